This is an optimization exercise on Yosys and OpenROAD, whose aim is small area, a short achievable clock period and few clock cycles, not a production implementation. RTL that was checked went through simulation tests only; none was proved equivalent to the original. Runs are listed by start time; runs that overlapped did not see each other's results, and the first one shown may already differ from the original design. Not every run is shown, and edits may drop behaviour that the tests do not exercise. No functional check of the RTL was part of runs 2 to 6, 13 to 16, 27, 30, 34, 39 and 41.

==> design/flow/design.v <==
module fxp_smul
#( parameter QINT=8,
    parameter QFRAC=16)
(out, a, b);
    localparam BIT_WIDTH = QINT + QFRAC; 
    output signed [BIT_WIDTH-1:0] out;
    input signed [BIT_WIDTH-1:0] a;
    input signed [BIT_WIDTH-1:0] b;
    wire [BIT_WIDTH*2-1:0] mul_out;
    assign mul_out = a * b;
    assign out = {mul_out[BIT_WIDTH*2-1],mul_out[BIT_WIDTH*2-QINT-2:QFRAC]};
endmodule
module cordic(i_clk, i_rst, i_en, o_vld, o_cosine, o_sine, i_theta);
    input i_clk;
    input i_rst;
    input i_en;
    input signed [23:0] i_theta;
    output signed [23:0] o_cosine;
    output signed [23:0] o_sine;
    output o_vld;
    localparam W = 19;
    reg signed [W-1:0] x, y, q;
    reg signed [23:0]  p;
    reg [5:0]          cnt;      
    reg                busy;
    reg                rot;      
    reg [3:0]          sh;       
    reg                zb;       
    reg                minv;     
    reg                vld;
    assign o_vld = vld;
    assign o_cosine = {{6{q[W-1]}}, q[W-1:1]};
    assign o_sine   = {{6{p[W-1]}}, p[W-1:1]};
    reg [15:0] ang;
    always @* begin
        case (sh)
            4'd0:  ang = 16'hc90f;  4'd1:  ang = 16'h76b1;
            4'd2:  ang = 16'h3eb6;  4'd3:  ang = 16'h1fd5;
            4'd4:  ang = 16'h0ffa;  4'd5:  ang = 16'h07ff;
            4'd6:  ang = 16'h03ff;  4'd7:  ang = 16'h01ff;
            4'd8:  ang = 16'h00ff;  4'd9:  ang = 16'h007f;
            4'd10: ang = 16'h003f;  4'd11: ang = 16'h001f;
            4'd12: ang = 16'h0010;  4'd13: ang = 16'h0008;
            default: ang = 16'h0004;
        endcase
    end
    wire pneg = p[23];
    wire signed [W-1:0] bx = zb ? {W{1'b0}} : (rot ? y : q);
    wire signed [W-1:0] by = zb ? {W{1'b0}} : (rot ? x : p[W-1:0]);
    wire signed [W-1:0] sx = bx >>> sh;
    wire signed [W-1:0] sy = by >>> sh;
    wire ix = rot ? ~pneg : minv;      
    wire iy = rot ?  pneg : minv;
    wire cx = rot & ~pneg;             
    wire cy = rot &  pneg;
    wire signed [W-1:0] xa = x + (ix ? ~sx : sx) + cx;
    wire signed [W-1:0] ya = y + (iy ? ~sy : sy) + cy;
    wire signed [23:0]  pa = pneg ? p + {8'd0, ang} : p - {8'd0, ang};
    wire [5:0] cn = cnt + 6'd1;
    always @(posedge i_clk) begin
        if (i_rst) begin
            busy <= 1'b0;
            vld  <= 1'b0;
        end else if (i_en) begin
            busy <= 1'b1;
            vld  <= 1'b0;
        end else begin
            vld <= busy && cnt == 6'd36;
            if (busy && cnt == 6'd36) busy <= 1'b0;
        end
        q <= xa;
        if (i_en) begin
            x    <= 19'sh10000;
            y    <= 0;
            p    <= i_theta;
            cnt  <= 0;
            rot  <= 1'b1;
            sh   <= 4'd0;
            zb   <= 1'b0;
            minv <= 1'b1;
        end else begin
            cnt <= cn;
            if (rot) begin
                x <= xa;
                y <= ya;
                p <= pa;
            end else begin
                p[W-1:0] <= ya;
            end
            rot  <= cn < 6'd30;
            sh   <= cn < 6'd30 ? cn[4:1] : (cn == 6'd35 ? 4'd4 : 4'd2);
            zb   <= cn == 6'd30;
            minv <= cn != 6'd35;
        end
    end
endmodule
==> design/flow/run.sh <==
#!/bin/bash
# synth_recipe.tcl (not shown) runs the flow's synth.tcl, then flattens the netlist and writes it again
# the make line also repeats each setting of config.mk as NAME=value (left out here)
make -C /OpenROAD-flow-scripts/flow DESIGN_CONFIG=/design/flow/config.mk WORK_HOME=/design/flow/orfs CLKGATE_MAP_FILE= SYNTH_SCRIPT=/design/flow/synth_recipe.tcl finish
==> design/flow/config.mk <==
export PLATFORM = sky130hd
export DESIGN_NAME = cordic
export DESIGN_NICKNAME = cordic
export VERILOG_FILES = /design/flow/design.v
export SDC_FILE = /design/flow/constraint.sdc
export NUM_CORES = 4
export LEC_CHECK = 0
export CAP_MARGIN = 20
export CORE_MARGIN = 2
export CORE_UTILIZATION = 40
export SLEW_MARGIN = 20
==> design/flow/constraint.sdc <==
create_clock -name core_clock -period 10.0 [get_ports {i_clk}]
set_input_delay 2.0000 -clock core_clock [delete_from_list [all_inputs] [get_ports {i_clk}]]
set_output_delay 2.0000 -clock core_clock [all_outputs]
set_load 0.01 [all_outputs]
==> results of run 1 <==
## cell families (layout without fill, tap and decap cells)
kind of cell / count (synthesis) / in the layout
XOR/XNOR: 97 / 97
flip-flops: 96 / 96
buffers and inverters: 144 / 139
AO/OA/AOI/OAI: 306 / 306
multiplexers: 107 / 107
adder cells (fa/ha/maj): 74 / 74
AND/OR/NAND/NOR: 350 / 350
## flip-flops by register name, summed over array words and instances (netlist names)
name,flops
busy,1
cnt,6
minv,1
p,24
q,19
rot,1
sh,4
vld,1
x,19
y,19
zb,1
## placed cells by master, fill, tap and decap left out, drive strengths merged, types with 6 or more instances in the layout
cell,Yosys,routed
xor2,39,39
buf,69,15
inv,31,31
o2111ai,7,7
nand4,7,7
clkinv,3,6
nand2,88,88
nor2b,8,8
clkdlybuf4s50,0,74
xnor2,58,58
nor2,135,135
nor3,29,29
a31oi,10,10
a211oi,28,28
clkbuf,41,10
nand2b,29,29
a21oi,81,81
o21bai,6,6
mux2,11,11
mux4,25,25
o211ai,8,8
and3,9,9
dfxtp,91,91
ha,69,69
a21o,12,12
mux2i,71,71
or3,7,7
nand3,21,21
o21ai,87,87
o21a,18,18
## final cells by class
| cell class | count | area (um^2) | area share [%] |
|---|---|---|---|
| well taps | 319 | 399 | 3.82 |
| repair buffers | 89 | 851 | 8.15 |
| inverters | 34 | 128 | 1.22 |
| flip-flops and latches | 96 | 1980 | 18.9 |
| clock inverters | 6 | 108 | 1.03 |
| clock buffers | 10 | 229 | 2.19 |
| multi-input cells | 934 | 6750 | 64.6 |
## critical path: cells and delay by family, from the launching register on
| kind | cells | cell delay [ps] |
|---|---|---|
| muxes | 1 | 250 |
| buffers and inverters | 2 | 790 |
| xor gates and xnor gates | 2 | 360 |
| and+or+nand+nor | 2 | 320 |
| AOI/OAI and AO/OA | 6 | 2590 |
| adders and majority gates | 2 | 830 |
| DFF | 1 | 310 |
## path summary, 6_finish.rpt
kind / endpoint / from / cells after the start
setup reg to reg: p[23] / sh[0] / 15
hold / removal: cnt[0] / cnt[0] / 1
setup / recovery: p[23] / sh[0] / 15
hold reg to reg: cnt[0] / cnt[0] / 1
## metrics by stage
stage	instances	worst slack, ps	utilization [%]	hold slack (ps)
6_report	1488	4270	44.7	484
3_5_place_dp	1472	4430	43.3	475
4_1_cts	1488	4400	44.7	491
5_1_grt	1488	3940	44.7	523
2_1_floorplan	1174	5470	-	437
3_3_place_gp	1472	4430	43.3	459
## per-layer routing
metal / global-route usage [%] / vias up / share of wire, %
met5: 0 / - / 0
met4: 6.19 / 0 / 1.7
met3: 3.48 / 22 / 5.0
met2: 35.5 / 266 / 46
met1: 30.2 / 3989 / 47
li1: - / 4162 / -
## synth_stat cells, types with 21 or more instances
master,count,area [um^2]
dfxtp_1,91,1820
a21oi_1,80,400
nand2b_1,29,181
buf_4,48,360
o21ai_0,86,430
clkbuf_1,41,154
a211oi_1,28,210
nand3_1,21,105
xor2_1,39,342
xnor2_1,58,508
nor2_1,135,507
mux4_2,25,563
mux2i_1,71,711
inv_1,30,113
ha_1,69,863
nand2_1,88,330
nor3_1,28,140
==> out/qor.yml, run 1 <==
grt_pass1_vias: 7764
post_dp_cell_area_um2: 10100
cts.path.max_buffers: 2
synth.distinct_cells: 70
crit_slowest_cell: "o32ai_1"
grt_max_degree: 80
synth-simple-area-share_pct: 16.9
dr.pass1.iters: 6
netlist_area_um2: 9450
fill_cells: 2361
dpl.hpwl_um: 20300
io_buffer_count: 75
die_h_um: 158
drt_iter0_markers: 637
relSlewSlack_pct: 42.3
overflow: 0
wire_per_inst_um: 18.2
skew_ps: 11.6
syn-instance-count: 1174
pin_count: 76
synth_fp_nets: 1275
synth_flop_cell: "dfxtp_1"
drc: 0
clk-insertion-delay-late_ps: 360
max_freq_mhz: 175
synth_top_family_by_area: "compound AO/OA/AOI/OAI gates"
synth_mux_area_share_pct: 14.8
synth_seq_area_share_pct: 20.9
synth-xor-area-share_pct: 8.99
rsz0062_at_grt: "no"
tritoncts: "yes"
final_nets: 1265
synth-seq-cells: 96
root_buffer: "clkbuf_16"
critPathMaxFanout: 42
finalCritPeriodShare_pct: 57.3
setup_viol: 0
synth_compound_area_share_pct: 20.5
critPathMaxStageDelay_ps: 780
slew_viol_final: 0
r2r_slack_ps: 4270
grt_pass1_wl_um: 42700
cp.arrival_ps: 5840
drive_above_1_share_pct: 6.67
dieWidth_um: 158
async_reset_ff_share_pct: 0
initial_core_util_pct: 40.5
hold_path_class: "reg2reg"
final_antenna_net_count: 0
postCtsHoldBufs: 0
antenna_found_initial: 1
worst_setup_path_end_kind: "register"
cts_resized: 0
synth-edff-count: 5
worst_pin_slew_ps: 862
cp.required_ps: 10110
cpMostUsedCell: "ha_1"
area_growth_syn_to_layout_pct: 10.5
synthAdderAreaFrac_pct: 10.2
finalCriticalPeriod_ps: 5730
path_class: "reg2reg"
h-tree-depth: 3
hold_violations: 0
vias_per_cell: 5.67
status: "no timing/DRC/antenna violations"
gp_congestion: 0.886
cts_setup_buffers: 0
crit_path_start_kind: "register"
grtUsageTotal_pct: 21.9
cts_buffers: 9
maxCapViolCount: 0
vias: 8439
final_area_um2: 10400
cts.sinks: 96
finalSetupTns_ps: 0
clk_pin_slew_ps: 70
wl_um: 27000
die-area_um2: 24900
coreArea_um2: 23300
crit_chain: "buf_4 > inv_2 > ha_1 > o32ai_1 > a21oi_2 > xor2_1 > ha_1 > a21o_1 > a2111oi_0 > o211ai_1 > nand2_1 > nor4b_1 > a211o_1 > xnor2_1 > mux2_2"
antenna-diode-count: 0
yosysWarnings: 1
rows: 56
syn_area_per_cell_um2: 8.05
Testbench counts, summed over its fixed seeds: cycles 77,832.
Power of run 1 is not shown: the default activity estimate is doubtful for this run.
==> inputs of run 2 (changes only) <==
==> design/flow/design.v (replaced) <==
module fxp_smul
#( parameter QINT=8,
    parameter QFRAC=16)
(out, a, b);
    localparam BIT_WIDTH = QINT + QFRAC; 
    output signed [BIT_WIDTH-1:0] out;
    input signed [BIT_WIDTH-1:0] a;
    input signed [BIT_WIDTH-1:0] b;
    wire [BIT_WIDTH*2-1:0] mul_out;
    assign mul_out = a * b;
    assign out = {mul_out[BIT_WIDTH*2-1],mul_out[BIT_WIDTH*2-QINT-2:QFRAC]};
endmodule
module cordic(i_clk, i_rst, i_en, o_vld, o_cosine, o_sine, i_theta);
    input i_clk;
    input i_rst;
    input i_en;
    input signed [23:0] i_theta;
    output signed [23:0] o_cosine;
    output signed [23:0] o_sine;
    output o_vld;
    localparam W = 19;
    reg signed [W-1:0] x, y, q;
    reg signed [23:0]  p;
    reg [5:0]          cnt;      
    reg                busy;
    reg                rot;      
    reg                wy;       
    reg [3:0]          sh;       
    reg                m1;       
    reg                minv;     
    reg                vld;
    assign o_vld = vld;
    assign o_cosine = {{6{q[W-1]}}, q[W-1:1]};
    assign o_sine   = {{6{p[W-1]}}, p[W-1:1]};
    wire [3:0] ai = cnt[4:1];
    wire [15:0] ang =
        ai == 4'd0 ? 16'hc90f :
        ai == 4'd1 ? 16'h76b1 :
        ai == 4'd2 ? 16'h3eb6 :
        ai == 4'd3 ? 16'h1fd5 :
        ai == 4'd4 ? 16'h0ffa :
        ai == 4'd5 ? 16'h07ff :
        ai == 4'd6 ? 16'h03ff :
        ai == 4'd7 ? 16'h01ff :
        ai == 4'd8 ? 16'h00ff :
        ai == 4'd9 ? 16'h007f :
        ai == 4'd10 ? 16'h003f :
        ai == 4'd11 ? 16'h001f :
        ai == 4'd12 ? 16'h0010 :
        ai == 4'd13 ? 16'h0008 :
        16'h0004;
    wire pneg = p[23];
    wire signed [W-1:0] bx = rot ? y : q;
    wire signed [W-1:0] by = rot ? x : p[W-1:0];
    wire signed [W-1:0] sx = bx >>> sh;
    wire signed [W-1:0] sy = by >>> sh;
    wire ix = rot ? ~pneg : minv;
    wire iy = rot ?  pneg : minv;
    wire cx = rot ? ~pneg : (m1 & ~|q[1:0]);
    wire cy = rot ?  pneg : (m1 & ~|p[1:0]);
    wire [W:0]  xs1 = {x, cx} + {ix ? ~sx : sx, cx};
    wire [W:0]  ys1 = {y, cy} + {iy ? ~sy : sy, cy};
    wire [24:0] ps1 = {p, ~pneg} + {pneg ? {8'd0, ang} : ~{8'd0, ang}, ~pneg};
    wire signed [W-1:0] xa = xs1[W:1];
    wire signed [W-1:0] ya = ys1[W:1];
    wire signed [23:0]  pa = ps1[24:1];
    wire [5:0] cn = cnt + 6'd1;
    always @(posedge i_clk) begin
        if (i_rst) begin
            busy <= 1'b0;
            vld  <= 1'b0;
        end else if (i_en) begin
            busy <= 1'b1;
            vld  <= 1'b0;
        end else begin
            vld <= busy && cnt == 6'd35;
            if (busy && cnt == 6'd35) busy <= 1'b0;
        end
        q <= xa;
        if (i_en) begin
            x    <= 19'sh10000;
            y    <= 0;
            p    <= i_theta;
            cnt  <= 0;
            rot  <= 1'b1;
            wy   <= 1'b0;
            sh   <= 4'd0;
            m1   <= 1'b0;
            minv <= 1'b1;
        end else begin
            cnt <= cn;
            if (rot) begin
                x <= xa;
                y <= ya;
            end
            if (wy) p[W-1:0] <= ya;
            else    p <= pa;
            rot  <= cn < 6'd30;
            wy   <= cn >= 6'd29;
            sh   <= cn < 6'd30 ? cn[4:1] : (cn == 6'd34 ? 4'd4 : 4'd2);
            m1   <= cn == 6'd30;
            minv <= cn != 6'd34;
        end
    end
endmodule
--- a/design/flow/config.mk
+++ b/design/flow/config.mk
@@ -8,4 +8,5 @@
 export CAP_MARGIN = 20
 export CORE_MARGIN = 2
 export CORE_UTILIZATION = 40
+export SETUP_SLACK_MARGIN = 5
 export SLEW_MARGIN = 20
==> run 2 against run 1 <==
Against the previous run: hold slack better by 1.4 ps; register-to-register slack gained 1000 ps; non-clock buffer count decreased by 4; design area up 1.9%; final cell count decreased by 1.4%; critical path type unchanged; critical endpoint is now p[16].
==> out/qor.yml, run 2 <==
vias_per_cell: 5.76  # was 5.67
synth_seq_area_share_pct: 20.7  # was 20.9%
setup_viol: 0  # unchanged
pin_count: 76  # unchanged
cts.sinks: 97  # was 96
area_growth_syn_to_layout_pct: 10.3  # was 10.5%
slew_viol_final: 0  # unchanged
cp.arrival_ps: 4960  # was 5840 ps
rows: 56  # unchanged
netlist_area_um2: 9650  # was 9450 um^2
grt_pass1_vias: 7743  # was 7,764
crit_path_start_kind: "register"  # unchanged
synthTopCellsByCount: "nor2_1 (113), dfxtp_1 (92), o21ai_0 (83)"  # was nor2_1 (135), dfxtp_1 (91), nand2_1 (88)
max_freq_mhz: 212  # was 175 MHz
yosysWarnings: 1  # unchanged
synth_flop_cell: "dfxtp_1"  # unchanged
yosysTopAreaCell: "dfxtp_1"  # unchanged
final_cell_mix: "nor2_1 (113), dfxtp_1 (89), o21ai_0 (83)"  # was nor2_1 (135), dfxtp_1 (89), nand2_1 (88)
io_buffer_count: 75  # unchanged
status: "no timing/DRC/antenna violations"  # unchanged
synth-edff-count: 5  # unchanged
drt_iter0_markers: 623  # was 637
grt_pass1_wl_um: 42800  # was 42,700 um
grtUsageTotal_pct: 20.9  # was 21.9%
path_class: "reg2reg"  # unchanged
regArea_um2: 2000  # was 1980 um^2
grt_max_degree: 75  # was 80
regMostFlops: "p"  # unchanged
multi_input_area_um2: 6930  # was 6750 um^2
worst_pin_slew_ps: 1020  # was 862 ps
hold_violations: 0  # unchanged
yosysMostFrequentCell: "nor2_1"  # unchanged
final_nets: 1239  # was 1,265
maxCapViolCount: 0  # unchanged
clk-insertion-delay-late_ps: 370  # was 360 ps
tritoncts: "yes"  # unchanged
drive_above_1_share_pct: 9.84  # was 6.67%
wl_um: 27000  # about the same
final_common_cell: "nor2_1"  # unchanged
clk_pin_slew_ps: 70  # about the same
synth_top_area_share_pct: 19.1  # was 19.3%
critPathMaxFanout: 29  # was 42
die_h_um: 159  # was 158 um
final_antenna_net_count: 0  # unchanged
overflow: 0  # unchanged
initial_core_util_pct: 41.0  # was 40.5%
synth_area_leaders: "dfxtp_1 (19%), ha_1 (8.7%), mux4_2 (7.5%)"  # was dfxtp_1 (19%), ha_1 (9.1%), mux2i_1 (7.5%)
syn_area_per_cell_um2: 8.35  # was 8.05 um^2
coreArea_um2: 23500  # was 23,300 um^2
finalSetupTns_ps: 0  # unchanged
gp_congestion: 0.955  # was 0.886
skew_ps: 20.0  # was 11.6 ps
fill_cells: 2373  # was 2,361
dr.pass1.iters: 5  # was 6
synth-seq-cells: 97  # was 96
worst_setup_path_end_kind: "register"  # unchanged
synth.distinct_cells: 84  # was 70
syn-instance-count: 1155  # was 1,174
finalCriticalPeriod_ps: 4720  # was 5730 ps
largest_register_ff_count: 24  # unchanged
cts.path.max_buffers: 2  # unchanged
cp.required_ps: 10240  # was 10,110 ps
hold_path_class: "reg2reg"  # unchanged
root_buffer: "clkbuf_16"  # unchanged
synth_fp_nets: 1251  # was 1,275
wire_per_inst_um: 18.4  # was 18.2 um
h-tree-depth: 3  # unchanged
antenna-diode-count: 0  # unchanged
finalCritPeriodShare_pct: 47.2  # was 57.3%
vias: 8451  # was 8,439
drc: 0  # unchanged
dpl.hpwl_um: 20200  # was 20,300 um
antenna_found_initial: 0  # was 1
rsz0062_at_grt: "yes"  # was no
dieWidth_um: 159  # was 158 um
async_reset_ff_share_pct: 0  # unchanged
final_area_um2: 10600  # was 10,400 um^2
relSlewSlack_pct: 32.0  # was 42.3%
post_dp_cell_area_um2: 10300  # was 10,100 um^2
cts_buffers: 9  # unchanged
die-area_um2: 25400  # was 24,900 um^2
run 2: worst paths after layout:
| kind | start | to | slack (ps) | cells past startpoint |
|---|---|---|---|---|
| min | busy | vld | 490 | 1 |
| max | sh[3] | p[16] | 5280 | 14 |
| max reg2reg | sh[3] | p[16] | 5280 | 14 |
| min reg2reg | busy | vld | 490 | 1 |
run 2: metrics by stage:
stage | hold slack (ps) | util, % | instances | worst slack, ps
after global placement | 464 | 43.6 | 1449 | 5060
after CTS | 490 | 44.9 | 1465 | 5040
final | 486 | 45.2 | 1467 | 5280
after detailed placement | 479 | 43.6 | 1449 | 4950
after floorplan | 441 | - | 1155 | 5630
after global routing | 508 | 45.2 | 1467 | 4940
run 2: cell families after synthesis:
family	Yosys count	synth area share [%]
flops	97	20.7
simple gates	318	15.9
xor+xnor	106	9.63
buf+inv	142	7.60
compound gates	312	21.1
fa+ha+maj	69	9.11
mux	111	15.9
run 2: area by class of cell:
cell class	instances	area share (%)
multi-input cells	916	65.2
clock inverters	6	0.847
clock buffers	10	2.15
well taps	319	3.75
flip-flops and latches	97	18.8
inverters	33	1.20
repair inverters	1	0.0470
repair buffers	85	8.06
run 2: worst max-delay path: stages, from the launching register on:
cell,delay [ps]
dfxtp_1,990
clkinvlp_2,820
mux2i_1,250
nand2_1,80
o21ai_0,120
xnor2_1,160
ha_1,370
a21o_1,210
a21o_1,200
a21oi_1,320
o21ba_2,230
a21oi_1,70
o21a_1,220
o211a_1,210
or3_1,350
run 2: per-layer routing:
metal  GRT usage [%]  part of all wire, %
met3            3.02                  4.3
met4            5.95                  2.3
met5               0                    0
met1            28.7                   47
met2            34.2                   47
run 2: timing repair:
item / CTS / global route
buffers inserted: 0 / 1
setup endpoints to repair: 1 / 21
resized for setup: 1 / 11
hold buffers: 0 / 0
cloned: 0 / 1
Power of run 2 is not shown: the default activity estimate is doubtful for this run.
==> inputs of run 3 (changes only) <==
--- a/design/flow/config.mk
+++ b/design/flow/config.mk
@@ -8,5 +8,4 @@
 export CAP_MARGIN = 20
 export CORE_MARGIN = 2
 export CORE_UTILIZATION = 40
-export SETUP_SLACK_MARGIN = 5
 export SLEW_MARGIN = 20
==> run 3 against run 2 <==
Against the previous run: first-iteration DRC count is 11% lower; setup slack worse by 420 ps; non-clock buffer count shrank 1; synthesized area unchanged; core utilization down 0.27 points; via count is 0.32% higher; sequential cell count unchanged; maximum frequency fell by 8.1%; register-to-register slack got worse by 420 ps; global-route usage unchanged; wire length down 0.37%; critical endpoint is now x[18]; largest cell class unchanged.
==> out/qor.yml, run 3 <==
overflow: 0  # unchanged
cp.arrival_ps: 5380  # was 4960 ps
max_freq_mhz: 195  # was 212 MHz
cts_buffers: 9  # unchanged
hold_path_class: "reg2reg"  # unchanged
synth_top_area_share_pct: 19.1  # unchanged
synth-seq-cells: 97  # unchanged
final_common_cell: "nor2_1"  # unchanged
clk-insertion-delay-late_ps: 370  # about the same
cts_setup_buffers: 0  # unchanged
area_growth_syn_to_layout_pct: 9.66  # was 10.3%
cts.path.max_buffers: 2  # unchanged
root_buffer: "clkbuf_16"  # unchanged
final_nets: 1237  # was 1,239
syn_area_per_cell_um2: 8.35  # unchanged
worst_setup_path_end_kind: "register"  # unchanged
dpl.hpwl_um: 20200  # unchanged
crit_path_start_kind: "register"  # unchanged
finalSetupTns_ps: 0  # unchanged
synth.distinct_cells: 84  # unchanged
gp_congestion: 0.955  # unchanged
rows: 56  # unchanged
antenna-diode-count: 0  # unchanged
drc: 0  # unchanged
cts_resized: 0  # was 1
finalCriticalPeriod_ps: 5130  # was 4720 ps
largest_register_ff_count: 24  # unchanged
wl_um: 26900  # was 27,000 um
slew_viol_final: 0  # unchanged
netlist_area_um2: 9650  # unchanged
path_class: "reg2reg"  # unchanged
h-tree-depth: 3  # unchanged
critPathMaxFanout: 55  # was 29
yosysMostFrequentCell: "nor2_1"  # unchanged
tritoncts: "yes"  # unchanged
die_h_um: 159  # unchanged
drive_above_1_share_pct: 9.42  # was 9.84%
postCtsHoldBufs: 0  # unchanged
worst_pin_slew_ps: 1000  # was 1020 ps
grt_max_degree: 75  # unchanged
pin_count: 76  # unchanged
initial_core_util_pct: 41.0  # unchanged
coreArea_um2: 23500  # unchanged
status: "no timing/DRC/antenna violations"  # unchanged
dieWidth_um: 159  # unchanged
yosysWarnings: 1  # unchanged
syn-instance-count: 1155  # unchanged
final_antenna_net_count: 0  # unchanged
finalCritPeriodShare_pct: 51.3  # was 47.2%
synth_flop_cell: "dfxtp_1"  # unchanged
grt_pass1_wl_um: 42800  # about the same
yosysTopAreaCell: "dfxtp_1"  # unchanged
io_buffer_count: 75  # unchanged
async_reset_ff_share_pct: 0  # unchanged
grtUsageTotal_pct: 20.9  # unchanged
synth_fp_nets: 1251  # unchanged
rsz0062_at_grt: "no"  # was yes
synth-edff-count: 5  # unchanged
fill_cells: 2378  # was 2,373
vias: 8478  # was 8,451
drt_iter0_markers: 553  # was 623
hold_violations: 0  # unchanged
final_cell_mix: "nor2_1 (113), dfxtp_1 (89), o21ai_0 (83)"  # unchanged
grt_pass1_vias: 7733  # was 7,743
clk_pin_slew_ps: 70  # about the same
synth_area_leaders: "dfxtp_1 (19%), ha_1 (8.7%), mux4_2 (7.5%)"  # unchanged
regMostFlops: "p"  # unchanged
wire_per_inst_um: 18.4  # about the same
cp.required_ps: 10250  # was 10,240 ps
die-area_um2: 25400  # unchanged
skew_ps: 25.0  # was 20.0 ps
antenna_found_initial: 0  # unchanged
synth_seq_area_share_pct: 20.7  # unchanged
cts.sinks: 97  # unchanged
setup_viol: 0  # unchanged
dr.pass1.iters: 5  # unchanged
relSlewSlack_pct: 33.1  # was 32.0%
maxCapViolCount: 0  # unchanged
synthTopCellsByCount: "nor2_1 (113), dfxtp_1 (92), o21ai_0 (83)"  # unchanged
vias_per_cell: 5.79  # was 5.76
## run 3: cell counts after synthesis
No cell type changed its count.
## run 3: layer usage
layer  global-route usage [%]  vias to the layer above  share of wire (%)
met4                     5.91                        0                2.3
li1                         -                     4150                  -
met2                     34.2                      279                 47
met5                        0                        -                  0
met3                     3.00                       37                4.7
met1                     28.7                     4012                 46
## run 3: cell type report
cell class	instances	area (um^2)	share of cell area [%]
clock inverters	6	90.1	0.852
clock buffers	10	229	2.16
flip-flops and latches	97	2000	18.9
multi-input cells	916	6920	65.5
well taps	319	399	3.77
repair buffers	84	813	7.69
inverters	33	124	1.17
## run 3: critical path: stages, from the launching register on
cell	delay, ps
dfxtp_4	550
buf_4	730
mux4_2	430
mux2_2	290
o21ai_0	250
o21ai_0	140
xor2_1	190
ha_1	400
a21oi_1	230
nor3b_1	190
o21ai_0	140
a221oi_1	370
a31oi_1	200
a31oi_1	310
mux2i_1	240
mux2_2	340
## run 3: cell families after synthesis
group	count (synthesis)	share of synthesized area (%)
simple gates	318	15.9
buf+inv	142	7.60
flops	97	20.7
xor+xnor	106	9.63
fa+ha+maj	69	9.11
compound gates	312	21.1
mux	111	15.9
## run 3: stage by stage
stage,hold WS (ps),instances,utilization (%),setup WS (ps),cell area (um^2)
after CTS,490,1465,44.9,4940,10600
after global placement,464,1449,43.6,5060,10300
after detailed placement,479,1449,43.6,4950,10300
after floorplan,441,1155,-,5630,9650
final,486,1465,44.9,4870,10600
after global routing,508,1465,44.9,4440,10600
## run 3: worst paths after layout
| kind | to | cells after the start | slack (ps) | startpoint |
|---|---|---|---|---|
| max reg2reg | x[18] | 15 | 4870 | rot |
| min | vld | 1 | 490 | busy |
| max | x[18] | 15 | 4870 | rot |
| min reg2reg | vld | 1 | 490 | busy |
Power of run 3 is not shown: the default activity estimate is doubtful for this run.
==> inputs of run 4 (changes only) <==
==> design/flow/design.v (replaced) <==
module fxp_smul
#( parameter QINT=8,
    parameter QFRAC=16)
(out, a, b);
    localparam BIT_WIDTH = QINT + QFRAC; 
    output signed [BIT_WIDTH-1:0] out;
    input signed [BIT_WIDTH-1:0] a;
    input signed [BIT_WIDTH-1:0] b;
    wire [BIT_WIDTH*2-1:0] mul_out;
    assign mul_out = a * b;
    assign out = {mul_out[BIT_WIDTH*2-1],mul_out[BIT_WIDTH*2-QINT-2:QFRAC]};
endmodule
module cordic(i_clk, i_rst, i_en, o_vld, o_cosine, o_sine, i_theta);
    input i_clk;
    input i_rst;
    input i_en;
    input signed [23:0] i_theta;
    output signed [23:0] o_cosine;
    output signed [23:0] o_sine;
    output o_vld;
    localparam W = 19;
    reg signed [W-1:0] x, y, q;
    reg signed [23:0]  p;
    reg [5:0]          cnt;      
    reg                busy;
    reg                rot;      
    reg                lst;      
    reg [3:0]          shx;      
    reg [3:0]          shyn;     
    reg                ix, iy;   
    reg                cxr, cyr; 
    reg                ip;       
    reg                m1;       
    reg                vld;
    assign o_vld = vld;
    assign o_cosine = {{6{y[W-1]}}, y[W-1:1]};
    assign o_sine   = {{6{x[W-1]}}, x[W-1:1]};
    wire [4:0] ai = cnt[5:1];
    wire [15:0] ang =
        ai == 5'd0  ? 16'hc90f :
        ai == 5'd1  ? 16'h76b1 :
        ai == 5'd2  ? 16'h3eb6 :
        ai == 5'd3  ? 16'h1fd5 :
        ai == 5'd4  ? 16'h0ffa :
        ai == 5'd5  ? 16'h07ff :
        ai == 5'd6  ? 16'h03ff :
        ai == 5'd7  ? 16'h01ff :
        ai == 5'd8  ? 16'h00ff :
        ai == 5'd9  ? 16'h007f :
        ai == 5'd10 ? 16'h003f :
        ai == 5'd11 ? 16'h001f :
        ai == 5'd12 ? 16'h0010 :
        ai == 5'd13 ? 16'h0008 :
        ai == 5'd14 ? 16'h0004 : 16'h0000;
    wire rw = rot | lst;
    wire signed [W-1:0] ax = rw ? x : q;
    wire signed [W-1:0] ay = rw ? y : p[W-1:0];
    wire signed [W-1:0] sx = y >>> shx;
    wire signed [W-1:0] sy = x >>> (~shyn);
    wire cx = cxr | (m1 & ~|y[1:0]);
    wire cy = cyr | (m1 & ~|x[1:0]);
    wire [W:0]  xs1 = {ax, cx} + {ix ? ~sx : sx, cx};
    wire [W:0]  ys1 = {ay, cy} + {iy ? ~sy : sy, cy};
    wire [24:0] ps1 = {p, ip} + {ip ? ~{8'd0, ang} : {8'd0, ang}, ip};
    wire signed [W-1:0] xa = xs1[W:1];
    wire signed [W-1:0] ya = ys1[W:1];
    wire signed [23:0]  pa = ps1[24:1];
    wire [5:0] cn = cnt + 6'd1;
    wire [3:0] shn = cn < 6'd30 ? cn[4:1] : (cn == 6'd34 ? 4'd4 : 4'd2);
    wire       minv = cn != 6'd34;
    always @(posedge i_clk) begin
        if (i_rst) begin
            busy <= 1'b0;
            vld  <= 1'b0;
        end else if (i_en) begin
            busy <= 1'b1;
            vld  <= 1'b0;
        end else begin
            vld <= busy && cnt == 6'd35;
            if (busy && cnt == 6'd35) busy <= 1'b0;
        end
        if (lst) q <= xa;
        if (i_en) begin
            x    <= 19'sh10000;
            y    <= 0;
            p    <= i_theta;
            cnt  <= 0;
            rot  <= 1'b1;
            lst  <= 1'b0;
            shx  <= 4'd0;
            shyn <= 4'd15;
            ix   <= ~i_theta[23];
            iy   <=  i_theta[23];
            cxr  <= ~i_theta[23];
            cyr  <=  i_theta[23];
            ip   <= ~i_theta[23];
            m1   <= 1'b0;
        end else begin
            cnt <= cn;
            if (rot) begin
                x <= xa;
                y <= ya;
            end else begin
                x <= ya;
                y <= xa;
            end
            if (lst) p[W-1:0] <= ya;
            else     p <= pa;
            rot  <= cn < 6'd29;
            lst  <= cn == 6'd29;
            shx  <= shn;
            shyn <= ~shn;
            ix   <= cn < 6'd30 ? ~pa[23] : minv;
            iy   <= cn < 6'd30 ?  pa[23] : minv;
            cxr  <= cn < 6'd30 & ~pa[23];
            cyr  <= cn < 6'd30 &  pa[23];
            ip   <= cn < 6'd30 & ~pa[23];
            m1   <= cn == 6'd30;
        end
    end
endmodule
--- a/design/flow/config.mk
+++ b/design/flow/config.mk
@@ -8,4 +8,5 @@
 export CAP_MARGIN = 20
 export CORE_MARGIN = 2
 export CORE_UTILIZATION = 40
+export SETUP_SLACK_MARGIN = 5
 export SLEW_MARGIN = 20
==> run 4 against run 3 <==
Against the previous run: non-clock buffer count grew 1; register-to-register slack gained 550 ps; die area grew 2.4%; highest routed layer unchanged; still clean on timing, DRC and antenna; synthesized cell count grew 4.2%; critical path type unchanged; wire length grew 5.7%; sequential share of layout area grew 2.6 points; hold slack gained 2.5 ps.
==> out/qor.yml, run 4 <==
cts.path.max_buffers: 2  # unchanged
tritoncts: "yes"  # unchanged
synth_area_leaders: "dfxtp_1 (16%), ha_1 (7.9%), edfxtp_1 (7.3%)"  # was dfxtp_1 (19%), ha_1 (8.7%), mux4_2 (7.5%)
hold_violations: 0  # unchanged
grt_pass1_wl_um: 44500  # was 42,800 um
initial_core_util_pct: 40.6  # was 41.0%
overflow: 0  # unchanged
cts_buffers: 9  # unchanged
use_met3_pct: 3.34  # was 3.00%
cp.arrival_ps: 4790  # was 5380 ps
h-tree-depth: 3  # unchanged
synth_flop_cell: "dfxtp_1"  # unchanged
regMostFlops: "p"  # unchanged
die_h_um: 161  # was 159 um
area_growth_syn_to_layout_pct: 9.33  # was 9.66%
synthTopCellsByCount: "nand2_1 (117), nor2_1 (103), a21oi_1 (82)"  # was nor2_1 (113), dfxtp_1 (92), o21ai_0 (83)
r2r_slack_ps: 5420  # was 4870 ps
finalSetupTns_ps: 0  # unchanged
maxCapViolCount: 0  # unchanged
grt_util_met2_pct: 36.9  # was 34.2%
pin_count: 76  # unchanged
setup_viol: 0  # unchanged
rsz0062_at_grt: "no"  # unchanged
vias: 8577  # was 8,478
antenna_found_initial: 0  # unchanged
hp-start: "busy"  # unchanged
hold-path-cell-count: 2  # was 1
clk_pin_slew_ps: 80  # was 70 ps
wire_per_inst_um: 18.8  # was 18.4 um
wl_um: 28500  # was 26,900 um
slew_viol_final: 0  # unchanged
drc: 0  # unchanged
rr_worst_depth: 12  # was 15
synth-seq-cells: 104  # was 97
critPathMaxStageDelay_ps: 640  # was 730 ps
drt_iter0_markers: 639  # was 553
vias_per_cell: 5.66  # was 5.79
final_cell_mix: "nand2_1 (117), nor2_1 (102), a21oi_1 (82)"  # was nor2_1 (113), dfxtp_1 (89), o21ai_0 (83)
top_usage_layer: "met2"  # unchanged
skew_ps: 9.55  # was 25.0 ps
worst_setup_path_end_kind: "register"  # unchanged
crit_slowest_cell: "dfxtp_2"  # was buf_4
root_buffer: "clkbuf_16"  # unchanged
dr.pass1.iters: 5  # unchanged
critPathMaxFanout: 22  # was 55
postCtsHoldBufs: 0  # unchanged
yosysWarnings: 1  # unchanged
r2r-end: "p[15]"  # was x[18]
yosysTopAreaCell: "dfxtp_1"  # unchanged
gr-usage-met1_pct: 29.7  # was 28.7%
final_common_cell: "nand2_1"  # was nor2_1
max_freq_mhz: 218  # was 195 MHz
path_buf_inv: 0  # was 1
grt_max_degree: 55  # was 75
clk-insertion-delay-late_ps: 370  # about the same
dpl.hpwl_um: 21900  # was 20,200 um
synth-edff-count: 24  # was 5
reg2reg_from: "shyn[1]"  # was rot
antenna-diode-count: 0  # unchanged
coreArea_um2: 24300  # was 23,500 um^2
min_to: "busy"  # was vld
cp.required_ps: 10210  # was 10,250 ps
finalCriticalPeriod_ps: 4580  # was 5130 ps
relSlewSlack_pct: 30.8  # was 33.1%
crit_path_start_kind: "register"  # unchanged
status: "no timing/DRC/antenna violations"  # unchanged
cts.sinks: 104  # was 97
async_reset_ff_share_pct: 0  # unchanged
largest_register_ff_count: 24  # unchanged
gp_congestion: 0.891  # was 0.955
netlist_area_um2: 9880  # was 9650 um^2
syn_area_per_cell_um2: 8.21  # was 8.35 um^2
path_class: "reg2reg"  # unchanged
synth_seq_area_share_pct: 23.5  # was 20.7%
dieWidth_um: 161  # was 159 um
finalCritPeriodShare_pct: 45.8  # was 51.3%
syn-instance-count: 1204  # was 1,155
crit_family: "compound AO/OA/AOI/OAI gates"  # unchanged
final_nets: 1277  # was 1,237
worst_pin_slew_ps: 1030  # was 1000 ps
grtUsageTotal_pct: 21.9  # was 20.9%
synth_fp_nets: 1295  # was 1,251
io_buffer_count: 75  # unchanged
final_antenna_net_count: 0  # unchanged
crit_chain: "mux2_2 > mux2_2 > mux4_2 > xor2_1 > ha_1 > a2111oi_0 > a211o_1 > a211oi_1 > or3_1 > a21oi_1 > xor2_1 > a222oi_1"  # was buf_4 > mux4_2 > mux2_2 > o21ai_0 > o21ai_0 > xor2_1 > ha_1 > a21oi_1 > nor3b_1 > o21ai_0 > a221oi_1 > a31oi_1 > a31oi_1 > mux2i_1 > mux2_2
synth.distinct_cells: 74  # was 84
drive_above_1_share_pct: 9.24  # was 9.42%
rows: 57  # was 56
grt_pass1_vias: 7966  # was 7,733
die-area_um2: 26000  # was 25,400 um^2
yosysMostFrequentCell: "nand2_1"  # was nor2_1
synth_top_area_share_pct: 16.2  # was 19.1%
hold_path_class: "reg2reg"  # unchanged
==> run 4: worst max path at each step <==
stage          endpoint  startpoint  slack, ps  cells past startpoint
2_1_floorplan     p[14]         lst       5900                     15
6_report          p[15]     shyn[1]       5420                     12
3_5_place_dp      p[16]     shyn[1]       5040                     16
4_1_cts           p[16]     shyn[1]       5010                     16
3_3_place_gp      p[16]     shyn[1]       5100                     16
5_1_grt           p[15]     shyn[1]       5060                     12
==> run 4: per-stage QoR <==
step | instance area (um^2) | setup slack [ps] | instances | util [%] | hold slack (ps)
2_1_floorplan | 9880 | 5900 | 1204 | - | 442
3_3_place_gp | 10500 | 5100 | 1497 | 43.1 | 469
3_5_place_dp | 10500 | 5040 | 1497 | 43.1 | 478
4_1_cts | 10800 | 5010 | 1513 | 44.3 | 493
5_1_grt | 10800 | 5060 | 1515 | 44.4 | 522
6_report | 10800 | 5420 | 1515 | 44.4 | 488
==> run 4: worst reg2reg max path, cell delays in order (launching register included) <==
cell and delay [ps]:
dfxtp_2 640, mux2_2 410, mux2_2 300, mux4_2 480, xor2_1 170, ha_1 360
a2111oi_0 540, a211o_1 290, a211oi_1 130, or3_1 360, a21oi_1 190, xor2_1 390
a222oi_1 160
==> run 4: layer usage <==
metal / part of all wire (%) / vias up
met4: 1.7 / 0
met1: 46 / 4064
met2: 47 / 219
met5: 0 / -
li1: - / 4262
met3: 4.9 / 32
==> run 4: logic make-up after synthesis <==
group,share of synthesized area (%)
buffers and inverters,7.95
multiplexers,14.9
flip-flops,23.5
AND/OR/NAND/NOR,16.3
AO/OA/AOI/OAI,19.2
XOR/XNOR,9.84
adder cells (fa/ha/maj),8.26
==> run 4: what timing repair did <==
item,CTS,global route
setup endpoints to repair,0,19
resized for setup,0,4
buffers inserted,0,2
==> run 4: area by class of cell <==
class | count | area, um^2
clock inverter | 6 | 53.8
clock buffer | 10 | 250
multi-input combinational | 944 | 6790
fill | 2460 | 13500
tap | 324 | 405
sequential | 104 | 2330
inverter | 42 | 158
timing repair buffer | 85 | 821
Power of run 4 is not shown: the default activity estimate is doubtful for this run.
==> inputs of run 5 (changes only) <==
--- a/design/flow/design.v
+++ b/design/flow/design.v
@@ -25,6 +25,8 @@
     reg                busy;
     reg                rot;      
     reg                lst;      
+    reg                rwx;      
+    reg                rwyn;     
     reg [3:0]          shx;      
     reg [3:0]          shyn;     
     reg                ix, iy;   
@@ -52,9 +54,8 @@
         ai == 5'd12 ? 16'h0010 :
         ai == 5'd13 ? 16'h0008 :
         ai == 5'd14 ? 16'h0004 : 16'h0000;
-    wire rw = rot | lst;
-    wire signed [W-1:0] ax = rw ? x : q;
-    wire signed [W-1:0] ay = rw ? y : p[W-1:0];
+    wire signed [W-1:0] ax = rwx ? x : q;
+    wire signed [W-1:0] ay = rwyn ? p[W-1:0] : y;
     wire signed [W-1:0] sx = y >>> shx;
     wire signed [W-1:0] sy = x >>> (~shyn);
     wire cx = cxr | (m1 & ~|y[1:0]);
@@ -87,6 +88,8 @@
             cnt  <= 0;
             rot  <= 1'b1;
             lst  <= 1'b0;
+            rwx  <= 1'b1;
+            rwyn <= 1'b0;
             shx  <= 4'd0;
             shyn <= 4'd15;
             ix   <= ~i_theta[23];
@@ -108,6 +111,8 @@
             else     p <= pa;
             rot  <= cn < 6'd29;
             lst  <= cn == 6'd29;
+            rwx  <= cn < 6'd30;
+            rwyn <= ~(cn < 6'd30);
             shx  <= shn;
             shyn <= ~shn;
             ix   <= cn < 6'd30 ? ~pa[23] : minv;
==> run 5 against run 4 <==
Against the previous run: critical path depth up 3; non-clock buffer count unchanged; synthesized area up 1.0%; global-route usage up 0.65 points; largest cell class unchanged.
==> out/qor.yml, run 5 <==
status: "no timing/DRC/antenna violations"  # unchanged
r2r_slack_ps: 5380  # was 5420 ps
fin_ws_ps: 5380  # was 5420 ps
yosysMostFrequentCell: "nor2_1"  # was nand2_1
r2r-end: "q[12]"  # was p[15]
reg2reg_from: "shx[1]"  # was shyn[1]
worst_pin_slew_ps: 1030  # about the same
crit_path_start_kind: "register"  # unchanged
largest_register_ff_count: 24  # unchanged
syn_area_per_cell_um2: 8.27  # was 8.21 um^2
synth_area_leaders: "dfxtp_1 (16%), ha_1 (7.8%), mux2i_1 (7.6%)"  # was dfxtp_1 (16%), ha_1 (7.9%), edfxtp_1 (7.3%)
rr_worst_depth: 15  # was 12
grt_max_degree: 44  # was 55
grt_pass1_wl_um: 45300  # was 44,500 um
dpl.hpwl_um: 22900  # was 21,900 um
gr-usage-met1_pct: 31.5  # was 29.7%
regArea_um2: 2370  # was 2330 um^2
crit_slowest_cell: "dfxtp_1"  # was dfxtp_2
setup_viol: 0  # unchanged
max_freq_mhz: 217  # was 218 MHz
cp.arrival_ps: 4710  # was 4790 ps
rows: 57  # unchanged
synthTopCellsByCount: "nor2_1 (103), nand2_1 (96), a21oi_1 (86)"  # was nand2_1 (117), nor2_1 (103), a21oi_1 (82)
finalCriticalPeriod_ps: 4620  # was 4580 ps
io_buffer_count: 75  # unchanged
cp-endpoint: "q[12]"  # was p[15]
relSlewSlack_pct: 31.2  # was 30.8%
die_h_um: 162  # was 161 um
drive_above_1_share_pct: 9.13  # was 9.24%
h-tree-depth: 3  # unchanged
syn-instance-count: 1207  # was 1,204
critPathMaxStageDelay_ps: 1000  # was 640 ps
finalSetupTns_ps: 0  # unchanged
cts_setup_buffers: 0  # unchanged
crit_chain: "mux2_2 > nor2_1 > a21oi_1 > mux2_2 > o21a_1 > xor2_1 > ha_1 > nand3_1 > a21oi_1 > o21a_1 > o21ai_0 > a311oi_1 > mux2i_1 > nor2_1 > inv_1"  # was mux2_2 > mux2_2 > mux4_2 > xor2_1 > ha_1 > a2111oi_0 > a211o_1 > a211oi_1 > or3_1 > a21oi_1 > xor2_1 > a222oi_1
synth_fp_nets: 1298  # was 1,295
synth-seq-cells: 106  # was 104
synth_flop_cell: "dfxtp_1"  # unchanged
tritoncts: "yes"  # unchanged
skew_ps: 14.4  # was 9.55 ps
die-area_um2: 26200  # was 26,000 um^2
wl_um: 29700  # was 28,500 um
hold_path_class: "reg2reg"  # unchanged
area_growth_syn_to_layout_pct: 9.15  # was 9.33%
cts.path.max_buffers: 2  # unchanged
yosysTopAreaCell: "dfxtp_1"  # unchanged
post-place-ws_ps: 5230  # was 5040 ps
async_reset_ff_share_pct: 0  # unchanged
use_met3_pct: 2.63  # was 3.34%
final_common_cell: "nor2_1"  # was nand2_1
drt_iter0_markers: 722  # was 639
drc: 0  # unchanged
clk-insertion-delay-late_ps: 360  # was 370 ps
cts_buffers: 9  # unchanged
wire_per_inst_um: 19.6  # was 18.8 um
dieWidth_um: 162  # was 161 um
rsz0062_at_grt: "no"  # unchanged
synth-edff-count: 24  # unchanged
worst_setup_path_end_kind: "register"  # unchanged
hold_violations: 0  # unchanged
path_class: "reg2reg"  # unchanged
synth.distinct_cells: 73  # was 74
finalCritPeriodShare_pct: 46.2  # was 45.8%
grtUsageTotal_pct: 22.5  # was 21.9%
root_buffer: "clkbuf_16"  # unchanged
overflow: 0  # unchanged
vias_per_cell: 5.68  # was 5.66
antenna-diode-count: 0  # unchanged
initial_core_util_pct: 40.9  # was 40.6%
clk_pin_slew_ps: 80  # about the same
slew_viol_final: 0  # unchanged
dr.pass1.iters: 5  # unchanged
multi_input_area_um2: 6820  # was 6790 um^2
maxCapViolCount: 0  # unchanged
cp.required_ps: 10100  # was 10,210 ps
grt_util_met2_pct: 35.9  # was 36.9%
vias: 8615  # was 8,577
netlist_area_um2: 9980  # was 9880 um^2
coreArea_um2: 24400  # was 24,300 um^2
fill_cells: 2492  # was 2,460
top_usage_layer: "met2"  # unchanged
worstSetupStartpoint: "shx[1]"  # was shyn[1]
synth_top_area_share_pct: 16.4  # was 16.2%
regMostFlops: "p"  # unchanged
gp_congestion: 0.915  # was 0.891
yosysWarnings: 1  # unchanged
cts.sinks: 106  # was 104
synth_seq_area_share_pct: 23.7  # was 23.5%
grt_pass1_vias: 7848  # was 7,966
final_antenna_net_count: 0  # unchanged
pin_count: 76  # unchanged
final_cell_mix: "nor2_1 (103), nand2_1 (96), a21oi_1 (86)"  # was nand2_1 (117), nor2_1 (102), a21oi_1 (82)
antenna_found_initial: 0  # unchanged
critPathMaxFanout: 24  # was 22
final_nets: 1280  # was 1,277
## run 5: timing repair
action,in CTS,in global routing
endpoints found under the setup margin,0,7
resized for setup,0,3
hold buffers,0,0
## run 5: cell families (layout without fill, tap and decap cells)
kind of cell	after synthesis	in the layout	share of synthesized area, %
compound gates	300	300	19.4
mux	138	138	16.1
fa+ha+maj	64	64	8.17
simple gates	329	329	15.2
buf+inv	162	149	8.03
xor+xnor	108	108	9.47
flops	106	106	23.7
## run 5: worst min-delay path by stage
| stage | start | to | slack [ps] | cells past startpoint |
|---|---|---|---|---|
| finish | busy | busy | 490 | 2 |
| CTS | busy | vld | 490 | 1 |
| detailed placement | busy | busy | 470 | 2 |
| floorplan | cnt[0] | cnt[0] | 440 | 1 |
| global placement | busy | busy | 460 | 2 |
| global route | busy | vld | 520 | 1 |
## run 5: per-layer routing
metal	part of all wire (%)	vias up
met5	0	-
met4	2.9	0
li1	-	4271
met2	45	300
met1	46	4000
met3	5.9	44
## run 5: worst max-delay path, delay by kind of cell (launching register included)
family / cells / cell delay, ps
buffers and inverters: 1 / 70
adder cells (fa/ha/maj): 1 / 360
multiplexers: 3 / 880
AND/OR/NAND/NOR: 3 / 490
XOR/XNOR: 1 / 150
AO/OA/AOI/OAI: 6 / 1420
flip-flops: 1 / 1000
## run 5: final cells by class
cell class / count / share of cell area, %
clock buffers: 12 / 2.26
clock inverters: 4 / 0.517
inverters: 48 / 1.65
multi-input cells: 939 / 62.6
flip-flops and latches: 106 / 21.7
well taps: 324 / 3.72
repair buffers: 85 / 7.53
## run 5: through the flow
stage	instances	cell area, um^2	hold slack, ps	util [%]
after floorplan	1207	9980	442	-
after global placement	1502	10600	458	43.4
after detailed placement	1502	10600	475	43.4
after CTS	1518	10900	490	44.7
after global routing	1518	10900	515	44.7
final	1518	10900	486	44.7
Power of run 5 is not shown: the default activity estimate is doubtful for this run.
==> inputs of run 6 (changes only) <==
--- a/design/flow/design.v
+++ b/design/flow/design.v
@@ -25,8 +25,6 @@
     reg                busy;
     reg                rot;      
     reg                lst;      
-    reg                rwx;      
-    reg                rwyn;     
     reg [3:0]          shx;      
     reg [3:0]          shyn;     
     reg                ix, iy;   
@@ -54,8 +52,9 @@
         ai == 5'd12 ? 16'h0010 :
         ai == 5'd13 ? 16'h0008 :
         ai == 5'd14 ? 16'h0004 : 16'h0000;
-    wire signed [W-1:0] ax = rwx ? x : q;
-    wire signed [W-1:0] ay = rwyn ? p[W-1:0] : y;
+    wire rw = rot | lst;
+    wire signed [W-1:0] ax = rw ? x : q;
+    wire signed [W-1:0] ay = rw ? y : p[W-1:0];
     wire signed [W-1:0] sx = y >>> shx;
     wire signed [W-1:0] sy = x >>> (~shyn);
     wire cx = cxr | (m1 & ~|y[1:0]);
@@ -88,8 +87,6 @@
             cnt  <= 0;
             rot  <= 1'b1;
             lst  <= 1'b0;
-            rwx  <= 1'b1;
-            rwyn <= 1'b0;
             shx  <= 4'd0;
             shyn <= 4'd15;
             ix   <= ~i_theta[23];
@@ -111,8 +108,6 @@
             else     p <= pa;
             rot  <= cn < 6'd29;
             lst  <= cn == 6'd29;
-            rwx  <= cn < 6'd30;
-            rwyn <= ~(cn < 6'd30);
             shx  <= shn;
             shyn <= ~shn;
             ix   <= cn < 6'd30 ? ~pa[23] : minv;
==> design/flow/flow/run.sh (new file) <==
#!/bin/bash
set -euo pipefail
export BUFFER_PORTS_ARGS="-buffer_cell sky130_fd_sc_hd__buf_1"
bash standard.sh finish > standard_flow.log 2>&1
==> design/flow/standard.sh (new file) <==
#!/bin/bash
# synth_recipe.tcl (not shown) runs the flow's synth.tcl, then flattens the netlist and writes it again
# the make line also repeats each setting of config.mk as NAME=value (left out here)
make -C /OpenROAD-flow-scripts/flow DESIGN_CONFIG=/design/flow/config.mk WORK_HOME=/design/flow/orfs CLKGATE_MAP_FILE= SYNTH_SCRIPT=/design/flow/synth_recipe.tcl "${@:-finish}"
removed: design/flow/run.sh
==> run 6 against run 5 <==
Against the previous run: critical path depth is 3 lower; via count is 0.68% lower; synthesized area is 1.0% lower; maximum frequency is 1.9% lower; still clean on timing, DRC and antenna; count of clock-buffer cells in the layout is 2 lower.
==> out/qor.yml, run 6 <==
status: "no timing/DRC/antenna violations"  # unchanged
syn_area_per_cell_um2: 8.21  # was 8.27 um^2
pin_count: 76  # unchanged
cts.sinks: 104  # was 106
wl_um: 28700  # was 29,700 um
crit_path_start_kind: "register"  # unchanged
dpl.hpwl_um: 21800  # was 22,900 um
drt_iter0_markers: 578  # was 722
crit_family: "compound AO/OA/AOI/OAI gates"  # unchanged
synth_fp_nets: 1295  # was 1,298
finalCritPeriodShare_pct: 47.1  # was 46.2%
syn-instance-count: 1204  # was 1,207
rsz0062_at_grt: "no"  # unchanged
wire_per_inst_um: 19.0  # was 19.6 um
h-tree-depth: 3  # unchanged
path_buf_inv: 0  # was 1
dr.pass1.iters: 5  # unchanged
synthTopCellsByCount: "nand2_1 (117), nor2_1 (103), a21oi_1 (82)"  # was nor2_1 (103), nand2_1 (96), a21oi_1 (86)
vias_per_cell: 5.66  # was 5.68
fin_ws_ps: 5290  # was 5380 ps
yosysTopAreaCell: "dfxtp_1"  # unchanged
path_class: "reg2reg"  # unchanged
grt_pass1_wl_um: 44600  # was 45,300 um
finalCriticalPeriod_ps: 4710  # was 4620 ps
antenna_found_initial: 0  # unchanged
slew_viol_final: 0  # unchanged
regMostFlops: "p"  # unchanged
tritoncts: "yes"  # unchanged
finalSetupTns_ps: 0  # unchanged
netlist_area_um2: 9880  # was 9980 um^2
synth-seq-cells: 104  # was 106
critPathMaxStageDelay_ps: 650  # was 1000 ps
cts_resized: 2  # was 0
post_dp_cell_area_um2: 10000  # was 10,600 um^2
die_h_um: 161  # was 162 um
setup_viol: 0  # unchanged
postCtsHoldBufs: 0  # unchanged
relSlewSlack_pct: 29.1  # was 31.2%
rows: 57  # unchanged
clk-insertion-delay-late_ps: 370  # was 360 ps
final_area_um2: 10300  # was 10,900 um^2
yosysWarnings: 1  # unchanged
post-place-ws_ps: 5000  # was 5230 ps
synth.distinct_cells: 74  # was 73
skew_ps: 12.5  # was 14.4 ps
largest_register_ff_count: 24  # unchanged
vias: 8556  # was 8,615
cts_buffers: 9  # unchanged
synth_top_area_share_pct: 16.2  # was 16.4%
hold_violations: 0  # unchanged
coreArea_um2: 24300  # was 24,400 um^2
final_common_cell: "nand2_1"  # was nor2_1
dp_cells: 1496  # was 1,502
crit_slowest_cell: "dfxtp_2"  # was dfxtp_1
critPathMaxFanout: 22  # was 24
cp.arrival_ps: 4910  # was 4710 ps
synth_area_leaders: "dfxtp_1 (16%), ha_1 (7.9%), edfxtp_1 (7.3%)"  # was dfxtp_1 (16%), ha_1 (7.8%), mux2i_1 (7.6%)
io_buffer_count: 75  # unchanged
maxCapViolCount: 0  # unchanged
antenna-diode-count: 0  # unchanged
area_growth_syn_to_layout_pct: 4.24  # was 9.15%
grtUsageTotal_pct: 22.0  # was 22.5%
grt_max_degree: 74  # was 44
synth_flop_cell: "dfxtp_1"  # unchanged
overflow: 0  # unchanged
max_freq_mhz: 213  # was 217 MHz
async_reset_ff_share_pct: 0  # unchanged
drc: 0  # unchanged
synth_seq_area_share_pct: 23.5  # was 23.7%
worst_setup_path_end_kind: "register"  # unchanged
layoutNonFillerInstCount: 1512  # was 1,518
worst_pin_slew_ps: 1060  # was 1030 ps
synth-edff-count: 24  # unchanged
grt_pass1_vias: 7936  # was 7,848
die-area_um2: 26000  # was 26,200 um^2
crit_chain: "mux2_2 > mux2_2 > mux4_2 > xor2_1 > ha_1 > a2111oi_1 > a211o_1 > a211oi_1 > or3_1 > a21oi_1 > xor2_1 > a222oi_1"  # was mux2_2 > nor2_1 > a21oi_1 > mux2_2 > o21a_1 > xor2_1 > ha_1 > nand3_1 > a21oi_1 > o21a_1 > o21ai_0 > a311oi_1 > mux2i_1 > nor2_1 > inv_1
cts.path.max_buffers: 2  # unchanged
final_cell_mix: "nand2_1 (117), nor2_1 (102), a21oi_1 (82)"  # was nor2_1 (103), nand2_1 (96), a21oi_1 (86)
clk_pin_slew_ps: 80  # about the same
initial_core_util_pct: 40.6  # was 40.9%
drive_above_1_share_pct: 8.92  # was 9.13%
dieWidth_um: 161  # was 162 um
cts_setup_buffers: 0  # unchanged
yosysMostFrequentCell: "nand2_1"  # was nor2_1
final_nets: 1274  # was 1,280
gp_congestion: 0.932  # was 0.915
final_antenna_net_count: 0  # unchanged
root_buffer: "clkbuf_16"  # unchanged
hold_path_class: "reg2reg"  # unchanged
cp.required_ps: 10210  # was 10,100 ps
[run 6: worst min-delay path, delay by kind of cell (launching register included)]
kind | cells | cell delay [ps]
flip-flops | 1 | 310
AND/OR/NAND/NOR | 2 | 130
[run 6: path summary, 6_finish.rpt]
check	startpoint	to	slack, ps	cells past startpoint
max	shyn[1]	p[15]	5290	12
min	busy	busy	490	2
max reg2reg	shyn[1]	p[15]	5290	12
min reg2reg	busy	busy	490	2
[run 6: cell type report]
class	count	area, um^2
Timing Repair Buffer	82	335
Tap cell	324	405
Sequential cell	104	2330
Clock inverter	6	57.6
Inverter	42	158
Multi-Input combinational cell	944	6790
Fill cell	2474	14000
Clock buffer	10	229
[run 6: cell families after synthesis]
| logic type | Yosys count | synth area share (%) |
|---|---|---|
| simple gates | 348 | 16.3 |
| buf+inv | 156 | 7.95 |
| compound gates | 296 | 19.2 |
| flops | 104 | 23.5 |
| fa+ha+maj | 64 | 8.26 |
| mux | 125 | 14.9 |
| xor+xnor | 111 | 9.84 |
[run 6: per-stage QoR]
stage	hold WS [ps]	util, %
floorplan	442	-
global placement	469	41.1
detailed placement	476	41.1
CTS	495	42.3
global route	552	42.4
finish	492	42.4
[run 6: per-layer routing]
| layer | up-vias | share of wire [%] | GRT usage, % |
|---|---|---|---|
| li1 | 4250 | - | - |
| met1 | 4048 | 47 | 31.3 |
| met2 | 234 | 46 | 35.8 |
| met3 | 24 | 5.0 | 2.93 |
| met4 | 0 | 1.5 | 4.79 |
| met5 | - | 0 | 0 |
Power of run 6 is not shown: the default activity estimate is doubtful for this run.
==> inputs of run 7 (changes only) <==
==> design/flow/design.v (replaced) <==
module fxp_smul
#( parameter QINT=8,
    parameter QFRAC=16)
(out, a, b);
    localparam BIT_WIDTH = QINT + QFRAC; 
    output signed [BIT_WIDTH-1:0] out;
    input signed [BIT_WIDTH-1:0] a;
    input signed [BIT_WIDTH-1:0] b;
    wire [BIT_WIDTH*2-1:0] mul_out;
    assign mul_out = a * b;
    assign out = {mul_out[BIT_WIDTH*2-1],mul_out[BIT_WIDTH*2-QINT-2:QFRAC]};
endmodule
module cordic(i_clk, i_rst, i_en, o_vld, o_cosine, o_sine, i_theta);
    input i_clk;
    input i_rst;
    input i_en;
    input signed [23:0] i_theta;
    output signed [23:0] o_cosine;
    output signed [23:0] o_sine;
    output o_vld;
    localparam W = 19;
    localparam R = 21;
    reg signed [W-1:0] x, y, q;
    reg signed [R-1:0] p;        
    reg [1:0]          mode;     
    reg [5:0]          cnt;      
    reg                busy;
    reg                rot;      
    reg                lst;      
    reg                rwx;      
    reg                rwyn;     
    reg                dbl;      
    reg [3:0]          shx;      
    reg [3:0]          shyn;     
    reg                ix, iy;   
    reg                cxr, cyr; 
    reg                ip;       
    reg                m1;       
    reg                vld;
    assign o_vld = vld;
    assign o_cosine = {{6{y[W-1]}}, y[W-1:1]};
    assign o_sine   = {{6{x[W-1]}}, x[W-1:1]};
    wire [4:0] ai = cnt[5:1];
    wire [16:0] ang =
        ai == 5'd0  ? (dbl ? 17'h1921e : 17'h0) :
        ai == 5'd1  ? 17'h76b1 :
        ai == 5'd2  ? 17'h3eb6 :
        ai == 5'd3  ? 17'h1fd5 :
        ai == 5'd4  ? 17'h0ffa :
        ai == 5'd5  ? 17'h07ff :
        ai == 5'd6  ? 17'h03ff :
        ai == 5'd7  ? 17'h01ff :
        ai == 5'd8  ? 17'h00ff :
        ai == 5'd9  ? 17'h007f :
        ai == 5'd10 ? 17'h003f :
        ai == 5'd11 ? 17'h001f :
        ai == 5'd12 ? 17'h0010 :
        ai == 5'd13 ? 17'h0008 :
        ai == 5'd14 ? 17'h0004 : 17'h0000;
    wire signed [W-1:0] ax = rwx ? x : q;
    wire signed [W-1:0] ay = rwyn ? p[W-1:0] : y;
    wire signed [W-1:0] sx = y >>> shx;
    wire signed [W-1:0] sy = x >>> (~shyn);
    wire cx = cxr | (m1 & ~|y[1:0]);
    wire cy = cyr | (m1 & ~|x[1:0]);
    wire [W:0]  xs1 = {ax, cx} + {ix ? ~sx : sx, cx};
    wire [W:0]  ys1 = {ay, cy} + {iy ? ~sy : sy, cy};
    wire [R:0]  ps1 = {p, ip} + {ip ? ~{4'd0, ang} : {4'd0, ang}, ip};
    wire signed [W-1:0] xa = xs1[W:1];
    wire signed [W-1:0] ya = ys1[W:1];
    wire signed [R-1:0] pa = ps1[R:1];
    wire pn = mode[1] ? (pa[R-1] | (mode[0] & ~pa[R-2])) : mode[0];
    wire [4:0] th = i_theta[23:19];
    wire [1:0] mode0 = th == 5'd0 ? 2'b10 : th == 5'h1f ? 2'b11 : {1'b0, i_theta[23]};
    wire d0n = i_theta[23];
    wire d1n = d0n ? (i_theta < -24'sd51471) : (i_theta < 24'sd51471);
    wire [5:0] cn = cnt + 6'd1;
    wire [3:0] shn = cn < 6'd30 ? cn[4:1] : (cn == 6'd34 ? 4'd4 : 4'd2);
    wire       minv = cn != 6'd34;
    always @(posedge i_clk) begin
        if (i_rst) begin
            busy <= 1'b0;
            vld  <= 1'b0;
        end else if (i_en) begin
            busy <= 1'b1;
            vld  <= 1'b0;
        end else begin
            vld <= busy && cnt == 6'd35;
            if (busy && cnt == 6'd35) busy <= 1'b0;
        end
        if (lst) q <= xa;
        if (i_en) begin
            x    <= 19'sh10000;
            y    <= d0n ? -19'sh10000 : 19'sh10000;
            p    <= {2'b00, i_theta[18:0]};
            mode <= mode0;
            dbl  <= d0n == d1n;
            cnt  <= 6'd1;
            rot  <= 1'b1;
            lst  <= 1'b0;
            rwx  <= 1'b1;
            rwyn <= 1'b0;
            shx  <= 4'd0;
            shyn <= 4'd15;
            ix   <= ~d1n;
            iy   <=  d1n;
            cxr  <= ~d1n;
            cyr  <=  d1n;
            ip   <= ~d0n;
            m1   <= 1'b0;
        end else begin
            cnt <= cn;
            if (rot) begin
                x <= xa;
                y <= ya;
            end else begin
                x <= ya;
                y <= xa;
            end
            if (lst) p[W-1:0] <= ya;
            else     p <= pa;
            rot  <= cn < 6'd29;
            lst  <= cn == 6'd29;
            rwx  <= cn < 6'd30;
            rwyn <= ~(cn < 6'd30);
            shx  <= shn;
            shyn <= ~shn;
            ix   <= cn < 6'd30 & ~pn | ~(cn < 6'd30) & minv;
            iy   <= cn < 6'd30 &  pn | ~(cn < 6'd30) & minv;
            cxr  <= cn < 6'd30 & ~pn;
            cyr  <= cn < 6'd30 &  pn;
            ip   <= cn < 6'd30 & ~pn;
            m1   <= cn == 6'd30;
        end
    end
endmodule
==> design/flow/run.sh (new file) <==
#!/bin/bash
# synth_recipe.tcl (not shown) runs the flow's synth.tcl, then flattens the netlist and writes it again
# the make line also repeats each setting of config.mk as NAME=value (left out here)
make -C /OpenROAD-flow-scripts/flow DESIGN_CONFIG=/design/flow/config.mk WORK_HOME=/design/flow/orfs CLKGATE_MAP_FILE= SYNTH_SCRIPT=/design/flow/synth_recipe.tcl finish
removed: design/flow/flow/run.sh
removed: design/flow/standard.sh
==> run 7 against run 6 <==
Against the previous run: still clean on timing, DRC and antenna; global-route usage up 0.71 points; synthesized area about the same; final cell count down 1.5%; via count down 0.78%; largest cell class unchanged; highest routed layer unchanged.
==> out/qor.yml, run 7 <==
final_common_cell: "nor2_1"  # was nand2_1
synth.distinct_cells: 75  # was 74
synth_seq_area_share_pct: 23.9  # was 23.5%
path_buf_inv: 1  # was 0
clk_pin_slew_ps: 80  # about the same
dieWidth_um: 161  # about the same
critPathMaxStageDelay_ps: 800  # was 650 ps
clk-insertion-delay-late_ps: 370  # about the same
crit_path_start_kind: "register"  # unchanged
wl_um: 29500  # was 28,700 um
grt_max_degree: 41  # was 74
hold_violations: 0  # unchanged
finalCriticalPeriod_ps: 4670  # was 4710 ps
initial_core_util_pct: 40.7  # was 40.6%
synth_area_leaders: "dfxtp_1 (17%), mux2i_1 (7.6%), ha_1 (7.5%)"  # was dfxtp_1 (16%), ha_1 (7.9%), edfxtp_1 (7.3%)
postCtsHoldBufs: 0  # unchanged
cts.sinks: 107  # was 104
path_class: "reg2reg"  # unchanged
coreArea_um2: 24300  # unchanged
rows: 57  # unchanged
overflow: 0  # unchanged
crit_family: "compound AO/OA/AOI/OAI gates"  # unchanged
io_buffer_count: 75  # unchanged
vias_per_cell: 5.70  # was 5.66
final_cell_mix: "nor2_1 (110), a21oi_1 (94), nand2_1 (88)"  # was nand2_1 (117), nor2_1 (102), a21oi_1 (82)
grtUsageTotal_pct: 22.7  # was 22.0%
antenna-diode-count: 0  # unchanged
critPathMaxFanout: 18  # was 22
netlist_area_um2: 9890  # was 9880 um^2
yosysMostFrequentCell: "nor2_1"  # was nand2_1
die-area_um2: 26000  # about the same
rsz0062_at_grt: "no"  # unchanged
area_growth_syn_to_layout_pct: 8.66  # was 4.24%
setup_viol: 0  # unchanged
antenna_found_initial: 0  # unchanged
vias: 8489  # was 8,556
dr.pass1.iters: 7  # was 5
cp.required_ps: 10120  # was 10,210 ps
synth_top_area_share_pct: 17.2  # was 16.2%
yosysWarnings: 1  # unchanged
multi_input_area_um2: 6740  # was 6790 um^2
skew_ps: 13.6  # was 12.5 ps
worst_setup_path_end_kind: "register"  # unchanged
h-tree-depth: 3  # unchanged
slew_viol_final: 0  # unchanged
cts_buffers: 9  # unchanged
synth_flop_cell: "dfxtp_1"  # unchanged
finalCritPeriodShare_pct: 46.7  # was 47.1%
root_buffer: "clkbuf_16"  # unchanged
syn_area_per_cell_um2: 8.36  # was 8.21 um^2
finalSetupTns_ps: 0  # unchanged
synth-seq-cells: 107  # was 104
fill_cells: 2414  # was 2,474
synth_fp_nets: 1270  # was 1,295
crit_slowest_cell: "dfxtp_1"  # was dfxtp_2
cpMostUsedCell: "a211oi_1"
wire_per_inst_um: 19.8  # was 19.0 um
pin_count: 76  # unchanged
drt_iter0_markers: 679  # was 578
final_antenna_net_count: 0  # unchanged
gp_congestion: 0.929  # was 0.932
drive_above_1_share_pct: 9.18  # was 8.92%
die_h_um: 161  # about the same
relSlewSlack_pct: 30.0  # was 29.1%
grt_pass1_wl_um: 45800  # was 44,600 um
async_reset_ff_share_pct: 0  # unchanged
hold_ws_ps: 465  # was 492 ps
largest_register_ff_count: 21  # was 24
final_nets: 1248  # was 1,274
yosysTopAreaCell: "dfxtp_1"  # unchanged
dpl.hpwl_um: 23400  # was 21,800 um
synth-edff-count: 22  # was 24
worst_pin_slew_ps: 1050  # was 1060 ps
tritoncts: "yes"  # unchanged
drc: 0  # unchanged
maxCapViolCount: 0  # unchanged
hold_path_class: "reg2reg"  # unchanged
cp.arrival_ps: 4790  # was 4910 ps
syn-instance-count: 1182  # was 1,204
regMostFlops: "p"  # unchanged
max_freq_mhz: 214  # was 213 MHz
grt_pass1_vias: 8004  # was 7,936
status: "no timing/DRC/antenna violations"  # unchanged
crit_chain: "inv_1 > a211oi_1 > a21oi_1 > mux4_2 > xor2_1 > ha_1 > or3_1 > o2bb2ai_1 > o211ai_1 > o21ai_0 > a211oi_1 > o21ai_1 > nor2b_1 > xnor2_1"  # was mux2_2 > mux2_2 > mux4_2 > xor2_1 > ha_1 > a2111oi_1 > a211o_1 > a211oi_1 > or3_1 > a21oi_1 > xor2_1 > a222oi_1
synthTopCellsByCount: "nor2_1 (110), a21oi_1 (94), nand2_1 (88)"  # was nand2_1 (117), nor2_1 (103), a21oi_1 (82)
cts.path.max_buffers: 2  # unchanged
regArea_um2: 2370  # was 2330 um^2
## run 7: cell types whose count changed after synthesis, sizes merged, moves of 5 or more
cell	delta
a21oi	+12
a31oi	-8
and2	+6
dfxtp	+5
mux2i	+13
nand2	-29
nand3	-9
nor2	+7
nor3b	-5
o21a	-6
o21ai	-9
o22ai	-7
xnor2	+16
xor2	-11
## run 7: routing by layer
layer  vias to the layer above  global-route usage, %  routed length [um]
met2                       243                   37.3               13800
met3                        38                   3.36                1290
li1                       4178                      -                   -
met1                      4030                   30.8               13700
met5                         -                      0                   0
met4                         0                   7.47                 782
## run 7: stage by stage
step | utilization, % | setup slack [ps] | instance area, um^2 | instances
after floorplan | - | 6210 | 9890 | 1182
after global placement | 42.9 | 5320 | 10400 | 1473
after detailed placement | 42.9 | 5330 | 10400 | 1473
after CTS | 44.2 | 5300 | 10700 | 1489
after global routing | 44.2 | 5000 | 10700 | 1489
final | 44.2 | 5330 | 10700 | 1489
## run 7: worst paths after layout
| path | startpoint | end | slack, ps | cells after the start |
|---|---|---|---|---|
| worst max-delay path | shx[0] | q[12] | 5330 | 14 |
| worst min-delay path | p[19] | p[19] | 470 | 2 |
| worst max register to register | shx[0] | q[12] | 5330 | 14 |
| worst min register to register | p[19] | p[19] | 470 | 2 |
## run 7: worst register-to-register path, stage by stage (launching register included)
cell and delay [ps]:
dfxtp_1 800, inv_1 370, a211oi_1 260, a21oi_1 110, mux4_2 510, xor2_1 160
ha_1 240, or3_1 310, o2bb2ai_1 380, o211ai_1 240, o21ai_0 350, a211oi_1 130
o21ai_1 270, nor2b_1 200, xnor2_1 80
## run 7: what timing repair did
item,4_1_cts,5_1_grt
resized for setup,0,3
setup buffers,0,0
endpoints found under the setup margin,0,11
## run 7: cell type report
cell class / count / area share (%)
well taps: 324 / 3.77
clock buffers: 12 / 2.60
flip-flops and latches: 107 / 22.0
clock inverters: 4 / 0.245
repair buffers: 80 / 7.29
multi-input cells: 923 / 62.7
inverters: 39 / 1.36
## run 7: cells by family (layout without fill, tap and decap cells)
kind of cell,Yosys count,in the layout,share of synthesized area (%)
compound gates,272,272,17.3
xor+xnor,116,116,10.3
fa+ha+maj,61,61,7.87
buf+inv,152,135,7.97
flops,107,107,23.9
mux,139,139,16.5
simple gates,335,335,16.2
Testbench counts for the RTL of run 7, summed over its fixed seeds: cycles 73,736.
Power of run 7 is not shown: the default activity estimate is doubtful for this run.
==> inputs of run 8 (changes only) <==
==> design/flow/flow/run.sh (new file) <==
#!/bin/bash
# The standard layout (standard.sh), except that the port buffers
# buffer_ports inserts are buf_1 cells instead of the larger delay buffers it
# picks by default (every port still gets one), and repair_timing aims at a
# setup slack margin of 5.7 ns.
set -euo pipefail
export BUFFER_PORTS_ARGS="-buffer_cell sky130_fd_sc_hd__buf_1"
bash standard.sh SETUP_SLACK_MARGIN=5.7 finish > standard_flow.log 2>&1
==> design/flow/standard.sh (new file) <==
#!/bin/bash
# synth_recipe.tcl (not shown) runs the flow's synth.tcl, then flattens the netlist and writes it again
# the make line also repeats each setting of config.mk as NAME=value (left out here)
make -C /OpenROAD-flow-scripts/flow DESIGN_CONFIG=/design/flow/config.mk WORK_HOME=/design/flow/orfs CLKGATE_MAP_FILE= SYNTH_SCRIPT=/design/flow/synth_recipe.tcl "${@:-finish}"
removed: design/flow/run.sh
==> run 8 against run 7 <==
Against the previous run: sequential share of layout area rose by 0.95 points; register-to-register slack improved by 500 ps; clock skew rose by 2.5 ps; wire length fell by 0.75%; core utilization fell by 1.5 points; non-clock buffer count rose by 3; synthesized area did not move; global-route usage fell by 0.46 points; final cell count rose by 0.20%; design area fell by 3.4%; critical path type unchanged; highest routed layer unchanged.
==> out/qor.yml, run 8 <==
worst_pin_slew_ps: 1120  # was 1050 ps
synthTopCellsByCount: "nor2_1 (110), a21oi_1 (94), nand2_1 (88)"  # unchanged
vias: 8488  # was 8,489
h-tree-depth: 3  # unchanged
synth_top_area_share_pct: 17.2  # unchanged
max_freq_mhz: 240  # was 214 MHz
io_buffer_count: 75  # unchanged
final_area_um2: 10400  # was 10,700 um^2
final_nets: 1251  # was 1,248
antenna-diode-count: 0  # unchanged
cts.sinks: 107  # unchanged
slew_viol_final: 0  # unchanged
post_dp_cell_area_um2: 9970  # was 10,400 um^2
grt_max_degree: 48  # was 41
dieWidth_um: 161  # unchanged
dpl.hpwl_um: 23200  # was 23,400 um
final_antenna_net_count: 0  # unchanged
yosysWarnings: 1  # unchanged
worst_setup_path_end_kind: "register"  # unchanged
tritoncts: "yes"  # unchanged
die_h_um: 161  # unchanged
regMostFlops: "p"  # unchanged
maxCapViolCount: 0  # unchanged
root_buffer: "clkbuf_16"  # unchanged
hold_violations: 0  # unchanged
async_reset_ff_share_pct: 0  # unchanged
wire_per_inst_um: 19.6  # was 19.8 um
synth-edff-count: 22  # unchanged
overflow: 0  # unchanged
cp.required_ps: 10220  # was 10,120 ps
largest_register_ff_count: 21  # unchanged
final_common_cell: "nor2_1"  # unchanged
syn_area_per_cell_um2: 8.36  # unchanged
yosysMostFrequentCell: "nor2_1"  # unchanged
syn-instance-count: 1182  # unchanged
finalCritPeriodShare_pct: 41.7  # was 46.7%
critPathMaxFanout: 18  # unchanged
hold_ws_ps: 462  # was 465 ps
skew_ps: 16.2  # was 13.6 ps
synth_seq_area_share_pct: 23.9  # unchanged
final_cell_mix: "nor2_1 (110), a21oi_1 (93), nand2_1 (88)"  # was nor2_1 (110), a21oi_1 (94), nand2_1 (88)
gp_congestion: 0.921  # was 0.929
drive_above_1_share_pct: 10.6  # was 9.18%
coreArea_um2: 24300  # unchanged
dr.pass1.iters: 6  # was 7
grt_pass1_wl_um: 44900  # was 45,800 um
fill_cells: 2472  # was 2,414
relSlewSlack_pct: 25.1  # was 30.0%
setup_viol: 0  # unchanged
drc: 0  # unchanged
cp.arrival_ps: 4390  # was 4790 ps
initial_core_util_pct: 40.7  # unchanged
grt_pass1_vias: 7756  # was 8,004
synth_flop_cell: "dfxtp_1"  # unchanged
status: "no timing/DRC/antenna violations"  # unchanged
netlist_area_um2: 9890  # unchanged
cts.path.max_buffers: 2  # unchanged
crit_path_start_kind: "register"  # unchanged
die-area_um2: 26000  # unchanged
yosysTopAreaCell: "dfxtp_1"  # unchanged
grtUsageTotal_pct: 22.3  # was 22.7%
clk-insertion-delay-late_ps: 360  # was 370 ps
dp_cells: 1473  # unchanged
finalCriticalPeriod_ps: 4170  # was 4670 ps
rows: 57  # unchanged
synth_area_leaders: "dfxtp_1 (17%), mux2i_1 (7.6%), ha_1 (7.5%)"  # unchanged
layoutNonFillerInstCount: 1492  # was 1,489
hold_path_class: "reg2reg"  # unchanged
synth_fp_nets: 1270  # unchanged
antenna_found_initial: 0  # unchanged
synth-seq-cells: 107  # unchanged
path_class: "reg2reg"  # unchanged
vias_per_cell: 5.69  # was 5.70
rsz0062_at_grt: "yes"  # was no
area_growth_syn_to_layout_pct: 4.99  # was 8.66%
wl_um: 29300  # was 29,500 um
synth.distinct_cells: 75  # unchanged
pin_count: 76  # unchanged
finalSetupTns_ps: 0  # unchanged
cts_buffers: 9  # unchanged
drt_iter0_markers: 598  # was 679
clk_pin_slew_ps: 80  # about the same
run 8: cell types whose count changed in the layout (fill, tap and decap cells not counted), sizes merged:
cell,before,now
clkbuf,12,13
clkdlybuf4s50,74,0
buf,6,81
clkinv,2,1
bufinv,0,1
clkinvlp,0,2
inv,41,40
run 8: final cells by class:
cell class                 count  area (um^2)  share of cell area [%]
clock buffer                  11          254                    2.45
clock inverter                 5         58.8                   0.567
inverter                      39          146                    1.41
multi-input combinational    923         6780                    65.3
sequential                   107         2380                    23.0
tap                          324          405                    3.91
timing repair buffer          83          355                    3.42
run 8: critical path, cell delays in order, from the launching register on:
cell and delay (ps):
dfxtp_1 500, or2_2 440, or4_1 470, xnor2_1 290, ha_1 380, and4_2 270
and4_1 200, o211ai_1 130, nand3b_1 220, a211oi_1 420, xnor2_1 180, a211oi_2 400
o21ai_1 130
run 8: cells by family (layout without fill, tap and decap cells):
group | Yosys count | count (layout) | share of synthesized area (%)
compound gates | 272 | 272 | 17.3
xor+xnor | 116 | 116 | 10.3
fa+ha+maj | 61 | 61 | 7.87
buf+inv | 152 | 138 | 7.97
flops | 107 | 107 | 23.9
mux | 139 | 139 | 16.5
simple gates | 335 | 335 | 16.2
run 8: path summary, 6_finish.rpt:
check | from | to | slack, ps | cells past startpoint
setup / recovery | cnt[4] | iy | 5830 | 12
hold / removal | p[19] | p[19] | 460 | 2
setup reg to reg | cnt[4] | iy | 5830 | 12
hold reg to reg | p[19] | p[19] | 460 | 2
run 8: metal layers:
metal	track usage, %	part of all wire, %
met5	0	0
met4	6.78	2.4
met3	3.60	5.3
met2	36.8	47
met1	30.0	46
run 8: through the flow:
stage	util [%]	setup slack (ps)
finish	42.7	5830
global route	42.7	5700
CTS	42.3	5700
detailed placement	41.0	5150
global placement	41.0	5270
floorplan	-	6210
run 8: repair_timing:
item / in CTS / in global routing
resized for setup: 9 / 14
pin swaps: 0 / 2
endpoints found under the setup margin: 39 / 34
setup buffers: 0 / 3
gates cloned: 0 / 0
hold buffers: 0 / 0
Power of run 8 is not shown: the default activity estimate is doubtful for this run.
==> inputs of run 9 (changes only) <==
==> design/flow/flow/run.sh (replaced) <==
#!/bin/bash
# The standard layout (standard.sh), except that the port buffers
# buffer_ports inserts are buf_1 cells instead of the larger delay buffers it
# picks by default (every port still gets one), and repair_timing aims at a
# setup slack margin of 5 ns.
set -euo pipefail
export BUFFER_PORTS_ARGS="-buffer_cell sky130_fd_sc_hd__buf_1"
bash standard.sh SETUP_SLACK_MARGIN=5 finish > standard_flow.log 2>&1
==> run 9 against run 8 <==
Against the previous run: still clean on timing, DRC and antenna; final cell count shrank 0.20%; maximum frequency shrank 12%; non-clock buffer count shrank 3; critical path depth is the same; global-route usage is the same; synthesized cell count is the same; via count shrank 0.90%; register-to-register slack lost 560 ps; sequential cell count is the same; count of clock-buffer cells in the layout is the same; clock skew grew 0.52 ps.
==> out/qor.yml, run 9 <==
reg2reg_from: "shyn[0]"  # was cnt[4]
skew_ps: 16.7  # was 16.2 ps
finalCritPeriodShare_pct: 47.4  # was 41.7%
path_class: "reg2reg"  # unchanged
netlist_area_um2: 9890  # unchanged
yosysTopAreaCell: "dfxtp_1"  # unchanged
root_buffer: "clkbuf_16"  # unchanged
drive_above_1_share_pct: 9.36  # was 10.6%
area_growth_syn_to_layout_pct: 4.06  # was 4.99%
syn_area_per_cell_um2: 8.36  # unchanged
cts.sinks: 107  # unchanged
rows: 57  # unchanged
synthTopCellsByCount: "nor2_1 (110), a21oi_1 (94), nand2_1 (88)"  # unchanged
maxCapViolCount: 0  # unchanged
setup_viol: 0  # unchanged
cts_setup_buffers: 0  # unchanged
worst_setup_path_end_kind: "register"  # unchanged
die_h_um: 161  # unchanged
pin_count: 76  # unchanged
largest_register_ff_count: 21  # unchanged
postCtsHoldBufs: 0  # unchanged
clk-insertion-delay-late_ps: 370  # was 360 ps
h-tree-depth: 3  # unchanged
syn-instance-count: 1182  # unchanged
vias_per_cell: 5.65  # was 5.69
grt_util_met2_pct: 36.8  # unchanged
synth_fp_nets: 1270  # unchanged
wire_per_inst_um: 19.5  # was 19.6 um
drt_iter0_markers: 566  # was 598
fill_cells: 2486  # was 2,472
use_met3_pct: 3.60  # unchanged
clk_pin_slew_ps: 80  # about the same
post-place-ws_ps: 5150  # unchanged
antenna-diode-count: 0  # unchanged
async_reset_ff_share_pct: 0  # unchanged
synth_top_area_share_pct: 17.2  # unchanged
slew_viol_final: 0  # unchanged
hold_path_class: "reg2reg"  # unchanged
final_common_cell: "nor2_1"  # unchanged
synth_seq_area_share_pct: 23.9  # unchanged
final_area_um2: 10300  # was 10,400 um^2
final_antenna_net_count: 0  # unchanged
grt_max_degree: 48  # unchanged
fin_ws_ps: 5260  # was 5830 ps
cp.required_ps: 10290  # was 10,220 ps
grt_pass1_vias: 7756  # unchanged
yosysMostFrequentCell: "nor2_1"  # unchanged
hold_violations: 0  # unchanged
drc: 0  # unchanged
grt_pass1_wl_um: 44900  # unchanged
worstSetupStartpoint: "shyn[0]"  # was cnt[4]
post_dp_cell_area_um2: 9970  # unchanged
crit_path_start_kind: "register"  # unchanged
die-area_um2: 26000  # unchanged
overflow: 0  # unchanged
io_buffer_count: 75  # unchanged
dpl.hpwl_um: 23200  # unchanged
finalSetupTns_ps: 0  # unchanged
cts.path.max_buffers: 2  # unchanged
top_usage_layer: "met2"  # unchanged
critPathMaxFanout: 19  # was 18
worst_pin_slew_ps: 1100  # was 1120 ps
vias: 8412  # was 8,488
initial_core_util_pct: 40.7  # unchanged
cts_buffers: 9  # unchanged
dr.pass1.iters: 5  # was 6
wl_um: 29100  # was 29,300 um
final_nets: 1248  # was 1,251
yosysWarnings: 1  # unchanged
gr-usage-met1_pct: 30.0  # unchanged
final_cell_mix: "nor2_1 (110), a21oi_1 (94), nand2_1 (88)"  # was nor2_1 (110), a21oi_1 (93), nand2_1 (88)
gp_congestion: 0.921  # unchanged
synth_flop_cell: "dfxtp_1"  # unchanged
coreArea_um2: 24300  # unchanged
cts_resized: 0  # was 9
rsz0062_at_grt: "no"  # was yes
cp.arrival_ps: 5020  # was 4390 ps
status: "no timing/DRC/antenna violations"  # unchanged
synth_area_leaders: "dfxtp_1 (17%), mux2i_1 (7.6%), ha_1 (7.5%)"  # unchanged
relSlewSlack_pct: 26.8  # was 25.1%
synth.distinct_cells: 75  # unchanged
dieWidth_um: 161  # unchanged
finalCriticalPeriod_ps: 4740  # was 4170 ps
antenna_found_initial: 0  # unchanged
grtUsageTotal_pct: 22.3  # unchanged
synth-seq-cells: 107  # unchanged
hp-start: "p[19]"  # unchanged
regMostFlops: "p"  # unchanged
max_freq_mhz: 211  # was 240 MHz
synth-edff-count: 22  # unchanged
tritoncts: "yes"  # unchanged
## run 9: cell counts after synthesis
No cell type changed its count.
## run 9: cell type report
class	instances	area, um^2	share of cell area (%)
Multi-Input combinational cell	923	6740	65.5
Sequential cell	107	2370	23.0
Tap cell	324	405	3.94
Timing Repair Buffer	80	320	3.11
Clock buffer	11	254	2.47
Inverter	39	146	1.42
Clock inverter	5	58.8	0.572
## run 9: cells by family (layout without fill, tap and decap cells)
group / after synthesis / in the layout / share of synthesized area [%]
flip-flops: 107 / 107 / 23.9
XOR/XNOR: 116 / 116 / 10.3
AO/OA/AOI/OAI: 272 / 272 / 17.3
multiplexers: 139 / 139 / 16.5
AND/OR/NAND/NOR: 335 / 335 / 16.2
buffers and inverters: 152 / 135 / 7.97
adder cells (fa/ha/maj): 61 / 61 / 7.87
## run 9: final timing paths
check / cells past startpoint / endpoint / slack (ps)
setup / recovery: 12 / p[13] / 5260
hold / removal: 2 / p[19] / 460
setup reg to reg: 12 / p[13] / 5260
hold reg to reg: 2 / p[19] / 460
## run 9: layer usage
| metal | vias up | part of all wire (%) |
|---|---|---|
| met5 | - | 0 |
| met4 | 0 | 2.2 |
| met3 | 29 | 5.4 |
| met2 | 242 | 47 |
| met1 | 3969 | 45 |
| li1 | 4172 | - |
## run 9: worst max-delay path: stages, from the launching register on
cell,delay [ps]
dfxtp_1,790
mux4_2,640
mux4_2,480
xor2_1,180
ha_1,410
a21oi_1,170
o21ai_0,140
or3_1,370
o211ai_1,260
nand2_1,80
o311ai_0,770
nand2_1,160
a2bb2oi_1,210
## run 9: per-stage QoR
| step | cells | hold WS (ps) | util (%) |
|---|---|---|---|
| after floorplan | 1182 | 429 | - |
| after global placement | 1473 | 447 | 41.0 |
| after detailed placement | 1473 | 451 | 41.0 |
| after CTS | 1489 | 465 | 42.3 |
| after global routing | 1489 | 477 | 42.3 |
| final | 1489 | 462 | 42.3 |
Power of run 9 is not shown: the default activity estimate is doubtful for this run.
==> inputs of run 10 (changes only) <==
==> design/flow/flow/run.sh (replaced) <==
#!/bin/bash
# The standard layout (standard.sh), except that the port buffers
# buffer_ports inserts are buf_1 cells instead of the larger delay buffers it
# picks by default (every port still gets one), and repair_timing aims at a
# setup slack margin of 6.4 ns.
set -euo pipefail
export BUFFER_PORTS_ARGS="-buffer_cell sky130_fd_sc_hd__buf_1"
bash standard.sh SETUP_SLACK_MARGIN=6.4 finish > standard_flow.log 2>&1
==> run 10 against run 9 <==
Against the previous run: non-clock buffer count is 59 higher; final cell count is 4.0% higher; register-to-register slack better by 960 ps; count of clock-buffer cells in the layout is 2 higher; largest cell class unchanged.
==> out/qor.yml, run 10 <==
status: "no timing/DRC/antenna violations"  # unchanged
hold_ws_ps: 477  # was 462 ps
dr.pass1.iters: 5  # unchanged
drc: 0  # unchanged
postCtsHoldBufs: 0  # unchanged
max_freq_mhz: 265  # was 211 MHz
synth-xor-area-share_pct: 10.3  # unchanged
root_buffer: "clkbuf_16"  # unchanged
largest_register_ff_count: 21  # unchanged
cp.required_ps: 10260  # was 10,290 ps
vias: 8900  # was 8,412
async_reset_ff_share_pct: 0  # unchanged
crit_path_start_kind: "register"  # unchanged
synth-seq-cells: 107  # unchanged
maxCapViolCount: 0  # unchanged
synth_mux_area_share_pct: 16.5  # unchanged
critPathMaxFanout: 6  # was 19
wl_um: 31800  # was 29,100 um
setup_viol: 0  # unchanged
yosysMostFrequentCell: "nor2_1"  # unchanged
drt_iter0_markers: 761  # was 566
grtUsageTotal_pct: 23.9  # was 22.3%
dpl.hpwl_um: 23400  # was 23,200 um
drive_above_1_share_pct: 26.3  # was 9.36%
synth-simple-area-share_pct: 16.2  # unchanged
coreArea_um2: 24300  # unchanged
syn-instance-count: 1182  # unchanged
synth_compound_area_share_pct: 17.3  # unchanged
initial_core_util_pct: 40.7  # unchanged
post_dp_cell_area_um2: 9960  # was 9970 um^2
dieWidth_um: 161  # unchanged
synth_flop_cell: "dfxtp_1"  # unchanged
synth_fp_nets: 1270  # unchanged
skew_ps: 10.7  # was 16.7 ps
clk_pin_slew_ps: 80  # about the same
final_area_um2: 11800  # was 10,300 um^2
synth_top_area_share_pct: 17.2  # unchanged
h-tree-depth: 3  # unchanged
antenna_found_initial: 0  # unchanged
synth_seq_area_share_pct: 23.9  # unchanged
io_buffer_count: 75  # unchanged
cts.sinks: 107  # unchanged
cts_buffers: 9  # unchanged
overflow: 0  # unchanged
pin_count: 76  # unchanged
die_h_um: 161  # unchanged
wire_per_inst_um: 20.5  # was 19.5 um
hold_path_class: "reg2reg"  # unchanged
synth-edff-count: 22  # unchanged
final_common_cell: "nor2_1"  # unchanged
path_class: "reg2reg"  # unchanged
yosysWarnings: 1  # unchanged
final_antenna_net_count: 0  # unchanged
synthTopCellsByCount: "nor2_1 (110), a21oi_1 (94), nand2_1 (88)"  # unchanged
relSlewSlack_pct: 28.3  # was 26.8%
final_nets: 1308  # was 1,248
tritoncts: "yes"  # unchanged
grt_pass1_wl_um: 48200  # was 44,900 um
syn_area_per_cell_um2: 8.36  # unchanged
netlist_area_um2: 9890  # unchanged
slew_viol_final: 0  # unchanged
rsz0062_at_grt: "yes"  # was no
gp_congestion: 0.982  # was 0.921
hold_violations: 0  # unchanged
clk-insertion-delay-late_ps: 370  # about the same
synth_top_family_by_area: "compound AO/OA/AOI/OAI gates"  # unchanged
grt_pass1_vias: 8415  # was 7,756
rows: 57  # unchanged
synthAdderAreaFrac_pct: 7.87  # unchanged
antenna-diode-count: 0  # unchanged
yosysTopAreaCell: "dfxtp_1"  # unchanged
vias_per_cell: 5.75  # was 5.65
synth_area_leaders: "dfxtp_1 (17%), mux2i_1 (7.6%), ha_1 (7.5%)"  # unchanged
finalCritPeriodShare_pct: 37.7  # was 47.4%
regMostFlops: "p"  # unchanged
worst_setup_path_end_kind: "register"  # unchanged
grt_max_degree: 41  # was 48
finalCriticalPeriod_ps: 3770  # was 4740 ps
worst_pin_slew_ps: 1070  # was 1100 ps
cts.path.max_buffers: 2  # unchanged
cp.arrival_ps: 4030  # was 5020 ps
finalSetupTns_ps: 0  # unchanged
die-area_um2: 26000  # unchanged
synth.distinct_cells: 75  # unchanged
area_growth_syn_to_layout_pct: 19.4  # was 4.06%
final_cell_mix: "nor2_1 (105), nand2_1 (86), buf_1 (72)"  # was nor2_1 (110), a21oi_1 (94), nand2_1 (88)
==> run 10: worst max-delay path: stages, from the launching register on <==
cell and delay (ps):
dfxtp_4 390, mux4_2 560, mux4_2 530, xor2_2 180, ha_4 220, a21o_1 180, a221o_1 410, o21ai_2 150
nand2_2 110, a211oi_4 290, xor2_2 290, mux2i_1 110, mux2_2 270
==> run 10: path summary, 6_finish.rpt <==
path | to | slack (ps) | from | depth (start not counted)
max | p[16] | 6230 | shyn[0] | 12
min | cnt[0] | 480 | cnt[0] | 1
max reg2reg | p[16] | 6230 | shyn[0] | 12
min reg2reg | cnt[0] | 480 | cnt[0] | 1
==> run 10: layout make-up <==
cell class                 count  area, um^2
timing repair inverter         1        5.00
tap                          324         405
sequential                   107        2420
multi-input combinational    923        7700
clock buffer                  13         272
clock inverter                 3        18.8
timing repair buffer         139         838
fill                        2278       12500
inverter                      39         154
==> run 10: metal layers <==
layer  vias up  part of all wire [%]  global-route usage (%)
met1      4300                    45                    32.7
met4         0                   2.5                    6.53
li1       4273                     -                       -
met3        40                   5.2                    3.31
met2       287                    47                    39.6
met5         -                     0                       0
==> run 10: cell families (layout without fill, tap and decap cells) <==
logic type,count (synthesis),after routing
and+or+nand+nor,335,335
AOI/OAI and AO/OA,272,272
buffers and inverters,152,195
muxes,139,139
xor gates and xnor gates,116,116
DFF,107,107
adders and majority gates,61,61
==> run 10: repair_timing <==
action | CTS | global route
resized for setup | 150 | 103
setup endpoints to repair | 73 | 57
gates cloned | 1 | 0
buffers inserted | 47 | 13
pin swaps | 56 | 55
==> run 10: per-stage QoR <==
step           setup WS [ps]  util [%]  instances
3_5_place_dp            5310      41.0       1472
6_report                6230      48.5       1549
2_1_floorplan           6380         -       1182
5_1_grt                 6070      48.5       1549
3_3_place_gp            5360      41.0       1472
4_1_cts                 6230      46.1       1536
Power of run 10 is not shown: default switching activity piles up to over one toggle a cycle in this logic, so the estimate is an artifact.
==> inputs of run 11 (changes only) <==
==> design/flow/flow/run.sh (replaced) <==
#!/bin/bash
# The standard layout (standard.sh), except that the port buffers
# buffer_ports inserts are buf_1 cells instead of the larger delay buffers it
# picks by default (every port still gets one), and repair_timing aims at a
# setup slack margin of 6.0 ns.
set -euo pipefail
export BUFFER_PORTS_ARGS="-buffer_cell sky130_fd_sc_hd__buf_1"
bash standard.sh SETUP_SLACK_MARGIN=6.0 finish > standard_flow.log 2>&1
==> run 11 against run 10 <==
Against the previous run: still clean on timing, DRC and antenna; via count is 3.4% lower; non-clock buffer count is 26 lower; critical path depth increased by 3; synthesized cell count unchanged; die area unchanged; register-to-register slack worse by 230 ps; clock skew is 6.0 ps higher; count of clock-buffer cells in the layout down 2; highest routed layer unchanged.
==> out/qor.yml, run 11 <==
final_common_cell: "nor2_1"  # unchanged
crit_path_start_kind: "register"  # unchanged
hold_violations: 0  # unchanged
synthTopCellsByCount: "nor2_1 (110), a21oi_1 (94), nand2_1 (88)"  # unchanged
synth-edff-count: 22  # unchanged
skew_ps: 16.6  # was 10.7 ps
path_class: "reg2reg"  # unchanged
critPathMaxFanout: 5  # was 6
synth_fp_nets: 1270  # unchanged
clk-insertion-delay-late_ps: 370  # about the same
slew_viol_final: 0  # unchanged
cp.required_ps: 10310  # was 10,260 ps
root_buffer: "clkbuf_16"  # unchanged
syn_area_per_cell_um2: 8.36  # unchanged
antenna_found_initial: 0  # unchanged
finalCriticalPeriod_ps: 4010  # was 3770 ps
relSlewSlack_pct: 23.8  # was 28.3%
drt_iter0_markers: 600  # was 761
cts.path.max_buffers: 2  # unchanged
clk_pin_slew_ps: 80  # about the same
area_growth_syn_to_layout_pct: 9.34  # was 19.4%
postCtsHoldBufs: 0  # unchanged
synth_top_area_share_pct: 17.2  # unchanged
hold_path_class: "reg2reg"  # unchanged
maxCapViolCount: 0  # unchanged
io_buffer_count: 75  # unchanged
yosysWarnings: 1  # unchanged
cts_buffers: 9  # unchanged
dieWidth_um: 161  # unchanged
syn-instance-count: 1182  # unchanged
synth_area_leaders: "dfxtp_1 (17%), mux2i_1 (7.6%), ha_1 (7.5%)"  # unchanged
initial_core_util_pct: 40.7  # unchanged
hold_ws_ps: 461  # was 477 ps
overflow: 0  # unchanged
synth_seq_area_share_pct: 23.9  # unchanged
worst_pin_slew_ps: 1140  # was 1070 ps
gp_congestion: 0.921  # was 0.982
layoutNonFillerInstCount: 1522  # was 1,549
yosysTopAreaCell: "dfxtp_1"  # unchanged
vias_per_cell: 5.65  # was 5.75
final_nets: 1281  # was 1,308
grt_pass1_wl_um: 45500  # was 48,200 um
cts.sinks: 107  # unchanged
grt_max_degree: 48  # was 41
final_cell_mix: "nor2_1 (109), nand2_1 (87), a21oi_1 (87)"  # was nor2_1 (105), nand2_1 (86), buf_1 (72)
async_reset_ff_share_pct: 0  # unchanged
largest_register_ff_count: 21  # unchanged
crit_family: "multiplexers"  # unchanged
final_antenna_net_count: 0  # unchanged
grtUsageTotal_pct: 22.6  # was 23.9%
drive_above_1_share_pct: 16.0  # was 26.3%
grt_pass1_vias: 7886  # was 8,415
max_freq_mhz: 250  # was 265 MHz
h-tree-depth: 3  # unchanged
dr.pass1.iters: 7  # was 5
cp.arrival_ps: 4310  # was 4030 ps
drc: 0  # unchanged
rows: 57  # unchanged
antenna-diode-count: 0  # unchanged
finalSetupTns_ps: 0  # unchanged
tritoncts: "yes"  # unchanged
crit_slowest_cell: "xnor2_1"  # was mux4_2
critPathMaxStageDelay_ps: 530  # was 560 ps
wl_um: 30100  # was 31,800 um
path_buf_inv: 2  # was 0
netlist_area_um2: 9890  # unchanged
wire_per_inst_um: 19.8  # was 20.5 um
vias: 8598  # was 8,900
pin_count: 76  # unchanged
finalCritPeriodShare_pct: 40.1  # was 37.7%
yosysMostFrequentCell: "nor2_1"  # unchanged
coreArea_um2: 24300  # unchanged
status: "no timing/DRC/antenna violations"  # unchanged
regMostFlops: "p"  # unchanged
rsz0062_at_grt: "yes"  # unchanged
setup_viol: 0  # unchanged
synth_flop_cell: "dfxtp_1"  # unchanged
synth-seq-cells: 107  # unchanged
die-area_um2: 26000  # unchanged
crit_chain: "buf_6 > mux2_2 > nor2_1 > a21oi_1 > mux4_2 > xor2_1 > ha_1 > and3_1 > a221o_1 > o21ai_2 > nand2_2 > buf_4 > xnor2_1 > nand2b_1 > nand3_1"  # was mux4_2 > mux4_2 > xor2_2 > ha_4 > a21o_1 > a221o_1 > o21ai_2 > nand2_2 > a211oi_4 > xor2_2 > mux2i_1 > mux2_2
worst_setup_path_end_kind: "register"  # unchanged
dpl.hpwl_um: 23200  # was 23,400 um
dp_cells: 1473  # was 1,472
fin_util_pct: 44.5  # was 48.5%
die_h_um: 161  # unchanged
synth.distinct_cells: 75  # unchanged
run 11: changes by cell type in the layout (fill, tap and decap cells not counted), moves of 10 or more:
cell / before / now
buf_4: 56 / 34
a21oi_2: 21 / 8
mux2i_1: 60 / 73
xnor2_2: 16 / 2
a21oi_1: 71 / 87
xnor2_1: 54 / 71
o21ai_0: 40 / 50
run 11: area by class of cell:
type	count	area, um^2
clock buffers	11	254
fillers	2435	13500
inverters	39	150
well taps	324	405
clock inverters	5	58.8
flip-flops and latches	107	2390
multi-input cells	923	6960
repair buffers	113	592
run 11: routing by layer:
metal | global-route usage [%] | part of all wire (%) | vias to the layer above
met5 | 0 | 0 | -
met4 | 7.14 | 2.7 | 0
met3 | 3.54 | 5.6 | 40
met2 | 37.2 | 47 | 261
met1 | 30.4 | 45 | 4074
li1 | - | - | 4223
run 11: repair_timing:
action	CTS	global route
gates resized for setup	27	48
buffers inserted	12	21
endpoints found under the hold margin	0	0
setup endpoints to repair	58	44
pin swaps	6	23
run 11: worst paths after layout:
check / startpoint / end / slack (ps) / cells past startpoint
max: shyn[1] / y[12] / 5990 / 15
max reg2reg: shyn[1] / y[12] / 5990 / 15
min reg2reg: p[19] / p[19] / 460 / 2
min: p[19] / p[19] / 460 / 2
run 11: cells by family after synthesis:
kind of cell,Yosys count,share of synthesized area [%]
xor+xnor,116,10.3
mux,139,16.5
flops,107,23.9
simple gates,335,16.2
buf+inv,152,7.97
fa+ha+maj,61,7.87
compound gates,272,17.3
run 11: stage by stage:
step	setup WS [ps]	cell area [um^2]
final	5990	10800
after CTS	6000	10500
after global placement	5270	9970
after detailed placement	5150	9970
after floorplan	6210	9890
after global routing	5920	10800
run 11: worst min-delay path: cells and delay by family, from the launching register on:
family,cells,cell delay (ps)
AO/OA/AOI/OAI,1,50
flip-flops,1,320
AND/OR/NAND/NOR,1,50
Power of run 11 is not shown: the default activity estimate is doubtful for this run.
==> inputs of run 12 (changes only) <==
--- a/design/flow/config.mk
+++ b/design/flow/config.mk
@@ -7,6 +7,7 @@
 export LEC_CHECK = 0
 export CAP_MARGIN = 20
 export CORE_MARGIN = 2
-export CORE_UTILIZATION = 40
+export CORE_UTILIZATION = 55
+export CTS_BUF_LIST = sky130_fd_sc_hd__clkbuf_4 sky130_fd_sc_hd__clkbuf_8
 export SETUP_SLACK_MARGIN = 5
 export SLEW_MARGIN = 20
==> run 12 against run 11 <==
Against the previous run: critical path depth stayed put; final cell count shrank 5.6%; wire length is 2.7% lower; sequential share of layout area up 0.10 points; non-clock buffer count increased by 9; hold slack gained 3.1 ps; die area down 27%; synthesized area is the same; global-route usage grew 6.6 points; maximum frequency increased by 1.2%; register-to-register slack gained 50 ps; setup slack better by 48 ps; critical endpoint is now q[17]; highest routed layer unchanged.
==> out/qor.yml, run 12 <==
vias_per_cell: 6.07  # was 5.65
io_buffer_count: 75  # unchanged
overflow: 0  # unchanged
final_antenna_net_count: 0  # unchanged
syn-instance-count: 1182  # unchanged
worst_setup_path_end_kind: "register"  # unchanged
die_h_um: 138  # was 161 um
crit_slowest_cell: "mux4_2"  # was xnor2_1
crit_chain: "buf_12 > buf_4 > mux2i_1 > a21oi_1 > mux4_2 > xor2_1 > ha_1 > nand4_1 > a21oi_1 > o311ai_2 > nand3_1 > a31o_2 > a21oi_1 > xor2_1 > inv_1"  # was buf_6 > mux2_2 > nor2_1 > a21oi_1 > mux4_2 > xor2_1 > ha_1 > and3_1 > a221o_1 > o21ai_2 > nand2_2 > buf_4 > xnor2_1 > nand2b_1 > nand3_1
gp_congestion: 0.942  # was 0.921
yosysWarnings: 1  # unchanged
synthTopCellsByCount: "nor2_1 (110), a21oi_1 (94), nand2_1 (88)"  # unchanged
synth-edff-count: 22  # unchanged
async_reset_ff_share_pct: 0  # unchanged
cpMostUsedCell: "a21oi_1"
worst_pin_slew_ps: 1110  # was 1140 ps
drive_above_1_share_pct: 18.0  # was 16.0%
final_nets: 1291  # was 1,281
antenna-diode-count: 0  # unchanged
area_growth_syn_to_layout_pct: 8.83  # was 9.34%
crit_family: "compound AO/OA/AOI/OAI gates"  # was multiplexers
regMostFlops: "p"  # unchanged
cts_buffers: 9  # unchanged
syn_area_per_cell_um2: 8.36  # unchanged
finalSetupTns_ps: 0  # unchanged
critPathMaxFanout: 6  # was 5
slew_viol_final: 0  # unchanged
synth_fp_nets: 1270  # unchanged
routed-wl-met2_um: 13900  # was 14,100 um
root_buffer: "clkbuf_8"  # was clkbuf_16
dr.pass1.iters: 5  # was 7
grtUsageTotal_pct: 29.2  # was 22.6%
rsz0062_at_grt: "yes"  # unchanged
path_class: "reg2reg"  # unchanged
synth_seq_area_share_pct: 23.9  # unchanged
largest_register_ff_count: 21  # unchanged
synth_flop_cell: "dfxtp_1"  # unchanged
rows: 49  # was 57
cp.required_ps: 10160  # was 10,310 ps
status: "no timing/DRC/antenna violations"  # unchanged
tritoncts: "yes"  # unchanged
finalCritPeriodShare_pct: 39.6  # was 40.1%
dieWidth_um: 138  # was 161 um
hold_violations: 0  # unchanged
drc: 0  # unchanged
grt_pass1_vias: 7818  # was 7,886
coreArea_um2: 17800  # was 24,300 um^2
pin_count: 76  # unchanged
final_common_cell: "nor2_1"  # unchanged
die-area_um2: 19100  # was 26,000 um^2
h-tree-depth: 3  # unchanged
synth_area_leaders: "dfxtp_1 (17%), mux2i_1 (7.6%), ha_1 (7.5%)"  # unchanged
clk-insertion-delay-late_ps: 400  # was 370 ps
wl_met3_um: 1710  # was 1670 um
critPathMaxStageDelay_ps: 490  # was 530 ps
maxCapViolCount: 0  # unchanged
wl_met1_um: 13000  # was 13,500 um
cts.path.max_buffers: 2  # unchanged
relSlewSlack_pct: 25.6  # was 23.8%
cts.sinks: 107  # unchanged
netlist_area_um2: 9890  # unchanged
postCtsHoldBufs: 0  # unchanged
drt_iter0_markers: 684  # was 600
finalCriticalPeriod_ps: 3960  # was 4010 ps
cp.arrival_ps: 4120  # was 4310 ps
synth_top_area_share_pct: 17.2  # unchanged
vias: 8717  # was 8,598
initial_core_util_pct: 55.6  # was 40.7%
hold_path_class: "reg2reg"  # unchanged
grt_pass1_wl_um: 43900  # was 45,500 um
max_freq_mhz: 253  # was 250 MHz
grt_max_degree: 61  # was 48
final_cell_mix: "nor2_1 (109), nand2_1 (87), a21oi_1 (86)"  # was nor2_1 (109), nand2_1 (87), a21oi_1 (87)
setup_viol: 0  # unchanged
yosysTopAreaCell: "dfxtp_1"  # unchanged
dpl.hpwl_um: 21900  # was 23,200 um
clk_pin_slew_ps: 110  # was 80 ps
crit_path_start_kind: "register"  # unchanged
skew_ps: 9.92  # was 16.6 ps
synth.distinct_cells: 75  # unchanged
wire_per_inst_um: 20.4  # was 19.8 um
yosysMostFrequentCell: "nor2_1"  # unchanged
synth-seq-cells: 107  # unchanged
wl_um: 29300  # was 30,100 um
antenna_found_initial: 0  # unchanged
path_buf_inv: 3  # was 2
top_layer: "met4"  # unchanged
-- run 12: kinds of logic (layout without fill, tap and decap cells) --
logic type,after synthesis,after routing,synth area share [%]
mux,139,139,16.5
simple gates,335,335,16.2
buf+inv,152,178,7.97
fa+ha+maj,61,61,7.87
compound gates,272,272,17.3
xor+xnor,116,116,10.3
flops,107,107,23.9
-- run 12: timing repair --
action,CTS,global route
pin swaps,3,31
setup buffers,7,37
resized for setup,27,77
gates cloned,0,1
endpoints found under the setup margin,55,47
-- run 12: worst paths after layout --
kind	from	cells after the start	endpoint	slack [ps]
setup / recovery	shx[1]	15	q[17]	6040
hold / removal	p[19]	2	p[19]	460
setup reg to reg	shx[1]	15	q[17]	6040
hold reg to reg	p[19]	2	p[19]	460
-- run 12: worst register-to-register path: stages, from the launching register on --
cell,delay [ps]
dfxtp_4,390
buf_12,110
buf_4,110
mux2i_1,320
a21oi_1,150
mux4_2,490
xor2_1,170
ha_1,420
nand4_1,120
a21oi_1,80
o311ai_2,430
nand3_1,160
a31o_2,250
a21oi_1,160
xor2_1,280
inv_1,70
-- run 12: cell type report --
cell class | instances | area (um^2)
Tap cell | 229 | 287
Multi-Input combinational cell | 923 | 7050
Clock buffer | 11 | 145
Fill cell | 1648 | 7020
Timing Repair inverter | 1 | 5.00
Timing Repair Buffer | 122 | 679
Sequential cell | 107 | 2390
Inverter | 39 | 154
Clock inverter | 5 | 46.3
-- run 12: per-stage QoR --
step / utilization (%) / hold slack [ps] / worst slack, ps / cells / area (um^2)
after floorplan: - / 429 / 6210 / 1182 / 9890
after global placement: 55.3 / 448 / 5180 / 1376 / 9840
after detailed placement: 55.3 / 454 / 5140 / 1376 / 9840
after CTS: 57.1 / 472 / 5960 / 1399 / 10100
after global routing: 60.5 / 507 / 5940 / 1437 / 10800
final: 60.5 / 464 / 6040 / 1437 / 10800
-- run 12: per-layer routing --
layer	vias to the layer above	global-route usage, %
li1	4236	-
met1	4140	39.9
met2	292	49.0
met3	49	3.60
met4	0	7.79
met5	-	0
Power of run 12 is not shown: the default activity estimate is doubtful for this run.
==> inputs of run 13 (changes only) <==
--- a/design/flow/design.v
+++ b/design/flow/design.v
@@ -59,12 +59,12 @@
         ai == 5'd14 ? 17'h0004 : 17'h0000;
     wire signed [W-1:0] ax = rwx ? x : q;
     wire signed [W-1:0] ay = rwyn ? p[W-1:0] : y;
-    wire signed [W-1:0] sx = y >>> shx;
-    wire signed [W-1:0] sy = x >>> (~shyn);
+    wire signed [W-1:0] sx = (ix ? ~y : y) >>> shx;
+    wire signed [W-1:0] sy = (iy ? ~x : x) >>> (~shyn);
     wire cx = cxr | (m1 & ~|y[1:0]);
     wire cy = cyr | (m1 & ~|x[1:0]);
-    wire [W:0]  xs1 = {ax, cx} + {ix ? ~sx : sx, cx};
-    wire [W:0]  ys1 = {ay, cy} + {iy ? ~sy : sy, cy};
+    wire [W:0]  xs1 = {ax, cx} + {sx, cx};
+    wire [W:0]  ys1 = {ay, cy} + {sy, cy};
     wire [R:0]  ps1 = {p, ip} + {ip ? ~{4'd0, ang} : {4'd0, ang}, ip};
     wire signed [W-1:0] xa = xs1[W:1];
     wire signed [W-1:0] ya = ys1[W:1];
--- a/design/flow/config.mk
+++ b/design/flow/config.mk
@@ -7,7 +7,6 @@
 export LEC_CHECK = 0
 export CAP_MARGIN = 20
 export CORE_MARGIN = 2
-export CORE_UTILIZATION = 55
-export CTS_BUF_LIST = sky130_fd_sc_hd__clkbuf_4 sky130_fd_sc_hd__clkbuf_8
+export CORE_UTILIZATION = 40
 export SETUP_SLACK_MARGIN = 5
 export SLEW_MARGIN = 20
==> run 13 against run 12 <==
Against the previous run: count of clock-buffer cells in the layout is 2 lower; first-iteration DRC count shrank 1.9%; sequential cell count is the same; wire length is 1.5% higher; via count is 1.9% lower; non-clock buffer count decreased by 21; global-route usage fell by 6.8 points; critical endpoint is now q[11]; highest routed layer unchanged; critical path depth grew 1; hold slack improved by 23 ps; sequential share of layout area grew 0.17 points; maximum frequency rose by 2.6%.
==> out/qor.yml, run 13 <==
status: "no timing/DRC/antenna violations"  # unchanged
grt_pass1_wl_um: 45200  # was 43,900 um
clk_pin_slew_ps: 80  # was 110 ps
synth_fp_nets: 1277  # was 1,270
area_growth_syn_to_layout_pct: 8.10  # was 8.83%
antenna_found_initial: 0  # unchanged
finalSetupTns_ps: 0  # unchanged
dieWidth_um: 161  # was 138 um
vias: 8548  # was 8,717
synth-edff-count: 22  # unchanged
finalCriticalPeriod_ps: 3860  # was 3960 ps
synth_flop_cell: "dfxtp_1"  # unchanged
rsz0062_at_grt: "no"  # was yes
die-area_um2: 26000  # was 19,100 um^2
grt_max_degree: 84  # was 61
hold_violations: 0  # unchanged
critPathMaxFanout: 7  # was 6
synth.distinct_cells: 76  # was 75
async_reset_ff_share_pct: 0  # unchanged
relSlewSlack_pct: 32.1  # was 25.6%
yosysWarnings: 1  # unchanged
netlist_area_um2: 9900  # was 9890 um^2
root_buffer: "clkbuf_16"  # was clkbuf_8
worst_pin_slew_ps: 1020  # was 1110 ps
skew_ps: 9.92  # about the same
finalCritPeriodShare_pct: 38.6  # was 39.6%
tritoncts: "yes"  # unchanged
initial_core_util_pct: 40.7  # was 55.6%
synth_top_area_share_pct: 17.2  # about the same
synth_seq_area_share_pct: 23.9  # about the same
vias_per_cell: 5.62  # was 6.07
dr.pass1.iters: 8  # was 5
final_antenna_net_count: 0  # unchanged
wire_per_inst_um: 19.5  # was 20.4 um
io_buffer_count: 75  # unchanged
hold_path_class: "reg2reg"  # unchanged
final_nets: 1280  # was 1,291
path_class: "reg2reg"  # unchanged
rows: 57  # was 49
largest_register_ff_count: 21  # unchanged
wl_um: 29700  # was 29,300 um
yosysMostFrequentCell: "nor2_1"  # unchanged
h-tree-depth: 3  # unchanged
cts_buffers: 9  # unchanged
regMostFlops: "p"  # unchanged
dpl.hpwl_um: 22400  # was 21,900 um
hold_ws_ps: 487  # was 464 ps
yosysTopAreaCell: "dfxtp_1"  # unchanged
crit_path_start_kind: "register"  # unchanged
setup_viol: 0  # unchanged
drt_iter0_markers: 671  # was 684
max_freq_mhz: 259  # was 253 MHz
dp_cells: 1485  # was 1,376
die_h_um: 161  # was 138 um
coreArea_um2: 24300  # was 17,800 um^2
cts.path.max_buffers: 2  # unchanged
grtUsageTotal_pct: 22.4  # was 29.2%
grt_pass1_vias: 7801  # was 7,818
pin_count: 76  # unchanged
synth-seq-cells: 107  # unchanged
crit_chain: "mux2_2 > mux2_2 > mux2_2 > xor2_1 > nand2_1 > o21ai_0 > ha_1 > and3_1 > o21ai_0 > nand2_1 > a21bo_2 > a21o_1 > a21o_1 > a21oi_1 > xnor2_2 > inv_1"  # was buf_12 > buf_4 > mux2i_1 > a21oi_1 > mux4_2 > xor2_1 > ha_1 > nand4_1 > a21oi_1 > o311ai_2 > nand3_1 > a31o_2 > a21oi_1 > xor2_1 > inv_1
cpMostUsedCell: "mux2_2"  # was a21oi_1
cp.arrival_ps: 3980  # was 4120 ps
clk-insertion-delay-late_ps: 370  # was 400 ps
syn_area_per_cell_um2: 8.33  # was 8.36 um^2
postCtsHoldBufs: 0  # unchanged
gp_congestion: 0.896  # was 0.942
cp.required_ps: 10120  # was 10,160 ps
critPathMaxStageDelay_ps: 420  # was 490 ps
synthTopCellsByCount: "nor2_1 (106), nand2_1 (101), dfxtp_1 (85)"  # was nor2_1 (110), a21oi_1 (94), nand2_1 (88)
maxCapViolCount: 0  # unchanged
antenna-diode-count: 0  # unchanged
drc: 0  # unchanged
overflow: 0  # unchanged
syn-instance-count: 1189  # was 1,182
drive_above_1_share_pct: 14.8  # was 18.0%
worst_setup_path_end_kind: "register"  # unchanged
slew_viol_final: 0  # unchanged
synth_area_leaders: "dfxtp_1 (17%), ha_1 (7.5%), mux2i_1 (7.1%)"  # was dfxtp_1 (17%), mux2i_1 (7.6%), ha_1 (7.5%)
final_cell_mix: "nor2_1 (105), nand2_1 (101), buf_1 (74)"  # was nor2_1 (109), nand2_1 (87), a21oi_1 (86)
crit_slowest_cell: "dfxtp_4"  # was mux4_2
layoutNonFillerInstCount: 1521  # was 1,437
final_common_cell: "nor2_1"  # unchanged
cts.sinks: 107  # unchanged
==> run 13: changes by cell type after synthesis, moves of 5 or more <==
cell | previous run | this run
o21a_1 | 4 | 10
a21oi_1 | 94 | 76
a21o_1 | 16 | 22
o22ai_1 | 1 | 7
buf_2 | 9 | 3
inv_1 | 36 | 49
o21ai_0 | 57 | 65
buf_1 | 9 | 16
xor2_1 | 43 | 50
xnor2_1 | 73 | 66
nand2_1 | 88 | 101
a31oi_1 | 9 | 14
or3_1 | 9 | 2
mux2i_1 | 75 | 70
==> run 13: what timing repair did <==
item,4_1_cts,5_1_grt
buffers inserted,3,17
pin swaps,0,11
setup endpoints to repair,57,43
resized for setup,23,45
==> run 13: cell families (layout without fill, tap and decap cells) <==
kind of cell	Yosys count	after routing	share of synthesized area, %
xor+xnor	116	116	10.3
fa+ha+maj	61	61	7.86
compound gates	278	278	18.2
simple gates	327	327	15.2
buf+inv	161	169	8.05
flops	107	107	23.9
mux	139	139	16.6
==> run 13: cell type report <==
cell class	count	area, um^2
Clock inverter	7	51.3
Inverter	52	195
Multi-Input combinational cell	921	6940
Tap cell	324	405
Timing Repair Buffer	101	485
Fill cell	2453	13600
Sequential cell	107	2400
Clock buffer	9	225
==> run 13: critical path: cells and delay by family, from the launching register on <==
kind	cells	cell delay, ps
buffers and inverters	1	70
DFF	1	420
xor gates and xnor gates	2	360
muxes	3	900
and+or+nand+nor	3	410
adders and majority gates	1	370
AOI/OAI and AO/OA	6	1070
==> run 13: final timing paths <==
kind	endpoint	start	slack [ps]	depth (start not counted)
max reg2reg	q[11]	shx[0]	6140	16
min	cnt[0]	cnt[0]	490	1
max	q[11]	shx[0]	6140	16
min reg2reg	cnt[0]	cnt[0]	490	1
==> run 13: per-stage QoR <==
stage                     area (um^2)  utilization, %  setup WS [ps]
after CTS                       10400            42.8           5980
after global routing            10700            44.0           5990
after global placement          10000            41.3           5310
after detailed placement        10000            41.3           5230
final                           10700            44.0           6140
after floorplan                  9900               -           6100
==> run 13: per-layer routing <==
layer / vias up / wire [um] / GRT usage [%]
met5: - / 0 / 0
met4: 0 / 284 / 3.49
met3: 21 / 1580 / 2.70
met2: 266 / 13900 / 37.0
met1: 4053 / 13900 / 31.9
li1: 4208 / - / -
Power of run 13 is not shown: the default activity estimate is doubtful for this run.
==> inputs of run 14 (changes only) <==
==> design/flow/design.v (replaced) <==
module fxp_smul
#( parameter QINT=8,
    parameter QFRAC=16)
(out, a, b);
    localparam BIT_WIDTH = QINT + QFRAC; 
    output signed [BIT_WIDTH-1:0] out;
    input signed [BIT_WIDTH-1:0] a;
    input signed [BIT_WIDTH-1:0] b;
    wire [BIT_WIDTH*2-1:0] mul_out;
    assign mul_out = a * b;
    assign out = {mul_out[BIT_WIDTH*2-1],mul_out[BIT_WIDTH*2-QINT-2:QFRAC]};
endmodule
module cordic(i_clk, i_rst, i_en, o_vld, o_cosine, o_sine, i_theta);
    input i_clk;
    input i_rst;
    input i_en;
    input signed [23:0] i_theta;
    output signed [23:0] o_cosine;
    output signed [23:0] o_sine;
    output o_vld;
    localparam W = 19;
    localparam R = 21;
    reg signed [W-1:0] r1, r2, q;
    reg signed [R-1:0] p;        
    reg [1:0]          mode;     
    reg [5:0]          cnt;      
    reg                busy;
    reg                lst;      
    reg                rw1;      
    reg                rw2n;     
    reg                dbl;      
    reg [3:0]          sh1;      
    reg [3:0]          sh2n;     
    reg                i1, i2;   
    reg                c1r, c2r; 
    reg                ip;       
    reg                m1;       
    reg                vld;
    assign o_vld = vld;
    assign o_cosine = {{6{r2[W-1]}}, r2[W-1:1]};
    assign o_sine   = {{6{r1[W-1]}}, r1[W-1:1]};
    wire [4:0] ai = cnt[5:1];
    wire [16:0] ang =
        ai == 5'd0  ? (dbl ? 17'h1921e : 17'h0) :
        ai == 5'd1  ? 17'h76b1 :
        ai == 5'd2  ? 17'h3eb6 :
        ai == 5'd3  ? 17'h1fd5 :
        ai == 5'd4  ? 17'h0ffa :
        ai == 5'd5  ? 17'h07ff :
        ai == 5'd6  ? 17'h03ff :
        ai == 5'd7  ? 17'h01ff :
        ai == 5'd8  ? 17'h00ff :
        ai == 5'd9  ? 17'h007f :
        ai == 5'd10 ? 17'h003f :
        ai == 5'd11 ? 17'h001f :
        ai == 5'd12 ? 17'h0010 :
        ai == 5'd13 ? 17'h0008 :
        ai == 5'd14 ? 17'h0004 : 17'h0000;
    wire signed [W-1:0] a1 = rw1 ? r1 : q;
    wire signed [W-1:0] a2 = rw2n ? p[W-1:0] : r2;
    wire signed [W-1:0] s1 = (i1 ? ~r2 : r2) >>> sh1;
    wire signed [W-1:0] s2 = (i2 ? ~r1 : r1) >>> (~sh2n);
    wire c1 = c1r | (m1 & ~|r2[1:0]);
    wire c2 = c2r | (m1 & ~|r1[1:0]);
    wire [W:0]  t1 = {a1, c1} + {s1, c1};
    wire [W:0]  t2 = {a2, c2} + {s2, c2};
    wire [R:0]  tp = {p, ip} + {ip ? ~{4'd0, ang} : {4'd0, ang}, ip};
    wire signed [W-1:0] n1 = t1[W:1];
    wire signed [W-1:0] n2 = t2[W:1];
    wire signed [R-1:0] pa = tp[R:1];
    wire pn = mode[1] ? (pa[R-1] | (mode[0] & ~pa[R-2])) : mode[0];
    wire [4:0] th = i_theta[23:19];
    wire [1:0] mode0 = th == 5'd0 ? 2'b10 : th == 5'h1f ? 2'b11 : {1'b0, i_theta[23]};
    wire d0n = i_theta[23];
    wire d1n = d0n ? (i_theta < -24'sd51471) : (i_theta < 24'sd51471);
    wire [5:0] cn = cnt + 6'd1;
    wire       rn = cn < 6'd30;    
    wire [3:0] shn = rn ? cn[4:1] : (cn == 6'd34 ? 4'd4 : 4'd2);
    wire       minv = cn != 6'd34;
    wire       sub1 = pn ^ cn[0];
    always @(posedge i_clk) begin
        if (i_rst) begin
            busy <= 1'b0;
            vld  <= 1'b0;
        end else if (i_en) begin
            busy <= 1'b1;
            vld  <= 1'b0;
        end else begin
            vld <= busy && cnt == 6'd35;
            if (busy && cnt == 6'd35) busy <= 1'b0;
        end
        if (lst) q <= n1;
        if (i_en) begin
            r1   <= 19'sh10000;
            r2   <= d0n ? -19'sh10000 : 19'sh10000;
            p    <= {2'b00, i_theta[18:0]};
            mode <= mode0;
            dbl  <= d0n == d1n;
            cnt  <= 6'd1;
            lst  <= 1'b0;
            rw1  <= 1'b1;
            rw2n <= 1'b0;
            sh1  <= 4'd0;
            sh2n <= 4'd15;
            i1   <= ~d1n;
            i2   <=  d1n;
            c1r  <= ~d1n;
            c2r  <=  d1n;
            ip   <= ~d0n;
            m1   <= 1'b0;
        end else begin
            cnt <= cn;
            r1 <= n2;
            r2 <= n1;
            if (lst) p[W-1:0] <= n2;
            else     p <= pa;
            lst  <= cn == 6'd29;
            rw1  <= rn;
            rw2n <= ~rn;
            sh1  <= shn;
            sh2n <= ~shn;
            i1   <= rn ?  sub1 : minv;
            i2   <= rn ? ~sub1 : minv;
            c1r  <= rn &  sub1;
            c2r  <= rn & ~sub1;
            ip   <= rn & ~pn;
            m1   <= cn == 6'd30;
        end
    end
endmodule
==> run 14 against run 13 <==
Against the previous run: still clean; non-clock buffer count decreased by 2; core utilization increased by 0.068 points; register-to-register slack got worse by 110 ps; global-route usage decreased by 0.14 points; synthesized cell count decreased by 7.8%; hold slack got worse by 17 ps.
==> out/qor.yml, run 14 <==
async_reset_ff_share_pct: 0  # unchanged
finalCriticalPeriod_ps: 3970  # was 3860 ps
initial_core_util_pct: 40.7  # about the same
critPathMaxFanout: 8  # was 7
finalSetupTns_ps: 0  # unchanged
die_h_um: 158  # was 161 um
coreArea_um2: 23400  # was 24,300 um^2
synth-edff-count: 22  # unchanged
setup_viol: 0  # unchanged
drt_iter0_markers: 743  # was 671
die-area_um2: 25100  # was 26,000 um^2
worstSetupStartpoint: "sh2n[0]"  # was shx[0]
cts.path.max_buffers: 2  # unchanged
synth_seq_area_share_pct: 24.6  # was 23.9%
hold_violations: 0  # unchanged
regMostFlops: "p"  # unchanged
final_area_um2: 10300  # was 10,700 um^2
cts.sinks: 106  # was 107
postCtsHoldBufs: 0  # unchanged
antenna-diode-count: 0  # unchanged
final_common_cell: "nand2_1"  # was nor2_1
hp-start: "p[19]"  # was cnt[0]
grtUsageTotal_pct: 22.2  # was 22.4%
crit_family: "compound AO/OA/AOI/OAI gates"  # unchanged
worst_pin_slew_ps: 1030  # was 1020 ps
syn_area_per_cell_um2: 8.69  # was 8.33 um^2
rr_worst_depth: 15  # was 16
synth.distinct_cells: 77  # was 76
reg2reg_from: "sh2n[0]"  # was shx[0]
worst_setup_path_end_kind: "register"  # unchanged
grt_pass1_wl_um: 42300  # was 45,200 um
min_to: "p[19]"  # was cnt[0]
final_cell_mix: "nand2_1 (80), a21oi_1 (76), buf_1 (74)"  # was nor2_1 (105), nand2_1 (101), buf_1 (74)
max_freq_mhz: 252  # was 259 MHz
slew_viol_final: 0  # unchanged
overflow: 0  # unchanged
cp.required_ps: 10250  # was 10,120 ps
dieWidth_um: 158  # was 161 um
h-tree-depth: 3  # unchanged
rsz0062_at_grt: "yes"  # was no
netlist_area_um2: 9520  # was 9900 um^2
cp.arrival_ps: 4220  # was 3980 ps
synth_top_area_share_pct: 17.7  # was 17.2%
io_buffer_count: 75  # unchanged
grt_pass1_vias: 7338  # was 7,801
clk-insertion-delay-late_ps: 370  # about the same
layoutNonFillerInstCount: 1423  # was 1,521
crit_path_start_kind: "register"  # unchanged
critPathMaxStageDelay_ps: 500  # was 420 ps
dp_cells: 1389  # was 1,485
hold_ws_ps: 470  # was 487 ps
yosysTopAreaCell: "dfxtp_1"  # unchanged
yosysMostFrequentCell: "dfxtp_1"  # was nor2_1
skew_ps: 12.6  # was 9.92 ps
wl_um: 27900  # was 29,700 um
status: "no timing/DRC/antenna violations"  # unchanged
antenna_found_initial: 0  # unchanged
drive_above_1_share_pct: 16.8  # was 14.8%
gp_congestion: 0.924  # was 0.896
rows: 56  # was 57
area_growth_syn_to_layout_pct: 8.34  # was 8.10%
cts_buffers: 9  # unchanged
synth_area_leaders: "dfxtp_1 (18%), ha_1 (7.8%), edfxtp_1 (6.9%)"  # was dfxtp_1 (17%), ha_1 (7.5%), mux2i_1 (7.1%)
tritoncts: "yes"  # unchanged
vias: 8011  # was 8,548
synth_fp_nets: 1184  # was 1,277
wire_per_inst_um: 19.6  # was 19.5 um
crit_slowest_cell: "mux4_2"  # was dfxtp_4
synth-seq-cells: 106  # was 107
relSlewSlack_pct: 31.2  # was 32.1%
clk_pin_slew_ps: 80  # about the same
r2r-end: "p[17]"  # was q[11]
root_buffer: "clkbuf_16"  # unchanged
final_antenna_net_count: 0  # unchanged
hold-path-cell-count: 2  # was 1
final_nets: 1187  # was 1,280
finalCritPeriodShare_pct: 39.7  # was 38.6%
grt_max_degree: 89  # was 84
path_buf_inv: 1  # unchanged
largest_register_ff_count: 21  # unchanged
maxCapViolCount: 0  # unchanged
crit_chain: "buf_6 > mux4_2 > xor2_1 > o211ai_1 > o21ai_1 > ha_1 > a21o_1 > a21oi_4 > a21oi_2 > or3_4 > a2111oi_4 > o41ai_2 > xnor2_2 > mux2i_1 > mux2_2"  # was mux2_2 > mux2_2 > mux2_2 > xor2_1 > nand2_1 > o21ai_0 > ha_1 > and3_1 > o21ai_0 > nand2_1 > a21bo_2 > a21o_1 > a21o_1 > a21oi_1 > xnor2_2 > inv_1
dr.pass1.iters: 7  # was 8
r2r_slack_ps: 6030  # was 6140 ps
synth_flop_cell: "dfxtp_1"  # unchanged
path_class: "reg2reg"  # unchanged
syn-instance-count: 1096  # was 1,189
synthTopCellsByCount: "dfxtp_1 (84), a21oi_1 (83), nand2_1 (80)"  # was nor2_1 (106), nand2_1 (101), dfxtp_1 (85)
drc: 0  # unchanged
hold_path_class: "reg2reg"  # unchanged
dpl.hpwl_um: 20700  # was 22,400 um
vias_per_cell: 5.63  # was 5.62
post_dp_cell_area_um2: 9650  # was 10,000 um^2
yosysWarnings: 1  # unchanged
pin_count: 76  # unchanged
## run 14: how the worst max path moves through the flow
stage / end / slack (ps) / cells after the start
after floorplan: p[17] / 6080 / 19
after global placement: r2[17] / 5350 / 15
after detailed placement: r2[17] / 5270 / 15
after CTS: r2[17] / 5970 / 18
after global routing: p[17] / 5840 / 15
final: p[17] / 6030 / 15
## run 14: tightest hold or removal path, stage by stage (launching register included)
cell	delay, ps
dfxtp_1	330
nand2_1	60
a21oi_1	50
## run 14: cell type report
| cell class | count | area [um^2] |
|---|---|---|
| fillers | 2327 | 13100 |
| multi-input cells | 852 | 6630 |
| flip-flops and latches | 106 | 2380 |
| repair buffers | 99 | 489 |
| well taps | 319 | 399 |
| clock buffers | 9 | 225 |
| inverters | 31 | 116 |
| clock inverters | 7 | 85.1 |
## run 14: what timing repair did
item	CTS	global route
endpoints found under the setup margin	47	28
pin swaps	3	12
gates cloned	0	0
resized for setup	22	47
setup buffers	9	9
## run 14: through the flow
step	util (%)	setup WS [ps]
floorplan	-	6080
global placement	41.2	5350
detailed placement	41.2	5270
CTS	43.0	5970
global route	44.1	5840
finish	44.1	6030
## run 14: cells by family after synthesis
kind of cell	count (synthesis)	share of synthesized area, %
adder cells (fa/ha/maj)	61	8.17
AND/OR/NAND/NOR	289	14.8
multiplexers	121	15.8
flip-flops	106	24.6
XOR/XNOR	119	11.2
AO/OA/AOI/OAI	262	17.9
buffers and inverters	138	7.58
## run 14: metal layers
metal / global-route usage, % / vias to the layer above / share of wire, %
li1: - / 3897 / -
met1: 31.3 / 3856 / 46
met2: 35.7 / 230 / 47
met3: 3.46 / 28 / 5.1
met4: 5.49 / 0 / 1.8
met5: 0 / - / 0
Power of run 14 is not shown: the default activity estimate is doubtful for this run.
==> inputs of run 15 (changes only) <==
==> design/flow/flow/run.sh (replaced) <==
#!/bin/bash
# The standard layout (standard.sh), except that the port buffers
# buffer_ports inserts are buf_1 cells instead of the larger delay buffers it
# picks by default (every port still gets one), and repair_timing aims at a
# setup slack margin of 6.5 ns.
set -euo pipefail
export BUFFER_PORTS_ARGS="-buffer_cell sky130_fd_sc_hd__buf_1"
bash standard.sh SETUP_SLACK_MARGIN=6.5 finish > standard_flow.log 2>&1
==> run 15 against run 14 <==
Against the previous run: still clean; synthesized area stayed put; critical path depth is 2 higher; sequential share of layout area down 2.4 points; wire length grew 6.7%; non-clock buffer count increased by 75; hold slack improved by 9.9 ps; clock skew grew 3.3 ps; design area increased by 12%; die area unchanged; global-route usage is 0.79 points higher; count of clock-buffer cells in the layout grew 2; synthesized cell count stayed put; largest cell class unchanged.
==> out/qor.yml, run 15 <==
synthTopCellsByCount: "dfxtp_1 (84), a21oi_1 (83), nand2_1 (80)"  # unchanged
overflow: 0  # unchanged
worstSetupStartpoint: "sh2n[0]"  # unchanged
hold_violations: 0  # unchanged
async_reset_ff_share_pct: 0  # unchanged
syn-instance-count: 1096  # unchanged
cts_buffers: 9  # unchanged
synth_area_leaders: "dfxtp_1 (18%), ha_1 (7.8%), edfxtp_1 (6.9%)"  # unchanged
h-tree-depth: 3  # unchanged
worst_setup_path_end_kind: "register"  # unchanged
drc: 0  # unchanged
tritoncts: "yes"  # unchanged
finalSetupTns_ps: 0  # unchanged
antenna_found_initial: 0  # unchanged
final_nets: 1262  # was 1,187
wire_per_inst_um: 19.8  # was 19.6 um
regMostFlops: "p"  # unchanged
vias: 8436  # was 8,011
antenna-diode-count: 0  # unchanged
max_freq_mhz: 255  # was 252 MHz
slew_viol_final: 0  # unchanged
synth_top_area_share_pct: 17.7  # unchanged
clk_pin_slew_ps: 80  # about the same
synth-seq-cells: 106  # unchanged
reg2reg_from: "sh2n[0]"  # unchanged
synth.distinct_cells: 77  # unchanged
pin_count: 76  # unchanged
worst_pin_slew_ps: 989  # was 1030 ps
rows: 56  # unchanged
hold-path-cell-count: 2  # unchanged
crit_family: "compound AO/OA/AOI/OAI gates"  # unchanged
hold_path_class: "reg2reg"  # unchanged
coreArea_um2: 23400  # unchanged
fill_cells: 2207  # was 2,327
grt_max_degree: 74  # was 89
synth_fp_nets: 1184  # unchanged
die_h_um: 158  # unchanged
crit_slowest_cell: "dfxtp_4"  # was mux4_2
drt_iter0_markers: 543  # was 743
crit_chain: "buf_12 > mux2i_2 > mux2i_1 > xnor2_1 > nand2_1 > o21ai_1 > a21oi_1 > ha_1 > a21oi_2 > o21bai_1 > or3_1 > or3_4 > a2111oi_4 > o41ai_2 > xnor2_2 > mux2i_1 > mux2_2"  # was buf_6 > mux4_2 > xor2_1 > o211ai_1 > o21ai_1 > ha_1 > a21o_1 > a21oi_4 > a21oi_2 > or3_4 > a2111oi_4 > o41ai_2 > xnor2_2 > mux2i_1 > mux2_2
cp.required_ps: 10250  # about the same
critPathMaxStageDelay_ps: 390  # was 500 ps
rsz0062_at_grt: "yes"  # unchanged
rr_worst_depth: 17  # was 15
final_cell_mix: "buf_4 (79), nand2_1 (76), buf_1 (72)"  # was nand2_1 (80), a21oi_1 (76), buf_1 (74)
vias_per_cell: 5.63  # about the same
crit_cells: 17  # was 15
cp.arrival_ps: 4180  # was 4220 ps
path_buf_inv: 1  # unchanged
cts.sinks: 106  # unchanged
relSlewSlack_pct: 34.0  # was 31.2%
skew_ps: 15.8  # was 12.6 ps
grt_pass1_vias: 7624  # was 7,338
die-area_um2: 25100  # unchanged
synth_seq_area_share_pct: 24.6  # unchanged
initial_core_util_pct: 40.7  # unchanged
critPathMaxFanout: 6  # was 8
finalCriticalPeriod_ps: 3930  # was 3970 ps
finalCritPeriodShare_pct: 39.3  # was 39.7%
dieWidth_um: 158  # unchanged
crit_path_start_kind: "register"  # unchanged
r2r-end: "p[17]"  # unchanged
maxCapViolCount: 0  # unchanged
io_buffer_count: 75  # unchanged
area_growth_syn_to_layout_pct: 21.8  # was 8.34%
yosysMostFrequentCell: "dfxtp_1"  # unchanged
drive_above_1_share_pct: 29.9  # was 16.8%
gp_congestion: 0.902  # was 0.924
largest_register_ff_count: 21  # unchanged
clk-insertion-delay-late_ps: 370  # about the same
cpMostUsedCell: "mux2i_1"
path_class: "reg2reg"  # unchanged
wl_um: 29700  # was 27,900 um
dr.pass1.iters: 5  # was 7
r2r_slack_ps: 6070  # was 6030 ps
setup_viol: 0  # unchanged
dpl.hpwl_um: 20600  # was 20,700 um
status: "no timing/DRC/antenna violations"  # unchanged
netlist_area_um2: 9520  # unchanged
synth_flop_cell: "dfxtp_1"  # unchanged
yosysTopAreaCell: "dfxtp_1"  # unchanged
final_antenna_net_count: 0  # unchanged
yosysWarnings: 1  # unchanged
grt_pass1_wl_um: 43500  # was 42,300 um
cts.path.max_buffers: 2  # unchanged
syn_area_per_cell_um2: 8.69  # unchanged
grtUsageTotal_pct: 23.0  # was 22.2%
final_common_cell: "buf_4"  # was nand2_1
cp-endpoint: "p[17]"  # unchanged
synth-edff-count: 22  # unchanged
root_buffer: "clkbuf_16"  # unchanged
==> run 15: changes by cell type in the layout (fill, tap and decap cells not counted), moves of 10 or more <==
cell     delta
o21ai_0    -18
a21oi_2    +14
o21ai_1    +10
buf_6      +10
a21oi_1    -16
buf_4      +59
==> run 15: how the worst min path moves through the flow <==
| stage | startpoint | endpoint | slack [ps] |
|---|---|---|---|
| after floorplan | p[19] | p[19] | 440 |
| after global placement | busy | busy | 460 |
| after detailed placement | p[19] | p[19] | 470 |
| after CTS | p[19] | p[19] | 490 |
| after global routing | busy | busy | 510 |
| final | p[19] | p[19] | 480 |
==> run 15: cells by family after synthesis <==
| group | after synthesis | synth area share, % |
|---|---|---|
| AOI/OAI and AO/OA | 262 | 17.9 |
| muxes | 121 | 15.8 |
| and+or+nand+nor | 289 | 14.8 |
| buffers and inverters | 138 | 7.58 |
| adders and majority gates | 61 | 8.17 |
| xor gates and xnor gates | 119 | 11.2 |
| DFF | 106 | 24.6 |
==> run 15: worst reg2reg max path, cell delays in order (launching register included) <==
cell and delay [ps]:
dfxtp_4 390, buf_12 130, mux2i_2 230, mux2i_1 130
xnor2_1 270, nand2_1 90, o21ai_1 100, a21oi_1 100
ha_1 350, a21oi_2 160, o21bai_1 110, or3_1 310
or3_4 350, a2111oi_4 390, o41ai_2 130, xnor2_2 210
mux2i_1 100, mux2_2 280
==> run 15: per-layer routing <==
metal | wire length, um | GRT usage, %
met5 | 0 | 0
met1 | 13200 | 31.0
met4 | 1110 | 9.09
met3 | 1780 | 3.84
met2 | 13700 | 36.8
==> run 15: cell type report <==
| type | count | area, um^2 | area share, % |
|---|---|---|---|
| flip-flops and latches | 106 | 2400 | 20.7 |
| inverters | 31 | 120 | 1.04 |
| multi-input cells | 852 | 7210 | 62.2 |
| repair buffers | 174 | 1160 | 9.98 |
| well taps | 319 | 399 | 3.44 |
| clock buffers | 11 | 233 | 2.01 |
| clock inverters | 5 | 80.1 | 0.690 |
==> run 15: repair_timing <==
| action | in CTS | in global routing |
|---|---|---|
| resized for setup | 128 | 90 |
| endpoints found under the setup margin | 64 | 49 |
| pin swaps | 60 | 57 |
| buffers inserted | 63 | 29 |
| hold buffers | 0 | 0 |
==> run 15: through the flow <==
stage | hold slack, ps | cell area, um^2 | instances | setup slack [ps] | util (%)
after CTS | 485 | 10900 | 1469 | 6160 | 46.7
after global placement | 457 | 9670 | 1390 | 5450 | 41.3
after detailed placement | 474 | 9670 | 1390 | 5370 | 41.3
after floorplan | 436 | 9610 | 1096 | 6370 | -
after global routing | 505 | 11600 | 1498 | 5880 | 49.6
final | 480 | 11600 | 1498 | 6070 | 49.6
Power of run 15 is not shown: the default activity estimate is doubtful for this run.
==> inputs of run 16 (changes only) <==
==> design/flow/flow/run.sh (replaced) <==
#!/bin/bash
# The standard layout (standard.sh), except that the port buffers
# buffer_ports inserts are buf_1 cells instead of the larger delay buffers it
# picks by default (every port still gets one), and repair_timing aims at a
# setup slack margin of 6.25 ns.
set -euo pipefail
export BUFFER_PORTS_ARGS="-buffer_cell sky130_fd_sc_hd__buf_1"
bash standard.sh SETUP_SLACK_MARGIN=6.25 finish > standard_flow.log 2>&1
==> run 16 against run 15 <==
Against the previous run: still clean on timing, DRC and antenna; setup slack gained 84 ps; sequential share of layout area up 1.6 points; die area stayed put; core utilization fell by 3.6 points; non-clock buffer count shrank 41; final cell count is 2.7% lower; critical path depth down 2; critical path type unchanged; critical endpoint unchanged; largest cell class unchanged.
==> out/qor.yml, run 16 <==
synthAdderAreaFrac_pct: 8.17  # unchanged
cp.arrival_ps: 4090  # was 4180 ps
syn_area_per_cell_um2: 8.69  # unchanged
antenna_found_initial: 0  # unchanged
grt_pass1_vias: 7540  # was 7,624
status: "no timing/DRC/antenna violations"  # unchanged
synth.distinct_cells: 77  # unchanged
vias_per_cell: 5.55  # was 5.63
fin_util_pct: 45.9  # was 49.6%
skew_ps: 11.2  # was 15.8 ps
final_common_cell: "nand2_1"  # was buf_4
synth-seq-cells: 106  # unchanged
coreArea_um2: 23400  # unchanged
area_growth_syn_to_layout_pct: 12.9  # was 21.8%
rsz0062_at_grt: "yes"  # unchanged
critPathMaxFanout: 6  # unchanged
synth_seq_area_share_pct: 24.6  # unchanged
yosysMostFrequentCell: "dfxtp_1"  # unchanged
clk_pin_slew_ps: 80  # about the same
grt_max_degree: 75  # was 74
crit_path_start_kind: "register"  # unchanged
pin_count: 76  # unchanged
grtUsageTotal_pct: 22.7  # was 23.0%
maxCapViolCount: 0  # unchanged
path_class: "reg2reg"  # unchanged
drive_above_1_share_pct: 21.8  # was 29.9%
hold_path_class: "reg2reg"  # unchanged
slew_viol_final: 0  # unchanged
finalSetupTns_ps: 0  # unchanged
grt_pass1_wl_um: 42900  # was 43,500 um
clk-insertion-delay-late_ps: 360  # was 370 ps
path_buf_inv: 3  # was 1
synth-simple-area-share_pct: 14.8  # unchanged
setup_viol: 0  # unchanged
synth_compound_area_share_pct: 17.9  # unchanged
hold-path-cell-count: 2  # unchanged
critPathMaxStageDelay_ps: 500  # was 390 ps
cts.path.max_buffers: 2  # unchanged
root_buffer: "clkbuf_16"  # unchanged
die-area_um2: 25100  # unchanged
crit_cells: 15  # was 17
wire_per_inst_um: 19.6  # was 19.8 um
cp.required_ps: 10250  # about the same
cpMostUsedCell: "inv_1"  # was mux2i_1
synth_top_area_share_pct: 17.7  # unchanged
vias: 8094  # was 8,436
gp_congestion: 0.882  # was 0.902
hold_violations: 0  # unchanged
relSlewSlack_pct: 37.5  # was 34.0%
crit_slowest_cell: "mux4_2"  # was dfxtp_4
worst_pin_slew_ps: 936  # was 989 ps
overflow: 0  # unchanged
drc: 0  # unchanged
dpl.hpwl_um: 20600  # about the same
synth_area_leaders: "dfxtp_1 (18%), ha_1 (7.8%), edfxtp_1 (6.9%)"  # unchanged
drt_iter0_markers: 678  # was 543
async_reset_ff_share_pct: 0  # unchanged
post-place-ws_ps: 5310  # was 5370 ps
final_cell_mix: "nand2_1 (79), a21oi_1 (75), buf_1 (74)"  # was buf_4 (79), nand2_1 (76), buf_1 (72)
die_h_um: 158  # unchanged
initial_core_util_pct: 40.7  # unchanged
synth_mux_area_share_pct: 15.8  # unchanged
synth-xor-area-share_pct: 11.2  # unchanged
cts_buffers: 9  # unchanged
syn-instance-count: 1096  # unchanged
tritoncts: "yes"  # unchanged
synthTopCellsByCount: "dfxtp_1 (84), a21oi_1 (83), nand2_1 (80)"  # unchanged
crit_chain: "buf_4 > mux4_2 > xor2_1 > inv_1 > o21ai_1 > ha_1 > inv_1 > o21bai_1 > or3_1 > or3_4 > a2111oi_4 > o41ai_2 > xnor2_2 > mux2i_1 > mux2_2"  # was buf_12 > mux2i_2 > mux2i_1 > xnor2_1 > nand2_1 > o21ai_1 > a21oi_1 > ha_1 > a21oi_2 > o21bai_1 > or3_1 > or3_4 > a2111oi_4 > o41ai_2 > xnor2_2 > mux2i_1 > mux2_2
synth_fp_nets: 1184  # unchanged
dr.pass1.iters: 5  # unchanged
fin_ws_ps: 6150  # was 6070 ps
rows: 56  # unchanged
io_buffer_count: 75  # unchanged
largest_register_ff_count: 21  # unchanged
regMostFlops: "p"  # unchanged
synth-edff-count: 22  # unchanged
wl_um: 28600  # was 29,700 um
synth_flop_cell: "dfxtp_1"  # unchanged
netlist_area_um2: 9520  # unchanged
final_nets: 1221  # was 1,262
cts.sinks: 106  # unchanged
final_antenna_net_count: 0  # unchanged
synth_top_family_by_area: "compound AO/OA/AOI/OAI gates"  # unchanged
yosysTopAreaCell: "dfxtp_1"  # unchanged
finalCritPeriodShare_pct: 38.5  # was 39.3%
worst_setup_path_end_kind: "register"  # unchanged
rr_worst_depth: 15  # was 17
max_freq_mhz: 260  # was 255 MHz
finalCriticalPeriod_ps: 3850  # was 3930 ps
h-tree-depth: 3  # unchanged
dieWidth_um: 158  # unchanged
yosysWarnings: 1  # unchanged
crit_family: "multiplexers"  # was compound AO/OA/AOI/OAI gates
-- run 16: repair_timing --
action                     4_1_cts  5_1_grt
setup endpoints to repair       64       35
resized for setup               71       56
buffers inserted                33       18
pin swaps                       19       37
hold buffers                     0        0
-- run 16: path summary, 6_finish.rpt --
| path | start | endpoint | slack (ps) |
|---|---|---|---|
| setup reg to reg | sh2n[0] | p[17] | 6150 |
| hold reg to reg | p[19] | p[19] | 480 |
| setup / recovery | sh2n[0] | p[17] | 6150 |
| hold / removal | p[19] | p[19] | 480 |
-- run 16: final cells by class --
type	count	area [um^2]
antenna	1	2.50
clock buffer	11	253
clock inverter	5	37.5
fill	2329	12700
inverter	31	116
multi-input combinational	852	6790
sequential	106	2390
tap	319	399
timing repair buffer	133	762
-- run 16: stage by stage --
stage	cell area [um^2]	hold WS [ps]	instances
2_1_floorplan	9560	436	1096
3_3_place_gp	9660	462	1390
3_5_place_dp	9660	474	1390
4_1_cts	10400	485	1439
5_1_grt	10700	507	1457
6_report	10800	475	1458
-- run 16: kinds of logic after synthesis --
group	count (synthesis)
multiplexers	121
AND/OR/NAND/NOR	289
XOR/XNOR	119
flip-flops	106
buffers and inverters	138
adder cells (fa/ha/maj)	61
AO/OA/AOI/OAI	262
-- run 16: worst min-delay path: cells and delay by family (launching register included) --
family             cells  cell delay [ps]
AOI/OAI and AO/OA      1               50
DFF                    1              330
and+or+nand+nor        1               50
-- run 16: layer usage --
metal  wire length, um  part of all wire (%)  GRT usage [%]  vias to the layer above
li1                  -                     -              -                     3968
met1             12900                    45           31.3                     3843
met2             13400                    47           36.9                      243
met3              1520                   5.3           3.05                       40
met4               796                   2.8           7.08                        0
met5                 0                     0              0                        -
Power of run 16 is not shown: the default activity estimate is doubtful for this run.
==> inputs of run 17 (changes only) <==
--- a/design/flow/design.v
+++ b/design/flow/design.v
@@ -73,6 +73,7 @@
     wire [1:0] mode0 = th == 5'd0 ? 2'b10 : th == 5'h1f ? 2'b11 : {1'b0, i_theta[23]};
     wire d0n = i_theta[23];
     wire d1n = d0n ? (i_theta < -24'sd51471) : (i_theta < 24'sd51471);
+    wire [W-1:0] pe = i_en ? i_theta[W-1:0] : pa[W-1:0];
     wire [5:0] cn = cnt + 6'd1;
     wire       rn = cn < 6'd30;    
     wire [3:0] shn = rn ? cn[4:1] : (cn == 6'd34 ? 4'd4 : 4'd2);
@@ -90,10 +91,11 @@
             if (busy && cnt == 6'd35) busy <= 1'b0;
         end
         if (lst) q <= n1;
+        p[W-1:0] <= (lst & ~i_en) ? n2 : pe;
         if (i_en) begin
             r1   <= 19'sh10000;
             r2   <= d0n ? -19'sh10000 : 19'sh10000;
-            p    <= {2'b00, i_theta[18:0]};
+            p[R-1:W] <= 2'b00;
             mode <= mode0;
             dbl  <= d0n == d1n;
             cnt  <= 6'd1;
@@ -112,8 +114,7 @@
             cnt <= cn;
             r1 <= n2;
             r2 <= n1;
-            if (lst) p[W-1:0] <= n2;
-            else     p <= pa;
+            p[R-1:W] <= pa[R-1:W];
             lst  <= cn == 6'd29;
             rw1  <= rn;
             rw2n <= ~rn;
==> design/flow/flow/run.sh (replaced) <==
#!/bin/bash
# The standard layout (standard.sh), except that the port buffers
# buffer_ports inserts are buf_1 cells instead of the larger delay buffers it
# picks by default (every port still gets one), and repair_timing aims at a
# setup slack margin of 6.0 ns.
set -euo pipefail
export BUFFER_PORTS_ARGS="-buffer_cell sky130_fd_sc_hd__buf_1"
bash standard.sh SETUP_SLACK_MARGIN=6.0 finish > standard_flow.log 2>&1
==> run 17 against run 16 <==
Against the previous run: still clean; synthesized cell count shrank 1.3%; clock skew grew 0.55 ps; first-iteration DRC count shrank 28%; critical endpoint is now i1.
==> out/qor.yml, run 17 <==
async_reset_ff_share_pct: 0  # unchanged
gp_congestion: 0.849  # was 0.882
use_met3_pct: 2.37  # was 3.05%
fill_cells: 2321  # was 2,329
dpl.hpwl_um: 19100  # was 20,600 um
area_growth_syn_to_layout_pct: 11.6  # was 12.9%
die-area_um2: 24700  # was 25,100 um^2
coreArea_um2: 23300  # was 23,400 um^2
finalSetupTns_ps: 0  # unchanged
pin_count: 76  # unchanged
yosysTopAreaCell: "dfxtp_1"  # unchanged
worst_pin_slew_ps: 898  # was 936 ps
critPathMaxFanout: 12  # was 6
r2r_slack_ps: 6100  # was 6150 ps
initial_core_util_pct: 40.4  # was 40.7%
clk-insertion-delay-late_ps: 370  # was 360 ps
dieWidth_um: 157  # was 158 um
skew_ps: 11.8  # was 11.2 ps
yosysWarnings: 1  # unchanged
io_buffer_count: 75  # unchanged
cts_buffers: 9  # unchanged
drc: 0  # unchanged
final_common_cell: "nor2_1"  # was nand2_1
regArea_um2: 2380  # was 2390 um^2
netlist_area_um2: 9400  # was 9520 um^2
relSlewSlack_pct: 40.1  # was 37.5%
setup_viol: 0  # unchanged
clk_pin_slew_ps: 80  # about the same
slew_viol_final: 0  # unchanged
wl_um: 25900  # was 28,600 um
synth_area_leaders: "dfxtp_1 (18%), ha_1 (7.9%), edfxtp_1 (7.0%)"  # was dfxtp_1 (18%), ha_1 (7.8%), edfxtp_1 (6.9%)
top_usage_layer: "met2"  # unchanged
crit_path_start_kind: "register"  # unchanged
worst_setup_path_end_kind: "register"  # unchanged
synth_top_area_share_pct: 17.9  # was 17.7%
hold_violations: 0  # unchanged
synth-seq-cells: 106  # unchanged
root_buffer: "clkbuf_16"  # unchanged
finalCriticalPeriod_ps: 3900  # was 3850 ps
maxCapViolCount: 0  # unchanged
vias: 7866  # was 8,094
syn_area_per_cell_um2: 8.68  # was 8.69 um^2
yosysMostFrequentCell: "dfxtp_1"  # unchanged
antenna_found_initial: 0  # unchanged
drive_above_1_share_pct: 18.0  # was 21.8%
max_freq_mhz: 257  # was 260 MHz
grtUsageTotal_pct: 20.6  # was 22.7%
h-tree-depth: 3  # unchanged
cts.path.max_buffers: 2  # unchanged
vias_per_cell: 5.54  # was 5.55
hp-start: "busy"  # was p[19]
final_antenna_net_count: 0  # unchanged
status: "no timing/DRC/antenna violations"  # unchanged
worstSetupStartpoint: "cnt[2]"  # was sh2n[0]
synth_fp_nets: 1170  # was 1,184
die_h_um: 157  # was 158 um
drt_iter0_markers: 487  # was 678
synth_flop_cell: "dfxtp_1"  # unchanged
final_cell_mix: "nor2_1 (77), buf_1 (74), nand2_1 (71)"  # was nand2_1 (79), a21oi_1 (75), buf_1 (74)
synth.distinct_cells: 85  # was 77
path_class: "reg2reg"  # unchanged
final_nets: 1185  # was 1,221
cts.sinks: 106  # unchanged
synth-edff-count: 22  # unchanged
syn-instance-count: 1082  # was 1,096
largest_register_ff_count: 21  # unchanged
synthTopCellsByCount: "dfxtp_1 (84), a21oi_1 (79), nor2_1 (78)"  # was dfxtp_1 (84), a21oi_1 (83), nand2_1 (80)
cp.required_ps: 10240  # was 10,250 ps
grt_util_met2_pct: 33.5  # was 36.9%
finalCritPeriodShare_pct: 39.0  # was 38.5%
tritoncts: "yes"  # unchanged
cp.arrival_ps: 4140  # was 4090 ps
grt_pass1_vias: 7119  # was 7,540
gr-usage-met1_pct: 28.5  # was 31.3%
wire_per_inst_um: 18.2  # was 19.6 um
dr.pass1.iters: 5  # unchanged
rsz0062_at_grt: "yes"  # unchanged
hold_path_class: "reg2reg"  # unchanged
overflow: 0  # unchanged
reg2reg_from: "cnt[2]"  # was sh2n[0]
antenna-diode-count: 0  # was 1
regMostFlops: "p"  # unchanged
rows: 56  # unchanged
grt_pass1_wl_um: 39200  # was 42,900 um
synth_seq_area_share_pct: 24.9  # was 24.6%
multi_input_area_um2: 6640  # was 6790 um^2
grt_max_degree: 80  # was 75
[run 17: changes by cell type in the layout (fill, tap and decap cells not counted), moves of 7 or more]
cell	before	now
dfxtp_2	14	6
mux2_2	53	46
o21ai_2	13	5
nand2_1	79	71
a21oi_1	75	68
buf_4	51	29
dfxtp_1	62	69
[run 17: worst paths after layout]
check | cells past startpoint | end
hold reg to reg | 1 | vld
setup reg to reg | 14 | i1
setup / recovery | 14 | i1
hold / removal | 1 | vld
[run 17: cells by family after synthesis]
family	Yosys count	share of synthesized area, %
and+or+nand+nor	291	15.3
AOI/OAI and AO/OA	255	18.0
buffers and inverters	141	7.68
xor gates and xnor gates	115	10.7
muxes	113	15.1
DFF	106	24.9
adders and majority gates	61	8.28
[run 17: area by class of cell]
cell class / instances / area share [%]
Timing Repair Buffer: 111 / 5.98
Sequential cell: 106 / 22.7
Tap cell: 319 / 3.81
Clock buffer: 9 / 2.15
Inverter: 34 / 1.22
Multi-Input combinational cell: 835 / 63.3
Clock inverter: 7 / 0.800
[run 17: worst max-delay path, stage by stage (launching register included)]
cell and delay (ps):
dfxtp_4 390, or3_1 380, a21oi_1 190, nor3b_2 80
xor2_1 190, ha_2 360, a2111o_1 470, a31oi_4 220
o31ai_4 130, a21oi_2 260, a311oi_2 150, xnor2_1 180
a22oi_2 270, xnor2_1 140, o211ai_1 360
[run 17: stage by stage]
step / worst slack, ps / utilization, % / hold slack [ps] / cells / cell area, um^2
after floorplan: 6010 / - / 439 / 1082 / 9400
after global placement: 5340 / 41.1 / 460 / 1378 / 9550
after detailed placement: 5310 / 41.1 / 485 / 1378 / 9550
after CTS: 5990 / 43.1 / 498 / 1400 / 10000
after global routing: 5940 / 45.1 / 541 / 1421 / 10500
final: 6100 / 45.1 / 498 / 1421 / 10500
[run 17: repair_timing]
item	CTS	global route
hold buffers	0	0
gates resized for setup	32	60
setup endpoints to repair	43	26
pin swaps	1	28
gates cloned	0	2
setup buffers	6	19
[run 17: layer usage]
| metal | vias to the layer above | share of wire, % | wire (um) |
|---|---|---|---|
| met5 | - | 0 | 0 |
| met4 | 0 | 2.1 | 554 |
| met3 | 26 | 4.4 | 1130 |
| met2 | 217 | 46 | 12000 |
| met1 | 3744 | 47 | 12200 |
| li1 | 3879 | - | - |
Testbench counts for the RTL of run 17, summed over its fixed seeds: cycles 73,736.
Power of run 17 is not shown: the default activity estimate is doubtful for this run.
==> inputs of run 18 (changes only) <==
--- a/design/flow/config.mk
+++ b/design/flow/config.mk
@@ -7,6 +7,7 @@
 export LEC_CHECK = 0
 export CAP_MARGIN = 20
 export CORE_MARGIN = 2
-export CORE_UTILIZATION = 40
+export CORE_UTILIZATION = 60
+export PLACE_DENSITY = 0.75
 export SETUP_SLACK_MARGIN = 5
 export SLEW_MARGIN = 20
==> run 18 against run 17 <==
Against the previous run: global-route usage up 8.4 points; wire length shrank 2.5%; die area is 33% lower; critical endpoint is now q[17]; maximum frequency fell by 3.3%.
==> out/qor.yml, run 18 <==
dr.pass1.iters: 5  # unchanged
cpMostUsedCell: "mux2i_1"  # was xnor2_1
final_nets: 1185  # unchanged
crit_slowest_cell: "mux4_2"  # was a2111o_1
yosysMostFrequentCell: "dfxtp_1"  # unchanged
synth.distinct_cells: 85  # unchanged
cts.sinks: 106  # unchanged
critPathMaxFanout: 6  # was 12
slew_viol_final: 0  # unchanged
die-area_um2: 16700  # was 24,700 um^2
drive_above_1_share_pct: 18.1  # was 18.0%
hold_path_class: "reg2reg"  # unchanged
grt_pass1_vias: 7029  # was 7,119
antenna-diode-count: 0  # unchanged
wire_per_inst_um: 19.2  # was 18.2 um
synth_seq_area_share_pct: 24.9  # unchanged
initial_core_util_pct: 61.6  # was 40.4%
dieWidth_um: 129  # was 157 um
vias: 8088  # was 7,866
grt_pass1_wl_um: 37700  # was 39,200 um
crit_path_start_kind: "register"  # unchanged
hold_violations: 0  # unchanged
max_freq_mhz: 248  # was 257 MHz
crit_chain: "buf_6 > mux4_2 > xor2_2 > mux2i_1 > mux2i_1 > ha_1 > nor2b_4 > o21ai_2 > a21boi_2 > o2111ai_2 > a31oi_4 > a21oi_2 > o211ai_1 > o311a_1 > or2_1"  # was or3_1 > a21oi_1 > nor3b_2 > xor2_1 > ha_2 > a2111o_1 > a31oi_4 > o31ai_4 > a21oi_2 > a311oi_2 > xnor2_1 > a22oi_2 > xnor2_1 > o211ai_1
syn_area_per_cell_um2: 8.68  # unchanged
post-place-ws_ps: 5190  # was 5310 ps
rsz0062_at_grt: "yes"  # unchanged
synthTopCellsByCount: "dfxtp_1 (84), a21oi_1 (79), nor2_1 (78)"  # unchanged
tritoncts: "yes"  # unchanged
h-tree-depth: 3  # unchanged
grtUsageTotal_pct: 29.0  # was 20.6%
yosysWarnings: 1  # unchanged
synth_compound_area_share_pct: 18.0  # unchanged
worst_pin_slew_ps: 1110  # was 898 ps
synth_top_family_by_area: "compound AO/OA/AOI/OAI gates"  # unchanged
grt_max_degree: 90  # was 80
drt_iter0_markers: 754  # was 487
finalCritPeriodShare_pct: 40.3  # was 39.0%
area_growth_syn_to_layout_pct: 9.38  # was 11.6%
clk-insertion-delay-late_ps: 370  # about the same
worst_setup_path_end_kind: "register"  # unchanged
maxCapViolCount: 0  # unchanged
dpl.hpwl_um: 17900  # was 19,100 um
synth_flop_cell: "dfxtp_1"  # unchanged
relSlewSlack_pct: 26.2  # was 40.1%
synth-simple-area-share_pct: 15.3  # unchanged
skew_ps: 9.94  # was 11.8 ps
vias_per_cell: 6.16  # was 5.54
status: "no timing/DRC/antenna violations"  # unchanged
reg2reg_from: "sh1[0]"  # was cnt[2]
cts.path.max_buffers: 2  # unchanged
pin_count: 76  # unchanged
overflow: 0  # unchanged
setup_viol: 0  # unchanged
final_antenna_net_count: 0  # unchanged
synth_fp_nets: 1170  # unchanged
synth-edff-count: 22  # unchanged
final_cell_mix: "nor2_1 (76), buf_1 (74), nand2_1 (72)"  # was nor2_1 (77), buf_1 (74), nand2_1 (71)
io_buffer_count: 75  # unchanged
largest_register_ff_count: 21  # unchanged
path_buf_inv: 1  # was 0
synth_top_area_share_pct: 17.9  # unchanged
hp-start: "busy"  # unchanged
drc: 0  # unchanged
syn-instance-count: 1082  # unchanged
clk_pin_slew_ps: 80  # about the same
synth_mux_area_share_pct: 15.1  # unchanged
netlist_area_um2: 9400  # unchanged
postCtsHoldBufs: 0  # unchanged
synth_area_leaders: "dfxtp_1 (18%), ha_1 (7.9%), edfxtp_1 (7.0%)"  # unchanged
hold_ws_ps: 482  # was 498 ps
wl_um: 25200  # was 25,900 um
rows: 45  # was 56
hold-path-cell-count: 1  # unchanged
r2r-end: "q[17]"  # was i1
path_class: "reg2reg"  # unchanged
rr_worst_depth: 15  # was 14
die_h_um: 129  # was 157 um
cp.arrival_ps: 4150  # was 4140 ps
critPathMaxStageDelay_ps: 510  # was 470 ps
synth-seq-cells: 106  # unchanged
worstSetupStartpoint: "sh1[0]"  # was cnt[2]
final_common_cell: "nor2_1"  # unchanged
synth-xor-area-share_pct: 10.7  # unchanged
r2r_slack_ps: 5970  # was 6100 ps
antenna_found_initial: 0  # unchanged
yosysTopAreaCell: "dfxtp_1"  # unchanged
root_buffer: "clkbuf_16"  # unchanged
coreArea_um2: 15300  # was 23,300 um^2
fin_ws_ps: 5970  # was 6100 ps
min_to: "vld"  # unchanged
synthAdderAreaFrac_pct: 8.28  # unchanged
finalCriticalPeriod_ps: 4030  # was 3900 ps
regMostFlops: "p"  # unchanged
gp_congestion: 0.942  # was 0.849
cp.required_ps: 10120  # was 10,240 ps
finalSetupTns_ps: 0  # unchanged
crit_family: "compound AO/OA/AOI/OAI gates"  # unchanged
async_reset_ff_share_pct: 0  # unchanged
cts_buffers: 9  # unchanged
## run 18: cell types whose count changed in the layout (fill, tap and decap cells not counted), moves of 2 or more
cell	change
xor2_1	-2
xor2_2	+2
clkinv_8	-2
clkinv_4	+2
nor2b_1	-2
a21oi_1	+2
o21ai_1	+2
clkbuf_16	-2
## run 18: worst max-delay path by stage
stage / endpoint / slack (ps) / cells after the start
floorplan: q[17] / 6010 / 16
global placement: q[17] / 5270 / 14
detailed placement: q[17] / 5190 / 14
CTS: q[17] / 5880 / 15
global route: q[17] / 5860 / 16
finish: q[17] / 5970 / 15
## run 18: layer usage
metal / vias to the layer above / track usage (%) / wire [um]
met5: - / 0 / 0
met4: 0 / 4.99 / 401
met3: 33 / 4.29 / 1650
met2: 368 / 46.3 / 11500
met1: 3823 / 42.4 / 11700
li1: 3864 / - / -
## run 18: cells by family after synthesis
logic type | count (synthesis)
AOI/OAI and AO/OA | 255
xor gates and xnor gates | 115
adders and majority gates | 61
buffers and inverters | 141
DFF | 106
muxes | 113
and+or+nand+nor | 291
## run 18: layout make-up
class / instances / area [um^2]
Multi-Input combinational cell: 835 / 6620
Fill cell: 1275 / 4980
Sequential cell: 106 / 2380
Timing Repair Buffer: 111 / 591
Tap cell: 211 / 264
Clock buffer: 10 / 229
Inverter: 34 / 128
Clock inverter: 6 / 62.6
## run 18: worst register-to-register path, cell delays in order (launching register included)
cell       delay (ps)
dfxtp_4           420
buf_6             110
mux4_2            510
xor2_2            180
mux2i_1           220
mux2i_1           140
ha_1              370
nor2b_4           150
o21ai_2           160
a21boi_2          100
o2111ai_2         320
a31oi_4           160
a21oi_2           210
o211ai_1          140
o311a_1           360
or2_1             230
## run 18: what timing repair did
item / CTS / global route
pin swaps: 3 / 27
cloned: 0 / 0
setup buffers: 7 / 23
setup endpoints to repair: 42 / 26
gates resized for setup: 22 / 69
## run 18: per-stage QoR
| stage | instances | utilization, % | cell area [um^2] |
|---|---|---|---|
| finish | 1313 | 67.3 | 10300 |
| global route | 1313 | 67.3 | 10300 |
| CTS | 1290 | 64.3 | 9810 |
| detailed placement | 1267 | 61.6 | 9390 |
| global placement | 1267 | 61.6 | 9390 |
| floorplan | 1082 | - | 9400 |
Power of run 18 is not shown: the default activity estimate is doubtful for this run.
==> inputs of run 19 (changes only) <==
--- a/design/flow/config.mk
+++ b/design/flow/config.mk
@@ -7,7 +7,7 @@
 export LEC_CHECK = 0
 export CAP_MARGIN = 20
 export CORE_MARGIN = 2
-export CORE_UTILIZATION = 60
-export PLACE_DENSITY = 0.75
+export CORE_UTILIZATION = 40
+export PLACE_DENSITY = 0.7
 export SETUP_SLACK_MARGIN = 5
 export SLEW_MARGIN = 20
==> run 19 against run 18 <==
Against the previous run: count of clock-buffer cells in the layout increased by 1; synthesized area stayed put; global-route usage down 8.8 points; design area rose by 2.6%; die area is 48% higher; non-clock buffer count is 7 higher; first-iteration DRC count decreased by 22%; critical path depth did not move; final cell count up 8.8%; clock skew rose by 2.1 ps; still clean; register-to-register slack better by 30 ps.
==> out/qor.yml, run 19 <==
drive_above_1_share_pct: 18.2  # was 18.1%
synth_seq_area_share_pct: 24.9  # unchanged
pin_count: 76  # unchanged
cts_buffers: 9  # unchanged
worst_pin_slew_ps: 983  # was 1110 ps
setup_viol: 0  # unchanged
h-tree-depth: 3  # unchanged
area_growth_syn_to_layout_pct: 12.2  # was 9.38%
max_freq_mhz: 250  # was 248 MHz
grt_pass1_vias: 7377  # was 7,029
cts.path.max_buffers: 2  # unchanged
gp_congestion: 0.872  # was 0.942
worst_setup_path_end_kind: "register"  # unchanged
tritoncts: "yes"  # unchanged
finalCritPeriodShare_pct: 40.0  # was 40.3%
hold_violations: 0  # unchanged
finalSetupTns_ps: 0  # unchanged
hold_path_class: "reg2reg"  # unchanged
dp_cells: 1376  # was 1,267
cp.required_ps: 10120  # about the same
vias_per_cell: 5.59  # was 6.16
synth-seq-cells: 106  # unchanged
final_antenna_net_count: 0  # unchanged
root_buffer: "clkbuf_16"  # unchanged
drt_iter0_markers: 589  # was 754
dr.pass1.iters: 6  # was 5
vias: 7982  # was 8,088
synth_top_area_share_pct: 17.9  # unchanged
crit_slowest_cell: "mux4_2"  # unchanged
clk_pin_slew_ps: 80  # about the same
crit_chain: "buf_12 > mux4_2 > xnor2_1 > a21oi_1 > mux2_2 > ha_1 > a21oi_2 > a21oi_4 > o311ai_4 > a31oi_4 > a31oi_4 > nor2_4 > o31ai_4 > a21oi_2 > or2_1"  # was buf_6 > mux4_2 > xor2_2 > mux2i_1 > mux2i_1 > ha_1 > nor2b_4 > o21ai_2 > a21boi_2 > o2111ai_2 > a31oi_4 > a21oi_2 > o211ai_1 > o311a_1 > or2_1
path_buf_inv: 1  # unchanged
coreArea_um2: 23300  # was 15,300 um^2
postCtsHoldBufs: 0  # unchanged
die_h_um: 157  # was 129 um
synth_flop_cell: "dfxtp_1"  # unchanged
slew_viol_final: 0  # unchanged
largest_register_ff_count: 21  # unchanged
reg2reg_from: "sh1[0]"  # unchanged
antenna-diode-count: 0  # unchanged
rsz0062_at_grt: "yes"  # unchanged
overflow: 0  # unchanged
yosysTopAreaCell: "dfxtp_1"  # unchanged
syn-instance-count: 1082  # unchanged
crit_path_start_kind: "register"  # unchanged
final_common_cell: "nor2_1"  # unchanged
netlist_area_um2: 9400  # unchanged
cts.sinks: 106  # unchanged
cp.arrival_ps: 4130  # was 4150 ps
cp-endpoint: "q[18]"  # was q[17]
async_reset_ff_share_pct: 0  # unchanged
synth_fp_nets: 1170  # unchanged
crit_family: "compound AO/OA/AOI/OAI gates"  # unchanged
r2r_slack_ps: 6000  # was 5970 ps
fill_cells: 2240  # was 1,275
final_nets: 1192  # was 1,185
final_cell_mix: "nor2_1 (77), buf_1 (74), nand2_1 (71)"  # was nor2_1 (76), buf_1 (74), nand2_1 (72)
dpl.hpwl_um: 18600  # was 17,900 um
finalCriticalPeriod_ps: 4000  # was 4030 ps
maxCapViolCount: 0  # unchanged
drc: 0  # unchanged
grt_max_degree: 90  # unchanged
yosysMostFrequentCell: "dfxtp_1"  # unchanged
path_class: "reg2reg"  # unchanged
r2r-end: "q[18]"  # was q[17]
rr_worst_depth: 15  # unchanged
critPathMaxStageDelay_ps: 540  # was 510 ps
initial_core_util_pct: 40.4  # was 61.6%
regMostFlops: "p"  # unchanged
io_buffer_count: 75  # unchanged
status: "no timing/DRC/antenna violations"  # unchanged
yosysWarnings: 1  # unchanged
die-area_um2: 24700  # was 16,700 um^2
syn_area_per_cell_um2: 8.68  # unchanged
wire_per_inst_um: 18.2  # was 19.2 um
wl_um: 26000  # was 25,200 um
skew_ps: 12.1  # was 9.94 ps
grtUsageTotal_pct: 20.3  # was 29.0%
synth.distinct_cells: 85  # unchanged
worstSetupStartpoint: "sh1[0]"  # unchanged
layoutNonFillerInstCount: 1428  # was 1,313
rows: 56  # was 45
relSlewSlack_pct: 34.4  # was 26.2%
synth_area_leaders: "dfxtp_1 (18%), ha_1 (7.9%), edfxtp_1 (7.0%)"  # unchanged
grt_pass1_wl_um: 39100  # was 37,700 um
fin_util_pct: 45.3  # was 67.3%
dieWidth_um: 157  # was 129 um
synth-edff-count: 22  # unchanged
crit_cells: 15  # unchanged
clk-insertion-delay-late_ps: 370  # about the same
critPathMaxFanout: 6  # unchanged
antenna_found_initial: 0  # unchanged
synthTopCellsByCount: "dfxtp_1 (84), a21oi_1 (79), nor2_1 (78)"  # unchanged
-- run 19: logic make-up after synthesis --
group / share of synthesized area, %
AO/OA/AOI/OAI: 18.0
XOR/XNOR: 10.7
adder cells (fa/ha/maj): 8.28
buffers and inverters: 7.68
flip-flops: 24.9
multiplexers: 15.1
AND/OR/NAND/NOR: 15.3
-- run 19: worst min path at each step --
stage            from      to  slack (ps)  cells after the start
3_5_place_dp     busy     vld         470                      1
4_1_cts          busy     vld         490                      1
3_3_place_gp     busy    busy         460                      2
5_1_grt          busy     vld         530                      1
2_1_floorplan  cnt[0]  cnt[0]         440                      1
6_report         busy     vld         490                      1
-- run 19: timing repair --
action	4_1_cts	5_1_grt
cloned	0	2
resized for setup	23	68
pin swaps	1	29
setup buffers	9	25
endpoints found under the setup margin	43	31
-- run 19: per-layer routing --
metal / up-vias / global-route usage, % / routed length (um)
met5: - / 0 / 0
met4: 0 / 9.22 / 1030
met3: 55 / 2.26 / 1300
met2: 252 / 33.5 / 12300
met1: 3796 / 26.5 / 11300
li1: 3879 / - / -
-- run 19: worst register-to-register path: stages, from the launching register on --
cell and delay [ps]:
dfxtp_4 390, buf_12 120, mux4_2 540, xnor2_1 180
a21oi_1 120, mux2_2 320, ha_1 320, a21oi_2 230
a21oi_4 110, o311ai_4 370, a31oi_4 170, a31oi_4 290
nor2_4 70, o31ai_4 210, a21oi_2 90, or2_1 230
-- run 19: cell type report --
cell class / instances / area (um^2) / area share (%)
inverters: 34 / 128 / 1.21
clock inverters: 5 / 40.0 / 0.380
flip-flops and latches: 106 / 2380 / 22.6
well taps: 319 / 399 / 3.79
repair buffers: 118 / 682 / 6.47
clock buffers: 11 / 264 / 2.50
multi-input cells: 835 / 6640 / 63.0
-- run 19: per-stage QoR --
step                      setup WS [ps]  cell area [um^2]  hold slack, ps
final                              6000             10500             491
after global routing               5900             10500             529
after CTS                          5960              9980             490
after detailed placement           5260              9540             474
after global placement             5380              9540             460
after floorplan                    6010              9400             439
Power of run 19 is not shown: the default activity estimate is doubtful for this run.
==> inputs of run 20 (changes only) <==
--- a/design/flow/design.v
+++ b/design/flow/design.v
@@ -26,13 +26,11 @@
     reg [5:0]          cnt;      
     reg                busy;
     reg                lst;      
-    reg                rw1;      
-    reg                rw2n;     
+    reg                rw;       
     reg                dbl;      
     reg [3:0]          sh1;      
     reg [3:0]          sh2n;     
     reg                i1, i2;   
-    reg                c1r, c2r; 
     reg                ip;       
     reg                m1;       
     reg                vld;
@@ -56,12 +54,12 @@
         ai == 5'd12 ? 17'h0010 :
         ai == 5'd13 ? 17'h0008 :
         ai == 5'd14 ? 17'h0004 : 17'h0000;
-    wire signed [W-1:0] a1 = rw1 ? r1 : q;
-    wire signed [W-1:0] a2 = rw2n ? p[W-1:0] : r2;
+    wire signed [W-1:0] a1 = rw ? r1 : q;
+    wire signed [W-1:0] a2 = rw ? r2 : p[W-1:0];
     wire signed [W-1:0] s1 = (i1 ? ~r2 : r2) >>> sh1;
     wire signed [W-1:0] s2 = (i2 ? ~r1 : r1) >>> (~sh2n);
-    wire c1 = c1r | (m1 & ~|r2[1:0]);
-    wire c2 = c2r | (m1 & ~|r1[1:0]);
+    wire c1 = (rw & i1) | (m1 & ~|r2[1:0]);
+    wire c2 = (rw & i2) | (m1 & ~|r1[1:0]);
     wire [W:0]  t1 = {a1, c1} + {s1, c1};
     wire [W:0]  t2 = {a2, c2} + {s2, c2};
     wire [R:0]  tp = {p, ip} + {ip ? ~{4'd0, ang} : {4'd0, ang}, ip};
@@ -100,14 +98,11 @@
             dbl  <= d0n == d1n;
             cnt  <= 6'd1;
             lst  <= 1'b0;
-            rw1  <= 1'b1;
-            rw2n <= 1'b0;
+            rw   <= 1'b1;
             sh1  <= 4'd0;
             sh2n <= 4'd15;
             i1   <= ~d1n;
             i2   <=  d1n;
-            c1r  <= ~d1n;
-            c2r  <=  d1n;
             ip   <= ~d0n;
             m1   <= 1'b0;
         end else begin
@@ -116,14 +111,11 @@
             r2 <= n1;
             p[R-1:W] <= pa[R-1:W];
             lst  <= cn == 6'd29;
-            rw1  <= rn;
-            rw2n <= ~rn;
+            rw   <= rn;
             sh1  <= shn;
             sh2n <= ~shn;
             i1   <= rn ?  sub1 : minv;
             i2   <= rn ? ~sub1 : minv;
-            c1r  <= rn &  sub1;
-            c2r  <= rn & ~sub1;
             ip   <= rn & ~pn;
             m1   <= cn == 6'd30;
         end
--- a/design/flow/config.mk
+++ b/design/flow/config.mk
@@ -8,6 +8,5 @@
 export CAP_MARGIN = 20
 export CORE_MARGIN = 2
 export CORE_UTILIZATION = 40
-export PLACE_DENSITY = 0.7
 export SETUP_SLACK_MARGIN = 5
 export SLEW_MARGIN = 20
==> run 20 against run 19 <==
Against the previous run: clock skew fell by 6.1 ps; non-clock buffer count fell by 10; critical endpoint is now r2[18]; still clean; maximum frequency rose by 1.2%; via count fell by 1.8%.
==> out/qor.yml, run 20 <==
rsz0062_at_grt: "yes"  # unchanged
rows: 55  # was 56
tritoncts: "yes"  # unchanged
synthTopCellsByCount: "nor2_1 (97), dfxtp_1 (81), a21oi_1 (79)"  # was dfxtp_1 (84), a21oi_1 (79), nor2_1 (78)
slew_viol_final: 0  # unchanged
max_freq_mhz: 253  # was 250 MHz
path_buf_inv: 2  # was 1
clk_pin_slew_ps: 70  # was 80 ps
critPathMaxFanout: 5  # was 6
path_class: "reg2reg"  # unchanged
skew_ps: 5.94  # was 12.1 ps
syn_area_per_cell_um2: 8.57  # was 8.68 um^2
cts_buffers: 9  # unchanged
worstSetupStartpoint: "sh1[0]"  # unchanged
final_cell_mix: "nor2_1 (96), a21oi_1 (75), buf_1 (74)"  # was nor2_1 (77), buf_1 (74), nand2_1 (71)
synth.distinct_cells: 71  # was 85
die-area_um2: 24600  # was 24,700 um^2
die_h_um: 157  # about the same
relSlewSlack_pct: 32.3  # was 34.4%
status: "no timing/DRC/antenna violations"  # unchanged
regMostFlops: "p"  # unchanged
vias_per_cell: 5.52  # was 5.59
drive_above_1_share_pct: 16.8  # was 18.2%
antenna_found_initial: 0  # unchanged
initial_core_util_pct: 41.0  # was 40.4%
grt_pass1_vias: 7383  # was 7,377
final_antenna_net_count: 0  # unchanged
crit_slowest_cell: "mux4_2"  # unchanged
finalCriticalPeriod_ps: 3960  # was 4000 ps
critPathMaxStageDelay_ps: 530  # was 540 ps
final_common_cell: "nor2_1"  # unchanged
crit_family: "compound AO/OA/AOI/OAI gates"  # unchanged
area_growth_syn_to_layout_pct: 9.58  # was 12.2%
hold_path_class: "reg2reg"  # unchanged
grt_pass1_wl_um: 40700  # was 39,100 um
rr_worst_depth: 16  # was 15
post_dp_cell_area_um2: 9480  # was 9540 um^2
cts.path.max_buffers: 2  # unchanged
synth-edff-count: 22  # unchanged
root_buffer: "clkbuf_16"  # unchanged
crit_cells: 16  # was 15
hold_violations: 0  # unchanged
maxCapViolCount: 0  # unchanged
synth_fp_nets: 1177  # was 1,170
coreArea_um2: 22800  # was 23,300 um^2
cp.required_ps: 10250  # was 10,120 ps
finalSetupTns_ps: 0  # unchanged
fin_ws_ps: 6040  # was 6000 ps
drc: 0  # unchanged
reg2reg_from: "sh1[0]"  # unchanged
drt_iter0_markers: 445  # was 589
synth_top_area_share_pct: 17.4  # was 17.9%
finalCritPeriodShare_pct: 39.6  # was 40.0%
antenna-diode-count: 0  # unchanged
dpl.hpwl_um: 19600  # was 18,600 um
cp.arrival_ps: 4210  # was 4130 ps
layoutNonFillerInstCount: 1421  # was 1,428
synth_seq_area_share_pct: 24.5  # was 24.9%
gp_congestion: 0.844  # was 0.872
largest_register_ff_count: 21  # unchanged
dp_cells: 1379  # was 1,376
io_buffer_count: 75  # unchanged
vias: 7839  # was 7,982
final_nets: 1191  # was 1,192
h-tree-depth: 3  # unchanged
crit_path_start_kind: "register"  # unchanged
dr.pass1.iters: 4  # was 6
grtUsageTotal_pct: 21.6  # was 20.3%
worst_pin_slew_ps: 1010  # was 983 ps
setup_viol: 0  # unchanged
worst_setup_path_end_kind: "register"  # unchanged
async_reset_ff_share_pct: 0  # unchanged
synth_area_leaders: "dfxtp_1 (17%), ha_1 (7.9%), edfxtp_1 (7.1%)"  # was dfxtp_1 (18%), ha_1 (7.9%), edfxtp_1 (7.0%)
cts.sinks: 103  # was 106
yosysWarnings: 1  # unchanged
grt_max_degree: 57  # was 90
hold-path-cell-count: 1  # unchanged
synth-seq-cells: 103  # was 106
post-place-ws_ps: 5020  # was 5260 ps
fill_cells: 2273  # was 2,240
r2r_slack_ps: 6040  # was 6000 ps
final_area_um2: 10200  # was 10,500 um^2
wire_per_inst_um: 18.5  # was 18.2 um
hp-start: "cnt[0]"  # was busy
netlist_area_um2: 9330  # was 9400 um^2
synth_flop_cell: "dfxtp_1"  # unchanged
syn-instance-count: 1089  # was 1,082
clk-insertion-delay-late_ps: 360  # was 370 ps
yosysMostFrequentCell: "nor2_1"  # was dfxtp_1
overflow: 0  # unchanged
wl_um: 26300  # was 26,000 um
dieWidth_um: 157  # about the same
pin_count: 76  # unchanged
yosysTopAreaCell: "dfxtp_1"  # unchanged
crit_chain: "buf_6 > buf_6 > mux4_2 > mux2i_1 > xor2_1 > mux2i_1 > ha_2 > a211oi_4 > a2111oi_4 > o311a_4 > o41a_1 > a21oi_2 > a21oi_1 > a21oi_2 > xnor2_1 > mux2_4"  # was buf_12 > mux4_2 > xnor2_1 > a21oi_1 > mux2_2 > ha_1 > a21oi_2 > a21oi_4 > o311ai_4 > a31oi_4 > a31oi_4 > nor2_4 > o31ai_4 > a21oi_2 > or2_1
run 20: area by class of cell:
| type | instances | area (um^2) | area share (%) |
|---|---|---|---|
| sequential | 103 | 2320 | 22.6 |
| timing repair buffer | 108 | 542 | 5.30 |
| tap | 313 | 392 | 3.83 |
| inverter | 32 | 120 | 1.17 |
| clock inverter | 6 | 82.6 | 0.807 |
| clock buffer | 10 | 239 | 2.34 |
| multi-input combinational | 849 | 6540 | 63.9 |
run 20: through the flow:
stage,hold WS (ps),util [%]
2_1_floorplan,413,-
3_3_place_gp,435,41.6
3_5_place_dp,439,41.6
4_1_cts,455,43.4
5_1_grt,467,44.9
6_report,456,44.9
run 20: logic make-up (layout without fill, tap and decap cells):
group / Yosys count / in the layout / share of synthesized area (%)
fa+ha+maj: 61 / 61 / 8.34
simple gates: 292 / 292 / 14.9
flops: 103 / 103 / 24.5
mux: 115 / 115 / 15.4
compound gates: 270 / 270 / 18.9
xor+xnor: 111 / 111 / 10.4
buf+inv: 137 / 156 / 7.56
run 20: worst paths after layout:
path	end
setup / recovery	r2[18]
hold / removal	cnt[0]
setup reg to reg	r2[18]
hold reg to reg	cnt[0]
run 20: routing by layer:
layer | routed length (um) | global-route usage, % | vias up
met5 | 0 | 0 | -
met4 | 348 | 5.42 | 0
met3 | 1030 | 3.77 | 19
met2 | 12700 | 36.6 | 154
met1 | 12200 | 28.3 | 3769
li1 | - | - | 3897
run 20: timing repair:
item	in CTS	in global routing
gates resized for setup	24	57
cloned	0	0
hold endpoints to repair	0	0
endpoints found under the setup margin	49	32
setup buffers	6	20
hold buffers	0	0
pin swaps	0	21
Testbench counts for the RTL of run 20, summed over its fixed seeds: cycles 73,736.
Power of run 20 is not shown: the default activity estimate is doubtful for this run.
==> inputs of run 21 (changes only) <==
--- a/design/flow/config.mk
+++ b/design/flow/config.mk
@@ -8,5 +8,7 @@
 export CAP_MARGIN = 20
 export CORE_MARGIN = 2
 export CORE_UTILIZATION = 40
+export CTS_CLUSTER_DIAMETER = 100
+export CTS_CLUSTER_SIZE = 30
 export SETUP_SLACK_MARGIN = 5
 export SLEW_MARGIN = 20
==> run 21 against run 20 <==
Against the previous run: non-clock buffer count did not move; hold slack did not move; core utilization did not move; design area did not move; die area did not move; sequential cell count did not move; setup slack did not move; synthesized cell count did not move; global-route usage did not move; clock skew did not move; critical path type unchanged; highest routed layer unchanged.
==> out/qor.yml, run 21 <==
slew_viol_final: 0  # unchanged
synth_area_leaders: "dfxtp_1 (17%), ha_1 (7.9%), edfxtp_1 (7.1%)"  # unchanged
regMostFlops: "p"  # unchanged
synth_flop_cell: "dfxtp_1"  # unchanged
initial_core_util_pct: 41.0  # unchanged
r2r-end: "r2[18]"  # unchanged
final_cell_mix: "nor2_1 (96), a21oi_1 (75), buf_1 (74)"  # unchanged
gp_congestion: 0.844  # unchanged
r2r_slack_ps: 6040  # about the same
dieWidth_um: 157  # unchanged
hp-start: "cnt[0]"  # unchanged
die_h_um: 157  # unchanged
crit_slowest_cell: "mux4_2"  # unchanged
synth-edff-count: 22  # unchanged
syn_area_per_cell_um2: 8.57  # unchanged
dr.pass1.iters: 4  # unchanged
area_growth_syn_to_layout_pct: 9.58  # unchanged
maxCapViolCount: 0  # unchanged
root_buffer: "clkbuf_16"  # unchanged
wire_per_inst_um: 18.5  # unchanged
syn-instance-count: 1089  # unchanged
finalCriticalPeriod_ps: 3960  # unchanged
antenna-diode-count: 0  # unchanged
grt_pass1_vias: 7383  # unchanged
synth.distinct_cells: 71  # unchanged
skew_ps: 5.94  # unchanged
reg2reg_from: "sh1[0]"  # unchanged
clk_pin_slew_ps: 70  # about the same
worst_setup_path_end_kind: "register"  # unchanged
crit_path_start_kind: "register"  # unchanged
largest_register_ff_count: 21  # unchanged
grt_pass1_wl_um: 40700  # unchanged
rr_worst_depth: 16  # unchanged
path_class: "reg2reg"  # unchanged
final_common_cell: "nor2_1"  # unchanged
synth-seq-cells: 103  # unchanged
synth_top_area_share_pct: 17.4  # unchanged
cts_buffers: 9  # unchanged
synth-simple-area-share_pct: 14.9  # unchanged
crit_chain: "buf_6 > buf_6 > mux4_2 > mux2i_1 > xor2_1 > mux2i_1 > ha_2 > a211oi_4 > a2111oi_4 > o311a_4 > o41a_1 > a21oi_2 > a21oi_1 > a21oi_2 > xnor2_1 > mux2_4"  # unchanged
rows: 55  # unchanged
cp.required_ps: 10250  # about the same
rsz0062_at_grt: "yes"  # unchanged
yosysTopAreaCell: "dfxtp_1"  # unchanged
pin_count: 76  # unchanged
synth_compound_area_share_pct: 18.9  # unchanged
synth-xor-area-share_pct: 10.4  # unchanged
cp.arrival_ps: 4210  # about the same
path_buf_inv: 2  # unchanged
yosysMostFrequentCell: "nor2_1"  # unchanged
yosysWarnings: 1  # unchanged
vias_per_cell: 5.52  # unchanged
critPathMaxStageDelay_ps: 530  # about the same
min_to: "cnt[0]"  # unchanged
overflow: 0  # unchanged
tritoncts: "yes"  # unchanged
multi_input_area_um2: 6540  # unchanged
finalCritPeriodShare_pct: 39.6  # unchanged
grtUsageTotal_pct: 21.6  # unchanged
cts.sinks: 103  # unchanged
dp_cells: 1379  # unchanged
postCtsHoldBufs: 0  # unchanged
synth_mux_area_share_pct: 15.4  # unchanged
crit_family: "compound AO/OA/AOI/OAI gates"  # unchanged
hold_ws_ps: 456  # unchanged
netlist_area_um2: 9330  # unchanged
dpl.hpwl_um: 19600  # unchanged
regArea_um2: 2320  # unchanged
io_buffer_count: 75  # unchanged
finalSetupTns_ps: 0  # unchanged
vias: 7839  # unchanged
drc: 0  # unchanged
die-area_um2: 24600  # unchanged
drt_iter0_markers: 445  # unchanged
drive_above_1_share_pct: 16.8  # unchanged
wl_um: 26300  # unchanged
setup_viol: 0  # unchanged
h-tree-depth: 3  # unchanged
max_freq_mhz: 253  # unchanged
relSlewSlack_pct: 32.3  # unchanged
hold_violations: 0  # unchanged
worst_pin_slew_ps: 1010  # unchanged
synthAdderAreaFrac_pct: 8.34  # unchanged
grt_max_degree: 57  # unchanged
synth_seq_area_share_pct: 24.5  # unchanged
hold_path_class: "reg2reg"  # unchanged
final_antenna_net_count: 0  # unchanged
coreArea_um2: 22800  # unchanged
antenna_found_initial: 0  # unchanged
clk-insertion-delay-late_ps: 360  # about the same
layoutNonFillerInstCount: 1421  # unchanged
synth_top_family_by_area: "compound AO/OA/AOI/OAI gates"  # unchanged
cts.path.max_buffers: 2  # unchanged
synth_fp_nets: 1177  # unchanged
hold-path-cell-count: 1  # unchanged
synthTopCellsByCount: "nor2_1 (97), dfxtp_1 (81), a21oi_1 (79)"  # unchanged
final_nets: 1191  # unchanged
fill_cells: 2273  # unchanged
critPathMaxFanout: 5  # unchanged
async_reset_ff_share_pct: 0  # unchanged
status: "no timing/DRC/antenna violations"  # unchanged
## run 21: cell counts after synthesis
Identical to the previous run, type by type.
## run 21: cell families after synthesis
| group | count (synthesis) |
|---|---|
| muxes | 115 |
| DFF | 103 |
| buffers and inverters | 137 |
| adders and majority gates | 61 |
| xor gates and xnor gates | 111 |
| AOI/OAI and AO/OA | 270 |
| and+or+nand+nor | 292 |
## run 21: through the flow
stage | area [um^2] | util (%) | setup WS [ps]
after floorplan | 9340 | - | 6030
after global placement | 9480 | 41.6 | 5100
after detailed placement | 9480 | 41.6 | 5020
after CTS | 9890 | 43.4 | 5990
after global routing | 10200 | 44.9 | 5900
final | 10200 | 44.9 | 6040
## run 21: worst max-delay path by stage
| stage | slack [ps] | start | to | cells past startpoint |
|---|---|---|---|---|
| detailed placement | 5020 | sh1[0] | r2[17] | 15 |
| CTS | 5990 | r2[8] | r2[17] | 18 |
| finish | 6040 | sh1[0] | r2[18] | 16 |
| floorplan | 6030 | sh1[1] | r2[17] | 16 |
| global route | 5900 | sh1[0] | r2[18] | 16 |
| global placement | 5100 | sh1[0] | r2[17] | 15 |
## run 21: layout make-up
class	instances	share of cell area (%)
clock buffer	10	2.34
clock inverter	6	0.807
inverter	32	1.17
multi-input combinational	849	63.9
sequential	103	22.6
tap	313	3.83
timing repair buffer	108	5.30
## run 21: routing by layer
layer | GRT usage (%) | vias up | wire (um)
li1 | - | 3897 | -
met3 | 3.77 | 19 | 1030
met2 | 36.6 | 154 | 12700
met1 | 28.3 | 3769 | 12200
met4 | 5.42 | 0 | 348
met5 | 0 | - | 0
## run 21: repair_timing
action                     CTS  global route
setup endpoints to repair   49            32
pin swaps                    0            21
resized for setup           24            57
buffers inserted             6            20
gates cloned                 0             0
Power of run 21 is not shown: the default activity estimate is doubtful for this run.
==> inputs of run 22 (changes only) <==
==> design/flow/config.mk (replaced) <==
export PLATFORM = sky130hd
export DESIGN_NAME = cordic
export DESIGN_NICKNAME = cordic
export VERILOG_FILES = /design/flow/design.v
export SDC_FILE = /design/flow/constraint.sdc
export NUM_CORES = 4
export LEC_CHECK = 0
export ABC_AREA = 1
export CAP_MARGIN = 20
export CORE_MARGIN = 2
export CORE_UTILIZATION = 40
export SETUP_SLACK_MARGIN = 5
export SLEW_MARGIN = 20
==> run 22 against run 21 <==
Against the previous run: synthesized cell count rose by 29%; global-route usage rose by 1.6 points; critical path type unchanged; first-iteration DRC count rose by 50%; count of clock-buffer cells in the layout did not move; final cell count rose by 22%; sequential cell count did not move; hold slack got worse by 11 ps; largest cell class unchanged; critical path depth rose by 3; core utilization fell by 2.0 points; design area fell by 2.5%; register-to-register slack improved by 250 ps; clock skew fell by 1.2 ps.
==> out/qor.yml, run 22 <==
crit_path_start_kind: "register"  # unchanged
skew_ps: 4.72  # was 5.94 ps
tritoncts: "yes"  # unchanged
drive_above_1_share_pct: 5.94  # was 16.8%
finalCriticalPeriod_ps: 3710  # was 3960 ps
cpMostUsedCell: "nand2_1"
final_nets: 1497  # was 1,191
crit_family: "compound AO/OA/AOI/OAI gates"  # unchanged
cp.required_ps: 10300  # was 10,250 ps
final_cell_mix: "nand2_1 (353), o21ai_0 (152), inv_1 (147)"  # was nor2_1 (96), a21oi_1 (75), buf_1 (74)
synthTopCellsByCount: "nand2_1 (353), o21ai_0 (155), inv_1 (150)"  # was nor2_1 (97), dfxtp_1 (81), a21oi_1 (79)
cts.sinks: 103  # unchanged
grt_max_degree: 73  # was 57
clk-insertion-delay-late_ps: 360  # about the same
rr_worst_depth: 19  # was 16
hp-start: "busy"  # was cnt[0]
r2r-end: "r2[15]"  # was r2[18]
grt_pass1_vias: 8176  # was 7,383
yosysWarnings: 1  # unchanged
synthAdderAreaFrac_pct: 8.28  # was 8.34%
pin_count: 76  # unchanged
antenna_found_initial: 0  # unchanged
root_buffer: "clkbuf_16"  # unchanged
synth-seq-cells: 103  # unchanged
worstSetupStartpoint: "sh1[0]"  # unchanged
synth_top_area_share_pct: 17.2  # was 17.4%
synth-simple-area-share_pct: 25.3  # was 14.9%
hold_violations: 0  # unchanged
hold_ws_ps: 445  # was 456 ps
overflow: 0  # unchanged
h-tree-depth: 3  # unchanged
drc: 0  # unchanged
dpl.hpwl_um: 23400  # was 19,600 um
r2r_slack_ps: 6290  # was 6040 ps
reg2reg_from: "sh1[0]"  # unchanged
grt_pass1_wl_um: 44200  # was 40,700 um
syn-instance-count: 1408  # was 1,089
status: "no timing/DRC/antenna violations"  # unchanged
fin_ws_ps: 6290  # was 6040 ps
cts_buffers: 9  # unchanged
post-place-ws_ps: 5720  # was 5020 ps
largest_register_ff_count: 21  # unchanged
regMostFlops: "p"  # unchanged
maxCapViolCount: 0  # unchanged
rows: 56  # was 55
dr.pass1.iters: 5  # was 4
wl_um: 28700  # was 26,300 um
synth_mux_area_share_pct: 0.745  # was 15.4%
synth-edff-count: 22  # unchanged
max_freq_mhz: 269  # was 253 MHz
setup_viol: 0  # unchanged
async_reset_ff_share_pct: 0  # unchanged
path_buf_inv: 3  # was 2
netlist_area_um2: 9400  # was 9330 um^2
synth_fp_nets: 1496  # was 1,177
dieWidth_um: 157  # about the same
worst_pin_slew_ps: 791  # was 1010 ps
synth-xor-area-share_pct: 9.78  # was 10.4%
syn_area_per_cell_um2: 6.68  # was 8.57 um^2
synth_area_leaders: "dfxtp_1 (17%), nand2_1 (14%), o21ai_0 (8.3%)"  # was dfxtp_1 (17%), ha_1 (7.9%), edfxtp_1 (7.1%)
cp.arrival_ps: 4020  # was 4210 ps
postCtsHoldBufs: 0  # unchanged
cts.path.max_buffers: 2  # unchanged
path_class: "reg2reg"  # unchanged
synth_flop_cell: "dfxtp_1"  # unchanged
io_buffer_count: 75  # unchanged
synth_top_family_by_area: "simple AND/OR/NAND/NOR gates"  # was compound AO/OA/AOI/OAI gates
vias: 9001  # was 7,839
grtUsageTotal_pct: 23.2  # was 21.6%
synth_seq_area_share_pct: 24.3  # was 24.5%
final_common_cell: "nand2_1"  # was nor2_1
slew_viol_final: 0  # unchanged
synth.distinct_cells: 58  # was 71
finalCritPeriodShare_pct: 37.1  # was 39.6%
critPathMaxStageDelay_ps: 460  # was 530 ps
wire_per_inst_um: 16.6  # was 18.5 um
die_h_um: 157  # about the same
antenna-diode-count: 0  # unchanged
vias_per_cell: 5.19  # was 5.52
relSlewSlack_pct: 47.2  # was 32.3%
finalSetupTns_ps: 0  # unchanged
drt_iter0_markers: 667  # was 445
hold_path_class: "reg2reg"  # unchanged
synth_compound_area_share_pct: 19.2  # was 18.9%
area_growth_syn_to_layout_pct: 6.11  # was 9.58%
crit_slowest_cell: "dfxtp_4"  # was mux4_2
worst_setup_path_end_kind: "register"  # unchanged
clk_pin_slew_ps: 70  # about the same
critPathMaxFanout: 16  # was 5
die-area_um2: 24700  # was 24,600 um^2
coreArea_um2: 23300  # was 22,800 um^2
rsz0062_at_grt: "no"  # was yes
crit_chain: "clkinvlp_4 > o21ai_0 > nand2_1 > o21ai_0 > nand2_1 > o21ai_1 > inv_1 > o21ai_0 > inv_1 > fa_1 > o31ai_2 > nand2_1 > nand2_1 > a21oi_2 > o21ai_2 > a21boi_1 > o21ai_2 > xor2_1 > and2_1"  # was buf_6 > buf_6 > mux4_2 > mux2i_1 > xor2_1 > mux2i_1 > ha_2 > a211oi_4 > a2111oi_4 > o311a_4 > o41a_1 > a21oi_2 > a21oi_1 > a21oi_2 > xnor2_1 > mux2_4
crit_cells: 19  # was 16
yosysMostFrequentCell: "nand2_1"  # was nor2_1
cp-endpoint: "r2[15]"  # was r2[18]
gp_congestion: 0.936  # was 0.844
initial_core_util_pct: 40.4  # was 41.0%
yosysTopAreaCell: "dfxtp_1"  # unchanged
final_antenna_net_count: 0  # unchanged
==> run 22: cell types whose count changed in the layout (fill, tap and decap cells not counted), sizes merged, moves of 24 or more <==
cell / delta
buf: -25
mux2: -49
nand3: +32
and2: -24
inv: +121
nand2: +289
o21ai: +99
mux2i: -41
==> run 22: layer usage <==
metal	track usage (%)	vias to the layer above	routed length, um
met5	0	-	0
met4	5.76	0	609
met3	3.17	38	1830
met2	37.8	282	13000
met1	32.3	4077	13300
li1	-	4604	-
==> run 22: cell families after synthesis <==
kind of cell / after synthesis
xor+xnor: 105
mux: 7
buf+inv: 255
fa+ha+maj: 61
flops: 103
simple gates: 565
compound gates: 312
==> run 22: worst min path at each step <==
stage | end | slack [ps] | cells past startpoint
floorplan | vld | 410 | 2
global placement | vld | 430 | 2
detailed placement | vld | 430 | 2
CTS | vld | 450 | 2
global route | vld | 480 | 2
finish | vld | 440 | 2
==> run 22: area by class of cell <==
class                           instances  area (um^2)
Clock inverter                          6         92.6
Sequential cell                       103         2300
Fill cell                            2549        13300
Timing Repair inverter                  4         22.5
Multi-Input combinational cell       1050         5980
Timing Repair Buffer                   83          350
Inverter                              158          604
Tap cell                              319          399
Clock buffer                           10          229
==> run 22: tightest hold or removal path, stage by stage (launching register included) <==
cell,delay (ps)
dfxtp_1,310
inv_1,40
nor4_1,40
==> run 22: what timing repair did <==
item / CTS / global route
cloned: 1 / 3
gates resized for setup: 4 / 21
endpoints found under the hold margin: 0 / 0
buffers inserted: 0 / 4
setup endpoints to repair: 29 / 41
==> run 22: through the flow <==
step | utilization, % | cell area (um^2) | cells
final | 42.9 | 9980 | 1733
after global routing | 42.9 | 9980 | 1733
after CTS | 42.5 | 9880 | 1726
after detailed placement | 41.0 | 9540 | 1709
after global placement | 41.0 | 9540 | 1709
after floorplan | - | 9400 | 1408
Power of run 22 is not shown: the default activity estimate is doubtful for this run.
==> inputs of run 23 (changes only) <==
==> design/flow/flow/run.sh (replaced) <==
#!/bin/bash
# The standard layout (standard.sh), except that the port buffers
# buffer_ports inserts are buf_1 cells instead of the larger delay buffers it
# picks by default (every port still gets one), and repair_timing aims at a
# setup slack margin of 6.8 ns.
set -euo pipefail
export BUFFER_PORTS_ARGS="-buffer_cell sky130_fd_sc_hd__buf_1"
bash standard.sh SETUP_SLACK_MARGIN=6.8 finish > standard_flow.log 2>&1
==> run 23 against run 22 <==
Against the previous run: synthesized cell count unchanged; first-iteration DRC count increased by 19%; register-to-register slack improved by 430 ps; core utilization up 10 points; design area increased by 24%; hold slack worse by 3.0 ps; count of clock-buffer cells in the layout decreased by 1; sequential cell count is the same; critical path depth up 1.
==> out/qor.yml, run 23 <==
regMostFlops: "p"  # unchanged
syn_area_per_cell_um2: 6.68  # unchanged
min_to: "vld"  # unchanged
wl_um: 31800  # was 28,700 um
setup_viol: 0  # unchanged
slew_viol_final: 0  # unchanged
pin_count: 76  # unchanged
status: "no timing/DRC/antenna violations"  # unchanged
dr.pass1.iters: 8  # was 5
gp_congestion: 0.955  # was 0.936
drt_iter0_markers: 794  # was 667
die-area_um2: 24700  # unchanged
critPathMaxFanout: 7  # was 16
tritoncts: "yes"  # unchanged
critPathMaxStageDelay_ps: 410  # was 460 ps
crit_slowest_cell: "dfxtp_4"  # unchanged
hold_violations: 0  # unchanged
dpl.hpwl_um: 23600  # was 23,400 um
synth_seq_area_share_pct: 24.3  # unchanged
final_antenna_net_count: 0  # unchanged
worst_setup_path_end_kind: "register"  # unchanged
skew_ps: 8.76  # was 4.72 ps
synth_area_leaders: "dfxtp_1 (17%), nand2_1 (14%), o21ai_0 (8.3%)"  # unchanged
yosysMostFrequentCell: "nand2_1"  # unchanged
wire_per_inst_um: 17.4  # was 16.6 um
yosysWarnings: 1  # unchanged
synth_top_area_share_pct: 17.2  # unchanged
async_reset_ff_share_pct: 0  # unchanged
grt_pass1_vias: 8545  # was 8,176
synth-seq-cells: 103  # unchanged
largest_register_ff_count: 21  # unchanged
syn-instance-count: 1408  # unchanged
worst_pin_slew_ps: 599  # was 791 ps
crit_chain: "buf_12 > buf_16 > xnor2_1 > nand2_1 > o21ai_1 > o21ai_0 > a21oi_1 > o21ai_0 > ha_1 > a21oi_2 > nor2_1 > o21ai_1 > nand2_1 > a21oi_2 > inv_2 > a21oi_4 > o21bai_4 > or2_1 > nand3_1 > nand3_1"  # was clkinvlp_4 > o21ai_0 > nand2_1 > o21ai_0 > nand2_1 > o21ai_1 > inv_1 > o21ai_0 > inv_1 > fa_1 > o31ai_2 > nand2_1 > nand2_1 > a21oi_2 > o21ai_2 > a21boi_1 > o21ai_2 > xor2_1 > and2_1
relSlewSlack_pct: 60.0  # was 47.2%
finalCritPeriodShare_pct: 32.8  # was 37.1%
yosysTopAreaCell: "dfxtp_1"  # unchanged
antenna-diode-count: 0  # unchanged
hold_path_class: "reg2reg"  # unchanged
io_buffer_count: 75  # unchanged
vias_per_cell: 5.27  # was 5.19
path_class: "reg2reg"  # unchanged
final_common_cell: "nand2_1"  # unchanged
fin_util_pct: 53.1  # was 42.9%
r2r-end: "p[16]"  # was r2[15]
maxCapViolCount: 0  # unchanged
synthTopCellsByCount: "nand2_1 (353), o21ai_0 (155), inv_1 (150)"  # unchanged
dieWidth_um: 157  # unchanged
synth.distinct_cells: 58  # unchanged
multi_input_area_um2: 7420  # was 5980 um^2
post-place-ws_ps: 5640  # was 5720 ps
netlist_area_um2: 9400  # unchanged
area_growth_syn_to_layout_pct: 31.5  # was 6.11%
root_buffer: "clkbuf_16"  # unchanged
final_nets: 1591  # was 1,497
grtUsageTotal_pct: 24.3  # was 23.2%
rr_worst_depth: 20  # was 19
hold_ws_ps: 442  # was 445 ps
drive_above_1_share_pct: 29.0  # was 5.94%
h-tree-depth: 3  # unchanged
max_freq_mhz: 305  # was 269 MHz
regArea_um2: 2340  # was 2300 um^2
drc: 0  # unchanged
postCtsHoldBufs: 0  # unchanged
final_cell_mix: "nand2_1 (326), inv_1 (135), nor2_1 (93)"  # was nand2_1 (353), o21ai_0 (152), inv_1 (147)
synth_fp_nets: 1496  # unchanged
cts.sinks: 103  # unchanged
grt_pass1_wl_um: 46400  # was 44,200 um
fin_ws_ps: 6720  # was 6290 ps
crit_path_start_kind: "register"  # unchanged
hold-path-cell-count: 2  # unchanged
synth-edff-count: 22  # unchanged
finalCriticalPeriod_ps: 3280  # was 3710 ps
hp-start: "busy"  # unchanged
cp.arrival_ps: 3540  # was 4020 ps
overflow: 0  # unchanged
grt_max_degree: 73  # unchanged
rows: 56  # unchanged
r2r_slack_ps: 6720  # was 6290 ps
synth_flop_cell: "dfxtp_1"  # unchanged
rsz0062_at_grt: "yes"  # was no
coreArea_um2: 23300  # unchanged
fill_cells: 2266  # was 2,549
antenna_found_initial: 0  # unchanged
vias: 9622  # was 9,001
die_h_um: 157  # unchanged
clk-insertion-delay-late_ps: 360  # about the same
initial_core_util_pct: 40.4  # unchanged
reg2reg_from: "i2"  # was sh1[0]
cp.required_ps: 10260  # was 10,300 ps
cts_buffers: 9  # unchanged
finalSetupTns_ps: 0  # unchanged
cts.path.max_buffers: 2  # unchanged
clk_pin_slew_ps: 80  # was 70 ps
[run 23: cell counts after synthesis]
Identical to the previous run, type by type.
[run 23: cells by family after synthesis]
kind of cell	count (synthesis)	synth area share, %
buffers and inverters	255	12.4
and+or+nand+nor	565	25.3
muxes	7	0.745
AOI/OAI and AO/OA	312	19.2
DFF	103	24.3
adders and majority gates	61	8.28
xor gates and xnor gates	105	9.78
[run 23: how the worst max path moves through the flow]
stage,start,endpoint,slack (ps),depth (start not counted)
2_1_floorplan,i2,p[14],6840,22
3_3_place_gp,i2,p[14],5710,18
3_5_place_dp,i2,p[14],5640,18
4_1_cts,i2,p[14],6700,23
5_1_grt,i1,r2[15],6550,22
6_report,i2,p[16],6720,20
[run 23: worst max-delay path: cells and delay by family, from the launching register on]
family,cells,cell delay (ps)
compound gates,9,1380
xor+xnor,1,190
fa+ha+maj,1,230
buf+inv,3,350
flops,1,410
simple gates,6,590
[run 23: final cells by class]
| class | instances | share of cell area, % |
|---|---|---|
| Clock inverter | 7 | 0.516 |
| Timing Repair Buffer | 177 | 10.2 |
| Timing Repair inverter | 4 | 0.223 |
| Tap cell | 319 | 3.23 |
| Inverter | 158 | 5.01 |
| Clock buffer | 9 | 1.82 |
| Multi-Input combinational cell | 1050 | 60.0 |
| Sequential cell | 103 | 18.9 |
[run 23: what timing repair did]
item,CTS,global route
pin swaps,50,100
gates resized for setup,203,260
gates cloned,6,0
setup endpoints to repair,78,55
buffers inserted,50,46
[run 23: metrics by stage]
stage	instances	area, um^2
final	1827	12400
after floorplan	1408	9410
after global routing	1827	12400
after CTS	1781	10800
after global placement	1709	9550
after detailed placement	1709	9550
[run 23: layer usage]
metal	part of all wire, %	up-vias	wire (um)	GRT usage (%)
met5	0	-	0	0
li1	-	4807	-	-
met3	5.7	40	1800	2.92
met2	48	321	15100	40.2
met1	44	4454	14100	33.3
met4	2.3	0	735	6.97
Power of run 23 is not shown: the default activity estimate is doubtful for this run.
==> inputs of run 24 (changes only) <==
==> design/flow/flow/run.sh (replaced) <==
#!/bin/bash
# The standard layout (standard.sh), except that the port buffers
# buffer_ports inserts are buf_1 cells instead of the larger delay buffers it
# picks by default (every port still gets one), and repair_timing aims at a
# setup slack margin of 7.1 ns.
set -euo pipefail
export BUFFER_PORTS_ARGS="-buffer_cell sky130_fd_sc_hd__buf_1"
bash standard.sh SETUP_SLACK_MARGIN=7.1 finish > standard_flow.log 2>&1
==> run 24 against run 23 <==
Against the previous run: still clean; clock skew rose by 3.2 ps; non-clock buffer count rose by 59; setup slack improved by 20 ps; core utilization rose by 6.2 points; critical path type unchanged; hold slack barely moved.
==> out/qor.yml, run 24 <==
grt_max_degree: 73  # unchanged
worstSetupStartpoint: "i2"  # unchanged
hold_violations: 0  # unchanged
critPathMaxFanout: 5  # was 7
cts.path.max_buffers: 2  # unchanged
antenna_found_initial: 0  # unchanged
root_buffer: "clkbuf_16"  # unchanged
clk_pin_slew_ps: 80  # about the same
cpMostUsedCell: "nand2_1"
drc: 0  # unchanged
dieWidth_um: 157  # unchanged
largest_register_ff_count: 21  # unchanged
yosysMostFrequentCell: "nand2_1"  # unchanged
die-area_um2: 24700  # unchanged
yosysTopAreaCell: "dfxtp_1"  # unchanged
yosysWarnings: 1  # unchanged
final_nets: 1654  # was 1,591
max_freq_mhz: 306  # was 305 MHz
clk-insertion-delay-late_ps: 370  # was 360 ps
synth_top_family_by_area: "simple AND/OR/NAND/NOR gates"  # unchanged
synthTopCellsByCount: "nand2_1 (353), o21ai_0 (155), inv_1 (150)"  # unchanged
crit_chain: "buf_12 > xnor2_2 > inv_1 > nand2_1 > o21ai_1 > inv_1 > o21ai_2 > nand2_1 > o21ai_2 > nand2_1 > nand2_2 > ha_4 > a21oi_2 > inv_1 > o21ai_1 > nand2_1 > a21oi_2 > inv_2 > a21oi_2 > o21bai_1 > or2_1 > nand2_1 > nand2_1"  # was buf_12 > buf_16 > xnor2_1 > nand2_1 > o21ai_1 > o21ai_0 > a21oi_1 > o21ai_0 > ha_1 > a21oi_2 > nor2_1 > o21ai_1 > nand2_1 > a21oi_2 > inv_2 > a21oi_4 > o21bai_4 > or2_1 > nand3_1 > nand3_1
setup_viol: 0  # unchanged
synth_top_area_share_pct: 17.2  # unchanged
io_buffer_count: 75  # unchanged
synth_seq_area_share_pct: 24.3  # unchanged
layoutNonFillerInstCount: 1890  # was 1,827
gp_congestion: 0.954  # was 0.955
crit_path_start_kind: "register"  # unchanged
syn_area_per_cell_um2: 6.68  # unchanged
hp-start: "busy"  # unchanged
cp.arrival_ps: 3490  # was 3540 ps
synth.distinct_cells: 58  # unchanged
grt_pass1_wl_um: 49700  # was 46,400 um
final_cell_mix: "nand2_1 (315), buf_4 (131), inv_1 (129)"  # was nand2_1 (326), inv_1 (135), nor2_1 (93)
synth-edff-count: 22  # unchanged
finalCritPeriodShare_pct: 32.6  # was 32.8%
netlist_area_um2: 9400  # unchanged
coreArea_um2: 23300  # unchanged
regMostFlops: "p"  # unchanged
pin_count: 76  # unchanged
grt_pass1_vias: 9288  # was 8,545
synth_fp_nets: 1496  # unchanged
wl_um: 35000  # was 31,800 um
rsz0062_at_grt: "yes"  # unchanged
synth_area_leaders: "dfxtp_1 (17%), nand2_1 (14%), o21ai_0 (8.3%)"  # unchanged
vias_per_cell: 5.41  # was 5.27
maxCapViolCount: 0  # unchanged
wire_per_inst_um: 18.5  # was 17.4 um
synth-xor-area-share_pct: 9.78  # unchanged
die_h_um: 157  # unchanged
async_reset_ff_share_pct: 0  # unchanged
final_common_cell: "nand2_1"  # unchanged
area_growth_syn_to_layout_pct: 46.8  # was 31.5%
synthAdderAreaFrac_pct: 8.28  # unchanged
postCtsHoldBufs: 0  # unchanged
path_class: "reg2reg"  # unchanged
relSlewSlack_pct: 60.5  # was 60.0%
rows: 56  # unchanged
synth_compound_area_share_pct: 19.2  # unchanged
dr.pass1.iters: 5  # was 8
finalCriticalPeriod_ps: 3260  # was 3280 ps
worst_pin_slew_ps: 592  # was 599 ps
h-tree-depth: 3  # unchanged
critPathMaxStageDelay_ps: 390  # was 410 ps
grtUsageTotal_pct: 26.1  # was 24.3%
synth-simple-area-share_pct: 25.3  # unchanged
slew_viol_final: 0  # unchanged
vias: 10200  # was 9,622
cp.required_ps: 10230  # was 10,260 ps
final_antenna_net_count: 0  # unchanged
finalSetupTns_ps: 0  # unchanged
status: "no timing/DRC/antenna violations"  # unchanged
reg2reg_from: "i2"  # unchanged
crit_slowest_cell: "dfxtp_4"  # unchanged
synth_flop_cell: "dfxtp_1"  # unchanged
dp_cells: 1709  # unchanged
skew_ps: 12.0  # was 8.76 ps
cts.sinks: 103  # unchanged
drive_above_1_share_pct: 42.5  # was 29.0%
overflow: 0  # unchanged
syn-instance-count: 1408  # unchanged
synth_mux_area_share_pct: 0.745  # unchanged
synth-seq-cells: 103  # unchanged
initial_core_util_pct: 40.4  # unchanged
dpl.hpwl_um: 23500  # was 23,600 um
worst_setup_path_end_kind: "register"  # unchanged
tritoncts: "yes"  # unchanged
drt_iter0_markers: 894  # was 794
antenna-diode-count: 0  # unchanged
cts_buffers: 9  # unchanged
hold_path_class: "reg2reg"  # unchanged
-- run 24: routing by layer --
metal  GRT usage (%)  share of wire (%)  vias up
met4            8.57                3.6        0
met3            3.52                5.3       73
li1                -                  -     4911
met2            43.9                 48      370
met1            34.5                 44     4871
met5               0                  0        -
-- run 24: layout make-up --
cell class	count	area (um^2)
multi-input combinational	1050	8100
inverter	158	623
sequential	103	2460
clock inverter	7	55.1
timing repair inverter	8	60.1
tap	319	399
fill	2016	9460
timing repair buffer	236	1870
clock buffer	9	225
-- run 24: path summary, 6_finish.rpt --
| check | end | slack, ps | depth (start not counted) |
|---|---|---|---|
| max | r1[16] | 6740 | 23 |
| min | vld | 440 | 2 |
| max reg2reg | r1[16] | 6740 | 23 |
| min reg2reg | vld | 440 | 2 |
-- run 24: metrics by stage --
stage	utilization [%]	area [um^2]	hold WS (ps)	setup slack [ps]
after floorplan	-	9560	413	6890
after global placement	41.6	9670	429	6000
after detailed placement	41.6	9670	426	5990
after CTS	51.9	12100	441	6830
after global routing	59.3	13800	473	6510
final	59.3	13800	442	6740
-- run 24: what timing repair did --
action                                  in CTS  in global routing
cloned                                       8                  1
pin swaps                                  119                146
endpoints found under the setup margin     135                117
setup buffers                               99                 57
resized for setup                          424                274
-- run 24: logic make-up (layout without fill, tap and decap cells) --
group / count (synthesis) / count (layout)
AOI/OAI and AO/OA: 312 / 312
xor gates and xnor gates: 105 / 105
adders and majority gates: 61 / 61
buffers and inverters: 255 / 418
DFF: 103 / 103
muxes: 7 / 7
and+or+nand+nor: 565 / 565
-- run 24: worst max-delay path: cells and delay by family (launching register included) --
kind	cells	cell delay [ps]
xor gates and xnor gates	1	130
DFF	1	390
and+or+nand+nor	8	770
buffers and inverters	5	460
AOI/OAI and AO/OA	8	1140
adders and majority gates	1	240
Power of run 24 is not shown: the default activity estimate is doubtful for this run.
==> inputs of run 25 (changes only) <==
==> design/flow/flow/run.sh (replaced) <==
#!/bin/bash
# The standard layout (standard.sh), except that the port buffers
# buffer_ports inserts are buf_1 cells instead of the larger delay buffers it
# picks by default (every port still gets one), and repair_timing aims at a
# setup slack margin of 6.5 ns.
set -euo pipefail
export BUFFER_PORTS_ARGS="-buffer_cell sky130_fd_sc_hd__buf_1"
bash standard.sh SETUP_SLACK_MARGIN=6.5 finish > standard_flow.log 2>&1
==> run 25 against run 24 <==
Against the previous run: still clean on timing, DRC and antenna; final cell count decreased by 6.6%; global-route usage decreased by 2.7 points; first-iteration DRC count decreased by 18%; die area unchanged; largest cell class unchanged.
==> out/qor.yml, run 25 <==
synth_top_area_share_pct: 17.2  # unchanged
cts.sinks: 103  # unchanged
syn_area_per_cell_um2: 6.68  # unchanged
synth.distinct_cells: 58  # unchanged
maxCapViolCount: 0  # unchanged
rr_worst_depth: 20  # was 23
top_usage_layer: "met2"  # unchanged
max_freq_mhz: 298  # was 306 MHz
use_met3_pct: 3.06  # was 3.52%
async_reset_ff_share_pct: 0  # unchanged
h-tree-depth: 3  # unchanged
rows: 56  # unchanged
cp.required_ps: 10110  # was 10,230 ps
hold_violations: 0  # unchanged
worst_setup_path_end_kind: "register"  # unchanged
wire_per_inst_um: 16.9  # was 18.5 um
finalCriticalPeriod_ps: 3350  # was 3260 ps
hold_path_class: "reg2reg"  # unchanged
wl_um: 29800  # was 35,000 um
yosysMostFrequentCell: "nand2_1"  # unchanged
status: "no timing/DRC/antenna violations"  # unchanged
drive_above_1_share_pct: 13.3  # was 42.5%
clk-insertion-delay-late_ps: 360  # was 370 ps
synth_flop_cell: "dfxtp_1"  # unchanged
syn-instance-count: 1408  # unchanged
reg2reg_from: "sh1[0]"  # was i2
slew_viol_final: 0  # unchanged
overflow: 0  # unchanged
drt_iter0_markers: 736  # was 894
final_nets: 1530  # was 1,654
grt_pass1_wl_um: 44700  # was 49,700 um
dr.pass1.iters: 8  # was 5
clk_pin_slew_ps: 70  # was 80 ps
path_buf_inv: 3  # was 5
crit_path_start_kind: "register"  # unchanged
final_common_cell: "nand2_1"  # unchanged
regMostFlops: "p"  # unchanged
crit_family: "compound AO/OA/AOI/OAI gates"  # unchanged
antenna-diode-count: 0  # unchanged
rsz0062_at_grt: "yes"  # unchanged
relSlewSlack_pct: 61.5  # was 60.5%
gp_congestion: 0.936  # was 0.954
skew_ps: 6.34  # was 12.0 ps
synth-seq-cells: 103  # unchanged
critPathMaxStageDelay_ps: 420  # was 390 ps
drc: 0  # unchanged
gr-usage-met1_pct: 32.7  # was 34.5%
r2r_slack_ps: 6650  # was 6740 ps
cp.arrival_ps: 3460  # was 3490 ps
r2r-end: "q[13]"  # was r1[16]
vias: 9272  # was 10.2k
setup_viol: 0  # unchanged
final_cell_mix: "nand2_1 (344), inv_1 (147), o21ai_0 (108)"  # was nand2_1 (315), buf_4 (131), inv_1 (129)
largest_register_ff_count: 21  # unchanged
grt_util_met2_pct: 38.2  # was 43.9%
die_h_um: 157  # unchanged
hp-start: "busy"  # unchanged
area_growth_syn_to_layout_pct: 13.0  # was 46.8%
postCtsHoldBufs: 0  # unchanged
yosysTopAreaCell: "dfxtp_1"  # unchanged
vias_per_cell: 5.25  # was 5.41
cpMostUsedCell: "nand2_1"  # unchanged
cp-endpoint: "q[13]"  # was r1[16]
crit_slowest_cell: "dfxtp_4"  # unchanged
crit_chain: "clkinvlp_4 > buf_4 > nand2_1 > o21ai_0 > nand2_1 > o21ai_0 > nand2_1 > o21ai_1 > nand2_1 > o21ai_0 > ha_1 > a21oi_2 > o31ai_4 > nand2_1 > nand2_1 > a21oi_2 > o21ai_2 > a21boi_2 > xor2_1 > inv_1"  # was buf_12 > xnor2_2 > inv_1 > nand2_1 > o21ai_1 > inv_1 > o21ai_2 > nand2_1 > o21ai_2 > nand2_1 > nand2_2 > ha_4 > a21oi_2 > inv_1 > o21ai_1 > nand2_1 > a21oi_2 > inv_2 > a21oi_2 > o21bai_1 > or2_1 > nand2_1 > nand2_1
critPathMaxFanout: 7  # was 5
finalSetupTns_ps: 0  # unchanged
finalCritPeriodShare_pct: 33.5  # was 32.6%
die-area_um2: 24700  # unchanged
cts.path.max_buffers: 2  # unchanged
synth-edff-count: 22  # unchanged
worst_pin_slew_ps: 577  # was 592 ps
path_class: "reg2reg"  # unchanged
cts_buffers: 9  # unchanged
io_buffer_count: 75  # unchanged
yosysWarnings: 1  # unchanged
synth_area_leaders: "dfxtp_1 (17%), nand2_1 (14%), o21ai_0 (8.3%)"  # unchanged
final_antenna_net_count: 0  # unchanged
synth_fp_nets: 1496  # unchanged
grtUsageTotal_pct: 23.4  # was 26.1%
dieWidth_um: 157  # unchanged
grt_pass1_vias: 8269  # was 9,288
pin_count: 76  # unchanged
synthTopCellsByCount: "nand2_1 (353), o21ai_0 (155), inv_1 (150)"  # unchanged
tritoncts: "yes"  # unchanged
synth_seq_area_share_pct: 24.3  # unchanged
crit_cells: 20  # was 23
initial_core_util_pct: 40.4  # unchanged
root_buffer: "clkbuf_16"  # unchanged
netlist_area_um2: 9400  # unchanged
worstSetupStartpoint: "sh1[0]"  # was i2
dpl.hpwl_um: 23400  # was 23,500 um
antenna_found_initial: 0  # unchanged
fill_cells: 2479  # was 2,016
grt_max_degree: 73  # unchanged
coreArea_um2: 23300  # unchanged
run 25: worst min path at each step:
stage | to | slack (ps) | cells after the start
2_1_floorplan | vld | 410 | 2
3_3_place_gp | vld | 430 | 2
3_5_place_dp | vld | 430 | 2
4_1_cts | vld | 450 | 2
5_1_grt | vld | 480 | 2
6_report | vld | 440 | 2
run 25: through the flow:
stage | instance area, um^2 | hold WS, ps | std cells | setup slack, ps | util, %
2_1_floorplan | 9400 | 413 | 1408 | 6760 | -
3_3_place_gp | 9540 | 430 | 1709 | 5720 | 41.0
3_5_place_dp | 9540 | 430 | 1709 | 5720 | 41.0
4_1_cts | 10100 | 446 | 1738 | 6490 | 43.3
5_1_grt | 10600 | 480 | 1766 | 6430 | 45.7
6_report | 10600 | 445 | 1766 | 6650 | 45.7
run 25: logic make-up after synthesis:
family | share of synthesized area (%)
multiplexers | 0.745
AO/OA/AOI/OAI | 19.2
XOR/XNOR | 9.78
AND/OR/NAND/NOR | 25.3
buffers and inverters | 12.4
adder cells (fa/ha/maj) | 8.28
flip-flops | 24.3
run 25: metal layers:
layer | vias to the layer above | wire length, um
li1 | 4670 | -
met1 | 4260 | 13600
met2 | 303 | 13900
met3 | 39 | 1740
met4 | 0 | 605
met5 | - | 0
run 25: cell type report:
cell class | instances | area [um^2] | area share, %
Multi-Input combinational cell | 1050 | 6330 | 59.6
Sequential cell | 103 | 2320 | 21.9
Timing Repair Buffer | 116 | 616 | 5.79
Inverter | 158 | 607 | 5.71
Tap cell | 319 | 399 | 3.76
Clock buffer | 10 | 229 | 2.15
Clock inverter | 6 | 92.6 | 0.871
Timing Repair inverter | 4 | 27.5 | 0.259
run 25: timing repair:
item / CTS / global route
setup buffers: 10 / 27
pin swaps: 5 / 29
setup endpoints to repair: 68 / 51
cloned: 3 / 1
gates resized for setup: 42 / 122
run 25: worst reg2reg max path, cell delays in order (launching register included):
cell and delay, ps:
dfxtp_4 420, clkinvlp_4 150, buf_4 150, nand2_1 50, o21ai_0 90, nand2_1 70
o21ai_0 100, nand2_1 80, o21ai_1 100, nand2_1 80, o21ai_0 110, ha_1 360
a21oi_2 230, o31ai_4 120, nand2_1 70, nand2_1 90, a21oi_2 230, o21ai_2 110
a21boi_2 210, xor2_1 220, inv_1 60
Power of run 25 is not shown: the default activity estimate is doubtful for this run.
==> inputs of run 26 (changes only) <==
==> design/flow/flow/run.sh (replaced) <==
#!/bin/bash
# The standard layout (standard.sh), except that the port buffers
# buffer_ports inserts are buf_1 cells instead of the larger delay buffers it
# picks by default (every port still gets one), and repair_timing aims at a
# setup slack margin of 6.8 ns.
set -euo pipefail
export BUFFER_PORTS_ARGS="-buffer_cell sky130_fd_sc_hd__buf_1"
bash standard.sh SETUP_SLACK_MARGIN=6.8 finish > standard_flow.log 2>&1
--- a/design/flow/config.mk
+++ b/design/flow/config.mk
@@ -11,3 +11,4 @@
 export CORE_UTILIZATION = 40
 export SETUP_SLACK_MARGIN = 5
 export SLEW_MARGIN = 20
+export TNS_END_PERCENT = 0
==> run 26 against run 25 <==
Against the previous run: still clean on timing, DRC and antenna; sequential share of layout area is 1.2 points lower; synthesized area stayed put; setup slack improved by 23 ps; sequential cell count is the same; wire length up 4.0%; global-route usage up 0.59 points; maximum frequency is 0.70% higher; count of clock-buffer cells in the layout shrank 1; hold slack lost 4.9 ps; die area is the same; design area rose by 6.1%; critical path type unchanged; critical endpoint is now p[17].
==> out/qor.yml, run 26 <==
netlist_area_um2: 9400  # unchanged
wire_per_inst_um: 17.2  # was 16.9 um
cp.arrival_ps: 3630  # was 3460 ps
gr-usage-met1_pct: 32.8  # was 32.7%
worst_setup_path_end_kind: "register"  # unchanged
skew_ps: 10.1  # was 6.34 ps
vias_per_cell: 5.30  # was 5.25
vias: 9543  # was 9,272
cp.required_ps: 10300  # was 10,110 ps
crit_path_start_kind: "register"  # unchanged
r2r_slack_ps: 6670  # was 6650 ps
synth_seq_area_share_pct: 24.3  # unchanged
tritoncts: "yes"  # unchanged
synth-edff-count: 22  # unchanged
synth-xor-area-share_pct: 9.78  # unchanged
crit_family: "compound AO/OA/AOI/OAI gates"  # unchanged
path_buf_inv: 3  # unchanged
regMostFlops: "p"  # unchanged
root_buffer: "clkbuf_16"  # unchanged
final_common_cell: "nand2_1"  # unchanged
yosysMostFrequentCell: "nand2_1"  # unchanged
max_freq_mhz: 301  # was 298 MHz
wl_um: 31000  # was 29,800 um
use_met3_pct: 3.44  # was 3.06%
antenna_found_initial: 0  # unchanged
drc: 0  # unchanged
rows: 56  # unchanged
path_class: "reg2reg"  # unchanged
async_reset_ff_share_pct: 0  # unchanged
crit_chain: "buf_12 > xnor2_1 > inv_1 > o21ai_0 > o21ai_0 > a21oi_1 > o21ai_1 > ha_1 > a21oi_2 > o21ai_2 > nand2_1 > o211ai_1 > buf_4 > nand2_1 > nand3_1 > xor2_2 > or2_2 > nand3_1"  # was clkinvlp_4 > buf_4 > nand2_1 > o21ai_0 > nand2_1 > o21ai_0 > nand2_1 > o21ai_1 > nand2_1 > o21ai_0 > ha_1 > a21oi_2 > o31ai_4 > nand2_1 > nand2_1 > a21oi_2 > o21ai_2 > a21boi_2 > xor2_1 > inv_1
finalCritPeriodShare_pct: 33.3  # was 33.5%
top_usage_layer: "met2"  # unchanged
synth.distinct_cells: 58  # unchanged
syn_area_per_cell_um2: 6.68  # unchanged
cts.sinks: 103  # unchanged
hold_violations: 0  # unchanged
finalSetupTns_ps: 0  # unchanged
setup_viol: 0  # unchanged
yosysWarnings: 1  # unchanged
gp_congestion: 0.967  # was 0.936
dieWidth_um: 157  # unchanged
die_h_um: 157  # unchanged
critPathMaxStageDelay_ps: 380  # was 420 ps
synth_compound_area_share_pct: 19.2  # unchanged
synth_flop_cell: "dfxtp_1"  # unchanged
antenna-diode-count: 0  # unchanged
maxCapViolCount: 0  # unchanged
worst_pin_slew_ps: 600  # was 577 ps
synth-simple-area-share_pct: 25.3  # unchanged
synth_fp_nets: 1496  # unchanged
synth_area_leaders: "dfxtp_1 (17%), nand2_1 (14%), o21ai_0 (8.3%)"  # unchanged
die-area_um2: 24700  # unchanged
grtUsageTotal_pct: 24.0  # was 23.4%
slew_viol_final: 0  # unchanged
grt_max_degree: 73  # unchanged
grt_util_met2_pct: 39.2  # was 38.2%
dr.pass1.iters: 5  # was 8
clk_pin_slew_ps: 70  # about the same
synthTopCellsByCount: "nand2_1 (353), o21ai_0 (155), inv_1 (150)"  # unchanged
synth-seq-cells: 103  # unchanged
largest_register_ff_count: 21  # unchanged
clk-insertion-delay-late_ps: 360  # about the same
synth_mux_area_share_pct: 0.745  # unchanged
critPathMaxFanout: 5  # was 7
overflow: 0  # unchanged
final_cell_mix: "nand2_1 (337), inv_1 (144), nor2_1 (97)"  # was nand2_1 (344), inv_1 (147), o21ai_0 (108)
h-tree-depth: 3  # unchanged
dpl.hpwl_um: 23700  # was 23,400 um
final_antenna_net_count: 0  # unchanged
final_nets: 1566  # was 1,530
cts_buffers: 9  # unchanged
drt_iter0_markers: 609  # was 736
grt_pass1_wl_um: 45700  # was 44,700 um
synth_top_area_share_pct: 17.2  # unchanged
drive_above_1_share_pct: 19.8  # was 13.3%
hold_path_class: "reg2reg"  # unchanged
coreArea_um2: 23300  # unchanged
io_buffer_count: 75  # unchanged
syn-instance-count: 1408  # unchanged
area_growth_syn_to_layout_pct: 19.9  # was 13.0%
relSlewSlack_pct: 60.0  # was 61.5%
synthAdderAreaFrac_pct: 8.28  # unchanged
status: "no timing/DRC/antenna violations"  # unchanged
cts.path.max_buffers: 2  # unchanged
pin_count: 76  # unchanged
crit_slowest_cell: "dfxtp_4"  # unchanged
rsz0062_at_grt: "yes"  # unchanged
yosysTopAreaCell: "dfxtp_1"  # unchanged
finalCriticalPeriod_ps: 3330  # was 3350 ps
synth_top_family_by_area: "simple AND/OR/NAND/NOR gates"  # unchanged
grt_pass1_vias: 8575  # was 8,269
initial_core_util_pct: 40.4  # unchanged
## run 26: cell count changes in the layout (fill, tap and decap cells not counted), moves of 7 or more
cell | previous run | this run
a21oi_1 | 57 | 50
nand2_1 | 344 | 337
o21ai_2 | 16 | 30
buf_4 | 36 | 68
o21ai_0 | 108 | 78
o21ai_1 | 38 | 53
## run 26: layout make-up
| cell class | instances | area, um^2 |
|---|---|---|
| multi-input cells | 1050 | 6660 |
| flip-flops and latches | 103 | 2330 |
| repair buffers | 153 | 980 |
| clock inverters | 7 | 55.1 |
| well taps | 319 | 399 |
| clock buffers | 9 | 225 |
| repair inverters | 3 | 22.5 |
| fillers | 2417 | 12000 |
| inverters | 158 | 607 |
## run 26: worst min-delay path, cell delays in order (launching register included)
cell and delay [ps]:
dfxtp_1 310, inv_1 50, nor4_1 40
## run 26: cell families (layout without fill, tap and decap cells)
kind of cell	after synthesis	in the layout
AOI/OAI and AO/OA	312	312
xor gates and xnor gates	105	105
adders and majority gates	61	61
buffers and inverters	255	330
DFF	103	103
muxes	7	7
and+or+nand+nor	565	565
## run 26: per-stage QoR
stage	util [%]	cells	worst slack, ps	instance area (um^2)	hold slack (ps)
floorplan	-	1408	6780	9410	413
global placement	41.0	1709	5710	9550	428
detailed placement	41.0	1709	5780	9550	435
CTS	44.8	1766	6710	10400	447
global route	48.5	1802	6520	11300	476
finish	48.5	1802	6670	11300	440
## run 26: what timing repair did
action	CTS	global route
hold buffers	0	0
pin swaps	19	85
resized for setup	100	188
setup buffers	38	36
cloned	3	0
setup endpoints to repair	78	63
## run 26: per-layer routing
metal / wire length, um / share of wire [%]
met5: 0 / 0
met4: 688 / 2.2
met1: 14000 / 45
met2: 14600 / 47
met3: 1720 / 5.6
## run 26: worst paths after layout
check / start / end / cells after the start
setup / recovery: i2 / p[17] / 18
hold / removal: busy / vld / 2
setup reg to reg: i2 / p[17] / 18
hold reg to reg: busy / vld / 2
Power of run 26 is not shown: the default activity estimate is doubtful for this run.
==> inputs of run 27 (changes only) <==
--- a/design/flow/design.v
+++ b/design/flow/design.v
@@ -28,8 +28,7 @@
     reg                lst;      
     reg                rw;       
     reg                dbl;      
-    reg [3:0]          sh1;      
-    reg [3:0]          sh2n;     
+    reg [3:0]          sh;       
     reg                i1, i2;   
     reg                ip;       
     reg                m1;       
@@ -56,8 +55,8 @@
         ai == 5'd14 ? 17'h0004 : 17'h0000;
     wire signed [W-1:0] a1 = rw ? r1 : q;
     wire signed [W-1:0] a2 = rw ? r2 : p[W-1:0];
-    wire signed [W-1:0] s1 = (i1 ? ~r2 : r2) >>> sh1;
-    wire signed [W-1:0] s2 = (i2 ? ~r1 : r1) >>> (~sh2n);
+    wire signed [W-1:0] s1 = (i1 ? ~r2 : r2) >>> sh;
+    wire signed [W-1:0] s2 = (i2 ? ~r1 : r1) >>> sh;
     wire c1 = (rw & i1) | (m1 & ~|r2[1:0]);
     wire c2 = (rw & i2) | (m1 & ~|r1[1:0]);
     wire [W:0]  t1 = {a1, c1} + {s1, c1};
@@ -99,8 +98,7 @@
             cnt  <= 6'd1;
             lst  <= 1'b0;
             rw   <= 1'b1;
-            sh1  <= 4'd0;
-            sh2n <= 4'd15;
+            sh   <= 4'd0;
             i1   <= ~d1n;
             i2   <=  d1n;
             ip   <= ~d0n;
@@ -112,8 +110,7 @@
             p[R-1:W] <= pa[R-1:W];
             lst  <= cn == 6'd29;
             rw   <= rn;
-            sh1  <= shn;
-            sh2n <= ~shn;
+            sh   <= shn;
             i1   <= rn ?  sub1 : minv;
             i2   <= rn ? ~sub1 : minv;
             ip   <= rn & ~pn;
==> design/flow/flow/run.sh (replaced) <==
#!/bin/bash
# The standard layout (standard.sh), except that the port buffers
# buffer_ports inserts are buf_1 cells instead of the larger delay buffers it
# picks by default (every port still gets one), and repair_timing aims at a
# setup slack margin of 6.5 ns.
set -euo pipefail
export BUFFER_PORTS_ARGS="-buffer_cell sky130_fd_sc_hd__buf_1"
bash standard.sh SETUP_SLACK_MARGIN=6.5 finish > standard_flow.log 2>&1
==> run 27 against run 26 <==
Against the previous run: still clean on timing, DRC and antenna; die area rose by 0.70%; global-route usage rose by 1.2 points; core utilization shrank 3.0 points; synthesized cell count is 2.8% higher; maximum frequency decreased by 3.3%; design area down 5.9%; setup slack worse by 110 ps; sequential share of layout area increased by 0.33 points; non-clock buffer count shrank 33; count of clock-buffer cells in the layout unchanged; critical endpoint is now p[15].
==> out/qor.yml, run 27 <==
final_antenna_net_count: 0  # unchanged
finalCritPeriodShare_pct: 34.4  # was 33.3%
cts_buffers: 9  # unchanged
synth_area_leaders: "dfxtp_1 (16%), nand2_1 (15%), ha_1 (7.8%)"  # was dfxtp_1 (17%), nand2_1 (14%), o21ai_0 (8.3%)
initial_core_util_pct: 40.6  # was 40.4%
worst_pin_slew_ps: 721  # was 600 ps
coreArea_um2: 23300  # about the same
dpl.hpwl_um: 24300  # was 23,700 um
final_common_cell: "nand2_1"  # unchanged
h-tree-depth: 3  # unchanged
io_buffer_count: 75  # unchanged
maxCapViolCount: 0  # unchanged
dieWidth_um: 158  # was 157 um
drc: 0  # unchanged
synth_seq_area_share_pct: 23.3  # was 24.3%
use_met3_pct: 3.20  # was 3.44%
gp_congestion: 0.988  # was 0.967
wire_per_inst_um: 17.7  # was 17.2 um
status: "no timing/DRC/antenna violations"  # unchanged
critPathMaxFanout: 10  # was 5
async_reset_ff_share_pct: 0  # unchanged
netlist_area_um2: 9470  # was 9400 um^2
synth.distinct_cells: 60  # was 58
gr-usage-met1_pct: 33.1  # was 32.8%
clk-insertion-delay-late_ps: 380  # was 360 ps
die_h_um: 158  # was 157 um
clk_pin_slew_ps: 80  # was 70 ps
vias_per_cell: 5.31  # was 5.30
synth-seq-cells: 99  # was 103
cp.arrival_ps: 3760  # was 3630 ps
dr.pass1.iters: 6  # was 5
grt_pass1_wl_um: 47400  # was 45,700 um
regMostFlops: "p"  # unchanged
grt_max_degree: 66  # was 73
relSlewSlack_pct: 51.8  # was 60.0%
slew_viol_final: 0  # unchanged
overflow: 0  # unchanged
largest_register_ff_count: 21  # unchanged
antenna-diode-count: 0  # unchanged
synthTopCellsByCount: "nand2_1 (368), inv_1 (150), o21ai_0 (135)"  # was nand2_1 (353), o21ai_0 (155), inv_1 (150)
wl_um: 32000  # was 31,000 um
cts.path.max_buffers: 2  # unchanged
area_growth_syn_to_layout_pct: 12.1  # was 19.9%
cp.required_ps: 10320  # was 10,300 ps
drt_iter0_markers: 710  # was 609
drive_above_1_share_pct: 11.4  # was 19.8%
skew_ps: 15.1  # was 10.1 ps
rsz0062_at_grt: "yes"  # unchanged
syn_area_per_cell_um2: 6.54  # was 6.68 um^2
final_nets: 1574  # was 1,566
synth_top_area_share_pct: 16.3  # was 17.2%
yosysTopAreaCell: "dfxtp_1"  # unchanged
vias: 9616  # was 9,543
grt_pass1_vias: 8662  # was 8,575
finalCriticalPeriod_ps: 3440  # was 3330 ps
setup_viol: 0  # unchanged
synth_flop_cell: "dfxtp_1"  # unchanged
die-area_um2: 24900  # was 24,700 um^2
grt_util_met2_pct: 42.2  # was 39.2%
yosysWarnings: 1  # unchanged
syn-instance-count: 1448  # was 1,408
root_buffer: "clkbuf_16"  # unchanged
finalSetupTns_ps: 0  # unchanged
antenna_found_initial: 0  # unchanged
synth_fp_nets: 1536  # was 1,496
crit_path_start_kind: "input port"  # was register
hold_violations: 0  # unchanged
path_class: "in2reg"  # was reg2reg
worst_setup_path_end_kind: "register"  # unchanged
synth-edff-count: 22  # unchanged
top_usage_layer: "met2"  # unchanged
cts.sinks: 99  # was 103
tritoncts: "yes"  # unchanged
hold_path_class: "reg2reg"  # unchanged
grtUsageTotal_pct: 25.2  # was 24.0%
pin_count: 76  # unchanged
yosysMostFrequentCell: "nand2_1"  # unchanged
max_freq_mhz: 291  # was 301 MHz
final_cell_mix: "nand2_1 (367), inv_1 (144), nor2_1 (122)"  # was nand2_1 (337), inv_1 (144), nor2_1 (97)
rows: 56  # unchanged
==> run 27: changes by cell type in the layout (fill, tap and decap cells not counted), moves of 12 or more <==
cell,previous run,this run
nand2_2,20,7
o21ai_2,30,9
a21oi_2,25,10
o21ai_1,53,41
nand2_1,337,367
buf_4,68,35
nand3_1,30,49
a21oi_1,50,77
o21ai_0,78,98
nor2_1,97,122
==> run 27: layer usage <==
layer | vias to the layer above | share of wire [%]
met2 | 313 | 47
met5 | - | 0
met3 | 55 | 5.3
li1 | 4809 | -
met4 | 0 | 3.1
met1 | 4439 | 45
==> run 27: final timing paths <==
check	start	to	slack, ps	depth (start not counted)
max	i_en	p[15]	6560	5
min	busy	vld	450	2
max reg2reg	sh[0]	q[10]	6580	17
min reg2reg	busy	vld	450	2
==> run 27: layout make-up <==
class,instances,area (um^2)
Clock buffer,9,225
Clock inverter,7,88.8
Fill cell,2480,12700
Inverter,158,619
Multi-Input combinational cell,1092,6350
Sequential cell,99,2230
Tap cell,319,399
Timing Repair Buffer,120,661
Timing Repair inverter,6,42.5
==> run 27: kinds of logic (layout without fill, tap and decap cells) <==
kind of cell               after synthesis  after routing  share of synthesized area [%]
xor gates and xnor gates                96             96                           9.08
adders and majority gates               61             61                           8.22
DFF                                     99             99                           23.3
muxes                                   10             10                           1.07
and+or+nand+nor                        619            619                           27.7
buffers and inverters                  257            300                           12.3
AOI/OAI and AO/OA                      306            306                           18.4
==> run 27: repair_timing <==
action | CTS | global route
gates resized for setup | 27 | 99
buffers inserted | 11 | 30
setup endpoints to repair | 78 | 52
pin swaps | 0 | 12
hold buffers | 0 | 0
gates cloned | 4 | 2
==> run 27: critical path: stages <==
cell and delay, ps:
clkbuf_2 120, nor2_1 580, clkinv_1 540, or2_2 440
nand3_1 80
==> run 27: metrics by stage <==
stage | hold WS [ps] | worst slack [ps] | std cells | util [%] | instance area [um^2]
global route | 477 | 6390 | 1810 | 45.5 | 10600
floorplan | 422 | 6710 | 1448 | - | 9470
global placement | 441 | 5340 | 1747 | 41.2 | 9610
CTS | 459 | 6460 | 1778 | 43.3 | 10100
finish | 454 | 6560 | 1810 | 45.5 | 10600
detailed placement | 447 | 5190 | 1747 | 41.2 | 9610
Power of run 27 is not shown: the default activity estimate is doubtful for this run.
==> inputs of run 28 (changes only) <==
--- a/design/flow/design.v
+++ b/design/flow/design.v
@@ -28,7 +28,8 @@
     reg                lst;      
     reg                rw;       
     reg                dbl;      
-    reg [3:0]          sh;       
+    reg [3:0]          sh1;      
+    reg [3:0]          sh2n;     
     reg                i1, i2;   
     reg                ip;       
     reg                m1;       
@@ -55,8 +56,8 @@
         ai == 5'd14 ? 17'h0004 : 17'h0000;
     wire signed [W-1:0] a1 = rw ? r1 : q;
     wire signed [W-1:0] a2 = rw ? r2 : p[W-1:0];
-    wire signed [W-1:0] s1 = (i1 ? ~r2 : r2) >>> sh;
-    wire signed [W-1:0] s2 = (i2 ? ~r1 : r1) >>> sh;
+    wire signed [W-1:0] s1 = (i1 ? ~r2 : r2) >>> sh1;
+    wire signed [W-1:0] s2 = (i2 ? ~r1 : r1) >>> (~sh2n);
     wire c1 = (rw & i1) | (m1 & ~|r2[1:0]);
     wire c2 = (rw & i2) | (m1 & ~|r1[1:0]);
     wire [W:0]  t1 = {a1, c1} + {s1, c1};
@@ -98,7 +99,8 @@
             cnt  <= 6'd1;
             lst  <= 1'b0;
             rw   <= 1'b1;
-            sh   <= 4'd0;
+            sh1  <= 4'd0;
+            sh2n <= 4'd15;
             i1   <= ~d1n;
             i2   <=  d1n;
             ip   <= ~d0n;
@@ -110,7 +112,8 @@
             p[R-1:W] <= pa[R-1:W];
             lst  <= cn == 6'd29;
             rw   <= rn;
-            sh   <= shn;
+            sh1  <= shn;
+            sh2n <= ~shn;
             i1   <= rn ?  sub1 : minv;
             i2   <= rn ? ~sub1 : minv;
             ip   <= rn & ~pn;
==> design/flow/flow/run.sh (replaced) <==
#!/bin/bash
# The standard layout (standard.sh), except that the port buffers
# buffer_ports inserts are buf_1 cells instead of the larger delay buffers it
# picks by default (every port still gets one), and repair_timing aims at a
# setup slack margin of 6.65 ns.
set -euo pipefail
export BUFFER_PORTS_ARGS="-buffer_cell sky130_fd_sc_hd__buf_1"
bash standard.sh SETUP_SLACK_MARGIN=6.65 finish > standard_flow.log 2>&1
==> run 28 against run 27 <==
Against the previous run: setup slack gained 160 ps; critical path depth grew 17; core utilization grew 2.0 points; synthesized cell count shrank 2.8%; hold slack lost 9.6 ps; wire length shrank 4.7%; design area grew 4.1%; synthesized area shrank 0.71%; register-to-register slack gained 140 ps; critical path type is now reg2reg.
==> out/qor.yml, run 28 <==
dr.pass1.iters: 5  # was 6
pin_count: 76  # unchanged
critPathMaxFanout: 6  # was 10
path_class: "reg2reg"  # was in2reg
regArea_um2: 2330  # was 2230 um^2
drive_above_1_share_pct: 17.6  # was 11.4%
vias_per_cell: 5.29  # was 5.31
final_cell_mix: "nand2_1 (343), inv_1 (144), nor2_1 (97)"  # was nand2_1 (367), inv_1 (144), nor2_1 (122)
largest_register_ff_count: 21  # unchanged
crit_path_start_kind: "register"  # was input port
postCtsHoldBufs: 0  # unchanged
synth_top_area_share_pct: 17.2  # was 16.3%
finalCritPeriodShare_pct: 32.8  # was 34.4%
yosysTopAreaCell: "dfxtp_1"  # unchanged
top_layer: "met4"  # unchanged
syn-instance-count: 1408  # was 1,448
clk-insertion-delay-late_ps: 360  # was 380 ps
cts_buffers: 9  # unchanged
dieWidth_um: 157  # was 158 um
tritoncts: "yes"  # unchanged
relSlewSlack_pct: 61.0  # was 51.8%
cpMostUsedCell: "o21ai_2"
drt_iter0_markers: 733  # was 710
gp_congestion: 0.936  # was 0.988
max_freq_mhz: 305  # was 291 MHz
netlist_area_um2: 9400  # was 9470 um^2
grt_max_degree: 73  # was 66
worst_pin_slew_ps: 585  # was 721 ps
coreArea_um2: 23300  # about the same
yosysMostFrequentCell: "nand2_1"  # unchanged
async_reset_ff_share_pct: 0  # unchanged
crit_chain: "buf_6 > xnor2_1 > inv_1 > nand2_1 > o21ai_2 > nand2_1 > o21ai_2 > nand2_1 > o21ai_2 > inv_1 > o21ai_2 > inv_1 > fa_2 > o31ai_4 > nand2_1 > nand2_2 > a21oi_4 > o21ai_2 > a21boi_2 > o21ai_2 > xor2_2 > and2_1"  # was clkbuf_2 > nor2_1 > clkinv_1 > or2_2 > nand3_1
finalSetupTns_ps: 0  # unchanged
critPathMaxStageDelay_ps: 410  # was 580 ps
slew_viol_final: 0  # unchanged
hold_path_class: "reg2reg"  # unchanged
h-tree-depth: 3  # unchanged
cts.sinks: 103  # was 99
status: "no timing/DRC/antenna violations"  # unchanged
overflow: 0  # unchanged
rsz0062_at_grt: "yes"  # unchanged
wl_um: 30500  # was 32,000 um
antenna-diode-count: 0  # unchanged
initial_core_util_pct: 40.4  # was 40.6%
finalCriticalPeriod_ps: 3280  # was 3440 ps
cp.required_ps: 10310  # was 10,320 ps
hold_violations: 0  # unchanged
wire_per_inst_um: 17.1  # was 17.7 um
post-place-ws_ps: 5720  # was 5190 ps
regMostFlops: "p"  # unchanged
drc: 0  # unchanged
crit_family: "compound AO/OA/AOI/OAI gates"  # was simple AND/OR/NAND/NOR gates
grtUsageTotal_pct: 23.6  # was 25.2%
routed-wl-met2_um: 14200  # was 15,000 um
synth.distinct_cells: 58  # was 60
final_common_cell: "nand2_1"  # unchanged
grt_pass1_vias: 8333  # was 8,662
maxCapViolCount: 0  # unchanged
die_h_um: 157  # was 158 um
skew_ps: 6.50  # was 15.1 ps
synth_flop_cell: "dfxtp_1"  # unchanged
grt_pass1_wl_um: 45000  # was 47,400 um
worst_setup_path_end_kind: "register"  # unchanged
final_nets: 1545  # was 1,574
synth_seq_area_share_pct: 24.3  # was 23.3%
root_buffer: "clkbuf_16"  # unchanged
wl_met1_um: 13800  # was 14,200 um
yosysWarnings: 1  # unchanged
fin_ws_ps: 6720  # was 6560 ps
die-area_um2: 24700  # was 24,900 um^2
final_antenna_net_count: 0  # unchanged
synth_fp_nets: 1496  # was 1,536
io_buffer_count: 75  # unchanged
path_buf_inv: 4  # was 2
cts.path.max_buffers: 2  # unchanged
area_growth_syn_to_layout_pct: 17.5  # was 12.1%
vias: 9417  # was 9,616
dpl.hpwl_um: 23400  # was 24,300 um
crit_slowest_cell: "dfxtp_4"  # was nor2_1
multi_input_area_um2: 6590  # was 6350 um^2
syn_area_per_cell_um2: 6.68  # was 6.54 um^2
synth-seq-cells: 103  # was 99
cp.arrival_ps: 3590  # was 3760 ps
synth_area_leaders: "dfxtp_1 (17%), nand2_1 (14%), o21ai_0 (8.3%)"  # was dfxtp_1 (16%), nand2_1 (15%), ha_1 (7.8%)
synthTopCellsByCount: "nand2_1 (353), o21ai_0 (155), inv_1 (150)"  # was nand2_1 (368), inv_1 (150), o21ai_0 (135)
wl_met3_um: 1810  # was 1690 um
antenna_found_initial: 0  # unchanged
setup_viol: 0  # unchanged
clk_pin_slew_ps: 70  # was 80 ps
rows: 56  # unchanged
fill_cells: 2448  # was 2,480
synth-edff-count: 22  # unchanged
run 28: changes by cell type in the layout (fill, tap and decap cells not counted), moves of 8 or more:
cell     previous run  this run
a21oi_1            77        50
nor2_1            122        97
nand2_1           367       343
o21ai_0            98        76
o21ai_2             9        30
nand3_1            49        32
a21oi_2            10        26
o21ai_1            41        56
buf_4              35        47
nand2_2             7        15
run 28: timing repair:
item | 4_1_cts | 5_1_grt
gates cloned | 4 | 3
buffers inserted | 17 | 32
pin swaps | 9 | 70
resized for setup | 75 | 195
setup endpoints to repair | 74 | 64
run 28: cell type report:
cell class	count	area share (%)
timing repair buffer	129	6.85
timing repair inverter	6	0.385
sequential	103	21.1
inverter	158	5.49
tap	319	3.61
clock inverter	6	0.838
multi-input combinational	1050	59.7
clock buffer	10	2.07
run 28: final timing paths:
path	from	endpoint	slack [ps]	depth (start not counted)
worst min register to register	busy	vld	440	2
worst max-delay path	i1	r2[15]	6720	22
worst min-delay path	busy	vld	440	2
worst max register to register	i1	r2[15]	6720	22
run 28: routing by layer:
layer  vias up  track usage [%]
li1       4709                -
met1      4356             32.9
met2       313             38.8
met3        39             3.06
met4         0             5.71
met5         -                0
run 28: logic make-up (layout without fill, tap and decap cells):
logic type,Yosys count,after routing,synth area share [%]
multiplexers,7,7,0.745
AO/OA/AOI/OAI,312,312,19.2
AND/OR/NAND/NOR,565,565,25.3
adder cells (fa/ha/maj),61,61,8.28
buffers and inverters,255,309,12.4
XOR/XNOR,105,105,9.78
flip-flops,103,103,24.3
run 28: tightest hold or removal path, delay by kind of cell, from the launching register on:
| kind | cells | cell delay, ps |
|---|---|---|
| flops | 1 | 310 |
| buf+inv | 1 | 40 |
| simple gates | 1 | 40 |
run 28: through the flow:
stage / util (%) / hold WS (ps) / instance area (um^2) / instances
after floorplan: - / 413 / 9400 / 1408
after global placement: 41.0 / 430 / 9540 / 1709
after detailed placement: 41.0 / 430 / 9540 / 1709
after CTS: 43.8 / 446 / 10200 / 1746
after global routing: 47.5 / 480 / 11000 / 1781
final: 47.5 / 444 / 11000 / 1781
Testbench counts for the RTL of run 28, summed over its fixed seeds: cycles 73,736.
Power of run 28 is not shown: the default activity estimate is doubtful for this run.
==> inputs of run 29 (changes only) <==
==> design/flow/flow/run.sh (replaced) <==
#!/bin/bash
# The standard layout (standard.sh), except that the port buffers
# buffer_ports inserts are buf_1 cells instead of the larger delay buffers it
# picks by default (every port still gets one), and repair_timing aims at a
# setup slack margin of 6.5 ns.
set -euo pipefail
export BUFFER_PORTS_ARGS="-buffer_cell sky130_fd_sc_hd__buf_1"
bash standard.sh SETUP_SLACK_MARGIN=6.5 finish > standard_flow.log 2>&1
--- a/design/flow/config.mk
+++ b/design/flow/config.mk
@@ -6,9 +6,9 @@
 export NUM_CORES = 4
 export LEC_CHECK = 0
 export ABC_AREA = 1
-export CAP_MARGIN = 20
+export CAP_MARGIN = 5
 export CORE_MARGIN = 2
 export CORE_UTILIZATION = 40
 export SETUP_SLACK_MARGIN = 5
-export SLEW_MARGIN = 20
+export SLEW_MARGIN = 5
 export TNS_END_PERCENT = 0
==> run 29 against run 28 <==
Against the previous run: count of clock-buffer cells in the layout did not move; maximum frequency fell by 2.1%; final cell count fell by 1.2%; clock skew decreased by 1.0 ps; register-to-register slack got worse by 70 ps; global-route usage decreased by 0.32 points; die area is the same; critical path depth is the same; sequential cell count unchanged; non-clock buffer count is 21 lower; hold slack hardly changed; core utilization shrank 2.1 points.
==> out/qor.yml, run 29 <==
grt_max_degree: 73  # unchanged
yosysMostFrequentCell: "nand2_1"  # unchanged
drt_iter0_markers: 703  # was 733
synth-seq-cells: 103  # unchanged
status: "no timing/DRC/antenna violations"  # unchanged
drive_above_1_share_pct: 12.8  # was 17.6%
cp.required_ps: 10300  # was 10,310 ps
coreArea_um2: 23300  # unchanged
async_reset_ff_share_pct: 0  # unchanged
hold_path_class: "reg2reg"  # unchanged
wire_per_inst_um: 16.9  # was 17.1 um
io_buffer_count: 75  # unchanged
final_common_cell: "nand2_1"  # unchanged
worst_pin_slew_ps: 581  # was 585 ps
vias_per_cell: 5.25  # was 5.29
yosysTopAreaCell: "dfxtp_1"  # unchanged
synth_seq_area_share_pct: 24.3  # unchanged
syn_area_per_cell_um2: 6.68  # unchanged
clk_pin_slew_ps: 70  # about the same
rows: 56  # unchanged
grt_pass1_vias: 8200  # was 8,333
skew_ps: 5.50  # was 6.50 ps
initial_core_util_pct: 40.4  # unchanged
pin_count: 76  # unchanged
hold_violations: 0  # unchanged
worst_setup_path_end_kind: "register"  # unchanged
max_freq_mhz: 298  # was 305 MHz
dr.pass1.iters: 6  # was 5
maxCapViolCount: 0  # unchanged
critPathMaxFanout: 7  # was 6
final_antenna_net_count: 0  # unchanged
dpl.hpwl_um: 23400  # unchanged
cts.sinks: 103  # unchanged
path_class: "reg2reg"  # unchanged
synth_area_leaders: "dfxtp_1 (17%), nand2_1 (14%), o21ai_0 (8.3%)"  # unchanged
tritoncts: "yes"  # unchanged
syn-instance-count: 1408  # unchanged
finalCritPeriodShare_pct: 33.5  # was 32.8%
antenna_found_initial: 0  # unchanged
dieWidth_um: 157  # unchanged
finalCriticalPeriod_ps: 3350  # was 3280 ps
synth_fp_nets: 1496  # unchanged
synthTopCellsByCount: "nand2_1 (353), o21ai_0 (155), inv_1 (150)"  # unchanged
grtUsageTotal_pct: 23.3  # was 23.6%
critPathMaxStageDelay_ps: 400  # was 410 ps
vias: 9234  # was 9,417
synth_flop_cell: "dfxtp_1"  # unchanged
yosysWarnings: 1  # unchanged
die_h_um: 157  # unchanged
root_buffer: "clkbuf_16"  # unchanged
synth-edff-count: 22  # unchanged
clk-insertion-delay-late_ps: 360  # about the same
synth.distinct_cells: 58  # unchanged
area_growth_syn_to_layout_pct: 12.3  # was 17.5%
relSlewSlack_pct: 61.2  # was 61.0%
synth_top_area_share_pct: 17.2  # unchanged
cts.path.max_buffers: 2  # unchanged
final_cell_mix: "nand2_1 (345), inv_1 (147), o21ai_0 (104)"  # was nand2_1 (343), inv_1 (144), nor2_1 (97)
setup_viol: 0  # unchanged
largest_register_ff_count: 21  # unchanged
cts_buffers: 9  # unchanged
finalSetupTns_ps: 0  # unchanged
cp.arrival_ps: 3660  # was 3590 ps
crit_chain: "buf_6 > xnor2_1 > inv_1 > nand2_1 > o21ai_1 > nand2_1 > o21ai_0 > nand2_1 > o21ai_2 > inv_1 > o21ai_2 > inv_1 > fa_2 > o31ai_4 > nand2_1 > nand2_2 > a21oi_4 > o21ai_2 > a21boi_2 > o21ai_2 > xor2_2 > and2_1"  # was buf_6 > xnor2_1 > inv_1 > nand2_1 > o21ai_2 > nand2_1 > o21ai_2 > nand2_1 > o21ai_2 > inv_1 > o21ai_2 > inv_1 > fa_2 > o31ai_4 > nand2_1 > nand2_2 > a21oi_4 > o21ai_2 > a21boi_2 > o21ai_2 > xor2_2 > and2_1
antenna-diode-count: 0  # unchanged
wl_um: 29800  # was 30,500 um
h-tree-depth: 3  # unchanged
gp_congestion: 0.936  # unchanged
final_nets: 1524  # was 1,545
slew_viol_final: 0  # unchanged
die-area_um2: 24700  # unchanged
netlist_area_um2: 9400  # unchanged
crit_path_start_kind: "register"  # unchanged
overflow: 0  # unchanged
drc: 0  # unchanged
grt_pass1_wl_um: 44400  # was 45,000 um
regMostFlops: "p"  # unchanged
rsz0062_at_grt: "yes"  # unchanged
crit_slowest_cell: "dfxtp_4"  # unchanged
[run 29: cell count changes in the layout (fill, tap and decap cells not counted), moves of 7 or more]
cell / previous run / this run
buf_4: 47 / 27
a21oi_2: 26 / 19
o21ai_2: 30 / 16
o21ai_0: 76 / 104
o21ai_1: 56 / 42
a21oi_1: 50 / 57
[run 29: kinds of logic after synthesis]
kind of cell / after synthesis / synth area share, %
xor+xnor: 105 / 9.78
fa+ha+maj: 61 / 8.28
buf+inv: 255 / 12.4
flops: 103 / 24.3
compound gates: 312 / 19.2
mux: 7 / 0.745
simple gates: 565 / 25.3
[run 29: worst max-delay path, delay by kind of cell (launching register included)]
kind,cells,cell delay [ps]
xor+xnor,2,290
flops,1,400
buf+inv,4,360
compound gates,9,1260
simple gates,6,570
fa+ha+maj,1,400
[run 29: final cells by class]
class                      count  area (um^2)
clock inverter                 6         92.6
multi-input combinational   1050         6310
tap                          319          399
sequential                   103         2320
clock buffer                  10          229
fill                        2497        12700
inverter                     158          607
timing repair buffer         108          559
timing repair inverter         6         42.5
[run 29: final timing paths]
path	from	cells past startpoint	to	slack, ps
setup reg to reg	i1	22	r2[15]	6650
hold reg to reg	busy	2	vld	440
setup / recovery	i1	22	r2[15]	6650
hold / removal	busy	2	vld	440
[run 29: stage by stage]
| step | utilization [%] | setup slack (ps) | std cells | hold WS [ps] | cell area (um^2) |
|---|---|---|---|---|---|
| floorplan | - | 6760 | 1408 | 413 | 9400 |
| global placement | 41.0 | 5720 | 1709 | 430 | 9540 |
| detailed placement | 41.0 | 5720 | 1709 | 430 | 9540 |
| CTS | 42.8 | 6320 | 1731 | 446 | 9950 |
| global route | 45.4 | 6430 | 1760 | 480 | 10600 |
| finish | 45.4 | 6650 | 1760 | 445 | 10600 |
[run 29: per-layer routing]
metal | vias up | GRT usage (%) | wire length, um
met2 | 299 | 37.8 | 13800
met1 | 4241 | 32.5 | 13800
met5 | - | 0 | 0
li1 | 4657 | - | -
met3 | 37 | 3.17 | 1590
met4 | 0 | 5.89 | 600
[run 29: timing repair]
item                                    4_1_cts  5_1_grt
pin swaps                                     0       32
buffers inserted                              3       26
gates cloned                                  3        3
resized for setup                            21      149
endpoints found under the setup margin       68       59
hold buffers                                  0        0
Power of run 29 is not shown: the default activity estimate is doubtful for this run.
==> inputs of run 30 (changes only) <==
--- a/design/flow/design.v
+++ b/design/flow/design.v
@@ -19,7 +19,7 @@
     output signed [23:0] o_sine;
     output o_vld;
     localparam W = 19;
-    localparam R = 21;
+    localparam R = 20;
     reg signed [W-1:0] r1, r2, q;
     reg signed [R-1:0] p;        
     reg [1:0]          mode;     
@@ -62,16 +62,16 @@
     wire c2 = (rw & i2) | (m1 & ~|r1[1:0]);
     wire [W:0]  t1 = {a1, c1} + {s1, c1};
     wire [W:0]  t2 = {a2, c2} + {s2, c2};
-    wire [R:0]  tp = {p, ip} + {ip ? ~{4'd0, ang} : {4'd0, ang}, ip};
+    wire [R:0]  tp = {p, ip} + {ip ? ~{3'd0, ang} : {3'd0, ang}, ip};
     wire signed [W-1:0] n1 = t1[W:1];
     wire signed [W-1:0] n2 = t2[W:1];
     wire signed [R-1:0] pa = tp[R:1];
     wire pn = mode[1] ? (pa[R-1] | (mode[0] & ~pa[R-2])) : mode[0];
-    wire [4:0] th = i_theta[23:19];
-    wire [1:0] mode0 = th == 5'd0 ? 2'b10 : th == 5'h1f ? 2'b11 : {1'b0, i_theta[23]};
+    wire [5:0] th = i_theta[23:18];
+    wire [1:0] mode0 = th == 6'd0 ? 2'b10 : th == 6'h3f ? 2'b11 : {1'b0, i_theta[23]};
     wire d0n = i_theta[23];
     wire d1n = d0n ? (i_theta < -24'sd51471) : (i_theta < 24'sd51471);
-    wire [W-1:0] pe = i_en ? i_theta[W-1:0] : pa[W-1:0];
+    wire [W-1:0] pe = i_en ? {1'b0, i_theta[W-2:0]} : pa[W-1:0];
     wire [5:0] cn = cnt + 6'd1;
     wire       rn = cn < 6'd30;    
     wire [3:0] shn = rn ? cn[4:1] : (cn == 6'd34 ? 4'd4 : 4'd2);
@@ -93,7 +93,7 @@
         if (i_en) begin
             r1   <= 19'sh10000;
             r2   <= d0n ? -19'sh10000 : 19'sh10000;
-            p[R-1:W] <= 2'b00;
+            p[R-1:W] <= 1'b0;
             mode <= mode0;
             dbl  <= d0n == d1n;
             cnt  <= 6'd1;
--- a/design/flow/config.mk
+++ b/design/flow/config.mk
@@ -6,9 +6,9 @@
 export NUM_CORES = 4
 export LEC_CHECK = 0
 export ABC_AREA = 1
-export CAP_MARGIN = 5
+export CAP_MARGIN = 20
 export CORE_MARGIN = 2
 export CORE_UTILIZATION = 40
 export SETUP_SLACK_MARGIN = 5
-export SLEW_MARGIN = 5
+export SLEW_MARGIN = 20
 export TNS_END_PERCENT = 0
==> run 30 against run 29 <==
Against the previous run: die area decreased by 1.8%; synthesized cell count down 1.2%; design area decreased by 2.2%; synthesized area shrank 1.8%; clock skew grew 6.9 ps; via count down 1.8%; non-clock buffer count up 3.
==> out/qor.yml, run 30 <==
status: "no timing/DRC/antenna violations"  # unchanged
yosysMostFrequentCell: "nand2_1"  # unchanged
hold_violations: 0  # unchanged
clk-insertion-delay-late_ps: 360  # about the same
path_class: "reg2reg"  # unchanged
die_h_um: 156  # was 157 um
drive_above_1_share_pct: 11.4  # was 12.8%
fin_ws_ps: 6520  # was 6650 ps
syn-instance-count: 1391  # was 1,408
critPathMaxStageDelay_ps: 400  # about the same
antenna_found_initial: 0  # unchanged
synth-edff-count: 22  # unchanged
dieWidth_um: 156  # was 157 um
path_buf_inv: 1  # was 4
netlist_area_um2: 9230  # was 9400 um^2
setup_viol: 0  # unchanged
pin_count: 76  # unchanged
gp_congestion: 0.939  # was 0.936
regMostFlops: "p"  # unchanged
clk_pin_slew_ps: 80  # was 70 ps
dr.pass1.iters: 8  # was 6
io_buffer_count: 75  # unchanged
async_reset_ff_share_pct: 0  # unchanged
rsz0062_at_grt: "yes"  # unchanged
synthTopCellsByCount: "nand2_1 (340), inv_1 (149), o21ai_0 (146)"  # was nand2_1 (353), o21ai_0 (155), inv_1 (150)
grtUsageTotal_pct: 24.2  # was 23.3%
crit_slowest_cell: "dfxtp_4"  # unchanged
rows: 55  # was 56
syn_area_per_cell_um2: 6.64  # was 6.68 um^2
finalCriticalPeriod_ps: 3480  # was 3350 ps
worst_pin_slew_ps: 719  # was 581 ps
cts.sinks: 102  # was 103
drt_iter0_markers: 750  # was 703
cpMostUsedCell: "o21ai_1"
skew_ps: 12.4  # was 5.50 ps
tritoncts: "yes"  # unchanged
synth-seq-cells: 102  # was 103
h-tree-depth: 3  # unchanged
area_growth_syn_to_layout_pct: 11.8  # was 12.3%
grt_max_degree: 70  # was 73
max_freq_mhz: 288  # was 298 MHz
hold_ws_ps: 443  # was 445 ps
final_nets: 1509  # was 1,524
maxCapViolCount: 0  # unchanged
wire_per_inst_um: 17.2  # was 16.9 um
synth_flop_cell: "dfxtp_1"  # unchanged
grt_pass1_wl_um: 45300  # was 44,400 um
dpl.hpwl_um: 23400  # about the same
post_dp_cell_area_um2: 9340  # was 9540 um^2
post-place-ws_ps: 5720  # about the same
drc: 0  # unchanged
crit_path_start_kind: "register"  # unchanged
overflow: 0  # unchanged
root_buffer: "clkbuf_16"  # unchanged
vias: 9068  # was 9,234
yosysTopAreaCell: "dfxtp_1"  # unchanged
largest_register_ff_count: 20  # was 21
synth_area_leaders: "dfxtp_1 (17%), nand2_1 (14%), o21ai_0 (7.9%)"  # was dfxtp_1 (17%), nand2_1 (14%), o21ai_0 (8.3%)
wl_um: 29500  # was 29,800 um
finalSetupTns_ps: 0  # unchanged
final_area_um2: 10300  # was 10,600 um^2
slew_viol_final: 0  # unchanged
final_antenna_net_count: 0  # unchanged
synth_seq_area_share_pct: 24.5  # was 24.3%
yosysWarnings: 1  # unchanged
cp.required_ps: 10110  # was 10,300 ps
final_cell_mix: "nand2_1 (337), inv_1 (144), nor2_1 (108)"  # was nand2_1 (345), inv_1 (147), o21ai_0 (104)
coreArea_um2: 22600  # was 23,300 um^2
synth_top_area_share_pct: 17.3  # was 17.2%
relSlewSlack_pct: 51.9  # was 61.2%
die-area_um2: 24300  # was 24,700 um^2
finalCritPeriodShare_pct: 34.8  # was 33.5%
hold_path_class: "reg2reg"  # unchanged
initial_core_util_pct: 40.8  # was 40.4%
cp.arrival_ps: 3590  # was 3660 ps
critPathMaxFanout: 6  # was 7
crit_chain: "buf_12 > xnor2_1 > o21ai_0 > mux2i_1 > o21ai_1 > nand2_1 > o21ai_1 > ha_4 > a21oi_2 > nand2_1 > a211o_1 > a21oi_2 > o21ai_2 > a21boi_2 > o21ai_1 > xor2_1"  # was buf_6 > xnor2_1 > inv_1 > nand2_1 > o21ai_1 > nand2_1 > o21ai_0 > nand2_1 > o21ai_2 > inv_1 > o21ai_2 > inv_1 > fa_2 > o31ai_4 > nand2_1 > nand2_2 > a21oi_4 > o21ai_2 > a21boi_2 > o21ai_2 > xor2_2 > and2_1
vias_per_cell: 5.30  # was 5.25
antenna-diode-count: 0  # unchanged
synth.distinct_cells: 56  # was 58
fill_cells: 2373  # was 2,497
grt_pass1_vias: 8161  # was 8,200
postCtsHoldBufs: 0  # unchanged
crit_family: "compound AO/OA/AOI/OAI gates"  # unchanged
final_common_cell: "nand2_1"  # unchanged
worst_setup_path_end_kind: "register"  # unchanged
synth_fp_nets: 1478  # was 1,496
cts.path.max_buffers: 2  # unchanged
cts_buffers: 9  # unchanged
-- run 30: cell count changes in the layout (fill, tap and decap cells not counted), sizes merged, moves of 5 or more --
cell   previous run  this run
nand2           360       350
a21oi            79        88
a31oi             7        12
o21ai           162       157
-- run 30: cell families after synthesis --
kind of cell,after synthesis,share of synthesized area [%]
buffers and inverters,252,12.5
DFF,102,24.5
and+or+nand+nor,555,24.8
muxes,8,0.867
adders and majority gates,60,8.29
xor gates and xnor gates,103,9.77
AOI/OAI and AO/OA,311,19.3
-- run 30: through the flow --
stage	cells	utilization, %
finish	1712	45.6
global route	1712	45.6
CTS	1692	43.5
detailed placement	1661	41.3
global placement	1661	41.3
floorplan	1391	-
-- run 30: path summary, 6_finish.rpt --
| path | start | to | slack [ps] | cells past startpoint |
|---|---|---|---|---|
| worst min register to register | busy | vld | 440 | 2 |
| worst min-delay path | busy | vld | 440 | 2 |
| worst max register to register | i1 | q[15] | 6520 | 16 |
| worst max-delay path | i1 | q[15] | 6520 | 16 |
-- run 30: area by class of cell --
type	count	area, um^2	share of cell area [%]
clock buffers	10	250	2.42
clock inverters	6	67.6	0.654
inverters	158	612	5.93
multi-input cells	1037	6120	59.3
flip-flops and latches	102	2300	22.2
well taps	285	357	3.45
repair buffers	111	602	5.83
repair inverters	3	22.5	0.218
-- run 30: metal layers --
layer | track usage (%) | part of all wire, % | up-vias
met5 | 0 | 0 | -
met4 | 7.16 | 2.4 | 0
met3 | 2.56 | 4.3 | 36
met2 | 38.5 | 45 | 263
met1 | 34.5 | 48 | 4174
li1 | - | - | 4595
-- run 30: worst register-to-register path: stages, from the launching register on --
cell	delay, ps
dfxtp_4	400
buf_12	150
xnor2_1	140
o21ai_0	240
mux2i_1	150
o21ai_1	200
nand2_1	70
o21ai_1	200
ha_4	280
a21oi_2	150
nand2_1	100
a211o_1	310
a21oi_2	210
o21ai_2	100
a21boi_2	230
o21ai_1	100
xor2_1	180
-- run 30: what timing repair did --
action	4_1_cts	5_1_grt
setup buffers	12	20
cloned	3	0
hold endpoints to repair	0	0
setup endpoints to repair	64	55
pin swaps	0	17
resized for setup	34	102
Power of run 30 is not shown: the default activity estimate is doubtful for this run.
==> inputs of run 31 (changes only) <==
--- a/design/flow/design.v
+++ b/design/flow/design.v
@@ -19,7 +19,7 @@
     output signed [23:0] o_sine;
     output o_vld;
     localparam W = 19;
-    localparam R = 20;
+    localparam R = 21;
     reg signed [W-1:0] r1, r2, q;
     reg signed [R-1:0] p;        
     reg [1:0]          mode;     
@@ -62,16 +62,16 @@
     wire c2 = (rw & i2) | (m1 & ~|r1[1:0]);
     wire [W:0]  t1 = {a1, c1} + {s1, c1};
     wire [W:0]  t2 = {a2, c2} + {s2, c2};
-    wire [R:0]  tp = {p, ip} + {ip ? ~{3'd0, ang} : {3'd0, ang}, ip};
+    wire [R:0]  tp = {p, ip} + {ip ? ~{4'd0, ang} : {4'd0, ang}, ip};
     wire signed [W-1:0] n1 = t1[W:1];
     wire signed [W-1:0] n2 = t2[W:1];
     wire signed [R-1:0] pa = tp[R:1];
     wire pn = mode[1] ? (pa[R-1] | (mode[0] & ~pa[R-2])) : mode[0];
-    wire [5:0] th = i_theta[23:18];
-    wire [1:0] mode0 = th == 6'd0 ? 2'b10 : th == 6'h3f ? 2'b11 : {1'b0, i_theta[23]};
+    wire [4:0] th = i_theta[23:19];
+    wire [1:0] mode0 = th == 5'd0 ? 2'b10 : th == 5'h1f ? 2'b11 : {1'b0, i_theta[23]};
     wire d0n = i_theta[23];
     wire d1n = d0n ? (i_theta < -24'sd51471) : (i_theta < 24'sd51471);
-    wire [W-1:0] pe = i_en ? {1'b0, i_theta[W-2:0]} : pa[W-1:0];
+    wire [W-1:0] pe = i_en ? i_theta[W-1:0] : pa[W-1:0];
     wire [5:0] cn = cnt + 6'd1;
     wire       rn = cn < 6'd30;    
     wire [3:0] shn = rn ? cn[4:1] : (cn == 6'd34 ? 4'd4 : 4'd2);
@@ -93,7 +93,7 @@
         if (i_en) begin
             r1   <= 19'sh10000;
             r2   <= d0n ? -19'sh10000 : 19'sh10000;
-            p[R-1:W] <= 1'b0;
+            p[R-1:W] <= 2'b00;
             mode <= mode0;
             dbl  <= d0n == d1n;
             cnt  <= 6'd1;
==> design/flow/run.sh (new file) <==
#!/bin/bash
# synth_recipe.tcl (not shown) runs the flow's synth.tcl, then flattens the netlist and writes it again
# the make line also repeats each setting of config.mk as NAME=value (left out here)
make -C /OpenROAD-flow-scripts/flow DESIGN_CONFIG=/design/flow/config.mk WORK_HOME=/design/flow/orfs CLKGATE_MAP_FILE= SYNTH_SCRIPT=/design/flow/synth_recipe.tcl finish
removed: design/flow/flow/run.sh
removed: design/flow/standard.sh
==> run 31 against run 30 <==
Against the previous run: count of clock-buffer cells in the layout decreased by 1; clock skew fell by 4.4 ps; non-clock buffer count is 32 lower; sequential share of layout area barely moved; critical path depth rose by 2; maximum frequency shrank 19%; die area increased by 1.8%; wire length fell by 1.8%; setup slack got worse by 830 ps; synthesized area rose by 1.8%; critical path type unchanged.
==> out/qor.yml, run 31 <==
synthTopCellsByCount: "nand2_1 (353), o21ai_0 (155), inv_1 (150)"  # was nand2_1 (340), inv_1 (149), o21ai_0 (146)
rr_worst_depth: 18  # was 16
grt_pass1_vias: 8200  # was 8,161
final_nets: 1489  # was 1,509
synth-edff-count: 22  # unchanged
grt_max_degree: 73  # was 70
yosysMostFrequentCell: "nand2_1"  # unchanged
rows: 56  # was 55
synth_area_leaders: "dfxtp_1 (17%), nand2_1 (14%), o21ai_0 (8.3%)"  # was dfxtp_1 (17%), nand2_1 (14%), o21ai_0 (7.9%)
netlist_area_um2: 9400  # was 9230 um^2
final_antenna_net_count: 0  # unchanged
antenna_found_initial: 0  # unchanged
die-area_um2: 24700  # was 24,300 um^2
finalCriticalPeriod_ps: 4310  # was 3480 ps
clk_pin_slew_ps: 70  # was 80 ps
dpl.hpwl_um: 23900  # was 23,400 um
final_cell_mix: "nand2_1 (353), o21ai_0 (155), inv_1 (150)"  # was nand2_1 (337), inv_1 (144), nor2_1 (108)
synth_seq_area_share_pct: 24.3  # was 24.5%
synth_mux_area_share_pct: 0.745  # was 0.867%
cts.path.max_buffers: 2  # unchanged
crit_family: "compound AO/OA/AOI/OAI gates"  # unchanged
cts_buffers: 9  # unchanged
max_freq_mhz: 232  # was 288 MHz
hold-path-cell-count: 2  # unchanged
io_buffer_count: 75  # unchanged
cts_setup_buffers: 0  # was 12
r2r-end: "p[14]"  # was q[15]
postCtsHoldBufs: 0  # unchanged
synth-xor-area-share_pct: 9.78  # was 9.77%
hold_ws_ps: 435  # was 443 ps
vias: 8972  # was 9,068
tritoncts: "yes"  # unchanged
path_buf_inv: 3  # was 1
cp.required_ps: 10230  # was 10,110 ps
initial_core_util_pct: 40.4  # was 40.8%
post_dp_cell_area_um2: 10000  # was 9340 um^2
crit_slowest_cell: "dfxtp_1"  # was dfxtp_4
clk-insertion-delay-late_ps: 360  # about the same
final_common_cell: "nand2_1"  # unchanged
final_area_um2: 10300  # about the same
synth_flop_cell: "dfxtp_1"  # unchanged
die_h_um: 157  # was 156 um
finalCritPeriodShare_pct: 43.1  # was 34.8%
synth_compound_area_share_pct: 19.2  # was 19.3%
syn-instance-count: 1408  # was 1,391
status: "no timing/DRC/antenna violations"  # unchanged
hold_violations: 0  # unchanged
worst_setup_path_end_kind: "register"  # unchanged
r2r_slack_ps: 5690  # was 6520 ps
cp.arrival_ps: 4540  # was 3590 ps
largest_register_ff_count: 21  # was 20
finalSetupTns_ps: 0  # unchanged
synth-simple-area-share_pct: 25.3  # was 24.8%
cts_resized: 0  # was 34
skew_ps: 8.05  # was 12.4 ps
slew_viol_final: 0  # unchanged
drc: 0  # unchanged
cts.sinks: 103  # was 102
worstSetupStartpoint: "i2"  # was i1
crit_cells: 18  # was 16
wl_um: 29000  # was 29,500 um
async_reset_ff_share_pct: 0  # unchanged
syn_area_per_cell_um2: 6.68  # was 6.64 um^2
antenna-diode-count: 0  # unchanged
grt_pass1_wl_um: 44400  # was 45,300 um
hold_path_class: "reg2reg"  # unchanged
synth_fp_nets: 1496  # was 1,478
overflow: 0  # unchanged
synth.distinct_cells: 58  # was 56
grtUsageTotal_pct: 23.4  # was 24.2%
cpMostUsedCell: "o21ai_0"  # was o21ai_1
rsz0062_at_grt: "no"  # was yes
root_buffer: "clkbuf_16"  # unchanged
hp-start: "busy"  # unchanged
regMostFlops: "p"  # unchanged
yosysTopAreaCell: "dfxtp_1"  # unchanged
reg2reg_from: "i2"  # was i1
worst_pin_slew_ps: 1070  # was 719 ps
critPathMaxFanout: 20  # was 6
fin_util_pct: 44.2  # was 45.6%
vias_per_cell: 5.20  # was 5.30
dieWidth_um: 157  # was 156 um
dr.pass1.iters: 5  # was 8
h-tree-depth: 3  # unchanged
synthAdderAreaFrac_pct: 8.28  # was 8.29%
critPathMaxStageDelay_ps: 1030  # was 400 ps
crit_path_start_kind: "register"  # unchanged
pin_count: 76  # unchanged
coreArea_um2: 23300  # was 22,600 um^2
synth_top_family_by_area: "simple AND/OR/NAND/NOR gates"  # unchanged
crit_chain: "xnor2_1 > o21ai_0 > o21ai_0 > o21ai_0 > nand2_1 > nand2_1 > ha_1 > a21oi_1 > inv_1 > o21ai_0 > nand2_1 > a21oi_1 > inv_1 > a21oi_2 > inv_1 > or2_2 > nand3_1 > o211ai_1"  # was buf_12 > xnor2_1 > o21ai_0 > mux2i_1 > o21ai_1 > nand2_1 > o21ai_1 > ha_4 > a21oi_2 > nand2_1 > a211o_1 > a21oi_2 > o21ai_2 > a21boi_2 > o21ai_1 > xor2_1
setup_viol: 0  # unchanged
drt_iter0_markers: 619  # was 750
area_growth_syn_to_layout_pct: 9.38  # was 11.8%
wire_per_inst_um: 16.8  # was 17.2 um
drive_above_1_share_pct: 4.20  # was 11.4%
synth_top_area_share_pct: 17.2  # was 17.3%
min_to: "vld"  # unchanged
yosysWarnings: 1  # unchanged
gp_congestion: 0.934  # was 0.939
relSlewSlack_pct: 28.6  # was 51.9%
synth-seq-cells: 103  # was 102
path_class: "reg2reg"  # unchanged
maxCapViolCount: 0  # unchanged
## run 31: cell count changes in the layout (fill, tap and decap cells not counted), sizes merged, moves of 3 or more
cell           previous run  this run
xnor2                    52        55
o21ai                   157       162
inv                     155       159
nor3                     16        13
or2                       8         4
o2111ai                   0         4
clkdlybuf4s50             0        74
clkinvlp                  8         2
a211oi                    1         5
nand2                   350       360
a21oi                    88        79
nand4                    12        16
a31oi                    12         7
buf                     110         5
## run 31: cells by family (layout without fill, tap and decap cells)
family | Yosys count | count (layout)
simple gates | 565 | 565
compound gates | 312 | 312
buf+inv | 255 | 253
xor+xnor | 105 | 105
flops | 103 | 103
fa+ha+maj | 61 | 61
mux | 7 | 7
## run 31: tightest hold or removal path, stage by stage, from the launching register on
cell,delay (ps)
dfxtp_1,310
inv_1,40
nor4_1,40
## run 31: metrics by stage
| stage | worst slack [ps] | std cells |
|---|---|---|
| 2_1_floorplan | 6760 | 1408 |
| 3_3_place_gp | 5730 | 1709 |
| 3_5_place_dp | 5720 | 1709 |
| 4_1_cts | 5700 | 1725 |
| 5_1_grt | 5330 | 1725 |
| 6_report | 5690 | 1725 |
## run 31: worst max path at each step
stage                     endpoint  slack, ps
after CTS                    p[14]       5700
after global placement       p[14]       5730
after global routing         p[14]       5330
after floorplan              p[17]       6760
after detailed placement     p[14]       5720
final                        p[14]       5690
## run 31: layer usage
metal  vias to the layer above  track usage, %  wire [um]
met1                      4101            31.8      13500
met4                         0            6.36        694
li1                       4594               -          -
met2                       242            38.6      13300
met5                         -               0          0
met3                        35            3.52       1460
## run 31: layout make-up
cell class	count	area (um^2)
fill	2537	13000
multi-input combinational	1050	5960
sequential	103	2280
timing repair buffer	79	776
inverter	158	593
tap	319	399
clock buffer	9	225
clock inverter	7	53.8
Testbench counts for the RTL of run 31, summed over its fixed seeds: cycles 73,736.
Power of run 31 is not shown: the default activity estimate is doubtful for this run.
==> inputs of run 32 (changes only) <==
==> design/flow/flow/run.sh (new file) <==
#!/bin/bash
# The standard layout (standard.sh), except that the port buffers
# buffer_ports inserts are buf_1 cells instead of the larger delay buffers it
# picks by default (every port still gets one), and repair_timing aims at a
# setup slack margin of 6.5 ns.
set -euo pipefail
export BUFFER_PORTS_ARGS="-buffer_cell sky130_fd_sc_hd__buf_1"
bash standard.sh SETUP_SLACK_MARGIN=6.5 finish > standard_flow.log 2>&1
==> design/flow/standard.sh (new file) <==
#!/bin/bash
# synth_recipe.tcl (not shown) runs the flow's synth.tcl, then flattens the netlist and writes it again
# the make line also repeats each setting of config.mk as NAME=value (left out here)
make -C /OpenROAD-flow-scripts/flow DESIGN_CONFIG=/design/flow/config.mk WORK_HOME=/design/flow/orfs CLKGATE_MAP_FILE= SYNTH_SCRIPT=/design/flow/synth_recipe.tcl "${@:-finish}"
removed: design/flow/run.sh
==> run 32 against run 31 <==
Against the previous run: sequential share of layout area fell by 0.21 points; sequential cell count stayed put; still clean; maximum frequency is 29% higher; setup slack better by 960 ps; critical path type unchanged.
==> out/qor.yml, run 32 <==
hold_path_class: "reg2reg"  # unchanged
dp_cells: 1709  # unchanged
netlist_area_um2: 9400  # unchanged
cts.sinks: 103  # unchanged
yosysTopAreaCell: "dfxtp_1"  # unchanged
antenna-diode-count: 0  # unchanged
drive_above_1_share_pct: 12.8  # was 4.20%
coreArea_um2: 23300  # unchanged
cts.path.max_buffers: 2  # unchanged
final_cell_mix: "nand2_1 (345), inv_1 (147), o21ai_0 (104)"  # was nand2_1 (353), o21ai_0 (155), inv_1 (150)
async_reset_ff_share_pct: 0  # unchanged
hold-path-cell-count: 2  # unchanged
path_class: "reg2reg"  # unchanged
critPathMaxFanout: 7  # was 20
crit_chain: "buf_6 > xnor2_1 > inv_1 > nand2_1 > o21ai_1 > nand2_1 > o21ai_0 > nand2_1 > o21ai_2 > inv_1 > o21ai_2 > inv_1 > fa_2 > o31ai_4 > nand2_1 > nand2_2 > a21oi_4 > o21ai_2 > a21boi_2 > o21ai_2 > xor2_2 > and2_1"  # was xnor2_1 > o21ai_0 > o21ai_0 > o21ai_0 > nand2_1 > nand2_1 > ha_1 > a21oi_1 > inv_1 > o21ai_0 > nand2_1 > a21oi_1 > inv_1 > a21oi_2 > inv_1 > or2_2 > nand3_1 > o211ai_1
wire_per_inst_um: 16.9  # was 16.8 um
crit_slowest_cell: "dfxtp_4"  # was dfxtp_1
cp.required_ps: 10300  # was 10,230 ps
hold_violations: 0  # unchanged
tritoncts: "yes"  # unchanged
fill_cells: 2497  # was 2,537
crit_family: "compound AO/OA/AOI/OAI gates"  # unchanged
worst_pin_slew_ps: 581  # was 1070 ps
die-area_um2: 24700  # unchanged
synth_area_leaders: "dfxtp_1 (17%), nand2_1 (14%), o21ai_0 (8.3%)"  # unchanged
status: "no timing/DRC/antenna violations"  # unchanged
die_h_um: 157  # unchanged
gp_congestion: 0.936  # was 0.934
area_growth_syn_to_layout_pct: 12.3  # was 9.38%
root_buffer: "clkbuf_16"  # unchanged
rows: 56  # unchanged
cts_buffers: 9  # unchanged
grt_pass1_vias: 8200  # unchanged
finalSetupTns_ps: 0  # unchanged
drc: 0  # unchanged
grt_pass1_wl_um: 44400  # about the same
synthTopCellsByCount: "nand2_1 (353), o21ai_0 (155), inv_1 (150)"  # unchanged
finalCritPeriodShare_pct: 33.5  # was 43.1%
path_buf_inv: 4  # was 3
crit_path_start_kind: "register"  # unchanged
synth.distinct_cells: 58  # unchanged
clk_pin_slew_ps: 70  # about the same
wl_um: 29800  # was 29,000 um
rsz0062_at_grt: "yes"  # was no
min_to: "vld"  # unchanged
synth_seq_area_share_pct: 24.3  # unchanged
dr.pass1.iters: 6  # was 5
synth-edff-count: 22  # unchanged
relSlewSlack_pct: 61.2  # was 28.6%
syn_area_per_cell_um2: 6.68  # unchanged
grtUsageTotal_pct: 23.3  # was 23.4%
io_buffer_count: 75  # unchanged
h-tree-depth: 3  # unchanged
critPathMaxStageDelay_ps: 400  # was 1030 ps
hold_ws_ps: 445  # was 435 ps
clk-insertion-delay-late_ps: 360  # about the same
initial_core_util_pct: 40.4  # unchanged
synth_flop_cell: "dfxtp_1"  # unchanged
hp-start: "busy"  # unchanged
worst_setup_path_end_kind: "register"  # unchanged
final_antenna_net_count: 0  # unchanged
r2r_slack_ps: 6650  # was 5690 ps
postCtsHoldBufs: 0  # unchanged
yosysMostFrequentCell: "nand2_1"  # unchanged
grt_max_degree: 73  # unchanged
maxCapViolCount: 0  # unchanged
finalCriticalPeriod_ps: 3350  # was 4310 ps
post_dp_cell_area_um2: 9540  # was 10,000 um^2
dieWidth_um: 157  # unchanged
synth_top_area_share_pct: 17.2  # unchanged
final_common_cell: "nand2_1"  # unchanged
overflow: 0  # unchanged
slew_viol_final: 0  # unchanged
skew_ps: 5.50  # was 8.05 ps
dpl.hpwl_um: 23400  # was 23,900 um
yosysWarnings: 1  # unchanged
cp.arrival_ps: 3660  # was 4540 ps
max_freq_mhz: 298  # was 232 MHz
reg2reg_from: "i1"  # was i2
rr_worst_depth: 22  # was 18
synth-seq-cells: 103  # unchanged
largest_register_ff_count: 21  # unchanged
vias_per_cell: 5.25  # was 5.20
synth_fp_nets: 1496  # unchanged
drt_iter0_markers: 703  # was 619
regMostFlops: "p"  # unchanged
pin_count: 76  # unchanged
final_nets: 1524  # was 1,489
syn-instance-count: 1408  # unchanged
antenna_found_initial: 0  # unchanged
layoutNonFillerInstCount: 1760  # was 1,725
setup_viol: 0  # unchanged
vias: 9234  # was 8,972
r2r-end: "r2[15]"  # was p[14]
final_area_um2: 10600  # was 10,300 um^2
-- run 32: cell counts after synthesis --
No cell type changed its count.
-- run 32: cell type report --
type,count,area [um^2],area share [%]
timing repair inverter,6,42.5,0.403
multi-input combinational,1050,6310,59.7
sequential,103,2320,22.0
inverter,158,607,5.75
clock inverter,6,92.6,0.877
clock buffer,10,229,2.17
timing repair buffer,108,559,5.30
tap,319,399,3.78
-- run 32: worst max-delay path by stage --
stage,start,to,depth (start not counted)
2_1_floorplan,i_en,p[17],5
3_3_place_gp,i2,p[14],18
3_5_place_dp,i2,p[14],18
4_1_cts,i1,q[13],16
5_1_grt,i1,r2[15],22
6_report,i1,r2[15],22
-- run 32: worst register-to-register path, stage by stage (launching register included) --
cell and delay, ps:
dfxtp_4 400, buf_6 150, xnor2_1 120, inv_1 70, nand2_1 50, o21ai_1 110
nand2_1 70, o21ai_0 110, nand2_1 100, o21ai_2 80, inv_1 60, o21ai_2 140
inv_1 80, fa_2 400, o31ai_4 290, nand2_1 100, nand2_2 110, a21oi_4 70
o21ai_2 180, a21boi_2 100, o21ai_2 180, xor2_2 180, and2_1 140
-- run 32: kinds of logic (layout without fill, tap and decap cells) --
| logic type | Yosys count | after routing | synth area share (%) |
|---|---|---|---|
| multiplexers | 7 | 7 | 0.745 |
| AO/OA/AOI/OAI | 312 | 312 | 19.2 |
| AND/OR/NAND/NOR | 565 | 565 | 25.3 |
| buffers and inverters | 255 | 288 | 12.4 |
| XOR/XNOR | 105 | 105 | 9.78 |
| adder cells (fa/ha/maj) | 61 | 61 | 8.28 |
| flip-flops | 103 | 103 | 24.3 |
-- run 32: metal layers --
metal | wire length, um | vias up | track usage, % | part of all wire (%)
met2 | 13800 | 299 | 37.8 | 46
met3 | 1590 | 37 | 3.17 | 5.3
met1 | 13800 | 4241 | 32.5 | 46
met4 | 600 | 0 | 5.89 | 2.0
met5 | 0 | - | 0 | 0
li1 | - | 4657 | - | -
-- run 32: what timing repair did --
item	in CTS	in global routing
endpoints found under the setup margin	68	59
pin swaps	0	32
cloned	3	3
resized for setup	21	149
setup buffers	3	26
-- run 32: through the flow --
step | util (%) | setup slack [ps]
final | 45.4 | 6650
after global placement | 41.0 | 5720
after floorplan | - | 6760
after global routing | 45.4 | 6430
after detailed placement | 41.0 | 5720
after CTS | 42.8 | 6320
Power of run 32 is not shown: the default activity estimate is doubtful for this run.
==> inputs of run 33 (changes only) <==
--- a/design/flow/config.mk
+++ b/design/flow/config.mk
@@ -9,6 +9,7 @@
 export CAP_MARGIN = 20
 export CORE_MARGIN = 2
 export CORE_UTILIZATION = 40
+export CTS_BUF_LIST = sky130_fd_sc_hd__clkbuf_8
 export SETUP_SLACK_MARGIN = 5
 export SLEW_MARGIN = 20
 export TNS_END_PERCENT = 0
==> run 33 against run 32 <==
Against the previous run: wire length down 1.5%; via count down 1.1%; synthesized area stayed put; first-iteration DRC count rose by 4.3%; final cell count shrank 0.45%; setup slack worse by 84 ps; count of clock-buffer cells in the layout fell by 1; hold slack better by 4.6 ps; maximum frequency down 2.4%.
==> out/qor.yml, run 33 <==
h-tree-depth: 3  # unchanged
yosysWarnings: 1  # unchanged
wl_um: 29300  # was 29,800 um
max_freq_mhz: 291  # was 298 MHz
cts.path.max_buffers: 2  # unchanged
synth_top_area_share_pct: 17.2  # unchanged
synth_area_leaders: "dfxtp_1 (17%), nand2_1 (14%), o21ai_0 (8.3%)"  # unchanged
finalCritPeriodShare_pct: 34.3  # was 33.5%
rsz0062_at_grt: "yes"  # unchanged
synth-edff-count: 22  # unchanged
postCtsHoldBufs: 0  # unchanged
cp.arrival_ps: 3770  # was 3660 ps
antenna-diode-count: 0  # unchanged
vias: 9134  # was 9,234
hold_path_class: "reg2reg"  # unchanged
grt_pass1_vias: 8260  # was 8,200
syn_area_per_cell_um2: 6.68  # unchanged
maxCapViolCount: 0  # unchanged
dpl.hpwl_um: 23400  # unchanged
worst_pin_slew_ps: 804  # was 581 ps
cts_buffers: 9  # unchanged
routed-wl-met2_um: 13400  # was 13,800 um
synth-seq-cells: 103  # unchanged
cts.sinks: 103  # unchanged
syn-instance-count: 1408  # unchanged
area_growth_syn_to_layout_pct: 9.83  # was 12.3%
yosysMostFrequentCell: "nand2_1"  # unchanged
initial_core_util_pct: 40.4  # unchanged
final_cell_mix: "nand2_1 (348), inv_1 (148), o21ai_0 (123)"  # was nand2_1 (345), inv_1 (147), o21ai_0 (104)
dr.pass1.iters: 5  # was 6
die-area_um2: 24700  # unchanged
critPathMaxFanout: 72  # was 7
rr_worst_depth: 18  # was 22
synth_fp_nets: 1496  # unchanged
yosysTopAreaCell: "dfxtp_1"  # unchanged
finalSetupTns_ps: 0  # unchanged
rows: 56  # unchanged
async_reset_ff_share_pct: 0  # unchanged
wire_per_inst_um: 16.7  # was 16.9 um
clk_pin_slew_ps: 100  # was 70 ps
vias_per_cell: 5.21  # was 5.25
crit_path_start_kind: "input port"  # was register
root_buffer: "clkbuf_8"  # was clkbuf_16
hold-path-cell-count: 2  # unchanged
hold_violations: 0  # unchanged
slew_viol_final: 0  # unchanged
die_h_um: 157  # unchanged
synthTopCellsByCount: "nand2_1 (353), o21ai_0 (155), inv_1 (150)"  # unchanged
status: "no timing/DRC/antenna violations"  # unchanged
worst_setup_path_end_kind: "register"  # unchanged
setup_viol: 0  # unchanged
wl_met3_um: 1610  # was 1590 um
post_dp_cell_area_um2: 9540  # unchanged
finalCriticalPeriod_ps: 3430  # was 3350 ps
wl_met1_um: 13700  # was 13,800 um
drive_above_1_share_pct: 11.0  # was 12.8%
regMostFlops: "p"  # unchanged
top_layer: "met4"  # unchanged
io_buffer_count: 75  # unchanged
largest_register_ff_count: 21  # unchanged
pin_count: 76  # unchanged
clk-insertion-delay-late_ps: 390  # was 360 ps
path_class: "in2reg"  # was reg2reg
antenna_found_initial: 0  # unchanged
coreArea_um2: 23300  # unchanged
grt_max_degree: 73  # unchanged
grt_pass1_wl_um: 44700  # was 44,400 um
synth_seq_area_share_pct: 24.3  # unchanged
gp_congestion: 0.936  # unchanged
skew_ps: 5.61  # was 5.50 ps
final_common_cell: "nand2_1"  # unchanged
dieWidth_um: 157  # unchanged
tritoncts: "yes"  # unchanged
grtUsageTotal_pct: 23.4  # was 23.3%
synth_flop_cell: "dfxtp_1"  # unchanged
netlist_area_um2: 9400  # unchanged
relSlewSlack_pct: 46.4  # was 61.2%
drc: 0  # unchanged
overflow: 0  # unchanged
cp.required_ps: 10340  # was 10,300 ps
final_antenna_net_count: 0  # unchanged
synth.distinct_cells: 58  # unchanged
drt_iter0_markers: 733  # was 703
final_area_um2: 10300  # was 10,600 um^2
hold_ws_ps: 449  # was 445 ps
final_nets: 1516  # was 1,524
run 33: metal layers:
metal	GRT usage (%)	vias to the layer above
met3	3.25	35
met4	5.84	0
met5	0	-
li1	-	4640
met2	38.1	270
met1	32.6	4189
run 33: what timing repair did:
item	in CTS	in global routing
endpoints found under the setup margin	66	52
buffers inserted	11	11
gates cloned	3	2
gates resized for setup	33	92
pin swaps	2	12
run 33: metrics by stage:
| stage | setup slack (ps) | instances | utilization [%] |
|---|---|---|---|
| CTS | 6450 | 1739 | 42.8 |
| global placement | 5720 | 1709 | 41.0 |
| detailed placement | 5720 | 1709 | 41.0 |
| finish | 6570 | 1752 | 44.4 |
| floorplan | 6760 | 1408 | - |
| global route | 6330 | 1752 | 44.4 |
run 33: final timing paths:
path                 to  slack [ps]     from
hold reg to reg     vld         450     busy
setup / recovery  p[17]        6570     i_en
hold / removal      vld         450     busy
setup reg to reg  p[14]        6570  sh2n[0]
run 33: area by class of cell:
class                           instances  area (um^2)
Timing Repair inverter                  5         35.0
Sequential cell                       103         2320
Timing Repair Buffer                  101          523
Clock buffer                            9          124
Tap cell                              319          399
Fill cell                            2521        12900
Multi-Input combinational cell       1050         6220
Clock inverter                          7         96.3
Inverter                              158          607
run 33: cells by family after synthesis:
group                    Yosys count  share of synthesized area [%]
XOR/XNOR                         105                           9.78
flip-flops                       103                           24.3
buffers and inverters            255                           12.4
AO/OA/AOI/OAI                    312                           19.2
adder cells (fa/ha/maj)           61                           8.28
multiplexers                       7                          0.745
AND/OR/NAND/NOR                  565                           25.3
run 33: worst max-delay path, cell delays in order:
cell      delay, ps
clkbuf_2         80
buf_4           340
nor2_2          440
clkinv_1        380
or2_2           400
nand3_1          80
Power of run 33 is not shown: the default activity estimate is doubtful for this run.
==> inputs of run 34 (changes only) <==
--- a/design/flow/design.v
+++ b/design/flow/design.v
@@ -28,6 +28,7 @@
     reg                lst;      
     reg                rw;       
     reg                dbl;      
+    reg                sm;       
     reg [3:0]          sh1;      
     reg [3:0]          sh2n;     
     reg                i1, i2;   
@@ -38,22 +39,21 @@
     assign o_cosine = {{6{r2[W-1]}}, r2[W-1:1]};
     assign o_sine   = {{6{r1[W-1]}}, r1[W-1:1]};
     wire [4:0] ai = cnt[5:1];
-    wire [16:0] ang =
-        ai == 5'd0  ? (dbl ? 17'h1921e : 17'h0) :
-        ai == 5'd1  ? 17'h76b1 :
-        ai == 5'd2  ? 17'h3eb6 :
-        ai == 5'd3  ? 17'h1fd5 :
-        ai == 5'd4  ? 17'h0ffa :
-        ai == 5'd5  ? 17'h07ff :
-        ai == 5'd6  ? 17'h03ff :
-        ai == 5'd7  ? 17'h01ff :
-        ai == 5'd8  ? 17'h00ff :
-        ai == 5'd9  ? 17'h007f :
-        ai == 5'd10 ? 17'h003f :
-        ai == 5'd11 ? 17'h001f :
-        ai == 5'd12 ? 17'h0010 :
-        ai == 5'd13 ? 17'h0008 :
-        ai == 5'd14 ? 17'h0004 : 17'h0000;
+    wire [17:0] ang =
+        ai == 5'd1  ? (cnt[0] | ~dbl ? 18'h76b1 : sm ? 18'h208cf : 18'h11b6d) :
+        ai == 5'd2  ? 18'h3eb6 :
+        ai == 5'd3  ? 18'h1fd5 :
+        ai == 5'd4  ? 18'h0ffa :
+        ai == 5'd5  ? 18'h07ff :
+        ai == 5'd6  ? 18'h03ff :
+        ai == 5'd7  ? 18'h01ff :
+        ai == 5'd8  ? 18'h00ff :
+        ai == 5'd9  ? 18'h007f :
+        ai == 5'd10 ? 18'h003f :
+        ai == 5'd11 ? 18'h001f :
+        ai == 5'd12 ? 18'h0010 :
+        ai == 5'd13 ? 18'h0008 :
+        ai == 5'd14 ? 18'h0004 : 18'h0000;
     wire signed [W-1:0] a1 = rw ? r1 : q;
     wire signed [W-1:0] a2 = rw ? r2 : p[W-1:0];
     wire signed [W-1:0] s1 = (i1 ? ~r2 : r2) >>> sh1;
@@ -62,7 +62,7 @@
     wire c2 = (rw & i2) | (m1 & ~|r1[1:0]);
     wire [W:0]  t1 = {a1, c1} + {s1, c1};
     wire [W:0]  t2 = {a2, c2} + {s2, c2};
-    wire [R:0]  tp = {p, ip} + {ip ? ~{4'd0, ang} : {4'd0, ang}, ip};
+    wire [R:0]  tp = {p, ip} + {ip ? ~{3'd0, ang} : {3'd0, ang}, ip};
     wire signed [W-1:0] n1 = t1[W:1];
     wire signed [W-1:0] n2 = t2[W:1];
     wire signed [R-1:0] pa = tp[R:1];
@@ -71,6 +71,8 @@
     wire [1:0] mode0 = th == 5'd0 ? 2'b10 : th == 5'h1f ? 2'b11 : {1'b0, i_theta[23]};
     wire d0n = i_theta[23];
     wire d1n = d0n ? (i_theta < -24'sd51471) : (i_theta < 24'sd51471);
+    wire d2n = d0n ? (~(i_theta < -24'sd51471) | (i_theta < -24'sd102942))
+                   : (~(i_theta < 24'sd51471) & (i_theta < 24'sd102942));
     wire [W-1:0] pe = i_en ? i_theta[W-1:0] : pa[W-1:0];
     wire [5:0] cn = cnt + 6'd1;
     wire       rn = cn < 6'd30;    
@@ -91,18 +93,19 @@
         if (lst) q <= n1;
         p[W-1:0] <= (lst & ~i_en) ? n2 : pe;
         if (i_en) begin
-            r1   <= 19'sh10000;
-            r2   <= d0n ? -19'sh10000 : 19'sh10000;
+            r1   <= d0n != d1n ? 19'sh0 : d0n ? -19'sh20000 : 19'sh20000;
+            r2   <= d0n != d1n ? 19'sh20000 : 19'sh0;
             p[R-1:W] <= 2'b00;
             mode <= mode0;
             dbl  <= d0n == d1n;
-            cnt  <= 6'd1;
+            sm   <= d2n == d0n;
+            cnt  <= 6'd2;
             lst  <= 1'b0;
             rw   <= 1'b1;
-            sh1  <= 4'd0;
-            sh2n <= 4'd15;
-            i1   <= ~d1n;
-            i2   <=  d1n;
+            sh1  <= 4'd1;
+            sh2n <= 4'd14;
+            i1   <=  d2n;
+            i2   <= ~d2n;
             ip   <= ~d0n;
             m1   <= 1'b0;
         end else begin
--- a/design/flow/config.mk
+++ b/design/flow/config.mk
@@ -9,7 +9,6 @@
 export CAP_MARGIN = 20
 export CORE_MARGIN = 2
 export CORE_UTILIZATION = 40
-export CTS_BUF_LIST = sky130_fd_sc_hd__clkbuf_8
 export SETUP_SLACK_MARGIN = 5
 export SLEW_MARGIN = 20
 export TNS_END_PERCENT = 0
==> run 34 against run 33 <==
Against the previous run: still clean on timing, DRC and antenna; non-clock buffer count increased by 13; setup slack got worse by 29 ps; synthesized cell count rose by 5.5%; hold slack worse by 6.0 ps; via count is 7.0% higher; maximum frequency shrank 0.83%; critical endpoint is now p[11].
==> out/qor.yml, run 34 <==
relSlewSlack_pct: 47.5  # was 46.4%
root_buffer: "clkbuf_16"  # was clkbuf_8
grt_max_degree: 53  # was 73
fill_cells: 2477  # was 2,521
drt_iter0_markers: 806  # was 733
cp.arrival_ps: 3780  # was 3770 ps
cts.sinks: 104  # was 103
rows: 56  # unchanged
crit_family: "compound AO/OA/AOI/OAI gates"  # was simple AND/OR/NAND/NOR gates
grtUsageTotal_pct: 24.0  # was 23.4%
path_buf_inv: 2  # was 3
hold_path_class: "reg2reg"  # unchanged
die_h_um: 160  # was 157 um
synth-edff-count: 23  # was 22
coreArea_um2: 23600  # was 23,300 um^2
final_cell_mix: "nand2_1 (372), inv_1 (163), nor2_1 (117)"  # was nand2_1 (348), inv_1 (148), o21ai_0 (123)
dr.pass1.iters: 5  # unchanged
h-tree-depth: 3  # unchanged
finalCriticalPeriod_ps: 3460  # was 3430 ps
synth_seq_area_share_pct: 23.9  # was 24.3%
area_growth_syn_to_layout_pct: 12.8  # was 9.83%
antenna-diode-count: 0  # unchanged
netlist_area_um2: 9680  # was 9400 um^2
grt_pass1_vias: 8726  # was 8,260
final_nets: 1601  # was 1,516
clk-insertion-delay-late_ps: 370  # was 390 ps
layoutNonFillerInstCount: 1837  # was 1,752
final_area_um2: 10900  # was 10,300 um^2
gp_congestion: 0.974  # was 0.936
worst_setup_path_end_kind: "register"  # unchanged
tritoncts: "yes"  # unchanged
status: "no timing/DRC/antenna violations"  # unchanged
crit_slowest_cell: "ha_1"  # was nor2_2
path_class: "reg2reg"  # was in2reg
max_freq_mhz: 289  # was 291 MHz
wl_um: 32300  # was 29,300 um
clk_pin_slew_ps: 90  # was 100 ps
pin_count: 76  # unchanged
synthTopCellsByCount: "nand2_1 (375), inv_1 (165), o21ai_0 (155)"  # was nand2_1 (353), o21ai_0 (155), inv_1 (150)
slew_viol_final: 0  # unchanged
final_antenna_net_count: 0  # unchanged
postCtsHoldBufs: 0  # unchanged
skew_ps: 13.8  # was 5.61 ps
dieWidth_um: 160  # was 157 um
finalSetupTns_ps: 0  # unchanged
synth.distinct_cells: 54  # was 58
maxCapViolCount: 0  # unchanged
worst_pin_slew_ps: 780  # was 804 ps
syn-instance-count: 1486  # was 1,408
wire_per_inst_um: 17.6  # was 16.7 um
yosysTopAreaCell: "dfxtp_1"  # unchanged
antenna_found_initial: 1  # was 0
rsz0062_at_grt: "yes"  # unchanged
synth_fp_nets: 1574  # was 1,496
initial_core_util_pct: 41.0  # was 40.4%
overflow: 0  # unchanged
syn_area_per_cell_um2: 6.52  # was 6.68 um^2
async_reset_ff_share_pct: 0  # unchanged
drc: 0  # unchanged
final_common_cell: "nand2_1"  # unchanged
vias_per_cell: 5.32  # was 5.21
synth_top_area_share_pct: 16.7  # was 17.2%
hold_violations: 0  # unchanged
critPathMaxFanout: 10  # was 72
post_dp_cell_area_um2: 9820  # was 9540 um^2
cpMostUsedCell: "o21ai_0"
grt_pass1_wl_um: 47600  # was 44,700 um
largest_register_ff_count: 21  # unchanged
regMostFlops: "p"  # unchanged
crit_chain: "buf_12 > xnor2_1 > inv_1 > nand2_1 > o21ai_0 > mux2i_1 > nand2_1 > nand3_1 > o21ai_0 > ha_1 > a21oi_2 > o21ai_0 > a21o_1 > a31oi_2 > o21ai_0 > or2_1 > a21oi_2 > nand2_1 > nand3_1"  # was clkbuf_2 > buf_4 > nor2_2 > clkinv_1 > or2_2 > nand3_1
cts_buffers: 9  # unchanged
cts.path.max_buffers: 2  # unchanged
die-area_um2: 25500  # was 24,700 um^2
critPathMaxStageDelay_ps: 420  # was 440 ps
synth-seq-cells: 104  # was 103
drive_above_1_share_pct: 12.0  # was 11.0%
cp.required_ps: 10320  # was 10,340 ps
vias: 9771  # was 9,134
finalCritPeriodShare_pct: 34.6  # was 34.3%
crit_path_start_kind: "register"  # was input port
yosysMostFrequentCell: "nand2_1"  # unchanged
yosysWarnings: 1  # unchanged
synth_area_leaders: "dfxtp_1 (17%), nand2_1 (15%), o21ai_0 (8.0%)"  # was dfxtp_1 (17%), nand2_1 (14%), o21ai_0 (8.3%)
io_buffer_count: 75  # unchanged
synth_flop_cell: "dfxtp_1"  # unchanged
dp_cells: 1786  # was 1,709
setup_viol: 0  # unchanged
dpl.hpwl_um: 25400  # was 23,400 um
[run 34: timing repair]
item                                    CTS  global route
gates cloned                              1             2
resized for setup                        51           121
endpoints found under the setup margin   69            58
setup buffers                             9            23
hold endpoints to repair                  0             0
pin swaps                                 3            34
[run 34: cell families (layout without fill, tap and decap cells)]
kind of cell	count (synthesis)	after routing	synth area share [%]
multiplexers	10	10	1.03
XOR/XNOR	97	97	8.77
flip-flops	104	104	23.9
adder cells (fa/ha/maj)	61	61	8.04
AO/OA/AOI/OAI	323	323	18.7
buffers and inverters	272	304	12.7
AND/OR/NAND/NOR	619	619	26.8
[run 34: final cells by class]
cell class                 instances  area (um^2)  share of cell area (%)
multi-input combinational       1110         6540                    59.9
inverter                         173          661                    6.05
clock buffer                       9          225                    2.06
clock inverter                     7         71.3                   0.653
timing repair inverter             1         7.51                  0.0687
tap                              319          399                    3.65
sequential                       104         2350                    21.5
timing repair buffer             114          663                    6.07
[run 34: worst paths after layout]
kind	end	startpoint	depth (start not counted)	slack, ps
setup / recovery	p[11]	i2	19	6540
hold / removal	vld	busy	2	440
setup reg to reg	p[11]	i2	19	6540
hold reg to reg	vld	busy	2	440
[run 34: stage by stage]
| step | utilization [%] | setup slack (ps) | hold WS [ps] |
|---|---|---|---|
| 2_1_floorplan | - | 6520 | 413 |
| 3_3_place_gp | 41.6 | 5610 | 426 |
| 3_5_place_dp | 41.6 | 5620 | 432 |
| 4_1_cts | 43.7 | 6470 | 444 |
| 5_1_grt | 46.3 | 6330 | 469 |
| 6_report | 46.3 | 6540 | 443 |
[run 34: worst register-to-register path: stages (launching register included)]
cell and delay (ps):
dfxtp_4 400, buf_12 170, xnor2_1 140, inv_1 70
nand2_1 50, o21ai_0 120, mux2i_1 260, nand2_1 90
nand3_1 90, o21ai_0 130, ha_1 420, a21oi_2 220
o21ai_0 150, a21o_1 210, a31oi_2 180, o21ai_0 120
or2_1 240, a21oi_2 200, nand2_1 90, nand3_1 80
[run 34: routing by layer]
| metal | vias to the layer above | share of wire (%) | global-route usage, % |
|---|---|---|---|
| met4 | 0 | 3.0 | 7.23 |
| met5 | - | 0 | 0 |
| met1 | 4467 | 46 | 33.0 |
| met3 | 48 | 6.7 | 3.96 |
| met2 | 356 | 45 | 38.5 |
| li1 | 4900 | - | - |
Power of run 34 is not shown: the default activity estimate is doubtful for this run.
==> inputs of run 35 (changes only) <==
==> design/flow/design.v: back to that of run 20 <==
--- a/design/flow/config.mk
+++ b/design/flow/config.mk
@@ -9,6 +9,7 @@
 export CAP_MARGIN = 20
 export CORE_MARGIN = 2
 export CORE_UTILIZATION = 40
+export PLACE_DENSITY = 0.8
 export SETUP_SLACK_MARGIN = 5
 export SLEW_MARGIN = 20
 export TNS_END_PERCENT = 0
==> run 35 against run 34 <==
Against the previous run: still clean on timing, DRC and antenna; sequential cell count fell by 1; core utilization fell by 1.1 points; die area fell by 2.8%; maximum frequency up 1.7%; first-iteration DRC count increased by 16%; via count is 1.4% lower; wire length down 7.0%; hold slack got worse by 5.9 ps; critical endpoint is now p[14]; largest cell class unchanged.
==> out/qor.yml, run 35 <==
syn-instance-count: 1408  # was 1,486
cts_buffers: 9  # unchanged
hold_violations: 0  # unchanged
grt_pass1_wl_um: 44500  # was 47,600 um
path_class: "reg2reg"  # unchanged
syn_area_per_cell_um2: 6.68  # was 6.52 um^2
drive_above_1_share_pct: 11.8  # was 12.0%
yosysWarnings: 1  # unchanged
crit_path_start_kind: "register"  # unchanged
clk_pin_slew_ps: 80  # was 90 ps
synth_flop_cell: "dfxtp_1"  # unchanged
drt_iter0_markers: 936  # was 806
synth.distinct_cells: 58  # was 54
synthTopCellsByCount: "nand2_1 (353), o21ai_0 (155), inv_1 (150)"  # was nand2_1 (375), inv_1 (165), o21ai_0 (155)
area_growth_syn_to_layout_pct: 11.6  # was 12.8%
cp.arrival_ps: 3640  # was 3780 ps
regArea_um2: 2320  # was 2350 um^2
synth_area_leaders: "dfxtp_1 (17%), nand2_1 (14%), o21ai_0 (8.3%)"  # was dfxtp_1 (17%), nand2_1 (15%), o21ai_0 (8.0%)
die_h_um: 157  # was 160 um
synth_top_area_share_pct: 17.2  # was 16.7%
cts.path.max_buffers: 2  # unchanged
h-tree-depth: 3  # unchanged
root_buffer: "clkbuf_16"  # unchanged
max_freq_mhz: 294  # was 289 MHz
die-area_um2: 24700  # was 25,500 um^2
gp_congestion: 0.987  # was 0.974
async_reset_ff_share_pct: 0  # unchanged
worst_pin_slew_ps: 600  # was 780 ps
synth_seq_area_share_pct: 24.3  # was 23.9%
maxCapViolCount: 0  # unchanged
netlist_area_um2: 9400  # was 9680 um^2
fill_cells: 2368  # was 2,477
dr.pass1.iters: 7  # was 5
finalCriticalPeriod_ps: 3400  # was 3460 ps
grt_pass1_vias: 8370  # was 8,726
antenna-diode-count: 0  # unchanged
yosysTopAreaCell: "dfxtp_1"  # unchanged
synth-edff-count: 22  # was 23
fin_util_pct: 45.1  # was 46.3%
regMostFlops: "p"  # unchanged
cp.required_ps: 10240  # was 10,320 ps
io_buffer_count: 75  # unchanged
final_common_cell: "nand2_1"  # unchanged
yosysMostFrequentCell: "nand2_1"  # unchanged
vias: 9635  # was 9,771
grtUsageTotal_pct: 23.2  # was 24.0%
finalCritPeriodShare_pct: 34.0  # was 34.6%
dpl.hpwl_um: 23000  # was 25,400 um
tritoncts: "yes"  # unchanged
drc: 0  # unchanged
status: "no timing/DRC/antenna violations"  # unchanged
coreArea_um2: 23300  # was 23,600 um^2
pin_count: 76  # unchanged
final_antenna_net_count: 0  # unchanged
final_nets: 1532  # was 1,601
multi_input_area_um2: 6240  # was 6540 um^2
final_cell_mix: "nand2_1 (347), inv_1 (146), o21ai_0 (113)"  # was nand2_1 (372), inv_1 (163), nor2_1 (117)
largest_register_ff_count: 21  # unchanged
hold_path_class: "reg2reg"  # unchanged
wl_um: 30000  # was 32,300 um
antenna_found_initial: 0  # was 1
postCtsHoldBufs: 0  # unchanged
finalSetupTns_ps: 0  # unchanged
wire_per_inst_um: 17.0  # was 17.6 um
rsz0062_at_grt: "yes"  # unchanged
dieWidth_um: 157  # was 160 um
slew_viol_final: 0  # unchanged
grt_max_degree: 73  # was 53
clk-insertion-delay-late_ps: 360  # was 370 ps
synth_fp_nets: 1496  # was 1,574
rows: 56  # unchanged
worst_setup_path_end_kind: "register"  # unchanged
initial_core_util_pct: 40.4  # was 41.0%
overflow: 0  # unchanged
setup_viol: 0  # unchanged
skew_ps: 11.1  # was 13.8 ps
critPathMaxFanout: 10  # unchanged
cts.sinks: 103  # was 104
synth-seq-cells: 103  # was 104
relSlewSlack_pct: 60.0  # was 47.5%
vias_per_cell: 5.45  # was 5.32
[run 35: cell count changes after synthesis, moves of 6 or more]
| cell | previous run | this run |
|---|---|---|
| nand3_1 | 47 | 36 |
| o21ai_1 | 8 | 2 |
| nor2_1 | 127 | 109 |
| xor2_1 | 42 | 50 |
| a21oi_1 | 89 | 75 |
| nand2_1 | 375 | 353 |
| inv_1 | 165 | 150 |
| buf_2 | 8 | 2 |
[run 35: critical path: stages, from the launching register on]
cell,delay (ps)
dfxtp_4,400
buf_6,200
xor2_1,200
nand2_1,80
o21ai_0,110
o21ai_0,170
a21oi_1,200
nand2_1,80
o21ai_1,130
ha_1,320
a21oi_2,180
o21a_1,140
nand2_1,70
a21oi_2,200
inv_2,70
a21oi_2,170
inv_1,60
or2_2,280
nand3_1,110
o211ai_1,90
[run 35: stage by stage]
| stage | cells | worst slack, ps | area (um^2) | hold WS [ps] |
|---|---|---|---|---|
| 3_5_place_dp | 1709 | 5740 | 9540 | 431 |
| 3_3_place_gp | 1709 | 5760 | 9540 | 425 |
| 2_1_floorplan | 1408 | 6760 | 9400 | 413 |
| 6_report | 1768 | 6600 | 10500 | 437 |
| 5_1_grt | 1768 | 6330 | 10500 | 473 |
| 4_1_cts | 1730 | 6320 | 9900 | 441 |
[run 35: layout make-up]
class | count | area share [%]
Clock buffer | 10 | 2.28
Tap cell | 319 | 3.80
Clock inverter | 6 | 0.405
Timing Repair Buffer | 115 | 5.77
Multi-Input combinational cell | 1050 | 59.4
Timing Repair inverter | 7 | 0.477
Sequential cell | 103 | 22.1
Inverter | 158 | 5.78
[run 35: layer usage]
| layer | vias up | wire length, um | track usage [%] |
|---|---|---|---|
| met3 | 78 | 2550 | 3.14 |
| met4 | 0 | 1070 | 7.79 |
| li1 | 4692 | - | - |
| met5 | - | 0 | 0 |
| met2 | 451 | 13400 | 36.6 |
| met1 | 4414 | 13000 | 32.5 |
[run 35: timing repair]
item	4_1_cts	5_1_grt
endpoints found under the hold margin	0	0
cloned	4	3
gates resized for setup	21	118
setup buffers	1	35
setup endpoints to repair	66	60
pin swaps	0	30
[run 35: final timing paths]
kind	from	endpoint	slack, ps	depth (start not counted)
setup / recovery	i2	p[14]	6600	19
hold / removal	busy	vld	440	2
hold reg to reg	busy	vld	440	2
setup reg to reg	i2	p[14]	6600	19
[run 35: cells by family (layout without fill, tap and decap cells)]
group	after synthesis	in the layout	share of synthesized area (%)
xor gates and xnor gates	105	105	9.78
muxes	7	7	0.745
buffers and inverters	255	296	12.4
DFF	103	103	24.3
AOI/OAI and AO/OA	312	312	19.2
adders and majority gates	61	61	8.28
and+or+nand+nor	565	565	25.3
Testbench counts for the RTL of run 35, summed over its fixed seeds: cycles 73,736.
Power of run 35 is not shown: the default activity estimate is doubtful for this run.
==> inputs of run 36 (changes only) <==
--- a/design/flow/config.mk
+++ b/design/flow/config.mk
@@ -9,7 +9,7 @@
 export CAP_MARGIN = 20
 export CORE_MARGIN = 2
 export CORE_UTILIZATION = 40
-export PLACE_DENSITY = 0.8
+export GPL_ROUTABILITY_DRIVEN = 0
 export SETUP_SLACK_MARGIN = 5
 export SLEW_MARGIN = 20
 export TNS_END_PERCENT = 0
==> run 36 against run 35 <==
Against the previous run: highest routed layer unchanged; critical path depth is 12 lower; largest cell class unchanged; hold slack worse by 3.5 ps; critical path type is now in2reg; via count is 4.5% lower; die area stayed put.
==> out/qor.yml, run 36 <==
overflow: 0  # unchanged
h-tree-depth: 3  # unchanged
grtUsageTotal_pct: 22.9  # was 23.2%
dieWidth_um: 157  # unchanged
async_reset_ff_share_pct: 0  # unchanged
worst_pin_slew_ps: 789  # was 600 ps
wire_per_inst_um: 16.5  # was 17.0 um
syn-instance-count: 1408  # unchanged
synth-edff-count: 22  # unchanged
setup_viol: 0  # unchanged
pin_count: 76  # unchanged
regArea_um2: 2310  # was 2320 um^2
slew_viol_final: 0  # unchanged
synth_seq_area_share_pct: 24.3  # unchanged
clk_pin_slew_ps: 70  # was 80 ps
drt_iter0_markers: 647  # was 936
cts.path.max_buffers: 2  # unchanged
cp.arrival_ps: 3680  # was 3640 ps
largest_register_ff_count: 21  # unchanged
multi_input_area_um2: 6260  # was 6240 um^2
grt_pass1_wl_um: 43500  # was 44,500 um
worst_setup_path_end_kind: "register"  # unchanged
synth-seq-cells: 103  # unchanged
yosysWarnings: 1  # unchanged
area_growth_syn_to_layout_pct: 12.0  # was 11.6%
drive_above_1_share_pct: 11.7  # was 11.8%
regMostFlops: "p"  # unchanged
tritoncts: "yes"  # unchanged
io_buffer_count: 75  # unchanged
finalCriticalPeriod_ps: 3430  # was 3400 ps
relSlewSlack_pct: 47.4  # was 60.0%
crit_path_start_kind: "input port"  # was register
grt_max_degree: 73  # unchanged
status: "no timing/DRC/antenna violations"  # unchanged
grt_pass1_vias: 8002  # was 8,370
wl_um: 29200  # was 30,000 um
netlist_area_um2: 9400  # unchanged
finalSetupTns_ps: 0  # unchanged
final_cell_mix: "nand2_1 (349), inv_1 (146), o21ai_0 (114)"  # was nand2_1 (347), inv_1 (146), o21ai_0 (113)
hold_violations: 0  # unchanged
synth.distinct_cells: 58  # unchanged
synth_area_leaders: "dfxtp_1 (17%), nand2_1 (14%), o21ai_0 (8.3%)"  # unchanged
cts.sinks: 103  # unchanged
synthTopCellsByCount: "nand2_1 (353), o21ai_0 (155), inv_1 (150)"  # unchanged
die-area_um2: 24700  # unchanged
antenna-diode-count: 0  # unchanged
cp.required_ps: 10240  # about the same
root_buffer: "clkbuf_16"  # unchanged
skew_ps: 8.42  # was 11.1 ps
clk-insertion-delay-late_ps: 360  # about the same
synth_flop_cell: "dfxtp_1"  # unchanged
syn_area_per_cell_um2: 6.68  # unchanged
synth_top_area_share_pct: 17.2  # unchanged
path_class: "in2reg"  # was reg2reg
final_nets: 1531  # was 1,532
synth_fp_nets: 1496  # unchanged
final_antenna_net_count: 0  # unchanged
vias_per_cell: 5.21  # was 5.45
drc: 0  # unchanged
yosysTopAreaCell: "dfxtp_1"  # unchanged
dpl.hpwl_um: 23200  # was 23,000 um
yosysMostFrequentCell: "nand2_1"  # unchanged
fin_util_pct: 45.3  # was 45.1%
cts_buffers: 9  # unchanged
finalCritPeriodShare_pct: 34.3  # was 34.0%
hold_path_class: "reg2reg"  # unchanged
die_h_um: 157  # unchanged
dr.pass1.iters: 5  # was 7
maxCapViolCount: 0  # unchanged
rows: 56  # unchanged
vias: 9200  # was 9,635
max_freq_mhz: 291  # was 294 MHz
initial_core_util_pct: 40.4  # unchanged
final_common_cell: "nand2_1"  # unchanged
fill_cells: 2451  # was 2,368
antenna_found_initial: 0  # unchanged
postCtsHoldBufs: 0  # unchanged
critPathMaxFanout: 72  # was 10
coreArea_um2: 23300  # unchanged
rsz0062_at_grt: "yes"  # unchanged
## run 36: cell counts after synthesis
No cell type changed its count.
## run 36: through the flow
step	hold WS (ps)	area, um^2	std cells	setup slack, ps
2_1_floorplan	413	9400	1408	6760
3_3_place_gp	430	9540	1709	5760
3_5_place_dp	423	9540	1709	5740
4_1_cts	437	9940	1733	6410
5_1_grt	464	10500	1766	6390
6_report	434	10500	1766	6570
## run 36: cell families (layout without fill, tap and decap cells)
kind of cell,count (synthesis),in the layout,synth area share [%]
buf+inv,255,294,12.4
fa+ha+maj,61,61,8.28
flops,103,103,24.3
mux,7,7,0.745
xor+xnor,105,105,9.78
simple gates,565,565,25.3
compound gates,312,312,19.2
## run 36: what timing repair did
action                                  4_1_cts  5_1_grt
pin swaps                                     0       21
cloned                                        4        2
resized for setup                            26      113
endpoints found under the setup margin       66       59
buffers inserted                              5       31
## run 36: cell type report
class                      count  area share (%)
inverter                     158            5.76
clock inverter                 3           0.428
clock buffer                  12            2.24
multi-input combinational   1050            59.4
tap                          319            3.79
timing repair inverter         6           0.404
timing repair buffer         115            5.99
sequential                   103            22.0
## run 36: worst paths after layout
check,from,end,slack (ps),cells after the start
worst min-delay path,busy,vld,430,2
worst max-delay path,i_en,p[16],6570,7
worst min register to register,busy,vld,430,2
worst max register to register,cnt[3],p[16],6620,22
## run 36: per-layer routing
| metal | part of all wire, % | wire (um) | vias up | track usage [%] |
|---|---|---|---|---|
| met5 | 0 | 0 | - | 0 |
| met4 | 1.6 | 456 | 0 | 4.55 |
| met3 | 5.7 | 1670 | 28 | 3.17 |
| met2 | 46 | 13400 | 277 | 37.8 |
| met1 | 47 | 13600 | 4239 | 31.9 |
| li1 | - | - | 4656 | - |
## run 36: worst max-delay path, stage by stage
cell and delay (ps):
clkbuf_2 80, buf_4 580, nor2_1 250, inv_1 430, a21oi_1 90, o21ai_1 110
nand3_1 80
Power of run 36 is not shown: the default activity estimate is doubtful for this run.
==> inputs of run 37 (changes only) <==
--- a/design/flow/design.v
+++ b/design/flow/design.v
@@ -25,7 +25,6 @@
     reg [1:0]          mode;     
     reg [5:0]          cnt;      
     reg                busy;
-    reg                lst;      
     reg                rw;       
     reg                dbl;      
     reg [3:0]          sh1;      
@@ -54,8 +53,8 @@
         ai == 5'd12 ? 17'h0010 :
         ai == 5'd13 ? 17'h0008 :
         ai == 5'd14 ? 17'h0004 : 17'h0000;
-    wire signed [W-1:0] a1 = rw ? r1 : q;
-    wire signed [W-1:0] a2 = rw ? r2 : p[W-1:0];
+    wire signed [W-1:0] a1 = rw ? r1 : m1 ? r2 : q;
+    wire signed [W-1:0] a2 = rw ? r2 : m1 ? r1 : p[W-1:0];
     wire signed [W-1:0] s1 = (i1 ? ~r2 : r2) >>> sh1;
     wire signed [W-1:0] s2 = (i2 ? ~r1 : r1) >>> (~sh2n);
     wire c1 = (rw & i1) | (m1 & ~|r2[1:0]);
@@ -88,8 +87,8 @@
             vld <= busy && cnt == 6'd35;
             if (busy && cnt == 6'd35) busy <= 1'b0;
         end
-        if (lst) q <= n1;
-        p[W-1:0] <= (lst & ~i_en) ? n2 : pe;
+        if (m1) q <= r2;
+        p[W-1:0] <= (m1 & ~i_en) ? r1 : pe;
         if (i_en) begin
             r1   <= 19'sh10000;
             r2   <= d0n ? -19'sh10000 : 19'sh10000;
@@ -97,7 +96,6 @@
             mode <= mode0;
             dbl  <= d0n == d1n;
             cnt  <= 6'd1;
-            lst  <= 1'b0;
             rw   <= 1'b1;
             sh1  <= 4'd0;
             sh2n <= 4'd15;
@@ -110,7 +108,6 @@
             r1 <= n2;
             r2 <= n1;
             p[R-1:W] <= pa[R-1:W];
-            lst  <= cn == 6'd29;
             rw   <= rn;
             sh1  <= shn;
             sh2n <= ~shn;
==> design/flow/flow/run.sh (replaced) <==
#!/bin/bash
# The standard layout (standard.sh), except that the port buffers
# buffer_ports inserts are buf_1 cells instead of the larger delay buffers it
# picks by default (every port still gets one), and repair_timing aims at a
# setup slack margin of 6.7 ns.
set -euo pipefail
export BUFFER_PORTS_ARGS="-buffer_cell sky130_fd_sc_hd__buf_1"
bash standard.sh SETUP_SLACK_MARGIN=6.7 finish > standard_flow.log 2>&1
--- a/design/flow/config.mk
+++ b/design/flow/config.mk
@@ -9,7 +9,6 @@
 export CAP_MARGIN = 20
 export CORE_MARGIN = 2
 export CORE_UTILIZATION = 40
-export GPL_ROUTABILITY_DRIVEN = 0
 export SETUP_SLACK_MARGIN = 5
 export SLEW_MARGIN = 20
 export TNS_END_PERCENT = 0
==> run 37 against run 36 <==
Against the previous run: still clean; synthesized area rose by 0.67%; global-route usage rose by 3.3 points; maximum frequency is 5.9% higher; hold slack better by 16 ps; via count grew 10%; register-to-register slack gained 180 ps; design area grew 4.8%; largest cell class unchanged.
==> out/qor.yml, run 37 <==
setup_viol: 0  # unchanged
post_dp_cell_area_um2: 9620  # was 9540 um^2
dieWidth_um: 158  # was 157 um
grt_pass1_vias: 9047  # was 8,002
vias: 10200  # was 9,200
cp.arrival_ps: 3490  # was 3680 ps
drive_above_1_share_pct: 16.8  # was 11.7%
pin_count: 76  # unchanged
path_class: "in2reg"  # unchanged
h-tree-depth: 3  # unchanged
cts.sinks: 102  # was 103
netlist_area_um2: 9470  # was 9400 um^2
vias_per_cell: 5.49  # was 5.21
r2r_slack_ps: 6800  # was 6620 ps
cp.required_ps: 10250  # was 10,240 ps
dpl.hpwl_um: 25200  # was 23,200 um
hold_ws_ps: 450  # was 434 ps
final_common_cell: "nand2_1"  # unchanged
synth-seq-cells: 102  # was 103
clk_pin_slew_ps: 90  # was 70 ps
overflow: 0  # unchanged
final_cell_mix: "nand2_1 (287), inv_1 (155), o21ai_0 (124)"  # was nand2_1 (349), inv_1 (146), o21ai_0 (114)
antenna_found_initial: 0  # unchanged
wire_per_inst_um: 18.2  # was 16.5 um
largest_register_ff_count: 21  # unchanged
grtUsageTotal_pct: 26.2  # was 22.9%
antenna-diode-count: 0  # unchanged
final_antenna_net_count: 0  # unchanged
cts.path.max_buffers: 2  # unchanged
regArea_um2: 2130  # was 2310 um^2
synth_flop_cell: "dfxtp_1"  # unchanged
clk-insertion-delay-late_ps: 370  # was 360 ps
synth-edff-count: 3  # was 22
cpMostUsedCell: "buf_4"
regMostFlops: "p"  # unchanged
synth_area_leaders: "dfxtp_1 (21%), nand2_1 (12%), o21ai_0 (9.7%)"  # was dfxtp_1 (17%), nand2_1 (14%), o21ai_0 (8.3%)
cts_buffers: 9  # unchanged
relSlewSlack_pct: 61.4  # was 47.4%
synth_top_area_share_pct: 20.9  # was 17.2%
grt_pass1_wl_um: 49800  # was 43,500 um
wl_um: 33600  # was 29,200 um
coreArea_um2: 23300  # about the same
critPathMaxFanout: 30  # was 72
gp_congestion: 0.952
async_reset_ff_share_pct: 0  # unchanged
die_h_um: 158  # was 157 um
syn_area_per_cell_um2: 6.40  # was 6.68 um^2
final_nets: 1614  # was 1,531
crit_chain: "clkbuf_2 > buf_4 > buf_4 > nor2_1 > buf_4 > inv_1 > o21ai_0 > o21bai_1"  # was clkbuf_2 > buf_4 > nor2_1 > inv_1 > a21oi_1 > o21ai_1 > nand3_1
finalSetupTns_ps: 0  # unchanged
worst_pin_slew_ps: 578  # was 789 ps
crit_path_start_kind: "input port"  # unchanged
dr.pass1.iters: 6  # was 5
grt_max_degree: 59  # was 73
critPathMaxStageDelay_ps: 430  # was 580 ps
hold_violations: 0  # unchanged
drt_iter0_markers: 857  # was 647
synthTopCellsByCount: "nand2_1 (300), o21ai_0 (184), inv_1 (164)"  # was nand2_1 (353), o21ai_0 (155), inv_1 (150)
finalCriticalPeriod_ps: 3240  # was 3430 ps
worst_setup_path_end_kind: "register"  # unchanged
drc: 0  # unchanged
max_freq_mhz: 308  # was 291 MHz
hold_path_class: "reg2reg"  # unchanged
yosysTopAreaCell: "dfxtp_1"  # unchanged
final_area_um2: 11000  # was 10,500 um^2
tritoncts: "yes"  # unchanged
slew_viol_final: 0  # unchanged
synth_fp_nets: 1567  # was 1,496
root_buffer: "clkbuf_16"  # unchanged
io_buffer_count: 75  # unchanged
initial_core_util_pct: 40.6  # was 40.4%
yosysMostFrequentCell: "nand2_1"  # unchanged
rows: 56  # unchanged
maxCapViolCount: 0  # unchanged
yosysWarnings: 1  # unchanged
synth_seq_area_share_pct: 21.9  # was 24.3%
rsz0062_at_grt: "yes"  # unchanged
multi_input_area_um2: 6600  # was 6260 um^2
skew_ps: 13.4  # was 8.42 ps
finalCritPeriodShare_pct: 32.4  # was 34.3%
crit_slowest_cell: "buf_4"  # unchanged
postCtsHoldBufs: 0  # unchanged
area_growth_syn_to_layout_pct: 16.6  # was 12.0%
synth.distinct_cells: 55  # was 58
syn-instance-count: 1480  # was 1,408
status: "no timing/DRC/antenna violations"  # unchanged
fill_cells: 2413  # was 2,451
die-area_um2: 24900  # was 24,700 um^2
## run 37: cell types whose count changed in the layout (fill, tap and decap cells not counted), moves of 14 or more
cell      previous run  this run
o21ai_2             13        29
nand2_1            349       287
a21oi_1             64       119
edfxtp_1            22         3
buf_4               34        49
o21ai_1             35        68
xor2_1              45        29
xnor2_1             50        36
## run 37: cells by family after synthesis
logic type | after synthesis | synth area share (%)
AOI/OAI and AO/OA | 447 | 26.3
xor gates and xnor gates | 76 | 7.03
adders and majority gates | 60 | 8.09
buffers and inverters | 287 | 13.5
DFF | 102 | 21.9
muxes | 6 | 0.635
and+or+nand+nor | 502 | 22.5
## run 37: timing repair
action                     in CTS  in global routing
gates resized for setup        38                187
pin swaps                       2                 47
buffers inserted                5                 44
setup endpoints to repair      48                 49
gates cloned                    4                  4
## run 37: final cells by class
class	count	share of cell area (%)
multi-input cells	1091	59.8
well taps	319	3.62
inverters	182	6.42
clock buffers	9	2.04
flip-flops and latches	102	19.3
clock inverters	7	0.657
repair buffers	136	7.90
repair inverters	5	0.317
## run 37: worst max-delay path, delay by kind of cell
kind	cells	cell delay (ps)
and+or+nand+nor	1	100
AOI/OAI and AO/OA	2	240
buffers and inverters	5	1130
## run 37: path summary, 6_finish.rpt
kind	startpoint	end	cells past startpoint
worst max-delay path	i_en	p[14]	8
worst min-delay path	busy	vld	2
worst max register to register	i2	r1[14]	21
worst min register to register	busy	vld	2
## run 37: layer usage
metal | vias to the layer above | global-route usage (%) | share of wire, % | wire, um
li1 | 5008 | - | - | -
met1 | 4677 | 35.6 | 44 | 14800
met2 | 397 | 40.4 | 44 | 14900
met3 | 75 | 3.78 | 7.1 | 2380
met4 | 0 | 13.0 | 4.6 | 1550
met5 | - | 0 | 0 | 0
## run 37: through the flow
step / setup slack (ps) / util [%] / std cells
finish: 6760 / 47.3 / 1851
global route: 6560 / 47.3 / 1851
CTS: 6590 / 43.4 / 1803
detailed placement: 5940 / 41.2 / 1778
global placement: 6020 / 41.2 / 1778
floorplan: 6880 / - / 1480
Testbench counts for the RTL of run 37, summed over its fixed seeds: cycles 73,736.
Power of run 37 is not shown: the default activity estimate is doubtful for this run.
==> inputs of run 38 (changes only) <==
==> design/flow/flow/run.sh (replaced) <==
#!/bin/bash
# The standard layout (standard.sh), except that the port buffers
# buffer_ports inserts are buf_1 cells instead of the larger delay buffers it
# picks by default (every port still gets one), and repair_timing aims at a
# setup slack margin of 6.5 ns.
set -euo pipefail
export BUFFER_PORTS_ARGS="-buffer_cell sky130_fd_sc_hd__buf_1"
bash standard.sh SETUP_SLACK_MARGIN=6.5 finish > standard_flow.log 2>&1
==> run 38 against run 37 <==
Against the previous run: clock skew grew 2.7 ps; maximum frequency decreased by 1.5%; hold slack worse by 3.2 ps; via count shrank 1.7%.
==> out/qor.yml, run 38 <==
synth_flop_cell: "dfxtp_1"  # unchanged
grt_pass1_wl_um: 49400  # was 49,800 um
syn_area_per_cell_um2: 6.40  # unchanged
coreArea_um2: 23300  # unchanged
max_freq_mhz: 304  # was 308 MHz
wl_met3_um: 2350  # was 2380 um
synth_seq_area_share_pct: 21.9  # unchanged
top_layer: "met4"  # unchanged
synth-edff-count: 3  # unchanged
final_nets: 1588  # was 1,614
cts_buffers: 9  # unchanged
drc: 0  # unchanged
relSlewSlack_pct: 61.7  # was 61.4%
hold_violations: 0  # unchanged
multi_input_area_um2: 6280  # was 6600 um^2
antenna_found_initial: 0  # unchanged
synthTopCellsByCount: "nand2_1 (300), o21ai_0 (184), inv_1 (164)"  # unchanged
drt_iter0_markers: 909  # was 857
grt_pass1_vias: 8986  # was 9,047
synth_mux_area_share_pct: 0.635  # unchanged
cts.path.max_buffers: 2  # unchanged
vias: 9981  # was 10.2k
synth-simple-area-share_pct: 22.5  # unchanged
worstSetupStartpoint: "i1"  # was i_en
synth_area_leaders: "dfxtp_1 (21%), nand2_1 (12%), o21ai_0 (9.7%)"  # unchanged
cp.arrival_ps: 3550  # was 3490 ps
area_growth_syn_to_layout_pct: 10.5  # was 16.6%
pin_count: 76  # unchanged
finalCritPeriodShare_pct: 32.9  # was 32.4%
final_antenna_net_count: 0  # unchanged
worst_setup_path_end_kind: "register"  # unchanged
synth-xor-area-share_pct: 7.03  # unchanged
syn-instance-count: 1480  # unchanged
synth-seq-cells: 102  # unchanged
regMostFlops: "p"  # unchanged
tritoncts: "yes"  # unchanged
synth_fp_nets: 1567  # unchanged
die-area_um2: 24900  # unchanged
skew_ps: 16.1  # was 13.4 ps
largest_register_ff_count: 21  # unchanged
worst_pin_slew_ps: 574  # was 578 ps
antenna-diode-count: 0  # unchanged
reg2reg_from: "i1"  # was i2
yosysTopAreaCell: "dfxtp_1"  # unchanged
yosysMostFrequentCell: "nand2_1"  # unchanged
h-tree-depth: 3  # unchanged
netlist_area_um2: 9470  # unchanged
crit_path_start_kind: "register"  # was input port
status: "no timing/DRC/antenna violations"  # unchanged
yosysWarnings: 1  # unchanged
rsz0062_at_grt: "yes"  # unchanged
routed-wl-met2_um: 14100  # was 14,900 um
synth.distinct_cells: 55  # unchanged
critPathMaxFanout: 5  # was 30
final_common_cell: "nand2_1"  # unchanged
wire_per_inst_um: 17.9  # was 18.2 um
hold_path_class: "reg2reg"  # unchanged
regArea_um2: 2120  # was 2130 um^2
fill_cells: 2469  # was 2,413
finalCriticalPeriod_ps: 3290  # was 3240 ps
path_class: "reg2reg"  # was in2reg
clk-insertion-delay-late_ps: 370  # about the same
final_cell_mix: "nand2_1 (297), o21ai_0 (163), inv_1 (157)"  # was nand2_1 (287), inv_1 (155), o21ai_0 (124)
rows: 56  # unchanged
synth_top_area_share_pct: 20.9  # unchanged
dieWidth_um: 158  # unchanged
grtUsageTotal_pct: 26.0  # was 26.2%
io_buffer_count: 75  # unchanged
postCtsHoldBufs: 0  # unchanged
cts.sinks: 102  # unchanged
die_h_um: 158  # unchanged
drive_above_1_share_pct: 10.9  # was 16.8%
overflow: 0  # unchanged
clk_pin_slew_ps: 90  # about the same
cp-endpoint: "r2[16]"  # was p[14]
finalSetupTns_ps: 0  # unchanged
synth_compound_area_share_pct: 26.3  # unchanged
synthAdderAreaFrac_pct: 8.09  # unchanged
dpl.hpwl_um: 25200  # unchanged
r2r-end: "r2[16]"  # was r1[14]
cp.required_ps: 10260  # was 10,250 ps
grt_max_degree: 59  # unchanged
setup_viol: 0  # unchanged
wl_um: 32600  # was 33,600 um
root_buffer: "clkbuf_16"  # unchanged
synth_top_family_by_area: "compound AO/OA/AOI/OAI gates"  # unchanged
gp_congestion: 0.952  # unchanged
async_reset_ff_share_pct: 0  # unchanged
r2r_slack_ps: 6710  # was 6800 ps
dr.pass1.iters: 8  # was 6
slew_viol_final: 0  # unchanged
maxCapViolCount: 0  # unchanged
vias_per_cell: 5.47  # was 5.49
initial_core_util_pct: 40.6  # unchanged
rr_worst_depth: 23  # was 21
wl_met1_um: 14600  # was 14,800 um
run 38: cell types whose count changed in the layout (fill, tap and decap cells not counted), moves of 15 or more:
cell and change:
buf_4 -21, o21ai_0 +39, o21ai_1 -23, a21oi_2 -15
a21oi_1 +15, o21ai_2 -15
run 38: worst max-delay path, cell delays in order, from the launching register on:
cell,delay [ps]
dfxtp_4,440
buf_12,160
xnor2_4,120
inv_2,90
nand2_1,60
o21ai_0,100
nand2_1,80
o21ai_1,90
nand2_1,70
o21ai_1,100
nand2_1,80
o21ai_0,110
ha_1,380
a21oi_1,160
o21ai_0,90
a21oi_1,160
inv_2,80
a21oi_4,160
o21ai_1,100
nand2_1,100
nand2_1,90
a21o_1,170
a21oi_1,110
o21ai_1,70
run 38: routing by layer:
layer  vias up  global-route usage [%]
li1       4943                       -
met1      4592                    35.3
met5         -                       0
met2       372                    40.1
met4         0                    12.6
met3        74                    3.91
run 38: layout make-up:
cell class / instances / area share, %
multi-input combinational: 1091 / 60.1
timing repair buffer: 110 / 5.90
inverter: 182 / 6.76
clock buffer: 9 / 2.15
clock inverter: 7 / 0.694
timing repair inverter: 5 / 0.335
sequential: 102 / 20.2
tap: 319 / 3.82
run 38: cell families (layout without fill, tap and decap cells):
group                      Yosys count  in the layout
AOI/OAI and AO/OA                  447            447
xor gates and xnor gates            76             76
adders and majority gates           60             60
buffers and inverters              287            313
DFF                                102            102
muxes                                6              6
and+or+nand+nor                    502            502
run 38: what timing repair did:
action | 4_1_cts | 5_1_grt
hold endpoints to repair | 0 | 0
cloned | 3 | 4
gates resized for setup | 23 | 77
pin swaps | 0 | 10
buffers inserted | 2 | 22
setup endpoints to repair | 24 | 36
run 38: worst min path at each step:
| stage | start | cells after the start | slack [ps] | endpoint |
|---|---|---|---|---|
| after floorplan | busy | 2 | 410 | vld |
| after global placement | q[13] | 2 | 420 | q[13] |
| after detailed placement | q[15] | 2 | 430 | q[15] |
| after CTS | q[13] | 2 | 450 | q[13] |
| after global routing | q[12] | 2 | 480 | q[12] |
| final | busy | 2 | 450 | vld |
run 38: per-stage QoR:
step / worst slack, ps / hold WS [ps] / cells / utilization [%] / instance area (um^2)
detailed placement: 5940 / 433 / 1778 / 41.2 / 9620
finish: 6710 / 447 / 1825 / 44.8 / 10500
floorplan: 6880 / 413 / 1480 / - / 9470
CTS: 6490 / 454 / 1799 / 42.9 / 10000
global route: 6440 / 478 / 1825 / 44.8 / 10500
global placement: 6020 / 424 / 1778 / 41.2 / 9620
Power of run 38 is not shown: the default activity estimate is doubtful for this run.
==> inputs of run 39 (changes only) <==
--- a/design/flow/design.v
+++ b/design/flow/design.v
@@ -19,7 +19,7 @@
     output signed [23:0] o_sine;
     output o_vld;
     localparam W = 19;
-    localparam R = 21;
+    localparam R = 20;
     reg signed [W-1:0] r1, r2, q;
     reg signed [R-1:0] p;        
     reg [1:0]          mode;     
@@ -61,16 +61,16 @@
     wire c2 = (rw & i2) | (m1 & ~|r1[1:0]);
     wire [W:0]  t1 = {a1, c1} + {s1, c1};
     wire [W:0]  t2 = {a2, c2} + {s2, c2};
-    wire [R:0]  tp = {p, ip} + {ip ? ~{4'd0, ang} : {4'd0, ang}, ip};
+    wire [R:0]  tp = {p, ip} + {ip ? ~{3'd0, ang} : {3'd0, ang}, ip};
     wire signed [W-1:0] n1 = t1[W:1];
     wire signed [W-1:0] n2 = t2[W:1];
     wire signed [R-1:0] pa = tp[R:1];
     wire pn = mode[1] ? (pa[R-1] | (mode[0] & ~pa[R-2])) : mode[0];
-    wire [4:0] th = i_theta[23:19];
-    wire [1:0] mode0 = th == 5'd0 ? 2'b10 : th == 5'h1f ? 2'b11 : {1'b0, i_theta[23]};
+    wire [5:0] th = i_theta[23:18];
+    wire [1:0] mode0 = th == 6'd0 ? 2'b10 : th == 6'h3f ? 2'b11 : {1'b0, i_theta[23]};
     wire d0n = i_theta[23];
     wire d1n = d0n ? (i_theta < -24'sd51471) : (i_theta < 24'sd51471);
-    wire [W-1:0] pe = i_en ? i_theta[W-1:0] : pa[W-1:0];
+    wire [W-1:0] pe = i_en ? {1'b0, i_theta[W-2:0]} : pa[W-1:0];
     wire [5:0] cn = cnt + 6'd1;
     wire       rn = cn < 6'd30;    
     wire [3:0] shn = rn ? cn[4:1] : (cn == 6'd34 ? 4'd4 : 4'd2);
@@ -92,7 +92,7 @@
         if (i_en) begin
             r1   <= 19'sh10000;
             r2   <= d0n ? -19'sh10000 : 19'sh10000;
-            p[R-1:W] <= 2'b00;
+            p[R-1:W] <= 1'b0;
             mode <= mode0;
             dbl  <= d0n == d1n;
             cnt  <= 6'd1;
==> run 39 against run 38 <==
Against the previous run: critical path type is now in2reg; core utilization is 0.75 points lower; via count is 0.20% lower; synthesized area increased by 0.54%; still clean on timing, DRC and antenna; register-to-register slack worse by 20 ps; synthesized cell count increased by 1.1%; final cell count increased by 0.11%; die area rose by 0.53%; clock skew down 6.7 ps; first-iteration DRC count is 4.8% higher; hold slack got worse by 4.0 ps.
==> out/qor.yml, run 39 <==
cp.required_ps: 10250  # was 10,260 ps
grt_pass1_wl_um: 48700  # was 49,400 um
dp_cells: 1794  # was 1,778
max_freq_mhz: 293  # was 304 MHz
cts_buffers: 9  # unchanged
clk_pin_slew_ps: 80  # was 90 ps
clk-insertion-delay-late_ps: 360  # was 370 ps
synth_top_area_share_pct: 20.6  # was 20.9%
antenna_found_initial: 1  # was 0
reg2reg_from: "cnt[1]"  # was i1
wire_per_inst_um: 17.5  # was 17.9 um
critPathMaxStageDelay_ps: 470  # was 440 ps
netlist_area_um2: 9520  # was 9470 um^2
finalSetupTns_ps: 0  # unchanged
final_cell_mix: "nand2_1 (343), o21ai_0 (162), inv_1 (161)"  # was nand2_1 (297), o21ai_0 (163), inv_1 (157)
drc: 0  # unchanged
skew_ps: 9.42  # was 16.1 ps
synth_fp_nets: 1582  # was 1,567
critPathMaxFanout: 34  # was 5
worst_pin_slew_ps: 571  # was 574 ps
dr.pass1.iters: 5  # was 8
regArea_um2: 2100  # was 2120 um^2
path_buf_inv: 3  # unchanged
status: "no timing/DRC/antenna violations"  # unchanged
area_growth_syn_to_layout_pct: 8.35  # was 10.5%
maxCapViolCount: 0  # unchanged
fill_cells: 2536  # was 2,469
post-place-ws_ps: 5970  # was 5940 ps
cts.path.max_buffers: 2  # unchanged
drt_iter0_markers: 953  # was 909
rr_worst_depth: 17  # was 23
grtUsageTotal_pct: 25.5  # was 26.0%
finalCritPeriodShare_pct: 34.1  # was 32.9%
grt_max_degree: 59  # unchanged
overflow: 0  # unchanged
worst_setup_path_end_kind: "register"  # unchanged
r2r-end: "i1"  # was r2[16]
vias: 9961  # was 9,981
hold_path_class: "reg2reg"  # unchanged
path_class: "in2reg"  # was reg2reg
synth_area_leaders: "dfxtp_1 (21%), nand2_1 (14%), o21ai_0 (9.5%)"  # was dfxtp_1 (21%), nand2_1 (12%), o21ai_0 (9.7%)
drive_above_1_share_pct: 8.22  # was 10.9%
die_h_um: 158  # about the same
finalCriticalPeriod_ps: 3410  # was 3290 ps
r2r_slack_ps: 6690  # was 6710 ps
yosysWarnings: 1  # unchanged
relSlewSlack_pct: 61.5  # was 61.7%
initial_core_util_pct: 40.7  # was 40.6%
synthTopCellsByCount: "nand2_1 (344), o21ai_0 (180), inv_1 (163)"  # was nand2_1 (300), o21ai_0 (184), inv_1 (164)
cp-endpoint: "p[14]"  # was r2[16]
cp.arrival_ps: 3660  # was 3550 ps
synth_seq_area_share_pct: 21.6  # was 21.9%
crit_path_start_kind: "input port"  # was register
hold_violations: 0  # unchanged
antenna-diode-count: 0  # unchanged
dieWidth_um: 158  # about the same
hold-path-cell-count: 2  # unchanged
io_buffer_count: 75  # unchanged
cts.sinks: 101  # was 102
slew_viol_final: 0  # unchanged
syn-instance-count: 1496  # was 1,480
multi_input_area_um2: 6350  # was 6280 um^2
gp_congestion: 0.977  # was 0.952
crit_family: "buffers and inverters"  # was compound AO/OA/AOI/OAI gates
root_buffer: "clkbuf_16"  # unchanged
synth-seq-cells: 101  # was 102
vias_per_cell: 5.45  # was 5.47
wl_um: 32000  # was 32,600 um
tritoncts: "yes"  # unchanged
die-area_um2: 25000  # was 24,900 um^2
layoutNonFillerInstCount: 1827  # was 1,825
final_antenna_net_count: 0  # unchanged
postCtsHoldBufs: 0  # unchanged
async_reset_ff_share_pct: 0  # unchanged
synth-edff-count: 3  # unchanged
worstSetupStartpoint: "i_en"  # was i1
syn_area_per_cell_um2: 6.36  # was 6.40 um^2
crit_cells: 7  # was 23
fin_ws_ps: 6590  # was 6710 ps
final_nets: 1589  # was 1,588
rows: 56  # unchanged
final_common_cell: "nand2_1"  # unchanged
synth.distinct_cells: 55  # unchanged
yosysTopAreaCell: "dfxtp_1"  # unchanged
synth_flop_cell: "dfxtp_1"  # unchanged
dpl.hpwl_um: 25400  # was 25,200 um
h-tree-depth: 3  # unchanged
regMostFlops: "p"  # unchanged
crit_chain: "clkbuf_2 > buf_4 > nor2_1 > inv_1 > a21oi_1 > o21ai_1 > nand3_1"  # was buf_12 > xnor2_4 > inv_2 > nand2_1 > o21ai_0 > nand2_1 > o21ai_1 > nand2_1 > o21ai_1 > nand2_1 > o21ai_0 > ha_1 > a21oi_1 > o21ai_0 > a21oi_1 > inv_2 > a21oi_4 > o21ai_1 > nand2_1 > nand2_1 > a21o_1 > a21oi_1 > o21ai_1
crit_slowest_cell: "buf_4"  # was dfxtp_4
setup_viol: 0  # unchanged
rsz0062_at_grt: "yes"  # unchanged
yosysMostFrequentCell: "nand2_1"  # unchanged
grt_pass1_vias: 8961  # was 8,986
pin_count: 76  # unchanged
coreArea_um2: 23400  # was 23,300 um^2
largest_register_ff_count: 20  # was 21
-- run 39: cell count changes after synthesis, moves of 6 or more --
cell,change
o211ai_1,+9
nand2_1,+44
inv_2,-8
nor2_1,+15
clkbuf_1,-6
o21ai_1,-15
-- run 39: per-layer routing --
layer | vias up | track usage, % | part of all wire, %
met5 | - | 0 | 0
met4 | 0 | 8.32 | 3.4
met3 | 59 | 3.09 | 6.6
met2 | 372 | 41.4 | 45
met1 | 4571 | 35.2 | 45
li1 | 4959 | - | -
-- run 39: worst min path at each step --
stage	start	endpoint	slack, ps
CTS	busy	vld	450
global route	q[16]	q[16]	470
detailed placement	q[6]	q[6]	430
finish	busy	vld	440
floorplan	busy	vld	410
global placement	q[6]	q[6]	420
-- run 39: cells by family (layout without fill, tap and decap cells) --
group                      after synthesis  count (layout)  share of synthesized area, %
muxes                                    8               8                         0.841
adders and majority gates               59              59                          7.91
AOI/OAI and AO/OA                      418             418                          24.5
xor gates and xnor gates                71              71                          6.53
and+or+nand+nor                        565             565                          25.3
buffers and inverters                  274             286                          13.3
DFF                                    101             101                          21.6
-- run 39: per-stage QoR --
stage,instance area [um^2],utilization [%],hold slack (ps)
after global placement,9620,41.1,424
after floorplan,9520,-,413
after global routing,10300,44.1,466
final,10300,44.1,443
after detailed placement,9620,41.1,429
after CTS,10000,42.8,445
-- run 39: repair_timing --
item                                    in CTS  in global routing
endpoints found under the setup margin      30                 46
pin swaps                                    0                 12
resized for setup                           16                 75
setup buffers                                0                 14
gates cloned                                 2                  1
hold endpoints to repair                     0                  0
-- run 39: final cells by class --
class	count	area share, %
Timing Repair Buffer	95	4.33
Inverter	172	6.38
Clock inverter	6	1.07
Tap cell	319	3.87
Clock buffer	10	2.22
Sequential cell	101	20.3
Timing Repair inverter	3	0.194
Multi-Input combinational cell	1121	61.6
-- run 39: worst reg2reg max path: cells and delay by family, from the launching register on --
family          cells  cell delay (ps)
buf+inv             1              150
simple gates       10             1330
xor+xnor            1              270
fa+ha+maj           1              350
compound gates      4              670
flops               1              440
Power of run 39 is not shown: the default activity estimate is doubtful for this run.
==> inputs of run 40 (changes only) <==
--- a/design/flow/design.v
+++ b/design/flow/design.v
@@ -19,7 +19,7 @@
     output signed [23:0] o_sine;
     output o_vld;
     localparam W = 19;
-    localparam R = 20;
+    localparam R = 21;
     reg signed [W-1:0] r1, r2, q;
     reg signed [R-1:0] p;        
     reg [1:0]          mode;     
@@ -61,16 +61,16 @@
     wire c2 = (rw & i2) | (m1 & ~|r1[1:0]);
     wire [W:0]  t1 = {a1, c1} + {s1, c1};
     wire [W:0]  t2 = {a2, c2} + {s2, c2};
-    wire [R:0]  tp = {p, ip} + {ip ? ~{3'd0, ang} : {3'd0, ang}, ip};
+    wire [R:0]  tp = {p, ip} + {ip ? ~{4'd0, ang} : {4'd0, ang}, ip};
     wire signed [W-1:0] n1 = t1[W:1];
     wire signed [W-1:0] n2 = t2[W:1];
     wire signed [R-1:0] pa = tp[R:1];
     wire pn = mode[1] ? (pa[R-1] | (mode[0] & ~pa[R-2])) : mode[0];
-    wire [5:0] th = i_theta[23:18];
-    wire [1:0] mode0 = th == 6'd0 ? 2'b10 : th == 6'h3f ? 2'b11 : {1'b0, i_theta[23]};
+    wire [4:0] th = i_theta[23:19];
+    wire [1:0] mode0 = th == 5'd0 ? 2'b10 : th == 5'h1f ? 2'b11 : {1'b0, i_theta[23]};
     wire d0n = i_theta[23];
     wire d1n = d0n ? (i_theta < -24'sd51471) : (i_theta < 24'sd51471);
-    wire [W-1:0] pe = i_en ? {1'b0, i_theta[W-2:0]} : pa[W-1:0];
+    wire [W-1:0] pe = i_en ? i_theta[W-1:0] : pa[W-1:0];
     wire [5:0] cn = cnt + 6'd1;
     wire       rn = cn < 6'd30;    
     wire [3:0] shn = rn ? cn[4:1] : (cn == 6'd34 ? 4'd4 : 4'd2);
@@ -92,7 +92,7 @@
         if (i_en) begin
             r1   <= 19'sh10000;
             r2   <= d0n ? -19'sh10000 : 19'sh10000;
-            p[R-1:W] <= 1'b0;
+            p[R-1:W] <= 2'b00;
             mode <= mode0;
             dbl  <= d0n == d1n;
             cnt  <= 6'd1;
==> design/flow/flow/run.sh (replaced) <==
#!/bin/bash
# The standard layout (standard.sh), except that the port buffers
# buffer_ports inserts are buf_1 cells instead of the larger delay buffers it
# picks by default (every port still gets one), and repair_timing aims at a
# setup slack margin of 6.35 ns.
set -euo pipefail
export BUFFER_PORTS_ARGS="-buffer_cell sky130_fd_sc_hd__buf_1"
bash standard.sh SETUP_SLACK_MARGIN=6.35 finish > standard_flow.log 2>&1
==> run 40 against run 39 <==
Against the previous run: first-iteration DRC count shrank 15%; hold slack better by 3.9 ps; synthesized cell count down 1.1%.
==> out/qor.yml, run 40 <==
cts.sinks: 102  # was 101
rr_worst_depth: 23  # was 17
postCtsHoldBufs: 0  # unchanged
final_antenna_net_count: 0  # unchanged
synth_seq_area_share_pct: 21.9  # was 21.6%
synth_flop_cell: "dfxtp_1"  # unchanged
path_class: "in2reg"  # unchanged
clk_pin_slew_ps: 90  # was 80 ps
regMostFlops: "p"  # unchanged
wl_um: 32100  # was 32,000 um
synth_mux_area_share_pct: 0.635  # was 0.841%
overflow: 0  # unchanged
coreArea_um2: 23300  # was 23,400 um^2
pin_count: 76  # unchanged
largest_register_ff_count: 21  # was 20
finalSetupTns_ps: 0  # unchanged
finalCritPeriodShare_pct: 34.5  # was 34.1%
async_reset_ff_share_pct: 0  # unchanged
root_buffer: "clkbuf_16"  # unchanged
final_common_cell: "nand2_1"  # unchanged
syn-instance-count: 1480  # was 1,496
synth-xor-area-share_pct: 7.03  # was 6.53%
dieWidth_um: 158  # about the same
cp.required_ps: 10220  # was 10,250 ps
final_nets: 1568  # was 1,589
yosysMostFrequentCell: "nand2_1"  # unchanged
antenna_found_initial: 0  # was 1
max_freq_mhz: 290  # was 293 MHz
worstSetupStartpoint: "i_en"  # unchanged
synthAdderAreaFrac_pct: 8.09  # was 7.91%
synth-edff-count: 3  # unchanged
antenna-diode-count: 0  # unchanged
synth_area_leaders: "dfxtp_1 (21%), nand2_1 (12%), o21ai_0 (9.7%)"  # was dfxtp_1 (21%), nand2_1 (14%), o21ai_0 (9.5%)
final_cell_mix: "nand2_1 (300), o21ai_0 (182), inv_1 (160)"  # was nand2_1 (343), o21ai_0 (162), inv_1 (161)
gp_congestion: 0.952  # was 0.977
drc: 0  # unchanged
critPathMaxFanout: 30  # was 34
skew_ps: 16.6  # was 9.42 ps
rsz0062_at_grt: "yes"  # unchanged
status: "no timing/DRC/antenna violations"  # unchanged
tritoncts: "yes"  # unchanged
grt_pass1_wl_um: 49300  # was 48,700 um
drt_iter0_markers: 810  # was 953
cp-endpoint: "p[1]"  # was p[14]
grt_max_degree: 59  # unchanged
synth-simple-area-share_pct: 22.5  # was 25.3%
r2r-end: "r2[16]"  # was i1
worst_pin_slew_ps: 627  # was 571 ps
die-area_um2: 24900  # was 25,000 um^2
reg2reg_from: "i1"  # was cnt[1]
synth_top_family_by_area: "compound AO/OA/AOI/OAI gates"  # was simple AND/OR/NAND/NOR gates
grt_pass1_vias: 8911  # was 8,961
synth-seq-cells: 102  # was 101
vias: 9862  # was 9,961
vias_per_cell: 5.46  # was 5.45
hold_path_class: "reg2reg"  # unchanged
synth_compound_area_share_pct: 26.3  # was 24.5%
netlist_area_um2: 9470  # was 9520 um^2
cts.path.max_buffers: 2  # unchanged
maxCapViolCount: 0  # unchanged
cts_buffers: 9  # unchanged
h-tree-depth: 3  # unchanged
setup_viol: 0  # unchanged
die_h_um: 158  # about the same
synthTopCellsByCount: "nand2_1 (300), o21ai_0 (184), inv_1 (164)"  # was nand2_1 (344), o21ai_0 (180), inv_1 (163)
synth_fp_nets: 1567  # was 1,582
hold_violations: 0  # unchanged
cp.arrival_ps: 3670  # was 3660 ps
r2r_slack_ps: 6570  # was 6690 ps
grtUsageTotal_pct: 25.9  # was 25.5%
clk-insertion-delay-late_ps: 370  # was 360 ps
dr.pass1.iters: 5  # unchanged
worst_setup_path_end_kind: "register"  # unchanged
io_buffer_count: 75  # unchanged
slew_viol_final: 0  # unchanged
crit_path_start_kind: "input port"  # unchanged
yosysWarnings: 1  # unchanged
synth_top_area_share_pct: 20.9  # was 20.6%
yosysTopAreaCell: "dfxtp_1"  # unchanged
rows: 56  # unchanged
syn_area_per_cell_um2: 6.40  # was 6.36 um^2
dpl.hpwl_um: 25200  # was 25,400 um
relSlewSlack_pct: 58.2  # was 61.5%
drive_above_1_share_pct: 8.01  # was 8.22%
area_growth_syn_to_layout_pct: 7.18  # was 8.35%
synth.distinct_cells: 55  # unchanged
finalCriticalPeriod_ps: 3450  # was 3410 ps
wire_per_inst_um: 17.8  # was 17.5 um
initial_core_util_pct: 40.6  # was 40.7%
fin_util_pct: 43.5  # was 44.1%
run 40: cell count changes after synthesis, sizes merged, moves of 4 or more:
cell / delta
o21ai: +23
clkbuf: +6
o211ai: -9
nor2: -16
a21oi: +4
nand2: -46
xnor2: +5
inv: +9
nand4: -6
nand3: +4
run 40: critical path, cell delays in order:
cell      delay (ps)
clkbuf_2          70
buf_4            250
buf_4            430
nor2_1           160
inv_1            500
o221ai_1         230
run 40: metal layers:
layer / wire length [um] / global-route usage [%]
met4: 1570 / 12.4
met5: 0 / 0
met3: 2150 / 3.81
met2: 13800 / 39.9
met1: 14500 / 35.4
run 40: layout make-up:
class | count | area [um^2]
Fill cell | 2495 | 13200
Multi-Input combinational cell | 1091 | 6210
Sequential cell | 102 | 2090
Inverter | 182 | 698
Timing Repair Buffer | 92 | 430
Tap cell | 319 | 399
Clock buffer | 9 | 225
Clock inverter | 7 | 72.6
Timing Repair inverter | 3 | 20.0
run 40: stage by stage:
step	cell area (um^2)	setup WS [ps]	cells	hold slack, ps
final	10100	6550	1805	447
after global placement	9620	6020	1778	424
after floorplan	9470	6880	1480	413
after global routing	10100	6260	1805	478
after CTS	9940	6290	1796	454
after detailed placement	9620	5940	1778	433
run 40: cells by family (layout without fill, tap and decap cells):
family                   Yosys count  count (layout)
multiplexers                       6               6
buffers and inverters            287             293
flip-flops                       102             102
adder cells (fa/ha/maj)           60              60
AO/OA/AOI/OAI                    447             447
XOR/XNOR                          76              76
AND/OR/NAND/NOR                  502             502
run 40: how the worst min path moves through the flow:
stage               start    end  slack [ps]  cells after the start
finish               busy    vld         450                      2
global route        q[12]  q[12]         480                      2
CTS                 q[13]  q[13]         450                      2
detailed placement  q[15]  q[15]         430                      2
global placement    q[13]  q[13]         420                      2
floorplan            busy    vld         410                      2
run 40: repair_timing:
action / 4_1_cts / 5_1_grt
setup endpoints to repair: 15 / 29
hold endpoints to repair: 0 / 0
gates cloned: 2 / 1
setup buffers: 0 / 8
pin swaps: 0 / 3
resized for setup: 8 / 37
Testbench counts for the RTL of run 40, summed over its fixed seeds: cycles 73,736.
Power of run 40 is not shown: the default activity estimate is doubtful for this run.
==> inputs of run 41 (changes only) <==
--- a/design/flow/design.v
+++ b/design/flow/design.v
@@ -30,6 +30,7 @@
     reg [3:0]          sh1;      
     reg [3:0]          sh2n;     
     reg                i1, i2;   
+    reg                i1hn, i2hn;  
     reg                ip;       
     reg                m1;       
     reg                vld;
@@ -55,8 +56,8 @@
         ai == 5'd14 ? 17'h0004 : 17'h0000;
     wire signed [W-1:0] a1 = rw ? r1 : m1 ? r2 : q;
     wire signed [W-1:0] a2 = rw ? r2 : m1 ? r1 : p[W-1:0];
-    wire signed [W-1:0] s1 = (i1 ? ~r2 : r2) >>> sh1;
-    wire signed [W-1:0] s2 = (i2 ? ~r1 : r1) >>> (~sh2n);
+    wire signed [W-1:0] s1 = $signed({r2[W-1:10] ^ {(W-10){~i1hn}}, r2[9:0] ^ {10{i1}}}) >>> sh1;
+    wire signed [W-1:0] s2 = $signed({r1[W-1:10] ^ {(W-10){~i2hn}}, r1[9:0] ^ {10{i2}}}) >>> (~sh2n);
     wire c1 = (rw & i1) | (m1 & ~|r2[1:0]);
     wire c2 = (rw & i2) | (m1 & ~|r1[1:0]);
     wire [W:0]  t1 = {a1, c1} + {s1, c1};
@@ -101,6 +102,8 @@
             sh2n <= 4'd15;
             i1   <= ~d1n;
             i2   <=  d1n;
+            i1hn <=  d1n;
+            i2hn <= ~d1n;
             ip   <= ~d0n;
             m1   <= 1'b0;
         end else begin
@@ -113,6 +116,8 @@
             sh2n <= ~shn;
             i1   <= rn ?  sub1 : minv;
             i2   <= rn ? ~sub1 : minv;
+            i1hn <= ~(rn ?  sub1 : minv);
+            i2hn <= ~(rn ? ~sub1 : minv);
             ip   <= rn & ~pn;
             m1   <= cn == 6'd30;
         end
==> design/flow/flow/run.sh (replaced) <==
#!/bin/bash
# The standard layout (standard.sh), except that the port buffers
# buffer_ports inserts are buf_1 cells instead of the larger delay buffers it
# picks by default (every port still gets one), and repair_timing aims at a
# setup slack margin of 6.5 ns.
set -euo pipefail
export BUFFER_PORTS_ARGS="-buffer_cell sky130_fd_sc_hd__buf_1"
bash standard.sh SETUP_SLACK_MARGIN=6.5 finish > standard_flow.log 2>&1
==> run 41 against run 40 <==
Against the previous run: still clean; via count about the same; count of clock-buffer cells in the layout up 1; register-to-register slack better by 30 ps; core utilization up 1.3 points; sequential cell count up 2; first-iteration DRC count up 29%; highest routed layer unchanged.
==> out/qor.yml, run 41 <==
synth-edff-count: 3  # unchanged
yosysMostFrequentCell: "nand2_1"  # unchanged
cts_buffers: 9  # unchanged
finalCriticalPeriod_ps: 3400  # was 3450 ps
syn_area_per_cell_um2: 6.34  # was 6.40 um^2
yosysWarnings: 1  # unchanged
hold-path-cell-count: 2  # unchanged
hold_ws_ps: 448  # was 447 ps
final_nets: 1599  # was 1,568
drc: 0  # unchanged
fin_util_pct: 44.8  # was 43.5%
finalCritPeriodShare_pct: 34.0  # was 34.5%
hold_path_class: "reg2reg"  # unchanged
post_dp_cell_area_um2: 9640  # was 9620 um^2
antenna-diode-count: 0  # unchanged
critPathMaxFanout: 6  # was 30
root_buffer: "clkbuf_16"  # unchanged
crit_path_start_kind: "register"  # was input port
worst_setup_path_end_kind: "register"  # unchanged
relSlewSlack_pct: 59.9  # was 58.2%
dieWidth_um: 158  # about the same
die_h_um: 158  # about the same
slew_viol_final: 0  # unchanged
clk_pin_slew_ps: 80  # was 90 ps
hold_violations: 0  # unchanged
path_class: "reg2reg"  # was in2reg
setup_viol: 0  # unchanged
final_cell_mix: "nand2_1 (322), inv_1 (166), o21ai_0 (158)"  # was nand2_1 (300), o21ai_0 (182), inv_1 (160)
synthTopCellsByCount: "nand2_1 (324), o21ai_0 (193), inv_1 (172)"  # was nand2_1 (300), o21ai_0 (184), inv_1 (164)
gp_congestion: 0.995  # was 0.952
wire_per_inst_um: 17.7  # was 17.8 um
grt_pass1_vias: 8684  # was 8,911
rsz0062_at_grt: "yes"  # unchanged
synth_area_leaders: "dfxtp_1 (21%), nand2_1 (13%), o21ai_0 (10%)"  # was dfxtp_1 (21%), nand2_1 (12%), o21ai_0 (9.7%)
worst_pin_slew_ps: 601  # was 627 ps
area_growth_syn_to_layout_pct: 10.3  # was 7.18%
max_freq_mhz: 294  # was 290 MHz
rr_worst_depth: 21  # was 23
clk-insertion-delay-late_ps: 370  # about the same
dpl.hpwl_um: 25300  # was 25,200 um
regMostFlops: "p"  # unchanged
die-area_um2: 25000  # was 24,900 um^2
initial_core_util_pct: 40.6  # about the same
cts.sinks: 104  # was 102
status: "no timing/DRC/antenna violations"  # unchanged
async_reset_ff_share_pct: 0  # unchanged
tritoncts: "yes"  # unchanged
vias: 9859  # was 9,862
cp.required_ps: 10250  # was 10,220 ps
wl_um: 32400  # was 32,100 um
syn-instance-count: 1498  # was 1,480
final_antenna_net_count: 0  # unchanged
crit_slowest_cell: "dfxtp_4"  # was inv_1
cpMostUsedCell: "a21oi_1"  # was buf_4
final_area_um2: 10500  # was 10,100 um^2
largest_register_ff_count: 21  # unchanged
rows: 56  # unchanged
coreArea_um2: 23400  # was 23,300 um^2
crit_chain: "buf_4 > xor2_1 > o21ai_1 > nand2_1 > o21ai_0 > inv_1 > nand2_1 > o21ai_2 > mux2i_2 > ha_1 > a21oi_1 > o21ai_0 > a21oi_1 > inv_1 > a21oi_2 > inv_1 > nand3_1 > a21oi_1 > or2_2 > a21oi_1 > o21ai_0"  # was clkbuf_2 > buf_4 > buf_4 > nor2_1 > inv_1 > o221ai_1
grt_max_degree: 59  # unchanged
h-tree-depth: 3  # unchanged
overflow: 0  # unchanged
yosysTopAreaCell: "dfxtp_1"  # unchanged
grtUsageTotal_pct: 25.4  # was 25.9%
synth_flop_cell: "dfxtp_1"  # unchanged
antenna_found_initial: 0  # unchanged
drt_iter0_markers: 1044  # was 810
finalSetupTns_ps: 0  # unchanged
critPathMaxStageDelay_ps: 400  # was 500 ps
cts.path.max_buffers: 2  # unchanged
grt_pass1_wl_um: 48000  # was 49,300 um
io_buffer_count: 75  # unchanged
final_common_cell: "nand2_1"  # unchanged
synth-seq-cells: 104  # was 102
synth_seq_area_share_pct: 22.2  # was 21.9%
synth_top_area_share_pct: 21.3  # was 20.9%
synth_fp_nets: 1585  # was 1,567
skew_ps: 10.0  # was 16.6 ps
drive_above_1_share_pct: 10.6  # was 8.01%
dr.pass1.iters: 6  # was 5
vias_per_cell: 5.37  # was 5.46
pin_count: 76  # unchanged
netlist_area_um2: 9500  # was 9470 um^2
synth.distinct_cells: 49  # was 55
maxCapViolCount: 0  # unchanged
cp.arrival_ps: 3650  # was 3670 ps
run 41: cell count changes after synthesis, sizes merged, moves of 7 or more:
cell / before / now
a21oi: 142 / 149
nand2: 310 / 336
nand3: 46 / 54
o21ai: 222 / 198
xnor2: 46 / 24
xor2: 30 / 48
run 41: routing by layer:
layer | wire (um) | global-route usage, %
met5 | 0 | 0
met4 | 1060 | 8.79
met3 | 1960 | 3.45
met2 | 14600 | 41.1
met1 | 14800 | 34.5
run 41: through the flow:
stage / std cells / setup slack [ps]
final: 1835 / 6600
after global routing: 1835 / 6390
after CTS: 1815 / 6490
after detailed placement: 1793 / 5910
after global placement: 1793 / 5960
after floorplan: 1498 / 7000
run 41: final cells by class:
cell class	count	area [um^2]
fillers	2517	12900
multi-input cells	1107	6330
flip-flops and latches	104	2180
inverters	182	706
repair buffers	104	520
well taps	319	399
clock buffers	10	239
clock inverters	5	80.1
repair inverters	4	30.0
run 41: cell families after synthesis:
family / after synthesis / synth area share, %
simple gates: 538 / 23.9
compound gates: 431 / 25.1
buf+inv: 287 / 13.4
flops: 104 / 22.2
xor+xnor: 72 / 6.64
fa+ha+maj: 60 / 8.06
mux: 6 / 0.632
run 41: worst paths after layout:
path              endpoint  startpoint  slack, ps
setup / recovery    r2[16]        i1hn       6600
hold reg to reg       q[3]        q[3]        450
setup reg to reg    r2[16]        i1hn       6600
hold / removal        q[3]        q[3]        450
run 41: repair_timing:
action,4_1_cts,5_1_grt
setup buffers,5,18
gates resized for setup,41,99
hold buffers,0,0
setup endpoints to repair,30,25
cloned,2,2
pin swaps,2,17
run 41: critical path, delay by kind of cell, from the launching register on:
family | cells | cell delay, ps
and+or+nand+nor | 4 | 540
buffers and inverters | 4 | 450
DFF | 1 | 400
adders and majority gates | 1 | 310
muxes | 1 | 220
xor gates and xnor gates | 1 | 150
AOI/OAI and AO/OA | 10 | 1210
Power of run 41 is not shown: the default activity estimate is doubtful for this run.

==> port drivers added, routing unchanged <==
How much do the figures lean on ideal ports? The routed layouts below were timed once more, with nothing changed but the port constraints. Step 1 (the two cells are an assumption about what drives the block):
set clk [get_ports {i_clk}]
set_driving_cell -lib_cell sky130_fd_sc_hd__clkbuf_16 $clk
set_driving_cell -lib_cell sky130_fd_sc_hd__buf_2 [delete_from_list [all_inputs] $clk]
Step 2 adds t to the input delays and takes it off the output delays; t is the mean of the earliest and latest rising clock arrival at the registers after step 1. Input paths then give back, and output paths get back, about the clock's delay inside the block. a / b / c = ideal / step 1 / step 2; a / b = the first two.
run | t (ns) | setup slack, ns | worst setup path after step 2 | worst slew at a driven data input, ns | pins driven straight from the clock port
run 1 | 0.395 | 4.272 / 4.272 / 4.272 | register to register | 0.04 | 1
run 2 | 0.405 | 5.284 / 5.284 / 5.284 | register to register | 0.03 | 1
run 3 | 0.410 | 4.868 / 4.868 / 4.868 | register to register | 0.03 | 1
run 4 | 0.411 | 5.419 / 5.419 / 5.419 | register to register | 0.03 | 1
run 5 | 0.401 | 5.383 / 5.383 / 5.383 | register to register | 0.05 | 1
run 6 | 0.413 | 5.294 / 5.294 / 5.294 | register to register | 0.03 | 1
run 7 | 0.411 | 5.334 / 5.334 / 5.334 | register to register | 0.04 | 1
run 8 | 0.407 | 5.829 / 5.829 / 5.628 | input to register | 0.04 | 1
run 9 | 0.408 | 5.265 / 5.265 / 5.265 | register to register | 0.04 | 1
run 10 | 0.404 | 6.228 / 6.228 / 5.889 | input to register | 0.06 | 1
run 11 | 0.409 | 5.995 / 5.995 / 5.693 | input to register | 0.04 | 1
run 12 | 0.435 | 6.043 / 6.043 / 5.799 | input to register | 0.03 | 1
run 13 | 0.413 | 6.141 / 6.141 / 6.141 | register to register | 0.03 | 1
run 14 | 0.409 | 6.031 / 6.031 / 5.888 | input to register | 0.03 | 1
run 15 | 0.410 | 6.071 / 6.071 / 6.071 | register to register | 0.04 | 1
run 16 | 0.403 | 6.155 / 6.155 / 5.980 | input to register | 0.04 | 1
run 17 | 0.408 | 6.102 / 6.102 / 5.865 | input to register | 0.04 | 1
run 18 | 0.408 | 5.967 / 5.967 / 5.967 | register to register | 0.03 | 1
run 19 | 0.407 | 5.996 / 5.996 / 5.967 | input to register | 0.05 | 1
run 20 | 0.407 | 6.043 / 6.043 / 6.043 | register to register | 0.05 | 1
run 21 | 0.407 | 6.043 / 6.043 / 6.043 | register to register | 0.05 | 1
run 22 | 0.396 | 6.288 / 6.288 / 5.915 | input to register | 0.03 | 1
run 23 | 0.409 | 6.718 / 6.718 / 6.446 | input to register | 0.07 | 1
run 24 | 0.400 | 6.737 / 6.737 / 6.421 | input to register | 0.05 | 1
run 25 | 0.396 | 6.650 / 6.650 / 6.356 | input to register | 0.03 | 1
run 26 | 0.404 | 6.673 / 6.673 / 6.286 | input to register | 0.05 | 1
run 27 | 0.418 | 6.560 / 6.582 / 6.164 | input to register | 0.04 | 1
run 28 | 0.400 | 6.719 / 6.719 / 6.353 | input to register | 0.03 | 1
run 29 | 0.397 | 6.649 / 6.649 / 6.319 | input to register | 0.03 | 1
run 30 | 0.400 | 6.523 / 6.523 / 6.284 | input to register | 0.03 | 1
run 31 | 0.394 | 5.692 / 5.692 / 5.692 | register to register | 0.04 | 1
run 32 | 0.397 | 6.649 / 6.649 / 6.319 | input to register | 0.03 | 1
run 33 | 0.423 | 6.565 / 6.566 / 6.159 | input to register | 0.03 | 1
run 34 | 0.411 | 6.537 / 6.537 / 6.209 | input to register | 0.06 | 1
run 35 | 0.396 | 6.596 / 6.596 / 6.256 | input to register | 0.03 | 1
run 36 | 0.393 | 6.566 / 6.586 / 6.193 | input to register | 0.03 | 1
run 37 | 0.408 | 6.758 / 6.772 / 6.367 | input to register | 0.03 | 1
run 38 | 0.409 | 6.708 / 6.705 / 6.366 | input to register | 0.04 | 1
run 39 | 0.401 | 6.590 / 6.605 / 6.205 | input to register | 0.04 | 1
run 40 | 0.408 | 6.553 / 6.567 / 6.163 | input to register | 0.04 | 1
run 41 | 0.408 | 6.602 / 6.602 / 6.316 | input to register | 0.04 | 1
After both steps every run listed still meets setup and hold. The setup slack of run 33, which loses most, moves by +0.001 ns with the drivers and by -0.406 ns with both steps.
